This design comes from an exercise in tuning for small area, a short achievable clock period and few clock cycles per item on the open sky130 flow, not from production work.
RTL that was checked went through simulation tests only; none was proved equivalent to the original.
The runs stand in the order in which they began. Some may have run side by side, so a run need not build on the results above it, and the first need not be the original design.
The series may have gaps, and a smaller design here may also do less where the tests do not look.
For runs 1 to 16, 19 to 33, 36, 38 to 42, 44, 50, 54 and 55, only the layout was checked, not whether the RTL still works.

--- design.v ---
module fir #(parameter NrOfTaps = 10,
	     parameter SampleWidth = 8,
	     parameter CoeffWidth = 12,
	     parameter SumWidth = 23,
             parameter TruncatedMSBs = 4,
             parameter TruncatedLSBs = 11,
	     parameter AddrsWidth = 4,
	     parameter CoeffAddrsWidth = 3)
            (
	     input wire resetN,
	     input wire clk,
	     input wire sampleClk,
	     input wire [SampleWidth-1:0] sample,
	     output reg [SumWidth-TruncatedMSBs-TruncatedLSBs-1:0] sum,
	     output reg dav,
	     output reg rwN1,
	     output reg rwN2,
	     output reg [AddrsWidth-1:0] sampleAddrs1,
	     output reg [AddrsWidth-1:0] sampleAddrs2,
	     output reg [SampleWidth-1:0] dataIn,
	     input wire [SampleWidth-1:0] dataOut1,
	     input wire [SampleWidth-1:0] dataOut2,
	     output reg read,
	     output reg [CoeffAddrsWidth-1:0] coeffAddrs,
	     input wire [CoeffWidth-1:0] coeff);
   localparam OutWidth = SumWidth-TruncatedMSBs-TruncatedLSBs;
   reg [AddrsWidth-1:0] x1Addrs;
   reg [AddrsWidth-1:0] xnAddrs;
   reg signed [SampleWidth-1:0] sampleHold;
   wire signed [SampleWidth-1:0] bitdataOut1 = dataOut1;
   wire signed [SampleWidth-1:0] bitdataOut2 = dataOut2;
   wire signed [CoeffWidth-1:0] bitcoeff = coeff;
   reg signed [SumWidth-1:0] convSum;
   localparam [AddrsWidth-1:0] N = NrOfTaps-2;
   localparam [CoeffAddrsWidth-1:0] M = ((NrOfTaps % 2)==0) ? (NrOfTaps/2)-1 : ((NrOfTaps-1)/2);
   localparam [2:0] ramInit = 3'd0, idle = 3'd1, firstMac = 3'd2, middleMacs = 3'd3, lastMac = 3'd4;
   reg [2:0] state;
   wire signed [SumWidth-1:0] firstProd = (sampleHold + bitdataOut2) * bitcoeff;
   wire signed [SumWidth-1:0] macSum = convSum + (bitdataOut1 + bitdataOut2) * bitcoeff;
   wire signed [SumWidth-1:0] intSum = macSum;
   reg [OutWidth-1:0] sumNext;
   always @*
     begin
	sumNext = intSum[SumWidth-TruncatedMSBs-1:TruncatedLSBs] + intSum[TruncatedLSBs-1];
        if ((intSum[SumWidth-1:SumWidth-TruncatedMSBs-1] != 0) && (intSum[SumWidth-1] == 1'b0))  
          sumNext = {1'b0, {(OutWidth-1){1'b1}}};
        if (!(&(intSum[SumWidth-1:SumWidth-TruncatedMSBs-1])) && (intSum[SumWidth-1]))  
          sumNext = {1'b1, {(OutWidth-1){1'b0}}};
     end
   always @(posedge clk, negedge resetN)
     if (!resetN)
       begin
	  state <= ramInit;
	  x1Addrs <= 0;
	  xnAddrs <= N;
	  sampleAddrs1 <= 0;
	  sampleAddrs2 <= N;
	  rwN1 <= 0;  
	  rwN2 <= 1;
	  dataIn <= 0;
	  coeffAddrs <= 0;
	  read <= 1;
	  sampleHold <= 0;
	  convSum <= 0;
	  sum <= 0;
	  dav <= 0;
       end
     else
       case (state)
	 ramInit:
	   if (sampleAddrs1 == N)
	     state <= idle;
	   else
	     begin
		sampleAddrs1 <= sampleAddrs1 + 1'b1;
		dataIn <= 0;
	     end
	 idle:
           begin
              dav <= 0;
              sum <= 0;
	      if (sampleClk == 1)
		begin
		   state <= firstMac;
		   sampleHold <= sample;
		   sampleAddrs1 <= x1Addrs;
	           if (xnAddrs == 1'b0)
		     sampleAddrs2 <= N;
	           else
		     sampleAddrs2 <= xnAddrs - 1'b1;
		   coeffAddrs <= coeffAddrs + 1'b1;
		   rwN1 <= 1;
		   rwN2 <= 1;
		   read <= 1;
		end
	   end
	 firstMac:
	   begin
	      convSum <= firstProd;
	      state <= middleMacs;
	      if (sampleAddrs2 == 1'b0)
		sampleAddrs2 <= N;
	      else
		sampleAddrs2 <= sampleAddrs2 - 1'b1;
	      if (sampleAddrs1 == N)
		sampleAddrs1 <= 0;
	      else
		sampleAddrs1 <= sampleAddrs1 + 1'b1;
	      coeffAddrs <= coeffAddrs + 1'b1;
	   end
	 middleMacs:
	   begin
	      convSum <= macSum;
	      if (sampleAddrs1 == N)
		sampleAddrs1 <= 0;
	      else
		sampleAddrs1 <= sampleAddrs1 + 1'b1;
	      if (sampleAddrs2 == 1'b0)
		sampleAddrs2 <= N;
	      else
		sampleAddrs2 <= sampleAddrs2 - 1'b1;
              if (coeffAddrs == M)
		begin
		   state <= lastMac;
		   coeffAddrs <= 0;
		end
	      else
		coeffAddrs <= coeffAddrs + 1'b1;
	   end
	 lastMac:
	   begin
	      sum <= sumNext;
              dav <= 1;
	      rwN1 <= 0;
	      dataIn <= sampleHold;
	      sampleAddrs1 <= xnAddrs;
	      if (x1Addrs == 1'b0)
		x1Addrs <= N;
	      else
		x1Addrs <= x1Addrs - 1'b1;
	      if (xnAddrs == 1'b0)
	        begin
		   xnAddrs <= N;
		   sampleAddrs2 <= N;
		end
	      else
		begin
 		   xnAddrs <= xnAddrs - 1'b1;
		   sampleAddrs2 <= xnAddrs - 1'b1;
	        end
	      coeffAddrs <= 0;
	      state <= idle;
	   end
	 default:
	   state <= idle;
       endcase
endmodule  
module ram #(parameter NrOfWords = 9,
	     parameter WordSize = 8,
	     parameter AddrsSize = 4)
            (
	    input wire resetN,
	    input wire clk,
	    input wire rwN1,
	    input wire rwN2,
	    input wire [AddrsSize-1:0] addrs1,
	    input wire [AddrsSize-1:0] addrs2,
	    input wire [WordSize-1:0] dataIn1,
	    input wire [WordSize-1:0] dataIn2,
	    output reg [WordSize-1:0] dataOut1,
	    output reg [WordSize-1:0] dataOut2);
 reg [WordSize-1:0] regArray [0:NrOfWords-1];
   localparam [AddrsSize:0] NW = NrOfWords;
   always @(posedge clk, negedge resetN)
     begin
	if (!resetN)
	  begin
	     dataOut1 <= 0;
	     dataOut2 <= 0;
	  end
	else
	  begin
	     if (rwN1 == 1'b1)
	       dataOut1 <= regArray[addrs1];
	     if (rwN2 == 1'b1)
	       dataOut2 <= regArray[addrs2];
	  end
     end
   always @(posedge clk)
     begin
	if (rwN1 == 1'b0 && {1'b0, addrs1} < NW)
	  regArray[addrs1] <= dataIn1;
	if (rwN2 == 1'b0 && {1'b0, addrs2} < NW)
	  regArray[addrs2] <= dataIn2;
     end
endmodule  
module rom #(parameter NrOfWords = 5,
	     parameter WordSize = 12,
	     parameter AddrsSize = 3,
             parameter [NrOfWords*WordSize-1:0] coeffs = {12'h8,12'hfe7,12'hfac,12'heb,12'h37a}
             )
            (
	     input wire resetN,
	     input wire clk,
	     input wire read,
	     input wire [AddrsSize-1:0] addrs,
	     output reg [WordSize-1:0] dataOut
	     );
   localparam [AddrsSize:0] NW = NrOfWords;
   wire [WordSize-1:0] romArray [0:NrOfWords-1];
   genvar gi;
   generate
      for (gi = 0; gi < NrOfWords; gi = gi + 1) begin : g_word
	 assign romArray[gi] = coeffs[(NrOfWords-1-gi)*WordSize +: WordSize];
      end
   endgenerate
   wire [WordSize-1:0] word = ({1'b0, addrs} < NW) ? romArray[addrs] : {WordSize{1'b0}};
   always @(posedge clk, negedge resetN)
     begin
	if (!resetN)
	  dataOut <= 0;
	else if (read == 1)
	  dataOut <= word;
     end
endmodule  
module fir_top (
    input  wire       clk,
    input  wire       resetN,
    input  wire       sampleClk,
    input  wire [7:0] sample,
    output wire [7:0] sum,
    output wire       dav
);
   wire       rwN1, rwN2, read;
   wire [3:0] addrs1, addrs2;
   wire [7:0] dataIn1, dataOut1, dataOut2;
   wire [2:0] coeffAddrs;
   wire [11:0] coeff;
   fir #(.NrOfTaps(10), .SampleWidth(8), .CoeffWidth(12), .SumWidth(23),
         .TruncatedMSBs(4), .TruncatedLSBs(11), .AddrsWidth(4), .CoeffAddrsWidth(3))
   fir0 (.resetN(resetN), .clk(clk), .sampleClk(sampleClk), .sample(sample),
         .sum(sum), .dav(dav),
         .rwN1(rwN1), .rwN2(rwN2), .sampleAddrs1(addrs1), .sampleAddrs2(addrs2),
         .dataIn(dataIn1), .dataOut1(dataOut1), .dataOut2(dataOut2),
         .read(read), .coeffAddrs(coeffAddrs), .coeff(coeff));
   ram #(.NrOfWords(9), .WordSize(8), .AddrsSize(4))
   ram0 (.resetN(resetN), .clk(clk), .rwN1(rwN1), .rwN2(rwN2),
         .addrs1(addrs1), .addrs2(addrs2), .dataIn1(dataIn1), .dataIn2(8'd0),
         .dataOut1(dataOut1), .dataOut2(dataOut2));
   rom #(.NrOfWords(5), .WordSize(12), .AddrsSize(3),
         .coeffs({12'h008, 12'hfe7, 12'hfac, 12'h0eb, 12'h37a}))
   rom0 (.resetN(resetN), .clk(clk), .read(read), .addrs(coeffAddrs), .dataOut(coeff));
endmodule
--- run.sh ---
#!/bin/bash
# synth_recipe.tcl (not shown) runs the flow's synth.tcl, then flattens the netlist and writes it again
# the make line also repeats each setting of config.mk as NAME=value (left out here)
make -C /OpenROAD-flow-scripts/flow DESIGN_CONFIG=/design/flow/config.mk WORK_HOME=/design/flow/orfs CLKGATE_MAP_FILE= SYNTH_SCRIPT=/design/flow/synth_recipe.tcl finish
--- config.mk ---
export PLATFORM = sky130hd
export DESIGN_NAME = fir_top
export DESIGN_NICKNAME = fir_top
export VERILOG_FILES = /design/flow/design.v
export SDC_FILE = /design/flow/constraint.sdc
export NUM_CORES = 4
export LEC_CHECK = 0
export CAP_MARGIN = 20
export CORE_MARGIN = 2
export CORE_UTILIZATION = 40
export SLEW_MARGIN = 20
--- constraint.sdc ---
create_clock -name core_clock -period 10.0 [get_ports {clk}]
set_input_delay 2.0000 -clock core_clock [delete_from_list [all_inputs] [get_ports {clk}]]
set_output_delay 2.0000 -clock core_clock [all_outputs]
set_load 0.01 [all_outputs]
==> results of run 1 <==
==> critical path, delay by kind of cell (launching register included) <==
kind | cells | cell delay (ns)
AO/OA/AOI/OAI | 14 | 3.42
XOR/XNOR | 1 | 0.19
adder cells (fa/ha/maj) | 8 | 2.93
buffers and inverters | 5 | 0.26
flip-flops | 1 | 0.39
AND/OR/NAND/NOR | 3 | 0.67
==> through the flow <==
stage / std cells / hold WS [ns] / utilization (%) / setup slack [ns]
after detailed placement: 2037 / 0.473 / 42.1 / 2.12
final: 2069 / 0.477 / 43.7 / 2.03
after global routing: 2069 / 0.505 / 43.7 / 1.52
after global placement: 2037 / 0.469 / 42.1 / 2.30
after floorplan: 1524 / 0.451 / - / 3.03
after CTS: 2069 / 0.483 / 43.7 / 2.06
==> final timing paths <==
kind / endpoint / slack (ns) / cells after the start
max in group asynchronous: fir0.convSum[22] / 7.24 / 2
setup / recovery: fir0.sum[2] / 2.03 / 31
hold / removal: ram0.dataOut2[4] / 0.48 / 2
min in group asynchronous: fir0.convSum[2] / 1.46 / 1
setup reg to reg: fir0.sum[2] / 2.03 / 31
hold reg to reg: ram0.dataOut2[4] / 0.48 / 2
==> registers in the layout, summed over array words and instances (netlist names), 4 cells and up <==
register	count
fir0.sampleAddrs1	4
ram0.dataOut2	8
fir0.xnAddrs	4
fir0.dataIn	8
rom0.dataOut	8
ram0.regArray	72
fir0.convSum	23
fir0.sampleAddrs2	4
fir0.sum	8
fir0.sampleHold	8
ram0.dataOut1	8
fir0.x1Addrs	4
==> cell usage after synthesis, drive strengths merged (14+ instances only) <==
master | number | area, sq um
o21ai | 78 | 402
a21oi | 46 | 238
nor3 | 19 | 95.1
edfxtp | 72 | 2160
mux2i | 27 | 270
mux2 | 15 | 169
xnor2 | 40 | 350
ha | 136 | 1700
nand2b | 14 | 87.6
mux4 | 32 | 721
a21o | 24 | 180
xor2 | 17 | 149
and2 | 84 | 527
fa | 198 | 3960
a22o | 18 | 158
dfrtp | 93 | 2330
nand2 | 123 | 462
clkbuf | 38 | 143
inv | 248 | 931
nor2 | 57 | 214
==> routing by layer <==
layer  share of wire, %  GRT usage, %
met1                 45          25.6
met2                 50          33.6
met3                3.8          3.33
met4                1.3          3.83
met5                  0             0
==> cell families (layout without fill, tap and decap cells) <==
family / Yosys count / in the layout / share of synthesized area, %
and+or+nand+nor: 363 / 363 / 11.2
DFF: 167 / 167 / 27.8
muxes: 74 / 74 / 7.10
xor gates and xnor gates: 57 / 57 / 3.06
adders and majority gates: 334 / 334 / 34.7
buffers and inverters: 294 / 307 / 6.77
AOI/OAI and AO/OA: 235 / 235 / 9.36
==> layout make-up <==
| class | instances | area (sq um) |
|---|---|---|
| Tap cell | 532 | 666 |
| Clock inverter | 15 | 199 |
| Inverter | 248 | 931 |
| Multi-Input combinational cell | 1063 | 10700 |
| Fill cell | 3870 | 22800 |
| Sequential cell | 167 | 4540 |
| Clock buffer | 17 | 425 |
| Timing Repair Buffer | 27 | 248 |
==> results.toml, run 1 <==
[detailed_routing]
ant_nets = 0
drtIter0Drc = 722
routed_wl_mm = 37.8
first_pass_iters = 5
detail_route.wl_per_cell_um = 18.3
drc_errors = 0
via_per_inst = 5.25
via_count = 10900

[cts]
cts_made_buffers = 17
postCtsResizedCells = 0
clk_latency_ns = 0.46
cts.path.max_buffers = 2
ctsHtreeMaxLevel = 4
root_buffer = "clkbuf_16"
cts.hold.buffers_added = 0
cts.sinks = 167
post-cts-setup-buffer-count = 0
cts_tree = "done"
clk_pin_slew_ns = 0.10

[critical_path]
arrival_ns = 8.31
slowest_delay_ns = 0.74
reg2reg_from = "ram0.dataOut1[0]"
crit_fanout = 11
start_kind = "flip-flop"
critPathRequiredTime_ns = 10.34
end_kind = "flip-flop"
slowest_stage = "o211ai_1"
path_class = "flip-flop to flip-flop"
setup.worst_path.start = "ram0.dataOut1[0]"

[cells_and_area]
nets = 1869
syn_to_final_growth_pct = 8.47
drive_gt1_share_pct = 7.48
final_cell_mix = "inv_1, fa_1, ha_1"
design_area_sq_um = 17700
layout_commonest_cell = "inv_1"
diodes = 0

[timing]
finalCritPeriodShare_pct = 79.7
max_freq_mhz = 125
hold_viol = 0
tns_ns = 0
skew_ns = 0.0241
setup_violations = 0
maxSlewViolCount = 0
finalCriticalPeriod_ns = 7.97
worst_pin_slew_ns = 0.997
rsz0062_at_grt = "no"
slew_headroom_pct = 33.1

[yosys]
synth_area_sq_um = 16300
yosysSeqAreaShare_pct = 27.8
synth_edf_count = 72
synth_ff_type = "dfrtp_1"
ys_types = 66
avgSynthCellArea_sq_um = 10.7
syn_inst = 1524
async_flop_share_pct = 56.9
ys_seq_elements = 167
yosysWarnings = 3

[placement]
io_buffers = 19
place_congestion = 0.852
dpl_cell_area_sq_um = 17100
dp_hpwl_mm = 29.7

[die]
die_x_um = 206
rows = 74
initial_core_util_pct = 40.3
io_pins = 20
die-area_sq_um = 42500
coreArea_sq_um = 40600
die-height_um = 206

[min_path]
hp-start = "ram0.regArray[8][4]"
hold_class = "flip-flop to flip-flop"

[global_routing]
antenna_found_initial = 1
grt_max_degree = 71
grt_pass1_vias = 11600
track_usage_pct = 19.4
grt_overflow = 0
grt_pass1_wl_mm = 62.7

[flow_run]
drv_cap = 0

[outcome]
status = "no timing/DRC/antenna violations"
Power of run 1 is not shown: default switching activity piles up to over one toggle a cycle in this logic, so the estimate is an artifact.
==> run 2: changes to the inputs <==
==> design.v (replaced) <==
module fir_top (
    input  wire       clk,
    input  wire       resetN,
    input  wire       sampleClk,
    input  wire [7:0] sample,
    output reg  [7:0] sum,
    output reg        dav
);
   reg signed [7:0] h1, h2, h3, h4, h5, h6, h7, h8;
   reg signed [16:0] qh;
   wire signed [7:0] x = sample;
   wire signed [16:0] a = qh + x;
   reg [7:0] sumNext;
   always @* begin
      sumNext = a[15:8] + a[7];
      if (!a[16] && a[15]) sumNext = 8'h7f;
      if (a[16] && !a[15]) sumNext = 8'h80;
   end
   wire signed [19:0] qNext = 20'sd8 * h8 - 20'sd25 * (x + h7) - 20'sd84 * (h1 + h6)
                              + 20'sd235 * (h2 + h5) + 20'sd890 * (h3 + h4);
   always @(posedge clk, negedge resetN)
     if (!resetN) begin
        h1 <= 0; h2 <= 0; h3 <= 0; h4 <= 0;
        h5 <= 0; h6 <= 0; h7 <= 0; h8 <= 0;
        qh <= 0;
        sum <= 0;
        dav <= 0;
     end else begin
        dav <= sampleClk;
        if (sampleClk) begin
           sum <= sumNext;
           qh <= qNext[19:3];
           h1 <= x; h2 <= h1; h3 <= h2; h4 <= h3;
           h5 <= h4; h6 <= h5; h7 <= h6; h8 <= h7;
        end
     end
endmodule
==> run 2 against run 1 <==
Effect of this change: clock-buffer cell count is 7 lower; clock skew is 0.015 ns lower; die area is 24% lower; still clean; via count decreased by 29%; core utilization is 0.29 points higher; register-to-register slack got worse by 1.5 ns; first-iteration DRC count is 65% lower; area after synthesis fell by 24%; design area is 24% lower; critical path depth grew 1; synthesized cell count is 22% lower; global-route usage down 3.0 points; critical path type unchanged.
==> results.toml, run 2 <==
[global_routing]
track_usage_pct = 16.4
grt_pass1_wl_mm = 42.6
grt_pass1_vias = 8144
grt_max_degree = 90
antenna_found_initial = 0
grt_overflow = 0

[yosys]
synth_edf_count = 0
yosysTopAreaCellShare_pct = 23.9
synth_ff_type = "dfrtp_1"
ys_types = 56
yosysSeqAreaShare_pct = 18.2
synth_commonest_cells = "inv_1, ha_1, fa_1"
synth_area_sq_um = 12400
yosysWarnings = 1
synth_top_cells_by_area = "fa_1, ha_1, dfrtp_1"
ys_seq_elements = 90
async_flop_share_pct = 100
syn_inst = 1185
synth_area_leader_cell = "fa_1"
synth_most_common_cell = "inv_1"
avgSynthCellArea_sq_um = 10.5

[detailed_routing]
drc_errors = 0
detail_route.wl_per_cell_um = 15.5
via_count = 7659
drtIter0Drc = 252
ant_nets = 0
routed_wl_mm = 24.8
via_per_inst = 4.77
first_pass_iters = 4

[cells_and_area]
diodes = 0
stdcell_count = 1607
largest_reg_flops = 17
final_util_pct = 44.0
regMostFlops = "qh"
final_cell_mix = "inv_1, ha_1, fa_1"
design_area_sq_um = 13400
syn_to_final_growth_pct = 8.51
layout_commonest_cell = "inv_1"
nets = 1595
drive_gt1_share_pct = 10.2

[timing]
setup_violations = 0
finalCriticalPeriod_ns = 9.45
rsz0062_at_grt = "yes"
max_freq_mhz = 106
setup_slack_ns = 0.550
finalCritPeriodShare_pct = 94.5
worst_pin_slew_ns = 1.01
hold_slack_ns = 0.516
maxSlewViolCount = 0
skew_ns = 0.00897
slew_headroom_pct = 30.7
hold_viol = 0
tns_ns = 0

[placement]
dpl_cell_area_sq_um = 13000
dp_hpwl_mm = 21.5
io_buffers = 19
place_congestion = 0.821
numPlacedInstances = 1591
place_ws_ns = 0.172

[cts]
clk_pin_slew_ns = 0.07
post-cts-setup-buffer-count = 0
root_buffer = "clkbuf_16"
cts.path.max_buffers = 2
clk_latency_ns = 0.35
cts_tree = "done"
cts.sinks = 90
cts_made_buffers = 9
ctsHtreeMaxLevel = 3

[die]
coreArea_sq_um = 30600
die-height_um = 180
die-area_sq_um = 32400
initial_core_util_pct = 40.5
io_pins = 20
rows = 64
die_x_um = 180

[critical_path]
end_kind = "flip-flop"
path_common_cell = "fa_1"
slowest_delay_ns = 0.54
reg2reg_from = "h3[0]"
r2r-end = "qh[16]"
path_class = "flip-flop to flip-flop"
arrival_ns = 9.64
slowest_stage = "fa_1"
crit_fanout = 5
r2r_cells = 32
r2r_slack_ns = 0.55
setup.worst_path.start = "h3[0]"
endpoint = "qh[16]"
start_kind = "flip-flop"
critPathRequiredTime_ns = 10.19

[flow_run]
drv_cap = 0

[min_path]
hold_class = "flip-flop to flip-flop"

[outcome]
status = "no timing/DRC/antenna violations"
## run 2: changes by cell type in the layout (fill, tap and decap cells not counted), sizes merged, moves of 23 or more
cell / delta
mux2: +63
xnor2: +23
mux4: -32
o21ai: -53
edfxtp: -72
fa: -50
inv: +36
and2: -77
ha: +94
nor2: -27
nand2: -106
## run 2: repair_timing
action	4_1_cts	5_1_grt
hold buffers	0	0
resized for setup	0	14
endpoints found under the setup margin	0	5
## run 2: critical path, delay by kind of cell, from the launching register on
family | cells | cell delay (ns)
buf+inv | 2 | 0.19
fa+ha+maj | 14 | 5.75
flops | 1 | 0.39
compound gates | 11 | 1.93
xor+xnor | 3 | 0.56
simple gates | 2 | 0.46
## run 2: area by class of cell
class	instances	area [sq um]
clock buffers	10	239
repair buffers	25	230
multi-input cells	788	9020
inverters	292	1100
clock inverters	6	119
well taps	396	495
flip-flops and latches	90	2250
fillers	2898	17100
## run 2: worst min-delay path by stage
stage | startpoint | endpoint | slack, ns | cells past startpoint
5_1_grt | qh[14] | qh[14] | 0.54 | 1
4_1_cts | qh[7] | qh[7] | 0.52 | 1
3_3_place_gp | qh[2] | qh[2] | 0.50 | 1
6_report | qh[7] | qh[7] | 0.52 | 1
2_1_floorplan | h7[0] | h8[0] | 0.47 | 2
3_5_place_dp | qh[7] | qh[7] | 0.50 | 1
## run 2: kinds of logic after synthesis
kind of cell	Yosys count	share of synthesized area (%)
xor gates and xnor gates	81	5.72
muxes	86	7.73
AOI/OAI and AO/OA	145	7.66
DFF	90	18.2
adders and majority gates	378	47.1
and+or+nand+nor	98	4.03
buffers and inverters	307	9.56
## run 2: layer usage
layer  track usage, %  wire, um  share of wire (%)
met1             22.9     11900                 48
met2             28.1     12200                 49
met3             2.16       522                2.1
met4             2.10       178               0.72
met5                0         0                  0
Power of run 2 is left out for the same reason.
--- run 3: outline of the changes from run 2 ---
design.v: 37 -> 341 lines; modules unchanged: 0
  fir_top: edited, 37 -> 341 lines, not shown
==> run 3 against run 2 <==
Effect of this change: still clean on timing, DRC and antenna; routed wire length is 26% lower; design area is 16% lower; global-route usage is 1.2 points lower; critical path depth is 8 lower; critical endpoint is now t2[15]; highest routed layer unchanged.
==> results.toml, run 3 <==
[cells_and_area]
final_cell_mix = "inv_1, fa_1, edfxtp_1"
diodes = 0
syn_to_final_growth_pct = 11.2
stdcell_count = 1295
layout_commonest_cell = "inv_1"
nets = 1168
drive_gt1_share_pct = 5.60
largestRegisters = "t1 (20), t2 (20)"

[yosys]
synth_top_family_by_area = "adder cells"
ys_types = 69
synth_area_leader_cell = "edfxtp_1"
synth_top_cells_by_area = "edfxtp_1, fa_1, ha_1"
synth_edf_count = 104
ys_seq_elements = 117
async_flop_share_pct = 4.27
synth_fa_ha_area_share_pct = 34.1
synth_commonest_cells = "inv_1, fa_1, edfxtp_1"
synthMuxAreaShare_pct = 0.640
syn_inst = 922
synth_most_common_cell = "inv_1"
synth_ff_type = "edfxtp_1"
yosysSeqAreaShare_pct = 33.5
avgSynthCellArea_sq_um = 11.0
synth_area_sq_um = 10200
synth_xor_area_share_pct = 6.85
synth-simple-area-share_pct = 7.49
yosysTopAreaCellShare_pct = 30.7
synth_compound_area_share_pct = 8.09
yosysWarnings = 1

[global_routing]
track_usage_pct = 15.3
grt_overflow = 0
grt_max_degree = 76
antenna_found_initial = 0
grt_pass1_wl_mm = 31.6
grt_pass1_vias = 6469

[timing]
tns_ns = 0
rsz0062_at_grt = "no"
slew_headroom_pct = 38.7
finalCritPeriodShare_pct = 65.3
max_freq_mhz = 153
setup_violations = 0
maxSlewViolCount = 0
hold_viol = 0
finalCriticalPeriod_ns = 6.53
skew_ns = 0.0206
worst_pin_slew_ns = 0.919

[critical_path]
arrival_ns = 6.70
slowest_delay_ns = 0.54
path_class = "flip-flop to flip-flop"
path_common_cell = "fa_1"
critPathRequiredTime_ns = 10.17
crit_fanout = 5
cp_cell_sequence = "ha_1, fa_1, a21oi_1, nor2_1, nor2_1, o21bai_1, a21oi_1, xnor2_1, inv_1, fa_1, inv_1, fa_1, fa_1, fa_1, inv_1, fa_1, inv_1, ha_1, nor3b_1, nand3_1, a21oi_1, o41ai_1, or3b_2, xnor2_1"
slowest_stage = "fa_1"
start_kind = "flip-flop"
cp_num_buf_inv = 4
cp_top_family = "adder cells"
end_kind = "flip-flop"

[cts]
cts_tree = "done"
post-cts-setup-buffer-count = 0
cts.hold.buffers_added = 0
ctsHtreeMaxLevel = 4
cts.sinks = 117
cts_made_buffers = 17
root_buffer = "clkbuf_16"
clk_pin_slew_ns = 0.06
cts.path.max_buffers = 2
postCtsResizedCells = 0
clk_latency_ns = 0.42

[detailed_routing]
via_per_inst = 4.71
first_pass_iters = 5
routed_wl_mm = 18.4
ant_nets = 0
detail_route.wl_per_cell_um = 14.2
drtIter0Drc = 325
via_count = 6095
drc_errors = 0

[die]
die-area_sq_um = 26700
io_pins = 20
initial_core_util_pct = 40.6
coreArea_sq_um = 25000
die_x_um = 163
rows = 58
die-height_um = 163

[flow_run]
drv_cap = 0

[outcome]
status = "no timing/DRC/antenna violations"

[placement]
numPlacedInstances = 1264
place_congestion = 0.832
io_buffers = 19
dp_hpwl_mm = 15.0

[min_path]
hold_class = "flip-flop to flip-flop"
-- run 3: cell types whose count changed in the layout (fill, tap and decap cells not counted), sizes merged, moves of 10 or more --
cell,change
xnor2,-10
edfxtp,+104
and3,+11
a21o,-10
inv,-47
dfrtp,-85
nand2,+13
a21oi,-22
fa,-38
ha,-136
mux2,-74
-- run 3: metrics by stage --
stage	util, %	worst slack, ns	cell area [sq um]	hold slack, ns
after CTS	45.2	3.44	11300	0.417
after detailed placement	42.9	3.47	10700	0.405
final	45.2	3.47	11300	0.416
after global placement	42.9	3.63	10700	0.402
after floorplan	-	4.04	10200	0.400
after global routing	45.2	2.96	11300	0.424
-- run 3: cells by family (layout without fill, tap and decap cells) --
group	count (synthesis)	in the layout
AOI/OAI and AO/OA	117	117
xor gates and xnor gates	77	77
adders and majority gates	213	213
buffers and inverters	248	291
DFF	117	117
muxes	6	6
and+or+nand+nor	144	144
-- run 3: final timing paths --
kind                       slack (ns)  startpoint  depth (start not counted)  endpoint
max                              3.47       h1[0]                         24    t2[15]
max in group asynchronous        8.00      resetN                          1       dav
max reg2reg                      3.47       h1[0]                         24    t2[15]
min reg2reg                      0.42       h5[7]                          0     h6[7]
min in group asynchronous        1.80      resetN                          1     ic[2]
min                              0.42       h5[7]                          0     h6[7]
-- run 3: final cells by class --
cell class / count / area, sq um
Timing Repair Buffer: 20 / 198
Clock inverter: 14 / 141
Multi-Input combinational cell: 557 / 5820
Clock buffer: 17 / 425
Tap cell: 330 / 413
Inverter: 240 / 901
Fill cell: 2401 / 13700
Sequential cell: 117 / 3410
-- run 3: metal layers --
layer	track usage (%)	share of wire, %	vias to the layer above
li1	-	-	3057
met5	0	0	-
met1	19.3	47	2962
met3	2.26	1.9	17
met2	26.9	50	59
met4	5.03	1.3	0
Power of run 3 is left out for the same reason.
==> run 4: changes to the inputs <==
==> design.v (replaced) <==
module fir_top (
    input  wire       clk,
    input  wire       resetN,
    input  wire       sampleClk,
    input  wire [7:0] sample,
    output reg  [7:0] sum,
    output reg        dav
);
   reg [7:0] h1, h2, h3, h4, h5, h6, h7, h8;
   reg [19:0] t1;
   reg [3:0] ic;
   wire busy = ~ic[3] | ~ic[2];
   wire en = sampleClk | busy;
   wire [7:0] xin = busy ? 8'd0 : sample;
   wire [8:0] pa = {h1[7], h1} + {h6[7], h6};
   wire [8:0] pb = {h2[7], h2} + {h5[7], h5};
   wire [8:0] pe = {h3[7], h3} + {h4[7], h4};
   wire tt_s0 = 1'b1 ^ ~pb[1] ^ pe[0];
   wire tt_c0 = (1'b1 & ~pb[1]) | (1'b1 & pe[0]) | (~pb[1] & pe[0]);
   wire tt_s1 = ~pa[0] ^ ~pb[2] ^ ~pb[0];
   wire tt_c1 = (~pa[0] & ~pb[2]) | (~pa[0] & ~pb[0]) | (~pb[2] & ~pb[0]);
   wire tt_s2 = pe[1] ^ ~h7[2] ^ tt_c0;
   wire tt_c2 = (pe[1] & ~h7[2]) | (pe[1] & tt_c0) | (~h7[2] & tt_c0);
   wire tt_s3 = ~pa[1] ^ ~pb[3] ^ ~pb[1];
   wire tt_c3 = (~pa[1] & ~pb[3]) | (~pa[1] & ~pb[1]) | (~pb[3] & ~pb[1]);
   wire tt_s4 = pe[2] ^ ~pe[0] ^ ~h7[3];
   wire tt_c4 = (pe[2] & ~pe[0]) | (pe[2] & ~h7[3]) | (~pe[0] & ~h7[3]);
   wire tt_s5 = h7[0] ^ h8[0] ^ tt_c1;
   wire tt_c5 = (h7[0] & h8[0]) | (h7[0] & tt_c1) | (h8[0] & tt_c1);
   wire tt_s6 = tt_s3 ^ tt_s4 ^ tt_c2;
   wire tt_c6 = (tt_s3 & tt_s4) | (tt_s3 & tt_c2) | (tt_s4 & tt_c2);
   wire tt_s7 = 1'b1 ^ ~pa[2] ^ ~pa[0];
   wire tt_c7 = (1'b1 & ~pa[2]) | (1'b1 & ~pa[0]) | (~pa[2] & ~pa[0]);
   wire tt_s8 = ~pb[4] ^ ~pb[2] ^ ~pb[0];
   wire tt_c8 = (~pb[4] & ~pb[2]) | (~pb[4] & ~pb[0]) | (~pb[2] & ~pb[0]);
   wire tt_s9 = pe[3] ^ ~pe[1] ^ ~h7[4];
   wire tt_c9 = (pe[3] & ~pe[1]) | (pe[3] & ~h7[4]) | (~pe[1] & ~h7[4]);
   wire tt_s10 = h7[1] ^ h8[1] ^ tt_c3;
   wire tt_c10 = (h7[1] & h8[1]) | (h7[1] & tt_c3) | (h8[1] & tt_c3);
   wire tt_s11 = tt_c4 ^ tt_s7 ^ tt_s8;
   wire tt_c11 = (tt_c4 & tt_s7) | (tt_c4 & tt_s8) | (tt_s7 & tt_s8);
   wire tt_s12 = tt_s9 ^ tt_c5 ^ tt_s10;
   wire tt_c12 = (tt_s9 & tt_c5) | (tt_s9 & tt_s10) | (tt_c5 & tt_s10);
   wire tt_s13 = tt_s11 ^ tt_c6 ^ tt_s12;
   wire tt_c13 = (tt_s11 & tt_c6) | (tt_s11 & tt_s12) | (tt_c6 & tt_s12);
   wire tt_s14 = ~pa[3] ^ ~pa[1] ^ ~pb[5];
   wire tt_c14 = (~pa[3] & ~pa[1]) | (~pa[3] & ~pb[5]) | (~pa[1] & ~pb[5]);
   wire tt_s15 = ~pb[3] ^ ~pb[1] ^ pe[4];
   wire tt_c15 = (~pb[3] & ~pb[1]) | (~pb[3] & pe[4]) | (~pb[1] & pe[4]);
   wire tt_s16 = ~pe[2] ^ ~h7[5] ^ h7[2];
   wire tt_c16 = (~pe[2] & ~h7[5]) | (~pe[2] & h7[2]) | (~h7[5] & h7[2]);
   wire tt_s17 = ~h7[0] ^ h8[2] ^ tt_c7;
   wire tt_c17 = (~h7[0] & h8[2]) | (~h7[0] & tt_c7) | (h8[2] & tt_c7);
   wire tt_s18 = tt_c8 ^ tt_c9 ^ tt_s14;
   wire tt_c18 = (tt_c8 & tt_c9) | (tt_c8 & tt_s14) | (tt_c9 & tt_s14);
   wire tt_s19 = tt_s15 ^ tt_s16 ^ tt_c10;
   wire tt_c19 = (tt_s15 & tt_s16) | (tt_s15 & tt_c10) | (tt_s16 & tt_c10);
   wire tt_s20 = tt_c11 ^ tt_s17 ^ tt_s18;
   wire tt_c20 = (tt_c11 & tt_s17) | (tt_c11 & tt_s18) | (tt_s17 & tt_s18);
   wire tt_s21 = tt_c12 ^ tt_s19 ^ tt_s20;
   wire tt_c21 = (tt_c12 & tt_s19) | (tt_c12 & tt_s20) | (tt_s19 & tt_s20);
   wire tt_s22 = ~pa[4] ^ ~pa[2] ^ ~pa[0];
   wire tt_c22 = (~pa[4] & ~pa[2]) | (~pa[4] & ~pa[0]) | (~pa[2] & ~pa[0]);
   wire tt_s23 = ~pb[6] ^ ~pb[4] ^ ~pb[2];
   wire tt_c23 = (~pb[6] & ~pb[4]) | (~pb[6] & ~pb[2]) | (~pb[4] & ~pb[2]);
   wire tt_s24 = pe[5] ^ ~pe[3] ^ ~h7[6];
   wire tt_c24 = (pe[5] & ~pe[3]) | (pe[5] & ~h7[6]) | (~pe[3] & ~h7[6]);
   wire tt_s25 = h7[3] ^ ~h7[1] ^ h8[3];
   wire tt_c25 = (h7[3] & ~h7[1]) | (h7[3] & h8[3]) | (~h7[1] & h8[3]);
   wire tt_s26 = tt_c14 ^ tt_c15 ^ tt_c16;
   wire tt_c26 = (tt_c14 & tt_c15) | (tt_c14 & tt_c16) | (tt_c15 & tt_c16);
   wire tt_s27 = tt_s22 ^ tt_s23 ^ tt_s24;
   wire tt_c27 = (tt_s22 & tt_s23) | (tt_s22 & tt_s24) | (tt_s23 & tt_s24);
   wire tt_s28 = tt_s25 ^ tt_c17 ^ tt_c18;
   wire tt_c28 = (tt_s25 & tt_c17) | (tt_s25 & tt_c18) | (tt_c17 & tt_c18);
   wire tt_s29 = tt_s26 ^ tt_s27 ^ tt_c19;
   wire tt_c29 = (tt_s26 & tt_s27) | (tt_s26 & tt_c19) | (tt_s27 & tt_c19);
   wire tt_s30 = tt_c20 ^ tt_s28 ^ tt_s29;
   wire tt_c30 = (tt_c20 & tt_s28) | (tt_c20 & tt_s29) | (tt_s28 & tt_s29);
   wire tt_s31 = 1'b1 ^ ~pa[5] ^ ~pa[3];
   wire tt_c31 = (1'b1 & ~pa[5]) | (1'b1 & ~pa[3]) | (~pa[5] & ~pa[3]);
   wire tt_s32 = ~pa[1] ^ ~pb[7] ^ ~pb[5];
   wire tt_c32 = (~pa[1] & ~pb[7]) | (~pa[1] & ~pb[5]) | (~pb[7] & ~pb[5]);
   wire tt_s33 = ~pb[3] ^ pe[6] ^ ~pe[4];
   wire tt_c33 = (~pb[3] & pe[6]) | (~pb[3] & ~pe[4]) | (pe[6] & ~pe[4]);
   wire tt_s34 = ~pe[0] ^ h7[7] ^ h7[4];
   wire tt_c34 = (~pe[0] & h7[7]) | (~pe[0] & h7[4]) | (h7[7] & h7[4]);
   wire tt_s35 = ~h7[2] ^ h8[4] ^ tt_c22;
   wire tt_c35 = (~h7[2] & h8[4]) | (~h7[2] & tt_c22) | (h8[4] & tt_c22);
   wire tt_s36 = tt_c23 ^ tt_c24 ^ tt_c25;
   wire tt_c36 = (tt_c23 & tt_c24) | (tt_c23 & tt_c25) | (tt_c24 & tt_c25);
   wire tt_s37 = tt_s31 ^ tt_s32 ^ tt_s33;
   wire tt_c37 = (tt_s31 & tt_s32) | (tt_s31 & tt_s33) | (tt_s32 & tt_s33);
   wire tt_s38 = tt_s34 ^ tt_c26 ^ tt_c27;
   wire tt_c38 = (tt_s34 & tt_c26) | (tt_s34 & tt_c27) | (tt_c26 & tt_c27);
   wire tt_s39 = tt_s35 ^ tt_s36 ^ tt_s37;
   wire tt_c39 = (tt_s35 & tt_s36) | (tt_s35 & tt_s37) | (tt_s36 & tt_s37);
   wire tt_s40 = tt_c28 ^ tt_s38 ^ tt_s39;
   wire tt_c40 = (tt_c28 & tt_s38) | (tt_c28 & tt_s39) | (tt_s38 & tt_s39);
   wire tt_s41 = tt_c29 ^ tt_s40 ^ tt_c30;
   wire tt_c41 = (tt_c29 & tt_s40) | (tt_c29 & tt_c30) | (tt_s40 & tt_c30);
   wire tt_s42 = 1'b1 ^ ~pa[6] ^ ~pa[4];
   wire tt_c42 = (1'b1 & ~pa[6]) | (1'b1 & ~pa[4]) | (~pa[6] & ~pa[4]);
   wire tt_s43 = ~pa[2] ^ pb[8] ^ ~pb[6];
   wire tt_c43 = (~pa[2] & pb[8]) | (~pa[2] & ~pb[6]) | (pb[8] & ~pb[6]);
   wire tt_s44 = ~pb[4] ^ pb[0] ^ pe[7];
   wire tt_c44 = (~pb[4] & pb[0]) | (~pb[4] & pe[7]) | (pb[0] & pe[7]);
   wire tt_s45 = ~pe[5] ^ ~pe[1] ^ h7[5];
   wire tt_c45 = (~pe[5] & ~pe[1]) | (~pe[5] & h7[5]) | (~pe[1] & h7[5]);
   wire tt_s46 = ~h7[3] ^ h8[5] ^ tt_c31;
   wire tt_c46 = (~h7[3] & h8[5]) | (~h7[3] & tt_c31) | (h8[5] & tt_c31);
   wire tt_s47 = tt_c32 ^ tt_c33 ^ tt_c34;
   wire tt_c47 = (tt_c32 & tt_c33) | (tt_c32 & tt_c34) | (tt_c33 & tt_c34);
   wire tt_s48 = tt_s42 ^ tt_s43 ^ tt_s44;
   wire tt_c48 = (tt_s42 & tt_s43) | (tt_s42 & tt_s44) | (tt_s43 & tt_s44);
   wire tt_s49 = tt_s45 ^ tt_c35 ^ tt_c36;
   wire tt_c49 = (tt_s45 & tt_c35) | (tt_s45 & tt_c36) | (tt_c35 & tt_c36);
   wire tt_s50 = tt_c37 ^ tt_s46 ^ tt_s47;
   wire tt_c50 = (tt_c37 & tt_s46) | (tt_c37 & tt_s47) | (tt_s46 & tt_s47);
   wire tt_s51 = tt_s48 ^ tt_c38 ^ tt_s49;
   wire tt_c51 = (tt_s48 & tt_c38) | (tt_s48 & tt_s49) | (tt_c38 & tt_s49);
   wire tt_s52 = tt_c39 ^ tt_s50 ^ tt_s51;
   wire tt_c52 = (tt_c39 & tt_s50) | (tt_c39 & tt_s51) | (tt_s50 & tt_s51);
   wire tt_s53 = tt_c40 ^ tt_s52 ^ tt_c41;
   wire tt_c53 = (tt_c40 & tt_s52) | (tt_c40 & tt_c41) | (tt_s52 & tt_c41);
   wire tt_s54 = ~pa[7] ^ ~pa[5] ^ ~pa[3];
   wire tt_c54 = (~pa[7] & ~pa[5]) | (~pa[7] & ~pa[3]) | (~pa[5] & ~pa[3]);
   wire tt_s55 = ~pb[7] ^ ~pb[5] ^ pb[1];
   wire tt_c55 = (~pb[7] & ~pb[5]) | (~pb[7] & pb[1]) | (~pb[5] & pb[1]);
   wire tt_s56 = ~pe[8] ^ ~pe[6] ^ ~pe[2];
   wire tt_c56 = (~pe[8] & ~pe[6]) | (~pe[8] & ~pe[2]) | (~pe[6] & ~pe[2]);
   wire tt_s57 = h7[6] ^ ~h7[4] ^ h8[6];
   wire tt_c57 = (h7[6] & ~h7[4]) | (h7[6] & h8[6]) | (~h7[4] & h8[6]);
   wire tt_s58 = tt_c42 ^ tt_c43 ^ tt_c44;
   wire tt_c58 = (tt_c42 & tt_c43) | (tt_c42 & tt_c44) | (tt_c43 & tt_c44);
   wire tt_s59 = tt_c45 ^ tt_s54 ^ tt_s55;
   wire tt_c59 = (tt_c45 & tt_s54) | (tt_c45 & tt_s55) | (tt_s54 & tt_s55);
   wire tt_s60 = tt_s56 ^ tt_s57 ^ tt_c46;
   wire tt_c60 = (tt_s56 & tt_s57) | (tt_s56 & tt_c46) | (tt_s57 & tt_c46);
   wire tt_s61 = tt_c47 ^ tt_c48 ^ tt_s58;
   wire tt_c61 = (tt_c47 & tt_c48) | (tt_c47 & tt_s58) | (tt_c48 & tt_s58);
   wire tt_s62 = tt_s59 ^ tt_c49 ^ tt_c50;
   wire tt_c62 = (tt_s59 & tt_c49) | (tt_s59 & tt_c50) | (tt_c49 & tt_c50);
   wire tt_s63 = tt_s60 ^ tt_s61 ^ tt_c51;
   wire tt_c63 = (tt_s60 & tt_s61) | (tt_s60 & tt_c51) | (tt_s61 & tt_c51);
   wire tt_s64 = tt_s62 ^ tt_c52 ^ tt_s63;
   wire tt_c64 = (tt_s62 & tt_c52) | (tt_s62 & tt_s63) | (tt_c52 & tt_s63);
   wire tt_s65 = 1'b1 ^ pa[8] ^ ~pa[6];
   wire tt_c65 = (1'b1 & pa[8]) | (1'b1 & ~pa[6]) | (pa[8] & ~pa[6]);
   wire tt_s66 = ~pa[4] ^ pb[8] ^ ~pb[6];
   wire tt_c66 = (~pa[4] & pb[8]) | (~pa[4] & ~pb[6]) | (pb[8] & ~pb[6]);
   wire tt_s67 = pb[2] ^ ~pe[7] ^ ~pe[3];
   wire tt_c67 = (pb[2] & ~pe[7]) | (pb[2] & ~pe[3]) | (~pe[7] & ~pe[3]);
   wire tt_s68 = pe[0] ^ ~h7[7] ^ ~h7[5];
   wire tt_c68 = (pe[0] & ~h7[7]) | (pe[0] & ~h7[5]) | (~h7[7] & ~h7[5]);
   wire tt_s69 = ~h8[7] ^ tt_c54 ^ tt_c55;
   wire tt_c69 = (~h8[7] & tt_c54) | (~h8[7] & tt_c55) | (tt_c54 & tt_c55);
   wire tt_s70 = tt_c56 ^ tt_c57 ^ tt_s65;
   wire tt_c70 = (tt_c56 & tt_c57) | (tt_c56 & tt_s65) | (tt_c57 & tt_s65);
   wire tt_s71 = tt_s66 ^ tt_s67 ^ tt_s68;
   wire tt_c71 = (tt_s66 & tt_s67) | (tt_s66 & tt_s68) | (tt_s67 & tt_s68);
   wire tt_s72 = tt_c58 ^ tt_c59 ^ tt_s69;
   wire tt_c72 = (tt_c58 & tt_c59) | (tt_c58 & tt_s69) | (tt_c59 & tt_s69);
   wire tt_s73 = tt_s70 ^ tt_s71 ^ tt_c60;
   wire tt_c73 = (tt_s70 & tt_s71) | (tt_s70 & tt_c60) | (tt_s71 & tt_c60);
   wire tt_s74 = tt_c61 ^ tt_s72 ^ tt_c62;
   wire tt_c74 = (tt_c61 & tt_s72) | (tt_c61 & tt_c62) | (tt_s72 & tt_c62);
   wire tt_s75 = tt_s73 ^ tt_c63 ^ tt_s74;
   wire tt_c75 = (tt_s73 & tt_c63) | (tt_s73 & tt_s74) | (tt_c63 & tt_s74);
   wire tt_s76 = ~pa[7] ^ ~pa[5] ^ ~pb[7];
   wire tt_c76 = (~pa[7] & ~pa[5]) | (~pa[7] & ~pb[7]) | (~pa[5] & ~pb[7]);
   wire tt_s77 = pb[3] ^ pe[8] ^ ~pe[4];
   wire tt_c77 = (pb[3] & pe[8]) | (pb[3] & ~pe[4]) | (pe[8] & ~pe[4]);
   wire tt_s78 = pe[1] ^ ~h7[6] ^ tt_c65;
   wire tt_c78 = (pe[1] & ~h7[6]) | (pe[1] & tt_c65) | (~h7[6] & tt_c65);
   wire tt_s79 = tt_c66 ^ tt_c67 ^ tt_c68;
   wire tt_c79 = (tt_c66 & tt_c67) | (tt_c66 & tt_c68) | (tt_c67 & tt_c68);
   wire tt_s80 = tt_s76 ^ tt_s77 ^ tt_c69;
   wire tt_c80 = (tt_s76 & tt_s77) | (tt_s76 & tt_c69) | (tt_s77 & tt_c69);
   wire tt_s81 = tt_c70 ^ tt_c71 ^ tt_s78;
   wire tt_c81 = (tt_c70 & tt_c71) | (tt_c70 & tt_s78) | (tt_c71 & tt_s78);
   wire tt_s82 = tt_s79 ^ tt_c72 ^ tt_s80;
   wire tt_c82 = (tt_s79 & tt_c72) | (tt_s79 & tt_s80) | (tt_c72 & tt_s80);
   wire tt_s83 = tt_s81 ^ tt_c73 ^ tt_s82;
   wire tt_c83 = (tt_s81 & tt_c73) | (tt_s81 & tt_s82) | (tt_c73 & tt_s82);
   wire tt_s84 = tt_c74 ^ tt_s83 ^ tt_c75;
   wire tt_c84 = (tt_c74 & tt_s83) | (tt_c74 & tt_c75) | (tt_s83 & tt_c75);
   wire tt_s85 = 1'b1 ^ pa[8] ^ ~pa[6];
   wire tt_c85 = (1'b1 & pa[8]) | (1'b1 & ~pa[6]) | (pa[8] & ~pa[6]);
   wire tt_s86 = pb[8] ^ pb[4] ^ ~pe[5];
   wire tt_c86 = (pb[8] & pb[4]) | (pb[8] & ~pe[5]) | (pb[4] & ~pe[5]);
   wire tt_s87 = pe[2] ^ h7[7] ^ tt_c76;
   wire tt_c87 = (pe[2] & h7[7]) | (pe[2] & tt_c76) | (h7[7] & tt_c76);
   wire tt_s88 = tt_c77 ^ tt_s85 ^ tt_s86;
   wire tt_c88 = (tt_c77 & tt_s85) | (tt_c77 & tt_s86) | (tt_s85 & tt_s86);
   wire tt_s89 = tt_c78 ^ tt_c79 ^ tt_s87;
   wire tt_c89 = (tt_c78 & tt_c79) | (tt_c78 & tt_s87) | (tt_c79 & tt_s87);
   wire tt_s90 = tt_s88 ^ tt_c80 ^ tt_c81;
   wire tt_c90 = (tt_s88 & tt_c80) | (tt_s88 & tt_c81) | (tt_c80 & tt_c81);
   wire tt_s91 = tt_s89 ^ tt_c82 ^ tt_s90;
   wire tt_c91 = (tt_s89 & tt_c82) | (tt_s89 & tt_s90) | (tt_c82 & tt_s90);
   wire tt_s92 = tt_c83 ^ tt_s91 ^ tt_c84;
   wire tt_c92 = (tt_c83 & tt_s91) | (tt_c83 & tt_c84) | (tt_s91 & tt_c84);
   wire tt_s93 = 1'b1 ^ ~pa[7] ^ pb[5];
   wire tt_c93 = (1'b1 & ~pa[7]) | (1'b1 & pb[5]) | (~pa[7] & pb[5]);
   wire tt_s94 = ~pe[6] ^ pe[3] ^ tt_c85;
   wire tt_c94 = (~pe[6] & pe[3]) | (~pe[6] & tt_c85) | (pe[3] & tt_c85);
   wire tt_s95 = tt_c86 ^ tt_s93 ^ tt_c87;
   wire tt_c95 = (tt_c86 & tt_s93) | (tt_c86 & tt_c87) | (tt_s93 & tt_c87);
   wire tt_s96 = tt_c88 ^ tt_s94 ^ tt_c89;
   wire tt_c96 = (tt_c88 & tt_s94) | (tt_c88 & tt_c89) | (tt_s94 & tt_c89);
   wire tt_s97 = tt_s95 ^ tt_c90 ^ tt_s96;
   wire tt_c97 = (tt_s95 & tt_c90) | (tt_s95 & tt_s96) | (tt_c90 & tt_s96);
   wire tt_s98 = tt_c91 ^ tt_s97 ^ tt_c92;
   wire tt_c98 = (tt_c91 & tt_s97) | (tt_c91 & tt_c92) | (tt_s97 & tt_c92);
   wire tt_s99 = 1'b1 ^ pa[8] ^ pb[6];
   wire tt_c99 = (1'b1 & pa[8]) | (1'b1 & pb[6]) | (pa[8] & pb[6]);
   wire tt_s100 = ~pe[7] ^ pe[4] ^ tt_c93;
   wire tt_c100 = (~pe[7] & pe[4]) | (~pe[7] & tt_c93) | (pe[4] & tt_c93);
   wire tt_s101 = tt_s99 ^ tt_c94 ^ tt_s100;
   wire tt_c101 = (tt_s99 & tt_c94) | (tt_s99 & tt_s100) | (tt_c94 & tt_s100);
   wire tt_s102 = tt_c95 ^ tt_s101 ^ tt_c96;
   wire tt_c102 = (tt_c95 & tt_s101) | (tt_c95 & tt_c96) | (tt_s101 & tt_c96);
   wire tt_s103 = tt_c97 ^ tt_s102 ^ tt_c98;
   wire tt_c103 = (tt_c97 & tt_s102) | (tt_c97 & tt_c98) | (tt_s102 & tt_c98);
   wire tt_s104 = 1'b1 ^ pb[7] ^ pe[8];
   wire tt_c104 = (1'b1 & pb[7]) | (1'b1 & pe[8]) | (pb[7] & pe[8]);
   wire tt_s105 = pe[5] ^ tt_c99 ^ tt_s104;
   wire tt_c105 = (pe[5] & tt_c99) | (pe[5] & tt_s104) | (tt_c99 & tt_s104);
   wire tt_s106 = tt_c100 ^ tt_s105 ^ tt_c101;
   wire tt_c106 = (tt_c100 & tt_s105) | (tt_c100 & tt_c101) | (tt_s105 & tt_c101);
   wire tt_s107 = tt_s106 ^ tt_c102 ^ tt_c103;
   wire tt_c107 = (tt_s106 & tt_c102) | (tt_s106 & tt_c103) | (tt_c102 & tt_c103);
   wire tt_s108 = 1'b1 ^ ~pb[8] ^ pe[6];
   wire tt_c108 = (1'b1 & ~pb[8]) | (1'b1 & pe[6]) | (~pb[8] & pe[6]);
   wire tt_s109 = tt_c104 ^ tt_s108 ^ tt_c105;
   wire tt_c109 = (tt_c104 & tt_s108) | (tt_c104 & tt_c105) | (tt_s108 & tt_c105);
   wire tt_s110 = tt_s109 ^ tt_c106 ^ tt_c107;
   wire tt_c110 = (tt_s109 & tt_c106) | (tt_s109 & tt_c107) | (tt_c106 & tt_c107);
   wire tt_s111 = pe[7] ^ tt_c108 ^ tt_c109;
   wire tt_c111 = (pe[7] & tt_c108) | (pe[7] & tt_c109) | (tt_c108 & tt_c109);
   wire [19:0] tt_a = {1'b1, ~pe[8], tt_c110, tt_s110, tt_s107, tt_s103, tt_s98, tt_s92, tt_s84, tt_c64, tt_c53, tt_s53, tt_s41, tt_c21, tt_c13, tt_s13, tt_s5, tt_s1, ~h7[1], ~pb[0]};
   wire [19:0] tt_b = {1'b0, tt_c111, tt_s111, 1'b0, 1'b0, 1'b0, 1'b0, 1'b0, 1'b0, tt_s75, tt_s64, 1'b0, 1'b0, tt_s30, tt_s21, 1'b0, tt_s6, tt_s2, tt_s0, ~h7[0]};
   wire [19:0] t1Next = tt_a + tt_b;
   wire rt_s0 = 1'b1 ^ t1[0] ^ ~h1[0];
   wire rt_c0 = (1'b1 & t1[0]) | (1'b1 & ~h1[0]) | (t1[0] & ~h1[0]);
   wire rt_s1 = t1[1] ^ ~h1[1] ^ rt_c0;
   wire rt_c1 = (t1[1] & ~h1[1]) | (t1[1] & rt_c0) | (~h1[1] & rt_c0);
   wire rt_s2 = t1[2] ^ ~h1[2] ^ rt_c1;
   wire rt_c2 = (t1[2] & ~h1[2]) | (t1[2] & rt_c1) | (~h1[2] & rt_c1);
   wire rt_s3 = t1[3] ^ ~h1[3] ^ h1[0];
   wire rt_c3 = (t1[3] & ~h1[3]) | (t1[3] & h1[0]) | (~h1[3] & h1[0]);
   wire rt_s4 = t1[4] ^ ~h1[4] ^ h1[1];
   wire rt_c4 = (t1[4] & ~h1[4]) | (t1[4] & h1[1]) | (~h1[4] & h1[1]);
   wire rt_s5 = 1'b1 ^ t1[5] ^ ~h1[5];
   wire rt_c5 = (1'b1 & t1[5]) | (1'b1 & ~h1[5]) | (t1[5] & ~h1[5]);
   wire rt_s6 = h1[2] ^ ~h1[0] ^ rt_c4;
   wire rt_c6 = (h1[2] & ~h1[0]) | (h1[2] & rt_c4) | (~h1[0] & rt_c4);
   wire rt_s7 = t1[6] ^ ~h1[6] ^ h1[3];
   wire rt_c7 = (t1[6] & ~h1[6]) | (t1[6] & h1[3]) | (~h1[6] & h1[3]);
   wire rt_s8 = ~h1[1] ^ rt_c5 ^ rt_s7;
   wire rt_c8 = (~h1[1] & rt_c5) | (~h1[1] & rt_s7) | (rt_c5 & rt_s7);
   wire rt_s9 = 1'b1 ^ t1[7] ^ h1[7];
   wire rt_c9 = (1'b1 & t1[7]) | (1'b1 & h1[7]) | (t1[7] & h1[7]);
   wire rt_s10 = h1[4] ^ ~h1[2] ^ rt_c7;
   wire rt_c10 = (h1[4] & ~h1[2]) | (h1[4] & rt_c7) | (~h1[2] & rt_c7);
   wire rt_s11 = rt_s9 ^ rt_c8 ^ rt_s10;
   wire rt_c11 = (rt_s9 & rt_c8) | (rt_s9 & rt_s10) | (rt_c8 & rt_s10);
   wire rt_s12 = 1'b1 ^ t1[8] ^ h1[5];
   wire rt_c12 = (1'b1 & t1[8]) | (1'b1 & h1[5]) | (t1[8] & h1[5]);
   wire rt_s13 = ~h1[3] ^ rt_c9 ^ rt_s12;
   wire rt_c13 = (~h1[3] & rt_c9) | (~h1[3] & rt_s12) | (rt_c9 & rt_s12);
   wire rt_s14 = rt_c10 ^ rt_s13 ^ rt_c11;
   wire rt_c14 = (rt_c10 & rt_s13) | (rt_c10 & rt_c11) | (rt_s13 & rt_c11);
   wire rt_s15 = 1'b1 ^ t1[9] ^ h1[6];
   wire rt_c15 = (1'b1 & t1[9]) | (1'b1 & h1[6]) | (t1[9] & h1[6]);
   wire rt_s16 = ~h1[4] ^ rt_c12 ^ rt_s15;
   wire rt_c16 = (~h1[4] & rt_c12) | (~h1[4] & rt_s15) | (rt_c12 & rt_s15);
   wire rt_s17 = rt_c13 ^ rt_s16 ^ rt_c14;
   wire rt_c17 = (rt_c13 & rt_s16) | (rt_c13 & rt_c14) | (rt_s16 & rt_c14);
   wire rt_s18 = t1[10] ^ ~h1[7] ^ ~h1[5];
   wire rt_c18 = (t1[10] & ~h1[7]) | (t1[10] & ~h1[5]) | (~h1[7] & ~h1[5]);
   wire rt_s19 = rt_c15 ^ rt_s18 ^ rt_c16;
   wire rt_c19 = (rt_c15 & rt_s18) | (rt_c15 & rt_c16) | (rt_s18 & rt_c16);
   wire rt_s20 = 1'b1 ^ t1[11] ^ ~h1[6];
   wire rt_c20 = (1'b1 & t1[11]) | (1'b1 & ~h1[6]) | (t1[11] & ~h1[6]);
   wire rt_s21 = rt_c18 ^ rt_s20 ^ rt_c19;
   wire rt_c21 = (rt_c18 & rt_s20) | (rt_c18 & rt_c19) | (rt_s20 & rt_c19);
   wire rt_s22 = t1[12] ^ h1[7] ^ rt_c20;
   wire rt_c22 = (t1[12] & h1[7]) | (t1[12] & rt_c20) | (h1[7] & rt_c20);
   wire rt_s23 = 1'b1 ^ t1[13] ^ rt_c22;
   wire rt_c23 = (1'b1 & t1[13]) | (1'b1 & rt_c22) | (t1[13] & rt_c22);
   wire rt_s24 = 1'b1 ^ t1[14] ^ rt_c23;
   wire rt_c24 = (1'b1 & t1[14]) | (1'b1 & rt_c23) | (t1[14] & rt_c23);
   wire rt_s25 = 1'b1 ^ t1[15] ^ rt_c24;
   wire rt_c25 = (1'b1 & t1[15]) | (1'b1 & rt_c24) | (t1[15] & rt_c24);
   wire rt_s26 = 1'b1 ^ t1[16] ^ rt_c25;
   wire rt_c26 = (1'b1 & t1[16]) | (1'b1 & rt_c25) | (t1[16] & rt_c25);
   wire rt_s27 = 1'b1 ^ t1[17] ^ rt_c26;
   wire rt_c27 = (1'b1 & t1[17]) | (1'b1 & rt_c26) | (t1[17] & rt_c26);
   wire rt_s28 = 1'b1 ^ t1[18] ^ rt_c27;
   wire rt_c28 = (1'b1 & t1[18]) | (1'b1 & rt_c27) | (t1[18] & rt_c27);
   wire [19:0] rt_a = {~t1[19], rt_s28, rt_s27, rt_s26, rt_s25, rt_s24, rt_s23, rt_c21, rt_s21, rt_c17, rt_s17, rt_s14, rt_s11, rt_c6, rt_s5, rt_c3, rt_c2, rt_s2, rt_s1, rt_s0};
   wire [19:0] rt_b = {rt_c28, 1'b0, 1'b0, 1'b0, 1'b0, 1'b0, 1'b0, rt_s22, 1'b0, rt_s19, 1'b0, 1'b0, 1'b0, rt_s8, rt_s6, rt_s4, rt_s3, 1'b0, 1'b0, 1'b0};
   wire [19:0] r = rt_a + rt_b;
   wire [8:0] lo = {1'b0, r[10:3]} + {1'b0, sample};
   wire [8:0] hi = r[19:11];
   wire [8:0] hiM = hi - 9'd1;
   wire [8:0] hiP = hi + 9'd1;
   wire up = lo[8] & ~sample[7];
   wire dn = ~lo[8] & sample[7];
   wire [8:0] ah = up ? hiP : dn ? hiM : hi;
   wire a7 = lo[7];
   reg [7:0] sumNext;
   always @* begin
      sumNext = ah[7:0] + a7;
      if (!ah[8] && ah[7]) sumNext = 8'h7f;
      if (ah[8] && !ah[7]) sumNext = 8'h80;
   end
   always @(posedge clk, negedge resetN)
     if (!resetN) begin
        ic <= 4'd0;
        dav <= 1'b0;
     end else begin
        if (busy) ic <= ic + 4'd1;
        dav <= sampleClk & ~busy;
     end
   always @(posedge clk) begin
      sum <= sumNext;
      if (en) begin
         t1 <= t1Next;
         h1 <= xin; h2 <= h1; h3 <= h2; h4 <= h3;
         h5 <= h4; h6 <= h5; h7 <= h6; h8 <= h7;
      end
   end
endmodule
==> run 4 against run 3 <==
Effect of this change: first-iteration DRC count shrank 41%; non-clock buffer count is the same; flip-flop and latch count shrank 20; routed wire length shrank 6.2%; area after synthesis shrank 10%; design area shrank 12%; global-route usage grew 0.42 points; setup slack lost 1.4 ns; cell count shrank 14%; core utilization shrank 0.88 points; critical endpoint is now t1[18]; largest cell class unchanged.
==> results.toml, run 4 <==
[critical_path]
end_kind = "flip-flop"
path_common_cell = "fa_1"
start_kind = "flip-flop"
path_class = "flip-flop to flip-flop"
arrival_ns = 8.06
crit_fanout = 3
slowest_stage = "fa_1"
slowest_delay_ns = 0.55
critPathRequiredTime_ns = 10.11

[timing]
worst_pin_slew_ns = 0.791
hold_viol = 0
slew_headroom_pct = 46.9
rsz0062_at_grt = "no"
max_freq_mhz = 126
setup_violations = 0
finalCritPeriodShare_pct = 79.5
skew_ns = 0.0112
finalCriticalPeriod_ns = 7.95
setup_slack_ns = 2.05
tns_ns = 0
maxSlewViolCount = 0
hold_slack_ns = 0.455

[detailed_routing]
via_count = 5314
ant_nets = 0
first_pass_iters = 4
detail_route.wl_per_cell_um = 15.5
routed_wl_mm = 17.3
via_per_inst = 4.77
drc_errors = 0
drtIter0Drc = 192

[outcome]
status = "no timing/DRC/antenna violations"

[yosys]
yosysTopAreaCellShare_pct = 27.6
synth_area_leader_cell = "edfxtp_1"
synth_area_sq_um = 9130
synth_top_cells_by_area = "edfxtp_1, fa_1, ha_1"
synth_edf_count = 84
async_flop_share_pct = 5.15
ys_seq_elements = 97
synth_commonest_cells = "inv_1, fa_1, edfxtp_1"
synth_most_common_cell = "inv_1"
synth_ff_type = "edfxtp_1"
ys_types = 71
yosysSeqAreaShare_pct = 30.7
avgSynthCellArea_sq_um = 11.4
syn_inst = 799
yosysWarnings = 1

[die]
die-height_um = 155
coreArea_sq_um = 22500
initial_core_util_pct = 40.6
die-area_sq_um = 24100
rows = 55
io_pins = 20
die_x_um = 155

[cts]
cts.hold.buffers_added = 0
ctsHtreeMaxLevel = 3
cts.sinks = 97
cts_made_buffers = 9
post-cts-setup-buffer-count = 0
root_buffer = "clkbuf_16"
postCtsResizedCells = 0
cts_tree = "done"
cts.path.max_buffers = 2
clk_latency_ns = 0.36
clk_pin_slew_ns = 0.08

[cells_and_area]
syn_to_final_growth_pct = 9.10
final_util_pct = 44.3
stdcell_count = 1115
drive_gt1_share_pct = 5.18
regMostFlops = "t1"
ff_latch_area_sq_um = 2810
n_fill_cell = 2095
diodes = 0
layout_commonest_cell = "inv_1"
nets = 1031
design_area_sq_um = 9960
largest_reg_flops = 20
multi_input_area_sq_um = 5530
final_cell_mix = "inv_1, fa_1, edfxtp_1"

[global_routing]
grt_overflow = 0
antenna_found_initial = 0
track_usage_pct = 15.7
grt_pass1_vias = 5844
grt_max_degree = 59
grt_pass1_wl_mm = 29.1

[placement]
dp_hpwl_mm = 14.3
dpl_cell_area_sq_um = 9660
io_buffers = 19
numPlacedInstances = 1099
place_ws_ns = 2.07
place_congestion = 0.915

[flow_run]
drv_cap = 0

[min_path]
hold_class = "flip-flop to flip-flop"
==> run 4: cell types whose count changed in the layout (fill, tap and decap cells not counted), moves of 4 or more <==
cell / change
nand2_1: -11
fa_1: +12
xnor2_1: -9
ha_1: -21
a211oi_1: -4
xor2_1: -7
o21ai_0: -8
clkbuf_16: -8
edfxtp_1: -20
inv_6: -5
nor2_1: -7
a31oi_1: -4
inv_1: -34
==> run 4: metal layers <==
layer	wire length (um)	part of all wire (%)	GRT usage [%]
met1	8030	46	19.9
met2	8360	48	27.1
met3	439	2.5	2.79
met4	456	2.6	5.47
met5	0	0	0
==> run 4: path summary, 6_finish.rpt <==
check	start	end	slack [ns]	depth (start not counted)
worst max-delay path	h2[0]	t1[18]	2.05	28
worst min-delay path	h4[5]	h5[5]	0.46	0
worst max register to register	h2[0]	t1[18]	2.05	28
worst min register to register	h4[5]	h5[5]	0.46	0
max in group asynchronous	resetN	dav	7.95	1
min in group asynchronous	resetN	ic[3]	1.86	1
==> run 4: layout make-up <==
cell class / count / area share, %
Sequential cell: 97 / 28.2
Clock inverter: 7 / 0.766
Clock buffer: 9 / 2.26
Multi-Input combinational cell: 491 / 55.5
Inverter: 206 / 7.76
Tap cell: 285 / 3.58
Timing Repair Buffer: 20 / 1.98
==> run 4: logic make-up after synthesis <==
family / after synthesis / share of synthesized area (%)
AOI/OAI and AO/OA: 95 / 7.80
adders and majority gates: 204 / 37.8
DFF: 97 / 30.7
xor gates and xnor gates: 60 / 6.04
buffers and inverters: 211 / 8.77
and+or+nand+nor: 125 / 8.10
muxes: 7 / 0.795
==> run 4: critical path, delay by kind of cell (launching register included) <==
kind / cells / cell delay (ns)
buf+inv: 5 / 0.44
flops: 1 / 0.42
simple gates: 5 / 0.53
fa+ha+maj: 12 / 5.03
xor+xnor: 1 / 0.09
compound gates: 5 / 1.15
Power of run 4 is left out for the same reason.
==> run 5: changes to the inputs <==
==> design.v: back to that of run 3 <==
--- a/config.mk
+++ b/config.mk
@@ -8,4 +8,5 @@
 export CAP_MARGIN = 20
 export CORE_MARGIN = 2
 export CORE_UTILIZATION = 40
+export SETUP_SLACK_MARGIN = 5
 export SLEW_MARGIN = 20
==> run 5 against run 4 <==
Effect of this change: largest cell class unchanged; first-iteration DRC count increased by 49%; core utilization rose by 5.5 points; worst hold slack worse by 0.035 ns; clock-buffer cell count rose by 8; fmax increased by 36%; global-route usage up 0.34 points; sequential share of layout area fell by 0.84 points; area after synthesis increased by 11%; routed wire length rose by 15%.
==> results.toml, run 5 <==
[placement]
dpl_cell_area_sq_um = 11000
dp_hpwl_mm = 15.1
place_ws_ns = 3.85
io_buffers = 19
numPlacedInstances = 1264
place_congestion = 0.814

[cells_and_area]
final_util_pct = 49.8
design_area_sq_um = 12500
drive_gt1_share_pct = 22.9
largest_class = "multi-input combinational cells"
n_all_buffers = 78
seq_area_share_pct = 27.3
clock_cell_area_share_pct = 4.38
nonClockInverterCount = 240
final_cell_mix = "inv_1, edfxtp_1, fa_1"
largestRegisters = "t1 (20), t2 (20)"
syn_to_final_growth_pct = 22.6
nets = 1226
multi_input_area_sq_um = 6520
diodes = 0
layout_commonest_cell = "inv_1"
nonClkBufAreaFrac_pct = 5.41
nClkBuffers = 17
multi_input_gates = 557
n_fill_cell = 2235
seq_cells = 117
multi_input_area_share_pct = 52.3
stdcell_count = 1353
ff_latch_area_sq_um = 3410

[timing]
finalCriticalPeriod_ns = 5.83
rsz0062_at_grt = "yes"
maxSlewViolCount = 0
hold_slack_ns = 0.420
slew_headroom_pct = 47.6
skew_ns = 0.0110
finalCritPeriodShare_pct = 58.3
max_freq_mhz = 171
setup_violations = 0
hold_viol = 0
worst_pin_slew_ns = 0.785
setup_slack_ns = 4.17
tns_ns = 0

[cts]
cts.sinks = 117
root_buffer = "clkbuf_16"
cts.path.max_buffers = 2
ctsHtreeMaxLevel = 4
clk_pin_slew_ns = 0.06
cts_made_buffers = 17
clk_latency_ns = 0.43
cts_tree = "done"

[critical_path]
r2r-end = "t1[19]"
r2r_slack_ns = 4.17
arrival_ns = 6.00
path_class = "flip-flop to flip-flop"
critPathRequiredTime_ns = 10.17
crit_fanout = 3
slowest_delay_ns = 0.51
end_kind = "flip-flop"
start_kind = "flip-flop"
path_common_cell = "fa_2"
r2r_cells = 25
slowest_stage = "edfxtp_1"
reg2reg_from = "h1[0]"

[yosys]
synth_edf_count = 104
synth_most_common_cell = "inv_1"
synth_commonest_cells = "inv_1, fa_1, edfxtp_1"
yosysWarnings = 1
yosysTopAreaCellShare_pct = 30.7
synth_area_leader_cell = "edfxtp_1"
avgSynthCellArea_sq_um = 11.0
synth_area_sq_um = 10200
synth_ff_type = "edfxtp_1"
ys_seq_elements = 117
yosysSeqAreaShare_pct = 33.5
async_flop_share_pct = 4.27
syn_inst = 922
synth_top_cells_by_area = "edfxtp_1, fa_1, ha_1"
ys_types = 69

[global_routing]
grt_pass1_vias = 6912
antenna_found_initial = 0
grt_overflow = 0
track_usage_pct = 16.0
grt_max_degree = 86
grt_pass1_wl_mm = 33.1

[min_path]
hold_class = "flip-flop to flip-flop"
hp-start = "h5[6]"
min_delay_path_depth = 0
hold_end = "h6[6]"

[detailed_routing]
ant_nets = 0
first_pass_iters = 5
detail_route.wl_per_cell_um = 14.7
drtIter0Drc = 286
via_count = 6457
via_per_inst = 4.77
drc_errors = 0
routed_wl_mm = 19.9

[flow_run]
drv_cap = 0

[die]
initial_core_util_pct = 40.6
rows = 58
io_pins = 20
die-height_um = 163
die-area_sq_um = 26700
die_x_um = 163
coreArea_sq_um = 25000
tap-cell-count = 330

[outcome]
status = "no timing/DRC/antenna violations"
==> run 5: cell types whose count changed after synthesis, moves of 4 or more <==
cell      before  now
o21ai_0        8   16
nor2_1        25   32
xor2_1        16   23
nand2_1       18   29
fa_1         122  110
ha_1          73   94
inv_1        206  240
a211oi_1       4    8
a31oi_1        2    6
xnor2_1       42   51
edfxtp_1      84  104
==> run 5: worst max-delay path: cells and delay by family, from the launching register on <==
family | cells | cell delay, ns
fa+ha+maj | 8 | 2.98
simple gates | 7 | 1.08
compound gates | 5 | 0.56
flops | 1 | 0.51
buf+inv | 3 | 0.23
xor+xnor | 2 | 0.21
==> run 5: cells by family after synthesis <==
kind of cell	after synthesis	synth area share, %
mux	6	0.640
compound gates	117	8.09
flops	117	33.5
xor+xnor	77	6.85
buf+inv	248	9.27
fa+ha+maj	213	34.1
simple gates	144	7.49
==> run 5: what timing repair did <==
item                                    CTS  global route
endpoints found under the setup margin   31            31
setup buffers                            46            12
endpoints found under the hold margin     0             0
hold buffers                              0             0
gates resized for setup                  54            49
pin swaps                                34            32
gates cloned                              0             0
==> run 5: per-layer routing <==
metal | wire, um | part of all wire, % | global-route usage [%] | vias to the layer above
met5 | 0 | 0 | 0 | -
met3 | 475 | 2.4 | 2.82 | 20
met4 | 327 | 1.6 | 4.91 | 0
met1 | 9020 | 45 | 19.6 | 3178
met2 | 10100 | 51 | 28.8 | 79
li1 | - | - | - | 3180
==> run 5: how the worst max path moves through the flow <==
stage                from      to  cells after the start
finish              h1[0]  t1[19]                     25
global route        h1[0]  t1[19]                     25
CTS                 h1[0]  t1[19]                     25
detailed placement  h1[0]  t1[19]                     25
global placement    h1[0]  t1[19]                     25
floorplan           h1[1]  t1[19]                     24
Power of run 5 is left out for the same reason.
==> run 6: changes to the inputs <==
--- a/config.mk
+++ b/config.mk
@@ -8,5 +8,5 @@
 export CAP_MARGIN = 20
 export CORE_MARGIN = 2
 export CORE_UTILIZATION = 40
-export SETUP_SLACK_MARGIN = 5
+export SETUP_SLACK_MARGIN = 3
 export SLEW_MARGIN = 20
==> run 6 against run 5 <==
Effect of this change: fmax is 10% lower; first-iteration DRC count is 14% higher; core utilization is 4.6 points lower; design area is 9.3% lower; die area stayed put; sequential share of layout area is 2.8 points higher; worst hold slack worse by 0.0047 ns; largest cell class unchanged; cell count is 4.3% lower; clock-buffer cell count stayed put; still clean.
==> results.toml, run 6 <==
[outcome]
status = "no timing/DRC/antenna violations"

[critical_path]
start_kind = "flip-flop"
critPathRequiredTime_ns = 10.15
end_kind = "flip-flop"
reg2reg_from = "h1[1]"
arrival_ns = 6.65
crit_fanout = 7
path_class = "flip-flop to flip-flop"
setup.worst_path.start = "h1[1]"

[yosys]
ys_seq_elements = 117
synthMuxAreaShare_pct = 0.640
synth_fa_ha_area_share_pct = 34.1
synth_top_family_by_area = "adder cells"
ys_types = 69
async_flop_share_pct = 4.27
synth-simple-area-share_pct = 7.49
yosysWarnings = 1
synth_top_cells_by_area = "edfxtp_1, fa_1, ha_1"
synth_commonest_cells = "inv_1, fa_1, edfxtp_1"
synth_compound_area_share_pct = 8.09
syn_inst = 922
synth_area_leader_cell = "edfxtp_1"
avgSynthCellArea_sq_um = 11.0
synth_ff_type = "edfxtp_1"
synth_most_common_cell = "inv_1"
synth_edf_count = 104
synth_area_sq_um = 10200
yosysTopAreaCellShare_pct = 30.7
synth_xor_area_share_pct = 6.85
yosysSeqAreaShare_pct = 33.5

[cells_and_area]
ff_latch_area_sq_um = 3410
stdcell_count = 1295
final_cell_mix = "inv_1, fa_1, edfxtp_1"
multi_input_area_sq_um = 5820
final_util_pct = 45.2
diodes = 0
largestRegisters = "t1 (20), t2 (20)"
n_fill_cell = 2400
syn_to_final_growth_pct = 11.2
drive_gt1_share_pct = 5.70
nets = 1168
design_area_sq_um = 11300
layout_commonest_cell = "inv_1"

[die]
io_pins = 20
rows = 58
die_x_um = 163
die-area_sq_um = 26700
initial_core_util_pct = 40.6
coreArea_sq_um = 25000
die-height_um = 163

[cts]
ctsHtreeMaxLevel = 4
cts.sinks = 117
clk_pin_slew_ns = 0.06
cts.hold.buffers_added = 0
cts_made_buffers = 17
root_buffer = "clkbuf_16"
cts.path.max_buffers = 2
postCtsResizedCells = 0
cts_tree = "done"
clk_latency_ns = 0.42
post-cts-setup-buffer-count = 0

[flow_run]
drv_cap = 0

[detailed_routing]
dr_wl_met3_um = 361
via_count = 6100
maxUsedRoutingLayer = "met4"
ant_nets = 0
drtIter0Drc = 325
first_pass_iters = 5
routed_wl_mm = 18.5
detail_route.wl_per_cell_um = 14.2
via_per_inst = 4.71
drc_errors = 0
wl_met1_mm = 8.63
wl_met2_mm = 9.22

[min_path]
hold_class = "flip-flop to flip-flop"
hp-start = "h5[7]"

[placement]
place_congestion = 0.832
io_buffers = 19
dp_hpwl_mm = 15.0
dpl_cell_area_sq_um = 10700
numPlacedInstances = 1264

[timing]
finalCritPeriodShare_pct = 65.0
tns_ns = 0
finalCriticalPeriod_ns = 6.50
rsz0062_at_grt = "no"
slew_headroom_pct = 38.9
worst_pin_slew_ns = 0.916
maxSlewViolCount = 0
max_freq_mhz = 154
hold_viol = 0
skew_ns = 0.0205
setup_violations = 0

[global_routing]
antenna_found_initial = 0
track_usage_pct = 15.3
grt_pass1_vias = 6469
grt_max_degree = 76
grt_pass1_wl_mm = 31.6
grt_overflow = 0
run 6: cell counts after synthesis:
Identical to the previous run, type by type.
run 6: layout make-up:
cell class	instances	area share, %
Timing Repair Buffer	20	1.75
Sequential cell	117	30.1
Tap cell	330	3.65
Clock buffer	17	3.76
Clock inverter	14	1.25
Multi-Input combinational cell	557	51.5
Inverter	240	7.96
run 6: kinds of logic (layout without fill, tap and decap cells):
family                   Yosys count  count (layout)
multiplexers                       6               6
XOR/XNOR                          77              77
AND/OR/NAND/NOR                  144             144
adder cells (fa/ha/maj)          213             213
AO/OA/AOI/OAI                    117             117
buffers and inverters            248             291
flip-flops                       117             117
run 6: stage by stage:
step                      setup slack (ns)  hold slack [ns]
after floorplan                       4.04            0.400
after global placement                3.63            0.402
after detailed placement              3.47            0.405
after CTS                             3.44            0.417
after global routing                  3.02            0.424
final                                 3.50            0.415
run 6: worst max-delay path, stage by stage, from the launching register on:
cell      delay [ns]
edfxtp_1        0.57
ha_1            0.36
a21o_1          0.17
a21oi_1         0.23
o21bai_1        0.09
a21oi_1         0.26
xnor2_1         0.17
ha_1            0.30
inv_1           0.05
fa_1            0.48
fa_1            0.37
inv_1           0.08
fa_1            0.43
fa_1            0.42
fa_1            0.48
nor3b_1         0.37
nand2_1         0.09
nor2_1          0.13
o21ai_0         0.10
a21oi_1         0.22
a21o_1          0.15
a21oi_1         0.08
or3_1           0.34
nor3_1          0.19
xnor2_1         0.10
run 6: per-layer routing:
layer  GRT usage [%]  vias up
li1                -     3056
met1            19.3     2966
met2            26.9       61
met3            2.26       17
met4            5.03        0
met5               0        -
run 6: worst paths after layout:
check | end | slack, ns | cells after the start
worst max-delay path | t1[19] | 3.50 | 24
worst max register to register | t1[19] | 3.50 | 24
worst min register to register | h6[7] | 0.42 | 0
min in group asynchronous | ic[2] | 1.80 | 1
worst min-delay path | h6[7] | 0.42 | 0
max in group asynchronous | dav | 8.00 | 1
Power of run 6 is left out for the same reason.
## Run 7: large edit since run 6, in outline
design.v: 341 -> 1025 lines; modules unchanged: 0
  fir_top: edited, 341 -> 1025 lines, shown in part
==> module fir_top as of run 7, first 22 of 1025 lines <==
module fir_top (
    input  wire       clk,
    input  wire       resetN,
    input  wire       sampleClk,
    input  wire [7:0] sample,
    output reg  [7:0] sum,
    output reg        dav
);
   reg [7:0] h1, h2, h3, h4, h5, h6, h7, h8;
   reg [19:0] t1, t2;
   reg [3:0] ic;
   wire busy = ~ic[3] | ~ic[2];
   wire en = sampleClk | busy;
   wire [7:0] xin = busy ? 8'd0 : sample;
   wire g1 = h2[0] & h3[0];
   wire p2 = h2[0] ^ h3[0];
   wire g3 = h2[1] & h3[1];
   wire p4 = h2[1] ^ h3[1];
   wire g5 = h2[2] & h3[2];
   wire p6 = h2[2] ^ h3[2];
   wire g7 = h2[3] & h3[3];
   wire p8 = h2[3] ^ h3[3];
--- a/config.mk
+++ b/config.mk
@@ -8,5 +8,4 @@
 export CAP_MARGIN = 20
 export CORE_MARGIN = 2
 export CORE_UTILIZATION = 40
-export SETUP_SLACK_MARGIN = 3
 export SLEW_MARGIN = 20
==> run 7 against run 6 <==
Effect of this change: setup slack better by 0.060 ns; global-route usage up 1.7 points; flip-flop and latch count did not move; synthesized cell count up 12%; worst hold slack improved by 0.0030 ns; design area grew 6.9%; core utilization down 0.18 points; critical path depth is 6 lower; area after synthesis up 7.4%; still clean on timing, DRC and antenna; largest cell class unchanged; register-to-register slack gained 0.06 ns; sequential share of layout area is 2.0 points lower; non-clock buffer count up 1.
==> results.toml, run 7 <==
[timing]
maxSlewViolCount = 0
max_freq_mhz = 155
hold_slack_ns = 0.418
hold_viol = 0
setup_slack_ns = 3.56
finalCriticalPeriod_ns = 6.44
worst_pin_slew_ns = 1.13
rsz0062_at_grt = "no"
setup_violations = 0
tns_ns = 0
skew_ns = 0.0162
slew_headroom_pct = 24.2
finalCritPeriodShare_pct = 64.4

[detailed_routing]
first_pass_iters = 5
detail_route.wl_per_cell_um = 16.2
via_count = 7243
drtIter0Drc = 361
via_per_inst = 5.12
drc_errors = 0
ant_nets = 0
routed_wl_mm = 22.9

[cells_and_area]
layout_commonest_cell = "inv_1"
clock_cell_area_share_pct = 4.93
nonClockInverterCount = 211
multi_input_gates = 693
stdcell_count = 1415
nonClkBufAreaFrac_pct = 1.70
nets = 1288
final_util_pct = 45.0
design_area_sq_um = 12100
nClkBuffers = 17
diodes = 0
ff_latch_area_sq_um = 3410
n_all_buffers = 21
drive_gt1_share_pct = 6.05
seq_area_share_pct = 28.2
multi_input_area_share_pct = 55.1
syn_to_final_growth_pct = 10.8
largestRegisters = "t1 (20), t2 (20)"
largest_class = "multi-input combinational cells"
n_fill_cell = 2562
final_cell_mix = "inv_1, ha_1, edfxtp_1"
seq_cells = 117
multi_input_area_sq_um = 6670

[cts]
cts.hold.buffers_added = 0
cts_made_buffers = 17
cts.path.max_buffers = 2
post-cts-setup-buffer-count = 0
root_buffer = "clkbuf_16"
clk_pin_slew_ns = 0.07
postCtsResizedCells = 0
ctsHtreeMaxLevel = 4
cts.sinks = 117
clk_latency_ns = 0.43
cts_tree = "done"

[min_path]
hold_class = "flip-flop to flip-flop"

[critical_path]
slowest_stage = "nor2_1"
cp_top_family = "compound AO/OA/AOI/OAI gates"
path_class = "flip-flop to flip-flop"
cp_cell_sequence = "inv_1, fa_1, fa_1, inv_1, fa_1, nand3_1, o31ai_4, a21oi_1, ha_1, nor3b_1, a2111oi_1, mux2i_1, nor2_1, nand2_2, a2111oi_4, xor2_1, a211oi_1, o311ai_2"
end_kind = "flip-flop"
crit_fanout = 14
start_kind = "flip-flop"
arrival_ns = 6.73
slowest_delay_ns = 0.91
path_common_cell = "fa_1"
critPathRequiredTime_ns = 10.30
cp_num_buf_inv = 2

[global_routing]
grt_pass1_wl_mm = 37.7
track_usage_pct = 17.0
antenna_found_initial = 0
grt_pass1_vias = 7476
grt_overflow = 0
grt_max_degree = 68

[placement]
io_buffers = 19
place_ws_ns = 3.63
place_congestion = 0.880
dp_hpwl_mm = 18.4
numPlacedInstances = 1383
dpl_cell_area_sq_um = 11500

[yosys]
synth_commonest_cells = "inv_1, ha_1, edfxtp_1"
synth_edf_count = 104
synth_most_common_cell = "inv_1"
avgSynthCellArea_sq_um = 10.6
synth_top_cells_by_area = "edfxtp_1, fa_1, ha_1"
synth_ff_type = "edfxtp_1"
synth_area_leader_cell = "edfxtp_1"
yosysWarnings = 1
syn_inst = 1032
async_flop_share_pct = 4.27
synth_area_sq_um = 10900
ys_seq_elements = 117
yosysSeqAreaShare_pct = 31.2
yosysTopAreaCellShare_pct = 28.6
ys_types = 80

[flow_run]
drv_cap = 0

[die]
coreArea_sq_um = 26900
rows = 60
die-height_um = 169
die-area_sq_um = 28600
initial_core_util_pct = 40.6
tap-cell-count = 341
io_pins = 20
die_x_um = 169

[outcome]
status = "no timing/DRC/antenna violations"
[run 7: changes by cell type after synthesis, moves of 12 or more]
cell     change
a21oi_1     +21
fa_1        -18
ha_1        +30
inv_1       -30
nor2_1      +16
o21ai_0     +12
[run 7: worst reg2reg max path, cell delays in order, from the launching register on]
cell,delay (ns)
edfxtp_1,0.55
inv_1,0.17
fa_1,0.47
fa_1,0.49
inv_1,0.05
fa_1,0.56
nand3_1,0.14
o31ai_4,0.43
a21oi_1,0.09
ha_1,0.35
nor3b_1,0.17
a2111oi_1,0.54
mux2i_1,0.23
nor2_1,0.91
nand2_2,0.19
a2111oi_4,0.38
xor2_1,0.10
a211oi_1,0.36
o311ai_2,0.14
[run 7: path summary, 6_finish.rpt]
| kind | endpoint | slack (ns) | cells after the start | startpoint |
|---|---|---|---|---|
| setup / recovery | sum[5] | 3.56 | 18 | h1[3] |
| max in group asynchronous | dav | 8.01 | 1 | resetN |
| setup reg to reg | sum[5] | 3.56 | 18 | h1[3] |
| hold / removal | h6[3] | 0.42 | 0 | h5[3] |
| min in group asynchronous | ic[2] | 1.79 | 1 | resetN |
| hold reg to reg | h6[3] | 0.42 | 0 | h5[3] |
[run 7: kinds of logic after synthesis]
kind of cell               after synthesis  share of synthesized area (%)
buffers and inverters                  222                           7.76
adders and majority gates              221                           31.5
and+or+nand+nor                        187                           8.72
AOI/OAI and AO/OA                      179                           11.9
DFF                                    117                           31.2
xor gates and xnor gates                95                           7.79
muxes                                   11                           1.04
[run 7: metal layers]
layer,vias up,global-route usage (%),share of wire (%)
met1,3546,21.1,46
met4,0,5.28,1.9
li1,3563,-,-
met2,105,29.9,50
met5,-,0,0
met3,29,3.29,2.9
Power of run 7 is left out for the same reason.
## Run 8: large edit since run 7, in outline
design.v: 1025 -> 1029 lines; modules unchanged: 0
  fir_top: edited, 1025 -> 1029 lines, not shown
==> run 8 against run 7 <==
Effect of this change: still clean; clock-buffer cell count unchanged; non-clock buffer count decreased by 1; clock skew increased by 0.0094 ns.
==> results.toml, run 8 <==
[cts]
clk_pin_slew_ns = 0.07
cts.path.max_buffers = 2
postCtsResizedCells = 0
cts_tree = "done"
cts.hold.buffers_added = 0
cts_made_buffers = 17
post-cts-setup-buffer-count = 0
clk_latency_ns = 0.43
ctsHtreeMaxLevel = 4
cts.sinks = 126
root_buffer = "clkbuf_16"

[yosys]
ys_seq_elements = 126
synth_ff_type = "edfxtp_1"
yosysWarnings = 1
synth_top_cells_by_area = "edfxtp_1, fa_1, ha_1"
async_flop_share_pct = 3.97
yosysTopAreaCellShare_pct = 30.7
yosysSeqAreaShare_pct = 33.3
synth_area_leader_cell = "edfxtp_1"
avgSynthCellArea_sq_um = 10.6
ys_types = 73
syn_inst = 1041
synth_area_sq_um = 11000
synth_edf_count = 113
synth_commonest_cells = "inv_1, ha_1, edfxtp_1"
synth_most_common_cell = "inv_1"

[timing]
max_freq_mhz = 167
hold_slack_ns = 0.420
hold_viol = 0
tns_ns = 0
finalCritPeriodShare_pct = 59.9
finalCriticalPeriod_ns = 5.99
skew_ns = 0.0256
setup_violations = 0
rsz0062_at_grt = "no"
slew_headroom_pct = 33.1
worst_pin_slew_ns = 1.00
maxSlewViolCount = 0
setup_slack_ns = 4.01

[global_routing]
track_usage_pct = 15.9
grt_pass1_vias = 7201
grt_max_degree = 81
antenna_found_initial = 1
grt_overflow = 0
grt_pass1_wl_mm = 35.9

[min_path]
hp-start = "h5[0]"
hold_class = "flip-flop to flip-flop"
hold_end = "h6[0]"
min_delay_path_depth = 0

[die]
die-height_um = 170
die_x_um = 170
initial_core_util_pct = 40.9
io_pins = 20
rows = 60
coreArea_sq_um = 27000
die-area_sq_um = 29000

[cells_and_area]
nets = 1299
design_area_sq_um = 12200
final_util_pct = 45.1
diodes = 0
layout_commonest_cell = "inv_1"
final_cell_mix = "inv_1, ha_1, edfxtp_1"
drive_gt1_share_pct = 6.01
largestRegisters = "t1 (20), t2 (20), q23 (9)"
syn_to_final_growth_pct = 10.3
n_fill_cell = 2540
stdcell_count = 1422

[detailed_routing]
drc_errors = 0
first_pass_iters = 5
via_per_inst = 4.92
drtIter0Drc = 356
via_count = 6997
routed_wl_mm = 21.0
detail_route.wl_per_cell_um = 14.8
ant_nets = 0

[critical_path]
reg2reg_from = "h1[0]"
path_class = "flip-flop to flip-flop"
arrival_ns = 6.15
endpoint = "t2[18]"
start_kind = "flip-flop"
r2r_slack_ns = 4.01
crit_fanout = 6
r2r-end = "t2[18]"
r2r_cells = 22
setup.worst_path.start = "h1[0]"
end_kind = "flip-flop"
critPathRequiredTime_ns = 10.16

[flow_run]
drv_cap = 0

[outcome]
status = "no timing/DRC/antenna violations"

[placement]
place_congestion = 0.849
numPlacedInstances = 1390
dpl_cell_area_sq_um = 11600
place_ws_ns = 4.02
dp_hpwl_mm = 16.8
io_buffers = 19
[run 8: cell types whose count changed in the layout (fill, tap and decap cells not counted), sizes merged, moves of 5 or more]
cell	delta
edfxtp	+9
a2111oi	-8
a21oi	+14
nand2b	-6
mux2i	-6
a21o	-5
fa	+7
xor2	-14
inv	+21
nor3	+8
a211oi	-5
[run 8: critical path, cell delays in order (launching register included)]
cell	delay (ns)
edfxtp_1	0.57
ha_1	0.31
a21o_1	0.16
a21oi_1	0.27
o21bai_1	0.11
a21oi_1	0.25
o21bai_1	0.10
a21oi_1	0.22
xnor2_1	0.22
inv_1	0.20
fa_1	0.57
inv_1	0.05
fa_1	0.49
inv_1	0.05
ha_1	0.27
ha_1	0.33
and2_1	0.16
or2_2	0.28
o21ai_0	0.32
a211oi_1	0.18
o31a_1	0.32
o21ai_0	0.20
xnor2_1	0.09
[run 8: final cells by class]
cell class	instances	area [sq um]	share of cell area (%)
inverter	233	877	7.20
timing repair buffer	20	198	1.62
sequential	126	3680	30.2
clock buffer	17	425	3.49
multi-input combinational	670	6440	52.8
tap	341	427	3.50
clock inverter	15	145	1.19
[run 8: kinds of logic (layout without fill, tap and decap cells)]
| kind of cell | Yosys count | after routing | share of synthesized area (%) |
|---|---|---|---|
| DFF | 126 | 126 | 33.3 |
| AOI/OAI and AO/OA | 176 | 176 | 10.0 |
| and+or+nand+nor | 188 | 188 | 9.23 |
| muxes | 5 | 5 | 0.487 |
| xor gates and xnor gates | 78 | 78 | 6.59 |
| adders and majority gates | 223 | 223 | 31.9 |
| buffers and inverters | 245 | 285 | 8.44 |
[run 8: per-layer routing]
metal	global-route usage, %	routed length, um	vias to the layer above	part of all wire [%]
met5	0	0	-	0
met2	26.8	10100	88	48
met1	21.2	10100	3354	48
met3	3.07	671	17	3.2
met4	3.72	189	0	0.90
li1	-	-	3538	-
Power of run 8 is left out for the same reason.
--- run 9: outline of the changes from run 8 ---
design.v: 1029 -> 1034 lines; modules unchanged: 0
  fir_top: edited, 1029 -> 1034 lines, not shown
--- a/config.mk
+++ b/config.mk
@@ -8,4 +8,5 @@
 export CAP_MARGIN = 20
 export CORE_MARGIN = 2
 export CORE_UTILIZATION = 40
+export SETUP_SLACK_MARGIN = 5
 export SLEW_MARGIN = 20
==> run 9 against run 8 <==
Effect of this change: non-clock buffer count increased by 31; die area increased by 5.7%; design area increased by 11%; fmax increased by 21%; sequential share of layout area increased by 1.0 points; still clean on timing, DRC and antenna; area after synthesis increased by 5.9%; register-to-register slack improved by 1.0 ns.
==> results.toml, run 9 <==
[outcome]
status = "no timing/DRC/antenna violations"

[global_routing]
track_usage_pct = 17.7
grt_pass1_vias = 7845
grt_overflow = 0
antenna_found_initial = 0
grt_max_degree = 83
grt_pass1_wl_mm = 42.1

[yosys]
yosysSeqAreaShare_pct = 36.1
synth_top_cells_by_area = "edfxtp_1, fa_1, ha_1"
syn_inst = 1075
yosysWarnings = 1
yosysTopAreaCellShare_pct = 33.6
synth_ff_type = "edfxtp_1"
synth_area_leader_cell = "edfxtp_1"
async_flop_share_pct = 3.47
avgSynthCellArea_sq_um = 10.9
synth_commonest_cells = "inv_1, edfxtp_1, ha_1"
ys_seq_elements = 144
synth_most_common_cell = "inv_1"
ys_types = 76
synth_edf_count = 131
synth_area_sq_um = 11700

[timing]
worst_pin_slew_ns = 1.04
setup_slack_ns = 5.06
tns_ns = 0
finalCritPeriodShare_pct = 49.4
setup_violations = 0
hold_slack_ns = 0.417
hold_viol = 0
skew_ns = 0.0195
finalCriticalPeriod_ns = 4.94
rsz0062_at_grt = "yes"
max_freq_mhz = 203
slew_headroom_pct = 30.7
maxSlewViolCount = 0

[die]
die-area_sq_um = 30600
rows = 62
die_x_um = 175
die-height_um = 175
io_pins = 20
initial_core_util_pct = 40.6
coreArea_sq_um = 28800

[placement]
io_buffers = 19
numPlacedInstances = 1468
place_ws_ns = 4.45
dpl_cell_area_sq_um = 12300
place_congestion = 0.864
dp_hpwl_mm = 20.7

[detailed_routing]
routed_wl_mm = 26.3
drc_errors = 0
via_per_inst = 5.05
via_count = 7741
detail_route.wl_per_cell_um = 17.2
ant_nets = 0
first_pass_iters = 5
drtIter0Drc = 483

[cts]
cts_made_buffers = 17
cts_tree = "done"
cts.hold.buffers_added = 0
clk_latency_ns = 0.43
clk_pin_slew_ns = 0.07
cts.path.max_buffers = 2
ctsHtreeMaxLevel = 4
root_buffer = "clkbuf_16"
cts.sinks = 144

[critical_path]
critPathRequiredTime_ns = 10.30
slowest_stage = "fa_1"
cp_cell_sequence = "fa_1, fa_2, ha_4, nand2_4, o31a_4, buf_4, nand2b_1, xnor2_1, ha_1, nor2_1, nor3_1, a311o_2, or3_4, nand4_1, a31oi_2, xor2_1, a2bb2oi_1, o31ai_1"
cp_num_buf_inv = 1
cp_top_family = "adder cells"
slowest_delay_ns = 0.56
end_kind = "flip-flop"
path_class = "flip-flop to flip-flop"
arrival_ns = 5.24
start_kind = "flip-flop"
crit_fanout = 7

[cells_and_area]
diodes = 0
nets = 1367
final_cell_mix = "inv_1, edfxtp_1, ha_1"
stdcell_count = 1532
drive_gt1_share_pct = 12.2
layout_commonest_cell = "inv_1"
syn_to_final_growth_pct = 15.6
largestRegisters = "t1 (20), t2 (20)"
design_area_sq_um = 13500
final_util_pct = 47.0

[min_path]
hold_class = "flip-flop to flip-flop"

[flow_run]
drv_cap = 0
[run 9: cell types whose count changed in the layout (fill, tap and decap cells not counted), sizes merged, moves of 6 or more]
cell and delta:
buf +31, edfxtp +18, xor2 -8, o32ai +7, a21oi -15, inv +7
xnor2 +6
[run 9: cell families (layout without fill, tap and decap cells)]
group	after synthesis	count (layout)	share of synthesized area, %
compound gates	189	189	11.3
xor+xnor	76	76	5.92
fa+ha+maj	221	221	29.9
buf+inv	254	326	8.19
flops	144	144	36.1
mux	4	4	0.375
simple gates	187	188	8.15
[run 9: repair_timing]
item	4_1_cts	5_1_grt
resized for setup	19	43
setup buffers	12	19
gates cloned	0	1
endpoints found under the setup margin	8	9
pin swaps	6	22
[run 9: path summary, 6_finish.rpt]
| path | start | endpoint | slack [ns] | depth (start not counted) |
|---|---|---|---|---|
| worst max-delay path | h1[3] | sum[6] | 5.06 | 18 |
| worst min-delay path | h4[7] | h5[7] | 0.42 | 0 |
| worst max register to register | h1[3] | sum[6] | 5.06 | 18 |
| worst min register to register | h4[7] | h5[7] | 0.42 | 0 |
| max in group asynchronous | resetN | ic[0] | 8.02 | 1 |
| min in group asynchronous | resetN | ic[1] | 1.79 | 1 |
[run 9: area by class of cell]
type,instances,area [sq um]
inverters,243,912
fillers,2636,15300
clock inverters,15,195
multi-input cells,678,6840
repair buffers,51,443
clock buffers,17,425
well taps,384,480
flip-flops and latches,144,4220
[run 9: per-layer routing]
| layer | up-vias | share of wire, % | global-route usage (%) |
|---|---|---|---|
| li1 | 3769 | - | - |
| met1 | 3804 | 46 | 24.4 |
| met2 | 133 | 49 | 29.3 |
| met3 | 35 | 3.2 | 2.39 |
| met4 | 0 | 1.9 | 5.17 |
| met5 | - | 0 | 0 |
Power of run 9 is left out for the same reason.
==> run 10: changes to the inputs <==
--- a/config.mk
+++ b/config.mk
@@ -8,5 +8,4 @@
 export CAP_MARGIN = 20
 export CORE_MARGIN = 2
 export CORE_UTILIZATION = 40
-export SETUP_SLACK_MARGIN = 5
 export SLEW_MARGIN = 20
==> run 10 against run 9 <==
Effect of this change: still clean on timing, DRC and antenna; first-iteration DRC count is 4.8% higher; flip-flop and latch count stayed put; register-to-register slack worse by 0.50 ns; die area unchanged; synthesized cell count is the same; non-clock buffer count fell by 31; via count shrank 2.9%; cell count shrank 2.1%; design area is 4.1% lower; critical path type unchanged.
==> results.toml, run 10 <==
[timing]
maxSlewViolCount = 0
worst_pin_slew_ns = 1.03
slew_headroom_pct = 30.6
max_freq_mhz = 184
rsz0062_at_grt = "no"
hold_slack_ns = 0.419
setup_violations = 0
hold_viol = 0
finalCritPeriodShare_pct = 54.4
skew_ns = 0.0209
finalCriticalPeriod_ns = 5.44
tns_ns = 0

[global_routing]
grt_pass1_vias = 7778
antenna_found_initial = 0
grt_overflow = 0
grt_max_degree = 83
track_usage_pct = 17.6
grt_pass1_wl_mm = 41.8

[detailed_routing]
wl_met1_mm = 12.0
detail_route.wl_per_cell_um = 17.0
dr_wl_met3_um = 712
wl_met2_mm = 12.3
first_pass_iters = 5
routed_wl_mm = 25.5
ant_nets = 0
via_count = 7515
maxUsedRoutingLayer = "met4"
via_per_inst = 5.01
drtIter0Drc = 506
drc_errors = 0

[min_path]
hold_class = "flip-flop to flip-flop"
hp-start = "h6[5]"

[yosys]
async_flop_share_pct = 3.47
synth_ff_type = "edfxtp_1"
synth_area_leader_cell = "edfxtp_1"
yosysSeqAreaShare_pct = 36.1
yosysWarnings = 1
yosysTopAreaCellShare_pct = 33.6
synth_most_common_cell = "inv_1"
synth_edf_count = 131
synth_commonest_cells = "inv_1, edfxtp_1, ha_1"
syn_inst = 1075
ys_types = 76
ys_seq_elements = 144
synth_area_sq_um = 11700
avgSynthCellArea_sq_um = 10.9
synth_top_cells_by_area = "edfxtp_1, fa_1, ha_1"

[cells_and_area]
drive_gt1_share_pct = 5.82
layout_commonest_cell = "inv_1"
final_cell_mix = "inv_1, edfxtp_1, ha_1"
n_fill_cell = 2675
design_area_sq_um = 13000
diodes = 0
stdcell_count = 1500
largestRegisters = "t1 (20), t2 (20)"
syn_to_final_growth_pct = 10.9
nets = 1335

[placement]
dpl_cell_area_sq_um = 12300
dp_hpwl_mm = 20.7
place_congestion = 0.864
numPlacedInstances = 1468
io_buffers = 19

[critical_path]
critPathRequiredTime_ns = 10.30
crit_fanout = 7
end_kind = "flip-flop"
path_common_cell = "ha_1"
setup.worst_path.start = "h1[5]"
reg2reg_from = "h1[5]"
start_kind = "flip-flop"
arrival_ns = 5.73
slowest_delay_ns = 0.51
cp_cell_sequence = "inv_1, ha_1, fa_1, inv_1, ha_1, ha_1, a21o_1, a21oi_2, o21ai_0, o21ai_2, o311ai_2, inv_2, ha_1, nor2b_1, nand4_1, or4_1, o221ai_2, a2bb2oi_1, o31ai_1"
slowest_stage = "fa_1"
path_class = "flip-flop to flip-flop"

[die]
die_x_um = 175
die-height_um = 175
coreArea_sq_um = 28800
rows = 62
initial_core_util_pct = 40.6
die-area_sq_um = 30600
io_pins = 20

[cts]
cts.sinks = 144
ctsHtreeMaxLevel = 4
cts.path.max_buffers = 2
root_buffer = "clkbuf_16"
post-cts-setup-buffer-count = 0
clk_pin_slew_ns = 0.08
cts_made_buffers = 17
clk_latency_ns = 0.43
cts.hold.buffers_added = 0
cts_tree = "done"
postCtsResizedCells = 0

[flow_run]
drv_cap = 0

[outcome]
status = "no timing/DRC/antenna violations"
==> run 10: layout make-up <==
type                       count  area (sq um)  share of cell area, %
clock buffer                  17           425                   3.28
clock inverter                15           195                   1.51
inverter                     243           912                   7.04
multi-input combinational    677          6530                   50.4
sequential                   144          4220                   32.5
tap                          384           480                   3.71
timing repair buffer          20           198                   1.52
==> run 10: path summary, 6_finish.rpt <==
check | cells after the start | slack (ns) | end
worst min-delay path | 0 | 0.42 | h7[5]
min in group asynchronous | 1 | 1.79 | ic[1]
worst min register to register | 0 | 0.42 | h7[5]
max in group asynchronous | 1 | 8.02 | ic[0]
worst max register to register | 19 | 4.56 | sum[6]
worst max-delay path | 19 | 4.56 | sum[6]
==> run 10: layer usage <==
layer,GRT usage [%],vias up
met5,0,-
met4,5.14,0
met3,2.33,33
met2,29.1,116
met1,24.3,3661
li1,-,3705
==> run 10: kinds of logic (layout without fill, tap and decap cells) <==
group / Yosys count / after routing / synth area share (%)
compound gates: 189 / 189 / 11.3
xor+xnor: 76 / 76 / 5.92
fa+ha+maj: 221 / 221 / 29.9
buf+inv: 254 / 295 / 8.19
flops: 144 / 144 / 36.1
mux: 4 / 4 / 0.375
simple gates: 187 / 187 / 8.15
==> run 10: critical path, delay by kind of cell, from the launching register on <==
kind	cells	cell delay [ns]
buffers and inverters	3	0.38
adders and majority gates	5	1.60
DFF	1	0.50
AOI/OAI and AO/OA	8	1.83
and+or+nand+nor	3	1.00
==> run 10: through the flow <==
stage / worst slack (ns) / utilization, %
final: 4.56 / 45.0
after detailed placement: 4.45 / 42.9
after floorplan: 5.27 / -
after CTS: 4.41 / 45.0
after global placement: 4.55 / 42.8
after global routing: 4.03 / 45.0
Power of run 10 is left out for the same reason.
==> run 11: too many edits to list; what changed since run 10 <==
design.v: 1034 -> 1296 lines; modules unchanged: 0
  fir_top: edited, 1034 -> 1296 lines, not shown
--- a/config.mk
+++ b/config.mk
@@ -8,4 +8,5 @@
 export CAP_MARGIN = 20
 export CORE_MARGIN = 2
 export CORE_UTILIZATION = 40
+export SETUP_SLACK_MARGIN = 5
 export SLEW_MARGIN = 20
==> run 11 against run 10 <==
Effect of this change: core utilization rose by 0.85 points; setup slack improved by 0.36 ns; register-to-register slack better by 0.36 ns; sequential share of layout area fell by 0.35 points; clock-buffer cell count stayed put; critical endpoint unchanged.
==> results.toml, run 11 <==
[critical_path]
start_kind = "flip-flop"
cp_top_family = "simple AND/OR/NAND/NOR gates"
crit_fanout = 6
reg2reg_from = "t1[4]"
slowest_stage = "fa_1"
cp_num_buf_inv = 2
r2r_slack_ns = 4.93
arrival_ns = 5.38
path_class = "flip-flop to flip-flop"
slowest_delay_ns = 0.51
r2r-end = "sum[6]"
cp_cell_sequence = "fa_1, fa_2, ha_4, or3_1, a31o_1, a31o_4, and2_4, o21a_1, nor2_2, buf_4, buf_4, xnor2_1, ha_1, nand2b_1, or4_4, nand3_4, nand2_4, o21a_1, or4_1, xnor2_1, o221ai_1"
end_kind = "flip-flop"
critPathRequiredTime_ns = 10.31
r2r_cells = 21

[die]
die_x_um = 186
die-height_um = 186
rows = 66
initial_core_util_pct = 40.8
die-area_sq_um = 34700
io_pins = 20
coreArea_sq_um = 32600

[detailed_routing]
via_count = 8739
drtIter0Drc = 530
drc_errors = 0
routed_wl_mm = 27.6
detail_route.wl_per_cell_um = 15.6
ant_nets = 0
via_per_inst = 4.96
first_pass_iters = 5

[cells_and_area]
layout_commonest_cell = "inv_1"
diodes = 0
syn_to_final_growth_pct = 12.5
drive_gt1_share_pct = 8.02
largestRegisters = "t1 (20), t2 (20), t3 (19)"
nets = 1576
final_cell_mix = "inv_1, ha_1, edfxtp_1"

[flow_run]
drv_cap = 0

[global_routing]
grtUsageMet2_pct = 27.4
top_usage_layer = "met2"
grt_use_met3_pct = 2.75
grt_pass1_wl_mm = 45.7
grt_max_degree = 84
track_usage_pct = 16.6
grt_pass1_vias = 8954
grt_use_met1_pct = 22.8
grt_overflow = 0
antenna_found_initial = 0

[cts]
root_buffer = "clkbuf_16"
cts_made_buffers = 17
cts_tree = "done"
clk_pin_slew_ns = 0.08
clk_latency_ns = 0.44
cts.sinks = 164
ctsHtreeMaxLevel = 4
cts.path.max_buffers = 2

[min_path]
hold_end = "h5[7]"
hp-start = "h4[7]"
min_delay_path_depth = 0
hold_class = "flip-flop to flip-flop"

[timing]
finalCritPeriodShare_pct = 50.7
tns_ns = 0
max_freq_mhz = 197
maxSlewViolCount = 0
skew_ns = 0.0164
hold_viol = 0
hold_slack_ns = 0.411
finalCriticalPeriod_ns = 5.07
worst_pin_slew_ns = 1.11
setup_violations = 0
rsz0062_at_grt = "yes"
slew_headroom_pct = 25.7

[placement]
place_congestion = 0.839
dp_hpwl_mm = 21.5
io_buffers = 19

[yosys]
yosysWarnings = 1
ys_seq_elements = 164
synth_area_sq_um = 13300
synth_top_cells_by_area = "edfxtp_1, ha_1, fa_1"
syn_inst = 1256
synth_commonest_cells = "inv_1, ha_1, edfxtp_1"
async_flop_share_pct = 3.05
synth_area_leader_cell = "edfxtp_1"
synth_most_common_cell = "inv_1"
avgSynthCellArea_sq_um = 10.6
yosysSeqAreaShare_pct = 36.2
synth_edf_count = 151
yosysTopAreaCellShare_pct = 34.1
ys_types = 79
synth_ff_type = "edfxtp_1"

[outcome]
status = "no timing/DRC/antenna violations"
==> run 11: cell types whose count changed after synthesis, sizes merged, moves of 8 or more <==
| cell | change |
|---|---|
| ha | +51 |
| inv | +46 |
| edfxtp | +20 |
| nor2 | +18 |
| a21oi | +15 |
| fa | -15 |
| xnor2 | +11 |
| xor2 | +10 |
| nand2 | +9 |
| o21bai | +8 |
==> run 11: kinds of logic after synthesis <==
kind of cell	synth area share, %
DFF	36.2
muxes	0.310
adders and majority gates	29.0
xor gates and xnor gates	6.39
buffers and inverters	8.53
AOI/OAI and AO/OA	11.8
and+or+nand+nor	7.77
==> run 11: cell type report <==
cell class                 instances  area [sq um]
multi-input combinational        792          7500
fill                            2997         17600
inverter                         289          1080
timing repair buffer              44           405
clock inverter                    15           179
tap                              442           553
sequential                       164          4820
clock buffer                      17           425
==> run 11: layer usage <==
| layer | wire length [um] | vias to the layer above |
|---|---|---|
| met5 | 0 | - |
| met2 | 12800 | 129 |
| met1 | 13500 | 4233 |
| met4 | 398 | 0 |
| li1 | - | 4348 |
| met3 | 887 | 29 |
==> run 11: worst max path at each step <==
stage               startpoint      to  slack [ns]  depth (start not counted)
floorplan                h1[4]  sum[4]        5.03                         23
global placement         h1[4]  sum[4]        4.42                         24
detailed placement       h1[4]  sum[4]        4.37                         24
CTS                      t1[4]  sum[6]        4.92                         21
global route             t1[4]  sum[4]        4.69                         23
finish                   t1[4]  sum[6]        4.93                         21
==> run 11: what timing repair did <==
action	4_1_cts	5_1_grt
setup buffers	16	5
cloned	1	0
pin swaps	20	12
hold buffers	0	0
gates resized for setup	21	19
setup endpoints to repair	8	8
==> run 11: through the flow <==
stage	util (%)	instances	setup slack, ns	instance area (sq um)
2_1_floorplan	-	1256	5.03	13300
5_1_grt	45.9	1763	4.69	15000
6_report	45.9	1763	4.93	15000
3_3_place_gp	43.0	1709	4.42	14000
3_5_place_dp	43.0	1709	4.37	14000
4_1_cts	45.6	1758	4.92	14900
Power of run 11 is left out for the same reason.
--- run 12: outline of the changes from run 11 ---
design.v: 1296 -> 1100 lines; modules unchanged: 0
  fir_top: edited, 1296 -> 1100 lines, not shown
==> run 12 against run 11 <==
Effect of this change: cell count shrank 12%; global-route usage grew 0.32 points; design area shrank 9.2%; worst hold slack gained 0.00093 ns; setup slack gained 0.21 ns; fmax grew 4.3%; clock skew shrank 0.0038 ns; non-clock buffer count shrank 10; flip-flop and latch count shrank 11.
==> results.toml, run 12 <==
[detailed_routing]
first_pass_iters = 5
detail_route.wl_per_cell_um = 16.4
routed_wl_mm = 25.3
ant_nets = 0
via_per_inst = 5.08
via_count = 7856
drc_errors = 0
drtIter0Drc = 463

[global_routing]
grt_max_degree = 80
grt_overflow = 0
track_usage_pct = 17.0
grt_pass1_vias = 8053
grt_pass1_wl_mm = 40.8
antenna_found_initial = 1

[cells_and_area]
drive_gt1_share_pct = 8.48
final_util_pct = 45.6
largestRegisters = "t1 (20), t2 (20), m3 (10)"
stdcell_count = 1545
diodes = 0
ff_latch_area_sq_um = 4490
nets = 1382
multi_input_area_sq_um = 6930
final_cell_mix = "inv_1, edfxtp_1, ha_1"
n_fill_cell = 2787
layout_commonest_cell = "inv_1"
syn_to_final_growth_pct = 11.9
design_area_sq_um = 13600

[min_path]
min_delay_path_depth = 0
hp-start = "h6[5]"
hold_end = "h7[5]"
hold_class = "flip-flop to flip-flop"

[die]
die-area_sq_um = 31800
die-height_um = 178
io_pins = 20
die_x_um = 178
coreArea_sq_um = 29800
rows = 63
initial_core_util_pct = 40.8

[timing]
maxSlewViolCount = 0
slew_headroom_pct = 33.7
skew_ns = 0.0125
hold_viol = 0
worst_pin_slew_ns = 0.995
finalCriticalPeriod_ns = 4.87
max_freq_mhz = 206
tns_ns = 0
setup_violations = 0
rsz0062_at_grt = "yes"
finalCritPeriodShare_pct = 48.7

[yosys]
ys_types = 79
ys_seq_elements = 153
synth_edf_count = 140
yosysWarnings = 1
yosysTopAreaCellShare_pct = 34.6
yosysSeqAreaShare_pct = 37.0
synth_area_leader_cell = "edfxtp_1"
synth_ff_type = "edfxtp_1"
async_flop_share_pct = 3.27
synth_commonest_cells = "inv_1, edfxtp_1, ha_1"
avgSynthCellArea_sq_um = 11.0
synth_most_common_cell = "inv_1"
synth_top_cells_by_area = "edfxtp_1, fa_1, ha_1"
synth_area_sq_um = 12100
syn_inst = 1100

[critical_path]
r2r-end = "sum[3]"
cp_top_family = "adder cells"
arrival_ns = 5.20
end_kind = "flip-flop"
slowest_delay_ns = 0.52
path_class = "flip-flop to flip-flop"
critPathRequiredTime_ns = 10.33
reg2reg_from = "h1[4]"
cp_cell_sequence = "inv_1, fa_1, fa_2, ha_4, and3_2, nand4_4, a211oi_4, o31a_1, o21ai_4, nand2_4, inv_1, ha_1, nand3_1, nor3_2, a21boi_1, nor3_2, o21ai_0, a22o_1"
r2r_slack_ns = 5.13
cp_num_buf_inv = 2
r2r_cells = 18
crit_fanout = 9
slowest_stage = "fa_1"
start_kind = "flip-flop"

[cts]
cts_made_buffers = 17
clk_latency_ns = 0.44
root_buffer = "clkbuf_16"
cts.sinks = 153
cts.hold.buffers_added = 0
ctsHtreeMaxLevel = 4
cts.path.max_buffers = 2
clk_pin_slew_ns = 0.07
cts_tree = "done"

[outcome]
status = "no timing/DRC/antenna violations"

[placement]
dp_hpwl_mm = 19.8
io_buffers = 19
numPlacedInstances = 1500
dpl_cell_area_sq_um = 12800
place_congestion = 0.883

[flow_run]
drv_cap = 0
run 12: cell types whose count changed after synthesis, moves of 6 or more:
cell,previous run,this run
inv_1,289,221
ha_1,174,136
xnor2_1,75,65
fa_1,83,93
edfxtp_1,151,140
nand2_1,45,38
a41oi_1,6,0
o21ai_0,40,30
nor2_1,69,49
run 12: kinds of logic after synthesis:
| group | count (synthesis) | synth area share (%) |
|---|---|---|
| simple gates | 190 | 8.17 |
| buf+inv | 232 | 7.22 |
| compound gates | 203 | 11.5 |
| flops | 153 | 37.0 |
| xor+xnor | 87 | 6.27 |
| mux | 6 | 0.505 |
| fa+ha+maj | 229 | 29.3 |
run 12: worst max-delay path by stage:
stage,start,to,slack (ns),depth (start not counted)
floorplan,h1[4],sum[4],5.43,22
global placement,sample[2],sum[4],4.66,12
detailed placement,sample[2],sum[4],4.65,12
CTS,h1[4],sum[4],4.98,21
global route,h1[5],sum[5],4.92,18
finish,h1[4],sum[3],5.13,18
run 12: routing by layer:
metal  share of wire, %  vias up  track usage [%]  wire [um]
met5                  0        -                0          0
met4                2.5        0             5.89        628
met3                2.7       35             2.83        687
met2                 49      120             29.1      12400
met1                 46     3850             21.7      11500
li1                   -     3851                -          -
run 12: what timing repair did:
item / in CTS / in global routing
buffers inserted: 2 / 11
endpoints found under the setup margin: 9 / 9
gates resized for setup: 8 / 26
pin swaps: 2 / 8
run 12: layout make-up:
class,instances,share of cell area (%)
sequential,153,33.0
tap,390,3.59
inverter,221,6.10
clock buffer,20,3.21
clock inverter,12,0.829
timing repair buffer,34,2.23
multi-input combinational,715,51.0
run 12: metrics by stage:
| step | setup WS, ns | hold slack, ns |
|---|---|---|
| 5_1_grt | 4.92 | 0.424 |
| 3_5_place_dp | 4.65 | 0.405 |
| 6_report | 5.13 | 0.412 |
| 4_1_cts | 4.98 | 0.416 |
| 2_1_floorplan | 5.43 | 0.400 |
| 3_3_place_gp | 4.66 | 0.401 |
Power of run 12 is left out for the same reason.
==> run 13: too many edits to list; what changed since run 12 <==
design.v: 1100 -> 1158 lines; modules unchanged: 0
  fir_top: edited, 1100 -> 1158 lines, not shown
==> run 13 against run 12 <==
Effect of this change: synthesized cell count down 0.45%; register-to-register slack got worse by 0.08 ns; area after synthesis is 0.33% higher; critical path depth shrank 3; core utilization rose by 0.84 points; still clean; setup slack lost 0.17 ns.
==> results.toml, run 13 <==
[flow_run]
drv_cap = 0

[detailed_routing]
first_pass_iters = 5
detail_route.wl_per_cell_um = 16.0
via_per_inst = 5.00
via_count = 7760
drtIter0Drc = 315
ant_nets = 0
routed_wl_mm = 24.8
drc_errors = 0

[global_routing]
top_usage_layer = "met2"
grt_pass1_wl_mm = 40.7
grt_overflow = 0
grt_use_met3_pct = 2.60
grtUsageMet2_pct = 29.9
track_usage_pct = 16.6
grt_max_degree = 85
grt_pass1_vias = 8013
grt_use_met1_pct = 20.2
antenna_found_initial = 1

[cells_and_area]
syn_to_final_growth_pct = 13.6
stdcell_count = 1553
largestRegisters = "t1 (20), t2 (20), m3 (10)"
design_area_sq_um = 13800
layout_commonest_cell = "inv_1"
nets = 1395
ff_latch_area_sq_um = 4490
final_cell_mix = "inv_1, edfxtp_1, ha_1"
diodes = 0
final_util_pct = 46.4
multi_input_area_sq_um = 7050
drive_gt1_share_pct = 10.7
n_fill_cell = 2744

[yosys]
synth_area_leader_cell = "edfxtp_1"
syn_inst = 1095
synth_edf_count = 140
yosysSeqAreaShare_pct = 36.8
async_flop_share_pct = 3.27
synth_commonest_cells = "inv_1, edfxtp_1, ha_1"
synth_top_cells_by_area = "edfxtp_1, fa_1, ha_1"
synth_area_sq_um = 12200
avgSynthCellArea_sq_um = 11.1
yosysTopAreaCellShare_pct = 34.5
ys_seq_elements = 153
ys_types = 78
synth_ff_type = "edfxtp_1"
synth_most_common_cell = "inv_1"
yosysWarnings = 1

[die]
die-area_sq_um = 31900
initial_core_util_pct = 40.9
die_x_um = 179
die-height_um = 179
rows = 63
io_pins = 20
coreArea_sq_um = 29800

[timing]
skew_ns = 0.00954
hold_viol = 0
finalCriticalPeriod_ns = 5.04
max_freq_mhz = 198
hold_slack_ns = 0.420
tns_ns = 0
finalCritPeriodShare_pct = 50.4
worst_pin_slew_ns = 1.09
slew_headroom_pct = 27.3
rsz0062_at_grt = "yes"
maxSlewViolCount = 0
setup_violations = 0
setup_slack_ns = 4.96

[cts]
cts_made_buffers = 17
root_buffer = "clkbuf_16"
clk_pin_slew_ns = 0.07
cts.hold.buffers_added = 0
clk_latency_ns = 0.42
cts_tree = "done"
cts.path.max_buffers = 2
ctsHtreeMaxLevel = 4
cts.sinks = 153

[critical_path]
r2r-end = "sum[2]"
cp_top_family = "simple AND/OR/NAND/NOR gates"
cp_cell_sequence = "clkdlybuf4s50_1, ha_1, and3b_1, a21oi_1, a31oi_2, o31a_1, o21ai_2, nand2b_1, ha_4, nand2b_4, or3_4, o41ai_4, nand2_2, o311ai_4, or4_1"
slowest_stage = "or4_1"
crit_fanout = 4
r2r_cells = 22
r2r_slack_ns = 5.05
cp_num_buf_inv = 1
start_kind = "primary input"
arrival_ns = 5.33
slowest_delay_ns = 0.54
endpoint = "sum[2]"
critPathRequiredTime_ns = 10.30
reg2reg_from = "h1[4]"
cp.depth = 15
setup.worst_path.start = "sample[1]"
end_kind = "flip-flop"
path_class = "primary input to flip-flop"

[placement]
io_buffers = 19
place_congestion = 0.842
dpl_cell_area_sq_um = 12800
numPlacedInstances = 1496
dp_hpwl_mm = 19.4
place_ws_ns = 4.12

[outcome]
status = "no timing/DRC/antenna violations"

[min_path]
hold_class = "flip-flop to flip-flop"
## run 13: cell types whose count changed in the layout (fill, tap and decap cells not counted), sizes merged, moves of 7 or more
| cell | change |
|---|---|
| nor2 | +7 |
| buf | +13 |
| nand2b | +7 |
| a21oi | -7 |
| nand3 | -7 |
| nand2 | -7 |
## run 13: how the worst min path moves through the flow
stage	startpoint	end	slack, ns	cells past startpoint
final	h6[4]	h7[4]	0.42	0
after global routing	h6[3]	h7[3]	0.43	0
after floorplan	h4[0]	h5[0]	0.40	0
after CTS	h6[4]	h7[4]	0.42	0
after global placement	h4[7]	h5[7]	0.40	0
after detailed placement	h4[1]	h5[1]	0.40	0
## run 13: cell families (layout without fill, tap and decap cells)
| group | count (synthesis) | in the layout | share of synthesized area [%] |
|---|---|---|---|
| xor gates and xnor gates | 85 | 85 | 6.33 |
| DFF | 153 | 153 | 36.8 |
| buffers and inverters | 232 | 299 | 7.28 |
| muxes | 10 | 10 | 0.852 |
| and+or+nand+nor | 199 | 200 | 8.90 |
| adders and majority gates | 233 | 233 | 29.7 |
| AOI/OAI and AO/OA | 183 | 183 | 10.1 |
## run 13: timing repair
item,4_1_cts,5_1_grt
gates resized for setup,25,16
pin swaps,9,11
setup buffers,8,17
setup endpoints to repair,8,9
endpoints found under the hold margin,0,0
gates cloned,0,1
## run 13: area by class of cell
class,instances,area share [%]
Inverter,221,6.00
Timing Repair Buffer,47,2.89
Sequential cell,153,32.4
Clock inverter,14,1.12
Clock buffer,17,3.07
Tap cell,390,3.53
Multi-Input combinational cell,711,50.9
## run 13: metal layers
metal	routed length [um]	vias up
li1	-	3852
met1	10900	3779
met2	12900	97
met3	569	32
met4	527	0
met5	0	-
Power of run 13 is left out for the same reason.
==> run 14: changes to the inputs <==
--- a/config.mk
+++ b/config.mk
@@ -8,5 +8,4 @@
 export CAP_MARGIN = 20
 export CORE_MARGIN = 2
 export CORE_UTILIZATION = 40
-export SETUP_SLACK_MARGIN = 5
 export SLEW_MARGIN = 20
==> run 14 against run 13 <==
Effect of this change: still clean; sequential share of layout area grew 1.1 points; core utilization shrank 1.5 points; synthesized cell count is the same; clock-buffer cell count is the same; via count shrank 1.9%; largest cell class unchanged; highest routed layer unchanged.
==> results.toml, run 14 <==
[yosys]
syn_inst = 1095
synth_area_sq_um = 12200
ys_seq_elements = 153
yosysSeqAreaShare_pct = 36.8
synth_area_leader_cell = "edfxtp_1"
synth_edf_count = 140
ys_types = 78
synth_ff_type = "edfxtp_1"
async_flop_share_pct = 3.27
avgSynthCellArea_sq_um = 11.1
synth_commonest_cells = "inv_1, edfxtp_1, ha_1"
yosysWarnings = 1
yosysTopAreaCellShare_pct = 34.5
synth_most_common_cell = "inv_1"
synth_top_cells_by_area = "edfxtp_1, fa_1, ha_1"

[timing]
setup_violations = 0
finalCriticalPeriod_ns = 5.85
skew_ns = 0.0133
tns_ns = 0
slew_headroom_pct = 28.0
worst_pin_slew_ns = 1.08
finalCritPeriodShare_pct = 58.5
max_freq_mhz = 171
maxSlewViolCount = 0
rsz0062_at_grt = "no"
hold_viol = 0

[min_path]
min_delay_path_depth = 0
hp-start = "h4[5]"
hold_end = "h5[5]"
hold_class = "flip-flop to flip-flop"

[die]
die-area_sq_um = 31900
io_pins = 20
initial_core_util_pct = 40.9
rows = 63
die_x_um = 179
die-height_um = 179
coreArea_sq_um = 29800

[cells_and_area]
largestRegisters = "t1 (20), t2 (20), m3 (10)"
syn_to_final_growth_pct = 9.99
drive_gt1_share_pct = 6.16
ff_latch_area_sq_um = 4490
multi_input_area_sq_um = 6810
diodes = 0
final_cell_mix = "inv_1, edfxtp_1, ha_1"
nets = 1369
n_fill_cell = 2760
layout_commonest_cell = "inv_1"

[detailed_routing]
routed_wl_mm = 24.4
detail_route.wl_per_cell_um = 16.0
drc_errors = 0
first_pass_iters = 5
via_count = 7614
ant_nets = 0
drtIter0Drc = 391
via_per_inst = 4.99

[global_routing]
grt_pass1_wl_mm = 39.9
grt_max_degree = 82
grt_overflow = 0
track_usage_pct = 16.4
grt_pass1_vias = 7903
antenna_found_initial = 0

[critical_path]
cp_num_buf_inv = 2
slowest_delay_ns = 0.86
slowest_stage = "nand3_1"
critPathRequiredTime_ns = 10.32
arrival_ns = 6.17
crit_fanout = 26
r2r_slack_ns = 4.15
end_kind = "flip-flop"
r2r-end = "sum[7]"
r2r_cells = 19
cp_cell_sequence = "inv_1, fa_1, fa_1, ha_1, a31oi_1, nor2b_1, o21a_1, o21a_1, o31a_1, a31oi_1, ha_1, inv_1, nor3_1, a221oi_1, nand3_1, and3_1, mux2_2, o21bai_1, a221o_1"
cp_top_family = "compound AO/OA/AOI/OAI gates"
path_class = "flip-flop to flip-flop"
reg2reg_from = "h1[4]"
start_kind = "flip-flop"

[cts]
clk_pin_slew_ns = 0.07
cts_made_buffers = 17
root_buffer = "clkbuf_16"
post-cts-setup-buffer-count = 0
postCtsResizedCells = 0
ctsHtreeMaxLevel = 4
cts.sinks = 153
cts_tree = "done"
cts.hold.buffers_added = 0
clk_latency_ns = 0.43
cts.path.max_buffers = 2

[placement]
io_buffers = 19
place_congestion = 0.855
dp_hpwl_mm = 19.5

[outcome]
status = "no timing/DRC/antenna violations"

[flow_run]
drv_cap = 0
[run 14: through the flow]
| stage | instance area (sq um) | util, % | cells | hold WS [ns] | setup WS (ns) |
|---|---|---|---|---|---|
| floorplan | 12200 | - | 1095 | 0.400 | 4.99 |
| global route | 13400 | 45.0 | 1527 | 0.428 | 3.72 |
| CTS | 13400 | 45.0 | 1527 | 0.423 | 4.18 |
| finish | 13400 | 45.0 | 1527 | 0.421 | 4.15 |
| detailed placement | 12800 | 43.1 | 1496 | 0.405 | 4.14 |
| global placement | 12800 | 43.1 | 1496 | 0.400 | 4.21 |
[run 14: cell type report]
class	instances	area share, %
Inverter	221	6.19
Multi-Input combinational cell	710	50.8
Tap cell	390	3.64
Sequential cell	153	33.5
Clock buffer	17	3.17
Timing Repair Buffer	22	1.59
Clock inverter	14	1.09
[run 14: metal layers]
metal,up-vias,part of all wire [%],GRT usage (%),wire [um]
met2,98,52,29.9,12700
met5,-,0,0,0
met1,3690,43,19.5,10600
met3,32,2.5,2.94,600
met4,0,2.3,5.32,550
li1,3794,-,-,-
[run 14: how the worst max path moves through the flow]
| stage | start | endpoint | depth (start not counted) |
|---|---|---|---|
| after detailed placement | sample[1] | sum[5] | 15 |
| final | h1[4] | sum[7] | 19 |
| after global routing | h1[4] | sum[7] | 19 |
| after CTS | h1[4] | sum[7] | 19 |
| after global placement | h1[4] | sum[7] | 19 |
| after floorplan | h1[4] | sum[2] | 21 |
[run 14: kinds of logic after synthesis]
logic type      share of synthesized area [%]
buf+inv                                  7.28
fa+ha+maj                                29.7
mux                                     0.852
flops                                    36.8
simple gates                             8.90
xor+xnor                                 6.33
compound gates                           10.1
Power of run 14 is left out for the same reason.
## Run 15: large edit since run 14, in outline
design.v: 1158 -> 1092 lines; modules unchanged: 0
  fir_top: edited, 1158 -> 1060 lines, not shown
  lowadd: new, 5 lines, not shown
  outsel: new, 15 lines, not shown
  fa: new, 4 lines, not shown
  ha: new, 4 lines
  han: new, 4 lines
==> module ha as of run 15 <==
module ha (input a, input b, output s, output co);
   assign s = a ^ b;
   assign co = a & b;
endmodule
==> module han as of run 15 <==
module han (input a, input b, output s, output co);
   assign s = a ^ b;
   assign co = ~(a | b);
endmodule
--- a/config.mk
+++ b/config.mk
@@ -8,4 +8,6 @@
 export CAP_MARGIN = 20
 export CORE_MARGIN = 2
 export CORE_UTILIZATION = 40
+export SETUP_SLACK_MARGIN = 5
 export SLEW_MARGIN = 20
+export SYNTH_HIERARCHICAL = 1
==> run 15 against run 14 <==
Effect of this change: register-to-register slack better by 0.93 ns; still clean; setup slack better by 0.93 ns; clock-buffer cell count up 2; critical path depth up 3; cell count down 1.0%; global-route usage down 0.26 points; critical path type unchanged.
==> results.toml, run 15 <==
[detailed_routing]
drtIter0Drc = 347
dr_wl_met3_um = 643
wl_met1_mm = 10.6
via_per_inst = 5.03
ant_nets = 0
first_pass_iters = 5
detail_route.wl_per_cell_um = 15.9
via_count = 7596
drc_errors = 0
wl_met2_mm = 12.2
routed_wl_mm = 24.1
maxUsedRoutingLayer = "met4"

[global_routing]
antenna_found_initial = 1
grt_use_met1_pct = 19.8
grt_overflow = 0
grt_max_degree = 80
track_usage_pct = 16.1
grt_use_met3_pct = 2.86
grtUsageMet2_pct = 28.5
grt_pass1_wl_mm = 39.7
grt_pass1_vias = 7800
top_usage_layer = "met2"

[critical_path]
slowest_delay_ns = 0.60
arrival_ns = 5.28
r2r_slack_ns = 5.08
cp_top_family = "adder cells"
cp_num_buf_inv = 1
end_kind = "flip-flop"
reg2reg_from = "t1[5]"
critPathRequiredTime_ns = 10.36
path_class = "flip-flop to flip-flop"
crit_fanout = 7
slowest_stage = "fa_1"
start_kind = "flip-flop"
path_common_cell = "ha_4"
setup.worst_path.start = "t1[5]"
cp_cell_sequence = "fa_1, ha_4, ha_4, nand2_4, o31ai_4, a21o_1, xor2_1, ha_1, a21oi_2, nor2_2, a2111oi_4, o21bai_4, xor2_2, or2_4, nand2_4, ha_4, ha_4, buf_6, mux2i_1, o21ai_1, o21ai_1, o211ai_1"

[yosys]
ys_seq_elements = 154
avgSynthCellArea_sq_um = 11.6
synth_compound_area_share_pct = 9.72
synth-simple-area-share_pct = 8.15
synth_edf_count = 141
async_flop_share_pct = 3.25
yosysSeqAreaShare_pct = 36.9
synth_most_common_cell = "inv_1"
syn_inst = 1060
synth_commonest_cells = "inv_1, ha_1, edfxtp_1"
synth_top_cells_by_area = "edfxtp_1, ha_1, fa_1"
synth_xor_area_share_pct = 7.57
synth_area_sq_um = 12300
synth_area_leader_cell = "edfxtp_1"
synthMuxAreaShare_pct = 1.98
yosysTopAreaCellShare_pct = 34.6
synth_ff_type = "edfxtp_1"
yosysWarnings = 8
synth_fa_ha_area_share_pct = 30.0
ys_types = 76
synth_top_family_by_area = "adder cells"

[cells_and_area]
drive_gt1_share_pct = 9.87
stdcell_count = 1511
largestRegisters = "t1 (20), t2 (20), m3 (10)"
final_util_pct = 45.5
syn_to_final_growth_pct = 12.7
diodes = 0
layout_commonest_cell = "inv_1"
design_area_sq_um = 13800
n_fill_cell = 2735
final_cell_mix = "inv_1, ha_1, edfxtp_1"
nets = 1353

[die]
die_x_um = 179
die-height_um = 179
rows = 64
io_pins = 20
die-area_sq_um = 32000
initial_core_util_pct = 40.4
coreArea_sq_um = 30300

[cts]
root_buffer = "clkbuf_16"
cts_tree = "done"
clk_latency_ns = 0.43
cts.path.max_buffers = 2
cts.hold.buffers_added = 0
ctsHtreeMaxLevel = 4
cts_made_buffers = 17
clk_pin_slew_ns = 0.07
cts.sinks = 154

[timing]
maxSlewViolCount = 0
setup_violations = 0
worst_pin_slew_ns = 0.980
hold_viol = 0
max_freq_mhz = 203
tns_ns = 0
finalCritPeriodShare_pct = 49.2
skew_ns = 0.0147
finalCriticalPeriod_ns = 4.92
slew_headroom_pct = 34.7
rsz0062_at_grt = "yes"
hold_slack_ns = 0.421
setup_slack_ns = 5.08

[outcome]
status = "no timing/DRC/antenna violations"

[placement]
dpl_cell_area_sq_um = 12900
dp_hpwl_mm = 18.9
place_congestion = 0.797
place_ws_ns = 3.86
numPlacedInstances = 1461
io_buffers = 19

[flow_run]
drv_cap = 0

[min_path]
hp-start = "h6[1]"
hold_class = "flip-flop to flip-flop"
==> run 15: cell count changes after synthesis, sizes merged, moves of 11 or more <==
| cell | change |
|---|---|
| ha | +11 |
| inv | -59 |
| mux2i | +15 |
| nand2 | +24 |
| nand3 | +11 |
| nor2 | -18 |
| o21bai | -12 |
| xnor2 | -15 |
| xor2 | +29 |
==> run 15: final timing paths <==
| path | end | depth (start not counted) |
|---|---|---|
| setup / recovery | sum[3] | 22 |
| hold / removal | h7[1] | 0 |
| setup reg to reg | sum[3] | 22 |
| hold reg to reg | h7[1] | 0 |
| max in group asynchronous | ic[3] | 1 |
| min in group asynchronous | ic[1] | 1 |
==> run 15: per-module statistics from Yosys (local to each module, per instance) <==
module,cells inside,times used,cell area (sq um)
han,3,2,20.0
fa,1,89,20.0
fir_top,800,1,8810
outsel,80,1,624
ha,1,67,12.5
lowadd,18,1,161
==> run 15: logic make-up (layout without fill, tap and decap cells) <==
| group | Yosys count | after routing |
|---|---|---|
| compound gates | 174 | 174 |
| flops | 154 | 154 |
| simple gates | 191 | 191 |
| buf+inv | 177 | 232 |
| fa+ha+maj | 240 | 240 |
| other cells | 1 | 1 |
| xor+xnor | 99 | 99 |
| mux | 24 | 24 |
==> run 15: what timing repair did <==
item / in CTS / in global routing
buffers inserted: 12 / 5
gates cloned: 0 / 1
resized for setup: 9 / 23
pin swaps: 6 / 24
endpoints found under the setup margin: 8 / 8
==> run 15: area by class of cell <==
class / count / area, sq um / share of cell area, %
timing repair buffer: 38 / 379 / 2.75
sequential: 154 / 4520 / 32.7
clock inverter: 13 / 139 / 1.01
inverter: 162 / 608 / 4.40
tap: 396 / 495 / 3.59
clock buffer: 19 / 433 / 3.13
multi-input combinational: 729 / 7240 / 52.4
Power of run 15 is left out for the same reason.
==> run 16: changes to the inputs <==
--- a/config.mk
+++ b/config.mk
@@ -8,6 +8,5 @@
 export CAP_MARGIN = 20
 export CORE_MARGIN = 2
 export CORE_UTILIZATION = 40
-export SETUP_SLACK_MARGIN = 5
 export SLEW_MARGIN = 20
 export SYNTH_HIERARCHICAL = 1
==> run 16 against run 15 <==
Effect of this change: still clean on timing, DRC and antenna; non-clock buffer count down 18; global-route usage down 0.14 points; area after synthesis unchanged; clock-buffer cell count down 1; synthesized cell count unchanged; design area down 2.4%; die area unchanged; critical path depth unchanged; first-iteration DRC count up 5.5%; critical path type unchanged; largest cell class unchanged.
==> results.toml, run 16 <==
[outcome]
status = "no timing/DRC/antenna violations"

[cts]
postCtsResizedCells = 0
clk_pin_slew_ns = 0.07
cts.sinks = 154
cts_tree = "done"
cts_made_buffers = 17
root_buffer = "clkbuf_16"
cts.hold.buffers_added = 0
ctsHtreeMaxLevel = 4
cts.path.max_buffers = 2
clk_latency_ns = 0.43
post-cts-setup-buffer-count = 0

[timing]
worst_pin_slew_ns = 0.923
setup_violations = 0
slew_headroom_pct = 38.5
finalCriticalPeriod_ns = 6.28
finalCritPeriodShare_pct = 62.8
hold_viol = 0
rsz0062_at_grt = "no"
tns_ns = 0
skew_ns = 0.0106
max_freq_mhz = 159
maxSlewViolCount = 0

[yosys]
yosysWarnings = 8
ys_types = 76
ys_seq_elements = 154
async_flop_share_pct = 3.25
yosysSeqAreaShare_pct = 36.9
synth_compound_area_share_pct = 9.72
synth_area_sq_um = 12300
syn_inst = 1060
synth_fa_ha_area_share_pct = 30.0
synth_area_leader_cell = "edfxtp_1"
synth_most_common_cell = "inv_1"
synth_edf_count = 141
synth_commonest_cells = "inv_1, ha_1, edfxtp_1"
synth_xor_area_share_pct = 7.57
synthMuxAreaShare_pct = 1.98
synth_top_family_by_area = "adder cells"
synth-simple-area-share_pct = 8.15
synth_top_cells_by_area = "edfxtp_1, ha_1, fa_1"
avgSynthCellArea_sq_um = 11.6
yosysTopAreaCellShare_pct = 34.6
synth_ff_type = "edfxtp_1"

[critical_path]
cp_top_family = "adder cells"
critPathRequiredTime_ns = 10.35
end_kind = "flip-flop"
crit_fanout = 17
slowest_stage = "ha_1"
cp_num_buf_inv = 1
slowest_delay_ns = 0.73
path_class = "flip-flop to flip-flop"
cp_cell_sequence = "inv_1, fa_1, ha_1, ha_1, nand2_1, o31ai_1, a41oi_1, xnor2_1, ha_1, nand4_1, a21oi_1, a2111oi_2, o21bai_1, xor2_1, or2_4, nand2_1, ha_1, ha_1, nor2b_1, o2bb2ai_1, o21ai_0, o211ai_1"
start_kind = "flip-flop"
path_common_cell = "ha_1"
arrival_ns = 6.63

[die]
initial_core_util_pct = 40.4
die-area_sq_um = 32000
io_pins = 20
die-height_um = 179
rows = 64
coreArea_sq_um = 30300
die_x_um = 179

[cells_and_area]
syn_to_final_growth_pct = 9.98
multi_input_area_sq_um = 7040
nets = 1335
layout_commonest_cell = "inv_1"
drive_gt1_share_pct = 6.75
diodes = 0
ff_latch_area_sq_um = 4520
largestRegisters = "t1 (20), t2 (20), m3 (10)"
final_cell_mix = "inv_1, ha_1, edfxtp_1"
n_fill_cell = 2779

[global_routing]
grt_max_degree = 78
grt_pass1_vias = 7700
grt_use_met3_pct = 2.69
top_usage_layer = "met2"
antenna_found_initial = 0
grt_use_met1_pct = 20.0
grtUsageMet2_pct = 28.3
track_usage_pct = 16.0
grt_pass1_wl_mm = 39.4
grt_overflow = 0

[detailed_routing]
routed_wl_mm = 23.7
drtIter0Drc = 366
first_pass_iters = 6
via_count = 7433
dr_wl_met3_um = 616
wl_met1_mm = 10.6
maxUsedRoutingLayer = "met4"
drc_errors = 0
via_per_inst = 4.98
wl_met2_mm = 12.1
ant_nets = 0
detail_route.wl_per_cell_um = 15.8

[placement]
place_congestion = 0.789
dp_hpwl_mm = 18.7
io_buffers = 19

[flow_run]
drv_cap = 0

[min_path]
hold_class = "flip-flop to flip-flop"
-- run 16: layout make-up --
cell class | count | area share (%)
multi-input combinational | 729 | 52.3
sequential | 154 | 33.5
inverter | 162 | 4.51
tap | 396 | 3.68
clock buffer | 18 | 3.19
timing repair buffer | 20 | 1.47
clock inverter | 14 | 1.34
-- run 16: metrics by stage --
stage / util [%] / instance area (sq um) / worst slack, ns / hold slack (ns) / std cells
5_1_grt: 44.4 / 13500 / 3.13 / 0.424 / 1493
2_1_floorplan: - / 12300 / 4.81 / 0.400 / 1060
3_3_place_gp: 42.4 / 12900 / 3.92 / 0.400 / 1461
4_1_cts: 44.4 / 13500 / 3.75 / 0.419 / 1493
3_5_place_dp: 42.4 / 12900 / 3.78 / 0.405 / 1461
6_report: 44.4 / 13500 / 3.72 / 0.416 / 1493
-- run 16: path summary, 6_finish.rpt --
kind | endpoint | slack (ns) | depth (start not counted) | from
hold / removal | h5[5] | 0.42 | 0 | h4[5]
max in group asynchronous | ic[0] | 8.02 | 1 | resetN
min in group asynchronous | dav | 1.79 | 1 | resetN
setup reg to reg | sum[2] | 3.72 | 22 | h1[5]
hold reg to reg | h5[5] | 0.42 | 0 | h4[5]
setup / recovery | sum[2] | 3.72 | 22 | h1[5]
-- run 16: per-module statistics from Yosys (local to each module, per instance) --
module | cells | cell area [sq um] | copies in the design
fa | 1 | 20.0 | 89
han | 3 | 20.0 | 2
lowadd | 18 | 161 | 1
fir_top | 800 | 8810 | 1
ha | 1 | 12.5 | 67
outsel | 80 | 624 | 1
-- run 16: worst register-to-register path: cells and delay by family (launching register included) --
| family | cells | cell delay [ns] |
|---|---|---|
| compound gates | 8 | 1.93 |
| xor+xnor | 2 | 0.46 |
| fa+ha+maj | 6 | 2.29 |
| buf+inv | 1 | 0.10 |
| flops | 1 | 0.43 |
| simple gates | 5 | 1.00 |
Power of run 16 is left out for the same reason.
--- run 17: outline of the changes from run 16 ---
design.v: 1092 -> 1044 lines; modules unchanged: 3
  fir_top: edited, 1060 -> 1009 lines, not shown
  outsel: edited, 15 -> 13 lines, not shown
  xr: new, 3 lines
  nr: new, 3 lines
  anb: new, 3 lines
  removed: han
==> module xr as of run 17 <==
module xr (input a, input b, output y);
   assign y = a ^ b;
endmodule
==> module nr as of run 17 <==
module nr (input a, input b, output y);
   assign y = ~(a | b);
endmodule
==> module anb as of run 17 <==
module anb (input a, input b, output y);
   assign y = ~a & b;
endmodule
==> run 17 against run 16 <==
Effect of this change: sequential share of layout area is 1.6 points higher; first-iteration DRC count is 10% higher; synthesized cell count is 8.9% lower; setup slack better by 1.4 ns; global-route usage is 0.53 points lower; clock-buffer cell count is 1 lower; flip-flop and latch count stayed put; routed wire length is 5.5% lower; area after synthesis is 5.2% lower; die area is 5.1% lower.
==> results.toml, run 17 <==
[yosys]
synth_compound_area_share_pct = 10.3
ys_types = 70
synthMuxAreaShare_pct = 2.83
synth_commonest_cells = "edfxtp_1, ha_1, fa_1"
synth_xor_area_share_pct = 7.59
yosysSeqAreaShare_pct = 38.9
synth_most_common_cell = "edfxtp_1"
synth_area_sq_um = 11600
synth_fa_ha_area_share_pct = 28.2
synth-simple-area-share_pct = 8.77
synth_ff_type = "edfxtp_1"
syn_inst = 966
ys_seq_elements = 154
synth_area_leader_cell = "edfxtp_1"
yosysWarnings = 7
avgSynthCellArea_sq_um = 12.0
synth_edf_count = 141
synth_top_family_by_area = "adder cells"
synth_top_cells_by_area = "edfxtp_1, fa_1, ha_1"
yosysTopAreaCellShare_pct = 36.4
async_flop_share_pct = 3.25

[detailed_routing]
via_count = 7041
detail_route.wl_per_cell_um = 15.9
routed_wl_mm = 22.4
ant_nets = 0
via_per_inst = 5.02
drc_errors = 0
first_pass_iters = 4
drtIter0Drc = 404

[outcome]
status = "no timing/DRC/antenna violations"

[min_path]
hold_class = "flip-flop to flip-flop"
min_delay_path_depth = 0

[critical_path]
r2r_cells = 18
cp.depth = 18
arrival_ns = 5.22
cp_top_family = "compound AO/OA/AOI/OAI gates"
cp_cell_sequence = "inv_1, fa_1, ha_1, o211a_1, nor2_1, o21ai_0, o22ai_1, xnor2_1, ha_1, nand4_1, a21oi_1, a2111oi_2, xnor2_2, buf_4, mux2_4, o211ai_2, o41ai_1, a211o_1"
start_kind = "flip-flop"
path_common_cell = "ha_1"
slowest_delay_ns = 0.56
critPathRequiredTime_ns = 10.31
end_kind = "flip-flop"
slowest_stage = "a2111oi_2"
crit_fanout = 35
path_class = "flip-flop to flip-flop"
cp_num_buf_inv = 2

[timing]
max_freq_mhz = 204
hold_slack_ns = 0.422
rsz0062_at_grt = "no"
setup_violations = 0
slew_headroom_pct = 29.0
skew_ns = 0.0149
finalCritPeriodShare_pct = 49.1
hold_viol = 0
tns_ns = 0
finalCriticalPeriod_ns = 4.91
maxSlewViolCount = 0
worst_pin_slew_ns = 1.06

[cts]
postCtsResizedCells = 0
post-cts-setup-buffer-count = 0
cts_made_buffers = 17
root_buffer = "clkbuf_16"
clk_latency_ns = 0.43
ctsHtreeMaxLevel = 4
cts.hold.buffers_added = 0
clk_pin_slew_ns = 0.07
cts.path.max_buffers = 2
cts.sinks = 154
cts_tree = "done"

[cells_and_area]
largestRegisters = "t1 (20), t2 (20), m3 (10)"
final_cell_mix = "edfxtp_1, ha_1, fa_1"
layout_commonest_cell = "edfxtp_1"
n_fill_cell = 2603
nets = 1221
final_util_pct = 45.0
ff_latch_area_sq_um = 4520
drive_gt1_share_pct = 7.46
syn_to_final_growth_pct = 10.8
diodes = 0
design_area_sq_um = 12900
multi_input_area_sq_um = 6750

[global_routing]
grt_pass1_wl_mm = 36.8
grt_max_degree = 84
grt_pass1_vias = 7286
antenna_found_initial = 0
grt_overflow = 0
track_usage_pct = 15.5

[die]
coreArea_sq_um = 28600
io_pins = 20
rows = 62
die-height_um = 174
initial_core_util_pct = 40.6
die_x_um = 174
die-area_sq_um = 30400

[flow_run]
drv_cap = 0

[placement]
place_congestion = 0.879
dpl_cell_area_sq_um = 12300
dp_hpwl_mm = 17.7
io_buffers = 19
## run 17: path summary, 6_finish.rpt
| path | to | from | slack, ns |
|---|---|---|---|
| min reg2reg | h7[4] | h6[4] | 0.42 |
| max | sum[7] | h1[4] | 5.09 |
| min | h7[4] | h6[4] | 0.42 |
| min in group asynchronous | ic[2] | resetN | 1.79 |
| max reg2reg | sum[7] | h1[4] | 5.09 |
| max in group asynchronous | ic[1] | resetN | 8.02 |
## run 17: stage by stage
| step | worst slack (ns) | cells |
|---|---|---|
| global placement | 4.98 | 1371 |
| detailed placement | 4.91 | 1371 |
| finish | 5.09 | 1403 |
| global route | 4.78 | 1403 |
| CTS | 5.02 | 1403 |
| floorplan | 5.81 | 974 |
## run 17: layout make-up
class | instances | share of cell area, %
multi-input combinational | 722 | 52.4
sequential | 154 | 35.1
tap | 384 | 3.73
clock buffer | 17 | 3.30
inverter | 88 | 2.57
timing repair buffer | 23 | 1.71
clock inverter | 15 | 1.20
## run 17: Yosys stat by module, one instance, submodules excluded
module / copies in the design / cell area, sq um
xr: 6 / 8.76
outsel: 1 / 802
anb: 6 / 13.8
nr: 1 / 3.75
fir_top: 1 / 7520
fa: 96 / 20.0
ha: 86 / 12.5
lowadd: 1 / 161
## run 17: kinds of logic after synthesis
| kind of cell | count (synthesis) |
|---|---|
| xor+xnor | 96 |
| other cells | 1 |
| fa+ha+maj | 204 |
| simple gates | 201 |
| flops | 154 |
| compound gates | 181 |
| mux | 31 |
| buf+inv | 98 |
## run 17: per-layer routing
layer | routed length, um | up-vias | track usage (%) | part of all wire (%)
li1 | - | 3493 | - | -
met1 | 10300 | 3404 | 20.7 | 46
met2 | 10600 | 117 | 25.7 | 47
met3 | 1140 | 27 | 2.45 | 5.1
met4 | 346 | 0 | 5.22 | 1.5
met5 | 0 | - | 0 | 0
Testbench counts for the RTL of run 17, summed over its fixed seeds: cycles 12,008, items 12,000.
Power of run 17 is left out for the same reason.
==> run 18: changes to the inputs <==
--- a/config.mk
+++ b/config.mk
@@ -8,5 +8,6 @@
 export CAP_MARGIN = 20
 export CORE_MARGIN = 2
 export CORE_UTILIZATION = 40
+export SETUP_SLACK_MARGIN = 5
 export SLEW_MARGIN = 20
 export SYNTH_HIERARCHICAL = 1
==> run 18 against run 17 <==
Effect of this change: via count shrank 0.14%; setup slack gained 0.19 ns; fmax grew 4.1%; die area is the same; critical endpoint unchanged; largest cell class unchanged; highest routed layer unchanged.
==> results.toml, run 18 <==
[die]
coreArea_sq_um = 28600
initial_core_util_pct = 40.6
die-area_sq_um = 30400
die-height_um = 174
die_x_um = 174
io_pins = 20
rows = 62

[cts]
root_buffer = "clkbuf_16"
cts.sinks = 154
cts_made_buffers = 17
cts.hold.buffers_added = 0
clk_pin_slew_ns = 0.07
post-cts-setup-buffer-count = 0
cts.path.max_buffers = 2
cts_tree = "done"
clk_latency_ns = 0.43
postCtsResizedCells = 0
ctsHtreeMaxLevel = 4

[yosys]
synth_area_sq_um = 11600
synth_top_cells_by_area = "edfxtp_1, fa_1, ha_1"
yosysTopAreaCellShare_pct = 36.4
yosysWarnings = 7
synth_commonest_cells = "edfxtp_1, ha_1, fa_1"
synth-simple-area-share_pct = 8.77
async_flop_share_pct = 3.25
synth_xor_area_share_pct = 7.59
avgSynthCellArea_sq_um = 12.0
syn_inst = 966
yosysSeqAreaShare_pct = 38.9
ys_seq_elements = 154
synth_compound_area_share_pct = 10.3
ys_types = 70
synth_edf_count = 141
synth_top_family_by_area = "adder cells"
synth_area_leader_cell = "edfxtp_1"
synthMuxAreaShare_pct = 2.83
synth_fa_ha_area_share_pct = 28.2
synth_ff_type = "edfxtp_1"
synth_most_common_cell = "edfxtp_1"

[cells_and_area]
syn_to_final_growth_pct = 11.0
nets = 1221
n_fill_cell = 2601
drive_gt1_share_pct = 7.46
layout_commonest_cell = "edfxtp_1"
largestRegisters = "t1 (20), t2 (20), m3 (10)"
multi_input_area_sq_um = 6760
ff_latch_area_sq_um = 4520
diodes = 0
final_cell_mix = "edfxtp_1, ha_1, fa_1"
stdcell_count = 1403

[global_routing]
grt_max_degree = 84
grt_pass1_vias = 7286
grt_overflow = 0
grt_pass1_wl_mm = 36.8
track_usage_pct = 15.5
antenna_found_initial = 0

[critical_path]
end_kind = "flip-flop"
reg2reg_from = "h1[4]"
slowest_stage = "edfxtp_1"
crit_fanout = 35
start_kind = "flip-flop"
path_class = "flip-flop to flip-flop"
path_common_cell = "ha_1"
setup.worst_path.start = "h1[4]"
critPathRequiredTime_ns = 10.31
slowest_delay_ns = 0.51
arrival_ns = 5.02
cp_cell_sequence = "inv_1, fa_1, ha_1, o211a_1, nor2_1, o21ai_0, o22ai_1, xnor2_1, ha_1, nand4_1, a21oi_1, a2111oi_4, xnor2_2, buf_6, mux2_4, o211ai_2, o41ai_1, a211o_1"

[detailed_routing]
via_per_inst = 5.01
drtIter0Drc = 393
detail_route.wl_per_cell_um = 15.9
first_pass_iters = 4
ant_nets = 0
routed_wl_mm = 22.4
via_count = 7031
drc_errors = 0

[placement]
dp_hpwl_mm = 17.7
numPlacedInstances = 1371
io_buffers = 19
place_congestion = 0.879

[min_path]
hold_class = "flip-flop to flip-flop"
hp-start = "h6[4]"

[timing]
finalCritPeriodShare_pct = 47.1
tns_ns = 0
hold_viol = 0
worst_pin_slew_ns = 1.07
setup_violations = 0
maxSlewViolCount = 0
slew_headroom_pct = 28.7
max_freq_mhz = 212
skew_ns = 0.0159
finalCriticalPeriod_ns = 4.71
rsz0062_at_grt = "no"

[flow_run]
drv_cap = 0

[outcome]
status = "no timing/DRC/antenna violations"
## run 18: path summary, 6_finish.rpt
check                               to  slack (ns)  cells after the start
min in group asynchronous        ic[2]        1.79                      1
worst min register to register   h7[4]        0.42                      0
max in group asynchronous        ic[0]        8.02                      1
worst max-delay path            sum[7]        5.29                     18
worst min-delay path             h7[4]        0.42                      0
worst max register to register  sum[7]        5.29                     18
## run 18: area by class of cell
class / instances / share of cell area [%]
clock buffers: 17 / 3.30
well taps: 384 / 3.73
repair buffers: 23 / 1.74
inverters: 88 / 2.56
flip-flops and latches: 154 / 35.1
clock inverters: 15 / 1.19
multi-input cells: 722 / 52.4
## run 18: metrics by stage
step	util (%)	worst slack [ns]	cell area [sq um]	hold slack (ns)
2_1_floorplan	-	5.81	11600	0.400
3_3_place_gp	43.0	4.98	12300	0.401
3_5_place_dp	43.0	4.91	12300	0.406
4_1_cts	45.0	5.02	12900	0.422
5_1_grt	45.0	5.02	12900	0.429
6_report	45.0	5.29	12900	0.422
## run 18: metal layers
metal	part of all wire [%]	GRT usage [%]	up-vias
met5	0	0	-
met4	1.6	5.22	0
met3	4.3	2.45	29
met2	47	25.7	109
met1	47	20.7	3399
li1	-	-	3494
## run 18: logic make-up after synthesis
kind of cell | Yosys count
AO/OA/AOI/OAI | 181
AND/OR/NAND/NOR | 201
adder cells (fa/ha/maj) | 204
XOR/XNOR | 96
multiplexers | 31
other | 1
flip-flops | 154
buffers and inverters | 98
## run 18: critical path: cells and delay by family (launching register included)
kind            cells  cell delay [ns]
buf+inv             2             0.46
simple gates        2             0.18
xor+xnor            2             0.32
flops               1             0.51
compound gates      8             1.71
fa+ha+maj           3             1.09
mux                 1             0.34
Power of run 18 is left out for the same reason.
--- run 19: outline of the changes from run 18 ---
design.v: 1044 -> 1795 lines; modules unchanged: 5
  fir_top: edited, 1009 -> 1751 lines, shown in part
  xn: new, 3 lines
  an: new, 3 lines
  ao: new, 3 lines
  outc: new, 15 lines, not shown
  mux8: new, 3 lines, not shown
  removed: lowadd, outsel
==> module fir_top, changes in run 19, first 14 of 2689 lines <==
@@ -7,977 +7,1717 @@
     output reg        dav
 );
    reg [7:0] h1, h2, h3, h4, h5, h6, h7, h8;
-   reg [8:0] s23, s14, s16;
+   reg [8:0] s12, s14, s16;
    reg [9:0] m3;
-   reg [19:0] t1, t2;
+   reg [19:0] t1, t2, t3;
    reg [3:0] ic;
    wire busy = ~ic[3] | ~ic[2];
    wire en = sampleClk | busy;
    wire [7:0] xin = busy ? 8'd0 : sample;
    wire s_1, c_2;
==> module xn as of run 19 <==
module xn (input a, input b, output y);
   assign y = ~(a ^ b);
endmodule
==> module an as of run 19 <==
module an (input a, input b, output y);
   assign y = a & b;
endmodule
==> module ao as of run 19 <==
module ao (input g, input p, input gl, output y);
   assign y = g | (p & gl);
endmodule
==> run 19 against run 18 <==
Effect of this change: routed wire length grew 61%; setup slack worse by 0.066 ns; design area increased by 32%; synthesized cell count up 51%; sequential share of layout area down 6.5 points; critical path depth shrank 9; global-route usage is 2.9 points higher; first-iteration DRC count grew 44%; area after synthesis is 34% higher; critical path type is now primary input to flip-flop; largest cell class unchanged.
==> results.toml, run 19 <==
[cells_and_area]
diodes = 0
largestRegisters = "t1 (20), t2 (20), t3 (19)"
stdcell_count = 2014
n_fill_cell = 3716
syn_to_final_growth_pct = 8.98
nets = 1690
final_cell_mix = "a21o_1, and2_1, edfxtp_1"
layout_commonest_cell = "a21o_1"
design_area_sq_um = 17000
drive_gt1_share_pct = 5.82

[yosys]
synth_ff_type = "edfxtp_1"
yosysSeqAreaShare_pct = 31.1
synth_commonest_cells = "a21o_1, and2_1, edfxtp_1"
synth_most_common_cell = "a21o_1"
async_flop_share_pct = 3.03
yosysWarnings = 7
synth_top_cells_by_area = "edfxtp_1, a21o_1, fa_1"
ys_types = 44
synth_area_sq_um = 15600
avgSynthCellArea_sq_um = 10.7
ys_seq_elements = 165
synth_area_leader_cell = "edfxtp_1"
yosysTopAreaCellShare_pct = 29.3
synth_edf_count = 152
syn_inst = 1455

[die]
rows = 72
io_pins = 20
die-height_um = 201
die-area_sq_um = 40600
coreArea_sq_um = 38600
die_x_um = 201
initial_core_util_pct = 40.5

[cts]
cts_made_buffers = 17
cts.path.max_buffers = 2
clk_latency_ns = 0.45
root_buffer = "clkbuf_16"
cts.sinks = 165
post-cts-setup-buffer-count = 0
cts.hold.buffers_added = 0
cts_tree = "done"
postCtsResizedCells = 0
ctsHtreeMaxLevel = 4
clk_pin_slew_ns = 0.07

[critical_path]
slowest_stage = "fa_2"
r2r_slack_ns = 5.30
endpoint = "sum[7]"
r2r-end = "sum[7]"
arrival_ns = 5.12
path_class = "primary input to flip-flop"
crit_fanout = 36
cp_cell_sequence = "clkdlybuf4s50_1, buf_4, inv_1, fa_2, nor2b_1, a211oi_1, o32ai_1, a211o_1, mux2_4"
cp_num_buf_inv = 3
setup.worst_path.start = "sample[7]"
slowest_delay_ns = 1.25
cp.depth = 9
critPathRequiredTime_ns = 10.34
cp_top_family = "adder cells"
start_kind = "primary input"
r2r_cells = 15
end_kind = "flip-flop"
reg2reg_from = "h1[5]"

[global_routing]
grt_max_degree = 63
antenna_found_initial = 2
grt_overflow = 0
grt_pass1_vias = 11000
track_usage_pct = 18.3
grt_pass1_wl_mm = 58.8

[detailed_routing]
ant_nets = 0
drc_errors = 0
drtIter0Drc = 566
via_per_inst = 5.19
detail_route.wl_per_cell_um = 17.9
routed_wl_mm = 36.1
via_count = 10500
first_pass_iters = 5

[placement]
io_buffers = 19
place_congestion = 0.836
numPlacedInstances = 1982
dpl_cell_area_sq_um = 16400
dp_hpwl_mm = 28.2

[timing]
worst_pin_slew_ns = 1.09
tns_ns = 0
finalCritPeriodShare_pct = 47.8
hold_viol = 0
rsz0062_at_grt = "no"
finalCriticalPeriod_ns = 4.78
setup_violations = 0
max_freq_mhz = 209
slew_headroom_pct = 27.2
maxSlewViolCount = 0
skew_ns = 0.0169
hold_slack_ns = 0.421

[min_path]
hp-start = "h2[5]"
min_delay_path_depth = 0
hold_end = "h3[5]"
hold_class = "flip-flop to flip-flop"

[outcome]
status = "no timing/DRC/antenna violations"

[flow_run]
drv_cap = 0
## run 19: cell count changes after synthesis, sizes merged, moves of 24 or more
cell | before | now
nand2 | 45 | 14
o21ai | 59 | 28
mux2i | 29 | 56
xor2 | 31 | 104
a21o | 16 | 274
a21oi | 42 | 6
nand2b | 9 | 33
and2 | 0 | 225
## run 19: Yosys stat by module, one instance, submodules excluded
module,flip-flops and latches,cell area [sq um],copies in the design,cells
ha,0,12.5,104,1
anb,0,13.8,23,1
ao,0,7.51,274,1
mux8,0,131,1,9
an,0,6.26,224,1
fa,0,20.0,82,1
outc,0,823,2,125
fir_top,165,5990,1,362
xn,0,8.76,31,1
xr,0,8.76,96,1
## run 19: kinds of logic (layout without fill, tap and decap cells)
kind of cell | Yosys count | count (layout) | synth area share (%)
AND/OR/NAND/NOR | 421 | 421 | 16.5
AO/OA/AOI/OAI | 353 | 353 | 16.7
adder cells (fa/ha/maj) | 196 | 196 | 19.8
flip-flops | 165 | 165 | 31.1
XOR/XNOR | 152 | 152 | 8.53
buffers and inverters | 99 | 127 | 2.88
multiplexers | 67 | 67 | 4.58
other | 2 | 15 | 0.0481
## run 19: per-layer routing
metal / GRT usage [%] / share of wire [%]
met1: 23.6 / 46
met2: 32.0 / 50
met3: 2.67 / 3.1
met4: 5.15 / 1.6
met5: 0 / 0.064
## run 19: area by class of cell
class | count | area, sq um | share of cell area, %
Clock buffer | 17 | 425 | 2.50
Clock inverter | 15 | 178 | 1.05
Inverter | 65 | 244 | 1.44
Multi-Input combinational cell | 1204 | 10400 | 61.1
Sequential cell | 165 | 4850 | 28.5
Tap cell | 518 | 648 | 3.81
Timing Repair Buffer | 30 | 273 | 1.60
## run 19: metrics by stage
step | utilization (%) | worst slack [ns]
detailed placement | 42.5 | 4.74
global placement | 42.5 | 4.78
floorplan | - | 5.60
global route | 44.1 | 5.02
finish | 44.1 | 5.22
CTS | 44.1 | 5.21
Power of run 19 is left out for the same reason.
--- run 20: outline of the changes from run 19 ---
design.v: 1795 -> 1525 lines; modules unchanged: 10
  fir_top: edited, 1751 -> 1481 lines, not shown
==> run 20 against run 19 <==
Effect of this change: largest cell class unchanged; via count decreased by 10%; worst hold slack got worse by 0.0013 ns; non-clock buffer count increased by 4; flip-flop and latch count decreased by 11; clock skew increased by 0.0055 ns; core utilization increased by 0.62 points; highest routed layer is now met4; still clean on timing, DRC and antenna.
==> results.toml, run 20 <==
[global_routing]
grt_pass1_vias = 9742
grt_max_degree = 79
grt_pass1_wl_mm = 53.7
grt_overflow = 0
track_usage_pct = 19.1
antenna_found_initial = 1

[yosys]
synth-simple-area-share_pct = 14.4
synth_area_sq_um = 14100
avgSynthCellArea_sq_um = 11.0
synth_commonest_cells = "a21o_1, and2_1, edfxtp_1"
ys_types = 51
ys_seq_elements = 154
yosysSeqAreaShare_pct = 32.0
synth_compound_area_share_pct = 15.5
synthMuxAreaShare_pct = 5.06
synth_top_cells_by_area = "edfxtp_1, fa_1, a21o_1"
synth_area_leader_cell = "edfxtp_1"
synth_fa_ha_area_share_pct = 22.8
syn_inst = 1279
async_flop_share_pct = 3.25
synth_edf_count = 141
synth_xor_area_share_pct = 7.31
synth_ff_type = "edfxtp_1"
yosysWarnings = 7
synth_top_family_by_area = "adder cells"
yosysTopAreaCellShare_pct = 30.0
synth_most_common_cell = "a21o_1"

[detailed_routing]
routed_wl_mm = 33.6
via_count = 9386
drtIter0Drc = 449
ant_nets = 0
via_per_inst = 5.28
drc_errors = 0
first_pass_iters = 5
detail_route.wl_per_cell_um = 18.9

[cts]
cts_made_buffers = 17
cts_tree = "done"
cts.sinks = 154
root_buffer = "clkbuf_16"
cts.path.max_buffers = 2
clk_pin_slew_ns = 0.07
cts.hold.buffers_added = 0
ctsHtreeMaxLevel = 4
clk_latency_ns = 0.44

[timing]
maxSlewViolCount = 0
slew_headroom_pct = 30.9
tns_ns = 0
worst_pin_slew_ns = 1.03
hold_slack_ns = 0.420
setup_violations = 0
finalCriticalPeriod_ns = 4.78
rsz0062_at_grt = "no"
max_freq_mhz = 209
hold_viol = 0
skew_ns = 0.0224
finalCritPeriodShare_pct = 47.8
setup_slack_ns = 5.22

[critical_path]
r2r-end = "sum[6]"
slowest_delay_ns = 1.02
path_class = "flip-flop to flip-flop"
r2r_slack_ns = 5.22
end_kind = "flip-flop"
critPathRequiredTime_ns = 10.31
setup.worst_path.start = "h1[5]"
r2r_cells = 16
arrival_ns = 5.09
cp_cell_sequence = "inv_1, fa_1, ha_1, and2_1, a21o_1, a21o_1, a21o_1, xor2_2, inv_1, fa_4, buf_16, mux2i_1, nor2_1, o21ai_0, o2111ai_1, mux2_4"
reg2reg_from = "h1[5]"
endpoint = "sum[6]"
start_kind = "flip-flop"
path_common_cell = "a21o_1"
crit_fanout = 19
slowest_stage = "fa_4"

[placement]
place_congestion = 0.904
numPlacedInstances = 1743
place_ws_ns = 4.73
io_buffers = 19
dp_hpwl_mm = 25.3
dpl_cell_area_sq_um = 14800

[cells_and_area]
multi_input_area_sq_um = 9290
largestRegisters = "t1 (20), t2 (20), m3 (10)"
syn_to_final_growth_pct = 9.57
drive_gt1_share_pct = 6.42
design_area_sq_um = 15500
diodes = 0
n_fill_cell = 3177
ff_latch_area_sq_um = 4520
stdcell_count = 1778
final_util_pct = 44.7
nets = 1520
final_cell_mix = "a21o_1, and2_1, edfxtp_1"
layout_commonest_cell = "a21o_1"

[die]
initial_core_util_pct = 40.8
io_pins = 20
coreArea_sq_um = 34600
die_x_um = 192
die-area_sq_um = 36800
rows = 68
die-height_um = 192

[flow_run]
drv_cap = 0

[min_path]
hold_class = "flip-flop to flip-flop"
min_delay_path_depth = 0

[outcome]
status = "no timing/DRC/antenna violations"
==> run 20: cell count changes in the layout (fill, tap and decap cells not counted), sizes merged, moves of 14 or more <==
cell,delta
a21o,-55
and2,-46
fa,+14
nand2b,-30
nor2b,-17
or2,+22
xor2,-31
==> run 20: layer usage <==
metal	wire length, um	vias up	global-route usage [%]
li1	-	4540	-
met1	15100	4641	24.2
met2	16900	156	34.0
met3	933	49	2.30
met4	668	0	5.86
met5	0	-	0
==> run 20: modules after synthesis (local to each module, per instance) <==
module   cells inside  copies in the design
fir_top           333                     1
an                  1                   179
anb                 1                     6
ao                  1                   219
xn                  1                    30
mux8                9                     1
fa                  1                    96
xr                  1                    63
nr                  1                     1
outc              125                     2
ha                  1                    93
==> run 20: what timing repair did <==
item	4_1_cts	5_1_grt
setup buffers	1	1
gates resized for setup	3	0
pin swaps	1	1
endpoints found under the setup margin	8	8
==> run 20: final cells by class <==
cell class	count	share of cell area, %
Multi-Input combinational cell	1047	60.0
Tap cell	455	3.68
Clock inverter	15	0.824
Sequential cell	154	29.2
Clock buffer	17	2.75
Timing Repair Buffer	34	2.21
Inverter	56	1.36
==> run 20: critical path: cells and delay by family (launching register included) <==
family / cells / cell delay [ns]
mux: 2 / 0.54
buf+inv: 3 / 0.45
xor+xnor: 1 / 0.33
simple gates: 2 / 0.26
fa+ha+maj: 3 / 1.78
flops: 1 / 0.50
compound gates: 5 / 0.79
==> run 20: how the worst min path moves through the flow <==
stage | start | slack (ns) | end
after global placement | h6[0] | 0.40 | h7[0]
after floorplan | h4[0] | 0.40 | h5[0]
after detailed placement | h4[4] | 0.40 | h5[4]
after CTS | h4[4] | 0.42 | h5[4]
final | h6[5] | 0.42 | h7[5]
after global routing | h4[4] | 0.43 | h5[4]
Power of run 20 is left out for the same reason.
## Run 21: large edit since run 20, in outline
design.v: 1525 -> 1254 lines; modules unchanged: 10
  fir_top: edited, 1481 -> 1205 lines, not shown
  outz: new, 5 lines
==> module outz as of run 21 <==
module outz (input [2:0] m, input [7:0] v0, input [7:0] v1, input [7:0] v2,
             input [5:0] sp, input [5:0] sn, output [7:0] o);
   wire [7:0] v = m[2] ? v2 : m[1] ? v1 : v0;
   assign o = sp[m] ? 8'h7f : sn[m] ? 8'h80 : v;
endmodule
==> run 21 against run 20 <==
Effect of this change: still clean; clock-buffer cell count increased by 2; fmax increased by 0.14%; flip-flop and latch count increased by 11; die area decreased by 8.4%; design area decreased by 8.1%; routed wire length decreased by 26%; critical path depth decreased by 5; largest cell class unchanged; highest routed layer unchanged.
==> results.toml, run 21 <==
[cells_and_area]
largestRegisters = "t1 (20), t2 (20), t3 (19)"
nonClkBufAreaFrac_pct = 1.74
nonClockInverterCount = 69
multi_input_area_share_pct = 54.6
seq_area_share_pct = 34.1
final_cell_mix = "a21o_1, edfxtp_1, ha_1"
largest_class = "multi-input combinational cells"
syn_to_final_growth_pct = 10.1
nets = 1282
diodes = 0
n_all_buffers = 25
n_fill_cell = 2875
layout_commonest_cell = "a21o_1"
multi_input_area_sq_um = 7760
seq_cells = 165
ff_latch_area_sq_um = 4850
drive_gt1_share_pct = 7.99
final_util_pct = 45.0
nClkBuffers = 19
clock_cell_area_share_pct = 4.20

[yosys]
synth_commonest_cells = "a21o_1, edfxtp_1, ha_1"
yosysSeqAreaShare_pct = 37.5
synth_area_sq_um = 12900
synth_compound_area_share_pct = 11.8
yosysTopAreaCellShare_pct = 35.3
syn_inst = 1035
synth_ff_type = "edfxtp_1"
async_flop_share_pct = 3.03
synthMuxAreaShare_pct = 3.04
synth-simple-area-share_pct = 11.6
synth_top_cells_by_area = "edfxtp_1, fa_1, ha_1"
synth_top_family_by_area = "adder cells"
synth_xor_area_share_pct = 9.43
synth_edf_count = 152
avgSynthCellArea_sq_um = 12.5
synth_most_common_cell = "a21o_1"
yosysWarnings = 7
synth_fa_ha_area_share_pct = 23.7
ys_types = 44

[die]
die-area_sq_um = 33700
tap-cell-count = 402
die_x_um = 184
coreArea_sq_um = 31600
initial_core_util_pct = 40.8
rows = 65

[detailed_routing]
ant_nets = 0
dr_wl_met3_um = 562
wl_met1_mm = 11.7
first_pass_iters = 5
wl_met2_mm = 12.5
drtIter0Drc = 306
via_per_inst = 5.03
routed_wl_mm = 25.0
detail_route.wl_per_cell_um = 16.8
via_count = 7504

[timing]
finalCritPeriodShare_pct = 47.8
rsz0062_at_grt = "no"
finalCriticalPeriod_ns = 4.78
worst_pin_slew_ns = 0.916
skew_ns = 0.0136
max_freq_mhz = 209
tns_ns = 0
maxSlewViolCount = 0
setup_violations = 0

[cts]
cts.hold.buffers_added = 0
cts.path.max_buffers = 2
cts.sinks = 165
root_buffer = "clkbuf_16"
cts_tree = "done"
cts_made_buffers = 17
clk_pin_slew_ns = 0.08
ctsHtreeMaxLevel = 4

[critical_path]
path_common_cell = "inv_1"
r2r_cells = 16
path_class = "primary input to flip-flop"
slowest_delay_ns = 0.58
start_kind = "primary input"
reg2reg_from = "h1[5]"
arrival_ns = 5.10
r2r_slack_ns = 5.27
cp_cell_sequence = "clkdlybuf4s50_1, buf_4, inv_1, ha_2, inv_1, fa_1, clkinvlp_4, mux4_2, a211oi_1, o221ai_1, mux2_4"
critPathRequiredTime_ns = 10.33
end_kind = "flip-flop"
slowest_stage = "fa_1"

[global_routing]
grt_use_met3_pct = 2.36
grt_use_met1_pct = 20.5
track_usage_pct = 15.8
grt_pass1_wl_mm = 41.1
grt_pass1_vias = 7803
top_usage_layer = "met2"
grtUsageMet2_pct = 27.9
antenna_found_initial = 0
grt_max_degree = 82

[outcome]
status = "no timing/DRC/antenna violations"

[min_path]
min_delay_path_depth = 0
hold_end = "h3[1]"
hp-start = "h2[1]"

[placement]
place_congestion = 0.782
place_ws_ns = 4.32
dp_hpwl_mm = 19.6
io_buffers = 19

[flow_run]
drv_cap = 0
run 21: changes by cell type after synthesis, sizes merged, moves of 14 or more:
cell | before | now
nor2 | 87 | 17
and2 | 179 | 111
a21o | 219 | 166
mux2i | 56 | 16
nand2b | 3 | 30
o21ai | 28 | 2
xor2 | 73 | 98
or2 | 22 | 2
fa | 98 | 83
o2111ai | 14 | 0
o21bai | 14 | 0
run 21: modules after synthesis (local to each module, per instance):
| module | copies in the design | cell area [sq um] |
|---|---|---|
| an | 109 | 6.26 |
| anb | 23 | 13.8 |
| ao | 166 | 7.51 |
| fa | 82 | 20.0 |
| fir_top | 1 | 5850 |
| ha | 104 | 12.5 |
| mux8 | 1 | 131 |
| outz | 2 | 318 |
| xn | 31 | 8.76 |
| xr | 96 | 8.76 |
run 21: repair_timing:
item                                    4_1_cts  5_1_grt
hold endpoints to repair                      0        0
gates resized for setup                       1        7
buffers inserted                              1        1
endpoints found under the setup margin        8        8
run 21: critical path: cells and delay by family:
kind / cells / cell delay, ns
compound gates: 2 / 0.40
fa+ha+maj: 2 / 0.98
buf+inv: 5 / 1.03
mux: 2 / 0.67
run 21: cell families (layout without fill, tap and decap cells):
family	Yosys count	in the layout
AND/OR/NAND/NOR	223	223
XOR/XNOR	139	139
buffers and inverters	83	126
AO/OA/AOI/OAI	198	198
other	2	13
adder cells (fa/ha/maj)	195	195
flip-flops	165	165
multiplexers	30	30
run 21: per-stage QoR:
stage,cells,area [sq um],hold WS [ns]
2_1_floorplan,1046,13000,0.400
3_3_place_gp,1456,13600,0.401
3_5_place_dp,1456,13600,0.405
4_1_cts,1489,14200,0.423
5_1_grt,1491,14200,0.428
6_report,1491,14200,0.419
run 21: worst max-delay path by stage:
stage / from / end / depth (start not counted)
floorplan: sampleClk / h1[0] / 1
global placement: sample[7] / sum[4] / 11
detailed placement: sample[7] / sum[6] / 11
CTS: h1[5] / sum[6] / 16
global route: sample[7] / sum[4] / 12
finish: sample[7] / sum[7] / 11
Power of run 21 is left out for the same reason.
==> run 22: changes to the inputs <==
==> flow/run.sh (new file) <==
#!/bin/bash
set -euo pipefail
bash standard.sh SETUP_SLACK_MARGIN=7 finish > flow_make.log 2>&1
==> standard.sh (new file) <==
#!/bin/bash
# synth_recipe.tcl (not shown) runs the flow's synth.tcl, then flattens the netlist and writes it again
# the make line also repeats each setting of config.mk as NAME=value (left out here)
make -C /OpenROAD-flow-scripts/flow DESIGN_CONFIG=/design/flow/config.mk WORK_HOME=/design/flow/orfs CLKGATE_MAP_FILE= SYNTH_SCRIPT=/design/flow/synth_recipe.tcl "${@:-finish}"
--- a/config.mk
+++ b/config.mk
@@ -8,6 +8,5 @@
 export CAP_MARGIN = 20
 export CORE_MARGIN = 2
 export CORE_UTILIZATION = 40
-export SETUP_SLACK_MARGIN = 5
 export SLEW_MARGIN = 20
 export SYNTH_HIERARCHICAL = 1
removed: run.sh
==> run 22 against run 21 <==
Effect of this change: core utilization up 6.8 points; flip-flop and latch count unchanged; critical path type is now flip-flop to flip-flop; routed wire length up 11%; largest cell class unchanged.
==> results.toml, run 22 <==
[yosys]
synth_area_sq_um = 12900
synth_top_cells_by_area = "edfxtp_1, fa_1, ha_1"
yosysWarnings = 7
syn_inst = 1035
synth_most_common_cell = "a21o_1"
avgSynthCellArea_sq_um = 12.5
yosysSeqAreaShare_pct = 37.5
synth_area_leader_cell = "edfxtp_1"
ys_types = 44
ys_seq_elements = 165
yosysTopAreaCellShare_pct = 35.3
synth_ff_type = "edfxtp_1"
synth_commonest_cells = "a21o_1, edfxtp_1, ha_1"
synth_edf_count = 152
async_flop_share_pct = 3.03

[min_path]
hp-start = "h2[1]"
min_delay_path_depth = 0
hold_end = "h3[1]"
hold_class = "flip-flop to flip-flop"

[global_routing]
grt_pass1_wl_mm = 45.2
antenna_found_initial = 1
track_usage_pct = 17.5
grt_overflow = 0
grt_max_degree = 38
grt_pass1_vias = 8403

[cts]
clk_latency_ns = 0.45
root_buffer = "clkbuf_16"
cts.hold.buffers_added = 0
ctsHtreeMaxLevel = 4
cts.sinks = 165
cts_tree = "done"
cts.path.max_buffers = 2
clk_pin_slew_ns = 0.08
cts_made_buffers = 17

[critical_path]
cp_top_family = "adder cells"
slowest_stage = "fa_1"
cp_cell_sequence = "inv_2, fa_1, ha_4, and2_1, and2_1, a21o_1, a21o_1, xor2_2, ha_4, inv_6, fa_1, inv_4, buf_6, mux4_2, buf_6, a311oi_2, o22a_1, mux2_4"
start_kind = "flip-flop"
arrival_ns = 4.62
critPathRequiredTime_ns = 10.39
end_kind = "flip-flop"
crit_fanout = 5
path_class = "flip-flop to flip-flop"
slowest_delay_ns = 0.52
reg2reg_from = "h1[5]"
r2r-end = "sum[6]"
cp_num_buf_inv = 5
r2r_cells = 18
r2r_slack_ns = 5.77

[placement]
io_buffers = 19
place_ws_ns = 4.69
numPlacedInstances = 1457
dp_hpwl_mm = 19.6
place_congestion = 0.772

[die]
io_pins = 20
die-area_sq_um = 33700
initial_core_util_pct = 40.8
rows = 65
die-height_um = 184
coreArea_sq_um = 31600
die_x_um = 184

[timing]
hold_slack_ns = 0.423
setup_slack_ns = 5.77
tns_ns = 0
setup_violations = 0
skew_ns = 0.0159
worst_pin_slew_ns = 0.795
slew_headroom_pct = 46.9
hold_viol = 0
finalCritPeriodShare_pct = 42.3
rsz0062_at_grt = "yes"
maxSlewViolCount = 0
finalCriticalPeriod_ns = 4.23
max_freq_mhz = 236

[cells_and_area]
n_fill_cell = 2648
nets = 1403
syn_to_final_growth_pct = 26.8
largestRegisters = "t1 (20), t2 (20), t3 (19)"
stdcell_count = 1612
layout_commonest_cell = "a21o_1"
final_cell_mix = "a21o_1, edfxtp_1, buf_4"
diodes = 0
drive_gt1_share_pct = 29.9

[detailed_routing]
routed_wl_mm = 27.9
first_pass_iters = 4
via_per_inst = 4.99
ant_nets = 0
detail_route.wl_per_cell_um = 17.3
via_count = 8040
drtIter0Drc = 337
drc_errors = 0

[outcome]
status = "no timing/DRC/antenna violations"

[flow_run]
drv_cap = 0
==> run 22: kinds of logic (layout without fill, tap and decap cells) <==
logic type | after synthesis | in the layout | synth area share [%]
mux | 30 | 30 | 3.04
xor+xnor | 139 | 139 | 9.43
fa+ha+maj | 195 | 195 | 23.7
compound gates | 198 | 198 | 11.8
buf+inv | 83 | 246 | 2.79
flops | 165 | 165 | 37.5
simple gates | 223 | 224 | 11.6
other cells | 2 | 13 | 0.0581
==> run 22: cell type report <==
cell class / count / area (sq um) / share of cell area [%]
multi-input combinational: 799 / 8750 / 53.4
sequential: 165 / 4850 / 29.6
timing repair buffer: 145 / 1380 / 8.45
tap: 402 / 503 / 3.07
clock buffer: 17 / 425 / 2.60
inverter: 69 / 275 / 1.68
clock inverter: 15 / 191 / 1.17
==> run 22: how the worst max path moves through the flow <==
stage / startpoint / end / cells after the start
floorplan: h1[5] / sum[6] / 17
global placement: sample[7] / sum[5] / 11
detailed placement: sample[7] / sum[5] / 11
CTS: h1[6] / sum[6] / 18
global route: h1[5] / sum[6] / 18
finish: h1[5] / sum[6] / 18
==> run 22: through the flow <==
step	area [sq um]	util, %
4_1_cts	15900	50.3
3_3_place_gp	14000	44.4
2_1_floorplan	13400	-
6_report	16400	51.8
3_5_place_dp	14000	44.4
5_1_grt	16400	51.8
==> run 22: metal layers <==
| metal | share of wire, % | vias up | wire length, um | GRT usage [%] |
|---|---|---|---|---|
| li1 | - | 3924 | - | - |
| met1 | 46 | 4000 | 12700 | 22.6 |
| met2 | 50 | 94 | 14000 | 30.7 |
| met3 | 2.8 | 22 | 794 | 2.67 |
| met4 | 1.3 | 0 | 362 | 4.51 |
| met5 | 0 | - | 0 | 0 |
==> run 22: timing repair <==
action	4_1_cts	5_1_grt
resized for setup	169	59
pin swaps	53	49
endpoints found under the setup margin	219	71
cloned	5	0
setup buffers	85	33
Power of run 22 is left out for the same reason.
## Run 23: large edit since run 22, in outline
design.v: 1254 -> 1053 lines; modules unchanged: 6
  fir_top: edited, 1205 -> 1008 lines, not shown
  carry7: new, 4 lines, not shown
  outm: new, 21 lines, not shown
  removed: xn, an, ao, outc, outz
removed: flow/run.sh
removed: standard.sh
==> run.sh (new file) <==
#!/bin/bash
# synth_recipe.tcl (not shown) runs the flow's synth.tcl, then flattens the netlist and writes it again
# the make line also repeats each setting of config.mk as NAME=value (left out here)
make -C /OpenROAD-flow-scripts/flow DESIGN_CONFIG=/design/flow/config.mk WORK_HOME=/design/flow/orfs CLKGATE_MAP_FILE= SYNTH_SCRIPT=/design/flow/synth_recipe.tcl finish
--- a/config.mk
+++ b/config.mk
@@ -7,6 +7,7 @@
 export LEC_CHECK = 0
 export CAP_MARGIN = 20
 export CORE_MARGIN = 2
-export CORE_UTILIZATION = 40
+export CORE_UTILIZATION = 65
+export SETUP_SLACK_MARGIN = 5
 export SLEW_MARGIN = 20
 export SYNTH_HIERARCHICAL = 1
==> run 23 against run 22 <==
Effect of this change: routed wire length fell by 16%; still clean; setup slack got worse by 0.30 ns; core utilization rose by 20 points; critical endpoint is now t1[19]; sequential share of layout area rose by 5.3 points; non-clock buffer count fell by 122; global-route usage rose by 8.6 points; clock-buffer cell count rose by 1; design area fell by 21%; flip-flop and latch count fell by 11; critical path depth fell by 5; largest cell class unchanged; via count fell by 6.9%; highest routed layer unchanged.
==> results.toml, run 23 <==
[critical_path]
r2r_slack_ns = 5.46
path_common_cell = "fa_1"
cp_cell_sequence = "fa_1, fa_1, fa_1, fa_1, fa_1, ha_1, and3_1, nand2_1, a21oi_1, o21ai_1, a221oi_2, a41oi_1, xor2_1"
slowest_delay_ns = 0.60
cp.depth = 13
setup.worst_path.start = "s16[0]"
r2r_cells = 13
endpoint = "t1[19]"
end_kind = "flip-flop"
critPathRequiredTime_ns = 10.18
crit_fanout = 4
r2r-end = "t1[19]"
cp_top_family = "adder cells"
reg2reg_from = "s16[0]"
cp_num_buf_inv = 0
arrival_ns = 4.72
start_kind = "flip-flop"
slowest_stage = "fa_1"
path_class = "flip-flop to flip-flop"

[yosys]
yosysTopAreaCellShare_pct = 35.6
avgSynthCellArea_sq_um = 12.0
synth_commonest_cells = "edfxtp_1, ha_1, fa_1"
ys_types = 77
synth_edf_count = 141
synth_most_common_cell = "edfxtp_1"
yosysWarnings = 8
syn_inst = 987
yosysSeqAreaShare_pct = 38.0
synth_top_cells_by_area = "edfxtp_1, fa_1, ha_1"
synth_ff_type = "edfxtp_1"
ys_seq_elements = 154
synth_area_leader_cell = "edfxtp_1"
synth_area_sq_um = 11900
async_flop_share_pct = 3.25

[cells_and_area]
largestRegisters = "t1 (20), t2 (20), m3 (10)"
diodes = 0
ff_latch_area_sq_um = 4520
syn_to_final_growth_pct = 8.98
drive_gt1_share_pct = 8.01
layout_commonest_cell = "edfxtp_1"
multi_input_area_sq_um = 7000
nets = 1239
n_fill_cell = 1262
final_util_pct = 72.1
final_cell_mix = "edfxtp_1, ha_1, fa_1"

[global_routing]
antenna_found_initial = 0
grt_max_degree = 82
grtUsageMet2_pct = 41.0
grt_use_met1_pct = 37.7
track_usage_pct = 26.2
grt_pass1_wl_mm = 39.7
grt_use_met3_pct = 4.78
top_usage_layer = "met2"
grt_overflow = 0
grt_pass1_vias = 7708

[detailed_routing]
ant_nets = 0
detail_route.wl_per_cell_um = 18.6
dr_wl_met3_mm = 1.02
routed_wl_mm = 23.6
wl_met1_mm = 11.1
via_count = 7489
wl_met2_mm = 11.0
drc_errors = 0
via_per_inst = 5.92
drtIter0Drc = 488
first_pass_iters = 5
maxUsedRoutingLayer = "met4"

[timing]
finalCritPeriodShare_pct = 45.4
hold_viol = 0
worst_pin_slew_ns = 0.992
slew_headroom_pct = 33.9
tns_ns = 0
skew_ns = 0.0132
hold_slack_ns = 0.420
rsz0062_at_grt = "no"
finalCriticalPeriod_ns = 4.54
max_freq_mhz = 220
maxSlewViolCount = 0
setup_violations = 0

[die]
die-area_sq_um = 19400
die_x_um = 139
io_pins = 20
die-height_um = 139
coreArea_sq_um = 18000
initial_core_util_pct = 66.2
rows = 49

[placement]
place_congestion = 0.866
io_buffers = 19
dp_hpwl_mm = 18.2

[cts]
cts.sinks = 154
root_buffer = "clkbuf_16"
cts.hold.buffers_added = 0
clk_latency_ns = 0.43
clk_pin_slew_ns = 0.07
post-cts-setup-buffer-count = 0
cts_tree = "done"
cts.path.max_buffers = 2
cts_made_buffers = 17
postCtsResizedCells = 0
ctsHtreeMaxLevel = 4

[flow_run]
drv_cap = 0

[min_path]
hold_class = "flip-flop to flip-flop"

[outcome]
status = "no timing/DRC/antenna violations"
==> run 23: cell count changes after synthesis, moves of 13 or more <==
cell	before	now
a21o_1	166	15
a21oi_1	3	70
a31o_1	0	16
and2_1	110	5
fa_1	83	96
inv_1	69	86
nand2_1	14	44
nand3_1	4	20
nor2_1	17	37
nor2b_4	23	7
o211ai_1	0	15
o21ai_0	0	22
xor2_1	98	35
==> run 23: cell type report <==
cell class | count | share of cell area, %
tap | 229 | 2.21
clock buffer | 18 | 3.31
sequential | 154 | 34.9
multi-input combinational | 740 | 54.0
inverter | 87 | 2.52
timing repair buffer | 23 | 1.70
clock inverter | 14 | 1.33
==> run 23: worst min path at each step <==
stage / from / to / slack [ns] / cells after the start
finish: h4[3] / h5[3] / 0.42 / 0
global route: h6[0] / h7[0] / 0.42 / 0
CTS: h4[3] / h5[3] / 0.42 / 0
detailed placement: h4[3] / h5[3] / 0.40 / 0
global placement: h6[2] / h7[2] / 0.40 / 0
floorplan: h4[0] / h5[0] / 0.40 / 0
==> run 23: per-stage QoR <==
stage | instances | setup slack, ns | cell area (sq um)
floorplan | 998 | 5.75 | 11900
global placement | 1233 | 5.35 | 12400
detailed placement | 1233 | 5.34 | 12400
CTS | 1265 | 5.47 | 13000
global route | 1265 | 5.20 | 13000
finish | 1265 | 5.46 | 13000
==> run 23: kinds of logic after synthesis <==
| kind of cell | count (synthesis) | share of synthesized area, % |
|---|---|---|
| AOI/OAI and AO/OA | 202 | 11.7 |
| xor gates and xnor gates | 81 | 6.19 |
| adders and majority gates | 205 | 27.6 |
| buffers and inverters | 104 | 3.56 |
| DFF | 154 | 38.0 |
| muxes | 37 | 3.50 |
| other | 2 | 0.0632 |
| and+or+nand+nor | 202 | 9.39 |
==> run 23: per-module statistics from Yosys (local to each module, per instance) <==
module	cells	area, sq um
fir_top	611	7300
ha	1	12.5
nr	1	3.75
mux8	9	131
anb	1	13.8
outm	79	597
xr	1	8.76
carry7	14	125
fa	1	20.0
Power of run 23 is left out for the same reason.
==> run 24: changes to the inputs <==
--- a/config.mk
+++ b/config.mk
@@ -7,7 +7,7 @@
 export LEC_CHECK = 0
 export CAP_MARGIN = 20
 export CORE_MARGIN = 2
-export CORE_UTILIZATION = 65
+export CORE_UTILIZATION = 40
 export SETUP_SLACK_MARGIN = 5
 export SLEW_MARGIN = 20
 export SYNTH_HIERARCHICAL = 1
==> run 24 against run 23 <==
Effect of this change: core utilization down 27 points; synthesized cell count stayed put; via count shrank 1.9%; critical endpoint is now t1[18]; flip-flop and latch count stayed put; die area rose by 60%; fmax is 1.7% lower; setup slack worse by 0.079 ns; register-to-register slack lost 0.08 ns; critical path depth fell by 1.
==> results.toml, run 24 <==
[outcome]
status = "no timing/DRC/antenna violations"

[placement]
numPlacedInstances = 1394
io_buffers = 19
place_ws_ns = 5.34
dp_hpwl_mm = 18.4
place_congestion = 0.855

[yosys]
synth_commonest_cells = "edfxtp_1, ha_1, fa_1"
synth_ff_type = "edfxtp_1"
async_flop_share_pct = 3.25
avgSynthCellArea_sq_um = 12.0
ys_seq_elements = 154
ys_types = 77
yosysTopAreaCellShare_pct = 35.6
synth_most_common_cell = "edfxtp_1"
yosysSeqAreaShare_pct = 38.0
yosysWarnings = 8
syn_inst = 987
synth_top_cells_by_area = "edfxtp_1, fa_1, ha_1"
synth_edf_count = 141
synth_area_leader_cell = "edfxtp_1"
synth_area_sq_um = 11900

[critical_path]
crit_fanout = 4
cp_cell_sequence = "fa_1, fa_1, fa_1, fa_1, fa_1, ha_1, and3_1, a31oi_1, a211oi_1, o31ai_1, a21oi_1, xor2_1"
path_class = "flip-flop to flip-flop"
start_kind = "flip-flop"
cp_top_family = "adder cells"
slowest_delay_ns = 0.59
critPathRequiredTime_ns = 10.18
end_kind = "flip-flop"
slowest_stage = "fa_1"
arrival_ns = 4.79
path_common_cell = "fa_1"
cp_num_buf_inv = 0

[global_routing]
track_usage_pct = 16.3
grt_max_degree = 75
grt_pass1_vias = 7578
antenna_found_initial = 0
grt_overflow = 0
grt_pass1_wl_mm = 39.3

[detailed_routing]
drtIter0Drc = 395
first_pass_iters = 4
ant_nets = 0
via_per_inst = 5.15
via_count = 7346
drc_errors = 0
detail_route.wl_per_cell_um = 16.5
routed_wl_mm = 23.5

[die]
initial_core_util_pct = 40.3
die-area_sq_um = 31100
rows = 63
io_pins = 20
die_x_um = 176
die-height_um = 176
coreArea_sq_um = 29500

[timing]
worst_pin_slew_ns = 0.927
hold_viol = 0
max_freq_mhz = 217
tns_ns = 0
maxSlewViolCount = 0
rsz0062_at_grt = "no"
setup_violations = 0
slew_headroom_pct = 38.2
finalCritPeriodShare_pct = 46.2
setup_slack_ns = 5.38
skew_ns = 0.00963
finalCriticalPeriod_ns = 4.62

[cells_and_area]
final_cell_mix = "edfxtp_1, ha_1, fa_1"
largestRegisters = "t1 (20), t2 (20), m3 (10)"
drive_gt1_share_pct = 8.11
stdcell_count = 1426
diodes = 0
layout_commonest_cell = "edfxtp_1"
syn_to_final_growth_pct = 10.7
nets = 1239

[cts]
postCtsResizedCells = 0
cts_tree = "done"
clk_pin_slew_ns = 0.07
cts.path.max_buffers = 2
post-cts-setup-buffer-count = 0
root_buffer = "clkbuf_16"
cts.hold.buffers_added = 0
clk_latency_ns = 0.43
ctsHtreeMaxLevel = 4
cts.sinks = 154
cts_made_buffers = 17

[min_path]
hold_class = "flip-flop to flip-flop"

[flow_run]
drv_cap = 0
[run 24: per-stage QoR]
step                cell area [sq um]  hold slack [ns]  util (%)
global placement                12600            0.400      42.6
finish                          13200            0.415      44.6
detailed placement              12600            0.405      42.6
floorplan                       11900            0.400         -
global route                    13200            0.426      44.6
CTS                             13200            0.420      44.6
[run 24: worst paths after layout]
check | endpoint | startpoint | cells after the start | slack [ns]
setup reg to reg | t1[18] | s16[0] | 12 | 5.38
max in group asynchronous | ic[1] | resetN | 1 | 8.03
setup / recovery | t1[18] | s16[0] | 12 | 5.38
hold reg to reg | h7[3] | h6[3] | 0 | 0.41
min in group asynchronous | dav | resetN | 1 | 1.79
hold / removal | h7[3] | h6[3] | 0 | 0.41
[run 24: kinds of logic after synthesis]
kind of cell | synth area share (%)
AOI/OAI and AO/OA | 11.7
adders and majority gates | 27.6
muxes | 3.50
other | 0.0632
xor gates and xnor gates | 6.19
and+or+nand+nor | 9.39
DFF | 38.0
buffers and inverters | 3.56
[run 24: layout make-up]
class / instances / area (sq um)
Clock buffer: 17 / 425
Clock inverter: 15 / 179
Fill cell: 2717 / 16300
Inverter: 87 / 327
Multi-Input combinational cell: 740 / 7000
Sequential cell: 154 / 4520
Tap cell: 390 / 488
Timing Repair Buffer: 23 / 220
[run 24: routing by layer]
metal,track usage (%),vias to the layer above,share of wire (%)
met5,0,-,0
met3,2.78,12,2.4
met1,21.7,3642,47
li1,-,3610,-
met2,27.7,82,49
met4,3.79,0,0.90
[run 24: per-module statistics from Yosys, one instance, submodules excluded]
module / cell area, sq um / copies in the design / cells / flops+latches
ha: 12.5 / 86 / 1 / 0
anb: 13.8 / 6 / 1 / 0
nr: 3.75 / 1 / 1 / 0
fa: 20.0 / 96 / 1 / 0
xr: 8.76 / 6 / 1 / 0
mux8: 131 / 1 / 9 / 0
carry7: 125 / 1 / 14 / 0
outm: 597 / 2 / 79 / 0
fir_top: 7300 / 1 / 611 / 154
Power of run 24 is left out for the same reason.
==> run 25: changes to the inputs <==
--- a/config.mk
+++ b/config.mk
@@ -7,7 +7,8 @@
 export LEC_CHECK = 0
 export CAP_MARGIN = 20
 export CORE_MARGIN = 2
-export CORE_UTILIZATION = 40
+export CORE_UTILIZATION = 65
+export CTS_BUF_LIST = sky130_fd_sc_hd__clkbuf_4 sky130_fd_sc_hd__clkbuf_8
 export SETUP_SLACK_MARGIN = 5
 export SLEW_MARGIN = 20
 export SYNTH_HIERARCHICAL = 1
==> run 25 against run 24 <==
Effect of this change: still clean; design area shrank 3.0%; worst hold slack improved by 0.010 ns; fmax grew 2.4%.
==> results.toml, run 25 <==
[yosys]
ys_seq_elements = 154
synth_area_leader_cell = "edfxtp_1"
avgSynthCellArea_sq_um = 12.0
yosysSeqAreaShare_pct = 38.0
synth_commonest_cells = "edfxtp_1, ha_1, fa_1"
async_flop_share_pct = 3.25
synth_ff_type = "edfxtp_1"
yosysTopAreaCellShare_pct = 35.6
synth_edf_count = 141
yosysWarnings = 8
synth_most_common_cell = "edfxtp_1"
synth_area_sq_um = 11900
syn_inst = 987
ys_types = 77
synth_top_cells_by_area = "edfxtp_1, fa_1, ha_1"

[detailed_routing]
ant_nets = 0
first_pass_iters = 5
dr_wl_met3_um = 968
routed_wl_mm = 23.1
drc_errors = 0
detail_route.wl_per_cell_um = 18.2
drtIter0Drc = 414
via_count = 7414
via_per_inst = 5.86
maxUsedRoutingLayer = "met4"
wl_met2_mm = 10.7
wl_met1_mm = 11.1

[die]
die_x_um = 139
rows = 49
io_pins = 20
die-height_um = 139
initial_core_util_pct = 66.2
die-area_sq_um = 19400
coreArea_sq_um = 18000

[critical_path]
path_class = "flip-flop to flip-flop"
arrival_ns = 4.71
path_common_cell = "fa_1"
start_kind = "flip-flop"
reg2reg_from = "s16[0]"
end_kind = "flip-flop"
slowest_delay_ns = 0.60
cp.depth = 13
r2r_cells = 13
slowest_stage = "fa_1"
cp_num_buf_inv = 0
crit_fanout = 4
r2r-end = "t1[19]"
cp_cell_sequence = "fa_1, fa_1, fa_1, fa_1, fa_1, ha_1, and3_1, nand2_1, a21oi_1, o21ai_1, a221oi_2, a41oi_1, xor2_1"
setup.worst_path.start = "s16[0]"
endpoint = "t1[19]"
r2r_slack_ns = 5.49
critPathRequiredTime_ns = 10.20
cp_top_family = "adder cells"

[global_routing]
track_usage_pct = 25.6
antenna_found_initial = 0
grt_pass1_vias = 7644
grt_overflow = 0
grt_max_degree = 82
grt_pass1_wl_mm = 39.1

[cts]
post-cts-setup-buffer-count = 0
postCtsResizedCells = 0
cts.path.max_buffers = 2
cts.hold.buffers_added = 0
clk_latency_ns = 0.45
cts.sinks = 154
ctsHtreeMaxLevel = 4
root_buffer = "clkbuf_8"
cts_made_buffers = 17
clk_pin_slew_ns = 0.10
cts_tree = "done"

[min_path]
hold_class = "flip-flop to flip-flop"
min_delay_path_depth = 0
hp-start = "h4[3]"
hold_end = "h5[3]"

[cells_and_area]
diodes = 0
nets = 1239
final_cell_mix = "edfxtp_1, ha_1, fa_1"
largestRegisters = "t1 (20), t2 (20), m3 (10)"
syn_to_final_growth_pct = 7.40
multi_input_area_sq_um = 7000
ff_latch_area_sq_um = 4520
drive_gt1_share_pct = 8.11
final_util_pct = 71.1
n_fill_cell = 1299
layout_commonest_cell = "edfxtp_1"

[timing]
tns_ns = 0
rsz0062_at_grt = "no"
finalCriticalPeriod_ns = 4.51
finalCritPeriodShare_pct = 45.1
hold_viol = 0
skew_ns = 0.0180
slew_headroom_pct = 32.8
setup_violations = 0
worst_pin_slew_ns = 1.01
max_freq_mhz = 222
maxSlewViolCount = 0

[flow_run]
drv_cap = 0

[placement]
dp_hpwl_mm = 18.2
io_buffers = 19
place_congestion = 0.866

[outcome]
status = "no timing/DRC/antenna violations"
## run 25: cell counts after synthesis
Identical to the previous run, type by type.
## run 25: per-module statistics from Yosys (local to each module, per instance)
module,flops+latches,cells inside,copies in the design,area [sq um]
xr,0,1,6,8.76
anb,0,1,6,13.8
mux8,0,9,1,131
carry7,0,14,1,125
fa,0,1,96,20.0
outm,0,79,2,597
nr,0,1,1,3.75
fir_top,154,611,1,7300
ha,0,1,86,12.5
## run 25: layout make-up
type / instances / area share [%]
Sequential cell: 154 / 35.4
Inverter: 87 / 2.56
Clock inverter: 14 / 1.35
Multi-Input combinational cell: 740 / 54.8
Clock buffer: 18 / 1.89
Tap cell: 229 / 2.24
Timing Repair Buffer: 23 / 1.72
## run 25: metrics by stage
step                      cell area (sq um)  hold WS, ns  std cells  worst slack (ns)
after global routing                  12800        0.432       1265              5.21
after floorplan                       11900        0.400        998              5.75
after CTS                             12800        0.427       1265              5.49
after detailed placement              12400        0.405       1233              5.34
final                                 12800        0.425       1265              5.49
after global placement                12400        0.403       1233              5.35
## run 25: logic make-up (layout without fill, tap and decap cells)
group,after synthesis,count (layout),share of synthesized area (%)
flops,154,154,38.0
xor+xnor,81,81,6.19
other cells,2,13,0.0632
compound gates,202,202,11.7
fa+ha+maj,205,205,27.6
simple gates,202,202,9.39
mux,37,37,3.50
buf+inv,104,142,3.56
## run 25: worst reg2reg max path, cell delays in order, from the launching register on
cell      delay (ns)
edfxtp_1        0.47
fa_1            0.60
fa_1            0.43
fa_1            0.40
fa_1            0.45
fa_1            0.40
ha_1            0.31
and3_1          0.22
nand2_1         0.07
a21oi_1         0.11
o21ai_1         0.12
a221oi_2        0.35
a41oi_1         0.18
xor2_1          0.17
## run 25: per-layer routing
metal | up-vias | GRT usage, %
li1 | 3608 | -
met1 | 3649 | 37.6
met2 | 137 | 40.1
met3 | 20 | 4.40
met4 | 0 | 7.23
met5 | - | 0
Power of run 25 is left out for the same reason.
==> run 26: changes to the inputs <==
--- a/config.mk
+++ b/config.mk
@@ -8,7 +8,8 @@
 export CAP_MARGIN = 20
 export CORE_MARGIN = 2
 export CORE_UTILIZATION = 65
-export CTS_BUF_LIST = sky130_fd_sc_hd__clkbuf_4 sky130_fd_sc_hd__clkbuf_8
+export CTS_BUF_LIST = sky130_fd_sc_hd__clkbuf_8
+export CTS_CLUSTER_SIZE = 30
 export SETUP_SLACK_MARGIN = 5
 export SLEW_MARGIN = 20
 export SYNTH_HIERARCHICAL = 1
==> run 26 against run 25 <==
Effect of this change: still clean; register-to-register slack about the same; cell count unchanged; flip-flop and latch count unchanged; synthesized cell count unchanged; critical path depth unchanged; via count about the same; clock skew up 0.00082 ns; critical endpoint unchanged; highest routed layer unchanged.
==> results.toml, run 26 <==
[outcome]
status = "no timing/DRC/antenna violations"

[global_routing]
antenna_found_initial = 0
grt_pass1_vias = 7644
grt_overflow = 0
grt_max_degree = 82
grt_pass1_wl_mm = 39.1
track_usage_pct = 25.6

[die]
coreArea_sq_um = 18000
rows = 49
die_x_um = 139
io_pins = 20
initial_core_util_pct = 66.2
die-height_um = 139
die-area_sq_um = 19400

[timing]
hold_viol = 0
tns_ns = 0
maxSlewViolCount = 0
setup_violations = 0
rsz0062_at_grt = "no"
setup_slack_ns = 5.49
max_freq_mhz = 222
finalCriticalPeriod_ns = 4.51
skew_ns = 0.0188
slew_headroom_pct = 32.7
finalCritPeriodShare_pct = 45.1
hold_slack_ns = 0.425
worst_pin_slew_ns = 1.01

[yosys]
synth_edf_count = 141
yosysWarnings = 8
syn_inst = 987
synthMuxAreaShare_pct = 3.50
yosysSeqAreaShare_pct = 38.0
synth_area_sq_um = 11900
ys_types = 77
synth_top_cells_by_area = "edfxtp_1, fa_1, ha_1"
avgSynthCellArea_sq_um = 12.0
ys_seq_elements = 154
synth_ff_type = "edfxtp_1"
synth_area_leader_cell = "edfxtp_1"
async_flop_share_pct = 3.25
synth_xor_area_share_pct = 6.19
synth_top_family_by_area = "adder cells"
synth-simple-area-share_pct = 9.39
synth_most_common_cell = "edfxtp_1"
synth_commonest_cells = "edfxtp_1, ha_1, fa_1"
synth_fa_ha_area_share_pct = 27.6
synth_compound_area_share_pct = 11.7
yosysTopAreaCellShare_pct = 35.6

[detailed_routing]
routed_wl_mm = 23.1
ant_nets = 0
first_pass_iters = 5
detail_route.wl_per_cell_um = 18.2
via_count = 7410
drtIter0Drc = 410
drc_errors = 0
via_per_inst = 5.86

[cts]
clk_latency_ns = 0.45
root_buffer = "clkbuf_8"
postCtsResizedCells = 0
post-cts-setup-buffer-count = 0
clk_pin_slew_ns = 0.10
cts_made_buffers = 17
cts.sinks = 154
cts_tree = "done"
cts.path.max_buffers = 2
cts.hold.buffers_added = 0
ctsHtreeMaxLevel = 4

[flow_run]
drv_cap = 0

[critical_path]
reg2reg_from = "s16[0]"
crit_fanout = 4
arrival_ns = 4.71
path_common_cell = "fa_1"
path_class = "flip-flop to flip-flop"
cp_cell_sequence = "fa_1, fa_1, fa_1, fa_1, fa_1, ha_1, and3_1, nand2_1, a21oi_1, o21ai_1, a221oi_2, a41oi_1, xor2_1"
cp.depth = 13
end_kind = "flip-flop"
slowest_stage = "fa_1"
r2r-end = "t1[19]"
cp_top_family = "adder cells"
cp_num_buf_inv = 0
slowest_delay_ns = 0.60
endpoint = "t1[19]"
setup.worst_path.start = "s16[0]"
r2r_slack_ns = 5.49
critPathRequiredTime_ns = 10.20
start_kind = "flip-flop"
r2r_cells = 13

[placement]
numPlacedInstances = 1233
io_buffers = 19
dpl_cell_area_sq_um = 12400
place_ws_ns = 5.34
place_congestion = 0.866
dp_hpwl_mm = 18.2

[cells_and_area]
layout_commonest_cell = "edfxtp_1"
syn_to_final_growth_pct = 7.37
diodes = 0
n_fill_cell = 1301
drive_gt1_share_pct = 8.01
final_util_pct = 71.1
final_cell_mix = "edfxtp_1, ha_1, fa_1"
nets = 1239
largestRegisters = "t1 (20), t2 (20), m3 (10)"
stdcell_count = 1265
design_area_sq_um = 12800

[min_path]
hold_class = "flip-flop to flip-flop"
min_delay_path_depth = 0
run 26: Yosys stat by module (local to each module, per instance):
module | copies in the design | flip-flops and latches | cell area (sq um) | cells inside
xr | 6 | 0 | 8.76 | 1
ha | 86 | 0 | 12.5 | 1
nr | 1 | 0 | 3.75 | 1
carry7 | 1 | 0 | 125 | 14
mux8 | 1 | 0 | 131 | 9
anb | 6 | 0 | 13.8 | 1
fir_top | 1 | 154 | 7300 | 611
fa | 96 | 0 | 20.0 | 1
outm | 2 | 0 | 597 | 79
run 26: worst reg2reg max path: stages (launching register included):
cell and delay [ns]:
edfxtp_1 0.47, fa_1 0.60, fa_1 0.43, fa_1 0.40, fa_1 0.45, fa_1 0.40, ha_1 0.31, and3_1 0.22
nand2_1 0.07, a21oi_1 0.11, o21ai_1 0.12, a221oi_2 0.35, a41oi_1 0.18, xor2_1 0.17
run 26: worst min path at each step:
| stage | from | to | slack (ns) |
|---|---|---|---|
| 2_1_floorplan | h4[0] | h5[0] | 0.40 |
| 3_3_place_gp | h6[2] | h7[2] | 0.40 |
| 3_5_place_dp | h4[3] | h5[3] | 0.40 |
| 4_1_cts | h4[3] | h5[3] | 0.43 |
| 5_1_grt | h6[0] | h7[0] | 0.43 |
| 6_report | h4[3] | h5[3] | 0.42 |
run 26: area by class of cell:
| cell class | instances | area, sq um | share of cell area [%] |
|---|---|---|---|
| inverters | 87 | 327 | 2.56 |
| well taps | 229 | 287 | 2.24 |
| clock buffers | 17 | 234 | 1.83 |
| flip-flops and latches | 154 | 4520 | 35.4 |
| multi-input cells | 740 | 7000 | 54.9 |
| repair buffers | 23 | 220 | 1.73 |
| clock inverters | 15 | 176 | 1.38 |
run 26: layer usage:
metal	wire [um]	share of wire [%]	vias up	track usage (%)
met5	0	0	-	0
met4	357	1.5	0	7.23
met3	991	4.3	20	4.40
met2	10700	46	142	40.1
met1	11000	48	3639	37.6
li1	-	-	3609	-
Power of run 26 is left out for the same reason.
--- run 27: outline of the changes from run 26 ---
design.v: 1053 -> 1102 lines; modules unchanged: 8
  fir_top: edited, 1008 -> 1057 lines, shown in part
==> module fir_top, changes in run 27, first 19 of 1247 lines <==
@@ -271,162 +271,177 @@
    assign m3n[8] = ~(s_195 ^ G_239);
    assign m3n[9] = s_197 ^ G_245;
    wire s_249, c_250;
-   fa us_249 (~s23[0], s14[1], 1'b1, s_249, c_250);
+   fa us_249 (s23[5], s23[1], s14[8], s_249, c_250);
    wire s_251, c_252;
-   fa us_251 (~s23[1], s14[2], s14[0], s_251, c_252);
+   xr xs_251 (s23[8], s23[6], s_251);
+   anb ns_251 (s23[8], s23[6], c_252);
    wire s_253, c_254;
-   fa us_253 (~s23[2], s23[0], 1'b1, s_253, c_254);
+   fa us_253 (s23[7], s23[3], s14[8], s_253, c_254);
    wire s_255, c_256;
-   fa us_255 (s14[3], s14[1], c_252, s_255, c_256);
+   xr xs_255 (s23[2], s23[0], s_255);
+   anb ns_255 (s23[2], s23[0], c_256);
    wire s_257, c_258;
-   fa us_257 (~s23[3], s23[1], 1'b1, s_257, c_258);
==> run 27 against run 26 <==
Effect of this change: still clean; die area up 4.7%; cell count increased by 7.2%; global-route usage fell by 0.86 points; sequential share of layout area is 1.4 points lower; critical path depth is 1 lower; clock skew fell by 0.0016 ns; clock-buffer cell count unchanged; via count is 6.9% higher; register-to-register slack got worse by 0.30 ns.
==> results.toml, run 27 <==
[outcome]
status = "no timing/DRC/antenna violations"

[cts]
ctsHtreeMaxLevel = 4
clk_latency_ns = 0.45
post-cts-setup-buffer-count = 0
cts.hold.buffers_added = 0
clk_pin_slew_ns = 0.10
cts.path.max_buffers = 2
root_buffer = "clkbuf_8"
cts.sinks = 154
cts_made_buffers = 17
postCtsResizedCells = 0
cts_tree = "done"

[yosys]
synth_area_leader_cell = "edfxtp_1"
yosysSeqAreaShare_pct = 36.3
ys_seq_elements = 154
synth_area_sq_um = 12500
synth_xor_area_share_pct = 6.89
synth_edf_count = 141
syn_inst = 1081
synth_most_common_cell = "edfxtp_1"
avgSynthCellArea_sq_um = 11.5
async_flop_share_pct = 3.25
synth-simple-area-share_pct = 12.3
synth_top_family_by_area = "adder cells"
yosysTopAreaCellShare_pct = 34.0
ys_types = 75
synth_fa_ha_area_share_pct = 25.1
synth_ff_type = "edfxtp_1"
synth_top_cells_by_area = "edfxtp_1, fa_1, ha_1"
yosysWarnings = 8
synth_compound_area_share_pct = 12.2
synthMuxAreaShare_pct = 3.34
synth_commonest_cells = "edfxtp_1, ha_1, inv_1"

[critical_path]
slowest_stage = "fa_1"
cp_num_buf_inv = 0
end_kind = "flip-flop"
crit_fanout = 7
start_kind = "flip-flop"
cp_cell_sequence = "fa_1, fa_1, fa_1, fa_1, ha_1, a2111o_1, a211o_1, a311o_1, a21oi_2, nor2_2, o311ai_2, xnor2_1"
critPathRequiredTime_ns = 10.21
slowest_delay_ns = 0.57
arrival_ns = 5.02
path_common_cell = "fa_1"
path_class = "flip-flop to flip-flop"
cp_top_family = "adder cells"

[global_routing]
track_usage_pct = 24.8
grt_max_degree = 83
grt_pass1_vias = 7893
grt_pass1_wl_mm = 39.1
grt_overflow = 0
antenna_found_initial = 0

[cells_and_area]
ff_latch_area_sq_um = 4520
multi_input_area_sq_um = 7500
drive_gt1_share_pct = 8.02
syn_to_final_growth_pct = 6.74
diodes = 0
final_util_pct = 70.9
n_fill_cell = 1347
layout_commonest_cell = "edfxtp_1"
final_cell_mix = "edfxtp_1, ha_1, inv_1"
largestRegisters = "t1 (20), t2 (20), m3 (10)"
nets = 1318

[timing]
max_freq_mhz = 208
finalCriticalPeriod_ns = 4.81
worst_pin_slew_ns = 1.02
skew_ns = 0.0172
finalCritPeriodShare_pct = 48.1
hold_viol = 0
rsz0062_at_grt = "no"
tns_ns = 0
setup_slack_ns = 5.19
maxSlewViolCount = 0
setup_violations = 0
hold_slack_ns = 0.426
slew_headroom_pct = 32.3

[die]
die-area_sq_um = 20300
initial_core_util_pct = 66.4
rows = 50
io_pins = 20
die_x_um = 142
coreArea_sq_um = 18800
die-height_um = 142

[detailed_routing]
drtIter0Drc = 408
ant_nets = 0
via_count = 7920
detail_route.wl_per_cell_um = 17.4
drc_errors = 0
routed_wl_mm = 23.6
via_per_inst = 5.84
first_pass_iters = 5

[placement]
place_congestion = 0.809
io_buffers = 19
place_ws_ns = 5.17
dp_hpwl_mm = 18.7

[flow_run]
drv_cap = 0

[min_path]
hold_class = "flip-flop to flip-flop"
## run 27: cell types whose count changed in the layout (fill, tap and decap cells not counted), sizes merged, moves of 4 or more
cell | previous run | this run
clkinv | 1 | 8
nand2 | 45 | 39
nor2 | 37 | 52
nor2b | 11 | 31
o21a | 11 | 16
nor4b | 0 | 4
fa | 96 | 86
a21oi | 73 | 86
o21bai | 2 | 7
xor2 | 35 | 50
nor3 | 12 | 20
## run 27: path summary, 6_finish.rpt
| path | from | end | slack [ns] | cells after the start |
|---|---|---|---|---|
| max | h7[7] | t1[18] | 5.19 | 12 |
| min | h6[7] | h7[7] | 0.43 | 0 |
| max reg2reg | h7[7] | t1[18] | 5.19 | 12 |
| min reg2reg | h6[7] | h7[7] | 0.43 | 0 |
| max in group asynchronous | resetN | ic[2] | 8.04 | 1 |
| min in group asynchronous | resetN | ic[1] | 1.76 | 1 |
## run 27: per-module statistics from Yosys (local to each module, per instance)
module   area [sq um]  cells inside  flops+latches
ha               12.5             1              0
anb              13.8             1              0
carry7            125            14              0
fa               20.0             1              0
outm              597            79              0
fir_top          7580           670            154
mux8              131             9              0
nr               3.75             1              0
xr               8.76             1              0
## run 27: cell type report
cell class              count  area share, %
clock buffers              17           1.76
multi-input cells         818           56.4
flip-flops and latches    154           34.0
repair buffers             23           1.66
clock inverters            15           1.30
inverters                  95           2.68
well taps                 234           2.20
## run 27: layer usage
metal	vias to the layer above	routed length, um	GRT usage [%]
met5	-	0	0
met2	114	12000	44.2
met1	3860	10700	32.5
met3	19	678	3.50
li1	3927	-	-
met4	0	267	5.16
## run 27: metrics by stage
stage	cell area, sq um	instances
detailed placement	12900	1324
finish	13300	1356
floorplan	12500	1089
global placement	12900	1324
global route	13300	1356
CTS	13300	1356
## run 27: cells by family after synthesis
logic type | after synthesis
buf+inv | 117
compound gates | 227
simple gates | 248
fa+ha+maj | 198
mux | 37
flops | 154
other cells | 2
xor+xnor | 98
Power of run 27 is left out for the same reason.
==> run 28: too many edits to list; what changed since run 27 <==
design.v: 1102 -> 1231 lines; modules unchanged: 8
  fir_top: edited, 1057 -> 1186 lines, not shown
==> run 28 against run 27 <==
Effect of this change: routed wire length grew 8.5%; clock skew grew 0.0054 ns; global-route usage grew 0.35 points; core utilization grew 0.32 points; via count grew 4.5%; clock-buffer cell count is the same; register-to-register slack gained 0.25 ns; critical path type unchanged.
==> results.toml, run 28 <==
[yosys]
syn_inst = 1112
synth_most_common_cell = "edfxtp_1"
async_flop_share_pct = 3.03
synth_area_sq_um = 13000
ys_types = 81
ys_seq_elements = 165
synth_top_cells_by_area = "edfxtp_1, fa_1, ha_1"
synth_edf_count = 152
synth_area_leader_cell = "edfxtp_1"
synth_commonest_cells = "edfxtp_1, ha_1, inv_1"
yosysTopAreaCellShare_pct = 35.1
avgSynthCellArea_sq_um = 11.7
yosysWarnings = 8
synth_ff_type = "edfxtp_1"
yosysSeqAreaShare_pct = 37.3

[cells_and_area]
layout_commonest_cell = "edfxtp_1"
multi_input_area_sq_um = 7760
diodes = 0
drive_gt1_share_pct = 8.26
n_fill_cell = 1472
final_cell_mix = "edfxtp_1, ha_1, inv_1"
largestRegisters = "t1 (20), t2 (20), t3 (19)"
ff_latch_area_sq_um = 4850
nets = 1367
syn_to_final_growth_pct = 6.97

[outcome]
status = "no timing/DRC/antenna violations"

[cts]
postCtsResizedCells = 0
cts.hold.buffers_added = 0
root_buffer = "clkbuf_8"
cts_tree = "done"
clk_latency_ns = 0.47
cts.sinks = 165
clk_pin_slew_ns = 0.10
cts_made_buffers = 17
cts.path.max_buffers = 2
ctsHtreeMaxLevel = 4
post-cts-setup-buffer-count = 0

[global_routing]
grt_pass1_vias = 8328
grt_max_degree = 86
grt_overflow = 0
grt_pass1_wl_mm = 41.6
antenna_found_initial = 0
track_usage_pct = 25.1

[flow_run]
drv_cap = 0

[timing]
worst_pin_slew_ns = 1.03
finalCriticalPeriod_ns = 4.56
tns_ns = 0
slew_headroom_pct = 31.5
max_freq_mhz = 219
maxSlewViolCount = 0
rsz0062_at_grt = "no"
finalCritPeriodShare_pct = 45.6
hold_viol = 0
skew_ns = 0.0226
setup_violations = 0

[detailed_routing]
via_count = 8278
via_per_inst = 5.80
ant_nets = 0
routed_wl_mm = 25.6
first_pass_iters = 5
detail_route.wl_per_cell_um = 17.9
drc_errors = 0
drtIter0Drc = 373

[placement]
place_congestion = 0.873
io_buffers = 19
dp_hpwl_mm = 20.4

[critical_path]
cp_num_buf_inv = 1
setup.worst_path.start = "m3[9]"
end_kind = "flip-flop"
slowest_stage = "a31oi_1"
critPathRequiredTime_ns = 10.36
start_kind = "flip-flop"
r2r_slack_ns = 5.44
r2r-end = "sum[7]"
cp.depth = 16
cp_cell_sequence = "ha_1, ha_1, ha_1, o21a_1, or2_1, clkinv_2, ha_1, nand3_1, nor3_2, nand2_1, a31oi_1, mux2i_1, o22ai_1, or3b_1, o32ai_1, mux2_4"
cp_top_family = "simple AND/OR/NAND/NOR gates"
path_class = "flip-flop to flip-flop"
r2r_cells = 16
arrival_ns = 4.93
reg2reg_from = "m3[9]"
path_common_cell = "ha_1"
slowest_delay_ns = 0.53
endpoint = "sum[7]"
crit_fanout = 8

[min_path]
hold_class = "flip-flop to flip-flop"
hp-start = "h4[1]"

[die]
initial_core_util_pct = 66.5
die-area_sq_um = 21100
rows = 51
coreArea_sq_um = 19500
io_pins = 20
die_x_um = 145
die-height_um = 145
run 28: changes by cell type after synthesis, sizes merged, moves of 5 or more:
| cell | previous run | this run |
|---|---|---|
| a211oi | 3 | 9 |
| nand2b | 22 | 27 |
| nor2b | 31 | 26 |
| ha | 112 | 125 |
| xor2 | 50 | 44 |
| edfxtp | 141 | 152 |
| and3 | 11 | 16 |
| inv | 95 | 88 |
| xnor2 | 48 | 64 |
| o21ai | 29 | 42 |
run 28: worst min-delay path by stage:
stage,cells past startpoint,endpoint
floorplan,0,h3[0]
global placement,0,h5[1]
detailed placement,0,h3[2]
CTS,0,h5[1]
global route,0,h5[1]
finish,0,h5[1]
run 28: layout make-up:
type | count | share of cell area [%]
multi-input combinational | 852 | 55.8
sequential | 165 | 34.9
inverter | 90 | 2.45
tap | 265 | 2.39
clock buffer | 17 | 1.68
timing repair buffer | 23 | 1.58
clock inverter | 15 | 1.19
run 28: routing by layer:
| metal | global-route usage [%] | vias up | routed length, um |
|---|---|---|---|
| li1 | - | 4086 | - |
| met5 | 0 | - | 0 |
| met1 | 30.6 | 4002 | 10700 |
| met2 | 45.7 | 150 | 13400 |
| met4 | 7.55 | 0 | 533 |
| met3 | 4.55 | 40 | 956 |
run 28: cells by family (layout without fill, tap and decap cells):
logic type | after synthesis | after routing | share of synthesized area [%]
other cells | 2 | 15 | 0.0578
flops | 165 | 165 | 37.3
fa+ha+maj | 207 | 207 | 24.7
xor+xnor | 108 | 108 | 7.45
buf+inv | 108 | 145 | 3.45
simple gates | 238 | 238 | 11.0
mux | 38 | 38 | 3.28
compound gates | 246 | 246 | 12.8
run 28: stage by stage:
stage	cell area, sq um	setup WS [ns]	instances	hold slack, ns	utilization (%)
global route	13900	5.13	1427	0.440	71.2
CTS	13900	5.42	1427	0.425	71.2
detailed placement	13500	5.34	1395	0.405	69.1
global placement	13500	5.36	1394	0.403	69.1
finish	13900	5.44	1427	0.428	71.2
floorplan	13000	5.69	1125	0.400	-
Power of run 28 is not shown: the default activity estimate is doubtful for this run.
--- run 29: outline of the changes from run 28 ---
design.v: 1231 -> 1069 lines; modules unchanged: 7
  fir_top: edited, 1186 -> 1035 lines, not shown
  outn: new, 10 lines, not shown
  removed: outm
==> run 29 against run 28 <==
Effect of this change: routed wire length decreased by 12%; via count decreased by 11%; critical path type unchanged; critical path depth decreased by 3.
==> results.toml, run 29 <==
[outcome]
status = "no timing/DRC/antenna violations"

[cells_and_area]
final_util_pct = 70.6
nets = 1233
diodes = 0
n_fill_cell = 1336
design_area_sq_um = 12600
layout_commonest_cell = "edfxtp_1"
syn_to_final_growth_pct = 7.30
final_cell_mix = "edfxtp_1, ha_1, fa_1"
drive_gt1_share_pct = 7.61
stdcell_count = 1267
largestRegisters = "t1 (20), t2 (20), m3 (10)"

[global_routing]
grt_max_degree = 86
grt_pass1_wl_mm = 37.7
grt_overflow = 0
grt_pass1_vias = 7634
antenna_found_initial = 0
track_usage_pct = 25.1

[timing]
hold_slack_ns = 0.423
maxSlewViolCount = 0
worst_pin_slew_ns = 1.19
max_freq_mhz = 212
skew_ns = 0.0174
rsz0062_at_grt = "no"
finalCriticalPeriod_ns = 4.71
setup_violations = 0
finalCritPeriodShare_pct = 47.1
tns_ns = 0
slew_headroom_pct = 20.3
hold_viol = 0
setup_slack_ns = 5.29

[yosys]
synth-simple-area-share_pct = 11.0
synth_commonest_cells = "edfxtp_1, ha_1, fa_1"
syn_inst = 979
ys_seq_elements = 154
synth_most_common_cell = "edfxtp_1"
yosysWarnings = 7
yosysTopAreaCellShare_pct = 36.1
yosysSeqAreaShare_pct = 38.5
synth_area_sq_um = 11700
avgSynthCellArea_sq_um = 12.0
synth_ff_type = "edfxtp_1"
synth_edf_count = 141
async_flop_share_pct = 3.25
synth_top_family_by_area = "adder cells"
synth_compound_area_share_pct = 10.8
synth_area_leader_cell = "edfxtp_1"
synth_fa_ha_area_share_pct = 27.1
synthMuxAreaShare_pct = 3.40
synth_top_cells_by_area = "edfxtp_1, fa_1, ha_1"
synth_xor_area_share_pct = 5.34
ys_types = 75

[placement]
numPlacedInstances = 1235
io_buffers = 19
dpl_cell_area_sq_um = 12200
place_ws_ns = 5.15
place_congestion = 0.876
dp_hpwl_mm = 17.8

[die]
initial_core_util_pct = 65.8
die_x_um = 138
rows = 49
die-area_sq_um = 19100
die-height_um = 138
io_pins = 20
coreArea_sq_um = 17800

[min_path]
hold_class = "flip-flop to flip-flop"

[detailed_routing]
ant_nets = 0
drc_errors = 0
drtIter0Drc = 453
routed_wl_mm = 22.4
via_per_inst = 5.79
first_pass_iters = 4
via_count = 7330
detail_route.wl_per_cell_um = 17.7

[critical_path]
arrival_ns = 4.93
slowest_stage = "fa_1"
crit_fanout = 4
start_kind = "flip-flop"
cp_cell_sequence = "fa_1, fa_1, fa_1, fa_1, fa_1, ha_1, and3_1, and3_1, a221oi_2, a21oi_1, a211oi_1, nor3_1, xor2_1"
path_common_cell = "fa_1"
cp_top_family = "adder cells"
critPathRequiredTime_ns = 10.22
slowest_delay_ns = 0.58
path_class = "flip-flop to flip-flop"
end_kind = "flip-flop"
cp_num_buf_inv = 0

[cts]
cts.sinks = 154
ctsHtreeMaxLevel = 4
cts_tree = "done"
clk_latency_ns = 0.48
cts_made_buffers = 17
clk_pin_slew_ns = 0.09
root_buffer = "clkbuf_8"
cts.path.max_buffers = 2

[flow_run]
drv_cap = 0
-- run 29: cell count changes after synthesis, sizes merged, moves of 11 or more --
cell	before	now
xor2	44	27
a21oi	85	65
xnor2	64	42
a31o	19	3
ha	125	101
o211ai	19	3
edfxtp	152	141
fa	82	96
-- run 29: layout make-up --
cell class                 count  area (sq um)  share of cell area (%)
multi-input combinational    739          6840                    54.3
sequential                   154          4520                    35.9
inverter                      91           342                    2.71
tap                          229           287                    2.28
clock buffer                  17           234                    1.86
timing repair buffer          22           213                    1.69
clock inverter                15           158                    1.25
-- run 29: logic make-up after synthesis --
group,count (synthesis)
AO/OA/AOI/OAI,188
XOR/XNOR,69
adder cells (fa/ha/maj),197
buffers and inverters,103
flip-flops,154
multiplexers,34
other,2
AND/OR/NAND/NOR,232
-- run 29: metal layers --
metal	global-route usage, %	wire length, um	vias up
met1	32.7	9910	3605
li1	-	-	3589
met2	43.7	11400	102
met3	4.33	671	34
met5	0	0	-
met4	7.41	453	0
-- run 29: path summary, 6_finish.rpt --
kind / start / to / slack [ns] / depth (start not counted)
worst max-delay path: s16[0] / t1[18] / 5.29 / 13
worst max register to register: s16[0] / t1[18] / 5.29 / 13
worst min register to register: h6[5] / h7[5] / 0.42 / 0
min in group asynchronous: resetN / dav / 1.74 / 1
worst min-delay path: h6[5] / h7[5] / 0.42 / 0
max in group asynchronous: resetN / ic[3] / 8.07 / 1
-- run 29: Yosys stat by module, one instance, submodules excluded --
module,cell area [sq um],times used,flip-flops and latches,cells
xr,8.76,6,0,1
ha,12.5,86,0,1
mux8,131,1,0,9
fa,20.0,96,0,1
outn,388,2,0,45
anb,13.8,6,0,1
nr,3.75,1,0,1
fir_top,7570,1,154,671
carry7,125,1,0,14
-- run 29: what timing repair did --
action                                  4_1_cts  5_1_grt
setup buffers                                 0        0
gates resized for setup                       0        1
hold buffers                                  0        0
endpoints found under the setup margin        0        1
Power of run 29 is not shown: default switching activity piles up to over one toggle a cycle in this logic, so the estimate is an artifact.
==> run 30: changes to the inputs <==
--- a/design.v
+++ b/design.v
@@ -77,23 +77,23 @@
    assign s23n[7] = ~(s_15 ^ G_53);
    assign s23n[8] = s_17 ^ G_55;
    wire s_61, c_62;
-   ha us_61 (xin[0], h3[0], s_61, c_62);
+   ha us_61 (sample[0], h3[0], s_61, c_62);
    wire s_63, c_64;
-   ha us_63 (xin[1], h3[1], s_63, c_64);
+   ha us_63 (sample[1], h3[1], s_63, c_64);
    wire s_65, c_66;
-   ha us_65 (xin[2], h3[2], s_65, c_66);
+   ha us_65 (sample[2], h3[2], s_65, c_66);
    wire s_67, c_68;
-   ha us_67 (xin[3], h3[3], s_67, c_68);
+   ha us_67 (sample[3], h3[3], s_67, c_68);
    wire s_69, c_70;
-   ha us_69 (xin[4], h3[4], s_69, c_70);
+   ha us_69 (sample[4], h3[4], s_69, c_70);
    wire s_71, c_72;
-   ha us_71 (xin[5], h3[5], s_71, c_72);
+   ha us_71 (sample[5], h3[5], s_71, c_72);
    wire s_73, c_74;
-   ha us_73 (xin[6], h3[6], s_73, c_74);
+   ha us_73 (sample[6], h3[6], s_73, c_74);
    wire s_75, c_76;
-   ha us_75 (xin[7], h3[7], s_75, c_76);
+   ha us_75 (sample[7], h3[7], s_75, c_76);
    wire s_77, c_78;
-   ha us_77 (xin[7], h3[7], s_77, c_78);
+   ha us_77 (sample[7], h3[7], s_77, c_78);
    wire G_79 = c_64 | (s_63 & c_62);
    wire G_81 = c_66 | (s_65 & c_64);
    wire P_82 = s_65 & s_63;
@@ -128,34 +128,35 @@
    wire G_117 = G_107 | (P_108 & G_99);
    wire P_118 = P_108 & P_100;
    wire G_119 = G_117 | (P_118 & c_62);
-   wire [8:0] s14n;
-   assign s14n[0] = ~(s_61);
-   assign s14n[1] = ~(s_63 ^ c_62);
-   assign s14n[2] = ~(s_65 ^ G_79);
-   assign s14n[3] = ~(s_67 ^ G_95);
-   assign s14n[4] = ~(s_69 ^ G_97);
-   assign s14n[5] = ~(s_71 ^ G_109);
-   assign s14n[6] = ~(s_73 ^ G_111);
-   assign s14n[7] = ~(s_75 ^ G_113);
-   assign s14n[8] = s_77 ^ G_115;
+   wire [8:0] s14nr;
+   assign s14nr[0] = ~(s_61);
+   assign s14nr[1] = ~(s_63 ^ c_62);
+   assign s14nr[2] = ~(s_65 ^ G_79);
+   assign s14nr[3] = ~(s_67 ^ G_95);
+   assign s14nr[4] = ~(s_69 ^ G_97);
+   assign s14nr[5] = ~(s_71 ^ G_109);
+   assign s14nr[6] = ~(s_73 ^ G_111);
+   assign s14nr[7] = ~(s_75 ^ G_113);
+   assign s14nr[8] = s_77 ^ G_115;
+   wire [8:0] s14n = busy ? 9'd255 : s14nr;
    wire s_121, c_122;
-   ha us_121 (xin[0], h5[0], s_121, c_122);
+   ha us_121 (sample[0], h5[0], s_121, c_122);
    wire s_123, c_124;
-   ha us_123 (xin[1], h5[1], s_123, c_124);
+   ha us_123 (sample[1], h5[1], s_123, c_124);
    wire s_125, c_126;
-   ha us_125 (xin[2], h5[2], s_125, c_126);
+   ha us_125 (sample[2], h5[2], s_125, c_126);
    wire s_127, c_128;
-   ha us_127 (xin[3], h5[3], s_127, c_128);
+   ha us_127 (sample[3], h5[3], s_127, c_128);
    wire s_129, c_130;
-   ha us_129 (xin[4], h5[4], s_129, c_130);
+   ha us_129 (sample[4], h5[4], s_129, c_130);
    wire s_131, c_132;
-   ha us_131 (xin[5], h5[5], s_131, c_132);
+   ha us_131 (sample[5], h5[5], s_131, c_132);
    wire s_133, c_134;
-   ha us_133 (xin[6], h5[6], s_133, c_134);
+   ha us_133 (sample[6], h5[6], s_133, c_134);
    wire s_135, c_136;
-   ha us_135 (xin[7], h5[7], s_135, c_136);
+   ha us_135 (sample[7], h5[7], s_135, c_136);
    wire s_137, c_138;
-   ha us_137 (xin[7], h5[7], s_137, c_138);
+   ha us_137 (sample[7], h5[7], s_137, c_138);
    wire G_139 = c_124 | (s_123 & c_122);
    wire G_141 = c_126 | (s_125 & c_124);
    wire P_142 = s_125 & s_123;
@@ -190,34 +191,35 @@
    wire G_177 = G_167 | (P_168 & G_159);
    wire P_178 = P_168 & P_160;
    wire G_179 = G_177 | (P_178 & c_122);
-   wire [8:0] s16n;
-   assign s16n[0] = ~(s_121);
-   assign s16n[1] = ~(s_123 ^ c_122);
-   assign s16n[2] = ~(s_125 ^ G_139);
-   assign s16n[3] = ~(s_127 ^ G_155);
-   assign s16n[4] = ~(s_129 ^ G_157);
-   assign s16n[5] = ~(s_131 ^ G_169);
-   assign s16n[6] = ~(s_133 ^ G_171);
-   assign s16n[7] = ~(s_135 ^ G_173);
-   assign s16n[8] = s_137 ^ G_175;
+   wire [8:0] s16nr;
+   assign s16nr[0] = ~(s_121);
+   assign s16nr[1] = ~(s_123 ^ c_122);
+   assign s16nr[2] = ~(s_125 ^ G_139);
+   assign s16nr[3] = ~(s_127 ^ G_155);
+   assign s16nr[4] = ~(s_129 ^ G_157);
+   assign s16nr[5] = ~(s_131 ^ G_169);
+   assign s16nr[6] = ~(s_133 ^ G_171);
+   assign s16nr[7] = ~(s_135 ^ G_173);
+   assign s16nr[8] = s_137 ^ G_175;
+   wire [8:0] s16n = busy ? 9'd255 : s16nr;
    wire s_181, c_182;
-   ha us_181 (xin[1], xin[0], s_181, c_182);
+   ha us_181 (sample[1], sample[0], s_181, c_182);
    wire s_183, c_184;
-   ha us_183 (xin[2], xin[1], s_183, c_184);
+   ha us_183 (sample[2], sample[1], s_183, c_184);
    wire s_185, c_186;
-   ha us_185 (xin[3], xin[2], s_185, c_186);
+   ha us_185 (sample[3], sample[2], s_185, c_186);
    wire s_187, c_188;
-   ha us_187 (xin[4], xin[3], s_187, c_188);
+   ha us_187 (sample[4], sample[3], s_187, c_188);
    wire s_189, c_190;
-   ha us_189 (xin[5], xin[4], s_189, c_190);
+   ha us_189 (sample[5], sample[4], s_189, c_190);
    wire s_191, c_192;
-   ha us_191 (xin[6], xin[5], s_191, c_192);
+   ha us_191 (sample[6], sample[5], s_191, c_192);
    wire s_193, c_194;
-   ha us_193 (xin[7], xin[6], s_193, c_194);
+   ha us_193 (sample[7], sample[6], s_193, c_194);
    wire s_195, c_196;
-   ha us_195 (xin[7], xin[7], s_195, c_196);
+   ha us_195 (sample[7], sample[7], s_195, c_196);
    wire s_197, c_198;
-   ha us_197 (xin[7], xin[7], s_197, c_198);
+   ha us_197 (sample[7], sample[7], s_197, c_198);
    wire G_199 = c_182 | (s_181 & 1'b0);
    wire G_201 = c_184 | (s_183 & c_182);
    wire P_202 = s_183 & s_181;
@@ -259,17 +261,18 @@
    wire P_244 = P_232 & P_224;
    wire G_245 = G_241 | (P_242 & 1'b0);
    wire G_247 = G_243 | (P_244 & G_199);
-   wire [9:0] m3n;
-   assign m3n[0] = ~(xin[0]);
-   assign m3n[1] = ~(s_181 ^ 1'b0);
-   assign m3n[2] = ~(s_183 ^ G_199);
-   assign m3n[3] = ~(s_185 ^ G_217);
-   assign m3n[4] = ~(s_187 ^ G_219);
-   assign m3n[5] = ~(s_189 ^ G_233);
-   assign m3n[6] = ~(s_191 ^ G_235);
-   assign m3n[7] = ~(s_193 ^ G_237);
-   assign m3n[8] = ~(s_195 ^ G_239);
-   assign m3n[9] = s_197 ^ G_245;
+   wire [9:0] m3nr;
+   assign m3nr[0] = ~(sample[0]);
+   assign m3nr[1] = ~(s_181 ^ 1'b0);
+   assign m3nr[2] = ~(s_183 ^ G_199);
+   assign m3nr[3] = ~(s_185 ^ G_217);
+   assign m3nr[4] = ~(s_187 ^ G_219);
+   assign m3nr[5] = ~(s_189 ^ G_233);
+   assign m3nr[6] = ~(s_191 ^ G_235);
+   assign m3nr[7] = ~(s_193 ^ G_237);
+   assign m3nr[8] = ~(s_195 ^ G_239);
+   assign m3nr[9] = s_197 ^ G_245;
+   wire [9:0] m3n = busy ? 10'd511 : m3nr;
    wire s_249, c_250;
    fa us_249 (~s23[0], s14[1], 1'b1, s_249, c_250);
    wire s_251, c_252;
==> run 30 against run 29 <==
Effect of this change: still clean on timing, DRC and antenna; critical path depth grew 4; flip-flop and latch count is the same; area after synthesis shrank 0.87%; via count grew 0.60%; critical path type unchanged.
==> results.toml, run 30 <==
[yosys]
synth_most_common_cell = "edfxtp_1"
synthMuxAreaShare_pct = 3.10
synth_area_sq_um = 11600
yosysTopAreaCellShare_pct = 36.4
synth_ff_type = "edfxtp_1"
synth-simple-area-share_pct = 10.1
avgSynthCellArea_sq_um = 12.3
ys_types = 74
yosysSeqAreaShare_pct = 38.8
yosysWarnings = 7
synth_fa_ha_area_share_pct = 27.4
synth_top_family_by_area = "adder cells"
synth_xor_area_share_pct = 5.78
synth_commonest_cells = "edfxtp_1, ha_1, fa_1"
syn_inst = 948
synth_edf_count = 141
synth_compound_area_share_pct = 11.1
ys_seq_elements = 154
synth_top_cells_by_area = "edfxtp_1, fa_1, ha_1"
synth_area_leader_cell = "edfxtp_1"
async_flop_share_pct = 3.25

[critical_path]
end_kind = "flip-flop"
crit_fanout = 8
r2r_cells = 17
r2r_slack_ns = 5.24
cp.depth = 17
cp_top_family = "compound AO/OA/AOI/OAI gates"
r2r-end = "sum[2]"
start_kind = "flip-flop"
path_class = "flip-flop to flip-flop"
reg2reg_from = "h1[5]"
arrival_ns = 5.11
cp_num_buf_inv = 1
slowest_delay_ns = 0.52
critPathRequiredTime_ns = 10.35
cp_cell_sequence = "inv_1, fa_1, ha_1, a21o_2, a21oi_2, o21ai_4, a21o_2, a21oi_2, xnor2_2, ha_1, or4b_1, a32o_1, mux2i_1, nand2_1, a221oi_4, o21ai_1, mux2_4"
slowest_stage = "or4b_1"

[global_routing]
grt_pass1_vias = 7578
grt_max_degree = 91
track_usage_pct = 27.9
grt_overflow = 0
antenna_found_initial = 1
grt_pass1_wl_mm = 39.0

[cells_and_area]
final_cell_mix = "edfxtp_1, ha_1, fa_1"
diodes = 0
layout_commonest_cell = "edfxtp_1"
largestRegisters = "t1 (20), t2 (20), m3 (10)"
nets = 1202
drive_gt1_share_pct = 9.43
n_fill_cell = 1219
syn_to_final_growth_pct = 7.68
design_area_sq_um = 12500
stdcell_count = 1232

[detailed_routing]
first_pass_iters = 5
via_count = 7374
routed_wl_mm = 24.5
ant_nets = 0
drtIter0Drc = 487
detail_route.wl_per_cell_um = 19.9
drc_errors = 0
via_per_inst = 5.99

[timing]
max_freq_mhz = 210
tns_ns = 0
slew_headroom_pct = 46.4
finalCritPeriodShare_pct = 47.6
skew_ns = 0.0170
setup_violations = 0
hold_slack_ns = 0.424
rsz0062_at_grt = "no"
worst_pin_slew_ns = 0.804
finalCriticalPeriod_ns = 4.76
hold_viol = 0
maxSlewViolCount = 0

[min_path]
hold_end = "h5[2]"
hold_class = "flip-flop to flip-flop"
min_delay_path_depth = 0
hp-start = "h4[2]"

[cts]
clk_latency_ns = 0.47
cts_tree = "done"
post-cts-setup-buffer-count = 0
root_buffer = "clkbuf_8"
cts_made_buffers = 17
cts.hold.buffers_added = 0
postCtsResizedCells = 0
ctsHtreeMaxLevel = 4
cts.sinks = 154
clk_pin_slew_ns = 0.09
cts.path.max_buffers = 2

[die]
io_pins = 20
die_x_um = 138
die-height_um = 138
die-area_sq_um = 19000
coreArea_sq_um = 17400
rows = 48
initial_core_util_pct = 66.8

[placement]
io_buffers = 19
place_congestion = 0.897
numPlacedInstances = 1197
dpl_cell_area_sq_um = 12100
dp_hpwl_mm = 19.0

[flow_run]
drv_cap = 0

[outcome]
status = "no timing/DRC/antenna violations"
-- run 30: cell count changes in the layout (fill, tap and decap cells not counted), moves of 4 or more --
cell      change
nor2_1       -17
nor3b_1       -4
nor2b_1       -5
a21o_1        +4
inv_1        -12
nand2b_1     -13
mux2i_1       -5
xnor2_1       +6
o21a_1        +6
nand2_1      +11
a21oi_1      -12
nand3_1       -5
nand3b_1      +6
o21ai_0       +4
-- run 30: per-layer routing --
layer | global-route usage, % | routed length, um
met5 | 0 | 10
met4 | 8.45 | 631
met3 | 6.25 | 1050
met2 | 48.0 | 12200
met1 | 35.4 | 10600
-- run 30: layout make-up --
type | instances | area (sq um) | share of cell area [%]
timing repair buffer | 25 | 246 | 1.97
tap | 225 | 282 | 2.25
clock buffer | 17 | 234 | 1.87
sequential | 154 | 4520 | 36.1
clock inverter | 15 | 163 | 1.30
multi-input combinational | 716 | 6780 | 54.1
inverter | 80 | 300 | 2.40
-- run 30: worst max-delay path by stage --
stage | start | endpoint
floorplan | h1[5] | sum[0]
global placement | h1[5] | sum[5]
detailed placement | h1[5] | sum[2]
CTS | h1[5] | sum[2]
global route | s16[0] | t1[18]
finish | h1[5] | sum[2]
-- run 30: worst register-to-register path: stages, from the launching register on --
cell	delay, ns
edfxtp_1	0.45
inv_1	0.11
fa_1	0.43
ha_1	0.34
a21o_2	0.23
a21oi_2	0.18
o21ai_4	0.12
a21o_2	0.24
a21oi_2	0.21
xnor2_2	0.16
ha_1	0.24
or4b_1	0.52
a32o_1	0.28
mux2i_1	0.13
nand2_1	0.11
a221oi_4	0.46
o21ai_1	0.15
mux2_4	0.29
-- run 30: metrics by stage --
stage          util, %  worst slack [ns]
5_1_grt           71.9              5.04
3_3_place_gp      69.3              5.27
6_report          71.9              5.24
4_1_cts           71.6              5.09
3_5_place_dp      69.3              5.15
2_1_floorplan        -              5.61
Power of run 30 is left out for the same reason.
## Run 31: large edit since run 30, in outline
design.v: 1072 -> 1072 lines; modules unchanged: 6
  fir_top: edited, 1038 -> 1041 lines, shown in part
  outr: new, 10 lines, not shown
  removed: outn, mux8
==> module fir_top, changes in run 31, first 23 of 1340 lines <==
@@ -3,7 +3,7 @@
     input  wire       resetN,
     input  wire       sampleClk,
     input  wire [7:0] sample,
-    output reg  [7:0] sum,
+    output wire [7:0] sum,
     output reg        dav
 );
    reg [7:0] h1, h2, h3, h4, h5, h6, h7, h8;
@@ -77,23 +77,23 @@
    assign s23n[7] = ~(s_15 ^ G_53);
    assign s23n[8] = s_17 ^ G_55;
    wire s_61, c_62;
-   ha us_61 (sample[0], h3[0], s_61, c_62);
+   ha us_61 (xin[0], h3[0], s_61, c_62);
    wire s_63, c_64;
-   ha us_63 (sample[1], h3[1], s_63, c_64);
+   ha us_63 (xin[1], h3[1], s_63, c_64);
    wire s_65, c_66;
-   ha us_65 (sample[2], h3[2], s_65, c_66);
+   ha us_65 (xin[2], h3[2], s_65, c_66);
    wire s_67, c_68;
-   ha us_67 (sample[3], h3[3], s_67, c_68);
==> run 31 against run 30 <==
Effect of this change: design area shrank 7.7%; routed wire length shrank 13%; clock skew shrank 0.0040 ns; synthesized cell count shrank 10%; critical path type is now flip-flop to output pin; critical path depth shrank 9; critical endpoint is now sum[0]; worst hold slack gained 0.0054 ns; flip-flop and latch count shrank 5; first-iteration DRC count shrank 17%; sequential share of layout area grew 1.4 points; fmax shrank 2.9%.
==> results.toml, run 31 <==
[cells_and_area]
design_area_sq_um = 11600
nets = 1107
ff_latch_area_sq_um = 4340
final_util_pct = 72.5
largestRegisters = "t1 (20), t2 (20)"
syn_to_final_growth_pct = 9.00
stdcell_count = 1129
drive_gt1_share_pct = 8.21
n_fill_cell = 1113
multi_input_area_sq_um = 5990
diodes = 0
layout_commonest_cell = "edfxtp_1"
final_cell_mix = "edfxtp_1, ha_1, fa_1"

[timing]
slew_headroom_pct = 53.3
setup_violations = 0
hold_viol = 0
max_freq_mhz = 204
rsz0062_at_grt = "yes"
finalCriticalPeriod_ns = 4.90
skew_ns = 0.0131
tns_ns = 0
hold_slack_ns = 0.429
worst_pin_slew_ns = 0.700
finalCritPeriodShare_pct = 49.0
maxSlewViolCount = 0
setup_slack_ns = 5.10

[die]
die-area_sq_um = 17400
initial_core_util_pct = 66.6
die-height_um = 132
coreArea_sq_um = 15900
rows = 46
io_pins = 20
die_x_um = 132

[cts]
cts_tree = "done"
cts_made_buffers = 17
cts.path.max_buffers = 2
ctsHtreeMaxLevel = 4
clk_latency_ns = 0.47
root_buffer = "clkbuf_8"
cts.hold.buffers_added = 0
clk_pin_slew_ns = 0.10
cts.sinks = 149

[critical_path]
slowest_stage = "or4_4"
arrival_ns = 2.90
endpoint = "sum[0]"
end_kind = "output pin"
reg2reg_from = "s23[1]"
cp_cell_sequence = "inv_2, fa_1, or4_4, nor4_4, buf_4, a21oi_4, maj3_2, dlygate4sd2_1"
slowest_delay_ns = 0.50
r2r_cells = 12
crit_fanout = 5
path_class = "flip-flop to output pin"
setup.worst_path.start = "h1[7]"
critPathRequiredTime_ns = 8.00
start_kind = "flip-flop"
r2r-end = "t2[19]"
r2r_slack_ns = 5.36

[yosys]
synth_area_leader_cell = "edfxtp_1"
yosysWarnings = 7
synth_commonest_cells = "edfxtp_1, ha_1, fa_1"
avgSynthCellArea_sq_um = 12.5
async_flop_share_pct = 3.36
synth_top_cells_by_area = "edfxtp_1, fa_1, ha_1"
synth_ff_type = "edfxtp_1"
synth_most_common_cell = "edfxtp_1"
synth_area_sq_um = 10600
ys_types = 61
ys_seq_elements = 149
syn_inst = 852
synth_edf_count = 133
yosysSeqAreaShare_pct = 40.9
yosysTopAreaCellShare_pct = 37.6

[placement]
dpl_cell_area_sq_um = 11100
dp_hpwl_mm = 17.1
io_buffers = 19
place_ws_ns = 5.17
place_congestion = 0.911
numPlacedInstances = 1093

[global_routing]
grt_max_degree = 81
track_usage_pct = 26.2
antenna_found_initial = 0
grt_pass1_wl_mm = 34.5
grt_pass1_vias = 6845
grt_overflow = 0

[outcome]
status = "no timing/DRC/antenna violations"

[detailed_routing]
via_per_inst = 5.85
first_pass_iters = 5
drc_errors = 0
detail_route.wl_per_cell_um = 18.9
routed_wl_mm = 21.4
drtIter0Drc = 405
ant_nets = 0
via_count = 6601

[min_path]
hold_class = "flip-flop to flip-flop"

[flow_run]
drv_cap = 0
## run 31: cell types whose count changed after synthesis, moves of 11 or more
cell,before,now
nand2_1,48,23
nor2_1,25,43
nand3b_1,13,0
mux2i_1,16,4
o21ai_1,18,6
nand2b_1,10,21
## run 31: cell families (layout without fill, tap and decap cells)
family	Yosys count	after routing	synth area share [%]
compound gates	159	159	9.63
xor+xnor	71	71	5.86
fa+ha+maj	199	199	30.2
buf+inv	86	139	3.04
flops	149	149	40.9
mux	5	5	0.483
other cells	1	9	0.0353
simple gates	182	182	9.82
## run 31: area by class of cell
| cell class | instances | area share [%] |
|---|---|---|
| timing repair buffer | 24 | 2.13 |
| sequential | 149 | 37.5 |
| clock inverter | 15 | 1.49 |
| clock buffer | 17 | 2.02 |
| inverter | 83 | 2.69 |
| tap | 216 | 2.34 |
| multi-input combinational | 625 | 51.8 |
## run 31: worst min path at each step
stage,startpoint,to,slack [ns],cells past startpoint
after floorplan,h4[0],h5[0],0.40,0
after global placement,h4[0],h5[0],0.40,0
after detailed placement,h4[1],h5[1],0.41,0
after CTS,h4[1],h5[1],0.43,0
after global routing,h4[1],h5[1],0.44,0
final,h4[1],h5[1],0.43,0
## run 31: timing repair
action                                 4_1_cts  5_1_grt
gates resized for setup                      5        7
setup buffers                                3        0
setup endpoints to repair                    8        5
pin swaps                                    1        1
endpoints found under the hold margin        0        0
## run 31: critical path: cells and delay by family, from the launching register on
kind | cells | cell delay (ns)
flip-flops | 1 | 0.42
AND/OR/NAND/NOR | 2 | 0.66
buffers and inverters | 3 | 0.52
AO/OA/AOI/OAI | 1 | 0.08
adder cells (fa/ha/maj) | 2 | 0.74
## run 31: per-layer routing
layer,routed length [um],track usage [%],part of all wire (%)
met2,10900,45.3,51
met1,9110,33.7,43
met4,484,9.36,2.3
met3,830,4.42,3.9
met5,0,0,0
Power of run 31 is not shown: the default activity estimate is doubtful for this run.
==> run 32: changes to the inputs <==
--- a/design.v
+++ b/design.v
@@ -77,23 +77,23 @@
    assign s23n[7] = ~(s_15 ^ G_53);
    assign s23n[8] = s_17 ^ G_55;
    wire s_61, c_62;
-   ha us_61 (xin[0], h3[0], s_61, c_62);
+   ha us_61 (sample[0], h3[0], s_61, c_62);
    wire s_63, c_64;
-   ha us_63 (xin[1], h3[1], s_63, c_64);
+   ha us_63 (sample[1], h3[1], s_63, c_64);
    wire s_65, c_66;
-   ha us_65 (xin[2], h3[2], s_65, c_66);
+   ha us_65 (sample[2], h3[2], s_65, c_66);
    wire s_67, c_68;
-   ha us_67 (xin[3], h3[3], s_67, c_68);
+   ha us_67 (sample[3], h3[3], s_67, c_68);
    wire s_69, c_70;
-   ha us_69 (xin[4], h3[4], s_69, c_70);
+   ha us_69 (sample[4], h3[4], s_69, c_70);
    wire s_71, c_72;
-   ha us_71 (xin[5], h3[5], s_71, c_72);
+   ha us_71 (sample[5], h3[5], s_71, c_72);
    wire s_73, c_74;
-   ha us_73 (xin[6], h3[6], s_73, c_74);
+   ha us_73 (sample[6], h3[6], s_73, c_74);
    wire s_75, c_76;
-   ha us_75 (xin[7], h3[7], s_75, c_76);
+   ha us_75 (sample[7], h3[7], s_75, c_76);
    wire s_77, c_78;
-   ha us_77 (xin[7], h3[7], s_77, c_78);
+   ha us_77 (sample[7], h3[7], s_77, c_78);
    wire G_79 = c_64 | (s_63 & c_62);
    wire G_81 = c_66 | (s_65 & c_64);
    wire P_82 = s_65 & s_63;
@@ -128,34 +128,35 @@
    wire G_117 = G_107 | (P_108 & G_99);
    wire P_118 = P_108 & P_100;
    wire G_119 = G_117 | (P_118 & c_62);
-   wire [8:0] s14n;
-   assign s14n[0] = ~(s_61);
-   assign s14n[1] = ~(s_63 ^ c_62);
-   assign s14n[2] = ~(s_65 ^ G_79);
-   assign s14n[3] = ~(s_67 ^ G_95);
-   assign s14n[4] = ~(s_69 ^ G_97);
-   assign s14n[5] = ~(s_71 ^ G_109);
-   assign s14n[6] = ~(s_73 ^ G_111);
-   assign s14n[7] = ~(s_75 ^ G_113);
-   assign s14n[8] = s_77 ^ G_115;
+   wire [8:0] s14nr;
+   assign s14nr[0] = ~(s_61);
+   assign s14nr[1] = ~(s_63 ^ c_62);
+   assign s14nr[2] = ~(s_65 ^ G_79);
+   assign s14nr[3] = ~(s_67 ^ G_95);
+   assign s14nr[4] = ~(s_69 ^ G_97);
+   assign s14nr[5] = ~(s_71 ^ G_109);
+   assign s14nr[6] = ~(s_73 ^ G_111);
+   assign s14nr[7] = ~(s_75 ^ G_113);
+   assign s14nr[8] = s_77 ^ G_115;
+   wire [8:0] s14n = busy ? 9'd255 : s14nr;
    wire s_121, c_122;
-   ha us_121 (xin[0], h5[0], s_121, c_122);
+   ha us_121 (sample[0], h5[0], s_121, c_122);
    wire s_123, c_124;
-   ha us_123 (xin[1], h5[1], s_123, c_124);
+   ha us_123 (sample[1], h5[1], s_123, c_124);
    wire s_125, c_126;
-   ha us_125 (xin[2], h5[2], s_125, c_126);
+   ha us_125 (sample[2], h5[2], s_125, c_126);
    wire s_127, c_128;
-   ha us_127 (xin[3], h5[3], s_127, c_128);
+   ha us_127 (sample[3], h5[3], s_127, c_128);
    wire s_129, c_130;
-   ha us_129 (xin[4], h5[4], s_129, c_130);
+   ha us_129 (sample[4], h5[4], s_129, c_130);
    wire s_131, c_132;
-   ha us_131 (xin[5], h5[5], s_131, c_132);
+   ha us_131 (sample[5], h5[5], s_131, c_132);
    wire s_133, c_134;
-   ha us_133 (xin[6], h5[6], s_133, c_134);
+   ha us_133 (sample[6], h5[6], s_133, c_134);
    wire s_135, c_136;
-   ha us_135 (xin[7], h5[7], s_135, c_136);
+   ha us_135 (sample[7], h5[7], s_135, c_136);
    wire s_137, c_138;
-   ha us_137 (xin[7], h5[7], s_137, c_138);
+   ha us_137 (sample[7], h5[7], s_137, c_138);
    wire G_139 = c_124 | (s_123 & c_122);
    wire G_141 = c_126 | (s_125 & c_124);
    wire P_142 = s_125 & s_123;
@@ -190,34 +191,35 @@
    wire G_177 = G_167 | (P_168 & G_159);
    wire P_178 = P_168 & P_160;
    wire G_179 = G_177 | (P_178 & c_122);
-   wire [8:0] s16n;
-   assign s16n[0] = ~(s_121);
-   assign s16n[1] = ~(s_123 ^ c_122);
-   assign s16n[2] = ~(s_125 ^ G_139);
-   assign s16n[3] = ~(s_127 ^ G_155);
-   assign s16n[4] = ~(s_129 ^ G_157);
-   assign s16n[5] = ~(s_131 ^ G_169);
-   assign s16n[6] = ~(s_133 ^ G_171);
-   assign s16n[7] = ~(s_135 ^ G_173);
-   assign s16n[8] = s_137 ^ G_175;
+   wire [8:0] s16nr;
+   assign s16nr[0] = ~(s_121);
+   assign s16nr[1] = ~(s_123 ^ c_122);
+   assign s16nr[2] = ~(s_125 ^ G_139);
+   assign s16nr[3] = ~(s_127 ^ G_155);
+   assign s16nr[4] = ~(s_129 ^ G_157);
+   assign s16nr[5] = ~(s_131 ^ G_169);
+   assign s16nr[6] = ~(s_133 ^ G_171);
+   assign s16nr[7] = ~(s_135 ^ G_173);
+   assign s16nr[8] = s_137 ^ G_175;
+   wire [8:0] s16n = busy ? 9'd255 : s16nr;
    wire s_181, c_182;
-   ha us_181 (xin[1], xin[0], s_181, c_182);
+   ha us_181 (sample[1], sample[0], s_181, c_182);
    wire s_183, c_184;
-   ha us_183 (xin[2], xin[1], s_183, c_184);
+   ha us_183 (sample[2], sample[1], s_183, c_184);
    wire s_185, c_186;
-   ha us_185 (xin[3], xin[2], s_185, c_186);
+   ha us_185 (sample[3], sample[2], s_185, c_186);
    wire s_187, c_188;
-   ha us_187 (xin[4], xin[3], s_187, c_188);
+   ha us_187 (sample[4], sample[3], s_187, c_188);
    wire s_189, c_190;
-   ha us_189 (xin[5], xin[4], s_189, c_190);
+   ha us_189 (sample[5], sample[4], s_189, c_190);
    wire s_191, c_192;
-   ha us_191 (xin[6], xin[5], s_191, c_192);
+   ha us_191 (sample[6], sample[5], s_191, c_192);
    wire s_193, c_194;
-   ha us_193 (xin[7], xin[6], s_193, c_194);
+   ha us_193 (sample[7], sample[6], s_193, c_194);
    wire s_195, c_196;
-   ha us_195 (xin[7], xin[7], s_195, c_196);
+   ha us_195 (sample[7], sample[7], s_195, c_196);
    wire s_197, c_198;
-   ha us_197 (xin[7], xin[7], s_197, c_198);
+   ha us_197 (sample[7], sample[7], s_197, c_198);
    wire G_199 = c_182 | (s_181 & 1'b0);
    wire G_201 = c_184 | (s_183 & c_182);
    wire P_202 = s_183 & s_181;
@@ -259,17 +261,18 @@
    wire P_244 = P_232 & P_224;
    wire G_245 = G_241 | (P_242 & 1'b0);
    wire G_247 = G_243 | (P_244 & G_199);
-   wire [9:0] m3n;
-   assign m3n[0] = ~(xin[0]);
-   assign m3n[1] = ~(s_181 ^ 1'b0);
-   assign m3n[2] = ~(s_183 ^ G_199);
-   assign m3n[3] = ~(s_185 ^ G_217);
-   assign m3n[4] = ~(s_187 ^ G_219);
-   assign m3n[5] = ~(s_189 ^ G_233);
-   assign m3n[6] = ~(s_191 ^ G_235);
-   assign m3n[7] = ~(s_193 ^ G_237);
-   assign m3n[8] = ~(s_195 ^ G_239);
-   assign m3n[9] = s_197 ^ G_245;
+   wire [9:0] m3nr;
+   assign m3nr[0] = ~(sample[0]);
+   assign m3nr[1] = ~(s_181 ^ 1'b0);
+   assign m3nr[2] = ~(s_183 ^ G_199);
+   assign m3nr[3] = ~(s_185 ^ G_217);
+   assign m3nr[4] = ~(s_187 ^ G_219);
+   assign m3nr[5] = ~(s_189 ^ G_233);
+   assign m3nr[6] = ~(s_191 ^ G_235);
+   assign m3nr[7] = ~(s_193 ^ G_237);
+   assign m3nr[8] = ~(s_195 ^ G_239);
+   assign m3nr[9] = s_197 ^ G_245;
+   wire [9:0] m3n = busy ? 10'd511 : m3nr;
    wire s_249, c_250;
    fa us_249 (s14[0], ~h6[0], 1'b1, s_249, c_250);
    wire s_251, c_252;
==> run 32 against run 31 <==
Effect of this change: routed wire length shrank 1.1%; setup slack lost 0.013 ns; clock-buffer cell count is the same; critical path depth is the same; via count grew 1.5%; area after synthesis grew 0.70%; die area grew 0.68%; critical endpoint is now sum[1]; largest cell class unchanged; highest routed layer unchanged.
==> results.toml, run 32 <==
[critical_path]
cp_num_buf_inv = 3
cp_cell_sequence = "inv_2, fa_2, or4_4, nor4_4, a21oi_2, buf_4, maj3_2, clkdlybuf4s15_1"
r2r_slack_ns = 5.36
cp_top_family = "adder cells"
slowest_delay_ns = 0.44
slowest_stage = "fa_2"
path_class = "flip-flop to output pin"
critPathRequiredTime_ns = 8.00
r2r_cells = 13
crit_fanout = 5
arrival_ns = 2.91
end_kind = "output pin"
start_kind = "flip-flop"
cp.depth = 8

[timing]
setup_slack_ns = 5.09
tns_ns = 0
maxSlewViolCount = 0
slew_headroom_pct = 31.2
rsz0062_at_grt = "yes"
finalCritPeriodShare_pct = 49.1
hold_viol = 0
worst_pin_slew_ns = 1.03
skew_ns = 0.0210
setup_violations = 0
max_freq_mhz = 204
hold_slack_ns = 0.425
finalCriticalPeriod_ns = 4.91

[die]
initial_core_util_pct = 66.8
coreArea_sq_um = 16000
die-height_um = 132
rows = 46
die-area_sq_um = 17500
io_pins = 20
die_x_um = 132

[placement]
io_buffers = 19
place_ws_ns = 5.18
place_congestion = 0.908
dp_hpwl_mm = 16.8

[global_routing]
grt_pass1_wl_mm = 35.3
antenna_found_initial = 0
grt_overflow = 0
grt_max_degree = 77
track_usage_pct = 26.2
grt_pass1_vias = 7151

[outcome]
status = "no timing/DRC/antenna violations"

[yosys]
synth_area_leader_cell = "edfxtp_1"
ys_types = 63
yosysWarnings = 7
synth_most_common_cell = "edfxtp_1"
synth_ff_type = "edfxtp_1"
syn_inst = 863
ys_seq_elements = 149
synth_edf_count = 133
avgSynthCellArea_sq_um = 12.4
async_flop_share_pct = 3.36
yosysTopAreaCellShare_pct = 37.4
synth_commonest_cells = "edfxtp_1, ha_1, fa_1"
synth_area_sq_um = 10700
yosysSeqAreaShare_pct = 40.6
synth_top_cells_by_area = "edfxtp_1, fa_1, ha_1"

[cts]
cts_made_buffers = 17
cts.path.max_buffers = 2
root_buffer = "clkbuf_8"
clk_pin_slew_ns = 0.09
cts_tree = "done"
cts.sinks = 149
clk_latency_ns = 0.47
ctsHtreeMaxLevel = 4

[detailed_routing]
detail_route.wl_per_cell_um = 18.5
via_count = 6698
drc_errors = 0
ant_nets = 0
via_per_inst = 5.88
routed_wl_mm = 21.1
first_pass_iters = 5
drtIter0Drc = 477

[cells_and_area]
diodes = 0
nets = 1117
drive_gt1_share_pct = 8.67
layout_commonest_cell = "edfxtp_1"
final_cell_mix = "edfxtp_1, ha_1, fa_1"
syn_to_final_growth_pct = 8.48
largestRegisters = "t1 (20), t2 (20)"
final_util_pct = 72.4

[min_path]
hold_class = "flip-flop to flip-flop"
min_delay_path_depth = 0

[flow_run]
drv_cap = 0
## run 32: layout make-up
class | instances | area [sq um]
clock buffers | 17 | 234
clock inverters | 15 | 139
fillers | 1168 | 4410
inverters | 71 | 267
multi-input cells | 643 | 6090
flip-flops and latches | 149 | 4340
well taps | 216 | 270
repair buffers | 28 | 253
## run 32: path summary, 6_finish.rpt
check,start,endpoint
max in group asynchronous,resetN,dav
max reg2reg,s23[3],t2[19]
min reg2reg,h4[7],h5[7]
min in group asynchronous,resetN,ic[0]
max,h1[7],sum[1]
min,h4[7],h5[7]
## run 32: cells by family after synthesis
kind of cell	count (synthesis)	share of synthesized area, %
XOR/XNOR	77	6.31
multiplexers	2	0.199
other	1	0.0351
buffers and inverters	79	2.78
AND/OR/NAND/NOR	194	10.0
flip-flops	149	40.6
AO/OA/AOI/OAI	162	10.0
adder cells (fa/ha/maj)	199	30.0
## run 32: per-stage QoR
stage	instance area, sq um	std cells
2_1_floorplan	10700	871
3_3_place_gp	11200	1100
3_5_place_dp	11200	1100
4_1_cts	11600	1137
5_1_grt	11600	1139
6_report	11600	1139
## run 32: metal layers
metal  up-vias  wire (um)  GRT usage [%]
met5         -          0              0
met4         0        446           8.12
met3        32        872           5.46
met2       131      10600           44.8
met1      3375       9180           33.9
li1       3160          -              -
## run 32: Yosys stat by module (local to each module, per instance)
module	cells inside	flip-flops and latches
nr	1	0
xr	1	0
anb	1	0
fa	1	0
carry7	14	0
ha	1	0
fir_top	602	149
outr	44	0
## run 32: what timing repair did
action / CTS / global route
setup buffers: 5 / 2
cloned: 0 / 0
pin swaps: 2 / 4
gates resized for setup: 5 / 10
endpoints found under the setup margin: 8 / 6
hold buffers: 0 / 0
Power of run 32 is not shown: the default activity estimate is doubtful for this run.
## Run 33: large edit since run 32, in outline
design.v: 1075 -> 1110 lines; modules unchanged: 6
  fir_top: edited, 1044 -> 1068 lines, not shown
  presel: new, 9 lines, not shown
  mux3: new, 3 lines, not shown
  xn: new, 3 lines
  an: new, 3 lines
  ao: new, 3 lines
  removed: outr
==> module xn as of run 33 <==
module xn (input a, input b, output y);
   assign y = ~(a ^ b);
endmodule
==> module an as of run 33 <==
module an (input a, input b, output y);
   assign y = a & b;
endmodule
==> module ao as of run 33 <==
module ao (input g, input p, input gl, output y);
   assign y = g | (p & gl);
endmodule
==> run 33 against run 32 <==
Effect of this change: fmax increased by 3.9%; register-to-register slack lost 0.09 ns; design area rose by 2.0%; cell count up 1.9%; setup slack better by 0.18 ns; routed wire length increased by 7.3%; area after synthesis is 2.6% higher; non-clock buffer count fell by 8; critical endpoint is now t2[19].
==> results.toml, run 33 <==
[outcome]
status = "no timing/DRC/antenna violations"

[min_path]
min_delay_path_depth = 0
hold_class = "flip-flop to flip-flop"

[critical_path]
path_common_cell = "fa_1"
cp_cell_sequence = "fa_1, fa_1, fa_1, fa_1, ha_1, and2_4, a22o_1, a211oi_2, o21ai_1, a21oi_2, nor4b_1, or3_1"
crit_fanout = 4
critPathRequiredTime_ns = 10.21
path_class = "flip-flop to flip-flop"
slowest_delay_ns = 0.58
slowest_stage = "fa_1"
arrival_ns = 4.93
start_kind = "flip-flop"
end_kind = "flip-flop"
r2r_cells = 12

[cts]
ctsHtreeMaxLevel = 4
cts.sinks = 149
post-cts-setup-buffer-count = 0
clk_latency_ns = 0.46
cts_made_buffers = 17
postCtsResizedCells = 0
cts_tree = "done"
cts.hold.buffers_added = 0
root_buffer = "clkbuf_8"
clk_pin_slew_ns = 0.09
cts.path.max_buffers = 2

[timing]
slew_headroom_pct = 32.1
hold_viol = 0
setup_slack_ns = 5.27
rsz0062_at_grt = "no"
max_freq_mhz = 212
finalCritPeriodShare_pct = 47.3
skew_ns = 0.0105
tns_ns = 0
finalCriticalPeriod_ns = 4.73
worst_pin_slew_ns = 1.02
hold_slack_ns = 0.418
maxSlewViolCount = 0
setup_violations = 0

[global_routing]
grt_pass1_vias = 7100
track_usage_pct = 26.9
grt_overflow = 0
grt_pass1_wl_mm = 36.7
antenna_found_initial = 0
grt_max_degree = 82

[cells_and_area]
design_area_sq_um = 11800
syn_to_final_growth_pct = 7.79
diodes = 0
final_cell_mix = "edfxtp_1, fa_1, ha_1"
drive_gt1_share_pct = 10.4
nets = 1118
multi_input_area_sq_um = 6390
ff_latch_area_sq_um = 4340
final_util_pct = 71.5
n_fill_cell = 1125
largestRegisters = "t1 (20), t2 (20), m3 (10)"
stdcell_count = 1161
layout_commonest_cell = "edfxtp_1"

[yosys]
synth_edf_count = 133
yosysSeqAreaShare_pct = 39.6
async_flop_share_pct = 3.36
synth_commonest_cells = "edfxtp_1, fa_1, ha_1"
yosysWarnings = 7
synth_area_sq_um = 11000
yosysTopAreaCellShare_pct = 36.4
synth_area_leader_cell = "edfxtp_1"
synth_top_cells_by_area = "edfxtp_1, fa_1, ha_1"
synth_ff_type = "edfxtp_1"
syn_inst = 885
ys_seq_elements = 149
ys_types = 66
synth_most_common_cell = "edfxtp_1"
avgSynthCellArea_sq_um = 12.4

[placement]
place_congestion = 0.872
numPlacedInstances = 1129
place_ws_ns = 5.34
dpl_cell_area_sq_um = 11500
io_buffers = 19
dp_hpwl_mm = 17.6

[detailed_routing]
via_count = 6786
routed_wl_mm = 22.7
ant_nets = 0
detail_route.wl_per_cell_um = 19.5
drtIter0Drc = 417
via_per_inst = 5.84
first_pass_iters = 5
drc_errors = 0

[die]
initial_core_util_pct = 66.4
coreArea_sq_um = 16500
die-area_sq_um = 17900
io_pins = 20
die_x_um = 134
rows = 47
die-height_um = 134

[flow_run]
drv_cap = 0
[run 33: cell types whose count changed in the layout (fill, tap and decap cells not counted), moves of 12 or more]
cell,previous run,this run
o21ai_0,25,9
or2_2,3,22
and2_1,3,16
a21oi_1,51,32
a21o_1,21,50
xnor2_1,43,61
ha_1,100,88
[run 33: path summary, 6_finish.rpt]
path                        start  endpoint  slack, ns
min in group asynchronous  resetN       dav       1.74
max in group asynchronous  resetN     ic[1]       8.08
max                        s23[1]    t2[19]       5.27
max reg2reg                s23[1]    t2[19]       5.27
min                         h4[3]     h5[3]       0.42
min reg2reg                 h4[3]     h5[3]       0.42
[run 33: Yosys stat by module, one instance, submodules excluded, excerpt]
module / area [sq um] / flip-flops and latches
anb: 13.8 / 0
xr: 8.76 / 0
nr: 3.75 / 0
carry7: 125 / 0
an: 6.26 / 0
ao: 7.51 / 0
[run 33: critical path, delay by kind of cell (launching register included)]
kind	cells	cell delay [ns]
compound gates	4	0.94
fa+ha+maj	5	2.43
flops	1	0.53
simple gates	3	0.56
[run 33: cells by family (layout without fill, tap and decap cells)]
family / after synthesis / in the layout / share of synthesized area [%]
compound gates: 152 / 152 / 9.90
mux: 4 / 4 / 0.411
other cells: 2 / 13 / 0.0685
flops: 149 / 149 / 39.6
buf+inv: 75 / 120 / 2.57
xor+xnor: 105 / 105 / 8.39
simple gates: 217 / 217 / 12.3
fa+ha+maj: 181 / 181 / 26.8
[run 33: area by class of cell]
class	count	area share [%]
clock buffer	17	1.98
clock inverter	15	1.10
inverter	68	2.16
multi-input combinational	672	54.1
sequential	149	36.7
tap	220	2.33
timing repair buffer	20	1.67
[run 33: metal layers]
| layer | vias to the layer above | share of wire [%] | global-route usage [%] |
|---|---|---|---|
| met4 | 0 | 2.0 | 7.62 |
| met1 | 3391 | 44 | 35.9 |
| met3 | 37 | 3.5 | 4.20 |
| met5 | - | 0 | 0 |
| met2 | 157 | 50 | 46.3 |
| li1 | 3201 | - | - |
Power of run 33 is not shown: default switching activity piles up to over one toggle a cycle in this logic, so the estimate is an artifact.
==> run 34: too many edits to list; what changed since run 33 <==
design.v: 1110 -> 1095 lines; modules unchanged: 8
  fir_top: edited, 1068 -> 1062 lines, shown in part
  removed: xn, an, ao
==> module fir_top, changes in run 34, first 22 of 1838 lines <==
@@ -77,965 +77,959 @@
    assign s23n[7] = ~(s_15 ^ G_53);
    assign s23n[8] = s_17 ^ G_55;
    wire s_61, c_62;
-   ha us_61 (sample[0], h3[0], s_61, c_62);
+   ha us_61 (xin[0], h3[0], s_61, c_62);
    wire s_63, c_64;
-   ha us_63 (sample[1], h3[1], s_63, c_64);
+   ha us_63 (xin[1], h3[1], s_63, c_64);
    wire s_65, c_66;
-   ha us_65 (sample[2], h3[2], s_65, c_66);
+   ha us_65 (xin[2], h3[2], s_65, c_66);
    wire s_67, c_68;
-   ha us_67 (sample[3], h3[3], s_67, c_68);
+   ha us_67 (xin[3], h3[3], s_67, c_68);
    wire s_69, c_70;
-   ha us_69 (sample[4], h3[4], s_69, c_70);
+   ha us_69 (xin[4], h3[4], s_69, c_70);
    wire s_71, c_72;
-   ha us_71 (sample[5], h3[5], s_71, c_72);
+   ha us_71 (xin[5], h3[5], s_71, c_72);
    wire s_73, c_74;
==> run 34 against run 33 <==
Effect of this change: clock skew rose by 0.0035 ns; first-iteration DRC count rose by 8.4%; critical path depth grew 1; largest cell class unchanged; highest routed layer unchanged.
==> results.toml, run 34 <==
[yosys]
synth_top_cells_by_area = "edfxtp_1, fa_1, ha_1"
synth_edf_count = 133
synth_area_leader_cell = "edfxtp_1"
avgSynthCellArea_sq_um = 12.2
synth_most_common_cell = "edfxtp_1"
syn_inst = 891
ys_seq_elements = 149
synth_commonest_cells = "edfxtp_1, fa_1, ha_1"
yosysSeqAreaShare_pct = 39.8
yosysTopAreaCellShare_pct = 36.7
synth_area_sq_um = 10900
ys_types = 71
async_flop_share_pct = 3.36
yosysWarnings = 7
synth_ff_type = "edfxtp_1"

[timing]
hold_slack_ns = 0.418
maxSlewViolCount = 0
worst_pin_slew_ns = 0.971
rsz0062_at_grt = "no"
max_freq_mhz = 215
hold_viol = 0
setup_violations = 0
setup_slack_ns = 5.35
finalCriticalPeriod_ns = 4.65
skew_ns = 0.0140
slew_headroom_pct = 35.3
tns_ns = 0
finalCritPeriodShare_pct = 46.5

[cts]
postCtsResizedCells = 0
cts.path.max_buffers = 2
cts.sinks = 149
clk_latency_ns = 0.45
ctsHtreeMaxLevel = 4
cts.hold.buffers_added = 0
clk_pin_slew_ns = 0.10
root_buffer = "clkbuf_8"
post-cts-setup-buffer-count = 0
cts_made_buffers = 17
cts_tree = "done"

[critical_path]
path_class = "flip-flop to flip-flop"
cp_num_buf_inv = 2
cp_cell_sequence = "fa_1, fa_1, fa_1, inv_1, fa_1, xor2_1, inv_2, a21oi_1, o21bai_1, nor2_1, a31oi_4, or4b_1, and3_1"
path_common_cell = "fa_1"
crit_fanout = 5
cp_top_family = "adder cells"
arrival_ns = 4.85
end_kind = "flip-flop"
slowest_stage = "edfxtp_1"
critPathRequiredTime_ns = 10.21
slowest_delay_ns = 0.63
start_kind = "flip-flop"

[cells_and_area]
multi_input_area_sq_um = 6250
layout_commonest_cell = "edfxtp_1"
n_fill_cell = 1136
ff_latch_area_sq_um = 4340
diodes = 0
final_cell_mix = "edfxtp_1, ha_1, fa_1"
syn_to_final_growth_pct = 8.30
nets = 1131
largestRegisters = "t1 (20), t2 (20), m3 (10)"
drive_gt1_share_pct = 8.73

[global_routing]
grt_pass1_vias = 7210
grt_max_degree = 69
grt_use_met3_pct = 3.39
track_usage_pct = 26.2
grt_pass1_wl_mm = 35.3
top_usage_layer = "met2"
grt_use_met1_pct = 32.5
antenna_found_initial = 0
grt_overflow = 0
grtUsageMet2_pct = 46.8

[flow_run]
drv_cap = 0

[die]
initial_core_util_pct = 66.2
die-height_um = 133
die-area_sq_um = 17800
rows = 47
die_x_um = 133
coreArea_sq_um = 16500
io_pins = 20

[detailed_routing]
first_pass_iters = 6
wl_met1_mm = 9.14
drc_errors = 0
wl_met2_mm = 11.3
routed_wl_mm = 21.8
detail_route.wl_per_cell_um = 18.6
ant_nets = 0
dr_wl_met3_um = 745
drtIter0Drc = 452
maxUsedRoutingLayer = "met4"
via_count = 6770
via_per_inst = 5.78

[placement]
io_buffers = 19
dp_hpwl_mm = 17.6
place_ws_ns = 5.28
place_congestion = 0.879

[outcome]
status = "no timing/DRC/antenna violations"

[min_path]
hold_class = "flip-flop to flip-flop"
## run 34: changes by cell type after synthesis, sizes merged, moves of 5 or more
cell / delta
nor2b: +5
a21o: -28
a21oi: +26
or2: -14
inv: +21
o21ai: +13
and2: -16
nand3: +5
xnor2: -19
nand2b: +10
## run 34: cells by family (layout without fill, tap and decap cells)
logic type	count (synthesis)	count (layout)	synth area share [%]
AO/OA/AOI/OAI	164	164	10.2
XOR/XNOR	87	87	6.99
adder cells (fa/ha/maj)	184	184	27.4
buffers and inverters	92	141	3.17
flip-flops	149	149	39.8
multiplexers	8	8	0.781
other	2	13	0.0689
AND/OR/NAND/NOR	205	205	11.6
## run 34: Yosys stat by module (local to each module, per instance)
| module | flip-flops and latches | area (sq um) |
|---|---|---|
| carry7 | 0 | 125 |
| fir_top | 149 | 7270 |
| mux3 | 0 | 33.8 |
| presel | 0 | 86.3 |
| fa | 0 | 20.0 |
| xr | 0 | 8.76 |
| ha | 0 | 12.5 |
| anb | 0 | 13.8 |
| nr | 0 | 3.75 |
## run 34: path summary, 6_finish.rpt
check	startpoint	end	slack [ns]	cells past startpoint
max in group asynchronous	resetN	ic[1]	8.06	1
min in group asynchronous	resetN	dav	1.75	1
max reg2reg	s23[4]	t2[17]	5.35	13
min	t2[0]	t1[0]	0.42	0
min reg2reg	t2[0]	t1[0]	0.42	0
max	s23[4]	t2[17]	5.35	13
## run 34: final cells by class
cell class	count	share of cell area, %
Timing Repair Buffer	20	1.68
Clock buffer	17	1.98
Inverter	89	2.83
Multi-Input combinational cell	661	53.0
Sequential cell	149	36.8
Tap cell	220	2.33
Clock inverter	15	1.40
## run 34: through the flow
step                      cell area, sq um  util (%)  instances
after detailed placement             11400      69.2       1139
final                                11800      71.7       1171
after global routing                 11800      71.7       1171
after floorplan                      10900         -        902
after global placement               11400      69.2       1139
after CTS                            11800      71.7       1171
Testbench counts for the RTL of run 34, summed over its fixed seeds: cycles 12,008, items 12,000.
Power of run 34 is left out for the same reason.
==> run 35: changes to the inputs <==
==> flow/run.sh (new file) <==
#!/bin/bash
set -euo pipefail
bash standard.sh SETUP_SLACK_MARGIN=6 finish > flow_make.log 2>&1
==> standard.sh (new file) <==
#!/bin/bash
# synth_recipe.tcl (not shown) runs the flow's synth.tcl, then flattens the netlist and writes it again
# the make line also repeats each setting of config.mk as NAME=value (left out here)
make -C /OpenROAD-flow-scripts/flow DESIGN_CONFIG=/design/flow/config.mk WORK_HOME=/design/flow/orfs CLKGATE_MAP_FILE= SYNTH_SCRIPT=/design/flow/synth_recipe.tcl "${@:-finish}"
removed: run.sh
==> run 35 against run 34 <==
Effect of this change: setup slack gained 0.16 ns; non-clock buffer count rose by 57; global-route usage up 1.4 points; synthesized cell count is the same; largest cell class unchanged.
==> results.toml, run 35 <==
[cells_and_area]
stdcell_count = 1227
design_area_sq_um = 12800
layout_commonest_cell = "edfxtp_1"
diodes = 0
largestRegisters = "t1 (20), t2 (20), m3 (10)"
final_util_pct = 77.7
ff_latch_area_sq_um = 4340
final_cell_mix = "edfxtp_1, inv_1, fa_1"
syn_to_final_growth_pct = 17.4
n_fill_cell = 1071
multi_input_area_sq_um = 6810
nets = 1188
drive_gt1_share_pct = 20.8

[timing]
finalCritPeriodShare_pct = 44.8
max_freq_mhz = 223
setup_violations = 0
slew_headroom_pct = 33.5
skew_ns = 0.0173
setup_slack_ns = 5.52
hold_viol = 0
worst_pin_slew_ns = 0.997
finalCriticalPeriod_ns = 4.48
hold_slack_ns = 0.420
rsz0062_at_grt = "yes"
tns_ns = 0
maxSlewViolCount = 0

[detailed_routing]
first_pass_iters = 16
via_per_inst = 5.83
via_count = 7150
routed_wl_mm = 23.6
drtIter0Drc = 500
drc_errors = 0
ant_nets = 0
detail_route.wl_per_cell_um = 19.2

[global_routing]
grt_pass1_wl_mm = 37.4
track_usage_pct = 27.6
grt_pass1_vias = 7605
grt_overflow = 0
grt_max_degree = 70
antenna_found_initial = 0

[critical_path]
path_common_cell = "fa_1"
slowest_stage = "fa_1"
path_class = "flip-flop to flip-flop"
crit_fanout = 6
arrival_ns = 4.69
critPathRequiredTime_ns = 10.20
cp_cell_sequence = "fa_1, fa_1, fa_1, fa_1, ha_4, a21o_1, a21o_1, a21oi_4, a31oi_4, or4b_1, and3_1"
start_kind = "flip-flop"
slowest_delay_ns = 0.61
end_kind = "flip-flop"

[yosys]
yosysWarnings = 7
syn_inst = 891
ys_types = 71
synth_commonest_cells = "edfxtp_1, fa_1, ha_1"
synth_ff_type = "edfxtp_1"
synth_area_leader_cell = "edfxtp_1"
synth_edf_count = 133
avgSynthCellArea_sq_um = 12.2
ys_seq_elements = 149
synth_most_common_cell = "edfxtp_1"
yosysTopAreaCellShare_pct = 36.7
async_flop_share_pct = 3.36
synth_top_cells_by_area = "edfxtp_1, fa_1, ha_1"
synth_area_sq_um = 10900
yosysSeqAreaShare_pct = 39.8

[min_path]
hold_class = "flip-flop to flip-flop"

[die]
die-height_um = 133
die-area_sq_um = 17800
coreArea_sq_um = 16500
io_pins = 20
initial_core_util_pct = 66.2
rows = 47
die_x_um = 133

[cts]
cts_made_buffers = 17
clk_latency_ns = 0.46
root_buffer = "clkbuf_8"
cts.sinks = 149
clk_pin_slew_ns = 0.09
ctsHtreeMaxLevel = 4
cts_tree = "done"
cts.path.max_buffers = 2

[placement]
dp_hpwl_mm = 17.3
numPlacedInstances = 1139
place_congestion = 0.873
place_ws_ns = 5.29
dpl_cell_area_sq_um = 11500
io_buffers = 19

[flow_run]
drv_cap = 0

[outcome]
status = "no timing/DRC/antenna violations"
==> run 35: cell counts after synthesis <==
Identical to the previous run, type by type.
==> run 35: metal layers <==
layer  vias to the layer above  share of wire, %  GRT usage (%)
li1                       3338                 -              -
met1                      3593                41           33.6
met5                         -                 0              0
met4                         0               2.9           9.46
met3                        51               3.0           4.76
met2                       168                53           49.9
==> run 35: cells by family (layout without fill, tap and decap cells) <==
logic type | count (synthesis) | in the layout | synth area share [%]
compound gates | 164 | 164 | 10.2
xor+xnor | 87 | 87 | 6.99
fa+ha+maj | 184 | 184 | 27.4
buf+inv | 92 | 197 | 3.17
flops | 149 | 149 | 39.8
mux | 8 | 8 | 0.781
other cells | 2 | 13 | 0.0689
simple gates | 205 | 205 | 11.6
==> run 35: layout make-up <==
class                           count  share of cell area, %
Multi-Input combinational cell    661                   53.2
Sequential cell                   149                   33.9
Timing Repair Buffer               77                   5.07
Inverter                           89                   2.63
Tap cell                          220                   2.15
Clock buffer                       17                   1.83
Clock inverter                     14                   1.19
==> run 35: final timing paths <==
path	start	to	slack, ns	cells after the start
min	h4[4]	h5[4]	0.42	0
max reg2reg	s14[8]	t2[17]	5.52	11
min reg2reg	h4[4]	h5[4]	0.42	0
max	s14[8]	t2[17]	5.52	11
min in group asynchronous	resetN	dav	1.74	1
max in group asynchronous	resetN	ic[0]	8.07	1
==> run 35: critical path, delay by kind of cell, from the launching register on <==
family / cells / cell delay, ns
adders and majority gates: 5 / 2.36
DFF: 1 / 0.51
and+or+nand+nor: 2 / 0.67
AOI/OAI and AO/OA: 4 / 0.69
==> run 35: what timing repair did <==
item                       in CTS  in global routing
gates resized for setup        61                 42
pin swaps                      41                 42
hold buffers                    0                  0
setup endpoints to repair      28                 92
buffers inserted               36                 21
Power of run 35 is left out for the same reason.
--- run 36: outline of the changes from run 35 ---
design.v: 1095 -> 949 lines; modules unchanged: 8
  fir_top: edited, 1062 -> 916 lines, not shown
removed: flow/run.sh
removed: standard.sh
==> run.sh (new file) <==
#!/bin/bash
# synth_recipe.tcl (not shown) runs the flow's synth.tcl, then flattens the netlist and writes it again
# the make line also repeats each setting of config.mk as NAME=value (left out here)
make -C /OpenROAD-flow-scripts/flow DESIGN_CONFIG=/design/flow/config.mk WORK_HOME=/design/flow/orfs CLKGATE_MAP_FILE= SYNTH_SCRIPT=/design/flow/synth_recipe.tcl finish
==> run 36 against run 35 <==
Effect of this change: worst hold slack better by 0.0092 ns; routed wire length down 10%; fmax down 10%; flip-flop and latch count down 12; first-iteration DRC count down 6.8%; critical endpoint is now t1[13].
==> results.toml, run 36 <==
[global_routing]
grt_use_met1_pct = 40.1
track_usage_pct = 27.6
top_usage_layer = "met2"
antenna_found_initial = 0
grtUsageMet2_pct = 42.9
grt_overflow = 0
grt_pass1_wl_mm = 33.3
grt_use_met3_pct = 5.09
grt_max_degree = 67
grt_pass1_vias = 6408

[die]
rows = 45
io_pins = 20
die-height_um = 128
die-area_sq_um = 16400
coreArea_sq_um = 15100
initial_core_util_pct = 66.2
die_x_um = 128

[yosys]
synth_area_leader_cell = "edfxtp_1"
avgSynthCellArea_sq_um = 12.8
syn_inst = 782
synth_commonest_cells = "edfxtp_1, fa_1, ha_1"
synth_area_sq_um = 9990
ys_types = 54
yosysSeqAreaShare_pct = 39.8
synth_most_common_cell = "edfxtp_1"
async_flop_share_pct = 3.65
ys_seq_elements = 137
synth_edf_count = 121
synth_top_cells_by_area = "edfxtp_1, fa_1, ha_1"
yosysWarnings = 7
synth_ff_type = "edfxtp_1"
yosysTopAreaCellShare_pct = 36.4

[flow_run]
drv_cap = 0

[min_path]
hold_class = "flip-flop to flip-flop"

[critical_path]
end_kind = "flip-flop"
path_common_cell = "fa_1"
arrival_ns = 5.23
start_kind = "flip-flop"
slowest_delay_ns = 0.57
critPathRequiredTime_ns = 10.24
cp_cell_sequence = "buf_4, fa_1, fa_1, fa_2, fa_2, fa_1, ha_2, a21oi_1, o21ai_2, o41ai_4, buf_4, o21ai_0, xnor2_1"
cp_top_family = "adder cells"
slowest_stage = "fa_1"
crit_fanout = 6
path_class = "flip-flop to flip-flop"
cp_num_buf_inv = 2

[timing]
worst_pin_slew_ns = 0.835
tns_ns = 0
skew_ns = 0.0172
hold_slack_ns = 0.429
max_freq_mhz = 201
finalCriticalPeriod_ns = 4.99
hold_viol = 0
maxSlewViolCount = 0
finalCritPeriodShare_pct = 49.9
rsz0062_at_grt = "yes"
setup_violations = 0
slew_headroom_pct = 44.3

[cells_and_area]
diodes = 0
syn_to_final_growth_pct = 11.9
largest_reg_flops = 20
stdcell_count = 1053
nets = 1047
largestRegisters = "t1 (20), m3 (10)"
layout_commonest_cell = "edfxtp_1"
drive_gt1_share_pct = 13.5
n_fill_cell = 976
final_cell_mix = "edfxtp_1, fa_1, inv_1"
regMostFlops = "t1"
final_util_pct = 74.0

[detailed_routing]
detail_route.wl_per_cell_um = 20.1
ant_nets = 0
drtIter0Drc = 466
wl_met1_mm = 9.68
via_per_inst = 5.80
via_count = 6105
maxUsedRoutingLayer = "met4"
first_pass_iters = 4
dr_wl_met3_mm = 1.03
drc_errors = 0
wl_met2_mm = 10.0
routed_wl_mm = 21.2

[outcome]
status = "no timing/DRC/antenna violations"

[cts]
post-cts-setup-buffer-count = 12
ctsHtreeMaxLevel = 4
cts.sinks = 137
root_buffer = "clkbuf_8"
postCtsResizedCells = 2
cts.path.max_buffers = 2
cts_tree = "done"
cts_made_buffers = 17
clk_pin_slew_ns = 0.09
clk_latency_ns = 0.45
cts.hold.buffers_added = 0

[placement]
numPlacedInstances = 997
io_buffers = 19
dp_hpwl_mm = 16.1
place_congestion = 0.904
run 36: cell count changes after synthesis, moves of 4 or more:
| cell | change |
|---|---|
| a21oi_1 | -9 |
| a21o_1 | -6 |
| xnor2_1 | -11 |
| inv_1 | -12 |
| nor2_1 | -7 |
| o21ai_1 | -4 |
| ha_1 | -10 |
| nor2b_4 | -4 |
| nand2b_1 | -4 |
| fa_1 | +12 |
| edfxtp_1 | -12 |
| o21ai_0 | -4 |
run 36: cell families after synthesis:
kind of cell	after synthesis	synth area share, %
fa+ha+maj	186	31.0
simple gates	168	10.2
flops	137	39.8
compound gates	129	8.72
buf+inv	79	2.97
xor+xnor	73	6.40
mux	8	0.852
other cells	2	0.0752
run 36: worst register-to-register path, cell delays in order (launching register included):
cell	delay, ns
edfxtp_1	0.47
buf_4	0.18
fa_1	0.52
fa_1	0.46
fa_2	0.56
fa_2	0.44
fa_1	0.57
ha_2	0.34
a21oi_1	0.21
o21ai_2	0.11
o41ai_4	0.30
buf_4	0.22
o21ai_0	0.11
xnor2_1	0.31
run 36: final timing paths:
check,from,endpoint,slack (ns),depth (start not counted)
max,s25[4],t1[13],5.01,13
min,h6[7],h7[7],0.43,0
max reg2reg,s25[4],t1[13],5.01,13
min reg2reg,h6[7],h7[7],0.43,0
max in group asynchronous,resetN,dav,8.05,1
min in group asynchronous,resetN,ic[1],1.77,1
run 36: final cells by class:
type | count | area, sq um | share of cell area, %
Sequential cell | 137 | 3980 | 35.6
Clock inverter | 15 | 141 | 1.27
Multi-Input combinational cell | 576 | 5920 | 53.0
Timing Repair Buffer | 44 | 378 | 3.38
Tap cell | 188 | 235 | 2.11
Clock buffer | 17 | 234 | 2.09
Inverter | 76 | 285 | 2.55
run 36: metrics by stage:
stage / setup slack (ns) / cell area, sq um
global route: 4.89 / 11200
global placement: 4.91 / 10500
CTS: 4.96 / 10900
floorplan: 5.28 / 10000
finish: 5.01 / 11200
detailed placement: 4.88 / 10500
Power of run 36 is left out for the same reason.
==> run 37: too many edits to list; what changed since run 36 <==
design.v: 949 -> 922 lines; modules unchanged: 8
  fir_top: edited, 916 -> 889 lines, shown in part
==> module fir_top, changes in run 37, first 19 of 916 lines <==
@@ -271,295 +271,280 @@
    assign m3n[8] = ~(s_195 ^ G_239);
    assign m3n[9] = s_197 ^ G_245;
    wire s_249, c_250;
-   fa us_249 (s34[1], s25[4], s25[2], s_249, c_250);
+   fa us_249 (s25[0], ~h7[0], 1'b1, s_249, c_250);
    wire s_251, c_252;
-   fa us_251 (s34[2], s25[5], s25[3], s_251, c_252);
+   fa us_251 (~s34[0], s25[1], 1'b1, s_251, c_252);
    wire s_253, c_254;
-   xr xs_253 (s34[4], s25[1], s_253);
-   anb ns_253 (s34[4], s25[1], c_254);
+   xr xs_253 (h7[1], c_250, s_253);
+   anb ns_253 (h7[1], c_250, c_254);
    wire s_255, c_256;
-   fa us_255 (s34[3], s25[6], s25[4], s_255, c_256);
+   fa us_255 (~s34[1], s25[2], s25[0], s_255, c_256);
    wire s_257, c_258;
-   fa us_257 (s25[2], s16[4], s16[2], s_257, c_258);
==> run 37 against run 36 <==
Effect of this change: first-iteration DRC count up 0.86%; fmax up 1.7%; clock-buffer cell count unchanged; non-clock buffer count down 3; critical path depth up 1; worst hold slack worse by 0.0042 ns; die area down 1.4%; sequential share of layout area up 0.83 points; routed wire length up 4.7%.
==> results.toml, run 37 <==
[critical_path]
crit_fanout = 3
critPathRequiredTime_ns = 10.21
r2r_cells = 14
path_class = "flip-flop to flip-flop"
end_kind = "flip-flop"
r2r-end = "t1[16]"
reg2reg_from = "h7[4]"
r2r_slack_ns = 5.10
arrival_ns = 5.12
start_kind = "flip-flop"

[detailed_routing]
drtIter0Drc = 470
via_count = 6195
detail_route.wl_per_cell_um = 21.8
ant_nets = 0
first_pass_iters = 5
drc_errors = 0
via_per_inst = 6.10
routed_wl_mm = 22.2

[yosys]
synth_most_common_cell = "edfxtp_1"
yosysWarnings = 7
ys_seq_elements = 137
async_flop_share_pct = 3.65
synth_area_sq_um = 9840
synth_commonest_cells = "edfxtp_1, fa_1, ha_1"
yosysSeqAreaShare_pct = 40.4
synth_ff_type = "edfxtp_1"
ys_types = 58
synth_top_cells_by_area = "edfxtp_1, fa_1, ha_1"
synth_edf_count = 121
avgSynthCellArea_sq_um = 13.1
yosysTopAreaCellShare_pct = 36.9
syn_inst = 751
synth_area_leader_cell = "edfxtp_1"

[cells_and_area]
drive_gt1_share_pct = 12.8
largestRegisters = "t1 (20), m3 (10)"
layout_commonest_cell = "edfxtp_1"
design_area_sq_um = 10900
nets = 1022
final_cell_mix = "edfxtp_1, fa_1, ha_1"
stdcell_count = 1015
largest_reg_flops = 20
syn_to_final_growth_pct = 10.9
n_fill_cell = 947
final_util_pct = 74.6
regMostFlops = "t1"
diodes = 0

[global_routing]
grt_use_met1_pct = 42.2
grt_max_degree = 77
grt_pass1_wl_mm = 35.2
antenna_found_initial = 0
grt_use_met3_pct = 4.27
track_usage_pct = 29.3
grtUsageMet2_pct = 47.5
grt_overflow = 0
grt_pass1_vias = 6519
top_usage_layer = "met2"

[cts]
cts_made_buffers = 17
root_buffer = "clkbuf_8"
clk_pin_slew_ns = 0.09
cts.sinks = 137
cts.path.max_buffers = 2
clk_latency_ns = 0.47
cts.hold.buffers_added = 0
cts_tree = "done"
ctsHtreeMaxLevel = 4

[timing]
maxSlewViolCount = 0
tns_ns = 0
hold_slack_ns = 0.425
rsz0062_at_grt = "no"
setup_violations = 0
hold_viol = 0
max_freq_mhz = 204
finalCriticalPeriod_ns = 4.90
setup_slack_ns = 5.10
skew_ns = 0.0157
slew_headroom_pct = 33.0
finalCritPeriodShare_pct = 49.0
worst_pin_slew_ns = 1.00

[die]
io_pins = 20
initial_core_util_pct = 67.2
coreArea_sq_um = 14600
rows = 44
die_x_um = 127
die-area_sq_um = 16100
die-height_um = 127

[placement]
numPlacedInstances = 962
dpl_cell_area_sq_um = 10300
place_ws_ns = 4.91
dp_hpwl_mm = 17.2
io_buffers = 19
place_congestion = 0.893

[outcome]
status = "no timing/DRC/antenna violations"

[min_path]
hp-start = "h6[3]"
hold_end = "h7[3]"
min_delay_path_depth = 0
hold_class = "flip-flop to flip-flop"

[flow_run]
drv_cap = 0
run 37: worst max-delay path by stage:
stage	start	endpoint	slack [ns]
after floorplan	s34[8]	t1[16]	5.09
after global routing	h7[4]	t1[16]	4.99
after global placement	s34[8]	t1[16]	4.94
final	h7[4]	t1[16]	5.10
after detailed placement	s34[8]	t1[16]	4.91
after CTS	s25[5]	t1[16]	5.02
run 37: layout make-up:
| class | instances | area, sq um | area share, % |
|---|---|---|---|
| Multi-Input combinational cell | 562 | 5750 | 52.7 |
| Sequential cell | 137 | 3980 | 36.4 |
| Timing Repair Buffer | 41 | 355 | 3.25 |
| Clock buffer | 17 | 234 | 2.14 |
| Tap cell | 184 | 230 | 2.11 |
| Inverter | 59 | 221 | 2.03 |
| Clock inverter | 15 | 149 | 1.36 |
run 37: what timing repair did:
action / CTS / global route
gates resized for setup: 4 / 15
cloned: 0 / 0
setup endpoints to repair: 4 / 6
setup buffers: 8 / 13
pin swaps: 1 / 1
run 37: critical path: stages, from the launching register on:
cell	delay (ns)
edfxtp_1	0.47
buf_4	0.19
fa_1	0.48
fa_1	0.40
fa_1	0.41
fa_1	0.44
fa_1	0.53
fa_2	0.46
ha_4	0.18
a21oi_2	0.15
nand2_1	0.09
a31oi_1	0.19
o2bb2ai_2	0.11
and4_1	0.20
or3_1	0.34
run 37: cell families (layout without fill, tap and decap cells):
kind of cell    count (synthesis)  after routing  synth area share (%)
fa+ha+maj                     195            195                  33.0
buf+inv                        65            132                  2.49
mux                             4              4                 0.458
simple gates                  152            152                  8.40
flops                         137            137                  40.4
xor+xnor                       66             66                  5.87
compound gates                130            130                  9.30
other cells                     2             15                0.0763
run 37: per-layer routing:
| layer | part of all wire, % | routed length, um |
|---|---|---|
| met1 | 44 | 9860 |
| met2 | 49 | 10800 |
| met3 | 5.0 | 1120 |
| met4 | 1.7 | 366 |
| met5 | 0 | 0 |
Testbench counts for the RTL of run 37, summed over its fixed seeds: cycles 12,008, items 12,000.
Power of run 37 is left out for the same reason.
==> run 38: changes to the inputs <==
--- a/design.v
+++ b/design.v
@@ -276,7 +276,7 @@
    fa us_251 (~s34[0], s25[1], 1'b1, s_251, c_252);
    wire s_253, c_254;
    xr xs_253 (h7[1], c_250, s_253);
-   anb ns_253 (h7[1], c_250, c_254);
+   nr ns_253 (h7[1], ~c_250, c_254);
    wire s_255, c_256;
    fa us_255 (~s34[1], s25[2], s25[0], s_255, c_256);
    wire s_257, c_258;
@@ -492,7 +492,7 @@
    nr ns_465 (s34[7], c_462, c_466);
    wire s_467, c_468;
    xr xs_467 (s_251, s_253, s_467);
-   anb ns_467 (s_253, s_251, c_468);
+   nr ns_467 (s_253, ~s_251, c_468);
    wire s_469, c_470;
    ha us_469 (s_257, s_259, s_469, c_470);
    wire s_471, c_472;
@@ -527,7 +527,7 @@
    ha us_499 (c_464, s_465, s_499, c_500);
    wire s_501, c_502;
    xr xs_501 (s34[8], c_466, s_501);
-   anb ns_501 (s34[8], c_466, c_502);
+   nr ns_501 (s34[8], ~c_466, c_502);
    wire G_503 = c_468 | (~s_467 & 1'b0);
    wire G_505 = c_470 | (s_469 & c_468);
    wire P_506 = s_469 & ~s_467;
@@ -690,13 +690,13 @@
    ha us_659 (t1[12], m3[9], s_659, c_660);
    wire s_661, c_662;
    xr xs_661 (t1[0], h1[0], s_661);
-   anb ns_661 (h1[0], t1[0], c_662);
+   nr ns_661 (h1[0], ~t1[0], c_662);
    wire s_663, c_664;
    xr xs_663 (t1[1], h1[1], s_663);
-   anb ns_663 (h1[1], t1[1], c_664);
+   nr ns_663 (h1[1], ~t1[1], c_664);
    wire s_665, c_666;
    xr xs_665 (t1[2], h1[2], s_665);
-   anb ns_665 (h1[2], t1[2], c_666);
+   nr ns_665 (h1[2], ~t1[2], c_666);
    wire s_667, c_668;
    ha us_667 (c_642, s_643, s_667, c_668);
    wire s_669, c_670;
==> run 38 against run 37 <==
Effect of this change: design area grew 1.5%; die area hardly changed; routed wire length down 2.7%; synthesized cell count rose by 0.67%; cell count rose by 1.6%; worst hold slack improved by 0.0028 ns; first-iteration DRC count increased by 4.5%; global-route usage fell by 0.80 points; setup slack worse by 0.050 ns; non-clock buffer count is 9 higher; register-to-register slack worse by 0.05 ns; critical endpoint is now t1[17]; highest routed layer unchanged.
==> results.toml, run 38 <==
[outcome]
status = "no timing/DRC/antenna violations"

[yosys]
ys_types = 60
async_flop_share_pct = 3.65
synth_area_sq_um = 9850
synth_top_cells_by_area = "edfxtp_1, fa_1, ha_1"
yosysSeqAreaShare_pct = 40.4
synth_area_leader_cell = "edfxtp_1"
avgSynthCellArea_sq_um = 13.0
synthMuxAreaShare_pct = 0.559
yosysTopAreaCellShare_pct = 36.9
yosysWarnings = 7
synth_xor_area_share_pct = 5.42
synth_top_family_by_area = "adder cells"
synth_edf_count = 121
synth-simple-area-share_pct = 8.04
syn_inst = 756
synth_commonest_cells = "edfxtp_1, fa_1, ha_1"
synth_ff_type = "edfxtp_1"
ys_seq_elements = 137
synth_fa_ha_area_share_pct = 32.9
synth_most_common_cell = "edfxtp_1"
synth_compound_area_share_pct = 9.63

[cells_and_area]
diodes = 0
largest_reg_flops = 20
final_util_pct = 75.7
regMostFlops = "t1"
final_cell_mix = "edfxtp_1, fa_1, ha_1"
layout_commonest_cell = "edfxtp_1"
largestRegisters = "t1 (20), m3 (10)"
nets = 1038
drive_gt1_share_pct = 13.3
syn_to_final_growth_pct = 12.5

[min_path]
min_delay_path_depth = 0
hp-start = "h6[1]"
hold_class = "flip-flop to flip-flop"
hold_end = "h7[1]"

[critical_path]
arrival_ns = 5.15
end_kind = "flip-flop"
r2r_cells = 13
start_kind = "flip-flop"
crit_fanout = 4
path_class = "flip-flop to flip-flop"
cp_cell_sequence = "fa_1, fa_2, fa_2, fa_2, fa_1, fa_1, ha_4, o21a_1, o2111ai_2, o22ai_2, a311oi_4, mux2i_1, o2111ai_1"
r2r-end = "t1[17]"
critPathRequiredTime_ns = 10.20
r2r_slack_ns = 5.05
slowest_stage = "fa_1"
reg2reg_from = "s34[4]"
slowest_delay_ns = 0.56

[timing]
setup_violations = 0
skew_ns = 0.0146
finalCriticalPeriod_ns = 4.95
maxSlewViolCount = 0
finalCritPeriodShare_pct = 49.5
tns_ns = 0
rsz0062_at_grt = "yes"
worst_pin_slew_ns = 1.00
slew_headroom_pct = 33.1
max_freq_mhz = 202
hold_viol = 0

[cts]
cts.sinks = 137
cts.path.max_buffers = 2
clk_pin_slew_ns = 0.09
cts.hold.buffers_added = 0
cts_tree = "done"
clk_latency_ns = 0.47
ctsHtreeMaxLevel = 4
cts_made_buffers = 17
postCtsResizedCells = 4
post-cts-setup-buffer-count = 20
root_buffer = "clkbuf_8"

[flow_run]
drv_cap = 0

[global_routing]
grt_max_degree = 81
antenna_found_initial = 0
grt_overflow = 0
track_usage_pct = 28.5
grt_pass1_wl_mm = 34.2
grt_pass1_vias = 6366

[die]
die-area_sq_um = 16200
initial_core_util_pct = 67.3
coreArea_sq_um = 14600
io_pins = 20
rows = 44
die-height_um = 127
die_x_um = 127

[detailed_routing]
drc_errors = 0
ant_nets = 0
drtIter0Drc = 491
first_pass_iters = 6
routed_wl_mm = 21.6
detail_route.wl_per_cell_um = 20.9
via_count = 6191
via_per_inst = 6.00

[placement]
io_buffers = 19
place_congestion = 0.952
dp_hpwl_mm = 16.7
run 38: how the worst max path moves through the flow:
stage,start,end
final,s34[4],t1[17]
after global routing,s34[4],t1[17]
after CTS,s25[7],t1[17]
after detailed placement,s34[6],t1[17]
after global placement,s25[2],t1[17]
after floorplan,s25[2],t1[17]
run 38: final cells by class:
type / count / area (sq um)
sequential: 137 / 3980
timing repair buffer: 50 / 427
tap: 184 / 230
inverter: 73 / 274
multi-input combinational: 555 / 5770
clock inverter: 15 / 171
fill: 949 / 3560
clock buffer: 17 / 234
run 38: metal layers:
metal	up-vias	wire length [um]	global-route usage, %
met2	173	10300	44.8
met5	-	0	0
met3	30	1160	5.99
met4	0	385	8.40
met1	3142	9680	41.0
li1	2846	-	-
run 38: worst max-delay path: cells and delay by family (launching register included):
kind | cells | cell delay, ns
fa+ha+maj | 7 | 3.00
compound gates | 5 | 0.99
mux | 1 | 0.24
flops | 1 | 0.44
run 38: cells by family after synthesis:
kind of cell / after synthesis
AOI/OAI and AO/OA: 128
xor gates and xnor gates: 61
adders and majority gates: 195
buffers and inverters: 77
DFF: 137
muxes: 5
other: 2
and+or+nand+nor: 151
run 38: metrics by stage:
step,hold WS [ns],cells,setup WS [ns],instance area (sq um)
3_5_place_dp,0.410,969,4.69,10300
4_1_cts,0.430,1021,5.01,10900
3_3_place_gp,0.401,969,4.82,10300
2_1_floorplan,0.400,769,5.04,9900
5_1_grt,0.443,1031,4.91,11100
6_report,0.428,1031,5.05,11100
run 38: per-module statistics from Yosys (local to each module, per instance):
module | cell area, sq um | times used | cells inside | flops+latches
fir_top | 6390 | 1 | 525 | 137
fa | 20.0 | 108 | 1 | 0
carry7 | 125 | 1 | 14 | 0
xr | 8.76 | 6 | 1 | 0
presel | 86.3 | 2 | 11 | 0
nr | 3.75 | 7 | 1 | 0
mux3 | 33.8 | 1 | 3 | 0
ha | 12.5 | 71 | 1 | 0
Power of run 38 is left out for the same reason.
==> run 39: changes to the inputs <==
--- a/config.mk
+++ b/config.mk
@@ -10,6 +10,5 @@
 export CORE_UTILIZATION = 65
 export CTS_BUF_LIST = sky130_fd_sc_hd__clkbuf_8
 export CTS_CLUSTER_SIZE = 30
-export SETUP_SLACK_MARGIN = 5
 export SLEW_MARGIN = 20
 export SYNTH_HIERARCHICAL = 1
==> run 39 against run 38 <==
Effect of this change: clock skew increased by 0.0017 ns; flip-flop and latch count unchanged; core utilization decreased by 2.5 points; clock-buffer cell count unchanged; non-clock buffer count is 30 lower; sequential share of layout area is 1.2 points higher; routed wire length is 2.9% lower; register-to-register slack lost 0.39 ns; critical path type unchanged; die area is the same; critical path depth increased by 1.
==> results.toml, run 39 <==
[critical_path]
start_kind = "flip-flop"
cp_top_family = "adder cells"
path_common_cell = "fa_1"
cp_cell_sequence = "inv_1, fa_1, fa_1, fa_1, fa_1, fa_1, fa_1, ha_1, o21a_1, o21ai_0, o22ai_2, a311oi_4, mux2i_1, o2111ai_1"
path_class = "flip-flop to flip-flop"
r2r_cells = 14
cp.depth = 14
crit_fanout = 4
arrival_ns = 5.55
slowest_stage = "fa_1"
end_kind = "flip-flop"
reg2reg_from = "s34[6]"
critPathRequiredTime_ns = 10.20
cp_num_buf_inv = 1
slowest_delay_ns = 0.53
setup.worst_path.start = "s34[6]"

[yosys]
yosysSeqAreaShare_pct = 40.4
synth_area_leader_cell = "edfxtp_1"
synth_ff_type = "edfxtp_1"
ys_seq_elements = 137
ys_types = 60
async_flop_share_pct = 3.65
yosysTopAreaCellShare_pct = 36.9
synth_commonest_cells = "edfxtp_1, fa_1, ha_1"
synth_edf_count = 121
synth_area_sq_um = 9850
yosysWarnings = 7
synth_top_cells_by_area = "edfxtp_1, fa_1, ha_1"
avgSynthCellArea_sq_um = 13.0
synth_most_common_cell = "edfxtp_1"
syn_inst = 756

[cts]
cts_made_buffers = 17
clk_pin_slew_ns = 0.08
clk_latency_ns = 0.47
postCtsResizedCells = 0
cts.hold.buffers_added = 0
post-cts-setup-buffer-count = 0
cts_tree = "done"
cts.sinks = 137
root_buffer = "clkbuf_8"
cts.path.max_buffers = 2
ctsHtreeMaxLevel = 4

[cells_and_area]
syn_to_final_growth_pct = 8.83
nets = 1008
regMostFlops = "t1"
drive_gt1_share_pct = 7.10
stdcell_count = 1001
largest_reg_flops = 20
final_cell_mix = "edfxtp_1, fa_1, ha_1"
largestRegisters = "t1 (20), m3 (10)"
layout_commonest_cell = "edfxtp_1"
diodes = 0

[placement]
dp_hpwl_mm = 16.7
io_buffers = 19
place_ws_ns = 4.69
place_congestion = 0.952
numPlacedInstances = 969

[flow_run]
drv_cap = 0

[timing]
finalCriticalPeriod_ns = 5.35
rsz0062_at_grt = "no"
maxSlewViolCount = 0
setup_slack_ns = 4.65
max_freq_mhz = 187
hold_viol = 0
slew_headroom_pct = 33.2
worst_pin_slew_ns = 1.00
finalCritPeriodShare_pct = 53.5
tns_ns = 0
setup_violations = 0
skew_ns = 0.0163

[detailed_routing]
via_count = 6035
drtIter0Drc = 440
first_pass_iters = 4
detail_route.wl_per_cell_um = 20.9
ant_nets = 0
via_per_inst = 6.03
routed_wl_mm = 20.9
drc_errors = 0

[global_routing]
track_usage_pct = 28.1
grt_max_degree = 81
grt_pass1_vias = 6274
grt_overflow = 0
grt_pass1_wl_mm = 33.7
antenna_found_initial = 0

[die]
die-height_um = 127
die-area_sq_um = 16200
coreArea_sq_um = 14600
io_pins = 20
rows = 44
die_x_um = 127
initial_core_util_pct = 67.3

[min_path]
hold_class = "flip-flop to flip-flop"
hp-start = "h6[1]"
min_delay_path_depth = 0

[outcome]
status = "no timing/DRC/antenna violations"
==> run 39: cell count changes in the layout (fill, tap and decap cells not counted), sizes merged <==
cell,previous run,this run
buf,31,1
==> run 39: logic make-up after synthesis <==
logic type	after synthesis	synth area share (%)
fa+ha+maj	195	32.9
simple gates	151	8.04
flops	137	40.4
compound gates	128	9.63
buf+inv	77	2.93
xor+xnor	61	5.42
mux	5	0.559
other cells	2	0.0762
==> run 39: through the flow <==
step | hold WS, ns | area, sq um | util, %
finish | 0.428 | 10700 | 73.2
global route | 0.443 | 10700 | 73.2
detailed placement | 0.410 | 10300 | 70.4
CTS | 0.430 | 10700 | 73.2
global placement | 0.401 | 10300 | 70.4
floorplan | 0.400 | 9900 | -
==> run 39: worst paths after layout <==
path	slack, ns	to
setup / recovery	4.65	t1[17]
hold / removal	0.43	h7[1]
setup reg to reg	4.65	t1[17]
hold reg to reg	0.43	h7[1]
max in group asynchronous	8.06	dav
min in group asynchronous	1.75	ic[1]
==> run 39: layout make-up <==
class	count	area [sq um]
Clock buffer	17	234
Clock inverter	15	171
Fill cell	997	3920
Inverter	73	274
Multi-Input combinational cell	555	5630
Sequential cell	137	3980
Tap cell	184	230
Timing Repair Buffer	20	198
==> run 39: layer usage <==
layer  wire (um)  track usage [%]  up-vias
li1            -                -     2782
met1        9610             40.7     3092
met2       10000             44.0      133
met3         944             5.65       28
met4         376             8.40        0
met5           0                0        -
==> run 39: per-module statistics from Yosys (local to each module, per instance) <==
module   flip-flops and latches  cell area, sq um  copies in the design
nr                            0              3.75                     7
fa                            0              20.0                   108
mux3                          0              33.8                     1
presel                        0              86.3                     2
ha                            0              12.5                    71
xr                            0              8.76                     6
fir_top                     137              6390                     1
carry7                        0               125                     1
Power of run 39 is left out for the same reason.
--- run 40: outline of the changes from run 39 ---
design.v: 922 -> 810 lines; modules unchanged: 8
  fir_top: edited, 889 -> 768 lines, not shown
  xn: new, 3 lines
  an: new, 3 lines
  ao: new, 3 lines
==> module xn as of run 40 <==
module xn (input a, input b, output y);
   assign y = ~(a ^ b);
endmodule
==> module an as of run 40 <==
module an (input a, input b, output y);
   assign y = a & b;
endmodule
==> module ao as of run 40 <==
module ao (input g, input p, input gl, output y);
   assign y = g | (p & gl);
endmodule
--- a/config.mk
+++ b/config.mk
@@ -10,5 +10,6 @@
 export CORE_UTILIZATION = 65
 export CTS_BUF_LIST = sky130_fd_sc_hd__clkbuf_8
 export CTS_CLUSTER_SIZE = 30
+export SETUP_SLACK_MARGIN = 5
 export SLEW_MARGIN = 20
 export SYNTH_HIERARCHICAL = 1
==> run 40 against run 39 <==
Effect of this change: synthesized cell count down 3.7%; first-iteration DRC count shrank 24%; highest routed layer unchanged; non-clock buffer count did not move; largest cell class unchanged; critical path type unchanged.
==> results.toml, run 40 <==
[outcome]
status = "no timing/DRC/antenna violations"

[cts]
clk_latency_ns = 0.46
postCtsResizedCells = 0
ctsHtreeMaxLevel = 4
cts.sinks = 154
cts_tree = "done"
cts_made_buffers = 17
cts.hold.buffers_added = 0
post-cts-setup-buffer-count = 0
cts.path.max_buffers = 2
clk_pin_slew_ns = 0.09
root_buffer = "clkbuf_8"

[cells_and_area]
drive_gt1_share_pct = 7.77
syn_to_final_growth_pct = 9.07
final_cell_mix = "edfxtp_1, fa_1, ha_1"
largest_reg_flops = 19
ff_latch_area_sq_um = 4490
largestRegisters = "t1a (19), t1b (18), m3 (10)"
stdcell_count = 996
regMostFlops = "t1a"
diodes = 0
layout_commonest_cell = "edfxtp_1"
multi_input_area_sq_um = 5500
n_fill_cell = 1002
nets = 978

[critical_path]
r2r_slack_ns = 5.53
setup.worst_path.start = "t1a[8]"
r2r_cells = 12
slowest_delay_ns = 0.57
r2r-end = "spq"
cp_cell_sequence = "fa_1, fa_1, ha_1, a21oi_1, o21ai_0, a311o_1, a41oi_2, mux2_4, or4_1, o41ai_2, a21oi_1, mux2_2"
slowest_stage = "fa_1"
reg2reg_from = "t1a[8]"
endpoint = "spq"
crit_fanout = 6
arrival_ns = 4.82
path_class = "flip-flop to flip-flop"
end_kind = "flip-flop"
critPathRequiredTime_ns = 10.35
start_kind = "flip-flop"

[timing]
finalCritPeriodShare_pct = 44.7
max_freq_mhz = 224
hold_viol = 0
tns_ns = 0
skew_ns = 0.0157
slew_headroom_pct = 35.1
worst_pin_slew_ns = 0.974
setup_violations = 0
finalCriticalPeriod_ns = 4.47
maxSlewViolCount = 0
rsz0062_at_grt = "no"
hold_slack_ns = 0.424

[die]
die-area_sq_um = 16700
rows = 45
die_x_um = 129
initial_core_util_pct = 66.8
die-height_um = 129
io_pins = 20
coreArea_sq_um = 15300

[global_routing]
grt_max_degree = 80
grtUsageMet2_pct = 44.3
top_usage_layer = "met2"
antenna_found_initial = 0
grt_pass1_wl_mm = 33.3
grt_use_met3_pct = 5.99
grt_use_met1_pct = 35.6
track_usage_pct = 27.6
grt_overflow = 0
grt_pass1_vias = 6280

[yosys]
yosysSeqAreaShare_pct = 44.0
syn_inst = 728
ys_types = 54
synth_xor_area_share_pct = 5.07
synthMuxAreaShare_pct = 0.687
avgSynthCellArea_sq_um = 14.0
ys_seq_elements = 154
synth_top_cells_by_area = "edfxtp_1, fa_1, ha_1"
synth_compound_area_share_pct = 7.85
synth_area_sq_um = 10200
yosysWarnings = 7
synth_fa_ha_area_share_pct = 33.0
synth-simple-area-share_pct = 6.74
synth_edf_count = 138
yosysTopAreaCellShare_pct = 40.6
synth_ff_type = "edfxtp_1"
synth_area_leader_cell = "edfxtp_1"
synth_top_family_by_area = "adder cells"
synth_commonest_cells = "edfxtp_1, fa_1, ha_1"
async_flop_share_pct = 3.25
synth_most_common_cell = "edfxtp_1"

[detailed_routing]
drtIter0Drc = 334
detail_route.wl_per_cell_um = 21.1
routed_wl_mm = 21.0
drc_errors = 0
ant_nets = 0
via_per_inst = 5.81
via_count = 5786
first_pass_iters = 4

[placement]
dp_hpwl_mm = 16.6
place_congestion = 0.861
io_buffers = 19
numPlacedInstances = 964

[flow_run]
drv_cap = 0

[min_path]
hold_class = "flip-flop to flip-flop"
==> run 40: changes by cell type in the layout (fill, tap and decap cells not counted), moves of 11 or more <==
cell      change
a21o_1       +18
edfxtp_1     +17
fa_1         +12
inv_1        -11
nor2_1       -20
nor3_1       -12
==> run 40: final cells by class <==
| type | instances | share of cell area [%] |
|---|---|---|
| clock buffers | 17 | 2.10 |
| inverters | 61 | 2.06 |
| repair buffers | 20 | 1.78 |
| multi-input cells | 518 | 49.4 |
| clock inverters | 15 | 1.88 |
| well taps | 211 | 2.37 |
| flip-flops and latches | 154 | 40.4 |
==> run 40: logic make-up after synthesis <==
family / count (synthesis)
adder cells (fa/ha/maj): 197
buffers and inverters: 70
AO/OA/AOI/OAI: 114
flip-flops: 154
XOR/XNOR: 59
other: 2
multiplexers: 6
AND/OR/NAND/NOR: 126
==> run 40: through the flow <==
stage          instance area, sq um  util, %  setup slack [ns]
6_report                      11100     72.9              5.53
5_1_grt                       11100     72.9              5.39
4_1_cts                       11100     72.9              5.55
3_5_place_dp                  10700     70.0              5.47
3_3_place_gp                  10700     70.0              5.57
2_1_floorplan                 10200        -              5.87
==> run 40: per-layer routing <==
layer	routed length [um]	part of all wire (%)
met5	0	0
met2	10500	50
met1	8680	41
met3	815	3.9
met4	1030	4.9
==> run 40: how the worst min path moves through the flow <==
stage                     start     to  slack, ns  depth (start not counted)
after global routing      h6[4]  h7[4]       0.43                          0
after detailed placement  h6[6]  h7[6]       0.41                          0
after floorplan           h6[0]  h7[0]       0.40                          0
final                     h6[4]  h7[4]       0.42                          0
after global placement    h6[6]  h7[6]       0.40                          0
after CTS                 h6[4]  h7[4]       0.43                          0
==> run 40: critical path: cells and delay by family (launching register included) <==
kind / cells / cell delay [ns]
AOI/OAI and AO/OA: 6 / 1.41
adders and majority gates: 3 / 1.39
DFF: 1 / 0.42
muxes: 2 / 0.63
and+or+nand+nor: 1 / 0.54
Power of run 40 is not shown: the default activity estimate is doubtful for this run.
--- run 41: outline of the changes from run 40 ---
design.v: 810 -> 792 lines; modules unchanged: 5
  fir_top: edited, 768 -> 764 lines, shown in part
  selj: new, 11 lines, not shown
  removed: carry7, presel, mux3, xn, an, ao
==> module fir_top, changes in run 41, first 20 of 1084 lines <==
@@ -140,611 +140,608 @@
    assign s25n[7] = ~(s_75 ^ G_113);
    assign s25n[8] = s_77 ^ G_115;
    wire s_121, c_122;
-   ha us_121 (sample[0], h5[0], s_121, c_122);
+   ha us_121 (xin[0], h5[0], s_121, c_122);
    wire s_123, c_124;
-   ha us_123 (sample[1], h5[1], s_123, c_124);
+   ha us_123 (xin[1], h5[1], s_123, c_124);
    wire s_125, c_126;
-   ha us_125 (sample[2], h5[2], s_125, c_126);
+   ha us_125 (xin[2], h5[2], s_125, c_126);
    wire s_127, c_128;
-   ha us_127 (sample[3], h5[3], s_127, c_128);
+   ha us_127 (xin[3], h5[3], s_127, c_128);
    wire s_129, c_130;
-   ha us_129 (sample[4], h5[4], s_129, c_130);
+   ha us_129 (xin[4], h5[4], s_129, c_130);
    wire s_131, c_132;
-   ha us_131 (sample[5], h5[5], s_131, c_132);
==> run 41 against run 40 <==
Effect of this change: routed wire length grew 6.0%; critical endpoint is now rq[4]; first-iteration DRC count up 58%; design area increased by 7.7%; core utilization grew 0.12 points; die area grew 5.9%; sequential share of layout area is 2.9 points lower; clock-buffer cell count stayed put; setup slack got worse by 0.59 ns; register-to-register slack got worse by 0.59 ns; critical path depth grew 7; still clean; global-route usage is 0.41 points lower; synthesized cell count grew 8.4%.
==> results.toml, run 41 <==
[outcome]
status = "no timing/DRC/antenna violations"

[global_routing]
grt_use_met1_pct = 36.5
grt_overflow = 0
track_usage_pct = 27.2
top_usage_layer = "met2"
grt_use_met3_pct = 4.75
grt_pass1_vias = 6661
antenna_found_initial = 0
grt_pass1_wl_mm = 35.5
grt_max_degree = 77
grtUsageMet2_pct = 45.7

[yosys]
synth_ff_type = "edfxtp_1"
async_flop_share_pct = 3.25
avgSynthCellArea_sq_um = 13.7
ys_types = 62
yosysTopAreaCellShare_pct = 38.3
ys_seq_elements = 154
synth_edf_count = 138
yosysWarnings = 7
yosysSeqAreaShare_pct = 41.5
synth_commonest_cells = "edfxtp_1, fa_1, ha_1"
synth_area_sq_um = 10800
synth_top_cells_by_area = "edfxtp_1, fa_1, ha_1"
syn_inst = 789
synth_area_leader_cell = "edfxtp_1"
synth_most_common_cell = "edfxtp_1"

[critical_path]
path_class = "flip-flop to flip-flop"
r2r_cells = 19
reg2reg_from = "t1a[4]"
r2r_slack_ns = 4.94
cp_cell_sequence = "fa_1, fa_1, fa_2, fa_2, fa_2, fa_1, ha_4, a21o_1, a21o_1, a21oi_2, a31oi_4, nor2_4, buf_6, nor2b_4, buf_6, buf_16, nor4bb_2, a31oi_1, o211ai_1"
end_kind = "flip-flop"
critPathRequiredTime_ns = 10.36
slowest_stage = "fa_1"
slowest_delay_ns = 0.57
start_kind = "flip-flop"
cp_top_family = "adder cells"
crit_fanout = 7
r2r-end = "rq[4]"
arrival_ns = 5.42
cp_num_buf_inv = 3

[cells_and_area]
syn_to_final_growth_pct = 10.8
largest_reg_flops = 19
drive_gt1_share_pct = 12.7
regMostFlops = "t1a"
n_fill_cell = 1108
diodes = 0
layout_commonest_cell = "edfxtp_1"
largestRegisters = "t1a (19), t1b (18), m3 (10)"
final_util_pct = 73.0
nets = 1054
final_cell_mix = "edfxtp_1, fa_1, ha_1"

[placement]
place_ws_ns = 4.45
dp_hpwl_mm = 16.6
io_buffers = 19
place_congestion = 0.918

[cts]
cts.hold.buffers_added = 0
clk_latency_ns = 0.47
cts.sinks = 154
cts_made_buffers = 17
clk_pin_slew_ns = 0.10
ctsHtreeMaxLevel = 4
cts.path.max_buffers = 2
root_buffer = "clkbuf_8"
cts_tree = "done"

[timing]
finalCritPeriodShare_pct = 50.6
finalCriticalPeriod_ns = 5.06
rsz0062_at_grt = "yes"
hold_viol = 0
setup_violations = 0
slew_headroom_pct = 39.2
setup_slack_ns = 4.94
worst_pin_slew_ns = 0.913
tns_ns = 0
skew_ns = 0.0227
maxSlewViolCount = 0
max_freq_mhz = 198
hold_slack_ns = 0.425

[detailed_routing]
drtIter0Drc = 528
routed_wl_mm = 22.2
detail_route.wl_per_cell_um = 20.8
ant_nets = 0
drc_errors = 0
wl_met2_mm = 11.6
via_count = 6215
via_per_inst = 5.81
wl_met1_mm = 9.21
dr_wl_met3_um = 937
maxUsedRoutingLayer = "met4"
first_pass_iters = 5

[die]
rows = 47
io_pins = 20
die-area_sq_um = 17700
die_x_um = 133
coreArea_sq_um = 16400
die-height_um = 133
initial_core_util_pct = 65.9

[min_path]
hp-start = "h6[2]"
hold_class = "flip-flop to flip-flop"
min_delay_path_depth = 0
hold_end = "h7[2]"

[flow_run]
drv_cap = 0
==> run 41: cell families (layout without fill, tap and decap cells) <==
kind of cell,after synthesis,after routing,share of synthesized area [%]
adders and majority gates,207,207,32.8
DFF,154,154,41.5
and+or+nand+nor,143,143,6.95
other,1,10,0.0347
AOI/OAI and AO/OA,117,117,7.67
buffers and inverters,86,137,3.51
muxes,18,18,1.82
xor gates and xnor gates,63,63,5.73
==> run 41: cell type report <==
cell class                      instances  area [sq um]  area share [%]
Clock buffer                           17           234            1.95
Sequential cell                       154          4490            37.5
Inverter                               70           263            2.19
Clock inverter                         15           198            1.65
Tap cell                              220           275            2.30
Timing Repair Buffer                   35           415            3.47
Multi-Input combinational cell        558          6100            51.0
==> run 41: through the flow <==
| stage | cells | area, sq um |
|---|---|---|
| 4_1_cts | 1068 | 11900 |
| 6_report | 1069 | 12000 |
| 2_1_floorplan | 798 | 10800 |
| 5_1_grt | 1069 | 12000 |
| 3_3_place_gp | 1025 | 11200 |
| 3_5_place_dp | 1025 | 11200 |
==> run 41: worst max path at each step <==
stage | from | end | slack, ns | cells past startpoint
6_report | t1a[4] | rq[4] | 4.94 | 19
5_1_grt | t1a[4] | rq[0] | 4.78 | 17
4_1_cts | t1a[4] | rq[0] | 4.93 | 17
3_5_place_dp | t1a[4] | rq[0] | 4.45 | 17
3_3_place_gp | t1a[4] | rq[3] | 4.64 | 17
2_1_floorplan | t1a[4] | rq[0] | 5.11 | 17
==> run 41: repair_timing <==
| action | in CTS | in global routing |
|---|---|---|
| buffers inserted | 8 | 1 |
| gates resized for setup | 23 | 13 |
| pin swaps | 7 | 3 |
| endpoints found under the setup margin | 10 | 10 |
| gates cloned | 3 | 0 |
==> run 41: per-module statistics from Yosys, one instance, submodules excluded <==
module	flip-flops and latches	times used	cell area (sq um)
fir_top	154	1	6710
selj	0	1	654
xr	0	8	8.76
nr	0	9	3.75
fa	0	127	20.0
ha	0	64	12.5
Power of run 41 is not shown: default switching activity piles up to over one toggle a cycle in this logic, so the estimate is an artifact.
==> run 42: too many edits to list; what changed since run 41 <==
design.v: 792 -> 831 lines; modules unchanged: 5
  fir_top: edited, 764 -> 798 lines, not shown
  carry7: new, 4 lines
  presel: new, 9 lines, not shown
  mux3: new, 3 lines
  removed: selj
==> module carry7 as of run 42 <==
module carry7 (input [6:0] a, input [6:0] b, output c);
   wire [7:0] s = {1'b0, a} + {1'b0, b};
   assign c = s[7];
endmodule
==> module mux3 as of run 42 <==
module mux3 (input s, input [2:0] a, input [2:0] b, output [2:0] y);
   assign y = s ? b : a;
endmodule
==> run 42 against run 41 <==
Effect of this change: still clean on timing, DRC and antenna; first-iteration DRC count is 33% lower; clock skew is 0.0080 ns lower; global-route usage is 1.5 points lower; critical path depth decreased by 9; sequential share of layout area increased by 3.8 points; clock-buffer cell count unchanged; critical endpoint is now m25[11].
==> results.toml, run 42 <==
[cts]
ctsHtreeMaxLevel = 4
postCtsResizedCells = 0
clk_pin_slew_ns = 0.09
clk_latency_ns = 0.45
cts.sinks = 157
cts.hold.buffers_added = 0
cts_tree = "done"
cts_made_buffers = 17
root_buffer = "clkbuf_8"
cts.path.max_buffers = 2
post-cts-setup-buffer-count = 0

[min_path]
min_delay_path_depth = 0
hp-start = "h6[3]"
hold_end = "h7[3]"
hold_class = "flip-flop to flip-flop"

[outcome]
status = "no timing/DRC/antenna violations"

[timing]
setup_violations = 0
worst_pin_slew_ns = 1.01
maxSlewViolCount = 0
skew_ns = 0.0148
hold_viol = 0
finalCritPeriodShare_pct = 44.2
rsz0062_at_grt = "no"
slew_headroom_pct = 32.8
tns_ns = 0
finalCriticalPeriod_ns = 4.42
max_freq_mhz = 226

[cells_and_area]
drive_gt1_share_pct = 7.38
nets = 987
largestRegisters = "t1a (19), t1b (18), m25 (13)"
largest_reg_flops = 19
final_cell_mix = "edfxtp_1, fa_1, ha_1"
layout_commonest_cell = "edfxtp_1"
regMostFlops = "t1a"
final_util_pct = 72.5
n_fill_cell = 1032
syn_to_final_growth_pct = 8.41
diodes = 0
design_area_sq_um = 11100

[detailed_routing]
via_count = 5651
ant_nets = 0
routed_wl_mm = 19.7
first_pass_iters = 5
drc_errors = 0
detail_route.wl_per_cell_um = 19.7
via_per_inst = 5.67
drtIter0Drc = 352

[yosys]
async_flop_share_pct = 3.18
synth_area_sq_um = 10200
synth_edf_count = 141
synth_area_leader_cell = "edfxtp_1"
yosysTopAreaCellShare_pct = 41.4
ys_types = 56
yosysSeqAreaShare_pct = 44.7
synth_commonest_cells = "edfxtp_1, fa_1, ha_1"
synth_most_common_cell = "edfxtp_1"
synth_top_cells_by_area = "edfxtp_1, fa_1, ha_1"
synth_ff_type = "edfxtp_1"
ys_seq_elements = 157
syn_inst = 724
avgSynthCellArea_sq_um = 14.1
yosysWarnings = 7

[die]
initial_core_util_pct = 66.8
die_x_um = 129
rows = 45
io_pins = 20
die-area_sq_um = 16800
coreArea_sq_um = 15300
die-height_um = 129

[placement]
dp_hpwl_mm = 15.8
place_congestion = 0.891
io_buffers = 19
dpl_cell_area_sq_um = 10700

[global_routing]
track_usage_pct = 25.6
antenna_found_initial = 0
grt_overflow = 0
grt_pass1_vias = 6076
grt_max_degree = 85
grt_pass1_wl_mm = 31.1

[critical_path]
reg2reg_from = "m25[12]"
endpoint = "m25[11]"
path_common_cell = "a21oi_1"
slowest_delay_ns = 0.51
start_kind = "primary input"
path_class = "primary input to flip-flop"
setup.worst_path.start = "sample[4]"
end_kind = "flip-flop"
critPathRequiredTime_ns = 10.20
arrival_ns = 4.62
r2r_cells = 13
cp_cell_sequence = "clkdlybuf4s50_1, and3_1, fa_1, ha_1, a21o_1, a21oi_1, nor2_1, o21ai_0, a21oi_1, xor2_1"
crit_fanout = 5
r2r_slack_ns = 5.76
slowest_stage = "fa_1"
r2r-end = "snq"

[flow_run]
drv_cap = 0
[run 42: cell types whose count changed in the layout (fill, tap and decap cells not counted), sizes merged, moves of 6 or more]
cell	delta
conb	+9
buf	-15
o21a	-6
xnor2	-12
nand2	-9
or4	+6
xor2	-6
o31ai	+6
a211o	-12
mux2i	-13
nor3	-6
[run 42: critical path, delay by kind of cell]
family | cells | cell delay, ns
and+or+nand+nor | 2 | 0.43
AOI/OAI and AO/OA | 4 | 0.77
adders and majority gates | 2 | 0.76
buffers and inverters | 1 | 0.49
xor gates and xnor gates | 1 | 0.16
[run 42: modules after synthesis (local to each module, per instance)]
module,area (sq um),cells inside,copies in the design
nr,3.75,1,7
fir_top,6520,481,1
mux3,33.8,3,1
carry7,125,14,1
presel,86.3,11,2
fa,20.0,1,122
ha,12.5,1,68
xr,8.76,1,7
[run 42: logic make-up after synthesis]
logic type | synth area share (%)
mux | 0.538
buf+inv | 2.98
compound gates | 7.71
simple gates | 6.14
other cells | 0.0734
xor+xnor | 3.85
flops | 44.7
fa+ha+maj | 34.0
[run 42: cell type report]
| type | count | area (sq um) | share of cell area [%] |
|---|---|---|---|
| clock inverter | 15 | 138 | 1.24 |
| inverter | 71 | 267 | 2.40 |
| sequential | 157 | 4580 | 41.3 |
| timing repair buffer | 20 | 198 | 1.78 |
| clock buffer | 17 | 234 | 2.11 |
| multi-input combinational | 506 | 5420 | 48.8 |
| tap | 211 | 264 | 2.38 |
[run 42: layer usage]
layer | part of all wire (%) | up-vias | track usage [%]
met5 | 0 | - | 0
li1 | - | 2651 | -
met4 | 1.8 | 0 | 7.91
met2 | 50 | 117 | 43.3
met1 | 44 | 2855 | 33.8
met3 | 3.8 | 28 | 5.74
[run 42: through the flow]
step	instances	setup WS [ns]	hold WS, ns
after detailed placement	965	5.12	0.407
after CTS	997	5.61	0.433
after global routing	997	5.41	0.443
after global placement	965	5.15	0.404
final	997	5.58	0.429
after floorplan	741	5.79	0.400
Power of run 42 is not shown: the default activity estimate is doubtful for this run.
## Run 43: large edit since run 42, in outline
design.v: 831 -> 798 lines; modules unchanged: 8
  fir_top: edited, 798 -> 765 lines, shown in part
==> module fir_top, changes in run 43, first 24 of 976 lines <==
@@ -8,7 +8,7 @@
 );
    reg [7:0] h1, h2, h3, h4, h5, h6, h7, h8;
    reg [8:0] s34, s25, s16;
-   reg [12:0] m25;
+   reg [9:0] m3;
    reg [18:0] t1a;
    reg [17:0] t1b;
    reg [3:0] ic;
@@ -202,570 +202,537 @@
    assign s16n[7] = ~(s_135 ^ G_173);
    assign s16n[8] = s_137 ^ G_175;
    wire s_181, c_182;
-   fa us_181 (xin[0], xin[1], xin[4], s_181, c_182);
+   ha us_181 (xin[1], xin[0], s_181, c_182);
    wire s_183, c_184;
-   fa us_183 (xin[1], xin[2], xin[5], s_183, c_184);
+   ha us_183 (xin[2], xin[1], s_183, c_184);
    wire s_185, c_186;
-   fa us_185 (xin[2], xin[3], xin[6], s_185, c_186);
+   ha us_185 (xin[3], xin[2], s_185, c_186);
    wire s_187, c_188;
-   fa us_187 (xin[3], xin[4], 1'b1, s_187, c_188);
+   ha us_187 (xin[4], xin[3], s_187, c_188);
==> run 43 against run 42 <==
Effect of this change: non-clock buffer count did not move; critical endpoint is now snq; register-to-register slack got worse by 0.16 ns; critical path depth rose by 3; still clean; core utilization fell by 0.54 points; global-route usage fell by 0.47 points.
==> results.toml, run 43 <==
[cells_and_area]
drive_gt1_share_pct = 6.80
diodes = 0
final_cell_mix = "edfxtp_1, fa_1, ha_1"
largest_reg_flops = 19
largestRegisters = "t1a (19), t1b (18), m3 (10)"
nets = 960
regMostFlops = "t1a"
layout_commonest_cell = "edfxtp_1"
syn_to_final_growth_pct = 9.08
design_area_sq_um = 10900

[critical_path]
start_kind = "flip-flop"
reg2reg_from = "m3[3]"
r2r_cells = 13
slowest_delay_ns = 0.52
cp_top_family = "adder cells"
r2r_slack_ns = 5.60
cp_num_buf_inv = 0
end_kind = "flip-flop"
cp_cell_sequence = "fa_1, fa_1, ha_1, and3_1, o31ai_1, a21boi_0, o21ai_0, o21ai_0, xor2_1, nand4b_1, or4_1, and3_1, mux2_2"
path_class = "flip-flop to flip-flop"
arrival_ns = 4.73
crit_fanout = 5
critPathRequiredTime_ns = 10.33
slowest_stage = "fa_1"
r2r-end = "snq"

[timing]
worst_pin_slew_ns = 0.932
slew_headroom_pct = 37.8
rsz0062_at_grt = "no"
max_freq_mhz = 227
skew_ns = 0.0237
tns_ns = 0
hold_viol = 0
hold_slack_ns = 0.428
maxSlewViolCount = 0
setup_violations = 0
finalCriticalPeriod_ns = 4.40
finalCritPeriodShare_pct = 44.0

[cts]
cts_tree = "done"
cts.sinks = 154
root_buffer = "clkbuf_8"
cts.path.max_buffers = 2
clk_latency_ns = 0.45
clk_pin_slew_ns = 0.09
cts_made_buffers = 17
post-cts-setup-buffer-count = 0
ctsHtreeMaxLevel = 4
cts.hold.buffers_added = 0
postCtsResizedCells = 0

[placement]
place_congestion = 0.921
io_buffers = 19
dpl_cell_area_sq_um = 10400
dp_hpwl_mm = 15.0

[yosys]
avgSynthCellArea_sq_um = 14.2
yosysSeqAreaShare_pct = 45.1
syn_inst = 702
synth_area_leader_cell = "edfxtp_1"
synth_top_cells_by_area = "edfxtp_1, fa_1, ha_1"
ys_seq_elements = 154
yosysWarnings = 7
synth_commonest_cells = "edfxtp_1, fa_1, ha_1"
synth_most_common_cell = "edfxtp_1"
yosysTopAreaCellShare_pct = 41.7
async_flop_share_pct = 3.25
synth_edf_count = 138
synth_area_sq_um = 9950
synth_ff_type = "edfxtp_1"
ys_types = 47

[global_routing]
track_usage_pct = 25.2
grt_max_degree = 79
antenna_found_initial = 0
grt_pass1_vias = 5822
grt_pass1_wl_mm = 30.1
grt_overflow = 0

[min_path]
hp-start = "h6[6]"
hold_class = "flip-flop to flip-flop"
hold_end = "h7[6]"
min_delay_path_depth = 0

[detailed_routing]
drtIter0Drc = 428
routed_wl_mm = 18.8
via_count = 5501
detail_route.wl_per_cell_um = 19.7
drc_errors = 0
first_pass_iters = 4
via_per_inst = 5.77
ant_nets = 0

[outcome]
status = "no timing/DRC/antenna violations"

[die]
initial_core_util_pct = 65.9
die_x_um = 128
coreArea_sq_um = 15100
die-height_um = 128
rows = 45
io_pins = 20
die-area_sq_um = 16300

[flow_run]
drv_cap = 0
run 43: through the flow:
stage	instances	worst slack (ns)	util, %
finish	953	5.60	71.9
global route	953	5.36	71.9
CTS	953	5.63	71.9
detailed placement	921	5.41	69.1
global placement	921	5.48	69.1
floorplan	716	5.87	-
run 43: routing by layer:
layer	GRT usage (%)	wire, um	share of wire, %
met5	0	0	0
met1	33.5	7720	41
met4	7.50	336	1.8
met3	5.09	1050	5.6
met2	42.6	9680	52
run 43: how the worst max path moves through the flow:
stage | start | end | slack, ns | cells after the start
4_1_cts | m3[3] | snq | 5.63 | 13
3_3_place_gp | sample[1] | m3[9] | 5.48 | 10
2_1_floorplan | sampleClk | h1[0] | 5.87 | 1
5_1_grt | h1[2] | snq | 5.36 | 14
3_5_place_dp | sample[1] | m3[9] | 5.41 | 10
6_report | m3[3] | snq | 5.60 | 13
run 43: worst register-to-register path, delay by kind of cell (launching register included):
family | cells | cell delay [ns]
flip-flops | 1 | 0.45
XOR/XNOR | 1 | 0.33
AO/OA/AOI/OAI | 4 | 0.90
adder cells (fa/ha/maj) | 3 | 1.32
multiplexers | 1 | 0.25
AND/OR/NAND/NOR | 4 | 1.03
run 43: layout make-up:
type,instances,area [sq um]
Sequential cell,154,4490
Timing Repair Buffer,20,198
Multi-Input combinational cell,494,5260
Inverter,65,244
Tap cell,188,235
Fill cell,1028,4240
Clock inverter,15,193
Clock buffer,17,234
run 43: modules after synthesis (local to each module, per instance):
module	cells inside	times used
fir_top	464	1
carry7	14	1
presel	11	2
mux3	3	1
fa	1	120
ha	1	64
xr	1	7
nr	1	8
run 43: kinds of logic after synthesis:
family / count (synthesis) / synth area share [%]
AND/OR/NAND/NOR: 124 / 6.45
AO/OA/AOI/OAI: 96 / 6.44
adder cells (fa/ha/maj): 199 / 34.0
flip-flops: 154 / 45.1
other: 2 / 0.0755
multiplexers: 4 / 0.453
XOR/XNOR: 55 / 4.84
buffers and inverters: 68 / 2.57
Testbench counts for the RTL of run 43, summed over its fixed seeds: cycles 12,008, items 12,000.
Power of run 43 is not shown: the default activity estimate is doubtful for this run.
==> run 44: changes to the inputs <==
--- a/design.v
+++ b/design.v
@@ -733,12 +733,116 @@
    assign r[17] = s_555 ^ G_691;
    assign r[18] = ~s_557 ^ G_693;
    assign r[19] = s_559 ^ G_695;
-   wire c7;
-   carry7 uc7 (r[9:3], sample[6:0], c7);
-   wire up0, sp0, sn0, up1, sp1, sn1, up, sp, sn;
-   presel ups0 (r[19:10], sample[7], 1'b0, up0, sp0, sn0);
-   presel ups1 (r[19:10], sample[7], 1'b1, up1, sp1, sn1);
-   mux3 upsm (c7, {up0, sp0, sn0}, {up1, sp1, sn1}, {up, sp, sn});
+   wire s_699, c_700;
+   xr xs_699 (s_471, s_473, s_699);
+   nr ns_699 (s_473, ~s_471, c_700);
+   wire s_701, c_702;
+   fa us_701 (c_474, c_700, s_477, s_701, c_702);
+   wire s_703, c_704;
+   fa us_703 (c_478, s_481, c_702, s_703, c_704);
+   wire s_705, c_706;
+   fa us_705 (c_482, s_485, c_704, s_705, c_706);
+   wire s_707, c_708;
+   fa us_707 (c_486, s_489, c_706, s_707, c_708);
+   wire s_709, c_710;
+   fa us_709 (c_490, s_493, sample[5], s_709, c_710);
+   wire s_711, c_712;
+   fa us_711 (s_497, c_494, sample[6], s_711, c_712);
+   wire s_713, c_714;
+   xr xs_713 (t1a[0], h1[0], s_713);
+   nr ns_713 (h1[0], ~t1a[0], c_714);
+   wire s_715, c_716;
+   xr xs_715 (c_468, s_469, s_715);
+   nr ns_715 (c_468, ~s_469, c_716);
+   wire s_717, c_718;
+   xr xs_717 (sample[0], s_699, s_717);
+   nr ns_717 (s_699, ~sample[0], c_718);
+   wire s_719, c_720;
+   ha us_719 (sample[1], s_701, s_719, c_720);
+   wire s_721, c_722;
+   ha us_721 (sample[2], s_703, s_721, c_722);
+   wire s_723, c_724;
+   ha us_723 (sample[3], s_705, s_723, c_724);
+   wire s_725, c_726;
+   ha us_725 (sample[4], s_707, s_725, c_726);
+   wire s_727, c_728;
+   ha us_727 (c_708, s_709, s_727, c_728);
+   wire s_729, c_730;
+   ha us_729 (c_710, s_711, s_729, c_730);
+   wire G_731 = 1'b0 | (~s_467 & c_714);
+   wire G_733 = c_716 | (~s_715 & 1'b0);
+   wire P_734 = ~s_715 & ~s_467;
+   wire G_735 = c_718 | (~s_717 & c_716);
+   wire P_736 = ~s_717 & ~s_715;
+   wire G_737 = c_720 | (s_719 & c_718);
+   wire P_738 = s_719 & ~s_717;
+   wire G_739 = c_722 | (s_721 & c_720);
+   wire P_740 = s_721 & s_719;
+   wire G_741 = c_724 | (s_723 & c_722);
+   wire P_742 = s_723 & s_721;
+   wire G_743 = c_726 | (s_725 & c_724);
+   wire P_744 = s_725 & s_723;
+   wire G_745 = c_728 | (s_727 & c_726);
+   wire P_746 = s_727 & s_725;
+   wire G_747 = c_730 | (s_729 & c_728);
+   wire P_748 = s_729 & s_727;
+   wire G_749 = 1'b0 | (c_712 & c_730);
+   wire P_750 = c_712 & s_729;
+   wire G_751 = 1'b0 | (1'b0 & 1'b0);
+   wire P_752 = 1'b0 & c_712;
+   wire G_753 = G_733 | (P_734 & c_714);
+   wire G_755 = G_735 | (P_736 & G_731);
+   wire G_757 = G_737 | (P_738 & G_733);
+   wire P_758 = P_738 & P_734;
+   wire G_759 = G_739 | (P_740 & G_735);
+   wire P_760 = P_740 & P_736;
+   wire G_761 = G_741 | (P_742 & G_737);
+   wire P_762 = P_742 & P_738;
+   wire G_763 = G_743 | (P_744 & G_739);
+   wire P_764 = P_744 & P_740;
+   wire G_765 = G_745 | (P_746 & G_741);
+   wire P_766 = P_746 & P_742;
+   wire G_767 = G_747 | (P_748 & G_743);
+   wire P_768 = P_748 & P_744;
+   wire G_769 = G_749 | (P_750 & G_745);
+   wire P_770 = P_750 & P_746;
+   wire G_771 = G_751 | (P_752 & G_747);
+   wire P_772 = P_752 & P_748;
+   wire G_773 = G_757 | (P_758 & c_714);
+   wire G_775 = G_759 | (P_760 & G_731);
+   wire G_777 = G_761 | (P_762 & G_753);
+   wire G_779 = G_763 | (P_764 & G_755);
+   wire G_781 = G_765 | (P_766 & G_757);
+   wire P_782 = P_766 & P_758;
+   wire G_783 = G_767 | (P_768 & G_759);
+   wire P_784 = P_768 & P_760;
+   wire G_785 = G_769 | (P_770 & G_761);
+   wire P_786 = P_770 & P_762;
+   wire G_787 = G_771 | (P_772 & G_763);
+   wire P_788 = P_772 & P_764;
+   wire G_789 = G_781 | (P_782 & c_714);
+   wire G_791 = G_783 | (P_784 & G_731);
+   wire G_793 = G_785 | (P_786 & G_753);
+   wire G_795 = G_787 | (P_788 & G_755);
+   wire [11:0] lw;
+   assign lw[0] = ~s_713;
+   assign lw[1] = ~s_467 ^ c_714;
+   assign lw[2] = ~s_715 ^ G_731;
+   assign lw[3] = ~s_717 ^ G_753;
+   assign lw[4] = s_719 ^ G_755;
+   assign lw[5] = s_721 ^ G_773;
+   assign lw[6] = s_723 ^ G_775;
+   assign lw[7] = s_725 ^ G_777;
+   assign lw[8] = s_727 ^ G_779;
+   assign lw[9] = s_729 ^ G_789;
+   assign lw[10] = c_712 ^ G_791;
+   assign lw[11] = 1'b0 ^ G_793;
+   wire p10 = c_498 ^ s_501;
+   wire up0, sp0, sn0, up1, sp1, sn1, up2, sp2, sn2, up, sp, sn;
+   presel8 ups0 (r[19:10], p10, sample[7], 2'd0, up0, sp0, sn0);
+   presel8 ups1 (r[19:10], p10, sample[7], 2'd1, up1, sp1, sn1);
+   presel8 ups2 (r[19:10], p10, sample[7], 2'd2, up2, sp2, sn2);
+   mux33 upsm (lw[11:10], {up0, sp0, sn0}, {up1, sp1, sn1}, {up2, sp2, sn2}, {up, sp, sn});
    reg [7:0] rq;
    reg upq, spq, snq;
    wire [7:0] rinc = rq + upq;
@@ -763,21 +867,19 @@
       end
    end
 endmodule
-module carry7 (input [6:0] a, input [6:0] b, output c);
-   wire [7:0] s = {1'b0, a} + {1'b0, b};
-   assign c = s[7];
-endmodule
-module presel (input [9:0] r, input x7, input c, output up, output sp, output sn);
+module presel8 (input [9:0] r, input p10, input x7, input [1:0] c,
+                output up, output sp, output sn);
    wire signed [8:0] rs = r[9:1];
-   wire nx = ~x7;
-   wire n0 = ~r[0] & ~nx & ~c;
-   wire n3 = r[0] & nx & c;
-   assign up = (r[0] & nx) | (r[0] & c) | (nx & c);
+   wire [2:0] n = {1'b0, c} + {2'b00, ~x7} + (p10 ? {1'b0, r[0], 1'b0} - 3'd1 : 3'd0);
+   wire n0 = (n[1:0] == 2'd0);
+   wire n3 = (n[1:0] == 2'd3);
+   assign up = n[1];
    assign sp = (rs >= 9'sd129) | ((rs == 9'sd128) & ~n0) | ((rs == 9'sd127) & n3);
    assign sn = (rs <= -9'sd130) | ((rs == -9'sd129) & ~n3) | ((rs == -9'sd128) & n0);
 endmodule
-module mux3 (input s, input [2:0] a, input [2:0] b, output [2:0] y);
-   assign y = s ? b : a;
+module mux33 (input [1:0] c, input [2:0] a, input [2:0] b, input [2:0] d,
+              output [2:0] y);
+   assign y = c[1] ? d : c[0] ? b : a;
 endmodule
 module fa (input a, input b, input c, output s, output co);
    assign s = a ^ b ^ c;
==> run 44 against run 43 <==
Effect of this change: flip-flop and latch count unchanged; clock-buffer cell count unchanged; non-clock buffer count up 1; critical path depth up 1; sequential share of layout area down 1.7 points; design area up 4.2%; setup slack worse by 0.44 ns; core utilization about the same; fmax down 9.0%; die area up 4.0%; first-iteration DRC count down 3.7%; largest cell class unchanged; highest routed layer unchanged.
==> results.toml, run 44 <==
[min_path]
min_delay_path_depth = 0
hold_class = "flip-flop to flip-flop"
hp-start = "h6[1]"
hold_end = "h7[1]"

[die]
die_x_um = 130
die-area_sq_um = 17000
die-height_um = 130
io_pins = 20
initial_core_util_pct = 65.9
rows = 46
coreArea_sq_um = 15700

[global_routing]
grt_overflow = 0
antenna_found_initial = 0
track_usage_pct = 26.6
grtUsageMet2_pct = 46.7
top_usage_layer = "met2"
grt_use_met3_pct = 5.86
grt_pass1_vias = 6514
grt_max_degree = 88
grt_pass1_wl_mm = 32.7
grt_use_met1_pct = 31.6

[yosys]
synth_area_sq_um = 10400
ys_types = 50
synth_top_family_by_area = "adder cells"
avgSynthCellArea_sq_um = 13.6
async_flop_share_pct = 3.25
ys_seq_elements = 154
synth_commonest_cells = "edfxtp_1, fa_1, ha_1"
yosysWarnings = 7
synth_edf_count = 138
synth-simple-area-share_pct = 7.43
synthMuxAreaShare_pct = 0.592
yosysSeqAreaShare_pct = 43.3
synth_area_leader_cell = "edfxtp_1"
synth_top_cells_by_area = "edfxtp_1, fa_1, ha_1"
yosysTopAreaCellShare_pct = 40.0
syn_inst = 761
synth_xor_area_share_pct = 4.65
synth_compound_area_share_pct = 7.02
synth_ff_type = "edfxtp_1"
synth_most_common_cell = "edfxtp_1"
synth_fa_ha_area_share_pct = 34.2

[detailed_routing]
routed_wl_mm = 20.7
dr_wl_met3_mm = 1.04
detail_route.wl_per_cell_um = 19.9
via_count = 6019
maxUsedRoutingLayer = "met4"
ant_nets = 0
wl_met2_mm = 10.8
wl_met1_mm = 8.20
first_pass_iters = 5
drtIter0Drc = 412
via_per_inst = 5.79
drc_errors = 0

[critical_path]
r2r-end = "snq"
endpoint = "snq"
slowest_stage = "fa_1"
r2r_slack_ns = 5.17
r2r_cells = 14
start_kind = "flip-flop"
arrival_ns = 5.17
cp_num_buf_inv = 0
reg2reg_from = "t1a[4]"
cp_cell_sequence = "fa_1, fa_1, fa_1, fa_1, fa_1, fa_1, ha_1, a211o_1, a21oi_1, nor2_1, o311a_4, a211oi_4, mux2i_1, o21ai_1"
critPathRequiredTime_ns = 10.34
end_kind = "flip-flop"
slowest_delay_ns = 0.56
cp_top_family = "adder cells"
setup.worst_path.start = "t1a[4]"
crit_fanout = 7
path_common_cell = "fa_1"
cp.depth = 14
path_class = "flip-flop to flip-flop"

[placement]
numPlacedInstances = 1007
dp_hpwl_mm = 16.7
io_buffers = 19
place_congestion = 0.930

[cts]
cts.sinks = 154
cts.hold.buffers_added = 0
post-cts-setup-buffer-count = 0
cts_made_buffers = 17
ctsHtreeMaxLevel = 4
clk_latency_ns = 0.45
root_buffer = "clkbuf_8"
cts.path.max_buffers = 2
cts_tree = "done"
clk_pin_slew_ns = 0.09

[cells_and_area]
largestRegisters = "t1a (19), t1b (18), m3 (10)"
syn_to_final_growth_pct = 9.17
regMostFlops = "t1a"
nets = 1028
stdcell_count = 1040
final_cell_mix = "edfxtp_1, fa_1, ha_1"
layout_commonest_cell = "edfxtp_1"
drive_gt1_share_pct = 5.70
diodes = 0
largest_reg_flops = 19

[timing]
setup_violations = 0
finalCriticalPeriod_ns = 4.83
maxSlewViolCount = 0
worst_pin_slew_ns = 0.685
rsz0062_at_grt = "no"
slew_headroom_pct = 53.7
finalCritPeriodShare_pct = 48.3
max_freq_mhz = 207
skew_ns = 0.0111
tns_ns = 0
hold_viol = 0

[outcome]
status = "no timing/DRC/antenna violations"

[flow_run]
drv_cap = 0
==> run 44: changes by cell type after synthesis, moves of 5 or more <==
cell,previous run,this run
mux2i_1,0,5
nand2_1,28,37
o21ai_0,17,9
a21oi_1,30,37
fa_1,120,129
o21ai_1,1,13
nor2_1,32,42
==> run 44: modules after synthesis, one instance, submodules excluded <==
module	times used	cell area, sq um	cells
fa	126	20.0	1
xr	10	8.76	1
mux33	1	56.3	9
presel8	3	109	16
fir_top	1	6440	486
ha	70	12.5	1
nr	12	3.75	1
==> run 44: worst register-to-register path: stages (launching register included) <==
cell and delay (ns):
edfxtp_1 0.40, fa_1 0.56, fa_1 0.46, fa_1 0.40, fa_1 0.40, fa_1 0.39
fa_1 0.40, ha_1 0.35, a211o_1 0.34, a21oi_1 0.13, nor2_1 0.09, o311a_4 0.16
a211oi_4 0.32, mux2i_1 0.24, o21ai_1 0.09
==> run 44: final cells by class <==
type,count,area [sq um]
multi-input combinational,548,5680
sequential,154,4490
fill,1059,4410
tap,216,270
inverter,69,259
clock buffer,17,234
timing repair buffer,21,218
clock inverter,15,156
==> run 44: through the flow <==
stage	instance area [sq um]	hold slack, ns	setup slack, ns	util (%)
6_report	11300	0.425	5.17	72.0
5_1_grt	11300	0.432	5.02	72.0
4_1_cts	11300	0.426	5.18	71.7
3_5_place_dp	10900	0.405	5.02	69.1
3_3_place_gp	10900	0.401	5.14	69.1
2_1_floorplan	10400	0.400	5.29	-
==> run 44: timing repair <==
action / in CTS / in global routing
setup endpoints to repair: 1 / 2
pin swaps: 0 / 1
resized for setup: 1 / 3
cloned: 0 / 0
==> run 44: cell families (layout without fill, tap and decap cells) <==
family | count (synthesis) | count (layout)
AO/OA/AOI/OAI | 111 | 111
XOR/XNOR | 55 | 55
adder cells (fa/ha/maj) | 206 | 206
buffers and inverters | 73 | 122
flip-flops | 154 | 154
multiplexers | 6 | 6
other | 2 | 16
AND/OR/NAND/NOR | 154 | 154
Power of run 44 is left out: the tool's default activity adds up to more than one toggle a clock period on the data nets, which glitch-free logic cannot reach.
==> run 45: changes to the inputs <==
==> design.v: back to that of run 43 <==
==> flow/run.sh (new file) <==
#!/bin/bash
set -euo pipefail
bash standard.sh SETUP_SLACK_MARGIN=5.6 finish > flow_make.log 2>&1
==> standard.sh (new file) <==
#!/bin/bash
# synth_recipe.tcl (not shown) runs the flow's synth.tcl, then flattens the netlist and writes it again
# the make line also repeats each setting of config.mk as NAME=value (left out here)
make -C /OpenROAD-flow-scripts/flow DESIGN_CONFIG=/design/flow/config.mk WORK_HOME=/design/flow/orfs CLKGATE_MAP_FILE= SYNTH_SCRIPT=/design/flow/synth_recipe.tcl "${@:-finish}"
removed: run.sh
==> run 45 against run 44 <==
Effect of this change: die area fell by 3.8%; core utilization rose by 0.35 points; global-route usage fell by 1.4 points; synthesized cell count fell by 7.8%; first-iteration DRC count fell by 2.7%; register-to-register slack improved by 0.58 ns; fmax rose by 14%; critical path depth fell by 1; non-clock buffer count did not move; critical path type unchanged; highest routed layer unchanged.
==> results.toml, run 45 <==
[cells_and_area]
multi_input_gates = 494
nonClockInverterCount = 65
largest_reg_flops = 19
seq_cells = 154
n_all_buffers = 21
drive_gt1_share_pct = 7.83
nonClkBufAreaFrac_pct = 1.88
final_cell_mix = "edfxtp_1, fa_1, ha_1"
multi_input_area_share_pct = 48.7
ff_latch_area_sq_um = 4490
multi_input_area_sq_um = 5310
layout_commonest_cell = "edfxtp_1"
largestRegisters = "t1a (19), t1b (18), m3 (10)"
diodes = 0
largest_class = "multi-input combinational cells"
n_fill_cell = 1022
seq_area_share_pct = 41.1
regMostFlops = "t1a"
nets = 961
nClkBuffers = 17
syn_to_final_growth_pct = 9.69
clock_cell_area_share_pct = 3.91

[critical_path]
setup.worst_path.start = "t1a[5]"
slowest_stage = "fa_1"
crit_fanout = 5
endpoint = "spq"
cp_cell_sequence = "fa_1, fa_1, ha_1, a21o_1, a21oi_1, a21boi_1, o21ai_0, o21ai_1, xor2_2, or4_4, o41ai_2, a21oi_1, mux2_2"
arrival_ns = 4.58
r2r_cells = 13
slowest_delay_ns = 0.56
end_kind = "flip-flop"
path_class = "flip-flop to flip-flop"
r2r_slack_ns = 5.75
r2r-end = "spq"
reg2reg_from = "t1a[5]"
start_kind = "flip-flop"
critPathRequiredTime_ns = 10.33

[yosys]
synth_top_cells_by_area = "edfxtp_1, fa_1, ha_1"
synth_most_common_cell = "edfxtp_1"
syn_inst = 702
yosysTopAreaCellShare_pct = 41.7
ys_seq_elements = 154
synth_edf_count = 138
yosysSeqAreaShare_pct = 45.1
synth_area_sq_um = 9950
yosysWarnings = 7
synth_commonest_cells = "edfxtp_1, fa_1, ha_1"
synth_area_leader_cell = "edfxtp_1"
async_flop_share_pct = 3.25
ys_types = 47
synth_ff_type = "edfxtp_1"
avgSynthCellArea_sq_um = 14.2

[detailed_routing]
maxUsedRoutingLayer = "met4"
dr_wl_met3_um = 874
first_pass_iters = 5
ant_nets = 0
detail_route.wl_per_cell_um = 19.9
via_per_inst = 5.84
drtIter0Drc = 401
wl_met2_mm = 9.66
wl_met1_mm = 8.00
drc_errors = 0
routed_wl_mm = 18.9
via_count = 5570

[flow_run]
drv_cap = 0

[placement]
place_congestion = 0.921
io_buffers = 19
dp_hpwl_mm = 15.0
place_ws_ns = 5.41

[die]
initial_core_util_pct = 65.9
die_x_um = 128
die-height_um = 128
rows = 45
io_pins = 20
coreArea_sq_um = 15100
die-area_sq_um = 16300
tap-cell-count = 188

[cts]
ctsHtreeMaxLevel = 4
cts_made_buffers = 17
cts.hold.buffers_added = 0
root_buffer = "clkbuf_8"
clk_latency_ns = 0.46
clk_pin_slew_ns = 0.09
cts.path.max_buffers = 2
cts_tree = "done"
cts.sinks = 154

[timing]
tns_ns = 0
skew_ns = 0.0241
setup_slack_ns = 5.75
worst_pin_slew_ns = 0.931
max_freq_mhz = 235
rsz0062_at_grt = "no"
finalCritPeriodShare_pct = 42.5
setup_violations = 0
maxSlewViolCount = 0
finalCriticalPeriod_ns = 4.25
slew_headroom_pct = 37.9
hold_viol = 0

[min_path]
hp-start = "h6[6]"
min_delay_path_depth = 0
hold_class = "flip-flop to flip-flop"
hold_end = "h7[6]"

[global_routing]
grtUsageMet2_pct = 42.6
grt_overflow = 0
track_usage_pct = 25.2
grt_max_degree = 79
grt_use_met1_pct = 33.5
antenna_found_initial = 0
grt_pass1_wl_mm = 30.1
grt_pass1_vias = 5822
grt_use_met3_pct = 5.09
top_usage_layer = "met2"

[outcome]
status = "no timing/DRC/antenna violations"
[run 45: cell types whose count changed after synthesis, sizes merged, moves of 4 or more]
cell | previous run | this run
o21bai | 5 | 1
o21ai | 22 | 18
inv | 69 | 65
a21oi | 37 | 31
nand2 | 37 | 28
mux2i | 5 | 0
or4 | 0 | 6
nor2 | 42 | 32
fa | 129 | 120
[run 45: Yosys stat by module (local to each module, per instance)]
module	times used	flip-flops and latches	cells	cell area [sq um]
carry7	1	0	14	125
fir_top	1	154	464	6320
ha	64	0	1	12.5
nr	8	0	1	3.75
xr	7	0	1	8.76
mux3	1	0	3	33.8
presel	2	0	11	86.3
fa	120	0	1	20.0
[run 45: worst max-delay path, delay by kind of cell, from the launching register on]
kind | cells | cell delay, ns
DFF | 1 | 0.41
xor gates and xnor gates | 1 | 0.23
muxes | 1 | 0.27
AOI/OAI and AO/OA | 7 | 1.40
and+or+nand+nor | 1 | 0.50
adders and majority gates | 3 | 1.32
[run 45: cells by family after synthesis]
kind of cell | count (synthesis) | share of synthesized area (%)
xor gates and xnor gates | 55 | 4.84
and+or+nand+nor | 124 | 6.45
adders and majority gates | 199 | 34.0
DFF | 154 | 45.1
AOI/OAI and AO/OA | 96 | 6.44
other | 2 | 0.0755
muxes | 4 | 0.453
buffers and inverters | 68 | 2.57
[run 45: stage by stage]
stage | cell area (sq um) | cells | hold WS [ns] | util (%)
5_1_grt | 10900 | 954 | 0.434 | 72.3
2_1_floorplan | 10000 | 716 | 0.400 | -
4_1_cts | 10900 | 953 | 0.429 | 71.9
3_3_place_gp | 10400 | 921 | 0.401 | 69.1
3_5_place_dp | 10400 | 921 | 0.405 | 69.1
6_report | 10900 | 954 | 0.427 | 72.3
[run 45: repair_timing]
item / CTS / global route
endpoints found under the setup margin: 0 / 2
gates resized for setup: 0 / 11
buffers inserted: 0 / 1
Testbench counts for the RTL of run 45, summed over its fixed seeds: cycles 12,008, items 12,000.
Power of run 45 is not shown: the default activity estimate is doubtful for this run.
==> run 46: changes to the inputs <==
==> flow/run.sh (replaced) <==
#!/bin/bash
set -euo pipefail
bash standard.sh SETUP_SLACK_MARGIN=6.0 finish > flow_make.log 2>&1
==> run 46 against run 45 <==
Effect of this change: still clean; worst hold slack lost 0.0029 ns; clock skew shrank 0.0072 ns; design area grew 2.0%; register-to-register slack gained 0.09 ns; largest cell class unchanged; highest routed layer unchanged.
==> results.toml, run 46 <==
[cells_and_area]
design_area_sq_um = 11100
n_fill_cell = 972
nets = 970
diodes = 0
layout_commonest_cell = "edfxtp_1"
regMostFlops = "t1a"
final_util_pct = 73.8
syn_to_final_growth_pct = 11.9
stdcell_count = 963
final_cell_mix = "edfxtp_1, fa_1, ha_1"
largestRegisters = "t1a (19), t1b (18), m3 (10)"
ff_latch_area_sq_um = 4490
largest_reg_flops = 19
drive_gt1_share_pct = 12.6
multi_input_area_sq_um = 5500

[min_path]
min_delay_path_depth = 0
hold_class = "flip-flop to flip-flop"
hp-start = "h6[6]"
hold_end = "h7[6]"

[yosys]
synth_top_cells_by_area = "edfxtp_1, fa_1, ha_1"
avgSynthCellArea_sq_um = 14.2
synth_ff_type = "edfxtp_1"
ys_seq_elements = 154
yosysTopAreaCellShare_pct = 41.7
syn_inst = 702
ys_types = 47
synth_area_leader_cell = "edfxtp_1"
yosysSeqAreaShare_pct = 45.1
synth_most_common_cell = "edfxtp_1"
synth_edf_count = 138
yosysWarnings = 7
synth_area_sq_um = 9950
synth_commonest_cells = "edfxtp_1, fa_1, ha_1"
async_flop_share_pct = 3.25

[timing]
hold_viol = 0
worst_pin_slew_ns = 0.808
rsz0062_at_grt = "yes"
setup_violations = 0
hold_slack_ns = 0.424
maxSlewViolCount = 0
setup_slack_ns = 5.84
tns_ns = 0
skew_ns = 0.0170
max_freq_mhz = 240
finalCriticalPeriod_ns = 4.16
slew_headroom_pct = 46.2
finalCritPeriodShare_pct = 41.6

[critical_path]
reg2reg_from = "t1b[5]"
slowest_stage = "fa_1"
end_kind = "flip-flop"
path_common_cell = "fa_1"
slowest_delay_ns = 0.57
r2r_cells = 13
cp_top_family = "adder cells"
start_kind = "flip-flop"
r2r_slack_ns = 5.84
cp_num_buf_inv = 1
r2r-end = "spq"
crit_fanout = 5
cp_cell_sequence = "fa_1, fa_1, ha_4, and3_1, o31ai_2, and2_4, o31a_1, buf_4, xnor2_2, or4_4, o41ai_4, a21oi_2, mux2_2"
path_class = "flip-flop to flip-flop"
cp.depth = 13
critPathRequiredTime_ns = 10.33
arrival_ns = 4.49

[die]
die-height_um = 128
io_pins = 20
initial_core_util_pct = 65.9
coreArea_sq_um = 15100
die-area_sq_um = 16300
rows = 45
die_x_um = 128

[cts]
ctsHtreeMaxLevel = 4
cts_tree = "done"
cts.sinks = 154
cts_made_buffers = 17
clk_pin_slew_ns = 0.08
root_buffer = "clkbuf_8"
clk_latency_ns = 0.45
cts.path.max_buffers = 2

[placement]
place_ws_ns = 5.44
dpl_cell_area_sq_um = 10400
dp_hpwl_mm = 14.8
place_congestion = 0.909
numPlacedInstances = 921
io_buffers = 19

[global_routing]
antenna_found_initial = 0
grt_max_degree = 82
grt_pass1_vias = 5964
track_usage_pct = 25.2
grt_overflow = 0
grt_pass1_wl_mm = 30.3

[detailed_routing]
via_per_inst = 5.76
drc_errors = 0
drtIter0Drc = 391
via_count = 5543
routed_wl_mm = 18.7
first_pass_iters = 5
ant_nets = 0
detail_route.wl_per_cell_um = 19.5

[outcome]
status = "no timing/DRC/antenna violations"

[flow_run]
drv_cap = 0
run 46: cell count changes in the layout (fill, tap and decap cells not counted), sizes merged:
cell,before,now
buf,2,11
clkdlybuf4s50,19,13
clkinv,4,5
clkinvlp,0,1
dlygate4sd2,0,5
dlymetal6s2s,0,1
inv,75,73
run 46: worst max path at each step:
stage               from      to  slack (ns)
6_report          t1b[5]     spq        5.84
4_1_cts           t1b[5]     spq        5.87
5_1_grt           t1b[4]     spq        5.73
3_3_place_gp   sample[1]   m3[9]        5.49
3_5_place_dp   sample[1]  s16[8]        5.44
2_1_floorplan     t1a[6]     spq        6.05
run 46: final cells by class:
class	count	share of cell area (%)
inverters	65	2.19
flip-flops and latches	154	40.3
clock inverters	15	1.39
multi-input cells	494	49.4
clock buffers	17	2.10
repair buffers	30	2.45
well taps	188	2.11
run 46: routing by layer:
layer  track usage (%)  vias to the layer above  wire length (um)
met5                 0                        -                 0
met4              9.50                        0               550
met3              5.22                       35               658
met2              42.3                      122              9460
met1              32.8                     2805              8070
li1                  -                     2581                 -
run 46: kinds of logic after synthesis:
kind of cell / synth area share, %
other cells: 0.0755
simple gates: 6.45
xor+xnor: 4.84
compound gates: 6.44
flops: 45.1
buf+inv: 2.57
mux: 0.453
fa+ha+maj: 34.0
run 46: per-module statistics from Yosys (local to each module, per instance), excerpt:
| module | times used | flops+latches | cells |
|---|---|---|---|
| fir_top | 1 | 154 | 464 |
| nr | 8 | 0 | 1 |
| carry7 | 1 | 0 | 14 |
| mux3 | 1 | 0 | 3 |
| ha | 64 | 0 | 1 |
| xr | 7 | 0 | 1 |
run 46: repair_timing:
item | 4_1_cts | 5_1_grt
setup endpoints to repair | 11 | 89
buffers inserted | 6 | 4
hold buffers | 0 | 0
gates resized for setup | 30 | 27
pin swaps | 13 | 13
Power of run 46 is not shown: the default activity estimate is doubtful for this run.
==> run 47: changes to the inputs <==
==> flow/run.sh (replaced) <==
#!/bin/bash
set -euo pipefail
bash standard.sh SETUP_SLACK_MARGIN=7.0 finish > flow_make.log 2>&1
==> run 47 against run 46 <==
Effect of this change: routed wire length up 16%; largest cell class unchanged; sequential share of layout area is 3.2 points lower; core utilization up 6.5 points; critical path depth is the same; non-clock buffer count up 63; worst hold slack improved by 0.00062 ns; highest routed layer unchanged; register-to-register slack improved by 0.12 ns.
==> results.toml, run 47 <==
[cells_and_area]
final_cell_mix = "edfxtp_1, fa_1, inv_1"
syn_to_final_growth_pct = 21.8
final_util_pct = 80.3
layout_commonest_cell = "edfxtp_1"
largestRegisters = "t1a (19), t1b (18), m3 (10)"
drive_gt1_share_pct = 32.2
nets = 1036
diodes = 0
largest_reg_flops = 19
regMostFlops = "t1a"

[cts]
clk_pin_slew_ns = 0.08
cts_tree = "done"
cts.sinks = 154
cts.path.max_buffers = 2
root_buffer = "clkbuf_8"
cts.hold.buffers_added = 0
cts_made_buffers = 17
clk_latency_ns = 0.45
ctsHtreeMaxLevel = 4

[min_path]
min_delay_path_depth = 0
hp-start = "h6[0]"
hold_end = "h7[0]"
hold_class = "flip-flop to flip-flop"

[critical_path]
cp_cell_sequence = "fa_1, fa_1, ha_4, a21o_1, a21oi_2, and2_4, o21ai_2, a31oi_1, xnor2_2, nand4b_1, or4_1, and3_1, mux2_4"
end_kind = "flip-flop"
critPathRequiredTime_ns = 10.34
arrival_ns = 4.38
r2r-end = "snq"
slowest_delay_ns = 0.58
reg2reg_from = "m3[2]"
path_common_cell = "fa_1"
r2r_cells = 13
start_kind = "flip-flop"
crit_fanout = 5
r2r_slack_ns = 5.96
cp_num_buf_inv = 0
path_class = "flip-flop to flip-flop"
cp_top_family = "adder cells"
slowest_stage = "fa_1"

[die]
die-area_sq_um = 16300
io_pins = 20
coreArea_sq_um = 15100
rows = 45
die-height_um = 128
initial_core_util_pct = 65.9
die_x_um = 128

[flow_run]
drv_cap = 0

[timing]
skew_ns = 0.0168
rsz0062_at_grt = "yes"
setup_violations = 0
worst_pin_slew_ns = 0.575
finalCritPeriodShare_pct = 40.4
slew_headroom_pct = 61.7
tns_ns = 0
hold_slack_ns = 0.425
max_freq_mhz = 247
hold_viol = 0
finalCriticalPeriod_ns = 4.04
maxSlewViolCount = 0

[placement]
io_buffers = 19
dp_hpwl_mm = 15.4
place_congestion = 0.963

[outcome]
status = "no timing/DRC/antenna violations"

[detailed_routing]
ant_nets = 0
routed_wl_mm = 21.8
drtIter0Drc = 400
via_per_inst = 5.86
first_pass_iters = 5
drc_errors = 0
detail_route.wl_per_cell_um = 21.2
via_count = 6033

[yosys]
async_flop_share_pct = 3.25
yosysSeqAreaShare_pct = 45.1
yosysWarnings = 7
synth_commonest_cells = "edfxtp_1, fa_1, ha_1"
synth_area_leader_cell = "edfxtp_1"
avgSynthCellArea_sq_um = 14.2
synth_area_sq_um = 9950
ys_seq_elements = 154
syn_inst = 702
synth_top_cells_by_area = "edfxtp_1, fa_1, ha_1"
synth_edf_count = 138
synth_ff_type = "edfxtp_1"
synth_most_common_cell = "edfxtp_1"
yosysTopAreaCellShare_pct = 41.7
ys_types = 47

[global_routing]
grt_max_degree = 55
track_usage_pct = 28.7
grt_pass1_vias = 6384
grt_overflow = 0
grt_pass1_wl_mm = 33.9
antenna_found_initial = 0
-- run 47: cell counts after synthesis --
Identical to the previous run, type by type.
-- run 47: metal layers --
layer	GRT usage (%)	share of wire [%]
met3	5.63	4.2
met2	47.1	50
met1	37.7	42
met4	12.9	3.9
met5	0	0
-- run 47: worst max path at each step --
| stage | startpoint | to | cells past startpoint |
|---|---|---|---|
| 3_3_place_gp | sampleClk | h1[5] | 3 |
| 5_1_grt | m3[2] | snq | 13 |
| 3_5_place_dp | sampleClk | h1[5] | 3 |
| 2_1_floorplan | m3[3] | snq | 13 |
| 6_report | m3[2] | snq | 13 |
| 4_1_cts | t1b[4] | spq | 13 |
-- run 47: layout make-up --
| class | instances | area [sq um] |
|---|---|---|
| Sequential cell | 154 | 4490 |
| Inverter | 65 | 246 |
| Tap cell | 188 | 235 |
| Multi-Input combinational cell | 497 | 6020 |
| Clock inverter | 15 | 100 |
| Fill cell | 823 | 2980 |
| Timing Repair Buffer | 93 | 785 |
| Clock buffer | 17 | 234 |
-- run 47: stage by stage --
stage	cells	cell area (sq um)	worst slack, ns
2_1_floorplan	716	10200	6.17
3_3_place_gp	921	10700	5.53
3_5_place_dp	921	10700	5.46
4_1_cts	1008	11800	5.90
5_1_grt	1029	12100	5.83
6_report	1029	12100	5.96
-- run 47: logic make-up (layout without fill, tap and decap cells) --
| kind of cell | count (synthesis) | in the layout | share of synthesized area, % |
|---|---|---|---|
| compound gates | 96 | 96 | 6.44 |
| xor+xnor | 55 | 55 | 4.84 |
| fa+ha+maj | 199 | 199 | 34.0 |
| buf+inv | 68 | 190 | 2.57 |
| flops | 154 | 154 | 45.1 |
| mux | 4 | 4 | 0.453 |
| other cells | 2 | 16 | 0.0755 |
| simple gates | 124 | 127 | 6.45 |
-- run 47: timing repair --
action,CTS,global route
pin swaps,67,42
gates cloned,3,0
endpoints found under the setup margin,191,49
setup buffers,52,21
gates resized for setup,143,40
Power of run 47 is not shown: the default activity estimate is doubtful for this run.
==> run 48: changes to the inputs <==
==> flow/run.sh (replaced) <==
#!/bin/bash
set -euo pipefail
bash standard.sh SETUP_SLACK_MARGIN=6.5 finish > flow_make.log 2>&1
==> run 48 against run 47 <==
Effect of this change: cell count decreased by 1.7%; core utilization decreased by 1.9 points; via count decreased by 3.3%; fmax decreased by 2.7%; area after synthesis unchanged; largest cell class unchanged; critical path type unchanged; die area unchanged; still clean; routed wire length decreased by 4.6%.
==> results.toml, run 48 <==
[yosys]
yosysSeqAreaShare_pct = 45.1
synth_xor_area_share_pct = 4.84
yosysTopAreaCellShare_pct = 41.7
synth_area_leader_cell = "edfxtp_1"
async_flop_share_pct = 3.25
synth_top_family_by_area = "adder cells"
ys_types = 47
synth_top_cells_by_area = "edfxtp_1, fa_1, ha_1"
ys_seq_elements = 154
synth_ff_type = "edfxtp_1"
synth-simple-area-share_pct = 6.45
synth_area_sq_um = 9950
synth_compound_area_share_pct = 6.44
yosysWarnings = 7
synth_fa_ha_area_share_pct = 34.0
syn_inst = 702
synth_commonest_cells = "edfxtp_1, fa_1, ha_1"
avgSynthCellArea_sq_um = 14.2
synth_edf_count = 138
synthMuxAreaShare_pct = 0.453
synth_most_common_cell = "edfxtp_1"

[timing]
maxSlewViolCount = 0
rsz0062_at_grt = "yes"
finalCriticalPeriod_ns = 4.15
worst_pin_slew_ns = 0.712
setup_slack_ns = 5.85
max_freq_mhz = 241
hold_viol = 0
setup_violations = 0
tns_ns = 0
slew_headroom_pct = 52.5
skew_ns = 0.0212
finalCritPeriodShare_pct = 41.5

[die]
rows = 45
initial_core_util_pct = 65.9
die-area_sq_um = 16300
die_x_um = 128
coreArea_sq_um = 15100
die-height_um = 128
io_pins = 20

[cts]
clk_latency_ns = 0.47
clk_pin_slew_ns = 0.09
cts_tree = "done"
cts.sinks = 154
ctsHtreeMaxLevel = 4
root_buffer = "clkbuf_8"
cts.path.max_buffers = 2
cts_made_buffers = 17

[global_routing]
grt_max_degree = 81
antenna_found_initial = 0
track_usage_pct = 27.3
grt_pass1_wl_mm = 32.7
grt_overflow = 0
grt_pass1_vias = 6278

[placement]
place_ws_ns = 5.53
io_buffers = 19
dp_hpwl_mm = 15.4
place_congestion = 0.894

[detailed_routing]
wl_met1_mm = 8.67
dr_wl_met3_um = 824
maxUsedRoutingLayer = "met4"
ant_nets = 0
wl_met2_mm = 10.7
routed_wl_mm = 20.8
via_count = 5834
first_pass_iters = 5
drtIter0Drc = 442
detail_route.wl_per_cell_um = 20.6
drc_errors = 0
via_per_inst = 5.77

[critical_path]
reg2reg_from = "m3[2]"
r2r_cells = 13
arrival_ns = 4.50
critPathRequiredTime_ns = 10.34
r2r-end = "snq"
start_kind = "flip-flop"
end_kind = "flip-flop"
path_class = "flip-flop to flip-flop"
endpoint = "snq"
r2r_slack_ns = 5.85
setup.worst_path.start = "m3[2]"
crit_fanout = 5

[cells_and_area]
final_cell_mix = "edfxtp_1, fa_1, inv_1"
syn_to_final_growth_pct = 18.8
largest_reg_flops = 19
largestRegisters = "t1a (19), t1b (18), m3 (10)"
layout_commonest_cell = "edfxtp_1"
drive_gt1_share_pct = 23.3
diodes = 0
nets = 1018
regMostFlops = "t1a"

[min_path]
hold_class = "flip-flop to flip-flop"
hold_end = "h7[6]"
hp-start = "h6[6]"
min_delay_path_depth = 0

[outcome]
status = "no timing/DRC/antenna violations"

[flow_run]
drv_cap = 0
==> run 48: cell counts after synthesis <==
No cell type changed its count.
==> run 48: cell type report <==
| class | instances | area (sq um) |
|---|---|---|
| Inverter | 65 | 246 |
| Sequential cell | 154 | 4490 |
| Clock inverter | 15 | 186 |
| Tap cell | 188 | 235 |
| Clock buffer | 17 | 234 |
| Fill cell | 884 | 3270 |
| Timing Repair Buffer | 77 | 616 |
| Multi-Input combinational cell | 495 | 5810 |
==> run 48: repair_timing <==
item	CTS	global route
setup buffers	41	16
gates cloned	1	0
gates resized for setup	92	34
pin swaps	28	30
setup endpoints to repair	105	74
hold buffers	0	0
==> run 48: critical path: stages (launching register included) <==
cell and delay, ns:
edfxtp_1 0.43, fa_1 0.58, fa_1 0.47, ha_4 0.30, and3_4 0.19, o31ai_4 0.09
and2_4 0.20, o31a_1 0.35, buf_4 0.17, xnor2_4 0.16, nand4_1 0.12, or4_1 0.55
and3_1 0.16, mux2_2 0.26
==> run 48: per-layer routing <==
layer  track usage [%]  up-vias
met5                 0        -
met4              10.9        0
met3              3.51       40
met2              46.8      159
met1              36.1     2967
li1                  -     2668
==> run 48: logic make-up (layout without fill, tap and decap cells) <==
family,count (synthesis),after routing
AND/OR/NAND/NOR,124,125
XOR/XNOR,55,55
adder cells (fa/ha/maj),199,199
AO/OA/AOI/OAI,96,96
multiplexers,4,4
flip-flops,154,154
buffers and inverters,68,174
other,2,16
==> run 48: stage by stage <==
| step | std cells | utilization [%] | instance area, sq um | hold slack [ns] |
|---|---|---|---|---|
| after global placement | 921 | 70.0 | 10600 | 0.405 |
| after global routing | 1011 | 78.3 | 11800 | 0.434 |
| after floorplan | 716 | - | 10100 | 0.400 |
| after detailed placement | 921 | 70.0 | 10600 | 0.405 |
| after CTS | 995 | 76.3 | 11500 | 0.422 |
| final | 1011 | 78.3 | 11800 | 0.417 |
Power of run 48 is not shown: the default activity estimate is doubtful for this run.
==> run 49: changes to the inputs <==
==> flow/run.sh (replaced) <==
#!/bin/bash
set -euo pipefail
bash standard.sh SETUP_SLACK_MARGIN=6.0 finish > flow_make.log 2>&1
cp orfs/logs/*/fir_top/base/*.log . 2>/dev/null || true
==> run 49 against run 48 <==
Effect of this change: worst hold slack improved by 0.0079 ns; critical path type unchanged; largest cell class unchanged; register-to-register slack barely moved; cell count fell by 4.7%; non-clock buffer count fell by 47; design area fell by 5.8%; core utilization fell by 4.6 points; first-iteration DRC count fell by 12%.
==> results.toml, run 49 <==
[cts]
cts_made_buffers = 17
clk_pin_slew_ns = 0.08
cts.hold.buffers_added = 0
clk_latency_ns = 0.45
postCtsResizedCells = 30
cts.sinks = 154
cts.path.max_buffers = 2
ctsHtreeMaxLevel = 4
root_buffer = "clkbuf_8"
post-cts-setup-buffer-count = 6
cts_tree = "done"

[timing]
worst_pin_slew_ns = 0.808
setup_violations = 0
finalCriticalPeriod_ns = 4.16
rsz0062_at_grt = "yes"
setup_slack_ns = 5.84
hold_slack_ns = 0.424
hold_viol = 0
tns_ns = 0
max_freq_mhz = 240
maxSlewViolCount = 0
skew_ns = 0.0170
slew_headroom_pct = 46.2
finalCritPeriodShare_pct = 41.6

[placement]
numPlacedInstances = 921
place_ws_ns = 5.44
place_congestion = 0.909
dpl_cell_area_sq_um = 10400
io_buffers = 19
dp_hpwl_mm = 14.8

[critical_path]
crit_fanout = 5
start_kind = "flip-flop"
end_kind = "flip-flop"
cp_cell_sequence = "fa_1, fa_1, ha_4, and3_1, o31ai_2, and2_4, o31a_1, buf_4, xnor2_2, or4_4, o41ai_4, a21oi_2, mux2_2"
r2r_cells = 13
slowest_delay_ns = 0.57
r2r-end = "spq"
path_common_cell = "fa_1"
reg2reg_from = "t1b[5]"
r2r_slack_ns = 5.84
arrival_ns = 4.49
critPathRequiredTime_ns = 10.33
slowest_stage = "fa_1"
path_class = "flip-flop to flip-flop"

[yosys]
avgSynthCellArea_sq_um = 14.2
synth_commonest_cells = "edfxtp_1, fa_1, ha_1"
ys_types = 47
yosysTopAreaCellShare_pct = 41.7
yosysSeqAreaShare_pct = 45.1
synth_top_cells_by_area = "edfxtp_1, fa_1, ha_1"
synth_ff_type = "edfxtp_1"
ys_seq_elements = 154
async_flop_share_pct = 3.25
synth_area_leader_cell = "edfxtp_1"
syn_inst = 702
synth_most_common_cell = "edfxtp_1"
yosysWarnings = 7
synth_edf_count = 138
synth_area_sq_um = 9950

[cells_and_area]
largest_reg_flops = 19
final_util_pct = 73.8
stdcell_count = 963
final_cell_mix = "edfxtp_1, fa_1, ha_1"
nets = 970
design_area_sq_um = 11100
largestRegisters = "t1a (19), t1b (18), m3 (10)"
diodes = 0
syn_to_final_growth_pct = 11.9
layout_commonest_cell = "edfxtp_1"
regMostFlops = "t1a"
n_fill_cell = 972
drive_gt1_share_pct = 12.6

[detailed_routing]
ant_nets = 0
via_count = 5543
drc_errors = 0
routed_wl_mm = 18.7
first_pass_iters = 5
detail_route.wl_per_cell_um = 19.5
via_per_inst = 5.76
drtIter0Drc = 391

[global_routing]
grt_max_degree = 82
grt_pass1_wl_mm = 30.3
antenna_found_initial = 0
track_usage_pct = 25.2
grt_pass1_vias = 5964
grt_overflow = 0

[die]
die-area_sq_um = 16300
initial_core_util_pct = 65.9
die_x_um = 128
rows = 45
die-height_um = 128
io_pins = 20
coreArea_sq_um = 15100

[min_path]
hp-start = "h6[6]"
hold_class = "flip-flop to flip-flop"
hold_end = "h7[6]"
min_delay_path_depth = 0

[outcome]
status = "no timing/DRC/antenna violations"

[flow_run]
drv_cap = 0
## run 49: changes by cell type in the layout (fill, tap and decap cells not counted), moves of 8 or more
cell	change
clkdlybuf4s50_1	+10
ha_4	-14
fa_1	+8
buf_2	-8
fa_2	-8
buf_4	-44
ha_1	+13
## run 49: kinds of logic (layout without fill, tap and decap cells)
logic type / count (synthesis) / count (layout) / share of synthesized area, %
xor+xnor: 55 / 55 / 4.84
buf+inv: 68 / 127 / 2.57
simple gates: 124 / 124 / 6.45
other cells: 2 / 16 / 0.0755
flops: 154 / 154 / 45.1
fa+ha+maj: 199 / 199 / 34.0
compound gates: 96 / 96 / 6.44
mux: 4 / 4 / 0.453
## run 49: area by class of cell
| type | instances | area (sq um) | area share [%] |
|---|---|---|---|
| tap | 188 | 235 | 2.11 |
| sequential | 154 | 4490 | 40.3 |
| clock inverter | 15 | 155 | 1.39 |
| inverter | 65 | 244 | 2.19 |
| multi-input combinational | 494 | 5500 | 49.4 |
| clock buffer | 17 | 234 | 2.10 |
| timing repair buffer | 30 | 273 | 2.45 |
## run 49: how the worst max path moves through the flow
| stage | startpoint | endpoint | slack, ns | cells after the start |
|---|---|---|---|---|
| finish | t1b[5] | spq | 5.84 | 13 |
| global route | t1b[4] | spq | 5.73 | 13 |
| CTS | t1b[5] | spq | 5.87 | 12 |
| detailed placement | sample[1] | s16[8] | 5.44 | 10 |
| global placement | sample[1] | m3[9] | 5.49 | 10 |
| floorplan | t1a[6] | spq | 6.05 | 13 |
## run 49: critical path, delay by kind of cell (launching register included)
family                   cells  cell delay (ns)
XOR/XNOR                     1             0.15
AND/OR/NAND/NOR              3             0.86
buffers and inverters        1             0.17
flip-flops                   1             0.41
AO/OA/AOI/OAI                4             0.83
multiplexers                 1             0.28
adder cells (fa/ha/maj)      3             1.34
## run 49: routing by layer
metal  GRT usage [%]  wire length, um
met2            42.3             9460
met5               0                0
met4            9.50              550
met1            32.8             8070
met3            5.22              658
Power of run 49 is not shown: the default activity estimate is doubtful for this run.
==> run 50: changes to the inputs <==
==> design.v: back to that of run 42 <==
==> run 50 against run 49 <==
Effect of this change: via count increased by 5.6%; core utilization increased by 2.7 points; first-iteration DRC count increased by 6.1%; global-route usage increased by 1.6 points; area after synthesis increased by 2.9%; still clean on timing, DRC and antenna; worst hold slack improved by 0.0071 ns; routed wire length increased by 12%.
==> results.toml, run 50 <==
[critical_path]
reg2reg_from = "t1a[6]"
critPathRequiredTime_ns = 10.35
r2r-end = "spq"
end_kind = "flip-flop"
path_class = "flip-flop to flip-flop"
r2r_slack_ns = 5.91
arrival_ns = 4.44
crit_fanout = 5
start_kind = "flip-flop"
r2r_cells = 13

[detailed_routing]
drc_errors = 0
detail_route.wl_per_cell_um = 20.7
drtIter0Drc = 415
maxUsedRoutingLayer = "met4"
via_per_inst = 5.76
wl_met2_mm = 10.8
routed_wl_mm = 21.0
wl_met1_mm = 8.63
first_pass_iters = 5
via_count = 5856
dr_wl_met3_mm = 1.16
ant_nets = 0

[yosys]
yosysTopAreaCellShare_pct = 41.4
ys_types = 56
syn_inst = 724
synth_area_leader_cell = "edfxtp_1"
synth_compound_area_share_pct = 7.71
avgSynthCellArea_sq_um = 14.1
synth_edf_count = 141
ys_seq_elements = 157
synth_xor_area_share_pct = 3.85
synth_fa_ha_area_share_pct = 34.0
synthMuxAreaShare_pct = 0.538
synth_top_cells_by_area = "edfxtp_1, fa_1, ha_1"
async_flop_share_pct = 3.18
synth_area_sq_um = 10200
yosysSeqAreaShare_pct = 44.7
synth_ff_type = "edfxtp_1"
synth_most_common_cell = "edfxtp_1"
synth_commonest_cells = "edfxtp_1, fa_1, ha_1"
yosysWarnings = 7
synth_top_family_by_area = "adder cells"
synth-simple-area-share_pct = 6.14

[cts]
post-cts-setup-buffer-count = 10
root_buffer = "clkbuf_8"
cts.path.max_buffers = 2
cts.sinks = 157
postCtsResizedCells = 37
clk_pin_slew_ns = 0.09
ctsHtreeMaxLevel = 4
cts_tree = "done"
cts.hold.buffers_added = 0
cts_made_buffers = 17
clk_latency_ns = 0.47

[cells_and_area]
nets = 1006
regMostFlops = "t1a"
largest_reg_flops = 19
diodes = 0
syn_to_final_growth_pct = 14.4
layout_commonest_cell = "edfxtp_1"
final_cell_mix = "edfxtp_1, fa_1, ha_1"
drive_gt1_share_pct = 16.5
largestRegisters = "t1a (19), t1b (18), m25 (13)"

[global_routing]
grt_pass1_wl_mm = 32.6
grt_use_met1_pct = 34.1
top_usage_layer = "met2"
grt_pass1_vias = 6287
grtUsageMet2_pct = 46.0
track_usage_pct = 26.8
grt_max_degree = 86
antenna_found_initial = 0
grt_use_met3_pct = 6.56
grt_overflow = 0

[placement]
place_congestion = 0.913
io_buffers = 19
dp_hpwl_mm = 15.7

[timing]
finalCriticalPeriod_ns = 4.09
tns_ns = 0
hold_viol = 0
slew_headroom_pct = 47.1
maxSlewViolCount = 0
worst_pin_slew_ns = 0.794
setup_violations = 0
skew_ns = 0.0135
max_freq_mhz = 244
rsz0062_at_grt = "yes"
finalCritPeriodShare_pct = 40.9

[die]
die-height_um = 129
io_pins = 20
die-area_sq_um = 16800
coreArea_sq_um = 15300
rows = 45
initial_core_util_pct = 66.8
die_x_um = 129

[min_path]
hold_end = "h7[1]"
hp-start = "h6[1]"
min_delay_path_depth = 0
hold_class = "flip-flop to flip-flop"

[outcome]
status = "no timing/DRC/antenna violations"

[flow_run]
drv_cap = 0
run 50: cell types whose count changed after synthesis, sizes merged, moves of 5 or more:
cell and change:
a21oi +5, and3 -8, xor2 -7, inv +6, nand3 +9, nand2 -7
run 50: modules after synthesis, one instance, submodules excluded:
module   times used  cell area (sq um)  flops+latches  cells inside
presel            2               86.3              0            11
ha               68               12.5              0             1
fir_top           1               6520            157           481
nr                7               3.75              0             1
mux3              1               33.8              0             3
xr                7               8.76              0             1
fa              122               20.0              0             1
carry7            1                125              0            14
run 50: metrics by stage:
| step | instance area [sq um] | setup slack (ns) | hold slack, ns | util [%] | cells |
|---|---|---|---|---|---|
| after detailed placement | 10800 | 5.23 | 0.406 | 70.2 | 965 |
| after floorplan | 10300 | 5.86 | 0.400 | - | 741 |
| after global routing | 11700 | 5.76 | 0.436 | 76.4 | 1016 |
| after CTS | 11400 | 5.85 | 0.429 | 74.4 | 1007 |
| final | 11700 | 5.91 | 0.432 | 76.4 | 1016 |
| after global placement | 10800 | 5.31 | 0.402 | 70.2 | 965 |
run 50: worst max-delay path by stage:
stage / from / depth (start not counted) / to
after detailed placement: sample[6] / 9 / m25[11]
after floorplan: sample[5] / 8 / m25[11]
after CTS: sample[6] / 9 / m25[11]
after global routing: t1a[6] / 13 / spq
final: t1a[6] / 13 / spq
after global placement: sample[6] / 9 / m25[11]
run 50: critical path: stages, from the launching register on:
cell	delay, ns
edfxtp_1	0.41
fa_1	0.48
ha_1	0.30
ha_1	0.38
a21oi_2	0.26
o21bai_1	0.13
a211oi_2	0.24
o21bai_1	0.12
a211oi_2	0.28
xnor2_1	0.17
or4_4	0.46
o41ai_4	0.38
a21oi_2	0.08
mux2_4	0.28
run 50: cell type report:
class / instances / area, sq um
clock buffers: 17 / 234
clock inverters: 15 / 214
fillers: 950 / 3610
inverters: 71 / 275
multi-input cells: 506 / 5790
flip-flops and latches: 157 / 4580
well taps: 211 / 264
repair buffers: 39 / 344
Power of run 50 is not shown: the default activity estimate is doubtful for this run.
==> run 51: changes to the inputs <==
==> design.v: back to that of run 43 <==
--- a/config.mk
+++ b/config.mk
@@ -7,7 +7,7 @@
 export LEC_CHECK = 0
 export CAP_MARGIN = 20
 export CORE_MARGIN = 2
-export CORE_UTILIZATION = 65
+export CORE_UTILIZATION = 75
 export CTS_BUF_LIST = sky130_fd_sc_hd__clkbuf_8
 export CTS_CLUSTER_SIZE = 30
 export SETUP_SLACK_MARGIN = 5
==> run 51 against run 50 <==
Effect of this change: still clean; flip-flop and latch count decreased by 3; critical path depth increased by 1; global-route usage increased by 5.2 points; fmax decreased by 5.1%; critical endpoint is now snq; highest routed layer unchanged.
==> results.toml, run 51 <==
[critical_path]
end_kind = "flip-flop"
reg2reg_from = "m3[2]"
setup.worst_path.start = "m3[2]"
crit_fanout = 5
r2r_slack_ns = 5.69
r2r-end = "snq"
start_kind = "flip-flop"
path_common_cell = "fa_1"
arrival_ns = 4.71
path_class = "flip-flop to flip-flop"
slowest_stage = "fa_1"
r2r_cells = 14
critPathRequiredTime_ns = 10.40
cp_cell_sequence = "fa_1, fa_1, ha_4, a21o_1, a21oi_2, and2_4, o21ai_2, a21oi_1, xnor2_1, or4_4, o41ai_4, buf_4, and3_4, mux2_4"
slowest_delay_ns = 0.61

[yosys]
synth_top_cells_by_area = "edfxtp_1, fa_1, ha_1"
synth_area_sq_um = 9950
yosysWarnings = 7
synth_edf_count = 138
ys_types = 47
async_flop_share_pct = 3.25
synth_area_leader_cell = "edfxtp_1"
avgSynthCellArea_sq_um = 14.2
yosysSeqAreaShare_pct = 45.1
yosysTopAreaCellShare_pct = 41.7
syn_inst = 702
synth_ff_type = "edfxtp_1"
ys_seq_elements = 154
synth_commonest_cells = "edfxtp_1, fa_1, ha_1"
synth_most_common_cell = "edfxtp_1"

[timing]
worst_pin_slew_ns = 0.841
hold_viol = 0
max_freq_mhz = 232
tns_ns = 0
skew_ns = 0.0160
setup_violations = 0
finalCriticalPeriod_ns = 4.31
maxSlewViolCount = 0
finalCritPeriodShare_pct = 43.1
slew_headroom_pct = 44.0
rsz0062_at_grt = "yes"
setup_slack_ns = 5.69

[die]
die-area_sq_um = 14200
rows = 42
io_pins = 20
die_x_um = 119
die-height_um = 119
coreArea_sq_um = 13100
initial_core_util_pct = 76.0

[placement]
io_buffers = 19
dp_hpwl_mm = 16.0
place_ws_ns = 5.39
place_congestion = 0.971

[global_routing]
grt_pass1_wl_mm = 33.0
antenna_found_initial = 0
top_usage_layer = "met2"
grt_max_degree = 79
grtUsageMet2_pct = 54.2
grt_pass1_vias = 6344
grt_use_met1_pct = 39.3
track_usage_pct = 32.1
grt_use_met3_pct = 7.52
grt_overflow = 0

[detailed_routing]
dr_wl_met3_mm = 1.72
detail_route.wl_per_cell_um = 23.9
drtIter0Drc = 712
first_pass_iters = 5
via_count = 6151
routed_wl_mm = 22.8
via_per_inst = 6.45
ant_nets = 0
maxUsedRoutingLayer = "met4"
wl_met2_mm = 11.6
wl_met1_mm = 8.38
drc_errors = 0

[cells_and_area]
n_fill_cell = 595
largest_reg_flops = 19
regMostFlops = "t1a"
drive_gt1_share_pct = 12.0
ff_latch_area_sq_um = 4490
layout_commonest_cell = "edfxtp_1"
diodes = 0
nets = 973
final_cell_mix = "edfxtp_1, fa_1, ha_1"
multi_input_area_sq_um = 5480
largestRegisters = "t1a (19), t1b (18), m3 (10)"
syn_to_final_growth_pct = 11.9

[min_path]
hold_end = "h7[2]"
hp-start = "h6[2]"
min_delay_path_depth = 0
hold_class = "flip-flop to flip-flop"

[outcome]
status = "no timing/DRC/antenna violations"

[cts]
clk_pin_slew_ns = 0.09
cts_made_buffers = 17
ctsHtreeMaxLevel = 4
clk_latency_ns = 0.46
cts.path.max_buffers = 2
cts.sinks = 154
cts_tree = "done"
root_buffer = "clkbuf_8"

[flow_run]
drv_cap = 0
==> run 51: through the flow <==
step | cell area, sq um | instances | hold slack [ns] | util [%]
4_1_cts | 11000 | 948 | 0.426 | 84.1
5_1_grt | 11100 | 954 | 0.434 | 85.0
2_1_floorplan | 10000 | 716 | 0.400 | -
3_3_place_gp | 10400 | 909 | 0.403 | 79.5
3_5_place_dp | 10400 | 909 | 0.405 | 79.5
6_report | 11100 | 954 | 0.426 | 85.0
==> run 51: how the worst max path moves through the flow <==
stage	slack (ns)	to
4_1_cts	5.74	spq
3_3_place_gp	5.50	s16[8]
5_1_grt	5.61	snq
3_5_place_dp	5.39	m3[9]
2_1_floorplan	6.05	spq
6_report	5.69	snq
==> run 51: final cells by class <==
cell class              count  share of cell area (%)
multi-input cells         494                    49.3
flip-flops and latches    154                    40.3
well taps                 176                    1.98
inverters                  65                    2.19
clock buffers              17                    2.10
repair buffers             33                    2.70
clock inverters            15                    1.42
==> run 51: cell families (layout without fill, tap and decap cells) <==
group                    after synthesis  in the layout  synth area share (%)
AND/OR/NAND/NOR                      124            124                  6.45
multiplexers                           4              4                 0.453
other                                  2             16                0.0755
buffers and inverters                 68            130                  2.57
flip-flops                           154            154                  45.1
XOR/XNOR                              55             55                  4.84
AO/OA/AOI/OAI                         96             96                  6.44
adder cells (fa/ha/maj)              199            199                  34.0
==> run 51: repair_timing <==
item	4_1_cts	5_1_grt
pin swaps	15	12
hold endpoints to repair	0	0
hold buffers	0	0
gates resized for setup	35	20
setup buffers	7	6
setup endpoints to repair	12	87
cloned	0	0
==> run 51: worst max-delay path: cells and delay by family (launching register included) <==
family                   cells  cell delay (ns)
buffers and inverters        1             0.17
adder cells (fa/ha/maj)      3             1.37
AO/OA/AOI/OAI                5             1.02
multiplexers                 1             0.14
flip-flops                   1             0.41
AND/OR/NAND/NOR              3             0.94
XOR/XNOR                     1             0.19
Testbench counts for the RTL of run 51, summed over its fixed seeds: cycles 12,008, items 12,000.
Power of run 51 is left out: the tool's default activity adds up to more than one toggle a clock period on the data nets, which glitch-free logic cannot reach.
==> run 52: changes to the inputs <==
==> flow/run.sh (replaced) <==
#!/bin/bash
set -euo pipefail
bash standard.sh SETUP_SLACK_MARGIN=6.2 finish > flow_make.log 2>&1
cp orfs/logs/*/fir_top/base/*.log . 2>/dev/null || true
--- a/config.mk
+++ b/config.mk
@@ -7,7 +7,7 @@
 export LEC_CHECK = 0
 export CAP_MARGIN = 20
 export CORE_MARGIN = 2
-export CORE_UTILIZATION = 75
+export CORE_UTILIZATION = 65
 export CTS_BUF_LIST = sky130_fd_sc_hd__clkbuf_8
 export CTS_CLUSTER_SIZE = 30
 export SETUP_SLACK_MARGIN = 5
==> run 52 against run 51 <==
Effect of this change: highest routed layer unchanged; area after synthesis did not move; clock skew rose by 0.0096 ns; still clean on timing, DRC and antenna; synthesized cell count did not move; sequential share of layout area fell by 0.11 points; largest cell class unchanged; routed wire length fell by 13%; global-route usage fell by 6.2 points; non-clock buffer count rose by 1.
==> results.toml, run 52 <==
[outcome]
status = "no timing/DRC/antenna violations"

[critical_path]
crit_fanout = 4
path_common_cell = "fa_1"
endpoint = "snq"
r2r_cells = 13
cp.depth = 13
r2r_slack_ns = 5.92
slowest_delay_ns = 0.57
start_kind = "flip-flop"
cp_num_buf_inv = 0
reg2reg_from = "t1a[5]"
cp_cell_sequence = "fa_1, fa_1, ha_4, and3_4, o31ai_2, a21boi_2, o21ai_1, o21ai_0, xor2_1, nand4b_1, or4_1, and3_1, mux2_2"
cp_top_family = "adder cells"
critPathRequiredTime_ns = 10.34
setup.worst_path.start = "t1a[5]"
arrival_ns = 4.42
slowest_stage = "fa_1"
r2r-end = "snq"
end_kind = "flip-flop"
path_class = "flip-flop to flip-flop"

[global_routing]
track_usage_pct = 25.8
grt_max_degree = 91
grt_overflow = 0
antenna_found_initial = 0
grt_pass1_wl_mm = 30.9
grt_pass1_vias = 5907

[yosys]
synth_most_common_cell = "edfxtp_1"
synth_area_leader_cell = "edfxtp_1"
yosysWarnings = 7
async_flop_share_pct = 3.25
synth_commonest_cells = "edfxtp_1, fa_1, ha_1"
synth_top_cells_by_area = "edfxtp_1, fa_1, ha_1"
ys_types = 47
syn_inst = 702
synth_ff_type = "edfxtp_1"
synth_edf_count = 138
ys_seq_elements = 154
synth_area_sq_um = 9950
yosysTopAreaCellShare_pct = 41.7
yosysSeqAreaShare_pct = 45.1
avgSynthCellArea_sq_um = 14.2

[detailed_routing]
detail_route.wl_per_cell_um = 20.5
ant_nets = 0
via_count = 5600
via_per_inst = 5.79
routed_wl_mm = 19.8
drc_errors = 0
drtIter0Drc = 414
first_pass_iters = 5

[die]
rows = 45
initial_core_util_pct = 65.9
io_pins = 20
die_x_um = 128
die-area_sq_um = 16300
coreArea_sq_um = 15100
die-height_um = 128

[timing]
skew_ns = 0.0256
finalCriticalPeriod_ns = 4.08
tns_ns = 0
worst_pin_slew_ns = 0.700
maxSlewViolCount = 0
hold_viol = 0
slew_headroom_pct = 53.3
rsz0062_at_grt = "yes"
finalCritPeriodShare_pct = 40.8
setup_violations = 0
max_freq_mhz = 245

[cells_and_area]
final_cell_mix = "edfxtp_1, fa_1, ha_1"
syn_to_final_growth_pct = 12.3
diodes = 0
nets = 974
layout_commonest_cell = "edfxtp_1"
regMostFlops = "t1a"
largest_reg_flops = 19
drive_gt1_share_pct = 14.8
largestRegisters = "t1a (19), t1b (18), m3 (10)"

[cts]
post-cts-setup-buffer-count = 14
cts.sinks = 154
cts.path.max_buffers = 2
clk_pin_slew_ns = 0.09
cts_made_buffers = 17
cts_tree = "done"
cts.hold.buffers_added = 0
clk_latency_ns = 0.45
ctsHtreeMaxLevel = 4
postCtsResizedCells = 38
root_buffer = "clkbuf_8"

[placement]
dp_hpwl_mm = 15.3
place_congestion = 0.938
io_buffers = 19

[min_path]
hp-start = "h6[6]"
hold_class = "flip-flop to flip-flop"
min_delay_path_depth = 0
hold_end = "h7[6]"

[flow_run]
drv_cap = 0
run 52: cell counts after synthesis:
No cell type changed its count.
run 52: cells by family after synthesis:
logic type               after synthesis  synth area share [%]
multiplexers                           4                 0.453
XOR/XNOR                              55                  4.84
AO/OA/AOI/OAI                         96                  6.44
other                                  2                0.0755
AND/OR/NAND/NOR                      124                  6.45
buffers and inverters                 68                  2.57
adder cells (fa/ha/maj)              199                  34.0
flip-flops                           154                  45.1
run 52: routing by layer:
metal	vias to the layer above	share of wire (%)	global-route usage, %
li1	2576	-	-
met1	2825	43	34.1
met2	150	50	43.3
met3	49	4.0	4.80
met4	0	2.6	9.83
met5	-	0	0
run 52: cell type report:
cell class | instances | area, sq um
fillers | 988 | 3920
multi-input cells | 494 | 5540
inverters | 65 | 244
clock buffers | 17 | 234
clock inverters | 15 | 126
flip-flops and latches | 154 | 4490
repair buffers | 34 | 292
well taps | 188 | 235
run 52: Yosys stat by module, one instance, submodules excluded, excerpt:
| module | cell area, sq um | copies in the design | flip-flops and latches |
|---|---|---|---|
| fa | 20.0 | 120 | 0 |
| mux3 | 33.8 | 1 | 0 |
| carry7 | 125 | 1 | 0 |
| fir_top | 6320 | 1 | 154 |
| xr | 8.76 | 7 | 0 |
| presel | 86.3 | 2 | 0 |
| ha | 12.5 | 64 | 0 |
run 52: through the flow:
| stage | setup slack, ns | std cells | util [%] | cell area, sq um | hold slack, ns |
|---|---|---|---|---|---|
| 2_1_floorplan | 6.18 | 716 | - | 10100 | 0.400 |
| 3_3_place_gp | 5.60 | 921 | 69.5 | 10500 | 0.405 |
| 3_5_place_dp | 5.52 | 921 | 69.5 | 10500 | 0.405 |
| 4_1_cts | 5.92 | 967 | 72.9 | 11000 | 0.423 |
| 5_1_grt | 5.73 | 967 | 74.0 | 11200 | 0.430 |
| 6_report | 5.92 | 967 | 74.0 | 11200 | 0.423 |
Power of run 52 is not shown: the default activity estimate is doubtful for this run.
==> run 53: changes to the inputs <==
--- a/design.v
+++ b/design.v
@@ -735,14 +735,16 @@
    assign r[19] = s_559 ^ G_695;
    wire c7;
    carry7 uc7 (r[9:3], sample[6:0], c7);
-   wire up0, sp0, sn0, up1, sp1, sn1, up, sp, sn;
-   presel ups0 (r[19:10], sample[7], 1'b0, up0, sp0, sn0);
-   presel ups1 (r[19:10], sample[7], 1'b1, up1, sp1, sn1);
-   mux3 upsm (c7, {up0, sp0, sn0}, {up1, sp1, sn1}, {up, sp, sn});
-   reg [7:0] rq;
-   reg upq, spq, snq;
-   wire [7:0] rinc = rq + upq;
-   assign sum = spq ? 8'h7f : snq ? 8'h80 : rinc;
+   wire [2:0] nf0, nf1, nf;
+   nflags unf0 (r[10], sample[7], 1'b0, nf0);
+   nflags unf1 (r[10], sample[7], 1'b1, nf1);
+   mux3 unfm (c7, nf0, nf1, nf);
+   reg [8:0] rq;
+   reg zq, oq, upq, n0q, n3q;
+   wire [7:0] rinc = rq[7:0] + upq;
+   wire sp = (~rq[8] & rq[7] & (~zq | ~n0q)) | (~rq[8] & ~rq[7] & oq & n3q);
+   wire sn = (rq[8] & ~rq[7] & (~oq | ~n3q)) | (rq[8] & rq[7] & zq & n0q);
+   assign sum = sp ? 8'h7f : sn ? 8'h80 : rinc;
    always @(posedge clk, negedge resetN)
      if (!resetN) begin
         ic <= 4'd0;
@@ -752,8 +754,9 @@
         dav <= sampleClk & ~busy;
      end
    always @(posedge clk) begin
-      rq <= r[18:11];
-      upq <= up; spq <= sp; snq <= sn;
+      rq <= r[19:11];
+      zq <= ~|r[17:11]; oq <= &r[17:11];
+      {upq, n0q, n3q} <= nf;
       if (en) begin
          t1a <= t1an; t1b <= t1bn;
          s34 <= s34n; s25 <= s25n; s16 <= s16n;
@@ -767,14 +770,11 @@
    wire [7:0] s = {1'b0, a} + {1'b0, b};
    assign c = s[7];
 endmodule
-module presel (input [9:0] r, input x7, input c, output up, output sp, output sn);
-   wire signed [8:0] rs = r[9:1];
+module nflags (input r0, input x7, input c, output [2:0] f);
    wire nx = ~x7;
-   wire n0 = ~r[0] & ~nx & ~c;
-   wire n3 = r[0] & nx & c;
-   assign up = (r[0] & nx) | (r[0] & c) | (nx & c);
-   assign sp = (rs >= 9'sd129) | ((rs == 9'sd128) & ~n0) | ((rs == 9'sd127) & n3);
-   assign sn = (rs <= -9'sd130) | ((rs == -9'sd129) & ~n3) | ((rs == -9'sd128) & n0);
+   assign f[2] = (r0 & nx) | (r0 & c) | (nx & c);
+   assign f[1] = ~r0 & ~nx & ~c;
+   assign f[0] = r0 & nx & c;
 endmodule
 module mux3 (input s, input [2:0] a, input [2:0] b, output [2:0] y);
    assign y = s ? b : a;
==> flow/run.sh (replaced) <==
#!/bin/bash
set -euo pipefail
bash standard.sh SETUP_SLACK_MARGIN=6.5 finish > flow_make.log 2>&1
cp orfs/logs/*/fir_top/base/*.log . 2>/dev/null || true
==> run 53 against run 52 <==
Effect of this change: still clean on timing, DRC and antenna; sequential share of layout area shrank 2.1 points; area after synthesis grew 0.84%; global-route usage grew 3.0 points; via count grew 8.8%; synthesized cell count grew 1.4%; highest routed layer unchanged.
==> results.toml, run 53 <==
[cts]
ctsHtreeMaxLevel = 4
postCtsResizedCells = 132
cts.sinks = 157
cts.hold.buffers_added = 0
cts_made_buffers = 17
cts_tree = "done"
root_buffer = "clkbuf_8"
clk_pin_slew_ns = 0.10
clk_latency_ns = 0.47
post-cts-setup-buffer-count = 47
cts.path.max_buffers = 2

[critical_path]
critPathRequiredTime_ns = 8.00
cp_top_family = "adder cells"
path_class = "flip-flop to output pin"
cp_cell_sequence = "ha_4, ha_4, and3_4, nand3_2, xnor2_1, maj3_2, buf_6"
r2r_slack_ns = 6.36
slowest_stage = "dfxtp_2"
reg2reg_from = "t1a[7]"
start_kind = "flip-flop"
crit_fanout = 2
cp_num_buf_inv = 1
r2r-end = "zq"
end_kind = "output pin"
path_common_cell = "ha_4"
r2r_cells = 10
slowest_delay_ns = 0.35
arrival_ns = 1.90

[cells_and_area]
design_area_sq_um = 11900
ff_latch_area_sq_um = 4560
layout_commonest_cell = "edfxtp_1"
multi_input_area_sq_um = 5760
diodes = 0
regMostFlops = "t1a"
largest_reg_flops = 19
nets = 1034
largestRegisters = "t1a (19), t1b (18), m3 (10)"
syn_to_final_growth_pct = 19.0
drive_gt1_share_pct = 26.7
final_cell_mix = "edfxtp_1, fa_1, inv_1"
n_fill_cell = 854

[yosys]
async_flop_share_pct = 3.18
yosysWarnings = 7
synth_commonest_cells = "edfxtp_1, fa_1, ha_1, inv_1, a21oi_1"
yosysSeqAreaShare_pct = 45.4
ys_seq_elements = 157
synth_edf_count = 138
synth_area_leader_cell = "edfxtp_1"
syn_inst = 712
synth_area_sq_um = 10000
synth_top_cells_by_area = "edfxtp_1, fa_1, ha_1"
synth_most_common_cell = "edfxtp_1"
synth_ff_type = "edfxtp_1"
avgSynthCellArea_sq_um = 14.1
ys_types = 59
yosysTopAreaCellShare_pct = 41.3

[timing]
maxSlewViolCount = 0
skew_ns = 0.0177
hold_viol = 0
finalCritPeriodShare_pct = 39.0
setup_violations = 0
worst_pin_slew_ns = 0.648
setup_slack_ns = 6.10
slew_headroom_pct = 56.8
finalCriticalPeriod_ns = 3.90
rsz0062_at_grt = "yes"
tns_ns = 0
max_freq_mhz = 257

[die]
die-area_sq_um = 16400
io_pins = 20
rows = 45
initial_core_util_pct = 66.2
coreArea_sq_um = 15100
die-height_um = 128
die_x_um = 128

[placement]
dpl_cell_area_sq_um = 10500
io_buffers = 19
place_congestion = 0.940
place_ws_ns = 5.54
dp_hpwl_mm = 15.5

[min_path]
hold_end = "h7[4]"
hold_class = "flip-flop to flip-flop"
hp-start = "h6[4]"
min_delay_path_depth = 0

[detailed_routing]
first_pass_iters = 5
ant_nets = 0
detail_route.wl_per_cell_um = 21.9
via_per_inst = 5.93
drtIter0Drc = 525
drc_errors = 0
via_count = 6094
routed_wl_mm = 22.5

[global_routing]
antenna_found_initial = 0
grt_max_degree = 91
grt_pass1_wl_mm = 34.3
track_usage_pct = 28.8
grt_pass1_vias = 6449
grt_overflow = 0

[flow_run]
drv_cap = 0

[outcome]
status = "no timing/DRC/antenna violations"
==> run 53: cell count changes after synthesis, sizes merged, moves of 7 or more <==
cell | before | now
xor2 | 33 | 19
o211ai | 1 | 12
inv | 65 | 77
o41ai | 7 | 0
a21o | 16 | 9
==> run 53: layout make-up <==
type | count | share of cell area, %
inverter | 78 | 2.46
sequential | 157 | 38.2
clock inverter | 15 | 1.20
timing repair buffer | 87 | 5.93
clock buffer | 17 | 1.96
tap | 188 | 1.97
multi-input combinational | 485 | 48.3
==> run 53: how the worst max path moves through the flow <==
stage | endpoint | startpoint | cells after the start
2_1_floorplan | m3[9] | sample[1] | 10
3_3_place_gp | h3[7] | sampleClk | 3
3_5_place_dp | h2[7] | sampleClk | 3
4_1_cts | sum[6] | upq | 7
5_1_grt | sum[7] | upq | 8
6_report | sum[6] | upq | 7
==> run 53: logic make-up after synthesis <==
kind of cell,after synthesis,share of synthesized area [%]
buffers and inverters,83,3.23
and+or+nand+nor,118,6.10
DFF,157,45.4
other,2,0.0749
AOI/OAI and AO/OA,99,6.46
xor gates and xnor gates,45,4.08
adders and majority gates,204,34.3
muxes,4,0.449
==> run 53: layer usage <==
| layer | share of wire (%) | global-route usage [%] |
|---|---|---|
| met1 | 41 | 37.2 |
| met2 | 52 | 49.0 |
| met3 | 4.9 | 5.43 |
| met4 | 2.3 | 11.1 |
| met5 | 0 | 0 |
==> run 53: per-stage QoR <==
step	utilization [%]	std cells	hold slack, ns
final	78.8	1027	0.428
after global routing	78.8	1027	0.437
after CTS	76.9	1006	0.428
after detailed placement	69.5	927	0.405
after global placement	69.5	927	0.403
after floorplan	-	724	0.400
==> run 53: per-module statistics from Yosys (local to each module, per instance) <==
module   cells  times used
ha           1          64
xr           1           7
mux3         3           1
fir_top    486           1
carry7      14           1
nflags       5           2
nr           1           8
fa           1         120
Testbench counts for the RTL of run 53, summed over its fixed seeds: cycles 12,008, items 12,000.
Power of run 53 is not shown: the default activity estimate is doubtful for this run.
==> run 54: too many edits to list; what changed since run 53 <==
design.v: 798 -> 810 lines; modules unchanged: 8
  fir_top: edited, 768 -> 771 lines, shown in part
  xn: new, 3 lines
  an: new, 3 lines
  ao: new, 3 lines
==> module fir_top, changes in run 54, first 8 of 1056 lines <==
@@ -140,599 +140,602 @@
    assign s25n[7] = ~(s_75 ^ G_113);
    assign s25n[8] = s_77 ^ G_115;
    wire s_121, c_122;
-   ha us_121 (xin[0], h5[0], s_121, c_122);
+   ha us_121 (sample[0], h5[0], s_121, c_122);
    wire s_123, c_124;
-   ha us_123 (xin[1], h5[1], s_123, c_124);
==> module xn as of run 54 <==
module xn (input a, input b, output y);
   assign y = ~(a ^ b);
endmodule
==> module an as of run 54 <==
module an (input a, input b, output y);
   assign y = a & b;
endmodule
==> module ao as of run 54 <==
module ao (input g, input p, input gl, output y);
   assign y = g | (p & gl);
endmodule
==> flow/run.sh (replaced) <==
#!/bin/bash
set -euo pipefail
bash standard.sh SETUP_SLACK_MARGIN=6.0 finish > flow_make.log 2>&1
cp orfs/logs/*/fir_top/base/*.log . 2>/dev/null || true
==> run 54 against run 53 <==
Effect of this change: area after synthesis up 0.36%; largest cell class unchanged; critical path type unchanged; design area decreased by 7.3%; critical path depth stayed put; sequential share of layout area is 3.0 points higher.
==> results.toml, run 54 <==
[yosys]
ys_types = 52
yosysWarnings = 7
synth_top_cells_by_area = "edfxtp_1, fa_1, ha_1"
yosysSeqAreaShare_pct = 45.2
syn_inst = 705
synth_most_common_cell = "edfxtp_1"
async_flop_share_pct = 3.18
yosysTopAreaCellShare_pct = 41.2
ys_seq_elements = 157
synth_ff_type = "edfxtp_1"
synth_commonest_cells = "edfxtp_1, fa_1, ha_1"
synth_area_leader_cell = "edfxtp_1"
synth_area_sq_um = 10100
avgSynthCellArea_sq_um = 14.3
synth_edf_count = 138

[cells_and_area]
diodes = 0
stdcell_count = 956
largest_reg_flops = 19
nets = 961
drive_gt1_share_pct = 11.6
final_cell_mix = "edfxtp_1, fa_1, ha_1"
ff_latch_area_sq_um = 4550
largestRegisters = "t1a (19), t1b (18), m3 (10)"
n_fill_cell = 998
layout_commonest_cell = "edfxtp_1"
regMostFlops = "t1a"
final_util_pct = 73.0
multi_input_area_sq_um = 5400
syn_to_final_growth_pct = 9.84

[cts]
clk_latency_ns = 0.46
cts_tree = "done"
clk_pin_slew_ns = 0.10
root_buffer = "clkbuf_8"
cts_made_buffers = 17
cts.path.max_buffers = 2
ctsHtreeMaxLevel = 4
cts.hold.buffers_added = 0
cts.sinks = 157

[outcome]
status = "no timing/DRC/antenna violations"

[timing]
maxSlewViolCount = 0
setup_violations = 0
slew_headroom_pct = 43.1
max_freq_mhz = 249
tns_ns = 0
finalCritPeriodShare_pct = 40.1
finalCriticalPeriod_ns = 4.01
rsz0062_at_grt = "yes"
hold_viol = 0
skew_ns = 0.0167
worst_pin_slew_ns = 0.854

[min_path]
min_delay_path_depth = 0
hold_class = "flip-flop to flip-flop"

[detailed_routing]
ant_nets = 0
first_pass_iters = 4
drtIter0Drc = 409
detail_route.wl_per_cell_um = 22.1
drc_errors = 0
via_count = 5639
routed_wl_mm = 21.2
via_per_inst = 5.90

[critical_path]
critPathRequiredTime_ns = 8.00
path_common_cell = "ha_4"
crit_fanout = 2
end_kind = "output pin"
start_kind = "flip-flop"
cp_num_buf_inv = 1
cp_top_family = "adder cells"
slowest_stage = "dfxtp_2"
arrival_ns = 2.01
cp_cell_sequence = "ha_4, ha_4, and3_4, nand3_1, xnor2_1, maj3_1, buf_2"
path_class = "flip-flop to output pin"
r2r_cells = 12
cp.depth = 7
slowest_delay_ns = 0.36

[global_routing]
grt_max_degree = 75
grt_pass1_wl_mm = 33.3
track_usage_pct = 28.0
antenna_found_initial = 0
grt_pass1_vias = 6101
grt_overflow = 0

[die]
initial_core_util_pct = 66.5
die_x_um = 128
die-height_um = 128
io_pins = 20
coreArea_sq_um = 15100
rows = 45
die-area_sq_um = 16500

[placement]
io_buffers = 19
place_congestion = 0.880
numPlacedInstances = 922
dp_hpwl_mm = 16.6

[flow_run]
drv_cap = 0
[run 54: logic make-up after synthesis]
logic type | Yosys count | share of synthesized area [%]
fa+ha+maj | 202 | 33.9
flops | 157 | 45.2
simple gates | 128 | 6.92
compound gates | 89 | 6.25
buf+inv | 70 | 2.61
xor+xnor | 52 | 4.52
mux | 5 | 0.547
other cells | 2 | 0.0746
[run 54: timing repair]
item / 4_1_cts / 5_1_grt
pin swaps: 1 / 1
setup endpoints to repair: 10 / 75
cloned: 0 / 1
buffers inserted: 1 / 0
resized for setup: 23 / 15
[run 54: stage by stage]
| stage | hold WS (ns) | area [sq um] | setup slack (ns) |
|---|---|---|---|
| floorplan | 0.400 | 10100 | 6.42 |
| global placement | 0.401 | 10500 | 5.58 |
| detailed placement | 0.405 | 10500 | 5.49 |
| CTS | 0.432 | 11000 | 5.90 |
| global route | 0.449 | 11100 | 5.88 |
| finish | 0.429 | 11100 | 5.99 |
[run 54: per-layer routing]
layer,wire length (um),GRT usage [%],vias to the layer above
li1,-,-,2546
met3,1090,6.53,32
met4,505,8.73,0
met1,8870,37.0,2890
met2,10700,46.9,171
met5,0,0,-
[run 54: layout make-up]
| class | instances | share of cell area (%) |
|---|---|---|
| Multi-Input combinational cell | 491 | 48.8 |
| Clock buffer | 17 | 2.12 |
| Tap cell | 188 | 2.13 |
| Timing Repair Buffer | 21 | 1.64 |
| Inverter | 67 | 2.27 |
| Clock inverter | 15 | 1.87 |
| Sequential cell | 157 | 41.2 |
[run 54: path summary, 6_finish.rpt]
check / start / endpoint / slack, ns
setup / recovery: rq[0] / sum[6] / 5.99
hold / removal: h6[7] / h7[7] / 0.43
setup reg to reg: t1a[5] / upq / 6.14
hold reg to reg: h6[7] / h7[7] / 0.43
max in group asynchronous: resetN / ic[0] / 8.07
min in group asynchronous: resetN / ic[2] / 1.74
Power of run 54 is not shown: the default activity estimate is doubtful for this run.
## Run 55: large edit since run 54, in outline
design.v: 810 -> 800 lines; modules unchanged: 8
  fir_top: edited, 771 -> 770 lines, shown in part
  removed: xn, an, ao
==> module fir_top, changes in run 55, first 26 of 1030 lines <==
@@ -157,585 +157,584 @@
    ha us_135 (sample[7], h5[7], s_135, c_136);
    wire s_137, c_138;
    ha us_137 (sample[7], h5[7], s_137, c_138);
-   wire y_139;
-   ao uy_139 (c_124, s_123, c_122, y_139);
-   wire y_140;
-   ao uy_140 (c_128, s_127, c_126, y_140);
-   wire y_141;
-   an uy_141 (s_127, s_125, y_141);
-   wire y_142;
-   ao uy_142 (c_132, s_131, c_130, y_142);
-   wire y_143;
-   an uy_143 (s_131, s_129, y_143);
-   wire y_144;
-   ao uy_144 (c_136, s_135, c_134, y_144);
-   wire y_145;
-   an uy_145 (s_135, s_133, y_145);
-   wire y_146;
-   ao uy_146 (c_126, s_125, y_139, y_146);
-   wire y_147;
-   ao uy_147 (y_140, y_141, y_139, y_147);
-   wire y_148;
-   ao uy_148 (c_134, s_133, y_142, y_148);
-   wire y_149;
-   an uy_149 (s_133, y_143, y_149);
==> run 55 against run 54 <==
Effect of this change: synthesized cell count is 4.0% higher; cell count is 5.2% higher; flip-flop and latch count stayed put; non-clock buffer count is 4 higher; clock-buffer cell count stayed put; die area is 0.86% higher; clock skew is 0.0011 ns higher; worst hold slack worse by 0.0042 ns; critical path type unchanged; critical endpoint unchanged; highest routed layer unchanged.
==> results.toml, run 55 <==
[cells_and_area]
diodes = 0
stdcell_count = 1006
syn_to_final_growth_pct = 10.2
regMostFlops = "t1a"
final_cell_mix = "edfxtp_1, fa_1, ha_1"
largestRegisters = "t1a (19), t1b (18), m3 (10)"
design_area_sq_um = 11200
final_util_pct = 73.3
largest_reg_flops = 19
nets = 990
layout_commonest_cell = "edfxtp_1"
drive_gt1_share_pct = 11.7

[timing]
hold_slack_ns = 0.425
setup_violations = 0
hold_viol = 0
finalCriticalPeriod_ns = 3.93
finalCritPeriodShare_pct = 39.3
slew_headroom_pct = 36.6
worst_pin_slew_ns = 0.950
setup_slack_ns = 6.07
tns_ns = 0
maxSlewViolCount = 0
rsz0062_at_grt = "yes"
max_freq_mhz = 254
skew_ns = 0.0178

[yosys]
syn_inst = 733
yosysWarnings = 7
yosysTopAreaCellShare_pct = 40.8
synth_most_common_cell = "edfxtp_1"
ys_seq_elements = 157
synth_edf_count = 138
synth_commonest_cells = "edfxtp_1, fa_1, ha_1"
synth_area_sq_um = 10200
avgSynthCellArea_sq_um = 13.9
yosysSeqAreaShare_pct = 44.8
synth_ff_type = "edfxtp_1"
synth_area_leader_cell = "edfxtp_1"
async_flop_share_pct = 3.18
synth_top_cells_by_area = "edfxtp_1, fa_1, ha_1"
ys_types = 64

[outcome]
status = "no timing/DRC/antenna violations"

[die]
die_x_um = 129
die-height_um = 129
die-area_sq_um = 16600
io_pins = 20
coreArea_sq_um = 15300
rows = 45
initial_core_util_pct = 66.6

[critical_path]
cp_top_family = "adder cells"
arrival_ns = 1.93
slowest_stage = "dfxtp_2"
slowest_delay_ns = 0.36
cp_num_buf_inv = 1
path_class = "flip-flop to output pin"
cp_cell_sequence = "ha_4, ha_4, and3_4, nand3_2, xnor2_1, maj3_2, buf_6"
end_kind = "output pin"
path_common_cell = "ha_4"
crit_fanout = 2
critPathRequiredTime_ns = 8.00
start_kind = "flip-flop"

[detailed_routing]
wl_met2_mm = 10.7
dr_wl_met3_um = 726
ant_nets = 0
routed_wl_mm = 21.1
detail_route.wl_per_cell_um = 21.0
first_pass_iters = 5
wl_met1_mm = 9.14
drtIter0Drc = 519
maxUsedRoutingLayer = "met4"
via_count = 5728
via_per_inst = 5.69
drc_errors = 0

[global_routing]
grt_pass1_wl_mm = 32.6
track_usage_pct = 27.3
antenna_found_initial = 0
grt_use_met3_pct = 5.86
grt_overflow = 0
grt_use_met1_pct = 36.6
grtUsageMet2_pct = 45.8
grt_pass1_vias = 6025
top_usage_layer = "met2"
grt_max_degree = 71

[cts]
cts.sinks = 157
clk_pin_slew_ns = 0.09
cts_tree = "done"
cts_made_buffers = 17
cts.path.max_buffers = 2
clk_latency_ns = 0.47
cts.hold.buffers_added = 0
ctsHtreeMaxLevel = 4
root_buffer = "clkbuf_8"

[placement]
dpl_cell_area_sq_um = 10600
io_buffers = 19
dp_hpwl_mm = 16.5
place_congestion = 0.895
numPlacedInstances = 969
place_ws_ns = 5.26

[min_path]
hold_class = "flip-flop to flip-flop"

[flow_run]
drv_cap = 0
-- run 55: cell count changes after synthesis, moves of 8 or more --
cell and delta:
xnor2_1 -8, o21ai_0 +11, nand2_1 +22, and2_1 -8, or2_2 -12, a21o_1 -19
-- run 55: cell families (layout without fill, tap and decap cells) --
family	Yosys count	count (layout)	share of synthesized area, %
DFF	157	157	44.8
other	2	14	0.0739
and+or+nand+nor	146	146	7.37
xor gates and xnor gates	43	43	3.86
buffers and inverters	77	127	2.97
AOI/OAI and AO/OA	99	99	6.58
adders and majority gates	204	204	33.8
muxes	5	5	0.530
-- run 55: what timing repair did --
action	CTS	global route
pin swaps	1	5
setup endpoints to repair	16	82
resized for setup	30	26
buffers inserted	1	4
-- run 55: path summary, 6_finish.rpt --
| check | start | end | slack, ns | depth (start not counted) |
|---|---|---|---|---|
| max in group asynchronous | resetN | ic[3] | 8.07 | 1 |
| min in group asynchronous | resetN | ic[0] | 1.74 | 1 |
| setup reg to reg | t1a[5] | zq | 6.14 | 10 |
| hold reg to reg | h6[5] | h7[5] | 0.43 | 0 |
| setup / recovery | upq | sum[6] | 6.07 | 7 |
| hold / removal | h6[5] | h7[5] | 0.43 | 0 |
-- run 55: layout make-up --
| cell class | instances | area [sq um] |
|---|---|---|
| Inverter | 70 | 267 |
| Timing Repair Buffer | 25 | 219 |
| Multi-Input combinational cell | 511 | 5480 |
| Fill cell | 1008 | 4070 |
| Tap cell | 211 | 264 |
| Sequential cell | 157 | 4550 |
| Clock buffer | 17 | 234 |
| Clock inverter | 15 | 171 |
-- run 55: modules after synthesis (local to each module, per instance) --
module / cells inside / flip-flops and latches / area [sq um] / copies in the design
fa: 1 / 0 / 20.0 / 120
nflags: 5 / 0 / 22.5 / 2
mux3: 3 / 0 / 33.8 / 1
carry7: 14 / 0 / 125 / 1
xr: 1 / 0 / 8.76 / 7
nr: 1 / 0 / 3.75 / 8
ha: 1 / 0 / 12.5 / 64
fir_top: 507 / 157 / 6660 / 1
Power of run 55 is not shown: the default activity estimate is doubtful for this run.
==> run 56: changes to the inputs <==
==> design.v: back to that of run 53 <==
==> run 56 against run 55 <==
Effect of this change: still clean on timing, DRC and antenna; critical path depth did not move; design area fell by 1.7%; cell count fell by 4.4%; clock skew fell by 0.0055 ns; critical path type unchanged.
==> results.toml, run 56 <==
[outcome]
status = "no timing/DRC/antenna violations"

[cts]
clk_pin_slew_ns = 0.09
cts_tree = "done"
root_buffer = "clkbuf_8"
ctsHtreeMaxLevel = 4
cts.path.max_buffers = 2
cts.sinks = 157
cts_made_buffers = 17
clk_latency_ns = 0.45

[yosys]
synth_edf_count = 138
yosysWarnings = 7
async_flop_share_pct = 3.18
ys_seq_elements = 157
synth_most_common_cell = "edfxtp_1"
syn_inst = 712
synth_area_sq_um = 10000
ys_types = 59
synth_ff_type = "edfxtp_1"
yosysSeqAreaShare_pct = 45.4
synth_commonest_cells = "edfxtp_1, fa_1, ha_1, inv_1, a21oi_1"
avgSynthCellArea_sq_um = 14.1
synth_area_leader_cell = "edfxtp_1"
yosysTopAreaCellShare_pct = 41.3
synth_top_cells_by_area = "edfxtp_1, fa_1, ha_1"

[die]
io_pins = 20
initial_core_util_pct = 66.2
die_x_um = 128
die-area_sq_um = 16400
die-height_um = 128
rows = 45
coreArea_sq_um = 15100

[timing]
finalCritPeriodShare_pct = 39.9
tns_ns = 0
worst_pin_slew_ns = 0.876
setup_violations = 0
slew_headroom_pct = 41.6
maxSlewViolCount = 0
hold_slack_ns = 0.425
max_freq_mhz = 250
hold_viol = 0
finalCriticalPeriod_ns = 3.99
setup_slack_ns = 6.01
skew_ns = 0.0123
rsz0062_at_grt = "yes"

[global_routing]
grt_pass1_vias = 5876
track_usage_pct = 25.6
grt_use_met3_pct = 5.05
grt_overflow = 0
grtUsageMet2_pct = 43.5
top_usage_layer = "met2"
grt_max_degree = 76
grt_pass1_wl_mm = 30.4
antenna_found_initial = 0
grt_use_met1_pct = 32.7

[detailed_routing]
wl_met2_mm = 9.49
drc_errors = 0
first_pass_iters = 5
detail_route.wl_per_cell_um = 19.7
wl_met1_mm = 8.11
via_per_inst = 5.71
maxUsedRoutingLayer = "met4"
ant_nets = 0
dr_wl_met3_um = 760
routed_wl_mm = 19.0
drtIter0Drc = 297
via_count = 5496

[critical_path]
path_class = "flip-flop to output pin"
cp_cell_sequence = "ha_4, ha_4, and3_4, nand3_2, xnor2_2, maj3_1, buf_2"
cp_num_buf_inv = 1
path_common_cell = "ha_4"
slowest_stage = "dfxtp_2"
slowest_delay_ns = 0.35
arrival_ns = 1.99
end_kind = "output pin"
cp_top_family = "adder cells"
critPathRequiredTime_ns = 8.00
crit_fanout = 2
start_kind = "flip-flop"

[placement]
place_ws_ns = 5.38
dp_hpwl_mm = 15.2
io_buffers = 19
place_congestion = 0.973
numPlacedInstances = 927
dpl_cell_area_sq_um = 10500

[cells_and_area]
regMostFlops = "t1a"
stdcell_count = 962
largest_reg_flops = 19
layout_commonest_cell = "edfxtp_1"
final_cell_mix = "edfxtp_1, fa_1, inv_1"
largestRegisters = "t1a (19), t1b (18), m3 (10)"
syn_to_final_growth_pct = 9.70
final_util_pct = 72.7
design_area_sq_um = 11000
n_fill_cell = 1025
drive_gt1_share_pct = 12.3
nets = 968

[min_path]
hold_class = "flip-flop to flip-flop"

[flow_run]
drv_cap = 0
==> run 56: changes by cell type after synthesis, sizes merged, moves of 4 or more <==
cell / previous run / this run
nand2: 40 / 28
a21boi: 5 / 1
nor2: 34 / 30
o211ai: 8 / 12
or3: 5 / 1
a21oi: 27 / 33
inv: 69 / 77
==> run 56: area by class of cell <==
| type | instances | area, sq um | share of cell area [%] |
|---|---|---|---|
| diodes | 1 | 2.50 | 0.0227 |
| repair buffers | 22 | 193 | 1.75 |
| clock inverters | 15 | 146 | 1.33 |
| clock buffers | 17 | 234 | 2.13 |
| flip-flops and latches | 157 | 4550 | 41.4 |
| well taps | 188 | 235 | 2.14 |
| inverters | 78 | 293 | 2.66 |
| multi-input cells | 484 | 5350 | 48.6 |
==> run 56: final timing paths <==
| kind | start | end | slack (ns) | cells past startpoint |
|---|---|---|---|---|
| max in group asynchronous | resetN | ic[1] | 8.08 | 1 |
| worst max-delay path | upq | sum[6] | 6.01 | 7 |
| worst max register to register | t1a[8] | zq | 6.21 | 10 |
| worst min-delay path | h6[7] | h7[7] | 0.43 | 0 |
| worst min register to register | h6[7] | h7[7] | 0.43 | 0 |
| min in group asynchronous | resetN | ic[0] | 1.75 | 1 |
==> run 56: cells by family (layout without fill, tap and decap cells) <==
family          Yosys count  count (layout)  share of synthesized area [%]
buf+inv                  83             132                           3.23
fa+ha+maj               204             204                           34.3
compound gates           99              99                           6.46
mux                       4               4                          0.449
simple gates            118             118                           6.10
flops                   157             157                           45.4
other cells               2              15                         0.0749
xor+xnor                 45              45                           4.08
==> run 56: repair_timing <==
item | 4_1_cts | 5_1_grt
hold buffers | 0 | 0
endpoints found under the setup margin | 11 | 86
setup buffers | 1 | 1
gates resized for setup | 32 | 25
pin swaps | 2 | 7
Testbench counts for the RTL of run 56, summed over its fixed seeds: cycles 12,008, items 12,000.
Power of run 56 is not shown: the default activity estimate is doubtful for this run.
==> run 57: changes to the inputs <==
==> flow/run.sh (replaced) <==
#!/bin/bash
set -euo pipefail
bash standard.sh SETUP_SLACK_MARGIN=6.0 "BUFFER_PORTS_ARGS=-buffer_cell sky130_fd_sc_hd__buf_4" finish > flow_make.log 2>&1
cp orfs/logs/*/fir_top/base/*.log . 2>/dev/null || true
==> run 57 against run 56 <==
Effect of this change: worst hold slack gained 0.0022 ns; global-route usage rose by 0.29 points; design area decreased by 0.27%; setup slack improved by 0.053 ns; critical endpoint is now sum[4]; first-iteration DRC count is 6.7% lower; largest cell class unchanged; die area unchanged; routed wire length rose by 0.66%; critical path depth shrank 1; flip-flop and latch count unchanged; non-clock buffer count fell by 1; critical path type unchanged; still clean.
==> results.toml, run 57 <==
[detailed_routing]
wl_met1_mm = 8.15
ant_nets = 0
via_per_inst = 5.84
first_pass_iters = 5
wl_met2_mm = 9.71
dr_wl_met3_um = 621
via_count = 5608
detail_route.wl_per_cell_um = 19.9
routed_wl_mm = 19.1
maxUsedRoutingLayer = "met4"
drtIter0Drc = 277
drc_errors = 0

[critical_path]
endpoint = "sum[4]"
slowest_delay_ns = 0.35
critPathRequiredTime_ns = 8.00
setup.worst_path.start = "rq[0]"
arrival_ns = 1.94
end_kind = "output pin"
crit_fanout = 2
path_common_cell = "ha_4"
path_class = "flip-flop to output pin"
reg2reg_from = "t1a[7]"
slowest_stage = "maj3_1"
r2r_slack_ns = 6.11
cp_cell_sequence = "ha_4, ha_4, and3_4, xor2_1, maj3_1, buf_4"
start_kind = "flip-flop"
r2r-end = "zq"
r2r_cells = 10

[yosys]
yosysSeqAreaShare_pct = 45.4
synth_edf_count = 138
synth_ff_type = "edfxtp_1"
synth_commonest_cells = "edfxtp_1, fa_1, ha_1, inv_1, a21oi_1"
syn_inst = 712
ys_seq_elements = 157
yosysWarnings = 7
synth_area_sq_um = 10000
synth_most_common_cell = "edfxtp_1"
synth_top_cells_by_area = "edfxtp_1, fa_1, ha_1"
async_flop_share_pct = 3.18
ys_types = 59
avgSynthCellArea_sq_um = 14.1
synth_area_leader_cell = "edfxtp_1"
yosysTopAreaCellShare_pct = 41.3

[die]
coreArea_sq_um = 15100
rows = 45
io_pins = 20
die-area_sq_um = 16400
initial_core_util_pct = 66.2
tap-cell-count = 188
die_x_um = 128
die-height_um = 128

[global_routing]
grt_use_met1_pct = 32.8
grt_pass1_vias = 6032
grt_pass1_wl_mm = 30.7
grt_overflow = 0
grt_use_met3_pct = 3.84
antenna_found_initial = 0
track_usage_pct = 25.8
top_usage_layer = "met2"
grtUsageMet2_pct = 44.2
grt_max_degree = 87

[cells_and_area]
drive_gt1_share_pct = 13.0
ff_latch_area_sq_um = 4550
largestRegisters = "t1a (19), t1b (18), m3 (10)"
final_cell_mix = "edfxtp_1, fa_1, inv_1"
largest_class = "multi-input combinational cells"
multi_input_area_share_pct = 48.4
syn_to_final_growth_pct = 9.41
nonClockInverterCount = 78
diodes = 0
layout_commonest_cell = "edfxtp_1"
n_fill_cell = 1019
n_all_buffers = 21
seq_cells = 157
nets = 967
nonClkBufAreaFrac_pct = 1.58
nClkBuffers = 17
multi_input_gates = 484
clock_cell_area_share_pct = 3.73
regMostFlops = "t1a"
seq_area_share_pct = 41.5
largest_reg_flops = 19
multi_input_area_sq_um = 5310

[cts]
cts.sinks = 157
cts_tree = "done"
cts.path.max_buffers = 2
ctsHtreeMaxLevel = 4
root_buffer = "clkbuf_8"
clk_latency_ns = 0.47
cts.hold.buffers_added = 0
cts_made_buffers = 17
clk_pin_slew_ns = 0.09
post-cts-setup-buffer-count = 0

[flow_run]
drv_cap = 0

[timing]
finalCritPeriodShare_pct = 39.4
skew_ns = 0.0160
maxSlewViolCount = 0
finalCriticalPeriod_ns = 3.94
max_freq_mhz = 254
hold_viol = 0
setup_violations = 0
rsz0062_at_grt = "yes"
worst_pin_slew_ns = 0.664
slew_headroom_pct = 55.7
tns_ns = 0

[placement]
io_buffers = 19
place_congestion = 0.946
dp_hpwl_mm = 15.4

[outcome]
status = "no timing/DRC/antenna violations"

[min_path]
hold_class = "flip-flop to flip-flop"
min_delay_path_depth = 0
==> run 57: cell count changes in the layout (fill, tap and decap cells not counted), moves of 3 or more <==
cell             change
buf_4               +17
clkdlybuf4s50_1     -12
buf_2                -4
a21oi_1              +3
a21oi_2              -3
dlygate4sd2_1        -3
inv_6                -3
==> run 57: worst min path at each step <==
stage | start | endpoint | slack, ns
after floorplan | h6[0] | h7[0] | 0.40
after global routing | h6[7] | h7[7] | 0.43
after CTS | h6[7] | h7[7] | 0.43
after detailed placement | h6[7] | h7[7] | 0.41
final | h6[0] | h7[0] | 0.43
after global placement | h6[5] | h7[5] | 0.40
==> run 57: cells by family after synthesis <==
kind of cell    synth area share (%)
xor+xnor                        4.08
compound gates                  6.46
fa+ha+maj                       34.3
flops                           45.4
mux                            0.449
simple gates                    6.10
other cells                   0.0749
buf+inv                         3.23
==> run 57: through the flow <==
step	setup WS (ns)	util [%]	hold slack (ns)	std cells	area, sq um
2_1_floorplan	6.10	-	0.400	724	10100
3_3_place_gp	5.82	68.9	0.401	927	10400
3_5_place_dp	5.73	68.9	0.406	927	10400
4_1_cts	5.97	71.8	0.428	959	10900
5_1_grt	5.99	72.5	0.431	960	11000
6_report	6.06	72.5	0.428	960	11000
==> run 57: worst max-delay path, delay by kind of cell, from the launching register on <==
family / cells / cell delay, ns
xor gates and xnor gates: 1 / 0.15
adders and majority gates: 3 / 0.66
buffers and inverters: 1 / 0.15
DFF: 1 / 0.33
and+or+nand+nor: 1 / 0.19
==> run 57: timing repair <==
| item | in CTS | in global routing |
|---|---|---|
| gates cloned | 0 | 0 |
| gates resized for setup | 7 | 18 |
| endpoints found under the setup margin | 4 | 9 |
| pin swaps | 2 | 3 |
==> run 57: Yosys stat by module, one instance, submodules excluded <==
module	area, sq um	times used	cells inside
carry7	125	1	14
fa	20.0	120	1
fir_top	6530	1	486
ha	12.5	64	1
mux3	33.8	1	3
nflags	22.5	2	5
nr	3.75	8	1
xr	8.76	7	1
Power of run 57 is not shown: the default activity estimate is doubtful for this run.
==> run 58: changes to the inputs <==
==> flow/run.sh (replaced) <==
#!/bin/bash
set -euo pipefail
bash standard.sh SETUP_SLACK_MARGIN=6.2 "BUFFER_PORTS_ARGS=-buffer_cell sky130_fd_sc_hd__buf_2" finish > flow_make.log 2>&1
cp orfs/logs/*/fir_top/base/*.log . 2>/dev/null || true
==> run 58 against run 57 <==
Effect of this change: worst hold slack lost 0.0099 ns; design area is 1.9% higher; clock skew fell by 0.0014 ns; via count grew 0.68%; critical path type unchanged; still clean on timing, DRC and antenna; sequential share of layout area fell by 0.77 points; clock-buffer cell count unchanged.
==> results.toml, run 58 <==
[die]
initial_core_util_pct = 66.2
die-height_um = 128
io_pins = 20
coreArea_sq_um = 15100
rows = 45
die_x_um = 128
die-area_sq_um = 16400

[detailed_routing]
drtIter0Drc = 289
drc_errors = 0
first_pass_iters = 4
via_count = 5646
via_per_inst = 5.80
routed_wl_mm = 19.3
ant_nets = 0
detail_route.wl_per_cell_um = 19.8

[placement]
place_congestion = 0.924
dp_hpwl_mm = 15.1
numPlacedInstances = 927
io_buffers = 19

[global_routing]
grt_max_degree = 75
grt_pass1_vias = 5935
antenna_found_initial = 0
grt_pass1_wl_mm = 30.1
grt_overflow = 0
track_usage_pct = 25.1

[cells_and_area]
layout_commonest_cell = "edfxtp_1"
final_cell_mix = "edfxtp_1, fa_1, inv_1"
largestRegisters = "t1a (19), t1b (18), m3 (10)"
diodes = 0
stdcell_count = 973
syn_to_final_growth_pct = 11.5
drive_gt1_share_pct = 16.3
largest_reg_flops = 19
regMostFlops = "t1a"
nets = 980

[yosys]
synthMuxAreaShare_pct = 0.449
synth_commonest_cells = "edfxtp_1, fa_1, ha_1, inv_1, a21oi_1"
synth_top_family_by_area = "adder cells"
synth_area_sq_um = 10000
synth_ff_type = "edfxtp_1"
synth_xor_area_share_pct = 4.08
synth_compound_area_share_pct = 6.46
synth_most_common_cell = "edfxtp_1"
yosysWarnings = 7
ys_seq_elements = 157
ys_types = 59
avgSynthCellArea_sq_um = 14.1
async_flop_share_pct = 3.18
synth_top_cells_by_area = "edfxtp_1, fa_1, ha_1"
yosysTopAreaCellShare_pct = 41.3
synth_fa_ha_area_share_pct = 34.3
synth-simple-area-share_pct = 6.10
synth_edf_count = 138
synth_area_leader_cell = "edfxtp_1"
syn_inst = 712
yosysSeqAreaShare_pct = 45.4

[timing]
skew_ns = 0.0146
rsz0062_at_grt = "yes"
max_freq_mhz = 254
finalCriticalPeriod_ns = 3.93
slew_headroom_pct = 33.5
maxSlewViolCount = 0
worst_pin_slew_ns = 0.997
finalCritPeriodShare_pct = 39.3
tns_ns = 0
setup_violations = 0
hold_slack_ns = 0.418
hold_viol = 0

[cts]
clk_pin_slew_ns = 0.09
root_buffer = "clkbuf_8"
cts_made_buffers = 17
cts.path.max_buffers = 2
cts.sinks = 157
cts_tree = "done"
clk_latency_ns = 0.46
ctsHtreeMaxLevel = 4

[min_path]
hp-start = "h6[4]"
hold_class = "flip-flop to flip-flop"

[critical_path]
end_kind = "output pin"
critPathRequiredTime_ns = 8.00
slowest_stage = "dfxtp_2"
setup.worst_path.start = "rq[0]"
start_kind = "flip-flop"
arrival_ns = 1.93
crit_fanout = 2
cp_cell_sequence = "ha_4, ha_4, and3_4, nand3_4, xnor2_2, maj3_2, buf_6"
reg2reg_from = "t1b[5]"
path_common_cell = "ha_4"
cp_num_buf_inv = 1
path_class = "flip-flop to output pin"
cp_top_family = "adder cells"
slowest_delay_ns = 0.35

[flow_run]
drv_cap = 0

[outcome]
status = "no timing/DRC/antenna violations"
run 58: area by class of cell:
type | count | area (sq um)
fillers | 999 | 3970
multi-input cells | 484 | 5500
clock inverters | 15 | 135
repair buffers | 34 | 230
inverters | 78 | 293
well taps | 188 | 235
flip-flops and latches | 157 | 4550
clock buffers | 17 | 234
run 58: final timing paths:
path	endpoint	slack [ns]	depth (start not counted)
hold / removal	h7[4]	0.42	0
min in group asynchronous	ic[2]	1.34	1
hold reg to reg	h7[4]	0.42	0
setup / recovery	sum[6]	6.07	7
setup reg to reg	zq	6.26	10
max in group asynchronous	ic[1]	8.54	1
run 58: cells by family (layout without fill, tap and decap cells):
kind of cell    Yosys count  count (layout)
fa+ha+maj               204             204
flops                   157             157
simple gates            118             118
compound gates           99              99
buf+inv                  83             144
xor+xnor                 45              45
mux                       4               4
other cells               2              14
run 58: through the flow:
stage,setup WS (ns),utilization (%),area [sq um]
2_1_floorplan,6.20,-,10100
3_3_place_gp,5.96,68.6,10400
3_5_place_dp,5.85,68.6,10400
4_1_cts,6.04,71.9,10900
5_1_grt,6.01,73.8,11200
6_report,6.07,73.8,11200
run 58: per-module statistics from Yosys, one instance, submodules excluded:
module	area, sq um	cells	flip-flops and latches
mux3	33.8	3	0
xr	8.76	1	0
nflags	22.5	5	0
fir_top	6530	486	157
ha	12.5	1	0
carry7	125	14	0
fa	20.0	1	0
nr	3.75	1	0
run 58: layer usage:
layer	wire [um]	GRT usage, %	vias up	part of all wire (%)
li1	-	-	2591	-
met5	0	0	-	0
met3	819	5.30	54	4.2
met4	761	11.9	0	3.9
met2	9560	42.4	157	50
met1	8160	31.3	2844	42
run 58: repair_timing:
item                                    4_1_cts  5_1_grt
gates cloned                                  0        0
hold buffers                                  0        0
endpoints found under the setup margin       13       14
buffers inserted                              1       13
resized for setup                            26       32
pin swaps                                     8       25
Power of run 58 is not shown: the default activity estimate is doubtful for this run.
==> run 59: changes to the inputs <==
==> flow/run.sh (replaced) <==
#!/bin/bash
set -euo pipefail
bash standard.sh SETUP_SLACK_MARGIN=6.4 "BUFFER_PORTS_ARGS=-buffer_cell sky130_fd_sc_hd__buf_2" finish > flow_make.log 2>&1
cp orfs/logs/*/fir_top/base/*.log . 2>/dev/null || true
==> run 59 against run 58 <==
Effect of this change: setup slack worse by 0.0097 ns; first-iteration DRC count is 16% higher; design area is 3.4% higher; die area stayed put; flip-flop and latch count stayed put; core utilization is 2.5 points higher; clock skew is 0.0036 ns higher; largest cell class unchanged.
==> results.toml, run 59 <==
[timing]
finalCriticalPeriod_ns = 3.94
maxSlewViolCount = 0
hold_slack_ns = 0.428
max_freq_mhz = 254
rsz0062_at_grt = "yes"
skew_ns = 0.0182
slew_headroom_pct = 44.0
hold_viol = 0
setup_violations = 0
tns_ns = 0
setup_slack_ns = 6.06
finalCritPeriodShare_pct = 39.4
worst_pin_slew_ns = 0.841

[yosys]
synth-simple-area-share_pct = 6.10
synth_commonest_cells = "edfxtp_1, fa_1, ha_1, inv_1, a21oi_1"
avgSynthCellArea_sq_um = 14.1
synth_ff_type = "edfxtp_1"
synth_area_leader_cell = "edfxtp_1"
synth_most_common_cell = "edfxtp_1"
synthMuxAreaShare_pct = 0.449
synth_compound_area_share_pct = 6.46
yosysTopAreaCellShare_pct = 41.3
synth_area_sq_um = 10000
synth_edf_count = 138
yosysWarnings = 7
yosysSeqAreaShare_pct = 45.4
ys_types = 59
synth_fa_ha_area_share_pct = 34.3
synth_top_cells_by_area = "edfxtp_1, fa_1, ha_1"
synth_xor_area_share_pct = 4.08
synth_top_family_by_area = "adder cells"
syn_inst = 712
async_flop_share_pct = 3.18
ys_seq_elements = 157

[cells_and_area]
multi_input_area_sq_um = 5630
drive_gt1_share_pct = 22.4
design_area_sq_um = 11600
n_fill_cell = 935
largest_reg_flops = 19
final_cell_mix = "edfxtp_1, fa_1, inv_1"
nets = 1011
final_util_pct = 76.3
layout_commonest_cell = "edfxtp_1"
diodes = 0
ff_latch_area_sq_um = 4560
regMostFlops = "t1a"
stdcell_count = 1004
syn_to_final_growth_pct = 15.2
largestRegisters = "t1a (19), t1b (18), m3 (10)"

[critical_path]
cp_top_family = "adder cells"
path_class = "flip-flop to output pin"
arrival_ns = 1.94
start_kind = "flip-flop"
slowest_stage = "dfxtp_2"
end_kind = "output pin"
path_common_cell = "ha_4"
slowest_delay_ns = 0.35
critPathRequiredTime_ns = 8.00
crit_fanout = 2
cp_num_buf_inv = 1
cp_cell_sequence = "ha_4, ha_4, and3_4, nand3_4, xnor2_2, maj3_2, buf_6"

[die]
die-area_sq_um = 16400
die_x_um = 128
io_pins = 20
coreArea_sq_um = 15100
initial_core_util_pct = 66.2
rows = 45
die-height_um = 128

[cts]
ctsHtreeMaxLevel = 4
cts.hold.buffers_added = 0
cts.path.max_buffers = 2
root_buffer = "clkbuf_8"
cts_tree = "done"
cts_made_buffers = 17
cts.sinks = 157
clk_latency_ns = 0.46
clk_pin_slew_ns = 0.08

[global_routing]
antenna_found_initial = 0
grt_pass1_wl_mm = 31.7
grt_overflow = 0
grt_pass1_vias = 6163
track_usage_pct = 26.5
grt_max_degree = 94

[placement]
place_congestion = 0.951
dp_hpwl_mm = 15.2
io_buffers = 19
dpl_cell_area_sq_um = 10400
numPlacedInstances = 927
place_ws_ns = 5.85

[detailed_routing]
drtIter0Drc = 336
via_count = 5795
routed_wl_mm = 20.6
via_per_inst = 5.77
drc_errors = 0
ant_nets = 0
detail_route.wl_per_cell_um = 20.6
first_pass_iters = 4

[outcome]
status = "no timing/DRC/antenna violations"

[min_path]
hold_class = "flip-flop to flip-flop"

[flow_run]
drv_cap = 0
run 59: cell types whose count changed in the layout (fill, tap and decap cells not counted), sizes merged:
cell,previous run,this run
clkinvlp,0,3
a31oi,1,2
clkinv,6,3
buf,34,64
run 59: layer usage:
layer / wire length [um] / vias to the layer above / part of all wire (%) / track usage (%)
met5: 0 / - / 0 / 0
met4: 486 / 0 / 2.4 / 10.7
met3: 835 / 38 / 4.0 / 5.18
met2: 10800 / 136 / 52 / 45.8
met1: 8500 / 2962 / 41 / 33.1
li1: - / 2659 / - / -
run 59: path summary, 6_finish.rpt:
kind | cells past startpoint | end | slack [ns] | startpoint
worst max-delay path | 7 | sum[6] | 6.06 | rq[0]
worst min-delay path | 0 | h7[1] | 0.43 | h6[1]
worst max register to register | 10 | zq | 6.30 | m3[3]
worst min register to register | 0 | h7[1] | 0.43 | h6[1]
max in group asynchronous | 1 | ic[1] | 8.55 | resetN
min in group asynchronous | 1 | dav | 1.33 | resetN
run 59: timing repair:
action / CTS / global route
endpoints found under the setup margin: 18 / 18
pin swaps: 19 / 32
resized for setup: 49 / 42
gates cloned: 0 / 1
buffers inserted: 21 / 23
run 59: final cells by class:
cell class / instances / area share, %
inverter: 78 / 2.57
clock inverter: 15 / 1.17
tap: 188 / 2.03
timing repair buffer: 64 / 4.08
clock buffer: 17 / 2.02
multi-input combinational: 485 / 48.7
sequential: 157 / 39.4
run 59: Yosys stat by module, one instance, submodules excluded:
module   cells inside  cell area, sq um  flops+latches
mux3                3              33.8              0
xr                  1              8.76              0
ha                  1              12.5              0
nflags              5              22.5              0
fa                  1              20.0              0
carry7             14               125              0
nr                  1              3.75              0
fir_top           486              6530            157
run 59: logic make-up (layout without fill, tap and decap cells):
group	Yosys count	count (layout)
AOI/OAI and AO/OA	99	100
xor gates and xnor gates	45	45
adders and majority gates	204	204
buffers and inverters	83	174
DFF	157	157
muxes	4	4
other	2	14
and+or+nand+nor	118	118
Power of run 59 is not shown: the default activity estimate is doubtful for this run.
==> run 60: changes to the inputs <==
==> flow/run.sh (replaced) <==
#!/bin/bash
set -euo pipefail
bash standard.sh SETUP_SLACK_MARGIN=6.0 "BUFFER_PORTS_ARGS=-buffer_cell sky130_fd_sc_hd__buf_2" finish > flow_make.log 2>&1
cp orfs/logs/*/fir_top/base/*.log . 2>/dev/null || true
==> run 60 against run 59 <==
Effect of this change: still clean on timing, DRC and antenna; routed wire length fell by 7.4%; worst hold slack got worse by 0.0024 ns; core utilization fell by 4.4 points; register-to-register slack got worse by 0.16 ns; first-iteration DRC count fell by 21%; sequential share of layout area rose by 2.4 points; fmax barely moved.
==> results.toml, run 60 <==
[yosys]
synth_fa_ha_area_share_pct = 34.3
ys_seq_elements = 157
yosysSeqAreaShare_pct = 45.4
syn_inst = 712
synth_commonest_cells = "edfxtp_1, fa_1, ha_1, inv_1, a21oi_1"
yosysWarnings = 7
synth_area_sq_um = 10000
synth_top_family_by_area = "adder cells"
synth_compound_area_share_pct = 6.46
avgSynthCellArea_sq_um = 14.1
async_flop_share_pct = 3.18
ys_types = 59
yosysTopAreaCellShare_pct = 41.3
synth_xor_area_share_pct = 4.08
synth_area_leader_cell = "edfxtp_1"
synth_edf_count = 138
synth-simple-area-share_pct = 6.10
synth_top_cells_by_area = "edfxtp_1, fa_1, ha_1"
synth_most_common_cell = "edfxtp_1"
synthMuxAreaShare_pct = 0.449
synth_ff_type = "edfxtp_1"

[detailed_routing]
wl_met2_mm = 9.78
routed_wl_mm = 19.1
dr_wl_met3_um = 868
first_pass_iters = 4
maxUsedRoutingLayer = "met4"
detail_route.wl_per_cell_um = 19.9
wl_met1_mm = 7.89
drc_errors = 0
ant_nets = 0
via_per_inst = 5.77
drtIter0Drc = 264
via_count = 5549

[critical_path]
start_kind = "flip-flop"
arrival_ns = 1.94
end_kind = "output pin"
path_class = "flip-flop to output pin"
cp_cell_sequence = "a21oi_1, a31oi_1, o21ai_0, a21boi_0, buf_2"
critPathRequiredTime_ns = 8.00
cp_top_family = "compound AO/OA/AOI/OAI gates"
cp_num_buf_inv = 1
crit_fanout = 9
slowest_delay_ns = 0.55
slowest_stage = "a31oi_1"

[cts]
ctsHtreeMaxLevel = 4
root_buffer = "clkbuf_8"
cts.sinks = 157
clk_latency_ns = 0.46
cts.hold.buffers_added = 0
cts_made_buffers = 17
clk_pin_slew_ns = 0.09
cts.path.max_buffers = 2
cts_tree = "done"

[timing]
max_freq_mhz = 254
rsz0062_at_grt = "yes"
maxSlewViolCount = 0
setup_violations = 0
tns_ns = 0
worst_pin_slew_ns = 0.815
finalCritPeriodShare_pct = 39.4
slew_headroom_pct = 45.7
finalCriticalPeriod_ns = 3.94
setup_slack_ns = 6.06
skew_ns = 0.0128
hold_viol = 0

[cells_and_area]
ff_latch_area_sq_um = 4550
multi_input_area_sq_um = 5310
largestRegisters = "t1a (19), t1b (18), m3 (10)"
diodes = 0
layout_commonest_cell = "edfxtp_1"
nets = 968
drive_gt1_share_pct = 12.8
design_area_sq_um = 10900
largest_reg_flops = 19
syn_to_final_growth_pct = 8.64
regMostFlops = "t1a"
final_cell_mix = "edfxtp_1, fa_1, inv_1"
n_fill_cell = 1020

[placement]
place_congestion = 0.942
dpl_cell_area_sq_um = 10400
place_ws_ns = 5.76
dp_hpwl_mm = 15.4
io_buffers = 19

[global_routing]
grt_use_met3_pct = 3.88
grt_overflow = 0
grt_pass1_vias = 5933
grt_max_degree = 90
grtUsageMet2_pct = 43.7
track_usage_pct = 25.6
top_usage_layer = "met2"
grt_pass1_wl_mm = 30.6
antenna_found_initial = 0
grt_use_met1_pct = 32.9

[outcome]
status = "no timing/DRC/antenna violations"

[die]
die_x_um = 128
rows = 45
initial_core_util_pct = 66.2
die-height_um = 128
die-area_sq_um = 16400
io_pins = 20
coreArea_sq_um = 15100

[min_path]
hold_class = "flip-flop to flip-flop"

[flow_run]
drv_cap = 0
-- run 60: changes by cell type in the layout (fill, tap and decap cells not counted), sizes merged --
cell,delta
clkinv,+1
clkinvlp,-1
buf,-42
a31oi,-1
-- run 60: layout make-up --
| class | instances | share of cell area, % |
|---|---|---|
| multi-input cells | 484 | 48.7 |
| inverters | 78 | 2.69 |
| well taps | 188 | 2.16 |
| repair buffers | 22 | 1.17 |
| clock buffers | 17 | 2.15 |
| clock inverters | 15 | 1.39 |
| flip-flops and latches | 157 | 41.8 |
-- run 60: worst paths after layout --
kind	to	slack [ns]	startpoint	depth (start not counted)
min in group asynchronous	ic[2]	1.33	resetN	1
max in group asynchronous	ic[1]	8.54	resetN	1
max	sum[7]	6.06	rq[7]	5
min reg2reg	h7[7]	0.43	h6[7]	0
min	h7[7]	0.43	h6[7]	0
max reg2reg	zq	6.14	t1a[7]	10
-- run 60: metrics by stage --
stage	cells	util (%)	hold WS, ns
finish	961	72.0	0.425
global route	961	72.0	0.434
CTS	960	71.4	0.426
detailed placement	928	68.6	0.406
global placement	928	68.6	0.402
floorplan	724	-	0.400
-- run 60: repair_timing --
item / in CTS / in global routing
pin swaps: 0 / 5
resized for setup: 7 / 16
endpoints found under the hold margin: 0 / 0
endpoints found under the setup margin: 2 / 6
buffers inserted: 0 / 1
-- run 60: cells by family after synthesis --
logic type	after synthesis
AND/OR/NAND/NOR	118
buffers and inverters	83
AO/OA/AOI/OAI	99
XOR/XNOR	45
other	2
adder cells (fa/ha/maj)	204
flip-flops	157
multiplexers	4
-- run 60: Yosys stat by module (local to each module, per instance) --
| module | cells | copies in the design |
|---|---|---|
| fir_top | 486 | 1 |
| xr | 1 | 7 |
| nr | 1 | 8 |
| mux3 | 3 | 1 |
| fa | 1 | 120 |
| carry7 | 14 | 1 |
| nflags | 5 | 2 |
| ha | 1 | 64 |
Power of run 60 is not shown: the default activity estimate is doubtful for this run.
==> run 61: changes to the inputs <==
--- a/config.mk
+++ b/config.mk
@@ -7,7 +7,7 @@
 export LEC_CHECK = 0
 export CAP_MARGIN = 20
 export CORE_MARGIN = 2
-export CORE_UTILIZATION = 65
+export CORE_UTILIZATION = 72
 export CTS_BUF_LIST = sky130_fd_sc_hd__clkbuf_8
 export CTS_CLUSTER_SIZE = 30
 export SETUP_SLACK_MARGIN = 5
==> run 61 against run 60 <==
Effect of this change: first-iteration DRC count increased by 68%; setup slack worse by 0.030 ns; design area increased by 0.30%; cell count fell by 0.94%; flip-flop and latch count is the same; highest routed layer unchanged.
==> results.toml, run 61 <==
[critical_path]
reg2reg_from = "t1a[7]"
r2r_slack_ns = 6.11
path_class = "flip-flop to output pin"
arrival_ns = 1.97
setup.worst_path.start = "rq[0]"
critPathRequiredTime_ns = 8.00
end_kind = "output pin"
endpoint = "sum[6]"
r2r-end = "zq"
start_kind = "flip-flop"
r2r_cells = 10
crit_fanout = 2

[cells_and_area]
final_cell_mix = "edfxtp_1, fa_1, inv_1"
largest_reg_flops = 19
stdcell_count = 952
largestRegisters = "t1a (19), t1b (18), m3 (10)"
syn_to_final_growth_pct = 8.97
design_area_sq_um = 10900
drive_gt1_share_pct = 13.2
nets = 967
layout_commonest_cell = "edfxtp_1"
regMostFlops = "t1a"
diodes = 0

[cts]
root_buffer = "clkbuf_8"
clk_latency_ns = 0.47
ctsHtreeMaxLevel = 4
cts.sinks = 157
cts_tree = "done"
cts_made_buffers = 17
cts.path.max_buffers = 2
clk_pin_slew_ns = 0.09
cts.hold.buffers_added = 0

[placement]
io_buffers = 19
dp_hpwl_mm = 15.9
place_congestion = 0.928
numPlacedInstances = 919
dpl_cell_area_sq_um = 10400

[yosys]
syn_inst = 712
yosysWarnings = 7
synth_area_leader_cell = "edfxtp_1"
avgSynthCellArea_sq_um = 14.1
ys_types = 59
synth_top_cells_by_area = "edfxtp_1, fa_1, ha_1"
synth_area_sq_um = 10000
yosysSeqAreaShare_pct = 45.4
synth_edf_count = 138
synth_most_common_cell = "edfxtp_1"
async_flop_share_pct = 3.18
synth_ff_type = "edfxtp_1"
synth_commonest_cells = "edfxtp_1, fa_1, ha_1, inv_1, a21oi_1"
yosysTopAreaCellShare_pct = 41.3
ys_seq_elements = 157

[die]
io_pins = 20
initial_core_util_pct = 73.1
die-area_sq_um = 14900
die-height_um = 122
coreArea_sq_um = 13700
rows = 43
die_x_um = 122

[timing]
tns_ns = 0
finalCriticalPeriod_ns = 3.97
maxSlewViolCount = 0
rsz0062_at_grt = "yes"
finalCritPeriodShare_pct = 39.7
setup_violations = 0
max_freq_mhz = 252
hold_viol = 0
slew_headroom_pct = 40.2
skew_ns = 0.0131
worst_pin_slew_ns = 0.897

[global_routing]
grt_pass1_vias = 6137
grt_max_degree = 73
grt_use_met3_pct = 4.96
track_usage_pct = 29.9
grtUsageMet2_pct = 51.9
antenna_found_initial = 0
top_usage_layer = "met2"
grt_pass1_wl_mm = 31.7
grt_use_met1_pct = 37.4
grt_overflow = 0

[detailed_routing]
ant_nets = 0
routed_wl_mm = 20.0
maxUsedRoutingLayer = "met4"
wl_met1_mm = 8.01
drc_errors = 0
first_pass_iters = 5
wl_met2_mm = 10.5
detail_route.wl_per_cell_um = 21.0
via_per_inst = 5.99
via_count = 5705
dr_wl_met3_um = 853
drtIter0Drc = 444

[min_path]
hold_class = "flip-flop to flip-flop"

[flow_run]
drv_cap = 0

[outcome]
status = "no timing/DRC/antenna violations"
==> run 61: changes by cell type in the layout (fill, tap and decap cells not counted), moves of 2 or more <==
cell | before | now
o21ai_1 | 2 | 5
o21ai_0 | 21 | 18
inv_6 | 4 | 6
inv_8 | 4 | 2
==> run 61: Yosys stat by module, one instance, submodules excluded <==
module   times used  cell area [sq um]
ha               64               12.5
fir_top           1               6530
nr                8               3.75
mux3              1               33.8
nflags            2               22.5
xr                7               8.76
carry7            1                125
fa              120               20.0
==> run 61: worst min-delay path by stage <==
stage,start,end,depth (start not counted)
final,h6[0],h7[0],0
after detailed placement,h6[0],h7[0],0
after global routing,h6[6],h7[6],0
after global placement,h6[1],h7[1],0
after CTS,h6[0],h7[0],0
after floorplan,h6[0],h7[0],0
==> run 61: per-stage QoR <==
stage	hold slack, ns	worst slack, ns	util, %
CTS	0.427	6.01	78.8
floorplan	0.400	6.10	-
global placement	0.401	5.83	75.6
global route	0.445	5.96	79.7
finish	0.425	6.03	79.7
detailed placement	0.406	5.66	75.6
==> run 61: timing repair <==
item	CTS	global route
buffers inserted	1	0
pin swaps	3	6
gates resized for setup	11	24
gates cloned	0	0
setup endpoints to repair	3	12
==> run 61: cell type report <==
class	instances	area [sq um]
timing repair buffer	21	116
inverter	78	293
tap	180	225
multi-input combinational	484	5360
clock inverter	15	151
clock buffer	17	234
fill	800	2790
sequential	157	4550
==> run 61: cell families after synthesis <==
group | after synthesis | synth area share [%]
other | 2 | 0.0749
multiplexers | 4 | 0.449
adder cells (fa/ha/maj) | 204 | 34.3
flip-flops | 157 | 45.4
AND/OR/NAND/NOR | 118 | 6.10
AO/OA/AOI/OAI | 99 | 6.46
XOR/XNOR | 45 | 4.08
buffers and inverters | 83 | 3.23
==> run 61: critical path, cell delays in order (launching register included) <==
cell	delay [ns]
dfxtp_2	0.35
ha_4	0.14
ha_4	0.12
and3_4	0.21
nand3_4	0.09
xnor2_2	0.14
maj3_2	0.31
buf_6	0.12
Power of run 61 is not shown: the default activity estimate is doubtful for this run.
==> run 62: changes to the inputs <==
--- a/config.mk
+++ b/config.mk
@@ -7,7 +7,7 @@
 export LEC_CHECK = 0
 export CAP_MARGIN = 20
 export CORE_MARGIN = 2
-export CORE_UTILIZATION = 72
+export CORE_UTILIZATION = 55
 export CTS_BUF_LIST = sky130_fd_sc_hd__clkbuf_8
 export CTS_CLUSTER_SIZE = 30
 export SETUP_SLACK_MARGIN = 5
==> run 62 against run 61 <==
Effect of this change: still clean on timing, DRC and antenna; core utilization shrank 19 points; clock skew grew 0.0044 ns; fmax grew 1.5%; global-route usage shrank 8.7 points; first-iteration DRC count shrank 16%; via count shrank 3.8%; non-clock buffer count is the same; sequential share of layout area is essentially flat; routed wire length shrank 5.7%; register-to-register slack is essentially flat; largest cell class unchanged; highest routed layer unchanged.
==> results.toml, run 62 <==
[min_path]
hold_class = "flip-flop to flip-flop"
min_delay_path_depth = 0
hold_end = "h7[0]"
hp-start = "h6[0]"

[yosys]
synth_top_cells_by_area = "edfxtp_1, fa_1, ha_1"
ys_seq_elements = 157
syn_inst = 712
async_flop_share_pct = 3.18
yosysWarnings = 7
synth_ff_type = "edfxtp_1"
synth_most_common_cell = "edfxtp_1"
yosysTopAreaCellShare_pct = 41.3
ys_types = 59
yosysSeqAreaShare_pct = 45.4
synth_edf_count = 138
synth_area_leader_cell = "edfxtp_1"
avgSynthCellArea_sq_um = 14.1
synth_area_sq_um = 10000
synth_commonest_cells = "edfxtp_1, fa_1, ha_1, inv_1, a21oi_1"

[critical_path]
reg2reg_from = "t1a[8]"
crit_fanout = 2
start_kind = "flip-flop"
end_kind = "output pin"
critPathRequiredTime_ns = 8.00
setup.worst_path.start = "rq[0]"
endpoint = "sum[6]"
r2r_cells = 10
arrival_ns = 1.91
r2r-end = "zq"
r2r_slack_ns = 6.10
path_class = "flip-flop to output pin"

[cells_and_area]
nets = 967
regMostFlops = "t1a"
syn_to_final_growth_pct = 8.84
n_fill_cell = 1413
diodes = 0
largestRegisters = "t1a (19), t1b (18), m3 (10)"
largest_reg_flops = 19
final_cell_mix = "edfxtp_1, fa_1, inv_1"
layout_commonest_cell = "edfxtp_1"
drive_gt1_share_pct = 12.7

[detailed_routing]
via_per_inst = 5.48
dr_wl_met3_um = 688
wl_met2_mm = 9.57
via_count = 5489
maxUsedRoutingLayer = "met4"
routed_wl_mm = 18.9
drtIter0Drc = 374
wl_met1_mm = 8.11
drc_errors = 0
detail_route.wl_per_cell_um = 18.9
first_pass_iters = 6
ant_nets = 0

[cts]
cts.sinks = 157
clk_pin_slew_ns = 0.09
cts_tree = "done"
cts.hold.buffers_added = 0
root_buffer = "clkbuf_8"
cts_made_buffers = 17
cts.path.max_buffers = 2
ctsHtreeMaxLevel = 4
clk_latency_ns = 0.46

[placement]
io_buffers = 19
place_congestion = 0.928
dp_hpwl_mm = 15.3

[global_routing]
grtUsageMet2_pct = 35.5
grt_max_degree = 72
top_usage_layer = "met2"
grt_overflow = 0
track_usage_pct = 21.1
grt_use_met1_pct = 27.5
antenna_found_initial = 0
grt_pass1_wl_mm = 30.7
grt_pass1_vias = 5976
grt_use_met3_pct = 4.21

[timing]
rsz0062_at_grt = "yes"
slew_headroom_pct = 36.0
finalCritPeriodShare_pct = 39.1
max_freq_mhz = 256
hold_viol = 0
worst_pin_slew_ns = 0.960
maxSlewViolCount = 0
tns_ns = 0
setup_violations = 0
skew_ns = 0.0174
finalCriticalPeriod_ns = 3.91

[flow_run]
drv_cap = 0

[die]
initial_core_util_pct = 56.0
coreArea_sq_um = 17900
io_pins = 20
die-height_um = 139
rows = 49
die-area_sq_um = 19300
die_x_um = 139

[outcome]
status = "no timing/DRC/antenna violations"
==> run 62: cell counts after synthesis <==
Identical to the previous run, type by type.
==> run 62: final cells by class <==
cell class,count,area [sq um],share of cell area [%]
multi-input cells,484,5290,48.5
clock inverters,15,149,1.36
well taps,229,287,2.62
repair buffers,21,110,1.01
inverters,78,293,2.68
clock buffers,17,234,2.14
flip-flops and latches,157,4550,41.7
==> run 62: kinds of logic (layout without fill, tap and decap cells) <==
family | Yosys count | count (layout) | share of synthesized area (%)
XOR/XNOR | 45 | 45 | 4.08
AO/OA/AOI/OAI | 99 | 99 | 6.46
AND/OR/NAND/NOR | 118 | 118 | 6.10
other | 2 | 14 | 0.0749
multiplexers | 4 | 4 | 0.449
adder cells (fa/ha/maj) | 204 | 204 | 34.3
buffers and inverters | 83 | 131 | 3.23
flip-flops | 157 | 157 | 45.4
==> run 62: metrics by stage <==
step	utilization, %	hold WS [ns]	worst slack (ns)	cells	instance area [sq um]
2_1_floorplan	-	0.400	6.10	724	10100
3_3_place_gp	58.3	0.401	5.78	968	10400
6_report	61.0	0.427	6.09	1001	10900
4_1_cts	60.6	0.428	5.98	1000	10900
5_1_grt	61.0	0.449	5.99	1001	10900
3_5_place_dp	58.3	0.405	5.74	968	10400
==> run 62: modules after synthesis (local to each module, per instance) <==
module	flip-flops and latches	cells	cell area, sq um	copies in the design
xr	0	1	8.76	7
carry7	0	14	125	1
ha	0	1	12.5	64
fir_top	157	486	6530	1
mux3	0	3	33.8	1
fa	0	1	20.0	120
nflags	0	5	22.5	2
nr	0	1	3.75	8
==> run 62: critical path: stages, from the launching register on <==
cell and delay, ns:
dfxtp_2 0.35, ha_4 0.14, ha_4 0.12, and3_4 0.20, nand3_2 0.08, xnor2_1 0.14, maj3_2 0.30, buf_2 0.14
==> run 62: timing repair <==
action	4_1_cts	5_1_grt
setup endpoints to repair	3	12
pin swaps	1	3
setup buffers	0	1
hold endpoints to repair	0	0
gates resized for setup	9	12
Power of run 62 is not shown: the default activity estimate is doubtful for this run.

## static timing again, ports no longer ideal
The results above use ideal ports. As a check the final layouts listed here were re-extracted and re-timed, cells and wires unchanged.
Step 1 assumes that a clkbuf_16 drives the clock port and a buf_2 every other input.
Step 2 adds t to the input delays and takes it off the output delays; t is the mean of the earliest and latest rising clock arrival at the registers after step 1. Input paths then give back, and output paths get back, about the clock's delay inside the block.
Slacks: no drivers / after step 1 / after step 2; pairs: no drivers / after step 1.
run	t (ns)	setup slack, ns	worst register clock-pin slew, ns
run 1	0.503	2.026 / 2.026 / 2.026	0.10 / 0.10
run 2	0.391	0.550 / 0.550 / 0.499	0.07 / 0.07
run 3	0.455	3.472 / 3.472 / 3.472	0.06 / 0.06
run 4	0.402	2.050 / 2.050 / 2.050	0.08 / 0.08
run 5	0.469	4.169 / 4.169 / 4.169	0.06 / 0.06
run 6	0.455	3.501 / 3.501 / 3.501	0.06 / 0.06
run 7	0.469	3.561 / 3.561 / 3.561	0.07 / 0.07
run 8	0.461	4.014 / 4.014 / 4.014	0.07 / 0.07
run 9	0.466	5.062 / 5.062 / 5.041	0.07 / 0.07
run 10	0.467	4.563 / 4.563 / 4.563	0.08 / 0.08
run 11	0.481	4.927 / 4.927 / 4.927	0.08 / 0.08
run 12	0.478	5.135 / 5.135 / 4.875	0.07 / 0.07
run 13	0.467	4.962 / 4.991 / 4.524	0.07 / 0.07
run 14	0.478	4.147 / 4.147 / 4.126	0.08 / 0.08
run 15	0.478	5.080 / 5.080 / 4.825	0.07 / 0.07
run 16	0.472	3.718 / 3.718 / 3.718	0.07 / 0.07
run 17	0.466	5.093 / 5.093 / 4.927	0.08 / 0.08
run 18	0.465	5.287 / 5.287 / 5.083	0.08 / 0.08
run 19	0.496	5.221 / 5.252 / 4.756	0.08 / 0.08
run 20	0.481	5.218 / 5.218 / 4.850	0.08 / 0.08
run 21	0.478	5.225 / 5.251 / 4.773	0.08 / 0.08
run 22	0.487	5.768 / 5.768 / 5.619	0.08 / 0.08
run 23	0.470	5.464 / 5.464 / 5.248	0.07 / 0.07
run 24	0.477	5.385 / 5.385 / 5.292	0.07 / 0.07
run 25	0.478	5.493 / 5.493 / 5.278	0.10 / 0.10
run 26	0.479	5.493 / 5.493 / 5.278	0.10 / 0.10
run 27	0.485	5.189 / 5.189 / 5.189	0.10 / 0.10
run 28	0.502	5.435 / 5.435 / 5.255	0.11 / 0.11
run 29	0.508	5.286 / 5.286 / 5.190	0.10 / 0.10
run 30	0.500	5.245 / 5.245 / 5.123	0.10 / 0.10
run 31	0.502	5.104 / 5.068 / 5.197	0.10 / 0.10
run 32	0.498	5.090 / 5.049 / 5.282	0.10 / 0.10
run 33	0.493	5.273 / 5.273 / 5.273	0.09 / 0.09
run 34	0.488	5.355 / 5.355 / 5.229	0.10 / 0.10
run 35	0.494	5.518 / 5.518 / 5.518	0.09 / 0.09
run 36	0.480	5.014 / 5.014 / 5.014	0.09 / 0.09
run 37	0.499	5.097 / 5.097 / 5.097	0.10 / 0.10
run 38	0.501	5.046 / 5.046 / 5.046	0.10 / 0.10
run 39	0.502	4.652 / 4.652 / 4.652	0.10 / 0.10
run 40	0.490	5.531 / 5.531 / 5.489	0.09 / 0.09
run 41	0.503	4.937 / 4.937 / 4.930	0.10 / 0.10
run 42	0.482	5.579 / 5.593 / 5.110	0.09 / 0.09
run 43	0.482	5.602 / 5.602 / 5.351	0.11 / 0.11
run 44	0.481	5.167 / 5.167 / 5.167	0.09 / 0.09
run 45	0.490	5.749 / 5.749 / 5.347	0.11 / 0.11
run 46	0.485	5.840 / 5.840 / 5.596	0.10 / 0.10
run 47	0.482	5.958 / 5.958 / 5.958	0.09 / 0.09
run 48	0.497	5.846 / 5.846 / 5.846	0.10 / 0.10
run 49	0.485	5.840 / 5.840 / 5.596	0.10 / 0.10
run 50	0.501	5.909 / 5.909 / 5.556	0.10 / 0.10
run 51	0.488	5.688 / 5.688 / 5.416	0.09 / 0.09
run 52	0.480	5.922 / 5.922 / 5.770	0.10 / 0.10
run 53	0.496	6.105 / 6.068 / 6.020	0.10 / 0.10
run 54	0.496	5.987 / 5.947 / 5.602	0.11 / 0.11
run 55	0.494	6.067 / 6.030 / 5.617	0.10 / 0.10
run 56	0.487	6.008 / 5.968 / 5.596	0.09 / 0.09
run 57	0.500	6.061 / 6.019 / 5.693	0.10 / 0.10
run 58	0.489	6.071 / 6.032 / 5.853	0.09 / 0.09
run 59	0.491	6.061 / 6.021 / 5.958	0.09 / 0.09
run 60	0.493	6.061 / 6.020 / 5.730	0.09 / 0.09
run 61	0.505	6.031 / 5.994 / 5.690	0.10 / 0.10
run 62	0.489	6.091 / 6.052 / 5.702	0.10 / 0.10
After both steps every run listed still meets setup and hold. The setup slack of run 42, which loses most, moves by +0.014 ns with the drivers and by -0.469 ns with both steps.
